From an optimization exercise on the open Yosys and OpenROAD flow, aimed at small area and a short achievable clock period; shortcuts taken in it are not production practice. RTL that was checked went through simulation tests only; none was proved equivalent to the original. The runs stand in the order in which they began. Some may have run side by side, so a run need not build on the results above it, and the first need not be the original design. The series may have gaps, and a smaller design here may also do less where the tests do not look. The RTL of runs 11, 18, 22, 23, 29 and 35 was laid out without a check of its function. Power is estimated from default activity; no workload was simulated.

`flow/design.v`:
```
module mux2 # (parameter WIDTH = 8)
(input [WIDTH-1:0] d0, d1, input s,
output [WIDTH-1:0] y);
assign y = s ? d1 : d0;
endmodule
module adder (input [3:0] a, b, output [3:0] y);
assign y = a + b;
endmodule
module flopr # (parameter WIDTH = 8)
(input clk, reset,
input [WIDTH-1:0] d,
output reg [WIDTH-1:0] q);
always @ (posedge clk, posedge reset)
if (reset) q <= 0;
else q <= d;
endmodule
module flopenr # (parameter WIDTH = 8)
(input clk, reset, en,
input [WIDTH-1:0] d,
output reg [WIDTH-1:0] q);
always @ (posedge clk, posedge reset)
if (reset) q <= 0;
else if (en) q <= d;
endmodule
module alu (a,b,sel, out, zero);
input [7:0] a,b;
input [2:0] sel; 
output reg [7:0] out;
output reg zero;
    always @ (*) 
    begin 
        case(sel) 
    3'b000: 
	begin
		out=a + b; 
		zero = (out ==0);
    end                   
    3'b001:
	begin
		out= a - b; 
		zero = (out ==0); 
	end		
	 3'b010:
	begin
		out= a + 1; 
		zero = (out ==0); 
	end
	 3'b011:
	begin
		out= 0; 
		zero = 1; 
	end	
	 3'b100:
	begin
		out= a & b; 
		zero = (out ==0); 
	end		
	 3'b101:
	begin
		out= a | b; 
		zero = (out ==0); 
	end	
    3'b110: 
	begin
		out=a ^ b;  
		zero = (out ==0);
    end              
    3'b111: 
	begin
		out= ~a;  
		zero = (out ==0);
    end         
	default: begin
			out = 8'h00;
			zero = 1'b1;
			end
        endcase
    end
endmodule
module dmem (input clk,
input [3:0] a, 
input we,
input [7:0] wd,
output [7:0] rd);
reg [7:0] RAM[15:0];
assign rd = RAM[a];  
always @ (posedge clk)
if(we)
RAM[a] <= wd;
endmodule
module datapath (input clk, reset,
input nop,
input load, store,
input mva, mvr,
input jump,
input [2:0] alucontrol,
output zero,
output [3:0] pc,
input [7:0] instr,
output [7:0] AC);
wire [7:0] aluout;
wire [3:0] pcnext, pcplus1;
wire [7:0] acnext, ldout, R, datamem, alub; 
wire zeronext;
flopr #(4) pcreg(clk, reset, pcnext, pc);
adder pcadd1 (pc, 4'h1, pcplus1);
mux2 #(4) pcmux(pcplus1, instr[3:0], jump, pcnext);
flopenr #(8) AC_reg(clk, reset, ~nop, acnext, AC);
flopenr #(8) R_reg (clk, reset, mva, AC, R);
mux2 #(8) ldmux(aluout, datamem, load, ldout);
mux2 #(8) mvmux(ldout, R, mvr, acnext); 
dmem dmem (clk, instr[3:0], store, AC,datamem);
mux2 #(8) bmux(R, AC, mva, alub);
alu alu(AC, alub, alucontrol, aluout, zeronext);
flopr #(1) zeroreg(clk, reset, zeronext, zero);
endmodule
module controller (input [3:0] op,
input zero,
output nop,
output load, store,
output mva, mvr,
output jump,
output [2:0] alucontrol);
reg [8:0] controls;
assign { nop, load, store, mva, mvr, jump, alucontrol }  = controls;
always@(*)
case(op) 
	4'h0: controls = 9'b100000100;  
	4'h1: controls = 9'b010000100;  
	4'h2: controls = 9'b101000100;  
	4'h3: controls = 9'b000100100;  
	4'h4: controls = 9'b000010000;  
	4'h5: controls = 9'b100001000;  
	4'h6: controls =   zero  ? 9'b100001000 : 9'b100000000;  
	4'h7: controls = (~zero) ? 9'b100001000 : 9'b100000000;  
	4'h8: controls = 9'b000000000;  
	4'h9: controls = 9'b000000001;  
	4'hA: controls = 9'b000000010;  
	4'hB: controls = 9'b000000011;  
	4'hC: controls = 9'b000000100;  
	4'hD: controls = 9'b000000101;  
	4'hE: controls = 9'b000000110;  
	4'hF: controls = 9'b000000111;  
endcase
endmodule
module smp8 (input clk, reset,
output [3:0] pc,
input [7:0] instr,
output [7:0] AC);
wire zero, nop, load, store, mva, mvr, jump;
wire [2:0] alucontrol;
controller c(instr[7:4], zero, nop, load, store, mva, mvr, jump, alucontrol);
datapath dp(clk, reset, nop, load, store, mva, mvr, jump, alucontrol, zero, pc, instr, AC);
endmodule
```
`flow/constraint.sdc`:
```
create_clock -name core_clock -period 3.7 [get_ports {clk}]
set_input_delay 0.7400 -clock core_clock [delete_from_list [all_inputs] [get_ports {clk}]]
set_output_delay 0.7400 -clock core_clock [all_outputs]
set_load 0.01 [all_outputs]
```
`flow/config.mk`:
```
export PLATFORM = sky130hd
export DESIGN_NAME = smp8
export DESIGN_NICKNAME = smp8
export VERILOG_FILES = /design/flow/design.v
export SDC_FILE = /design/flow/constraint.sdc
export NUM_CORES = 4
export LEC_CHECK = 0
export CAP_MARGIN = 20
export CORE_MARGIN = 2
export CORE_UTILIZATION = 40
export SLEW_MARGIN = 20
```
`flow/run.sh`:
```
#!/bin/bash
# synth_recipe.tcl (not shown) runs the flow's synth.tcl, then flattens the netlist and writes it again
# the make line also repeats each setting of config.mk as NAME=value (left out here)
make -C /OpenROAD-flow-scripts/flow DESIGN_CONFIG=/design/flow/config.mk WORK_HOME=/design/flow/orfs CLKGATE_MAP_FILE= SYNTH_SCRIPT=/design/flow/synth_recipe.tcl finish
```
==> results of run 1 <==
## sequential cells by signal, summed over array words and instances (netlist names)
| name | flops |
|---|---|
| dp.zeroreg.q | 1 |
| dp.pcreg.q | 4 |
| dp.R_reg.q | 8 |
| dp.dmem.RAM | 128 |
| dp.AC_reg.q | 8 |
## kinds of logic (layout without fill, tap and decap cells)
kind of cell | Yosys count | count (layout) | share of synthesized area (%)
flops | 149 | 149 | 56.55
simple gates | 140 | 140 | 8.454
compound gates | 121 | 121 | 10.11
buf+inv | 64 | 165 | 3.644
mux | 55 | 55 | 14.25
fa+ha+maj | 28 | 28 | 4.729
xor+xnor | 20 | 20 | 2.267
## layer usage
layer  up-vias  track usage (%)  wire length, um
met5         -                0                0
met4         0            7.764              488
met3        36            4.829             1289
met2       211            34.17            10130
met1      2717            32.56             9651
li1       2417                -                -
## report_power, final
part | internal (mW) | switching [mW]
Combinational | 1.13 | 1.39
Sequential | 2.05 | 0.115
Clock | 0.872 | 0.734
Total | 4.05 | 2.24
## final cells by class
type | instances | area share, %
flip-flops and latches | 149 | 46.99
clock inverters | 15 | 1.292
clock buffers | 17 | 4.575
repair buffers | 104 | 9.311
multi-input cells | 364 | 33.17
inverters | 29 | 1.171
well taps | 260 | 3.498
## synthesized netlist by cell type (8+ instances only)
cell,number
ha_1,26
inv_1,27
buf_2,8
o22ai_1,10
nor2_1,57
mux4_1,14
mux2_2,8
o21ai_0,27
edfxtp_1,128
nor3_1,9
dfrtp_1,21
xnor2_1,16
clkbuf_1,17
a22oi_1,9
a21oi_1,32
nand2_1,30
mux4_2,25
mux2i_1,8
## through the flow
| stage | area, um2 | utilization, % |
|---|---|---|
| floorplan | 7727 | - |
| global placement | 8745 | 46.44 |
| detailed placement | 8745 | 46.44 |
| CTS | 9290 | 49.34 |
| global route | 9299 | 49.38 |
| finish | 9299 | 49.38 |
## how the worst max path moves through the flow
stage	start	end	slack (ps)	depth (start not counted)
after detailed placement	instr[7]	dp.zeroreg.q	-270	13
final	instr[7]	dp.zeroreg.q	250	13
after CTS	instr[7]	dp.zeroreg.q	170	13
after floorplan	instr[6]	dp.AC_reg.q[7]	50	14
after global routing	instr[7]	dp.AC_reg.q[6]	60	16
after global placement	instr[7]	dp.zeroreg.q	-230	13
## critical path, delay by kind of cell
family,cells,cell delay [ps]
AO/OA/AOI/OAI,2,410
adder cells (fa/ha/maj),1,240
multiplexers,1,360
AND/OR/NAND/NOR,5,1160
XOR/XNOR,1,190
buffers and inverters,3,670
## what timing repair did
action,4_1_cts,5_1_grt
endpoints found under the hold margin,0,0
endpoints found under the setup margin,0,3
buffers inserted,0,0
resized for setup,0,3
==> notes.md, run 1 <==
* Seq cells post-synth at 149
* Footprint of the multi-input gates at just over 3000 um2
* Vias in the first global route at 5404
* Slew @ Worst Pin at around 970 ps
* Sequential share of the synthesized area at between 50% and 60%
* Reg2reg start: dp.AC_reg.q[0]
* Antenna violations before repair at 0
* Setup TNS at 0 ps
* Die Ht at between 100 and 150 um
* Slowest stage delay, CP at between 500 and 600 ps
* Vias per cell at about 5.7
* Clock skew at around 7 ps
* Final Hold Vio Count at 0
* Layout cell share with drive strength beyond 1 at between 20% and 30%
* Mapped Area at between 7000 and 8000 um2
* Synthesized instance count at around 580
* Core ar. at ~19000 um2
* N_diodes at 0
* Wirelength per Cell at roughly 23 um
* Run status: timing/DRC/antenna clean
* GP Congestion at roughly 0.97
* Share of the synthesized area in the top cell type at between 40% and 50%
* Main synth FF type: edfxtp_1
* Initial DRT Pass Iterations at 5
* Period minus WS final at approximately 3500 ps
* Endpoint, Worst Hold: dp.pcreg.q[0]
* CP Launch Type: input pin
* Chip Width at 143.0 um
* Number of synthesized flops with an enable pin at between 100 and 150
* Min-delay src: dp.pcreg.q[0]
* Max_cap viols at 0
* Hold path cells at 1
* Critical Path RT at ~4000 ps
* Final hold slack at approximately 520 ps
* Syn Area/Cell at about 13 um2
* Cell Pwr Density at a little under 700 nW/um2
* Setup ws final at ~250 ps
* Commonest non-fill, non-tap cells in the layout: edfxtp_1 (128), buf_4 (80), nor2_1 (57)
* Post-place setup slack at -268.5 ps
* Port bufs at 21
* CP endpoint kind: register
* Largest net degree at the start of global routing at 38
* WL final at 21.56 mm
* CP Cell Sequence: clkdlybuf4s50_1 > nor2_1 > and3_2 > buf_4 > mux2_2 > inv_1 > ha_1 > or4_1 > o22ai_1 > nor2_1 > xnor2_1 > nand4_1 > o31ai_1
* Reg2reg end: dp.zeroreg.q
* RSZ-0062 raised after global routing: no
* Final Setup Violations at 0
* DP HPWL at ~15 mm
* Crit-path slowest cell: or4_1
* Total congestion overflow at 0
* CTS Buffer Depth at 2
* Reg2Reg Depth at 11
* Vias at around 5400
* Total track usage at between 20% and 30%
* Synthesis-to-layout area growth at 20.36%
* CTS tree: yes
* HP Class: register to register
* Fmax at between 200 and 300 MHz
* Placed insts at 906
* I/O pin count at 22
* Final Instance Count excl. Fillers at ~940
* Site Rows at 50
* Yosys warning count at 6
* DRT antenna net count at 0
* Register Area at between 4000 and 5000 um2
* CTS Hold Buffers Added at 0
* Clk latency of the worst-skew pair at 430 ps
* Pleak at roughly 3.4 nW
* Arr. time, crit path at 3780 ps
* Area leader, netlist: edfxtp_1
* Final Max Tran Viols at 0
* Cell variety after synth at 63
* Critical path's most frequent cell: nor2_1
* Drt initial violations at between 600 and 700
* Clock sinks at roughly 150
* Nets at approximately 700
* Root buffer cell: clkbuf_16
* Peak supply drop at roughly 0.33 mV
* Post-synth ARST share at about 14%
* Crit Path Max Fanout at 5
* Synth top area cells: edfxtp_1 (50%), mux4_2 (7.3%), dfrtp_1 (6.8%), mux4_1 (4.8%), ha_1 (4.2%)
* Tot Pwr at around 6.3 mW
* Die area at between 20000 and 25000 um2
* Mapped Nets at a little over 600
* Clock slew at reported path FFs at 60 ps
* Initial Util at 41.03%
* DR DRC count at 0
* Layout fillers at ~1600
* Commonest non-fill, non-tap cell in the layout: edfxtp_1
* First-pass GRT wire length at 33.44 mm
* CP Class: input pin to register
* Period utilization at about 93%
* Worst reg-to-reg setup slack at about 730 ps
* Slew HR at a little over a third
* Num CTS Buffers at 17
* Htree depth at 4
==> run 2, diff against run 1 <==
==> flow/design.v (replaced) <==
module smp8 (input clk, reset,
output reg [3:0] pc,
input [7:0] instr,
output reg [7:0] AC);
wire [3:0] op = instr[7:4];
wire [3:0] a  = instr[3:0];
reg [7:0] R;
reg       Z;
reg [7:0] RAM [15:0];
wire [7:0] mem = RAM[a];
always @(posedge clk)
  if (op == 4'h2) RAM[a] <= AC;
wire [7:0] sum = AC + R;
wire [7:0] dif = AC - R;
wire [7:0] inc = AC + 8'd1;
reg [7:0] acnext;
always @(*)
  case (op)
    4'h1: acnext = mem;
    4'h4: acnext = R;
    4'h8: acnext = sum;
    4'h9: acnext = dif;
    4'hA: acnext = inc;
    4'hB: acnext = 8'h00;
    4'hC: acnext = AC & R;
    4'hD: acnext = AC | R;
    4'hE: acnext = AC ^ R;
    4'hF: acnext = ~AC;
    default: acnext = AC;
  endcase
wire [7:0] p = AC ^ R;
wire [7:0] g = AC | R;
wire z_and = ~|(AC & R);
wire z_ac0 = ~|AC;
wire z_acff = &AC;
wire z_eq  = ~|p;
wire z_or  = ~|g;
wire z_sum = ~p[0] & &(p[7:1] ~^ g[6:0]);    
reg znext;
always @(*)
  case (op)
    4'h3: znext = z_ac0;
    4'h4, 4'h5, 4'h6, 4'h7, 4'h8: znext = z_sum;
    4'h9, 4'hE: znext = z_eq;
    4'hA, 4'hF: znext = z_acff;
    4'hB: znext = 1'b1;
    4'hD: znext = z_or;
    default: znext = z_and;    
  endcase
wire jump = (op == 4'h5) | ((op == 4'h6) & Z) | ((op == 4'h7) & ~Z);
always @(posedge clk, posedge reset)
  if (reset) begin
    pc <= 4'h0;
    AC <= 8'h00;
    R  <= 8'h00;
    Z  <= 1'b0;
  end else begin
    pc <= jump ? a : pc + 4'h1;
    AC <= acnext;
    if (op == 4'h3) R <= AC;
    Z  <= znext;
  end
endmodule
==> run 2 against run 1 <==
Effect of this change:
- via count fell by 16%
- highest routed layer unchanged
- critical path type unchanged
- sequential share of layout area rose by 4.5 points
- still clean
- global-route usage fell by 4.0 points
- die area fell by 4.7%
- flip-flop and latch count did not move
- first-iteration DRC count fell by 32%
- area after synthesis fell by 4.9%
- critical endpoint is now AC[7]
- clock power barely moved
- largest cell class unchanged
==> notes.md, run 2 <==
* Run status: timing/DRC/antenna clean
* CP Buf/Inv Count at 1
* Number of synthesized flops with an enable pin at roughly 130
* Port bufs at 21
* Nets at between 500 and 600
* Seq cells post-synth at between 100 and 150
* Post-CTS Setup Bufs at 0
* Layout cell share with drive strength beyond 1 at ~17%
* Drt initial violations at 425
* Cell Pwr Density at roughly 570 nW/um2
* Slew @ Worst Pin at slightly above 1000 ps
* Yosys warning count at 1
* GP Congestion at approximately 0.9
* Met2 Use GR at between 20 and 30%
* WL final at 17.38 mm
* CP Launch Type: input pin
* Die area at a little under 20000 um2
* Synthesized instance count at around 500
* Gr busiest metal: met2
* CP Class: input pin to register
* Crit-path slowest cell: clkdlybuf4s50_1
* Most common cell in the netlist: edfxtp_1
* Clock sinks at about 150
* Internal power at roughly 3.4 mW
* Sequential share of the synthesized area at about 60%
* N_diodes at 0
* Clock skew at around 8.5 ps
* Root buffer cell: clkbuf_16
* Vias at roughly 4500
* Arr. time, crit path at approximately 3500 ps
* Antenna violations before repair at 0
* Biggest regs: RAM (128), AC (8), R (8)
* Total congestion overflow at 0
* Slowest stage delay, CP at 460 ps
* CP endpoint kind: register
* Period utilization at between 80 and 90%
* Final hold slack at slightly above 500 ps
* DR DRC count at 0
* Critical Path RT at between 3000 and 4000 ps
* RSZ-0062 raised after global routing: no
* Synth top area cells: edfxtp_1 (52%), mux4_2 (8.9%), dfrtp_1 (7.2%), mux4_1 (4.6%), ha_1 (4.4%)
* Htree depth at 4
* Clk pwr share at 33.2%
* Num CTS Buffers at 17
* Final Max Tran Viols at 0
* Fmax at a little over 300 MHz
* DRT antenna net count at 0
* Initial Util at between 40% and 50%
* Syn Area/Cell at roughly 15 um2
* Switch Pwr at 1.459 mW
* I/O pin count at 22
* CP Cell Sequence: clkdlybuf4s50_1 > nand4bb_1 > and2_1 > a22o_1 > ha_1 > a21oi_1 > o211ai_1 > or4_1 > and3_1 > mux2i_1 > a31oi_1
* Max_cap viols at 0
* Crit path max-delay family: simple AND/OR/NAND/NOR gates
* Total track usage at 18.58%
* Reg with most FFs: RAM
* Mapped Area at roughly 7300 um2
* Core ar. at 18020 um2
* # resized after CTS at 0
* Routing usage on met3 at between 3 and 4%
* Number of flip-flops in the largest register at ~130
* Peak supply drop at about 0.32 mV
* Die Ht at 139.6 um
* Synthesis-to-layout area growth at 15.37%
* Flop pwr share at between 40 and 50%
* Crit Path Max Fanout at 7
* Switching share of power at a little under a third
* Mapped Nets at roughly 540
* Chip Width at 139.6 um
* Met1 usage in global routing at a little over a quarter
* Post-synth top cells: edfxtp_1 (128), nor2_1 (36), nand2_1 (33), mux4_2 (29), ha_1 (26)
* Main synth FF type: edfxtp_1
* Post-synth ARST share at between 10% and 20%
* Final Hold Vio Count at 0
* First-pass GRT wire length at roughly 27 mm
* HP Class: register to register
* Commonest non-fill, non-tap cell in the layout: edfxtp_1
* Wirelength per Cell at roughly 22 um
* DP HPWL at 11.66 mm
* Setup TNS at 0 ps
* Commonest non-fill, non-tap cells in the layout: edfxtp_1 (128), nor2_1 (36), nand2_1 (33)
* CTS Buffer Depth at 2
* Site Rows at 49
* Cell variety after synth at a little over 50
* CTS Hold Buffers Added at 0
* Slew HR at between 30% and 40%
* CTS tree: yes
* Vias per cell at between 5 and 6
* Initial DRT Pass Iterations at 5
* Combinational share of power at between 20% and 30%
* Pleak at about 3 nW
* Clk latency of the worst-skew pair at 410 ps
* Share of the synthesized area in the top cell type at roughly 52%
* Vias in the first global route at around 4500
* Area leader, netlist: edfxtp_1
* Largest net degree at the start of global routing at 38
* Period minus WS final at 3233 ps
* Clock slew at reported path FFs at roughly 60 ps
* Final Setup Violations at 0
==> run 2: layout make-up <==
type / instances / area, um2
Clock buffer: 19 / 432.9
Timing Repair Buffer: 52 / 450.4
Multi-Input combinational cell: 306 / 2729
Clock inverter: 13 / 125.1
Tap cell: 229 / 286.5
Inverter: 23 / 86.33
Sequential cell: 149 / 4369
Fill cell: 1577 / 9545
==> run 2: power groups by stage <==
stage,logic [mW],registers [mW],clock network (mW)
CTS,1.12,2.11,1.65
floorplan,0.658,2.17,0
detailed placement,1.11,2.15,0
finish,1.13,2.11,1.61
global route,1.22,2.13,1.72
global placement,1.09,2.14,0
==> run 2: worst paths after layout <==
kind	startpoint	endpoint	slack, ps	cells past startpoint
min reg2reg	pc[0]	pc[0]	510	1
max reg2reg	R[1]	AC[6]	860	11
max	instr[6]	AC[7]	470	11
min in group asynchronous	reset	AC[6]	840	2
min	pc[0]	pc[0]	510	1
max in group asynchronous	reset	R[7]	2300	2
==> run 2: metrics by stage <==
stage,utilization (%),total power [mW],setup slack (ps),instances,cell area [um2]
floorplan,-,2.825,721.8,506,7350
global placement,43.95,3.231,221.6,759,7921
detailed placement,43.95,3.258,81.42,759,7921
CTS,47.04,4.879,519.4,791,8479
global route,47.04,5.070,254.1,791,8479
finish,47.04,4.855,467.1,791,8479
==> run 2: routing by layer <==
metal  wire, um  share of wire, %  vias to the layer above
li1           -                 -                     2062
met1       8049                46                     2305
met2       8236                47                      137
met3        906               5.2                       12
met4        189               1.1                        0
met5          0                 0                        -
==> run 2: logic make-up after synthesis <==
kind of cell	share of synthesized area [%]
flops	59.45
simple gates	8.444
compound gates	7.269
mux	15.05
buf+inv	3.422
fa+ha+maj	4.699
xor+xnor	1.668
==> run 3, diff against run 2 <==
--- a/flow/config.mk
+++ b/flow/config.mk
@@ -9,3 +9,4 @@
 export CORE_MARGIN = 2
 export CORE_UTILIZATION = 40
+export SETUP_SLACK_MARGIN = 1.6
 export SLEW_MARGIN = 20
==> run 3 against run 2 <==
Effect of this change:
- worst hold slack lost 11 ps
- register-to-register slack better by 180 ps
- setup slack better by 530 ps
- total power increased by 10%
- die area unchanged
- final area up 12%
- routed wire length rose by 17%
- still clean on timing, DRC and antenna
- final cell count up 4.6%
- sequential share of layout area fell by 5.4 points
- global-route usage increased by 2.4 points
- via count is 7.8% higher
- non-clock buffer count is 36 higher
==> notes.md, run 3 <==
* Run status: timing/DRC/antenna clean
* Vias at just under 5000
* CTS tree: yes
* Final Instance Count excl. Fillers at about 830
* Num CTS Buffers at 17
* WL final at 20.36 mm
* Mapped Nets at between 500 and 600
* Placed insts at between 700 and 800
* Slew HR at between 30% and 40%
* Synth top area cells: edfxtp_1 (52%), mux4_2 (8.9%), dfrtp_1 (7.2%), mux4_1 (4.6%), ha_1 (4.4%)
* Share of the synthesized area in the top cell type at a little over half
* Max_cap viols at 0
* DRT antenna net count at 0
* Worst Setup SP: instr[4]
* N_diodes at 0
* Period utilization at between 70% and 80%
* Final core utilization at 52.76%
* Clock sinks at around 150
* Synthesis-to-layout area growth at 29.40%
* Peak supply drop at 0.3502 mV
* Period minus WS final at approximately 2700 ps
* Post-synthesis mux area share at around 15%
* Total congestion overflow at 0
* Post-DP Area at between 8000 and 9000 um2
* Area leader, netlist: edfxtp_1
* Port bufs at 21
* Total track usage at a little over a fifth
* Core ar. at roughly 18000 um2
* DP HPWL at approximately 12 mm
* Number of synthesized flops with an enable pin at 128
* Critical Path RT at 3980 ps
* Reg2reg start: R[0]
* Site Rows at 49
* Die Ht at between 100 and 150 um
* Mapped Area at 7350 um2
* Clock skew at 9.034 ps
* Setup TNS at 0 ps
* Final Max Tran Viols at 0
* Commonest non-fill, non-tap cell in the layout: edfxtp_1
* Pleak at 3.384 nW
* I/O pin count at 22
* Antenna violations before repair at 1
* Final Hold Vio Count at 0
* Seq cells post-synth at 149
* Tot Pwr at between 5 and 6 mW
* Wirelength per Cell at ~25 um
* CP Launch Type: input pin
* CTS Hold Buffers Added at 0
* Biggest regs: RAM (128), AC (8), R (8)
* Die area at approximately 19000 um2
* Yosys warning count at 1
* Most common cell in the netlist: edfxtp_1
* Clk latency of the worst-skew pair at between 400 and 500 ps
* RSZ-0062 raised after global routing: yes
* DR DRC count at 0
* Slew @ Worst Pin at 922.8 ps
* Initial Util at roughly two fifths
* Chip Width at roughly 140 um
* CTS Buffer Depth at 2
* First-pass GRT wire length at a little under 30 mm
* Root buffer cell: clkbuf_16
* Commonest non-fill, non-tap cells in the layout: edfxtp_1 (128), buf_4 (39), nand2_1 (30)
* Vias in the first global route at approximately 4800
* Synth Area in Simple Gates at between 8 and 9%
* Post-synth ARST share at between 10% and 20%
* Sequential share of the synthesized area at roughly 60%
* Worst reg-to-reg setup slack at 1040 ps
* Drt initial violations at 601
* GP Congestion at 0.9206
* Nets at between 600 and 700
* Synth Area in Compound Gates at 7.269%
* Synth Area in XOR/XNOR at under 10%
* Final Setup Violations at 0
* Initial DRT Pass Iterations at 4
* Htree depth at 4
* Synthesized instance count at 506
* CP endpoint kind: register
* Main synth FF type: edfxtp_1
* Largest family of logic cells by synthesized area: multiplexers
* Vias per cell at approximately 5.9
* Cell Pwr Density at 562.3 nW/um2
* Number of flip-flops in the largest register at between 100 and 150
* Largest net degree at the start of global routing at 37
* Adder-Cell Fraction of Synth Area at under 10%
* Arr. time, crit path at 2990 ps
* Cell variety after synth at between 50 and 60
* Clock slew at reported path FFs at ~60 ps
* Layout cell share with drive strength beyond 1 at ~34%
* Min-delay src: pc[0]
* Syn Area/Cell at approximately 15 um2
* HP Class: register to register
* Crit Path Max Fanout at 4
* Reg with most FFs: RAM
* Post-synth top cells: edfxtp_1 (128), nor2_1 (36), nand2_1 (33), mux4_2 (29), ha_1 (26)
* Fmax at between 300 and 400 MHz
* Final instance area at between 9000 and 10000 um2
* CP Class: input pin to register
## run 3: path summary, 6_finish.rpt
path                            endpoint  cells after the start
max in group asynchronous          AC[2]                      2
min in group asynchronous          AC[6]                      2
worst min register to register     pc[0]                      1
worst max-delay path               AC[7]                     11
worst min-delay path               pc[0]                      1
worst max register to register     AC[7]                     13
## run 3: where the power goes
group	total [mW]	switching [mW]	internal (mW)
Combinational	1.54	0.847	0.696
Clock	1.70	0.749	0.956
Sequential	2.10	0.112	1.99
## run 3: logic make-up (layout without fill, tap and decap cells)
family | Yosys count | after routing
flops | 149 | 149
mux | 53 | 53
fa+ha+maj | 27 | 27
simple gates | 129 | 129
buf+inv | 51 | 143
compound gates | 83 | 83
xor+xnor | 14 | 14
## run 3: cell type report
class | count | area, um2
clock buffer | 17 | 425.4
tap | 229 | 286.5
multi-input combinational | 306 | 3163
clock inverter | 15 | 161.4
timing repair buffer | 88 | 1002
inverter | 23 | 86.33
fill | 1461 | 8514
sequential | 149 | 4385
## run 3: per-layer routing
| metal | vias up | wire [um] | track usage [%] |
|---|---|---|---|
| li1 | 2152 | - | - |
| met1 | 2479 | 8554 | 29.04 |
| met5 | - | 0 | 0 |
| met3 | 29 | 1657 | 5.162 |
| met4 | 0 | 370 | 7.000 |
| met2 | 208 | 9775 | 32.74 |
## run 3: timing repair
item / in CTS / in global routing
endpoints found under the setup margin: 150 / 136
cloned: 2 / 2
gates resized for setup: 71 / 43
buffers inserted: 29 / 16
pin swaps: 27 / 29
## run 3: critical path, stage by stage
cell	delay [ps]
buf_6	110
nand4bb_4	260
and2_1	170
a22o_1	210
ha_1	310
a21oi_2	170
o211ai_1	130
or4_4	460
and3_4	200
mux2i_1	110
a31oi_1	110
## run 3: stage by stage
step           setup slack [ps]  hold slack [ps]
3_5_place_dp              91.32            502.0
3_3_place_gp              194.0            483.1
6_report                  994.7            503.1
5_1_grt                   899.7            535.3
4_1_cts                    1003            506.4
2_1_floorplan             870.5            525.2
==> run 4, diff against run 3 <==
--- a/flow/config.mk
+++ b/flow/config.mk
@@ -9,4 +9,5 @@
 export CORE_MARGIN = 2
 export CORE_UTILIZATION = 40
-export SETUP_SLACK_MARGIN = 1.6
+export CTS_BUF_LIST = sky130_fd_sc_hd__clkbuf_8
+export GPL_TIMING_DRIVEN = 0
 export SLEW_MARGIN = 20
==> run 4 against run 3 <==
Effect of this change:
- critical path depth increased by 3
- area after synthesis unchanged
- largest cell class unchanged
- still clean on timing, DRC and antenna
- combinational power shrank 36%
- critical path type unchanged
==> notes.md, run 4 <==
* Site Rows at roughly 50
* Final Instance Count excl. Fillers at 785
* Fmax at roughly 290 MHz
* Clock sinks at 149
* Main synth FF type: edfxtp_1
* Area leader, netlist: edfxtp_1
* Num CTS Buffers at 17
* Clk latency of the worst-skew pair at around 450 ps
* Pleak at 2.828 nW
* Slew HR at between 20 and 30%
* Post-synthesis mux area share at 15.05%
* RSZ-0062 raised after global routing: no
* Chip Width at between 100 and 150 um
* Post-place setup slack at -351.8 ps
* Number of synthesized flops with an enable pin at 128
* Number of flip-flops in the largest register at 128
* Clock skew at 20.81 ps
* Post-synth top cells: edfxtp_1 (128), nor2_1 (36), nand2_1 (33), mux4_2 (29), ha_1 (26)
* Placed insts at around 750
* Htree depth at 4
* Final Max Tran Viols at 0
* Clock slew at reported path FFs at 90 ps
* Peak supply drop at about 0.27 mV
* CTS Buffer Depth at 2
* HP Class: register to register
* Reg with most FFs: RAM
* Share of the synthesized area in the top cell type at 52.30%
* I/O pin count at 22
* Syn Area/Cell at between 10 and 15 um2
* CTS Hold Buffers Added at 0
* N_diodes at 0
* DR DRC count at 0
* Initial DRT Pass Iterations at 5
* Most common cell in the netlist: edfxtp_1
* CP Class: input pin to register
* Arr. time, crit path at 3800 ps
* Antenna violations before repair at 0
* Seq cells post-synth at between 100 and 150
* Synth top area cells: edfxtp_1 (52%), mux4_2 (8.9%), dfrtp_1 (7.2%), mux4_1 (4.6%), ha_1 (4.4%)
* CP Launch Type: input pin
* Nets at between 500 and 600
* Setup ws final at about 210 ps
* DRT antenna net count at 0
* Vias in the first global route at around 4500
* Max_cap viols at 0
* Slew @ Worst Pin at roughly 1100 ps
* Mapped Nets at 543
* Core ar. at ~18000 um2
* Total congestion overflow at 0
* Synth Area in Simple Gates at between 8 and 9%
* Wirelength per Cell at approximately 23 um
* Initial Util at roughly 41%
* Commonest non-fill, non-tap cell in the layout: edfxtp_1
* Die Ht at roughly 140 um
* Cell variety after synth at about 50
* Layout cell share with drive strength beyond 1 at between 10% and 20%
* Layout fillers at 1632
* Final instance area at about 8000 um2
* Biggest regs: RAM (128), AC (8), R (8)
* Post-synth ARST share at 14.09%
* Final Hold Vio Count at 0
* GP Congestion at ~0.95
* Drt initial violations at between 400 and 500
* Largest family of logic cells by synthesized area: multiplexers
* Sequential share of the synthesized area at between 50% and 60%
* Post-CTS Setup Bufs at 0
* Largest net degree at the start of global routing at 27
* Root buffer cell: clkbuf_8
* Post-DP Area at approximately 7800 um2
* Crit Path Max Fanout at 10
* Synthesized instance count at 506
* Adder-Cell Fraction of Synth Area at 4.699%
* Period minus WS final at 3489 ps
* Synthesis-to-layout area growth at 11.78%
* Die area at between 15000 and 20000 um2
* Cell Pwr Density at about 540 nW/um2
* Worst reg-to-reg setup slack at ~800 ps
* Final hold slack at 532.9 ps
* Yosys warning count at 1
* Total track usage at about a fifth
* Period utilization at a little over nine tenths
* WL final at about 18 mm
* Vias per cell at approximately 5.8
* Synth Area in Compound Gates at between 7 and 8%
* CTS tree: yes
* CP endpoint kind: register
* Critical Path RT at roughly 4000 ps
* Synth Area in XOR/XNOR at approximately 1.7%
* Mapped Area at about 7300 um2
* Commonest non-fill, non-tap cells in the layout: edfxtp_1 (128), nor2_1 (36), nand2_1 (33)
* Final Setup Violations at 0
* First-pass GRT wire length at around 27 mm
* Port bufs at 17
* Vias at between 4000 and 5000
* DP HPWL at roughly 12 mm
* Run status: timing/DRC/antenna clean
## run 4: cell counts after synthesis
No cell type changed its count.
## run 4: report_power, final
part	switching [mW]	internal [mW]	total, mW
Clock	0.642	0.535	1.18
Sequential	0.252	1.98	2.23
Combinational	0.525	0.462	0.987
## run 4: critical path, cell delays in order
cell,delay (ps)
clkdlybuf4s50_1,510
clkbuf_2,240
nand2b_1,220
nor2_1,250
nand2_1,110
nand3_1,90
o21ai_0,90
ha_1,360
nand3_1,100
o211ai_1,110
or4_1,430
and3_1,190
mux2i_2,230
a31oi_1,110
## run 4: kinds of logic after synthesis
group,after synthesis
fa+ha+maj,27
mux,53
compound gates,83
simple gates,129
flops,149
buf+inv,51
xor+xnor,14
## run 4: routing by layer
metal | up-vias | routed length [um] | share of wire, % | track usage, %
li1 | 2054 | - | - | -
met1 | 2356 | 8364 | 47 | 28.22
met2 | 139 | 8236 | 46 | 28.84
met3 | 15 | 1051 | 5.9 | 3.751
met4 | 0 | 179 | 1.0 | 4.737
met5 | - | 0 | 0 | 0
## run 4: worst paths after layout
path	start	endpoint	cells after the start
worst max-delay path	instr[6]	AC[7]	14
worst min-delay path	pc[0]	pc[0]	1
worst max register to register	AC[1]	AC[7]	7
worst min register to register	pc[0]	pc[0]	1
max in group asynchronous	reset	AC[7]	2
min in group asynchronous	reset	R[0]	2
## run 4: per-stage QoR
step | total power, mW | utilization [%] | TNS (ps)
final | 4.397 | 45.58 | 0
after global routing | 4.604 | 45.58 | 0
after CTS | 4.397 | 45.49 | 0
after detailed placement | 3.232 | 43.46 | -515.8
after global placement | 3.202 | 43.31 | -4509
after floorplan | 2.825 | - | 0
## run 4: final cells by class
type / instances / area [um2] / share of cell area (%)
inverters: 23 / 86.33 / 1.051
clock inverters: 15 / 131.4 / 1.599
repair buffers: 18 / 177.7 / 2.163
well taps: 229 / 286.5 / 3.488
plain buffers: 28 / 167.7 / 2.041
clock buffers: 17 / 234.0 / 2.848
multi-input cells: 306 / 2763 / 33.63
flip-flops and latches: 149 / 4369 / 53.18
## run 4: repair_timing
item | CTS | global route
hold endpoints to repair | 0 | 0
endpoints found under the setup margin | 0 | 1
gates resized for setup | 0 | 7
==> run 5, diff against run 4 <==
==> flow/design.v (replaced) <==
module smp8 (input clk, reset,
output reg [3:0] pc,
input [7:0] instr,
output reg [7:0] AC);
wire [3:0] op = instr[7:4];
wire [3:0] a  = instr[3:0];
reg [7:0] R;
reg       Z;
reg [7:0] RAM [15:0];
wire [15:0] opd = 16'h1 << op;
wire [3:0] lo = 4'h1 << a[1:0];
wire [3:0] hi = 4'h1 << a[3:2];
wire [3:0] hi_ld = hi & {4{opd[1]}};
wire [3:0] hi_st = hi & {4{opd[2]}};
genvar w;
generate for (w = 0; w < 16; w = w + 1) begin : mem_w
  always @(posedge clk)
    if (hi_st[w/4] & lo[w%4]) RAM[w] <= AC;
end endgenerate
reg [7:0] memld;
integer k;
always @(*) begin
  memld = 8'h00;
  for (k = 0; k < 16; k = k + 1)
    memld = memld | (RAM[k] & {8{hi_ld[k/4] & lo[k%4]}});
end
function [7:0] addp(input [7:0] x, input [7:0] z, input cin);
  reg [7:0] g, p, G, P;
  reg [8:0] c;
  integer i;
  begin
    g = x & z; p = x ^ z;
    G = g; P = p;
    G[0] = g[0] | (p[0] & cin);
    G[1] = G[1] | (P[1] & G[0]);  P[1] = P[1] & P[0];
    G[3] = G[3] | (P[3] & G[2]);  P[3] = P[3] & P[2];
    G[5] = G[5] | (P[5] & G[4]);  P[5] = P[5] & P[4];
    G[2] = G[2] | (P[2] & G[1]);
    G[3] = G[3] | (P[3] & G[1]);
    G[6] = G[6] | (P[6] & G[5]);  P[6] = P[6] & P[5];
    G[7] = G[7] | (P[7] & G[5]);  P[7] = P[7] & P[5];
    G[4] = G[4] | (P[4] & G[3]);
    G[5] = G[5] | (P[5] & G[3]);
    G[6] = G[6] | (P[6] & G[3]);
    c = {G[6:0], cin};
    addp = p ^ c[7:0];
  end
endfunction
wire [7:0] sum = addp(AC, R, 1'b0);
wire [7:0] dif = addp(AC, ~R, 1'b1);
wire [7:0] inc = AC + 8'd1;
wire [7:0] acnext = memld
  | (R   & {8{opd[4]}})
  | (sum & {8{opd[8]}})
  | (dif & {8{opd[9]}})
  | (inc & {8{opd[10]}})
  | ((AC & R) & {8{opd[12]}})
  | ((AC | R) & {8{opd[13]}})
  | ((AC ^ R) & {8{opd[14]}})
  | (~AC & {8{opd[15]}})
  | (AC  & {8{opd[0] | opd[2] | opd[3] | opd[5] | opd[6] | opd[7]}});
wire [7:0] p = AC ^ R;
wire [7:0] g = AC | R;
wire z_and = ~|(AC & R);
wire z_ac0 = ~|AC;
wire z_acff = &AC;
wire z_eq  = ~|p;
wire z_or  = ~|g;
wire z_sum = ~p[0] & &(p[7:1] ~^ g[6:0]);    
wire znext = (z_ac0 & opd[3])
  | (z_sum & (opd[4] | opd[5] | opd[6] | opd[7] | opd[8]))
  | (z_eq & (opd[9] | opd[14]))
  | (z_acff & (opd[10] | opd[15]))
  | opd[11]
  | (z_or & opd[13])
  | (z_and & (opd[0] | opd[1] | opd[2] | opd[12]));
wire jump = opd[5] | (opd[6] & Z) | (opd[7] & ~Z);
always @(posedge clk, posedge reset)
  if (reset) begin
    pc <= 4'h0;
    AC <= 8'h00;
    R  <= 8'h00;
    Z  <= 1'b0;
  end else begin
    pc <= jump ? a : pc + 4'h1;
    AC <= acnext;
    if (opd[3]) R <= AC;
    Z  <= znext;
  end
endmodule
--- a/flow/config.mk
+++ b/flow/config.mk
@@ -9,5 +9,4 @@
 export CORE_MARGIN = 2
 export CORE_UTILIZATION = 40
-export CTS_BUF_LIST = sky130_fd_sc_hd__clkbuf_8
-export GPL_TIMING_DRIVEN = 0
+export SETUP_SLACK_MARGIN = 2.0
 export SLEW_MARGIN = 20
==> run 5 against run 4 <==
Effect of this change:
- maximum frequency is 28% higher
- core utilization is 13 points higher
- worst hold slack worse by 8.2 ps
- setup slack better by 770 ps
- area after synthesis is 3.1% higher
- sequential power is 5% lower
- first-iteration DRC count is 74% higher
- final area is 32% higher
- largest cell class unchanged
- highest routed layer unchanged
==> notes.md, run 5 <==
* Reg2reg end: AC[4]
* Peak supply drop at 0.3359 mV
* DR DRC count at 0
* Crit path max-delay family: adder cells
* Critical Path RT at around 4100 ps
* Post-place setup slack at slightly below 400 ps
* Layout cell share with drive strength beyond 1 at around two fifths
* CP Buf/Inv Count at 2
* Post-synth ARST share at ~14%
* Htree depth at 4
* Crit-path slowest cell: dfrtp_4
* Yosys warning count at 2
* Slew @ Worst Pin at ~670 ps
* Setup ws final at 984.8 ps
* Largest net degree at the start of global routing at 26
* Area leader, netlist: edfxtp_1
* Placed insts at 880
* Wirelength per Cell at between 20 and 30 um
* CP Class: register to register
* Chip Width at approximately 140 um
* CP Launch Type: register
* Total track usage at approximately 28%
* Switching share of power at 32.61%
* Reg with most FFs: RAM
* Footprint of the multi-input gates at around 3500 um2
* Cell Pwr Density at 556.6 nW/um2
* CTS tree: yes
* Combinational share of power at roughly 36%
* Biggest regs: RAM (128), AC (8), R (8)
* Slew HR at between 50% and 60%
* Synth top area cells: edfxtp_1 (51%), dfrtp_1 (6.9%), ha_1 (4.1%), nand2_1 (2.6%), nor2_1 (2.4%)
* Total congestion overflow at 0
* CTS Buffer Depth at 2
* Seq cells post-synth at ~150
* Nets at between 800 and 900
* Sequential share of the synthesized area at slightly below 60%
* Synthesis-to-layout area growth at 43.62%
* WL final at ~28 mm
* Num CTS Buffers at 17
* Site Rows at 50
* Arr. time, crit path at about 3100 ps
* DP HPWL at 15.72 mm
* Final Setup Violations at 0
* Post-synth top cells: edfxtp_1 (128), nand2_1 (53), nor2_1 (49), a21oi_1 (35), o21ai_0 (28)
* Mapped Nets at roughly 680
* Reg2Reg Depth at 14
* Layout fillers at around 1400
* Commonest non-fill, non-tap cells in the layout: edfxtp_1 (128), buf_4 (74), nand2_1 (47)
* Synthesized instance count at approximately 640
* Number of flip-flops in the largest register at 128
* Commonest non-fill, non-tap cell in the layout: edfxtp_1
* Clock slew at reported path FFs at 70 ps
* Reg2reg start: AC[0]
* Number of synthesized flops with an enable pin at 128
* Fmax at 368.3 MHz
* Final Instance Count excl. Fillers at 1029
* Core ar. at roughly 19000 um2
* Worst Setup SP: AC[0]
* Vias at about 6400
* Max_cap viols at 0
* Initial DRT Pass Iterations at 7
* Setup TNS at 0 ps
* N_diodes at 0
* Hold path cells at 2
* Drt initial violations at between 700 and 800
* Die area at about 20000 um2
* Syn Area/Cell at roughly 12 um2
* Crit Path Max Fanout at 4
* Clk latency of the worst-skew pair at approximately 440 ps
* Flop pwr share at a little over a third
* Final Hold Vio Count at 0
* Root buffer cell: clkbuf_16
* CP endpoint kind: register
* Period minus WS final at 2715 ps
* Share of the synthesized area in the top cell type at between 50% and 60%
* RSZ-0062 raised after global routing: yes
* Switch Pwr at slightly below 2 mW
* Final Max Tran Viols at 0
* Clock sinks at approximately 150
* Pleak at around 4.0 nW
* First-pass GRT wire length at a little over 40 mm
* Most common cell in the netlist: edfxtp_1
* HP Class: register to register
* CTS Hold Buffers Added at 0
* Run status: timing/DRC/antenna clean
* Mapped Area at 7579 um2
* Slowest stage delay, CP at 530 ps
* Final core utilization at around three fifths
* Initial Util at 40.65%
* Main synth FF type: edfxtp_1
* Antenna violations before repair at 0
* Clk pwr share at about 29%
* Vias in the first global route at 6305
* Port bufs at 21
* Clock skew at 12.70 ps
* GP Congestion at roughly 0.9
* DRT antenna net count at 0
* Internal power at about 4.1 mW
* Endpoint, Worst Hold: AC[2]
* Vias per cell at approximately 6.2
* Worst reg-to-reg setup slack at slightly below 1000 ps
* Die Ht at around 140 um
* Period utilization at around three quarters
* Min-delay src: RAM[4][2]
* Register Area at roughly 4400 um2
* I/O pin count at 22
* Cell variety after synth at 62
* CP Cell Sequence: inv_4 > ha_4 > inv_2 > fa_2 > nand2b_1 > nand2b_1 > a21oi_2 > fa_2 > nand2b_4 > a21oi_4 > o21ai_2 > a21oi_2 > a211oi_1 > o2111ai_1
[run 5: changes by cell type after synthesis, moves of 7 or more]
cell | before | now
a22oi_1 | 3 | 15
mux4_2 | 29 | 3
nor2b_1 | 4 | 11
buf_2 | 5 | 16
nor2_1 | 36 | 49
a21oi_1 | 20 | 35
a221oi_1 | 3 | 11
mux4_1 | 13 | 0
o21ai_0 | 16 | 28
nand3_1 | 10 | 27
nand2_1 | 33 | 53
[run 5: how the worst max path moves through the flow]
stage	end	slack, ps	depth (start not counted)
floorplan	AC[5]	1150	10
global placement	AC[3]	420	8
detailed placement	AC[3]	380	8
CTS	AC[5]	1010	10
global route	AC[5]	880	13
finish	AC[4]	980	14
[run 5: timing repair]
action                                 4_1_cts  5_1_grt
cloned                                      13        0
endpoints found under the hold margin        0        0
buffers inserted                            88       16
pin swaps                                   37       34
setup endpoints to repair                  161      149
resized for setup                          176       46
[run 5: kinds of logic (layout without fill, tap and decap cells)]
logic type	Yosys count	count (layout)	share of synthesized area [%]
muxes	17	17	2.840
buffers and inverters	67	225	4.326
adders and majority gates	31	31	5.712
xor gates and xnor gates	18	18	2.080
and+or+nand+nor	191	191	12.28
DFF	149	149	57.65
AOI/OAI and AO/OA	164	164	15.11
[run 5: power groups by stage]
stage | clock [mW] | combinational, mW | sequential (mW)
6_report | 1.75 | 2.20 | 2.11
5_1_grt | 1.84 | 2.31 | 2.12
4_1_cts | 1.75 | 2.00 | 2.11
3_5_place_dp | 0 | 1.44 | 2.18
3_3_place_gp | 0 | 1.42 | 2.17
2_1_floorplan | 0 | 0.861 | 2.23
[run 5: tightest hold or removal path: cells and delay by family, from the launching register on]
family | cells | cell delay [ps]
AND/OR/NAND/NOR | 1 | 80
flip-flops | 1 | 330
AO/OA/AOI/OAI | 1 | 80
[run 5: area by class of cell]
class	instances	area share, %
clock buffer	21	4.230
sequential	149	40.27
timing repair buffer	168	19.05
inverter	25	0.8852
clock inverter	11	1.173
multi-input combinational	421	31.70
tap	234	2.690
[run 5: metal layers]
layer	track usage, %	up-vias	routed length [um]
li1	-	2746	-
met1	36.10	3171	10670
met2	45.48	403	13330
met3	5.704	102	2382
met4	14.00	0	1413
met5	0	-	0
[run 5: stage by stage]
step                      hold WS [ps]  area, um2  total power, mW
after global placement           489.1       8376            3.596
after detailed placement         511.3       8391            3.622
after CTS                        521.9      10580            5.865
after global routing             542.8      10880            6.274
final                            524.6      10880            6.058
after floorplan                  484.7       7974            3.088
==> run 6, diff against run 5 <==
--- a/flow/config.mk
+++ b/flow/config.mk
@@ -9,4 +9,4 @@
 export CORE_MARGIN = 2
 export CORE_UTILIZATION = 40
-export SETUP_SLACK_MARGIN = 2.0
+export SETUP_SLACK_MARGIN = 1.6
 export SLEW_MARGIN = 20
==> run 6 against run 5 <==
Effect of this change:
- final area fell by 7.8%
- flip-flop and latch count did not move
- total power fell by 2.6%
- core utilization shrank 4.6 points
- via count down 7.9%
- register-to-register slack got worse by 120 ps
- routed wire length is 9.4% lower
- setup slack worse by 120 ps
- count of clock-buffer cells in the layout fell by 4
- combinational power shrank 11%
- maximum frequency is 4.3% lower
- critical path type unchanged
- clock skew shrank 5.3 ps
==> notes.md, run 6 <==
* Post-synth ARST share at approximately 14%
* Cell variety after synth at 62
* CP endpoint kind: register
* CTS tree: yes
* Clk latency of the worst-skew pair at between 400 and 500 ps
* Cell Pwr Density at 587.9 nW/um2
* I/O pin count at 22
* Initial Util at around 41%
* Vias per cell at ~6
* Core ar. at ~19000 um2
* GP Congestion at between 0.8 and 0.9
* Crit Path Max Fanout at 2
* Reg with most FFs: RAM
* Drt initial violations at between 700 and 800
* Antenna violations before repair at 0
* Vias in the first global route at ~5600
* Chip Width at 141.6 um
* RSZ-0062 raised after global routing: yes
* Commonest non-fill, non-tap cell in the layout: edfxtp_1
* Period minus WS final at ~2800 ps
* Fmax at between 300 and 400 MHz
* Total congestion overflow at 0
* Share of the synthesized area in the top cell type at 50.72%
* Slew @ Worst Pin at roughly 950 ps
* Peak supply drop at ~0.37 mV
* DRT antenna net count at 0
* DP HPWL at roughly 15 mm
* Critical Path RT at about 4000 ps
* CTS Buffer Depth at 2
* Main synth FF type: edfxtp_1
* Initial DRT Pass Iterations at 5
* Commonest non-fill, non-tap cells in the layout: edfxtp_1 (128), nand2_1 (49), buf_4 (46)
* Htree depth at 4
* Mapped Nets at 678
* Slew HR at between 30% and 40%
* Root buffer cell: clkbuf_16
* Synthesis-to-layout area growth at 32.39%
* Crit-path slowest cell: fa_2
* Sequential share of the synthesized area at slightly below 60%
* Slowest stage delay, CP at between 400 and 500 ps
* Final Max Tran Viols at 0
* Port bufs at 21
* Die Ht at roughly 140 um
* Synth top area cells: edfxtp_1 (51%), dfrtp_1 (6.9%), ha_1 (4.1%), nand2_1 (2.6%), nor2_1 (2.4%)
* Met1 usage in global routing at between 30% and 40%
* Nets at between 700 and 800
* Seq cells post-synth at between 100 and 150
* Post-DP Area at 8309 um2
* Period utilization at 76.66%
* Clock sinks at approximately 150
* CP Cell Sequence: inv_4 > ha_4 > inv_2 > fa_2 > nand2b_1 > nand2b_1 > a21oi_2 > fa_2 > nand2b_4 > a21oi_4 > o21ai_2 > a21oi_2 > a211oi_2 > o2111ai_2
* Setup TNS at 0 ps
* Clock slew at reported path FFs at 70 ps
* Most common cell in the netlist: edfxtp_1
* Layout cell share with drive strength beyond 1 at approximately 32%
* Post-synth top cells: edfxtp_1 (128), nand2_1 (53), nor2_1 (49), a21oi_1 (35), o21ai_0 (28)
* HP Class: register to register
* Area leader, netlist: edfxtp_1
* Final Setup Violations at 0
* CP Launch Type: register
* Final instance area at ~10000 um2
* N_diodes at 0
* Total track usage at between 20 and 30%
* Die area at 20060 um2
* Arr. time, crit path at around 3200 ps
* Yosys warning count at 2
* Run status: timing/DRC/antenna clean
* Vias at approximately 5900
* First-pass GRT wire length at 36.35 mm
* DR DRC count at 0
* Wirelength per Cell at 26.11 um
* Routing usage on met3 at between 5 and 6%
* WL final at between 20 and 30 mm
* Biggest regs: RAM (128), AC (8), R (8)
* CP Class: register to register
* Pleak at between 3 and 4 nW
* Gr busiest metal: met2
* Number of flip-flops in the largest register at roughly 130
* Syn Area/Cell at approximately 12 um2
* Num CTS Buffers at 17
* Site Rows at 50
* Met2 Use GR at about two fifths
* Largest net degree at the start of global routing at 31
* Mapped Area at approximately 7600 um2
* Number of synthesized flops with an enable pin at roughly 130
* Final Hold Vio Count at 0
* Synthesized instance count at ~640
* Max_cap viols at 0
* Clock skew at between 7 and 8 ps
run 6: area by class of cell:
class | count | area, um2
Inverter | 25 | 100.1
Clock inverter | 15 | 192.7
Clock buffer | 17 | 425.4
Multi-Input combinational cell | 421 | 3436
Sequential cell | 149 | 4384
Timing Repair Buffer | 103 | 1202
Fill cell | 1544 | 8610
Tap cell | 234 | 292.8
run 6: cells by family (layout without fill, tap and decap cells):
family | Yosys count | count (layout) | synth area share [%]
AOI/OAI and AO/OA | 164 | 164 | 15.11
xor gates and xnor gates | 18 | 18 | 2.080
adders and majority gates | 31 | 31 | 5.712
buffers and inverters | 67 | 160 | 4.326
DFF | 149 | 149 | 57.65
muxes | 17 | 17 | 2.840
and+or+nand+nor | 191 | 191 | 12.28
run 6: path summary, 6_finish.rpt:
kind | startpoint | endpoint | slack [ps] | cells past startpoint
min in group asynchronous | reset | AC[1] | 720 | 2
max in group asynchronous | reset | AC[1] | 2480 | 2
worst max register to register | AC[0] | AC[4] | 860 | 14
worst max-delay path | AC[0] | AC[4] | 860 | 14
worst min-delay path | pc[0] | pc[0] | 530 | 1
worst min register to register | pc[0] | pc[0] | 530 | 1
run 6: critical path, delay by kind of cell (launching register included):
| kind | cells | cell delay, ps |
|---|---|---|
| adder cells (fa/ha/maj) | 3 | 940 |
| AND/OR/NAND/NOR | 3 | 360 |
| buffers and inverters | 2 | 100 |
| AO/OA/AOI/OAI | 6 | 900 |
| flip-flops | 1 | 440 |
run 6: report_power, final:
part           switching (mW)  internal [mW]
Sequential              0.105           2.02
Combinational            1.11          0.847
Clock                   0.739           1.08
run 6: metal layers:
| metal | part of all wire [%] | vias up |
|---|---|---|
| met2 | 48 | 314 |
| met3 | 8.0 | 57 |
| li1 | - | 2607 |
| met5 | 0 | - |
| met1 | 41 | 2939 |
| met4 | 3.4 | 0 |
run 6: timing repair:
| item | 4_1_cts | 5_1_grt |
|---|---|---|
| pin swaps | 18 | 20 |
| resized for setup | 93 | 65 |
| endpoints found under the setup margin | 148 | 101 |
| hold buffers | 0 | 0 |
| cloned | 5 | 4 |
| setup buffers | 31 | 13 |
run 6: per-stage QoR:
| step | instances | hold WS, ps | total power, mW | utilization (%) | setup slack (ps) |
|---|---|---|---|---|---|
| floorplan | 637 | 484.7 | 3.077 | - | 1149 |
| global placement | 879 | 485.2 | 3.609 | 44.57 | 616.7 |
| detailed placement | 879 | 517.6 | 3.622 | 44.57 | 581.2 |
| CTS | 947 | 521.9 | 5.587 | 51.46 | 985.7 |
| global route | 964 | 544.1 | 6.150 | 53.82 | 763.6 |
| finish | 964 | 525.2 | 5.899 | 53.82 | 863.6 |
==> run 7, diff against run 6 <==
==> flow/flow/run.sh (new file) <==
#!/bin/bash
# Standard ORFS layout with two changes:
#  - Yosys's full-adder extraction is off, so ABC maps the adders itself;
#  - the port buffers that buffer_ports inserts are plain buf_4 cells
#    instead of the delay cells it otherwise picks.
export ADDER_MAP_FILE=
export BUFFER_PORTS_ARGS="-buffer_cell sky130_fd_sc_hd__buf_4"
bash standard.sh > standard.log 2>&1
==> flow/standard.sh (new file) <==
#!/bin/bash
# synth_recipe.tcl (not shown) runs the flow's synth.tcl, then flattens the netlist and writes it again
# the make line also repeats each setting of config.mk as NAME=value (left out here)
make -C /OpenROAD-flow-scripts/flow DESIGN_CONFIG=/design/flow/config.mk WORK_HOME=/design/flow/orfs CLKGATE_MAP_FILE= SYNTH_SCRIPT=/design/flow/synth_recipe.tcl "${@:-finish}"
--- a/flow/config.mk
+++ b/flow/config.mk
@@ -6,7 +6,8 @@
 export NUM_CORES = 4
 export LEC_CHECK = 0
+export ABC_AREA = 1
 export CAP_MARGIN = 20
 export CORE_MARGIN = 2
 export CORE_UTILIZATION = 40
-export SETUP_SLACK_MARGIN = 1.6
+export SETUP_SLACK_MARGIN = 2.0
 export SLEW_MARGIN = 20
removed: flow/run.sh
==> run 7 against run 6 <==
Effect of this change:
- flip-flop and latch count unchanged
- via count increased by 9.0%
- first-iteration DRC count is 12% higher
- critical path depth decreased by 13
- clock skew shrank 0.54 ps
- count of clock-buffer cells in the layout is 2 higher
- routed wire length about the same
- core utilization increased by 2.1 points
- die area fell by 4.3%
- maximum frequency up 50%
- non-clock buffer count rose by 12
- sequential power increased by 5%
- critical endpoint is now AC[1]
- largest cell class unchanged
- largest power group unchanged
==> notes.md, run 7 <==
* Final Max Tran Viols at 0
* Root buffer cell: clkbuf_16
* Area leader, netlist: edfxtp_1
* Cell Pwr Density at between 500 and 600 nW/um2
* CP Cell Sequence: buf_6
* N_diodes at 0
* Footprint of the multi-input gates at between 3000 and 4000 um2
* Die area at 19200 um2
* Vias at 6447
* GP Congestion at around 0.95
* Syn Area/Cell at about 9.1 um2
* Initial DRT Pass Iterations at 5
* Sequential share of the synthesized area at between 60% and 70%
* Main synth FF type: edfxtp_1
* CP Launch Type: register
* Reg with most FFs: RAM
* Core ar. at 17840 um2
* Chip Width at approximately 140 um
* Pleak at between 4 and 5 nW
* RSZ-0062 raised after global routing: yes
* Wirelength per Cell at 21.48 um
* Crit path max-delay family: flip-flops
* Mapped Area at approximately 7200 um2
* Fmax at 528.4 MHz
* CP endpoint kind: output port
* Seq cells post-synth at approximately 150
* Run status: timing/DRC/antenna clean
* Synthesized instance count at 800
* Vias in the first global route at roughly 6000
* Die Ht at 138.6 um
* Register Area at ~4400 um2
* Clk latency of the worst-skew pair at ~430 ps
* Synthesis-to-layout area growth at 37.74%
* Total track usage at between 20% and 30%
* Tot Pwr at 5.803 mW
* Biggest regs: RAM (128), AC (8), R (8)
* Max_cap viols at 0
* Post-synth top cells: nand2_1 (276), edfxtp_1 (128), nor2_1 (97), nand3_1 (57), inv_1 (56)
* Antenna violations before repair at 0
* Nets at 940
* CTS tree: yes
* Crit-path slowest cell: dfrtp_4
* Critical Path RT at ~3000 ps
* Crit Path Max Fanout at 7
* Slew HR at ~35%
* Setup TNS at 0 ps
* Layout fillers at roughly 1500
* Post-synth ARST share at between 10 and 15%
* Arr. time, crit path at about 1200 ps
* Slowest stage delay, CP at approximately 570 ps
* Commonest non-fill, non-tap cell in the layout: nand2_1
* Peak supply drop at between 0.3 and 0.4 mV
* Clock skew at approximately 7 ps
* CTS Buffer Depth at 2
* DR DRC count at 0
* Synth top area cells: edfxtp_1 (53%), nand2_1 (14%), dfrtp_1 (7.3%), nor2_1 (5.0%), nand3_1 (3.9%)
* Clock sinks at between 100 and 150
* DRT antenna net count at 0
* Vias per cell at roughly 5.5
* DP HPWL at ~16 mm
* Final Setup Violations at 0
* WL final at 25.15 mm
* Slew @ Worst Pin at 976.0 ps
* Share of the synthesized area in the top cell type at between 50% and 60%
* Cell variety after synth at 33
* Number of flip-flops in the largest register at ~130
* HP Class: input pin to asynchronous set/reset pin
* First-pass GRT wire length at between 30 and 40 mm
* Number of synthesized flops with an enable pin at 128
* Num CTS Buffers at 17
* Drt initial violations at around 800
* Total congestion overflow at 0
* CP Class: register to output port
* I/O pin count at 22
* Yosys warning count at 2
* Commonest non-fill, non-tap cells in the layout: nand2_1 (244), edfxtp_1 (128), buf_4 (70)
* Most common cell in the netlist: nand2_1
* CP Buf/Inv Count at 1
* Layout cell share with drive strength beyond 1 at a little under 30%
* Final Hold Vio Count at 0
* Site Rows at a little under 50
* Final core utilization at 55.92%
* Port bufs at 21
* Mapped Nets at a little over 800
* CTS Hold Buffers Added at 0
* Initial Util at ~40%
* Clock slew at reported path FFs at around 60 ps
* Htree depth at 4
* Period minus WS final at between 1500 and 2000 ps
* Largest net degree at the start of global routing at 22
* Period utilization at between 50% and 60%
==> run 7: cell count changes in the layout (fill, tap and decap cells not counted), sizes merged, moves of 17 or more <==
| cell | previous run | this run |
|---|---|---|
| nand2 | 53 | 280 |
| buf | 78 | 115 |
| inv | 29 | 65 |
| nor2 | 49 | 117 |
| nand4 | 6 | 42 |
| a21oi | 35 | 18 |
| ha | 25 | 0 |
| nand3 | 27 | 58 |
==> run 7: final timing paths <==
check                      slack (ps)      start  depth (start not counted)     to
min in group core_clock           560  RAM[1][0]                          4  AC[0]
setup reg to reg                 1850      AC[1]                          9  AC[7]
max in group asynchronous        2760      reset                          2  AC[5]
hold / removal                    420      reset                          2  pc[1]
hold reg to reg                   560  RAM[1][0]                          4  AC[0]
setup / recovery                 1810      AC[1]                          1  AC[1]
==> run 7: what timing repair did <==
item,4_1_cts,5_1_grt
endpoints found under the setup margin,149,120
resized for setup,94,68
pin swaps,23,32
buffers inserted,58,30
cloned,2,0
==> run 7: power breakdown <==
group,switching (mW),internal (mW),total [mW]
registers,0.152,2.08,2.23
logic,1.16,0.738,1.90
clock network,0.686,0.989,1.67
total,2.00,3.80,5.80
==> run 7: cells by family after synthesis <==
kind of cell,count (synthesis),synth area share [%]
and+or+nand+nor,512,30.70
buffers and inverters,75,4.128
xor gates and xnor gates,1,0.1209
AOI/OAI and AO/OA,63,4.733
DFF,149,60.32
==> run 7: routing by layer <==
metal  up-vias  routed length (um)  global-route usage [%]
met5         -                   0                       0
met4         0                1173                   12.19
met3        62                2060                   7.079
met2       308               11410                   38.85
met1      3085               10520                   35.01
li1       2992                   -                       -
==> run 7: area by class of cell <==
class,instances,area share [%]
Tap cell,229,2.872
Clock inverter,12,1.292
Sequential cell,149,43.99
Multi-Input combinational cell,578,31.90
Inverter,69,3.110
Clock buffer,19,4.339
Timing Repair Buffer,115,12.49
==> run 7: through the flow <==
stage | cell area (um2) | setup WS (ps) | cells | hold slack (ps)
after global routing | 9977 | 1774 | 1171 | 460.2
after CTS | 9365 | 1822 | 1141 | 546.7
after floorplan | 7462 | 1942 | 800 | 496.2
after global placement | 7910 | 1096 | 1050 | 507.6
after detailed placement | 7910 | 1082 | 1050 | 515.7
final | 9977 | 1807 | 1171 | 421.6
==> run 8, diff against run 7 <==
--- a/flow/config.mk
+++ b/flow/config.mk
@@ -10,4 +10,4 @@
 export CORE_MARGIN = 2
 export CORE_UTILIZATION = 40
-export SETUP_SLACK_MARGIN = 2.0
+export SETUP_SLACK_MARGIN = 1.75
 export SLEW_MARGIN = 20
==> run 8 against run 7 <==
Effect of this change:
- synthesized cell count did not move
- maximum frequency down 2.7%
- core utilization decreased by 5.9 points
- critical path depth rose by 12
- area after synthesis did not move
- sequential power down 2%
- clock skew rose by 1.3 ps
- critical path type is now input pin to register
- largest power group unchanged
==> notes.md, run 8 <==
* Run status: timing/DRC/antenna clean
* CTS Buffer Depth at 2
* Vias at just over 6000
* Sequential share of the synthesized area at roughly three fifths
* Crit Path Max Fanout at 7
* Vias in the first global route at 5669
* Critical Path RT at around 4000 ps
* Setup ws final at 1755 ps
* Root buffer cell: clkbuf_16
* Post-DP Area at about 7700 um2
* Commonest non-fill, non-tap cells in the layout: nand2_1 (265), edfxtp_1 (128), nor2_1 (66)
* Share of the synthesized area in the top cell type at around 53%
* CP endpoint kind: register
* Pleak at ~3.6 nW
* Total track usage at about 25%
* Synthesis-to-layout area growth at 23.25%
* CP Buf/Inv Count at 3
* Clock slew at reported path FFs at about 70 ps
* I/O pin count at 22
* Max_cap viols at 0
* Critical path's most frequent cell: nand2_1
* Number of synthesized flops with an enable pin at 128
* CP Cell Sequence: buf_4 > inv_4 > nand2_8 > nor2_8 > buf_12 > nand2_1 > nor2_4 > nand2_1 > nand2_1 > nor2_2 > o21ai_1 > a21oi_1 > nand2_1
* Syn Area/Cell at between 9 and 10 um2
* Final Instance Count excl. Fillers at 1115
* Crit path max-delay family: simple AND/OR/NAND/NOR gates
* Site Rows at 49
* DP HPWL at 15.72 mm
* Final hold slack at between 300 and 400 ps
* Slowest stage delay, CP at 210 ps
* Slew @ Worst Pin at 904.1 ps
* Cell Pwr Density at slightly above 600 nW/um2
* Drt initial violations at between 700 and 800
* Yosys warning count at 2
* Number of flip-flops in the largest register at ~130
* Placed insts at around 1100
* Synth top area cells: edfxtp_1 (53%), nand2_1 (14%), dfrtp_1 (7.3%), nor2_1 (5.0%), nand3_1 (3.9%)
* N_diodes at 0
* Final Hold Vio Count at 0
* Mapped Nets at 810
* Most common cell in the netlist: nand2_1
* Core ar. at 17840 um2
* First-pass GRT wire length at roughly 35 mm
* Nets at 883
* Wirelength per Cell at approximately 21 um
* Final core utilization at between 50% and 60%
* Chip Width at approximately 140 um
* Post-synth top cells: nand2_1 (276), edfxtp_1 (128), nor2_1 (97), nand3_1 (57), inv_1 (56)
* RSZ-0062 raised after global routing: yes
* Tot Pwr at between 5 and 6 mW
* Post-place setup slack at ~870 ps
* Num CTS Buffers at 17
* Mapped Area at 7243 um2
* Peak supply drop at 0.3320 mV
* Biggest regs: RAM (128), AC (8), R (8)
* Arr. time, crit path at 2260 ps
* Synthesized instance count at 800
* Largest net degree at the start of global routing at 22
* Period utilization at between 50 and 60%
* Final instance area at slightly below 9000 um2
* Layout cell share with drive strength beyond 1 at between 20% and 30%
* Period minus WS final at about 1900 ps
* CTS tree: yes
* WL final at between 20 and 25 mm
* Crit-path slowest cell: nor2_2
* GP Congestion at 0.9258
* Cell variety after synth at 33
* HP Class: input pin to asynchronous set/reset pin
* Post-synth ARST share at 14.09%
* Die area at about 19000 um2
* Clock skew at 8.220 ps
* DR DRC count at 0
* Area leader, netlist: edfxtp_1
* Seq cells post-synth at ~150
* DRT antenna net count at 0
* Initial DRT Pass Iterations at 6
* CP Class: input pin to register
* Final Max Tran Viols at 0
* Commonest non-fill, non-tap cell in the layout: nand2_1
* Htree depth at 4
* Total congestion overflow at 0
* CP Launch Type: input pin
* Fmax at 514.3 MHz
* Slew HR at roughly 40%
* Clk latency of the worst-skew pair at around 430 ps
* Clock sinks at roughly 150
* Antenna violations before repair at 0
* Die Ht at 138.6 um
* Vias per cell at about 5.6
* Initial Util at about two fifths
* Reg with most FFs: RAM
* Port bufs at 21
* Final Setup Violations at 0
* Main synth FF type: edfxtp_1
* Setup TNS at 0 ps
-- run 8: changes by cell type in the layout (fill, tap and decap cells not counted), moves of 7 or more --
cell / before / now
nand3_1: 46 / 54
nand3_2: 10 / 3
nand2_1: 244 / 265
buf_4: 70 / 46
nor2_2: 8 / 18
nand2_4: 12 / 2
nor2_4: 47 / 31
nand2_2: 20 / 12
buf_6: 20 / 5
buf_12: 24 / 5
-- run 8: cell type report --
| type | instances | area (um2) |
|---|---|---|
| Tap cell | 229 | 286.5 |
| Timing Repair Buffer | 59 | 546.8 |
| Clock buffer | 20 | 446.7 |
| Sequential cell | 149 | 4384 |
| Fill cell | 1631 | 8914 |
| Inverter | 69 | 272.8 |
| Multi-Input combinational cell | 577 | 2872 |
| Clock inverter | 12 | 118.9 |
-- run 8: kinds of logic (layout without fill, tap and decap cells) --
logic type                after synthesis  count (layout)  synth area share, %
and+or+nand+nor                       512             513                30.70
DFF                                   149             149                60.32
buffers and inverters                  75             160                4.128
AOI/OAI and AO/OA                      63              63                4.733
xor gates and xnor gates                1               1               0.1209
-- run 8: layer usage --
metal / share of wire, % / vias up / global-route usage [%] / routed length (um)
met2: 46 / 351 / 37.83 / 10980
li1: - / 2874 / - / -
met1: 40 / 2946 / 34.49 / 9547
met5: 0 / - / 0 / 0
met4: 3.6 / 0 / 10.31 / 856
met3: 9.6 / 55 / 5.076 / 2260
-- run 8: timing repair --
item / CTS / global route
setup endpoints to repair: 145 / 68
cloned: 1 / 0
resized for setup: 67 / 39
pin swaps: 2 / 7
buffers inserted: 15 / 14
hold buffers: 0 / 0
-- run 8: worst register-to-register path, cell delays in order (launching register included) --
cell and delay (ps):
dfrtp_2 420, buf_4 190, inv_1 200, nand2_1 180, nand2_2 170, nand2_1 110
nor2_1 100, nand2_1 90, nand2_1 80, nand2_1 40, nand3_1 110, nand3_1 100
-- run 8: worst paths after layout --
path / start / end / slack (ps) / cells after the start
worst max-delay path: instr[6] / AC[2] / 1760 / 13
worst min-delay path: reset / pc[1] / 400 / 2
worst max register to register: AC[4] / AC[7] / 1790 / 11
worst min register to register: pc[0] / pc[0] / 520 / 1
max in group asynchronous: reset / AC[5] / 2820 / 2
min in group core_clock: pc[0] / pc[0] / 520 / 1
-- run 8: where the power goes --
part / switching, mW / internal, mW
combinational: 1.06 / 0.538
clock: 0.723 / 0.955
sequential: 0.118 / 2.07
==> run 9, diff against run 8 <==
--- a/flow/config.mk
+++ b/flow/config.mk
@@ -10,4 +10,4 @@
 export CORE_MARGIN = 2
 export CORE_UTILIZATION = 40
-export SETUP_SLACK_MARGIN = 1.75
+export SETUP_SLACK_MARGIN = 1.6
 export SLEW_MARGIN = 20
==> run 9 against run 8 <==
Effect of this change:
- sequential power is 3% higher
- die area did not move
- flip-flop and latch count is the same
- register-to-register slack got worse by 70 ps
- core utilization fell by 1.9 points
- final area is 3.7% lower
- worst hold slack lost 120 ps
- non-clock buffer count down 24
- critical path type unchanged
- largest cell class unchanged
- first-iteration DRC count is 10% higher
==> notes.md, run 9 <==
* Worst reg-to-reg setup slack at between 1500 and 2000 ps
* Largest net degree at the start of global routing at 25
* Wirelength per Cell at ~21 um
* Most common cell in the netlist: nand2_1
* CTS tree: yes
* CP Launch Type: input pin
* GP Congestion at 0.9588
* Reg with most FFs: RAM
* Cell Pwr Density at ~620 nW/um2
* Largest family of logic cells by synthesized area: simple AND/OR/NAND/NOR gates
* Total congestion overflow at 0
* Nets at 860
* Initial Util at about two fifths
* Initial DRT Pass Iterations at 6
* Synth Area in Compound Gates at 4.733%
* Seq cells post-synth at approximately 150
* DP HPWL at ~16 mm
* Share of the synthesized area in the top cell type at approximately 53%
* Final Hold Vio Count at 0
* Synthesized instance count at 800
* Biggest regs: RAM (128), AC (8), R (8)
* Die Ht at 138.6 um
* Area leader, netlist: edfxtp_1
* Port bufs at 21
* Commonest non-fill, non-tap cells in the layout: nand2_1 (274), edfxtp_1 (128), nor2_1 (73)
* WL final at around 23 mm
* Site Rows at 49
* Antenna violations before repair at 0
* Slew HR at between 50 and 60%
* Post-synth ARST share at roughly 14%
* Synth Area in XOR/XNOR at less than 1%
* N_diodes at 0
* CTS Buffer Depth at 2
* Post-DP Area at approximately 7700 um2
* Num CTS Buffers at 17
* Flop pwr share at 42.2%
* Sequential share of the synthesized area at about three fifths
* Pleak at 3.499 nW
* RSZ-0062 raised after global routing: yes
* Syn Area/Cell at a little over 9 um2
* Htree depth at 4
* I/O pin count at 22
* Core ar. at roughly 18000 um2
* CP endpoint kind: register
* HP Class: input pin to asynchronous set/reset pin
* CP Class: input pin to register
* Post-synthesis mux area share at 0%
* Adder-Cell Fraction of Synth Area at 0%
* Period minus WS final at around 2200 ps
* Combinational share of power at about a quarter
* Mapped Nets at between 800 and 900
* Max_cap viols at 0
* Switching share of power at 34.82%
* Layout fillers at about 1700
* Clock slew at reported path FFs at about 70 ps
* Yosys warning count at 2
* Vias in the first global route at approximately 5700
* Vias at about 6000
* Post-place setup slack at between 800 and 900 ps
* Mapped Area at 7243 um2
* Clock sinks at ~150
* Fmax at around 450 MHz
* Final Max Tran Viols at 0
* First-pass GRT wire length at approximately 34 mm
* DR DRC count at 0
* Total track usage at about 24%
* Main synth FF type: edfxtp_1
* Peak supply drop at ~0.36 mV
* Drt initial violations at about 820
* Cell variety after synth at 33
* Clock skew at 7.403 ps
* Synthesis-to-layout area growth at 18.64%
* Tot Pwr at 5.354 mW
* Final instance area at ~8600 um2
* CTS Hold Buffers Added at 0
* Die area at approximately 19000 um2
* Internal power at between 3 and 4 mW
* Run status: timing/DRC/antenna clean
* Synth Area in Simple Gates at between 30% and 40%
* Post-synth top cells: nand2_1 (276), edfxtp_1 (128), nor2_1 (97), nand3_1 (57), inv_1 (56)
* Final Setup Violations at 0
* Period utilization at about three fifths
* Synth top area cells: edfxtp_1 (53%), nand2_1 (14%), dfrtp_1 (7.3%), nor2_1 (5.0%), nand3_1 (3.9%)
* Clk pwr share at between 30 and 40%
* Number of synthesized flops with an enable pin at 128
* Worst Setup SP: instr[0]
* Commonest non-fill, non-tap cell in the layout: nand2_1
* Slew @ Worst Pin at 686.4 ps
* Crit Path Max Fanout at 9
* Vias per cell at around 5.6
* DRT antenna net count at 0
* Chip Width at 138.6 um
* Setup ws final at 1479 ps
* Layout cell share with drive strength beyond 1 at 16.11%
* Switch Pwr at around 1.9 mW
* Reg2reg start: AC[2]
* Arr. time, crit path at about 2500 ps
* Number of flip-flops in the largest register at roughly 130
* Clk latency of the worst-skew pair at about 440 ps
* Root buffer cell: clkbuf_16
* Setup TNS at 0 ps
* Critical Path RT at roughly 4000 ps
-- run 9: cell count changes in the layout (fill, tap and decap cells not counted), moves of 3 or more --
cell,before,now
buf_12,5,0
inv_6,5,2
nand3_1,54,57
buf_8,3,0
buf_4,46,28
nor2_1,66,73
nand2_1,265,274
nand2_2,12,5
nor2_4,31,23
inv_1,52,55
-- run 9: critical path, cell delays in order --
cell and delay [ps]:
buf_4 150, nand2_2 350, inv_2 200, nand4_1 150, nand3_1 70, nor2_1 230
nand3_1 200, nor2_1 260, nand3_1 150
-- run 9: kinds of logic (layout without fill, tap and decap cells) --
| logic type | Yosys count | in the layout |
|---|---|---|
| AND/OR/NAND/NOR | 512 | 514 |
| flip-flops | 149 | 149 |
| buffers and inverters | 75 | 136 |
| AO/OA/AOI/OAI | 63 | 63 |
| XOR/XNOR | 1 | 1 |
-- run 9: repair_timing --
action / in CTS / in global routing
setup buffers: 5 / 2
gates resized for setup: 36 / 25
pin swaps: 1 / 1
cloned: 1 / 1
setup endpoints to repair: 145 / 139
-- run 9: layer usage --
metal,GRT usage (%),vias to the layer above,part of all wire (%)
li1,-,2832,-
met1,33.61,2834,41
met2,38.20,358,46
met3,4.765,70,9.1
met4,8.324,0,3.4
met5,0,-,0
-- run 9: per-stage QoR --
| stage | utilization (%) | hold slack [ps] | cells |
|---|---|---|---|
| 6_report | 48.17 | 270.8 | 1092 |
| 5_1_grt | 48.17 | 294.1 | 1092 |
| 4_1_cts | 47.28 | 520.4 | 1088 |
| 3_5_place_dp | 43.12 | 513.6 | 1050 |
| 3_3_place_gp | 43.12 | 509.2 | 1050 |
| 2_1_floorplan | - | 496.2 | 800 |
-- run 9: cell type report --
type	count	area (um2)	share of cell area (%)
clock buffers	17	425.4	4.950
well taps	229	286.5	3.334
multi-input cells	578	2753	32.03
repair buffers	35	305.3	3.553
flip-flops and latches	149	4383	51.00
clock inverters	15	175.2	2.038
inverters	69	265.3	3.087
-- run 9: power by group through the flow --
stage          sequential [mW]  clock [mW]  combinational [mW]
2_1_floorplan             2.29           0               0.681
3_5_place_dp              2.32           0                1.18
6_report                  2.26        1.77                1.33
5_1_grt                   2.28        1.83                1.46
3_3_place_gp              2.32           0                1.18
4_1_cts                   2.28        1.77                1.23
-- run 9: worst paths after layout --
kind | endpoint | cells past startpoint
min in group core_clock | pc[0] | 1
min | pc[0] | 2
max | AC[7] | 9
max reg2reg | AC[5] | 9
min reg2reg | pc[0] | 1
max in group asynchronous | AC[1] | 3
==> run 10, diff against run 9 <==
--- a/flow/config.mk
+++ b/flow/config.mk
@@ -9,5 +9,5 @@
 export CAP_MARGIN = 20
 export CORE_MARGIN = 2
-export CORE_UTILIZATION = 40
-export SETUP_SLACK_MARGIN = 1.6
+export CORE_UTILIZATION = 60
+export SETUP_SLACK_MARGIN = 1.75
 export SLEW_MARGIN = 20
==> run 10 against run 9 <==
Effect of this change:
- final cell count shrank 6.2%
- register-to-register slack gained 60 ps
- synthesized cell count is the same
- area after synthesis is the same
- sequential share of layout area shrank 0.25 points
- count of clock-buffer cells in the layout grew 3
- maximum frequency grew 7.2%
- total power grew 0.39%
- critical endpoint is now RAM[0][6]
- largest power group unchanged
==> notes.md, run 10 <==
* Run status: timing/DRC/antenna clean
* Cell variety after synth at 33
* Clock skew at 10.86 ps
* Antenna violations before repair at 0
* Htree depth at 4
* Biggest regs: RAM (128), AC (8), R (8)
* DP HPWL at roughly 16 mm
* Crit-path slowest cell: nor2_2
* Worst Setup SP: instr[4]
* Final core utilization at between 70% and 80%
* HP Class: register to register
* Commonest non-fill, non-tap cell in the layout: nand2_1
* Synth top area cells: edfxtp_1 (53%), nand2_1 (14%), dfrtp_1 (7.3%), nor2_1 (5.0%), nand3_1 (3.9%)
* RSZ-0062 raised after global routing: yes
* Slowest stage delay, CP at about 460 ps
* Min-delay src: pc[0]
* Crit Path Max Fanout at 8
* Synth Area in XOR/XNOR at less than 1%
* Routing usage on met3 at roughly 9.7%
* Vias in the first global route at just under 6000
* Root buffer cell: clkbuf_16
* Share of the synthesized area in the top cell type at a little over half
* Port bufs at 21
* Most common cell in the netlist: nand2_1
* Gr busiest metal: met2
* Critical path's most frequent cell: nand2_1
* Post-synthesis mux area share at 0%
* Max_cap viols at 0
* Total congestion overflow at 0
* Die Ht at 113.9 um
* Die area at ~13000 um2
* Slew @ Worst Pin at 956.3 ps
* Met1 usage in global routing at about half
* Number of synthesized flops with an enable pin at 128
* Mapped Area at ~7200 um2
* Clk latency of the worst-skew pair at around 430 ps
* Crit path max-delay family: simple AND/OR/NAND/NOR gates
* Cell Pwr Density at 622.9 nW/um2
* CP Buf/Inv Count at 2
* Final Instance Count excl. Fillers at between 1000 and 1500
* Final Setup Violations at 0
* Yosys warning count at 2
* Slew HR at between 30% and 40%
* Period utilization at 55.99%
* Mapped Nets at 810
* Sequential share of the synthesized area at about three fifths
* Reg with most FFs: RAM
* Placed insts at between 900 and 1000
* Site Rows at 40
* Layout cell share with drive strength beyond 1 at a little under a fifth
* Seq cells post-synth at about 150
* DRT antenna net count at 0
* Reg2reg start: AC[1]
* Area leader, netlist: edfxtp_1
* Main synth FF type: edfxtp_1
* GP Congestion at 0.9682
* CTS Buffer Depth at 2
* Core ar. at about 12000 um2
* Adder-Cell Fraction of Synth Area at 0%
* Post-synth ARST share at around 14%
* I/O pin count at 22
* Arr. time, crit path at ~2200 ps
* Met2 Use GR at between 50% and 60%
* Number of flip-flops in the largest register at 128
* Setup TNS at 0 ps
* Final Max Tran Viols at 0
* Largest net degree at the start of global routing at 22
* Vias per cell at roughly 6.2
* Clock sinks at about 150
* Initial Util at 60.81%
* Clock slew at reported path FFs at 60 ps
* Pleak at around 3.6 nW
* Tot Pwr at between 5 and 6 mW
* CP endpoint kind: register
* Commonest non-fill, non-tap cells in the layout: nand2_1 (271), edfxtp_1 (128), nor2_1 (71)
* Nets at slightly below 900
* Peak supply drop at 0.5728 mV
* Critical Path RT at 3780 ps
* First-pass GRT wire length at between 30 and 40 mm
* Syn Area/Cell at between 9 and 10 um2
* Vias at roughly 6400
* Synth Area in Compound Gates at 4.733%
* Synth Area in Simple Gates at between 30% and 40%
* WL final at between 20 and 25 mm
* Drt initial violations at between 1000 and 1500
* Chip Width at 113.9 um
* Final Hold Vio Count at 0
* Post-synth top cells: nand2_1 (276), edfxtp_1 (128), nor2_1 (97), nand3_1 (57), inv_1 (56)
* Wirelength per Cell at ~23 um
* CP Class: input pin to register
* Fmax at just under 500 MHz
* CTS tree: yes
* Largest family of logic cells by synthesized area: simple AND/OR/NAND/NOR gates
* Initial DRT Pass Iterations at 7
* N_diodes at 0
* Total track usage at between 30% and 40%
* CP Launch Type: input pin
* Num CTS Buffers at 17
* Period minus WS final at just over 2000 ps
* CP Cell Sequence: buf_4 > inv_1 > nand2_1 > nor2_4 > nand2_1 > nor2_2
* DR DRC count at 0
* Synthesis-to-layout area growth at 19.12%
* Synthesized instance count at 800
[run 10: cell types whose count changed in the layout (fill, tap and decap cells not counted), sizes merged]
| cell | change |
|---|---|
| buf | +15 |
| clkbuf | +4 |
| inv | -2 |
| bufinv | -1 |
| clkinv | -1 |
| clkinvlp | -1 |
[run 10: power by group]
part / internal, mW / total, mW / switching [mW] / leakage [nW]
combinational: 0.532 / 1.57 / 1.04 / 1.89
clock: 0.922 / 1.60 / 0.680 / 0.261
sequential: 2.07 / 2.20 / 0.131 / 1.42
[run 10: final timing paths]
path                             endpoint  slack (ps)  cells after the start
worst max-delay path            RAM[0][6]        1630                      6
worst min-delay path                pc[0]         510                      1
worst max register to register      AC[5]        1780                     10
worst min register to register      pc[0]         510                      1
max in group asynchronous           AC[5]        2520                      2
min in group asynchronous           AC[4]         530                      2
[run 10: layout make-up]
cell class              count  area (um2)
inverters                  69       266.5
well taps                 147       183.9
clock inverters            10       100.1
clock buffers              20       436.7
multi-input cells         578        2789
repair buffers             51       473.0
fillers                   893        3283
flip-flops and latches    149        4379
[run 10: cell families after synthesis]
logic type                count (synthesis)
and+or+nand+nor                         512
buffers and inverters                    75
DFF                                     149
xor gates and xnor gates                  1
AOI/OAI and AO/OA                        63
[run 10: timing repair]
| item | 4_1_cts | 5_1_grt |
|---|---|---|
| hold buffers | 0 | 0 |
| buffers inserted | 9 | 11 |
| gates cloned | 2 | 1 |
| gates resized for setup | 51 | 26 |
| pin swaps | 3 | 2 |
| endpoints found under the setup margin | 143 | 109 |
[run 10: worst register-to-register path, delay by kind of cell (launching register included)]
kind          cells  cell delay (ps)
simple gates      9             1110
flops             1              440
buf+inv           1              230
[run 10: layer usage]
| metal | wire, um | part of all wire, % |
|---|---|---|
| met5 | 0 | 0 |
| met4 | 1117 | 4.8 |
| met3 | 2907 | 13 |
| met2 | 10180 | 44 |
| met1 | 8849 | 38 |
[run 10: stage by stage]
| step | hold WS, ps | worst slack [ps] | instance area (um2) |
|---|---|---|---|
| floorplan | 496.2 | 1676 | 7251 |
| global route | 542.4 | 1611 | 8628 |
| global placement | 498.3 | 907.1 | 7620 |
| finish | 506.1 | 1628 | 8628 |
| CTS | 512.5 | 1751 | 8422 |
| detailed placement | 504.9 | 843.8 | 7620 |
==> run 11, diff against run 10 <==
--- a/flow/design.v
+++ b/flow/design.v
@@ -18,11 +18,5 @@
     if (hi_st[w/4] & lo[w%4]) RAM[w] <= AC;
 end endgenerate
-reg [7:0] memld;
-integer k;
-always @(*) begin
-  memld = 8'h00;
-  for (k = 0; k < 16; k = k + 1)
-    memld = memld | (RAM[k] & {8{hi_ld[k/4] & lo[k%4]}});
-end
+wire [7:0] memld = RAM[a] & {8{opd[1]}};
 function [7:0] addp(input [7:0] x, input [7:0] z, input cin);
   reg [7:0] g, p, G, P;
@@ -47,17 +41,21 @@
   end
 endfunction
-wire [7:0] sum = addp(AC, R, 1'b0);
-wire [7:0] dif = addp(AC, ~R, 1'b1);
-wire [7:0] inc = AC + 8'd1;
-wire [7:0] acnext = memld
-  | (R   & {8{opd[4]}})
-  | (sum & {8{opd[8]}})
-  | (dif & {8{opd[9]}})
-  | (inc & {8{opd[10]}})
-  | ((AC & R) & {8{opd[12]}})
-  | ((AC | R) & {8{opd[13]}})
-  | ((AC ^ R) & {8{opd[14]}})
-  | (~AC & {8{opd[15]}})
-  | (AC  & {8{opd[0] | opd[2] | opd[3] | opd[5] | opd[6] | opd[7]}});
+wire sub = opd[9];
+wire inc = opd[10];
+wire [7:0] sum = addp(AC, (R ^ {8{sub}}) & {8{~inc}}, sub | inc);
+reg [3:0] tt;
+always @(*)
+  case (op)
+    4'h0, 4'h2, 4'h3, 4'h5, 4'h6, 4'h7: tt = 4'b1100;   
+    4'h4: tt = 4'b1010;   
+    4'hC: tt = 4'b1000;   
+    4'hD: tt = 4'b1110;   
+    4'hE: tt = 4'b0110;   
+    4'hF: tt = 4'b0011;   
+    default: tt = 4'b0000;   
+  endcase
+wire [7:0] lut = ({8{tt[3]}} &  AC &  R) | ({8{tt[2]}} &  AC & ~R)
+               | ({8{tt[1]}} & ~AC &  R) | ({8{tt[0]}} & ~AC & ~R);
+wire [7:0] acnext = memld | (sum & {8{opd[8] | opd[9] | opd[10]}}) | lut;
 wire [7:0] p = AC ^ R;
 wire [7:0] g = AC | R;
--- a/flow/config.mk
+++ b/flow/config.mk
@@ -9,5 +9,6 @@
 export CAP_MARGIN = 20
 export CORE_MARGIN = 2
-export CORE_UTILIZATION = 60
+export CORE_UTILIZATION = 40
+export CTS_BUF_LIST = sky130_fd_sc_hd__clkbuf_8
 export SETUP_SLACK_MARGIN = 1.75
 export SLEW_MARGIN = 20
==> run 11 against run 10 <==
Effect of this change:
- die area is 41% higher
- first-iteration DRC count shrank 34%
- routed wire length shrank 10%
- synthesized cell count decreased by 16%
- combinational power rose by 34%
- critical path depth is 5 higher
- clock skew grew 2.4 ps
- register-to-register slack improved by 150 ps
- setup slack better by 140 ps
- count of clock-buffer cells in the layout shrank 1
- critical endpoint is now AC[5]
- highest routed layer unchanged
==> notes.md, run 11 <==
* Run status: timing/DRC/antenna clean
* First-pass GRT wire length at ~30 mm
* Layout fillers at 1496
* Syn Area/Cell at ~10 um2
* Main synth FF type: edfxtp_1
* CP Buf/Inv Count at 3
* Clock slew at reported path FFs at ~90 ps
* GP Congestion at roughly 0.93
* Commonest non-fill, non-tap cells in the layout: nand2_1 (152), edfxtp_1 (128), buf_4 (68)
* CTS Buffer Depth at 2
* Crit Path Max Fanout at 7
* Mapped Area at 6880 um2
* Internal power at between 3 and 4 mW
* Sequential share of the synthesized area at a little under two thirds
* Cell variety after synth at between 40 and 50
* Largest net degree at the start of global routing at 25
* Gr busiest metal: met2
* CP endpoint kind: register
* CP Cell Sequence: buf_4 > inv_2 > nor2_2 > nand2_2 > inv_4 > nand2_1 > nand4_1 > nor4_4 > a21boi_2 > nor3_1 > nand2_1
* Layout cell share with drive strength beyond 1 at ~29%
* WL final at ~21 mm
* Post-synth top cells: nand2_1 (182), edfxtp_1 (128), inv_1 (70), nor2_1 (61), nand3_1 (41)
* Clk pwr share at between 20 and 25%
* Routing usage on met3 at 5.200%
* Fmax at just over 500 MHz
* Num CTS Buffers at 17
* Area leader, netlist: edfxtp_1
* Clock skew at roughly 13 ps
* Number of flip-flops in the largest register at about 130
* Commonest non-fill, non-tap cell in the layout: nand2_1
* Initial DRT Pass Iterations at 7
* I/O pin count at 22
* Yosys warning count at 2
* Biggest regs: RAM (128), AC (8), R (8)
* Met2 Use GR at roughly a third
* Total congestion overflow at 0
* Final instance area at 8782 um2
* Synthesis-to-layout area growth at 27.64%
* Post-DP Area at 7408 um2
* CP Class: input pin to register
* Pleak at 3.432 nW
* Most common cell in the netlist: nand2_1
* Combinational share of power at between 30% and 40%
* Antenna violations before repair at 0
* Max_cap viols at 0
* Number of synthesized flops with an enable pin at between 100 and 150
* Vias in the first global route at ~5100
* Slew HR at around 36%
* Total track usage at about 23%
* Register Area at 4382 um2
* Root buffer cell: clkbuf_8
* Cell Pwr Density at around 650 nW/um2
* Slowest stage delay, CP at approximately 400 ps
* CP Launch Type: input pin
* Synthesized instance count at between 600 and 700
* Final Setup Violations at 0
* Core ar. at about 17000 um2
* Crit-path slowest cell: nor4_4
* Clock sinks at around 150
* Flop pwr share at around two fifths
* Period utilization at between 50% and 60%
* Vias per cell at 5.636
* Reg with most FFs: RAM
* DRT antenna net count at 0
* Final Max Tran Viols at 0
* Drt initial violations at just over 700
* Port bufs at 21
* Reg2reg start: AC[7]
* Final core utilization at a little over half
* Switch Pwr at around 2.0 mW
* Slew @ Worst Pin at 961.1 ps
* Post-synth ARST share at 14.09%
* Critical path's most frequent cell: nand2_1
* Vias at around 5700
* DR DRC count at 0
* Peak supply drop at approximately 0.28 mV
* Final Hold Vio Count at 0
* Nets at 782
* Critical Path RT at 4040 ps
* Die area at approximately 18000 um2
* Crit path max-delay family: simple AND/OR/NAND/NOR gates
* Initial Util at between 40% and 50%
* Period minus WS final at approximately 1900 ps
* Site Rows at 47
* N_diodes at 0
* Htree depth at 4
* RSZ-0062 raised after global routing: yes
* Clk latency of the worst-skew pair at approximately 460 ps
* Share of the synthesized area in the top cell type at a little under three fifths
* Footprint of the multi-input gates at 2635 um2
* HP Class: input pin to asynchronous set/reset pin
* Seq cells post-synth at roughly 150
* Met1 usage in global routing at around a third
* Die Ht at roughly 140 um
* Mapped Nets at between 600 and 700
* Arr. time, crit path at ~2300 ps
* CTS tree: yes
* Wirelength per Cell at roughly 21 um
* DP HPWL at roughly 14 mm
* Chip Width at 135.2 um
* Switching share of power at a little over a third
* Setup TNS at 0 ps
* CTS Hold Buffers Added at 0
* Synth top area cells: edfxtp_1 (56%), nand2_1 (9.9%), dfrtp_1 (7.6%), inv_1 (3.8%), nor2_1 (3.3%)
* Worst Setup SP: instr[0]
-- run 11: changes by cell type after synthesis, sizes merged, moves of 8 or more --
| cell | change |
|---|---|
| nor2 | -49 |
| a22o | +8 |
| a221oi | +10 |
| nand2 | -85 |
| nor3 | +8 |
| nand4 | -15 |
| nand3 | -16 |
-- run 11: final cells by class --
cell class                      instances  share of cell area, %
Clock inverter                         13                  1.781
Tap cell                              220                  3.134
Multi-Input combinational cell        447                  30.00
Timing Repair Buffer                   83                  8.819
Inverter                               74                  3.391
Sequential cell                       149                  49.89
Clock buffer                           19                  2.978
-- run 11: repair_timing --
action                     in CTS  in global routing
setup endpoints to repair      89                144
setup buffers                  11                 36
gates resized for setup        51                116
gates cloned                    0                  2
pin swaps                       3                 31
-- run 11: kinds of logic after synthesis --
logic type	count (synthesis)	share of synthesized area [%]
simple gates	357	23.22
flops	149	63.50
compound gates	85	8.111
buf+inv	81	4.546
xor+xnor	4	0.6184
-- run 11: worst reg2reg max path: cells and delay by family (launching register included) --
| kind | cells | cell delay, ps |
|---|---|---|
| and+or+nand+nor | 4 | 740 |
| AOI/OAI and AO/OA | 2 | 230 |
| DFF | 1 | 440 |
| buffers and inverters | 2 | 280 |
-- run 11: path summary, 6_finish.rpt --
check	endpoint	slack [ps]	depth (start not counted)
worst max register to register	Z	1930	8
worst max-delay path	AC[5]	1770	11
worst min register to register	pc[0]	590	1
worst min-delay path	R[3]	500	2
min in group core_clock	pc[0]	590	1
max in group asynchronous	AC[3]	2500	2
-- run 11: per-stage QoR --
step / hold slack (ps) / std cells / setup WS [ps] / power, mW
floorplan: 499.3 / 676 / 1578 / 3.155
global placement: 542.2 / 924 / 867.3 / 3.725
detailed placement: 571.7 / 924 / 858.3 / 3.742
CTS: 509.4 / 967 / 1569 / 5.207
global route: 564.4 / 1005 / 1692 / 5.941
finish: 502.9 / 1005 / 1768 / 5.669
-- run 11: routing by layer --
layer	vias to the layer above	wire length, um
met5	-	0
met4	0	626
met3	48	1617
met2	255	9778
met1	2791	8710
li1	2570	-
-- run 11: power groups by stage --
| stage | clock [mW] | combinational, mW | sequential [mW] |
|---|---|---|---|
| detailed placement | 0 | 1.36 | 2.38 |
| finish | 1.32 | 2.10 | 2.26 |
| global placement | 0 | 1.35 | 2.37 |
| CTS | 1.32 | 1.60 | 2.28 |
| floorplan | 0 | 0.780 | 2.38 |
| global route | 1.40 | 2.27 | 2.28 |
==> run 12, diff against run 11 <==
--- a/flow/design.v
+++ b/flow/design.v
@@ -18,5 +18,11 @@
     if (hi_st[w/4] & lo[w%4]) RAM[w] <= AC;
 end endgenerate
-wire [7:0] memld = RAM[a] & {8{opd[1]}};
+reg [7:0] memld;
+integer k;
+always @(*) begin
+  memld = 8'h00;
+  for (k = 0; k < 16; k = k + 1)
+    memld = memld | (RAM[k] & {8{hi_ld[k/4] & lo[k%4]}});
+end
 function [7:0] addp(input [7:0] x, input [7:0] z, input cin);
   reg [7:0] g, p, G, P;
@@ -41,21 +47,17 @@
   end
 endfunction
-wire sub = opd[9];
-wire inc = opd[10];
-wire [7:0] sum = addp(AC, (R ^ {8{sub}}) & {8{~inc}}, sub | inc);
-reg [3:0] tt;
-always @(*)
-  case (op)
-    4'h0, 4'h2, 4'h3, 4'h5, 4'h6, 4'h7: tt = 4'b1100;   
-    4'h4: tt = 4'b1010;   
-    4'hC: tt = 4'b1000;   
-    4'hD: tt = 4'b1110;   
-    4'hE: tt = 4'b0110;   
-    4'hF: tt = 4'b0011;   
-    default: tt = 4'b0000;   
-  endcase
-wire [7:0] lut = ({8{tt[3]}} &  AC &  R) | ({8{tt[2]}} &  AC & ~R)
-               | ({8{tt[1]}} & ~AC &  R) | ({8{tt[0]}} & ~AC & ~R);
-wire [7:0] acnext = memld | (sum & {8{opd[8] | opd[9] | opd[10]}}) | lut;
+wire [7:0] sum = addp(AC, R, 1'b0);
+wire [7:0] dif = addp(AC, ~R, 1'b1);
+wire [7:0] inc = AC + 8'd1;
+wire [7:0] acnext = memld
+  | (R   & {8{opd[4]}})
+  | (sum & {8{opd[8]}})
+  | (dif & {8{opd[9]}})
+  | (inc & {8{opd[10]}})
+  | ((AC & R) & {8{opd[12]}})
+  | ((AC | R) & {8{opd[13]}})
+  | ((AC ^ R) & {8{opd[14]}})
+  | (~AC & {8{opd[15]}})
+  | (AC  & {8{opd[0] | opd[2] | opd[3] | opd[5] | opd[6] | opd[7]}});
 wire [7:0] p = AC ^ R;
 wire [7:0] g = AC | R;
==> run 12 against run 11 <==
Effect of this change:
- critical path type is now register to output port
- largest cell class unchanged
- total power is 10% lower
- synthesized cell count is 18% higher
- clock skew is 1.2 ps lower
- still clean on timing, DRC and antenna
- flip-flop and latch count stayed put
==> notes.md, run 12 <==
* Final Setup Violations at 0
* Period minus WS final at around 2000 ps
* Switching share of power at between 30 and 40%
* Wirelength per Cell at ~21 um
* CP endpoint kind: output port
* Number of synthesized flops with an enable pin at around 130
* RSZ-0062 raised after global routing: yes
* Vias at 6263
* Switch Pwr at 1.890 mW
* Yosys warning count at 2
* CP Buf/Inv Count at 2
* Die Ht at ~140 um
* Root buffer cell: clkbuf_8
* Peak supply drop at 0.2834 mV
* Crit path max-delay family: flip-flops
* Final core utilization at a little under 50%
* Internal power at 3.203 mW
* Clock skew at 12.03 ps
* Most common cell in the netlist: nand2_1
* Layout fillers at 1677
* Chip Width at around 140 um
* CP Launch Type: register
* Slowest stage delay, CP at 500 ps
* Clock slew at reported path FFs at approximately 90 ps
* Placed insts at ~1100
* Post-synth ARST share at between 10% and 20%
* Reg2reg start: AC[2]
* Period utilization at between 50% and 60%
* Total track usage at between 20% and 30%
* Final Hold Vio Count at 0
* Reg2Reg Depth at 10
* Synthesized instance count at 800
* Final hold slack at 204.6 ps
* GP Congestion at between 0.9 and 1
* Commonest non-fill, non-tap cell in the layout: nand2_1
* Pleak at approximately 3.5 nW
* Fmax at 510.2 MHz
* Adder-Cell Fraction of Synth Area at 0%
* Largest net degree at the start of global routing at 22
* Mapped Area at between 7000 and 8000 um2
* Seq cells post-synth at ~150
* Tot Pwr at about 5 mW
* Run status: timing/DRC/antenna clean
* Synth top area cells: edfxtp_1 (53%), nand2_1 (14%), dfrtp_1 (7.3%), nor2_1 (5.0%), nand3_1 (3.9%)
* Die area at a little under 20000 um2
* Critical path depth in cells at 2
* Syn Area/Cell at ~9 um2
* Final Instance Count excl. Fillers at 1112
* Initial Util at about two fifths
* First-pass GRT wire length at 35.36 mm
* Vias in the first global route at ~5800
* Setup ws final at approximately 1700 ps
* Post-synthesis mux area share at 0%
* N_diodes at 0
* Crit-path slowest cell: dfrtp_4
* CTS tree: yes
* Synth Area in XOR/XNOR at less than 1%
* Worst Setup SP: AC[2]
* Htree depth at 4
* Largest family of logic cells by synthesized area: simple AND/OR/NAND/NOR gates
* Slew @ Worst Pin at 678.7 ps
* Post-DP Area at 7722 um2
* Site Rows at between 40 and 50
* Total congestion overflow at 0
* CTS Buffer Depth at 2
* Flop pwr share at a little over two fifths
* WL final at between 20 and 25 mm
* Mapped Nets at between 800 and 900
* Slew HR at 54.62%
* Synth Area in Simple Gates at between 30% and 40%
* Max_cap viols at 0
* Area leader, netlist: edfxtp_1
* Core ar. at about 18000 um2
* Final Max Tran Viols at 0
* CP Class: register to output port
* Commonest non-fill, non-tap cells in the layout: nand2_1 (265), edfxtp_1 (128), nor2_1 (65)
* Cell variety after synth at 33
* HP Class: input pin to asynchronous set/reset pin
* Final instance area at about 8700 um2
* Capture point of the critical path: AC[2]
* Port bufs at 21
* Reg2reg end: AC[3]
* Antenna violations before repair at 0
* Post-synth top cells: nand2_1 (276), edfxtp_1 (128), nor2_1 (97), nand3_1 (57), inv_1 (56)
* Cell Pwr Density at slightly below 600 nW/um2
* Clk latency of the worst-skew pair at ~460 ps
* Reg with most FFs: RAM
* Synthesis-to-layout area growth at 19.85%
* Num CTS Buffers at 17
* Worst reg-to-reg setup slack at ~1800 ps
* Layout cell share with drive strength beyond 1 at about a fifth
* Post-place setup slack at 868.9 ps
* Setup TNS at 0 ps
* Crit Path Max Fanout at 2
* Sequential share of the synthesized area at 60.32%
* Critical Path RT at just under 3000 ps
* Combinational share of power at roughly a third
* Vias per cell at approximately 5.6
* Clock sinks at around 150
* I/O pin count at 22
* Clk pwr share at approximately a quarter
* DRT antenna net count at 0
* Drt initial violations at between 700 and 800
* Share of the synthesized area in the top cell type at 53.07%
* Arr. time, crit path at around 1200 ps
* Synth Area in Compound Gates at approximately 4.7%
* DR DRC count at 0
* Biggest regs: RAM (128), AC (8), R (8)
* Number of flip-flops in the largest register at about 130
* CP Cell Sequence: buf_8 > buf_6
* Nets at roughly 900
* Initial DRT Pass Iterations at 8
* DP HPWL at 15.72 mm
* Main synth FF type: edfxtp_1
-- run 12: worst min path at each step --
stage	to	slack [ps]
floorplan	R[7]	500
global placement	pc[0]	520
detailed placement	pc[0]	530
CTS	pc[3]	510
global route	pc[2]	210
finish	pc[3]	200
-- run 12: repair_timing --
| action | CTS | global route |
|---|---|---|
| setup buffers | 22 | 3 |
| cloned | 1 | 0 |
| pin swaps | 1 | 5 |
| hold buffers | 0 | 0 |
| setup endpoints to repair | 145 | 108 |
| gates resized for setup | 61 | 43 |
-- run 12: cells by family after synthesis --
logic type                Yosys count
and+or+nand+nor                   512
xor gates and xnor gates            1
buffers and inverters              75
DFF                               149
AOI/OAI and AO/OA                  63
-- run 12: per-layer routing --
metal	global-route usage (%)	share of wire, %
met5	0	0
met4	10.96	3.4
met3	4.454	9.3
met2	38.46	46
met1	34.91	41
-- run 12: power by group through the flow --
stage	Clock (mW)	Sequential [mW]	Combinational [mW]
after CTS	1.23	2.19	1.54
final	1.22	2.19	1.68
after floorplan	0	2.29	0.681
after global routing	1.30	2.20	1.81
after detailed placement	0	2.32	1.19
after global placement	0	2.32	1.19
-- run 12: layout make-up --
class	instances	area, um2	share of cell area, %
clock buffer	18	247.7	2.854
clock inverter	14	126.4	1.456
inverter	69	277.8	3.200
sequential	149	4385	50.52
timing repair buffer	56	525.5	6.054
tap	229	286.5	3.301
multi-input combinational	577	2831	32.62
==> run 13, diff against run 12 <==
--- a/flow/config.mk
+++ b/flow/config.mk
@@ -13,2 +13,3 @@
 export SETUP_SLACK_MARGIN = 1.75
 export SLEW_MARGIN = 20
+export TNS_END_PERCENT = 10
==> run 13 against run 12 <==
Effect of this change:
- synthesized cell count is the same
- via count shrank 0.46%
- clock power grew 7%
- count of clock-buffer cells in the layout shrank 1
- core utilization grew 0.070 points
- flip-flop and latch count is the same
- sequential power is essentially flat
- routed wire length shrank 1.3%
- worst hold slack gained 2.5 ps
- clock skew grew 1.7 ps
- global-route usage shrank 0.60 points
- total power shrank 0.16%
- largest cell class unchanged
==> notes.md, run 13 <==
* Max_cap viols at 0
* Area leader, netlist: edfxtp_1
* Final Instance Count excl. Fillers at ~1100
* Core ar. at between 15000 and 20000 um2
* Clock skew at 13.68 ps
* Main synth FF type: edfxtp_1
* Mapped Area at 7243 um2
* Pleak at ~3.5 nW
* Run status: timing/DRC/antenna clean
* Peak supply drop at 0.3953 mV
* Met1 wire length at between 9 and 10 mm
* Largest net degree at the start of global routing at 25
* Layout cell share with drive strength beyond 1 at between 20% and 30%
* Register Area at between 4000 and 5000 um2
* Clk latency of the worst-skew pair at between 400 and 500 ps
* Synthesis-to-layout area growth at 20.02%
* Setup TNS at 0 ps
* CTS Hold Buffers Added at 0
* Vias per cell at between 5 and 6
* Reg with most FFs: RAM
* WL final at ~24 mm
* Number of synthesized flops with an enable pin at 128
* Total congestion overflow at 0
* DRT antenna net count at 0
* Switch Pwr at approximately 1.9 mW
* Share of the synthesized area in the top cell type at between 50% and 60%
* Cell variety after synth at 33
* Final core utilization at between 40% and 50%
* CP endpoint kind: register
* Num CTS Buffers at 17
* Placed insts at 1050
* DP HPWL at 15.73 mm
* First-pass GRT wire length at 34.65 mm
* Clock sinks at 149
* CP Launch Type: input pin
* Nets at ~880
* Top routing layer used: met4
* Slew @ Worst Pin at 529.9 ps
* Post-synth ARST share at 14.09%
* Final Hold Vio Count at 0
* HP Class: input pin to asynchronous set/reset pin
* Commonest non-fill, non-tap cells in the layout: nand2_1 (264), edfxtp_1 (128), nor2_1 (65)
* N_diodes at 0
* Tot Pwr at 5.085 mW
* Final hold slack at 207.2 ps
* Final Max Tran Viols at 0
* Routed met3 length at 2.037 mm
* Critical path's most frequent cell: nand2_1
* Port bufs at 21
* Internal power at about 3.2 mW
* CP Class: input pin to register
* Footprint of the multi-input gates at roughly 2900 um2
* Clk pwr share at between 20% and 30%
* Period minus WS final at roughly 2100 ps
* Clock slew at reported path FFs at roughly 100 ps
* Vias at between 6000 and 7000
* Switching share of power at 36.90%
* CTS tree: yes
* Initial Util at around 41%
* Biggest regs: RAM (128), AC (8), R (8)
* Initial DRT Pass Iterations at 6
* Most common cell in the netlist: nand2_1
* CTS Buffer Depth at 2
* Combinational share of power at between 30% and 40%
* Htree depth at 4
* Vias in the first global route at roughly 5700
* Met2 wire length at 11.04 mm
* Chip Width at 138.6 um
* Layout fillers at 1674
* Commonest non-fill, non-tap cell in the layout: nand2_1
* Crit Path Max Fanout at 8
* Wirelength per Cell at roughly 21 um
* Yosys warning count at 2
* Die Ht at around 140 um
* Synth top area cells: edfxtp_1 (53%), nand2_1 (14%), dfrtp_1 (7.3%), nor2_1 (5.0%), nand3_1 (3.9%)
* Drt initial violations at ~740
* RSZ-0062 raised after global routing: yes
* Sequential share of the synthesized area at between 60% and 70%
* Cell Pwr Density at roughly 600 nW/um2
* Arr. time, crit path at roughly 2200 ps
* Die area at 19200 um2
* Mapped Nets at between 800 and 900
* GP Congestion at between 0.9 and 1
* DR DRC count at 0
* Number of flip-flops in the largest register at approximately 130
* CP Cell Sequence: buf_4 > inv_1 > nand2_1 > nor2_2 > nand2_1 > nor2_4
* Slowest stage delay, CP at 380 ps
* Antenna violations before repair at 0
* Total track usage at between 20% and 30%
* Crit-path slowest cell: nor2_2
* Flop pwr share at a little over two fifths
* Post-synth top cells: nand2_1 (276), edfxtp_1 (128), nor2_1 (97), nand3_1 (57), inv_1 (56)
* Fmax at around 490 MHz
* Final Setup Violations at 0
* I/O pin count at 22
* Period utilization at a little under three fifths
* Critical Path RT at between 3000 and 4000 ps
* Root buffer cell: clkbuf_8
* Synthesized instance count at 800
* Site Rows at just under 50
* Syn Area/Cell at ~9 um2
* Seq cells post-synth at roughly 150
* Slew HR at 64.59%
-- run 13: worst max-delay path, delay by kind of cell --
kind / cells / cell delay, ps
buffers and inverters: 2 / 270
AND/OR/NAND/NOR: 4 / 1190
-- run 13: cells by family after synthesis --
kind of cell / after synthesis / share of synthesized area (%)
flops: 149 / 60.32
simple gates: 512 / 30.70
xor+xnor: 1 / 0.1209
compound gates: 63 / 4.733
buf+inv: 75 / 4.128
-- run 13: final cells by class --
class	count	area share, %
tap	229	3.296
clock buffer	17	2.691
clock inverter	15	2.015
sequential	149	50.43
timing repair inverter	1	0.05757
inverter	69	3.094
timing repair buffer	52	5.354
multi-input combinational	577	33.06
-- run 13: power by group through the flow --
stage                     logic [mW]  clock network [mW]  registers [mW]
after floorplan                0.681                   0            2.29
after global placement          1.18                   0            2.32
after detailed placement        1.18                   0            2.32
after CTS                       1.37                1.31            2.22
after global routing            1.70                1.38            2.22
final                           1.57                1.31            2.21
-- run 13: metal layers --
metal / track usage, % / vias to the layer above
met1: 33.83 / 2960
met5: 0 / -
met3: 3.902 / 53
met2: 38.48 / 360
met4: 9.989 / 0
li1: - / 2861
-- run 13: final timing paths --
kind | to | slack (ps) | cells past startpoint | startpoint
min reg2reg | pc[0] | 530 | 1 | pc[0]
max reg2reg | AC[3] | 1810 | 10 | AC[2]
min in group core_clock | pc[0] | 530 | 1 | pc[0]
min | pc[0] | 210 | 2 | reset
max | RAM[1][6] | 1640 | 6 | instr[4]
max in group asynchronous | AC[2] | 3020 | 3 | reset
-- run 13: timing repair --
action | 4_1_cts | 5_1_grt
pin swaps | 1 | 5
setup buffers | 12 | 12
setup endpoints to repair | 145 | 142
cloned | 1 | 1
gates resized for setup | 44 | 66
-- run 13: metrics by stage --
step	area [um2]	setup slack [ps]
5_1_grt	8693	1600
6_report	8693	1642
4_1_cts	8342	1607
3_5_place_dp	7692	898.0
3_3_place_gp	7692	890.8
2_1_floorplan	7243	1676
==> run 14, diff against run 13 <==
--- a/flow/config.mk
+++ b/flow/config.mk
@@ -11,5 +11,4 @@
 export CORE_UTILIZATION = 40
 export CTS_BUF_LIST = sky130_fd_sc_hd__clkbuf_8
-export SETUP_SLACK_MARGIN = 1.75
+export SETUP_SLACK_MARGIN = 1.85
 export SLEW_MARGIN = 20
-export TNS_END_PERCENT = 10
==> run 14 against run 13 <==
Effect of this change:
- still clean on timing, DRC and antenna
- flip-flop and latch count unchanged
- total power is 4.2% higher
- setup slack better by 130 ps
- core utilization grew 2.7 points
- sequential power about the same
- critical endpoint is now AC[1]
==> notes.md, run 14 <==
* Number of flip-flops in the largest register at about 130
* Commonest non-fill, non-tap cell in the layout: nand2_1
* Synthesized instance count at 800
* Clock skew at approximately 17 ps
* Biggest regs: RAM (128), AC (8), R (8)
* Vias at 6377
* Routed met3 length at ~2.1 mm
* CTS tree: yes
* Met1 wire length at 10.53 mm
* Vias per cell at approximately 5.6
* Antenna violations before repair at 0
* Share of the synthesized area in the top cell type at a little over half
* Layout cell share with drive strength beyond 1 at between 20 and 30%
* Die area at between 15000 and 20000 um2
* Area leader, netlist: edfxtp_1
* HP Class: input pin to asynchronous set/reset pin
* Post-synth top cells: nand2_1 (276), edfxtp_1 (128), nor2_1 (97), nand3_1 (57), inv_1 (56)
* DP HPWL at ~16 mm
* I/O pin count at 22
* Nets at between 900 and 1000
* Drt initial violations at between 700 and 800
* Period utilization at approximately 52%
* Sequential share of the synthesized area at just over 60%
* Clock slew at reported path FFs at 100 ps
* Chip Width at roughly 140 um
* Site Rows at 49
* Arr. time, crit path at around 1200 ps
* Root buffer cell: clkbuf_8
* Main synth FF type: edfxtp_1
* DR DRC count at 0
* Final hold slack at between 200 and 250 ps
* Slowest stage delay, CP at about 450 ps
* Mapped Nets at a little over 800
* Reg with most FFs: RAM
* Mapped Area at about 7200 um2
* Clock sinks at around 150
* CTS Buffer Depth at 2
* Fmax at between 500 and 600 MHz
* Pleak at approximately 3.7 nW
* CTS Hold Buffers Added at 0
* CP Buf/Inv Count at 2
* N_diodes at 0
* Num CTS Buffers at 17
* CP Class: register to output port
* Crit-path slowest cell: dfrtp_2
* Most common cell in the netlist: nand2_1
* Wirelength per Cell at ~22 um
* Setup TNS at 0 ps
* CP Launch Type: register
* First-pass GRT wire length at 36.25 mm
* Slew @ Worst Pin at ~470 ps
* Seq cells post-synth at ~150
* Number of synthesized flops with an enable pin at roughly 130
* Top routing layer used: met4
* Setup ws final at 1773 ps
* Critical Path RT at between 2000 and 3000 ps
* Cell Pwr Density at between 500 and 600 nW/um2
* Peak supply drop at 0.3492 mV
* Initial Util at approximately two fifths
* Post-place setup slack at about 1000 ps
* Final Max Tran Viols at 0
* Crit path max-delay family: flip-flops
* WL final at 25.21 mm
* Htree depth at 4
* Largest net degree at the start of global routing at 22
* RSZ-0062 raised after global routing: yes
* Run status: timing/DRC/antenna clean
* DRT antenna net count at 0
* Initial DRT Pass Iterations at 5
* Yosys warning count at 2
* CP Cell Sequence: buf_12 > buf_6
* Met2 wire length at 11.66 mm
* Commonest non-fill, non-tap cells in the layout: nand2_1 (255), edfxtp_1 (128), nor2_1 (62)
* Core ar. at 17840 um2
* Syn Area/Cell at 9.054 um2
* Port bufs at 21
* Max_cap viols at 0
* Final Setup Violations at 0
* Final Hold Vio Count at 0
* Die Ht at roughly 140 um
* Clk latency of the worst-skew pair at between 400 and 500 ps
* Total congestion overflow at 0
* Post-synth ARST share at approximately 14%
* GP Congestion at between 0.9 and 1
* Period minus WS final at between 1500 and 2000 ps
* CP endpoint kind: output port
* Tot Pwr at between 5 and 6 mW
* Total track usage at 25.83%
* Slew HR at between 60% and 70%
* Cell variety after synth at 33
* Vias in the first global route at a little under 6000
* Final core utilization at 51.47%
* Synth top area cells: edfxtp_1 (53%), nand2_1 (14%), dfrtp_1 (7.3%), nor2_1 (5.0%), nand3_1 (3.9%)
* Synthesis-to-layout area growth at 26.77%
* Crit Path Max Fanout at 5
[run 14: cell types whose count changed in the layout (fill, tap and decap cells not counted), moves of 3 or more]
cell / previous run / this run
dfrtp_2: 6 / 3
nor2_4: 34 / 39
inv_1: 52 / 48
inv_4: 1 / 4
inv_6: 2 / 6
buf_4: 40 / 56
nor2_1: 65 / 62
nand2_2: 13 / 16
buf_12: 3 / 12
nand2_8: 0 / 3
nand2_1: 264 / 255
nand2_4: 3 / 6
[run 14: worst paths after layout]
kind | startpoint | to | slack [ps] | cells after the start
setup / recovery | AC[1] | AC[1] | 1770 | 2
hold / removal | reset | pc[3] | 210 | 2
setup reg to reg | AC[3] | AC[3] | 1880 | 6
hold reg to reg | pc[0] | pc[0] | 530 | 1
max in group asynchronous | reset | AC[3] | 3000 | 3
min in group core_clock | pc[0] | pc[0] | 530 | 1
[run 14: cell type report]
class                   instances  area (um2)
repair buffers                 81       835.8
inverters                      69       285.3
well taps                     229       286.5
fillers                      1634        8658
clock inverters                15       140.1
flip-flops and latches        149        4384
multi-input cells             578        3017
clock buffers                  17       234.0
[run 14: timing repair]
item	CTS	global route
endpoints found under the hold margin	0	0
setup buffers	35	17
cloned	3	0
pin swaps	6	15
gates resized for setup	55	68
setup endpoints to repair	56	74
[run 14: cell families (layout without fill, tap and decap cells)]
group	count (synthesis)	in the layout	share of synthesized area, %
AND/OR/NAND/NOR	512	514	30.70
flip-flops	149	149	60.32
buffers and inverters	75	182	4.128
AO/OA/AOI/OAI	63	63	4.733
XOR/XNOR	1	1	0.1209
[run 14: per-layer routing]
metal	global-route usage, %	up-vias
li1	-	2929
met2	40.59	329
met3	4.696	62
met5	0	-
met1	36.39	3057
met4	8.915	0
[run 14: metrics by stage]
step	cell area (um2)	std cells
2_1_floorplan	7382	800
5_1_grt	9183	1138
3_5_place_dp	7830	1050
6_report	9183	1138
4_1_cts	8720	1120
3_3_place_gp	7830	1050
[run 14: where the power goes]
part           switching [mW]  internal, mW  total [mW]
clock network           0.719         0.494        1.21
logic                    1.19         0.703        1.89
registers               0.120          2.07        2.19
total                    2.03          3.27        5.30
[run 14: worst register-to-register path, delay by kind of cell, from the launching register on]
kind	cells	cell delay, ps
AOI/OAI and AO/OA	2	520
buffers and inverters	1	210
and+or+nand+nor	3	440
DFF	1	530
==> run 15, diff against run 14 <==
--- a/flow/config.mk
+++ b/flow/config.mk
@@ -9,6 +9,6 @@
 export CAP_MARGIN = 20
 export CORE_MARGIN = 2
-export CORE_UTILIZATION = 40
+export CORE_UTILIZATION = 50
 export CTS_BUF_LIST = sky130_fd_sc_hd__clkbuf_8
-export SETUP_SLACK_MARGIN = 1.85
+export SETUP_SLACK_MARGIN = 1.75
 export SLEW_MARGIN = 20
==> run 15 against run 14 <==
Effect of this change:
- still clean
- die area decreased by 19%
- setup slack worse by 100 ps
- combinational power is 4% lower
- first-iteration DRC count up 9.1%
- maximum frequency decreased by 5.0%
- synthesized cell count did not move
- critical path type is now input pin to register
- largest power group unchanged
- highest routed layer unchanged
==> notes.md, run 15 <==
* Synthesis-to-layout area growth at 21.59%
* Vias in the first global route at just under 6000
* CTS Hold Buffers Added at 0
* Post-place setup slack at roughly 960 ps
* N_diodes at 0
* Reg with most FFs: RAM
* Chip Width at approximately 120 um
* Synthesized instance count at 800
* Num CTS Buffers at 17
* Period minus WS final at 2028 ps
* DRT antenna net count at 0
* I/O pin count at 22
* Initial DRT Pass Iterations at 7
* Arr. time, crit path at 2170 ps
* Final Hold Vio Count at 0
* Number of flip-flops in the largest register at between 100 and 150
* Vias per cell at a little under 6
* Fmax at 493.0 MHz
* Mapped Area at slightly above 7000 um2
* Core ar. at between 10000 and 15000 um2
* Drt initial violations at 828
* Port bufs at 21
* Final Max Tran Viols at 0
* Clock sinks at approximately 150
* Slew HR at around a third
* Clk latency of the worst-skew pair at roughly 460 ps
* Die area at approximately 15000 um2
* Critical path's most frequent cell: nand2_1
* Clock slew at reported path FFs at 90 ps
* Commonest non-fill, non-tap cell in the layout: nand2_1
* Critical Path RT at ~3800 ps
* Share of the synthesized area in the top cell type at between 50 and 60%
* Pleak at between 3 and 4 nW
* Die Ht at between 100 and 150 um
* Initial Util at 51.58%
* Root buffer cell: clkbuf_8
* CTS tree: yes
* Setup TNS at 0 ps
* Largest net degree at the start of global routing at 24
* Period utilization at 54.82%
* Biggest regs: RAM (128), AC (8), R (8)
* Site Rows at 43
* Final Setup Violations at 0
* WL final at approximately 24 mm
* Wirelength per Cell at approximately 23 um
* Main synth FF type: edfxtp_1
* First-pass GRT wire length at 34.73 mm
* Slew @ Worst Pin at 980.9 ps
* Sequential share of the synthesized area at 60.32%
* Layout cell share with drive strength beyond 1 at around a fifth
* Crit-path slowest cell: nor2_2
* Post-synth top cells: nand2_1 (276), edfxtp_1 (128), nor2_1 (97), nand3_1 (57), inv_1 (56)
* Commonest non-fill, non-tap cells in the layout: nand2_1 (266), edfxtp_1 (128), nor2_1 (61)
* Seq cells post-synth at between 100 and 150
* Area leader, netlist: edfxtp_1
* CP endpoint kind: register
* CP Launch Type: input pin
* Htree depth at 4
* Number of synthesized flops with an enable pin at 128
* Layout fillers at between 1000 and 1500
* Max_cap viols at 0
* Yosys warning count at 2
* Syn Area/Cell at just over 9 um2
* Most common cell in the netlist: nand2_1
* Antenna violations before repair at 0
* Run status: timing/DRC/antenna clean
* CP Buf/Inv Count at 2
* DP HPWL at 15.89 mm
* RSZ-0062 raised after global routing: yes
* CP Class: input pin to register
* CP Cell Sequence: buf_4 > inv_1 > nand2_1 > nor2_2 > nand2_1 > nor2_4
* CTS Buffer Depth at 2
* Mapped Nets at 810
* Post-synth ARST share at 14.09%
* Crit path max-delay family: simple AND/OR/NAND/NOR gates
* Nets at around 900
* Cell Pwr Density at about 600 nW/um2
* Setup ws final at around 1700 ps
* Clock skew at just over 8 ps
* Total track usage at 30.37%
* GP Congestion at 0.9725
* Peak supply drop at approximately 0.5 mV
* DR DRC count at 0
* Vias at 6331
* Total congestion overflow at 0
* Slowest stage delay, CP at 350 ps
* Crit Path Max Fanout at 8
* Synth top area cells: edfxtp_1 (53%), nand2_1 (14%), dfrtp_1 (7.3%), nor2_1 (5.0%), nand3_1 (3.9%)
* Cell variety after synth at 33
* HP Class: input pin to asynchronous set/reset pin
-- run 15: final cells by class --
type                    instances  area, um2  area share (%)
repair buffers                 62      649.4           7.373
flip-flops and latches        149       4380           49.74
inverters                      69      271.5           3.083
clock inverters                15      176.4           2.003
well taps                     180      225.2           2.557
multi-input cells             577       2870           32.59
clock buffers                  17      234.0           2.657
-- run 15: metrics by stage --
step           cells  hold slack, ps  util (%)  area (um2)  power (mW)
6_report        1069           506.0     62.72        8807       5.316
4_1_cts         1055           519.3     60.71        8526       5.074
5_1_grt         1069           564.7     62.72        8807       5.531
3_5_place_dp    1003           516.3     54.50        7654       3.517
2_1_floorplan    800           496.2         -        7251       2.967
3_3_place_gp    1003           504.0     54.50        7654       3.507
-- run 15: final timing paths --
path                       depth (start not counted)      from   endpoint  slack, ps
max                                                6  instr[4]  RAM[5][1]       1670
min                                                2     reset      AC[7]        510
max reg2reg                                       10     AC[1]      AC[5]       1830
min reg2reg                                        1     pc[0]      pc[0]        530
max in group asynchronous                          2     reset      AC[7]       2490
min in group core_clock                            1     pc[0]      pc[0]        530
-- run 15: kinds of logic (layout without fill, tap and decap cells) --
group,after synthesis,after routing,synth area share (%)
compound gates,63,63,4.733
xor+xnor,1,1,0.1209
buf+inv,75,163,4.128
flops,149,149,60.32
simple gates,512,513,30.70
-- run 15: repair_timing --
| action | 4_1_cts | 5_1_grt |
|---|---|---|
| setup buffers | 16 | 14 |
| resized for setup | 64 | 51 |
| cloned | 4 | 0 |
| setup endpoints to repair | 145 | 142 |
| pin swaps | 1 | 4 |
-- run 15: worst register-to-register path: cells and delay by family, from the launching register on --
kind / cells / cell delay [ps]
flip-flops: 1 / 400
AND/OR/NAND/NOR: 9 / 1140
buffers and inverters: 1 / 210
-- run 15: per-layer routing --
metal / part of all wire (%) / GRT usage, % / vias to the layer above
met2: 46 / 47.25 / 375
met5: 0 / 0 / -
met1: 40 / 41.94 / 3017
met4: 3.5 / 12.03 / 0
met3: 10 / 6.400 / 57
li1: - / - / 2882
-- run 15: power by group --
group          switching [mW]  total (mW)  internal, mW
logic                    1.12        1.81         0.690
registers               0.127        2.19          2.07
clock network           0.692        1.31         0.616
==> run 16, diff against run 15 <==
--- a/flow/config.mk
+++ b/flow/config.mk
@@ -9,5 +9,5 @@
 export CAP_MARGIN = 20
 export CORE_MARGIN = 2
-export CORE_UTILIZATION = 50
+export CORE_UTILIZATION = 30
 export CTS_BUF_LIST = sky130_fd_sc_hd__clkbuf_8
 export SETUP_SLACK_MARGIN = 1.75
==> run 16 against run 15 <==
Effect of this change:
- synthesized cell count unchanged
- total power is 1.1% lower
- flip-flop and latch count unchanged
- area after synthesis unchanged
- setup slack improved by 37 ps
- via count fell by 1.7%
- sequential share of layout area is 0.78 points lower
==> notes.md, run 16 <==
* Internal power at 3.316 mW
* Synthesis-to-layout area growth at 23.65%
* Initial DRT Pass Iterations at 8
* Synth Area in Simple Gates at a little under a third
* Vias in the first global route at slightly below 6000
* Largest family of logic cells by synthesized area: simple AND/OR/NAND/NOR gates
* GP Congestion at between 0.9 and 1
* Period minus WS final at around 2000 ps
* Post-synthesis mux area share at 0%
* Reg2reg start: AC[1]
* Final Hold Vio Count at 0
* Core ar. at about 24000 um2
* Period utilization at 53.83%
* Mapped Area at around 7200 um2
* Most common cell in the netlist: nand2_1
* Wirelength per Cell at approximately 20 um
* Sequential share of the synthesized area at about 60%
* Die area at around 25000 um2
* Clock slew at reported path FFs at 100 ps
* N_diodes at 0
* Clk pwr share at between 20% and 30%
* DR DRC count at 0
* Vias at roughly 6200
* Worst reg-to-reg setup slack at approximately 1800 ps
* Critical Path RT at approximately 4000 ps
* Yosys warning count at 2
* Slew @ Worst Pin at 929.3 ps
* Synthesized instance count at 800
* Htree depth at 4
* Port bufs at 21
* Commonest non-fill, non-tap cells in the layout: nand2_1 (265), edfxtp_1 (128), nor2_1 (68)
* Placed insts at 1143
* DRT antenna net count at 0
* Clock skew at roughly 23 ps
* Post-DP Area at 7835 um2
* Chip Width at 159.4 um
* CP Class: input pin to register
* Post-synth top cells: nand2_1 (276), edfxtp_1 (128), nor2_1 (97), nand3_1 (57), inv_1 (56)
* CP endpoint kind: register
* Antenna violations before repair at 1
* Largest net degree at the start of global routing at 22
* Crit path max-delay family: simple AND/OR/NAND/NOR gates
* Die Ht at roughly 160 um
* Commonest non-fill, non-tap cell in the layout: nand2_1
* CTS Buffer Depth at 2
* Synth top area cells: edfxtp_1 (53%), nand2_1 (14%), dfrtp_1 (7.3%), nor2_1 (5.0%), nand3_1 (3.9%)
* CP Cell Sequence: buf_4 > inv_2 > nor2_4 > inv_2 > nor2_4 > nand2_1 > nand2_1 > nor2_1 > nand3_1 > nor2_2 > nand3_1
* Mapped Nets at 810
* Final instance area at between 8000 and 9000 um2
* Final Max Tran Viols at 0
* Cell Pwr Density at approximately 590 nW/um2
* CP Buf/Inv Count at 3
* Slowest stage delay, CP at 310 ps
* Clk latency of the worst-skew pair at 470 ps
* Num CTS Buffers at 17
* Fmax at approximately 500 MHz
* Tot Pwr at 5.256 mW
* Synth Area in XOR/XNOR at 0.1209%
* Layout cell share with drive strength beyond 1 at a little over a fifth
* Drt initial violations at slightly above 900
* Biggest regs: RAM (128), AC (8), R (8)
* CP Launch Type: input pin
* Area leader, netlist: edfxtp_1
* CTS Hold Buffers Added at 0
* Arr. time, crit path at 2330 ps
* Final Instance Count excl. Fillers at between 1000 and 1500
* Max_cap viols at 0
* Peak supply drop at 0.2290 mV
* WL final at 24.24 mm
* First-pass GRT wire length at between 30 and 40 mm
* Initial Util at between 30 and 40%
* Layout fillers at 2339
* Switch Pwr at about 1.9 mW
* Reg2Reg Depth at 10
* Switching share of power at a little under two fifths
* Setup TNS at 0 ps
* Root buffer cell: clkbuf_8
* Nets at around 900
* Slew HR at around 38%
* Crit-path slowest cell: inv_2
* Worst Setup SP: instr[1]
* Vias per cell at just over 5
* Number of synthesized flops with an enable pin at about 130
* Site Rows at 56
* Pleak at about 3.6 nW
* Reg with most FFs: RAM
* Flop pwr share at between 40% and 50%
* I/O pin count at 22
* Final Setup Violations at 0
* Combinational share of power at between 30 and 40%
* Main synth FF type: edfxtp_1
* Crit Path Max Fanout at 8
* RSZ-0062 raised after global routing: yes
* Clock sinks at 149
* Run status: timing/DRC/antenna clean
* Post-synth ARST share at about 14%
* Final hold slack at roughly 460 ps
* Cell variety after synth at 33
* Seq cells post-synth at between 100 and 150
* Reg2reg end: AC[7]
* Syn Area/Cell at a little over 9 um2
* HP Class: input pin to asynchronous set/reset pin
* Total congestion overflow at 0
* Number of flip-flops in the largest register at between 100 and 150
* Share of the synthesized area in the top cell type at 53.07%
* Synth Area in Compound Gates at between 4 and 5%
* DP HPWL at between 15 and 20 mm
* CTS tree: yes
* Adder-Cell Fraction of Synth Area at 0%
* Total track usage at about a fifth
run 16: power groups by stage:
stage | registers [mW] | logic [mW] | clock network [mW]
detailed placement | 2.28 | 1.25 | 0
global route | 2.23 | 1.87 | 1.37
finish | 2.21 | 1.74 | 1.30
CTS | 2.22 | 1.58 | 1.31
floorplan | 2.29 | 0.681 | 0
global placement | 2.28 | 1.25 | 0
run 16: worst register-to-register path, cell delays in order, from the launching register on:
cell and delay (ps):
dfrtp_2 440, buf_4 160, buf_4 160, nor2_1 220
o21ai_1 120, nand3_1 120, nand2_1 130, nand3_1 120
nand3_1 70, nand3_1 80, nand3_1 130
run 16: cells by family (layout without fill, tap and decap cells):
kind of cell / after synthesis / in the layout
AO/OA/AOI/OAI: 63 / 63
buffers and inverters: 75 / 162
AND/OR/NAND/NOR: 512 / 514
flip-flops: 149 / 149
XOR/XNOR: 1 / 1
run 16: timing repair:
action                                  in CTS  in global routing
setup buffers                               21                  9
pin swaps                                    2                  5
endpoints found under the setup margin     145                141
resized for setup                           62                 59
gates cloned                                 3                  0
run 16: worst max path at each step:
stage,cells after the start,endpoint,slack [ps]
4_1_cts,1,AC[7],1690
3_3_place_gp,6,RAM[7][5],920
5_1_grt,6,RAM[12][6],1700
3_5_place_dp,6,RAM[12][5],870
2_1_floorplan,4,RAM[2][0],1680
6_report,11,AC[7],1710
run 16: final cells by class:
cell class | instances | area [um2] | area share [%]
timing repair buffer | 61 | 584.3 | 6.524
clock buffer | 17 | 234.0 | 2.612
sequential | 149 | 4384 | 48.95
tap | 319 | 399.1 | 4.457
multi-input combinational | 578 | 2894 | 32.31
clock inverter | 15 | 173.9 | 1.942
inverter | 69 | 286.5 | 3.199
run 16: routing by layer:
layer / GRT usage (%) / part of all wire, % / vias up / wire (um)
li1: - / - / 2878 / -
met1: 24.85 / 40 / 2912 / 9811
met2: 28.38 / 44 / 363 / 10700
met3: 5.314 / 10 / 71 / 2540
met4: 9.959 / 4.9 / 2 / 1177
met5: 0 / 0.041 / - / 10
run 16: through the flow:
stage          worst slack (ps)  utilization, %
2_1_floorplan              1676               -
3_3_place_gp              918.5           33.18
3_5_place_dp              868.2           33.18
4_1_cts                    1687           36.69
5_1_grt                    1702           37.93
6_report                   1708           37.93
==> run 17, diff against run 16 <==
--- a/flow/config.mk
+++ b/flow/config.mk
@@ -9,6 +9,8 @@
 export CAP_MARGIN = 20
 export CORE_MARGIN = 2
-export CORE_UTILIZATION = 30
+export CORE_UTILIZATION = 40
 export CTS_BUF_LIST = sky130_fd_sc_hd__clkbuf_8
+export CTS_CLUSTER_DIAMETER = 60
+export CTS_CLUSTER_SIZE = 30
 export SETUP_SLACK_MARGIN = 1.75
 export SLEW_MARGIN = 20
==> run 17 against run 16 <==
Effect of this change:
- maximum frequency up 1.6%
- first-iteration DRC count down 20%
- global-route usage up 6.1 points
- final cell count down 7.9%
- sequential power about the same
- worst hold slack worse by 260 ps
- critical path depth down 9
- largest cell class unchanged
==> notes.md, run 17 <==
* Number of synthesized flops with an enable pin at 128
* Seq cells post-synth at 149
* Clock sinks at around 150
* Final instance area at between 8000 and 9000 um2
* Post-DP Area at 7722 um2
* Clock slew at reported path FFs at 90 ps
* CTS Buffer Depth at 2
* Nets at roughly 900
* Slew HR at a little over half
* RSZ-0062 raised after global routing: yes
* Antenna violations before repair at 0
* CTS tree: yes
* Number of flip-flops in the largest register at about 130
* Max_cap viols at 0
* Combinational share of power at 33.1%
* Reg with most FFs: RAM
* Final Max Tran Viols at 0
* Largest net degree at the start of global routing at 22
* Pleak at ~3.5 nW
* Switching share of power at a little under two fifths
* Reg2Reg Depth at 10
* Slew @ Worst Pin at between 600 and 700 ps
* Commonest non-fill, non-tap cell in the layout: nand2_1
* Clk pwr share at 24.0%
* Synth top area cells: edfxtp_1 (53%), nand2_1 (14%), dfrtp_1 (7.3%), nor2_1 (5.0%), nand3_1 (3.9%)
* Yosys warning count at 2
* Mapped Area at roughly 7200 um2
* Flop pwr share at about 43%
* GP Congestion at around 0.93
* Synthesized instance count at 800
* Clock skew at 12.03 ps
* Site Rows at between 40 and 50
* Worst reg-to-reg setup slack at 1800 ps
* Num CTS Buffers at 17
* Initial Util at 40.60%
* Final core utilization at a little under 50%
* Peak supply drop at around 0.28 mV
* Post-synth ARST share at 14.09%
* Clk latency of the worst-skew pair at 460 ps
* Internal power at approximately 3.2 mW
* First-pass GRT wire length at ~35 mm
* DP HPWL at between 15 and 20 mm
* Critical Path RT at 2960 ps
* Vias per cell at ~5.6
* Drt initial violations at between 700 and 800
* Layout fillers at approximately 1700
* DR DRC count at 0
* CTS Hold Buffers Added at 0
* CP endpoint kind: output port
* Layout cell share with drive strength beyond 1 at between 20% and 30%
* Final Setup Violations at 0
* Arr. time, crit path at around 1200 ps
* Total congestion overflow at 0
* Cell Pwr Density at just under 600 nW/um2
* Sequential share of the synthesized area at about three fifths
* Htree depth at 4
* Setup TNS at 0 ps
* Vias in the first global route at between 5000 and 6000
* Share of the synthesized area in the top cell type at between 50 and 60%
* Vias at 6263
* HP Class: input pin to asynchronous set/reset pin
* Synthesis-to-layout area growth at 19.85%
* Mapped Nets at a little over 800
* Syn Area/Cell at 9.054 um2
* WL final at roughly 24 mm
* Cell variety after synth at 33
* Run status: timing/DRC/antenna clean
* Die Ht at 138.6 um
* CP Cell Sequence: buf_8 > buf_6
* Core ar. at around 18000 um2
* Period utilization at between 50 and 60%
* Reg2reg end: AC[3]
* Crit-path slowest cell: dfrtp_4
* Die area at 19200 um2
* Period minus WS final at slightly below 2000 ps
* Post-synth top cells: nand2_1 (276), edfxtp_1 (128), nor2_1 (97), nand3_1 (57), inv_1 (56)
* Total track usage at approximately a quarter
* Switch Pwr at between 1.5 and 2 mW
* Slowest stage delay, CP at ~500 ps
* Most common cell in the netlist: nand2_1
* Chip Width at between 100 and 150 um
* Port bufs at 21
* Fmax at roughly 510 MHz
* Root buffer cell: clkbuf_8
* CP Class: register to output port
* Wirelength per Cell at about 21 um
* Reg2reg start: AC[2]
* Biggest regs: RAM (128), AC (8), R (8)
* CP Launch Type: register
* I/O pin count at 22
* Final Hold Vio Count at 0
* Initial DRT Pass Iterations at 8
* Area leader, netlist: edfxtp_1
* Worst Setup SP: AC[2]
* Main synth FF type: edfxtp_1
* DRT antenna net count at 0
* Crit Path Max Fanout at 2
* Commonest non-fill, non-tap cells in the layout: nand2_1 (265), edfxtp_1 (128), nor2_1 (65)
* N_diodes at 0
run 17: cell families (layout without fill, tap and decap cells):
kind of cell | count (synthesis) | in the layout | synth area share [%]
compound gates | 63 | 63 | 4.733
xor+xnor | 1 | 1 | 0.1209
buf+inv | 75 | 157 | 4.128
flops | 149 | 149 | 60.32
simple gates | 512 | 513 | 30.70
run 17: worst max path at each step:
stage | cells after the start | slack, ps | endpoint
after detailed placement | 6 | 870 | RAM[1][7]
after floorplan | 4 | 1680 | RAM[2][0]
after global placement | 6 | 910 | RAM[7][4]
final | 2 | 1740 | AC[2]
after CTS | 1 | 1710 | AC[3]
after global routing | 10 | 1670 | AC[3]
run 17: worst max-delay path: cells and delay by family (launching register included):
kind | cells | cell delay, ps
flops | 1 | 500
buf+inv | 2 | 250
run 17: layout make-up:
class                           instances  area [um2]  share of cell area (%)
Tap cell                              229       286.5                   3.301
Clock inverter                         14       126.4                   1.456
Timing Repair Buffer                   56       525.5                   6.054
Sequential cell                       149        4385                   50.52
Clock buffer                           18       247.7                   2.854
Inverter                               69       277.8                   3.200
Multi-Input combinational cell        577        2831                   32.62
run 17: what timing repair did:
| item | in CTS | in global routing |
|---|---|---|
| setup endpoints to repair | 145 | 108 |
| pin swaps | 1 | 5 |
| gates resized for setup | 61 | 43 |
| buffers inserted | 22 | 3 |
| cloned | 1 | 0 |
run 17: layer usage:
layer	track usage, %	routed length, um	vias to the layer above
met5	0	0	-
met4	10.96	805	0
met3	4.454	2214	45
met2	38.46	11050	359
met1	34.91	9794	3002
li1	-	-	2857
run 17: metrics by stage:
step | power [mW] | std cells | hold WS, ps | setup slack (ps)
after floorplan | 2.967 | 800 | 496.2 | 1676
after global placement | 3.506 | 1053 | 522.9 | 907.9
after detailed placement | 3.507 | 1053 | 533.3 | 868.9
after CTS | 4.959 | 1108 | 511.3 | 1707
after global routing | 5.314 | 1112 | 206.4 | 1669
final | 5.093 | 1112 | 204.6 | 1740
run 17: power groups by stage:
| stage | registers (mW) | clock network (mW) | logic [mW] |
|---|---|---|---|
| detailed placement | 2.32 | 0 | 1.19 |
| finish | 2.19 | 1.22 | 1.68 |
| floorplan | 2.29 | 0 | 0.681 |
| global route | 2.20 | 1.30 | 1.81 |
| CTS | 2.19 | 1.23 | 1.54 |
| global placement | 2.32 | 0 | 1.19 |
==> run 18, diff against run 17 <==
--- a/flow/design.v
+++ b/flow/design.v
@@ -47,11 +47,10 @@
   end
 endfunction
-wire [7:0] sum = addp(AC, R, 1'b0);
-wire [7:0] dif = addp(AC, ~R, 1'b1);
+wire sub = opd[9];
+wire [7:0] sum = addp(AC, R ^ {8{sub}}, sub);
 wire [7:0] inc = AC + 8'd1;
 wire [7:0] acnext = memld
   | (R   & {8{opd[4]}})
-  | (sum & {8{opd[8]}})
-  | (dif & {8{opd[9]}})
+  | (sum & {8{opd[8] | opd[9]}})
   | (inc & {8{opd[10]}})
   | ((AC & R) & {8{opd[12]}})
--- a/flow/config.mk
+++ b/flow/config.mk
@@ -11,6 +11,4 @@
 export CORE_UTILIZATION = 40
 export CTS_BUF_LIST = sky130_fd_sc_hd__clkbuf_8
-export CTS_CLUSTER_DIAMETER = 60
-export CTS_CLUSTER_SIZE = 30
 export SETUP_SLACK_MARGIN = 1.75
 export SLEW_MARGIN = 20
==> run 18 against run 17 <==
Effect of this change:
- flip-flop and latch count did not move
- die area fell by 2.4%
- non-clock buffer count rose by 13
- area after synthesis fell by 2.5%
- combinational power fell by 15%
- critical path type is now input pin to register
==> notes.md, run 18 <==
* Run status: timing/DRC/antenna clean
* CP Launch Type: input pin
* First-pass GRT wire length at approximately 33 mm
* Syn Area/Cell at roughly 10 um2
* Chip Width at roughly 140 um
* CP Cell Sequence: buf_4 > inv_2 > nand2_2 > nor2_8 > nand2_4 > nor2_4 > nand2_1 > nand2_1 > a221oi_1 > nand4_1
* Synth Area in XOR/XNOR at less than 1%
* Largest family of logic cells by synthesized area: simple AND/OR/NAND/NOR gates
* Largest net degree at the start of global routing at 23
* Vias in the first global route at between 5000 and 6000
* Vias at between 5000 and 6000
* Final instance area at roughly 8800 um2
* Synthesis-to-layout area growth at 23.89%
* Share of the synthesized area in the top cell type at a little over half
* Final Hold Vio Count at 0
* Fmax at about 510 MHz
* Final Setup Violations at 0
* Total congestion overflow at 0
* Post-synth ARST share at ~14%
* RSZ-0062 raised after global routing: yes
* Nets at around 800
* Initial DRT Pass Iterations at 7
* Biggest regs: RAM (128), AC (8), R (8)
* N_diodes at 0
* CP Class: input pin to register
* CP endpoint kind: register
* Number of synthesized flops with an enable pin at approximately 130
* Wirelength per Cell at between 20 and 25 um
* Sequential share of the synthesized area at 61.85%
* Clk latency of the worst-skew pair at 450 ps
* Clock slew at reported path FFs at around 80 ps
* Vias per cell at 5.626
* Seq cells post-synth at approximately 150
* Slowest stage delay, CP at 560 ps
* Post-synthesis mux area share at 0%
* Reg2reg end: AC[2]
* Reg with most FFs: RAM
* HP Class: input pin to asynchronous set/reset pin
* Drt initial violations at 567
* Synthesized instance count at between 700 and 800
* Final Max Tran Viols at 0
* Crit Path Max Fanout at 7
* Critical path's most frequent cell: nand2_1
* Slew HR at about two fifths
* Synth Area in Simple Gates at 26.59%
* Max_cap viols at 0
* Synth Area in Compound Gates at 7.333%
* Layout cell share with drive strength beyond 1 at 24.69%
* Layout fillers at between 1500 and 2000
* I/O pin count at 22
* Peak supply drop at around 0.35 mV
* Number of flip-flops in the largest register at about 130
* Total track usage at roughly 25%
* Period minus WS final at between 1500 and 2000 ps
* Area leader, netlist: edfxtp_1
* Yosys warning count at 2
* Cell Pwr Density at roughly 540 nW/um2
* Post-synth top cells: nand2_1 (211), edfxtp_1 (128), nor2_1 (66), inv_1 (59), nand3_1 (48)
* Reg2reg start: AC[2]
* Worst reg-to-reg setup slack at ~1800 ps
* CTS Buffer Depth at 2
* CTS Hold Buffers Added at 0
* Site Rows at 48
* Commonest non-fill, non-tap cell in the layout: nand2_1
* Die Ht at around 140 um
* Port bufs at 21
* Clock skew at approximately 9 ps
* Die area at 18740 um2
* GP Congestion at 0.9321
* DP HPWL at between 15 and 20 mm
* Antenna violations before repair at 0
* Most common cell in the netlist: nand2_1
* Arr. time, crit path at 2270 ps
* Reg2Reg Depth at 8
* Critical Path RT at ~4000 ps
* Slew @ Worst Pin at 920.7 ps
* Pleak at approximately 3.4 nW
* Core ar. at ~17000 um2
* Root buffer cell: clkbuf_8
* DR DRC count at 0
* DRT antenna net count at 0
* Htree depth at 4
* Crit-path slowest cell: a221oi_1
* Num CTS Buffers at 17
* Final core utilization at between 50 and 60%
* Main synth FF type: edfxtp_1
* Synth top area cells: edfxtp_1 (54%), nand2_1 (11%), dfrtp_1 (7.4%), nor2_1 (3.5%), nand3_1 (3.4%)
* Setup TNS at 0 ps
* CTS tree: yes
* Final hold slack at slightly below 500 ps
* Mapped Nets at around 700
* Commonest non-fill, non-tap cells in the layout: nand2_1 (201), edfxtp_1 (128), inv_1 (58)
* Period utilization at 53.00%
* Clock sinks at 149
* Post-DP Area at between 7000 and 8000 um2
* Adder-Cell Fraction of Synth Area at 0%
* WL final at between 20 and 25 mm
* Cell variety after synth at roughly 40
* Mapped Area at just over 7000 um2
* Initial Util at 40.84%
==> run 18: power breakdown <==
group          switching [mW]  total [mW]  internal (mW)
sequential              0.129        2.18           2.05
clock                   0.589        1.10          0.510
combinational           0.902        1.43          0.527
==> run 18: logic make-up (layout without fill, tap and decap cells) <==
logic type	after synthesis	in the layout
buf+inv	69	166
simple gates	408	409
compound gates	79	79
xor+xnor	3	3
flops	149	149
==> run 18: metrics by stage <==
step,setup WS [ps],power [mW],instances
after floorplan,1702,2.877,708
after global placement,1048,3.345,958
after detailed placement,1060,3.354,958
after CTS,1712,4.582,1011
after global routing,1701,4.909,1031
final,1739,4.704,1031
==> run 18: worst max-delay path by stage <==
| stage | start | to | slack, ps | cells past startpoint |
|---|---|---|---|---|
| final | instr[5] | AC[1] | 1740 | 10 |
| after global placement | instr[0] | AC[3] | 1050 | 10 |
| after floorplan | instr[7] | AC[7] | 1700 | 16 |
| after detailed placement | instr[0] | AC[4] | 1060 | 11 |
| after CTS | AC[1] | AC[1] | 1710 | 1 |
| after global routing | AC[0] | AC[5] | 1700 | 12 |
==> run 18: worst max-delay path, delay by kind of cell <==
kind            cells  cell delay [ps]
compound gates      1              560
simple gates        7              730
buf+inv             2              210
==> run 18: routing by layer <==
metal | part of all wire, % | track usage [%] | vias to the layer above
li1 | - | - | 2640
met1 | 41 | 32.27 | 2829
met2 | 49 | 41.58 | 279
met3 | 7.8 | 5.185 | 52
met4 | 3.1 | 9.107 | 0
met5 | 0 | 0 | -
==> run 18: final cells by class <==
| type | count | area (um2) | area share, % |
|---|---|---|---|
| sequential | 149 | 4383 | 50.08 |
| multi-input combinational | 491 | 2756 | 31.49 |
| timing repair buffer | 69 | 734.5 | 8.392 |
| tap | 225 | 281.5 | 3.217 |
| inverter | 65 | 262.8 | 3.002 |
| clock buffer | 17 | 234.0 | 2.673 |
| clock inverter | 15 | 100.1 | 1.144 |
==> run 18: repair_timing <==
| action | 4_1_cts | 5_1_grt |
|---|---|---|
| resized for setup | 46 | 26 |
| buffers inserted | 21 | 18 |
| pin swaps | 9 | 19 |
| cloned | 0 | 2 |
| endpoints found under the setup margin | 37 | 141 |
==> run 19, diff against run 18 <==
--- a/flow/design.v
+++ b/flow/design.v
@@ -48,10 +48,9 @@
 endfunction
 wire sub = opd[9];
-wire [7:0] sum = addp(AC, R ^ {8{sub}}, sub);
-wire [7:0] inc = AC + 8'd1;
+wire inc = opd[10];
+wire [7:0] sum = addp(AC, (R ^ {8{sub}}) & {8{~inc}}, sub | inc);
 wire [7:0] acnext = memld
   | (R   & {8{opd[4]}})
-  | (sum & {8{opd[8] | opd[9]}})
-  | (inc & {8{opd[10]}})
+  | (sum & {8{opd[8] | opd[9] | opd[10]}})
   | ((AC & R) & {8{opd[12]}})
   | ((AC | R) & {8{opd[13]}})
==> run 19 against run 18 <==
Effect of this change:
- still clean on timing, DRC and antenna
- total power up 9.0%
- core utilization is 2.3 points higher
- register-to-register slack better by 100 ps
- non-clock buffer count increased by 11
- first-iteration DRC count up 29%
- final area up 0.50%
- routed wire length shrank 3.3%
- via count down 3.5%
- sequential power about the same
- clock power increased by 5%
- global-route usage fell by 0.87 points
- critical path type unchanged
- critical endpoint is now AC[7]
- largest power group unchanged
==> notes.md, run 19 <==
* Mapped Area at 6820 um2
* Total track usage at about a quarter
* Htree depth at 4
* Vias at between 5000 and 6000
* Final Setup Violations at 0
* Clock sinks at 149
* CTS Buffer Depth at 2
* Mapped Nets at 660
* DRT antenna net count at 0
* Arr. time, crit path at around 2300 ps
* Commonest non-fill, non-tap cell in the layout: nand2_1
* Largest net degree at the start of global routing at 23
* Pleak at roughly 3.4 nW
* DP HPWL at 14.10 mm
* Clk latency of the worst-skew pair at about 460 ps
* Layout fillers at 1473
* Synthesis-to-layout area growth at 28.97%
* Sequential share of the synthesized area at between 60% and 70%
* Biggest regs: RAM (128), AC (8), R (8)
* Nets at approximately 760
* Period utilization at roughly 52%
* Cell Pwr Density at between 500 and 600 nW/um2
* Core ar. at 16640 um2
* Number of synthesized flops with an enable pin at between 100 and 150
* Die area at around 18000 um2
* CP endpoint kind: register
* Cell variety after synth at 43
* Final Hold Vio Count at 0
* Initial DRT Pass Iterations at 5
* Synthesized instance count at 650
* Main synth FF type: edfxtp_1
* Antenna violations before repair at 0
* Site Rows at 47
* Reg2reg start: AC[2]
* Syn Area/Cell at 10.49 um2
* HP Class: input pin to asynchronous set/reset pin
* First-pass GRT wire length at roughly 32 mm
* Seq cells post-synth at ~150
* Worst reg-to-reg setup slack at around 1900 ps
* Total congestion overflow at 0
* Commonest non-fill, non-tap cells in the layout: nand2_1 (137), edfxtp_1 (128), buf_4 (61)
* Footprint of the multi-input gates at ~2700 um2
* Slew HR at 35.32%
* CTS tree: yes
* Period minus WS final at ~1900 ps
* Max_cap viols at 0
* RSZ-0062 raised after global routing: yes
* Vias in the first global route at between 5000 and 6000
* Vias per cell at approximately 5.7
* Setup TNS at 0 ps
* DR DRC count at 0
* Reg2Reg Depth at 9
* Crit Path Max Fanout at 7
* Slowest stage delay, CP at approximately 220 ps
* CP Cell Sequence: buf_4 > inv_1 > nand2_1 > buf_6 > inv_1 > nand3_1 > inv_2 > a22o_1 > a21oi_2 > nand3_2 > nor3_2 > nand2_1
* Clock slew at reported path FFs at 90 ps
* Layout cell share with drive strength beyond 1 at roughly a third
* Die Ht at approximately 130 um
* Peak supply drop at 0.3141 mV
* Number of flip-flops in the largest register at ~130
* Fmax at 515.4 MHz
* CP Buf/Inv Count at 5
* WL final at approximately 22 mm
* Final hold slack at ~500 ps
* Wirelength per Cell at 22.39 um
* GP Congestion at a little over 0.9
* CP Launch Type: input pin
* Post-synth top cells: nand2_1 (162), edfxtp_1 (128), inv_1 (71), nor2_1 (53), nand3_1 (51)
* Root buffer cell: clkbuf_8
* Slew @ Worst Pin at roughly 970 ps
* Share of the synthesized area in the top cell type at approximately 56%
* Port bufs at 21
* Crit path max-delay family: simple AND/OR/NAND/NOR gates
* Area leader, netlist: edfxtp_1
* Synth top area cells: edfxtp_1 (56%), nand2_1 (8.9%), dfrtp_1 (7.7%), inv_1 (3.9%), nand3_1 (3.7%)
* Initial Util at roughly two fifths
* I/O pin count at 22
* Most common cell in the netlist: nand2_1
* Num CTS Buffers at 17
* Reg with most FFs: RAM
* CP Class: input pin to register
* Critical Path RT at ~4000 ps
* Yosys warning count at 2
* Final Max Tran Viols at 0
* Chip Width at between 100 and 150 um
* Drt initial violations at 731
* Reg2reg end: AC[2]
* Register Area at between 4000 and 5000 um2
* Post-synth ARST share at between 10 and 15%
* Crit-path slowest cell: a22o_1
* Clock skew at between 10 and 15 ps
* Run status: timing/DRC/antenna clean
==> run 19: changes by cell type after synthesis, sizes merged, moves of 3 or more <==
cell,change
nand2,-62
nor2,-33
a22o,+11
inv,+11
a221oi,+10
a211oi,-4
a21oi,-4
xor2,+4
o211ai,-3
o21ai,+3
o22ai,+3
==> run 19: area by class of cell <==
class / count / area share, %
antenna: 1 / 0.02845
clock buffer: 17 / 2.660
clock inverter: 15 / 1.408
inverter: 76 / 3.471
multi-input combinational: 422 / 30.46
sequential: 149 / 49.80
tap: 220 / 3.129
timing repair buffer: 80 / 9.047
==> run 19: cell families after synthesis <==
family                   Yosys count  synth area share (%)
adder cells (fa/ha/maj)            1                0.1651
AND/OR/NAND/NOR                  315                 20.36
AO/OA/AOI/OAI                     98                 9.943
XOR/XNOR                           6                0.7705
flip-flops                       149                 64.06
buffers and inverters             81                 4.696
==> run 19: worst max-delay path by stage <==
stage | from | end | slack (ps) | depth (start not counted)
3_3_place_gp | instr[7] | AC[6] | 740 | 11
2_1_floorplan | instr[6] | AC[7] | 1530 | 16
6_report | instr[1] | AC[7] | 1760 | 12
5_1_grt | instr[4] | AC[7] | 1720 | 16
4_1_cts | instr[6] | AC[4] | 1670 | 11
3_5_place_dp | instr[7] | AC[6] | 660 | 11
==> run 19: repair_timing <==
item | 4_1_cts | 5_1_grt
gates cloned | 0 | 5
pin swaps | 2 | 22
setup buffers | 14 | 33
hold buffers | 0 | 0
setup endpoints to repair | 75 | 15
resized for setup | 63 | 79
==> run 19: power by group <==
group          internal (mW)  leakage [nW]  switching (mW)
combinational          0.706          1.83            1.08
sequential              2.08          1.42           0.116
clock                  0.481         0.171           0.667
==> run 19: layer usage <==
layer / global-route usage, % / up-vias / routed length (um)
li1: - / 2523 / -
met1: 32.99 / 2714 / 9215
met2: 36.20 / 304 / 9886
met3: 5.781 / 55 / 1873
met4: 11.70 / 0 / 967
met5: 0 / - / 0
==> run 19: stage by stage <==
step | utilization [%] | setup slack [ps] | area [um2] | power [mW] | cells
2_1_floorplan | - | 1533 | 7018 | 2.954 | 650
3_3_place_gp | 44.88 | 740.8 | 7468 | 3.433 | 895
6_report | 52.85 | 1760 | 8796 | 5.128 | 980
5_1_grt | 52.84 | 1718 | 8793 | 5.371 | 979
3_5_place_dp | 44.88 | 660.0 | 7468 | 3.454 | 895
4_1_cts | 49.06 | 1673 | 8165 | 4.796 | 941
==> run 20, diff against run 19 <==
--- a/flow/design.v
+++ b/flow/design.v
@@ -47,10 +47,12 @@
   end
 endfunction
-wire sub = opd[9];
-wire inc = opd[10];
-wire [7:0] sum = addp(AC, (R ^ {8{sub}}) & {8{~inc}}, sub | inc);
+wire [7:0] sum = addp(AC, R, 1'b0);
+wire [7:0] dif = addp(AC, ~R, 1'b1);
+wire [7:0] inc = AC + 8'd1;
 wire [7:0] acnext = memld
   | (R   & {8{opd[4]}})
-  | (sum & {8{opd[8] | opd[9] | opd[10]}})
+  | (sum & {8{opd[8]}})
+  | (dif & {8{opd[9]}})
+  | (inc & {8{opd[10]}})
   | ((AC & R) & {8{opd[12]}})
   | ((AC | R) & {8{opd[13]}})
--- a/flow/config.mk
+++ b/flow/config.mk
@@ -11,4 +11,5 @@
 export CORE_UTILIZATION = 40
 export CTS_BUF_LIST = sky130_fd_sc_hd__clkbuf_8
+export GPL_TIMING_DRIVEN = 0
 export SETUP_SLACK_MARGIN = 1.75
 export SLEW_MARGIN = 20
==> run 20 against run 19 <==
Effect of this change:
- combinational power down 17%
- synthesized cell count rose by 23%
- setup slack got worse by 38 ps
- sequential power is 2% higher
- total power is 2.5% lower
- routed wire length rose by 8.6%
- sequential share of layout area down 0.21 points
- critical path type unchanged
- die area up 6.0%
- maximum frequency fell by 1.9%
- flip-flop and latch count stayed put
- non-clock buffer count down 8
==> notes.md, run 20 <==
* Run status: timing/DRC/antenna clean
* CTS Buffer Depth at 2
* CP Launch Type: input pin
* DRT antenna net count at 0
* Number of flip-flops in the largest register at approximately 130
* First-pass GRT wire length at about 35 mm
* CP Buf/Inv Count at 3
* Reg with most FFs: RAM
* Final core utilization at between 40% and 50%
* HP Class: input pin to asynchronous set/reset pin
* Post-synth top cells: nand2_1 (276), edfxtp_1 (128), nor2_1 (97), nand3_1 (57), inv_1 (56)
* N_diodes at 0
* Biggest regs: RAM (128), AC (8), R (8)
* Peak supply drop at 0.4181 mV
* Area leader, netlist: edfxtp_1
* I/O pin count at 22
* Vias per cell at 5.569
* Root buffer cell: clkbuf_8
* Site Rows at between 40 and 50
* Slew @ Worst Pin at approximately 980 ps
* Clock skew at ~11 ps
* CP Class: input pin to register
* CTS tree: yes
* Largest net degree at the start of global routing at 22
* Slew HR at between 30% and 40%
* Register Area at about 4400 um2
* Pleak at 3.632 nW
* Total track usage at between 20% and 30%
* Period utilization at between 50% and 60%
* Cell Pwr Density at approximately 560 nW/um2
* WL final at 23.83 mm
* Yosys warning count at 2
* Die Ht at between 100 and 150 um
* RSZ-0062 raised after global routing: yes
* Clk latency of the worst-skew pair at about 450 ps
* Number of synthesized flops with an enable pin at about 130
* Crit-path slowest cell: nand2_1
* Final Max Tran Viols at 0
* Reg2reg start: AC[2]
* Nets at 895
* Antenna violations before repair at 0
* Period minus WS final at 1978 ps
* Arr. time, crit path at ~2200 ps
* Reg2reg end: AC[6]
* DP HPWL at approximately 15 mm
* CP Cell Sequence: buf_4 > inv_1 > nand2_1 > nor2_2 > nand2_1 > nor2_4 > buf_4
* Slowest stage delay, CP at slightly above 300 ps
* Final Setup Violations at 0
* Fmax at 505.6 MHz
* DR DRC count at 0
* Initial DRT Pass Iterations at 6
* Synthesized instance count at 800
* Mapped Nets at 810
* Final Hold Vio Count at 0
* Main synth FF type: edfxtp_1
* Syn Area/Cell at between 9 and 10 um2
* Mapped Area at between 7000 and 8000 um2
* Worst reg-to-reg setup slack at about 1800 ps
* Critical Path RT at approximately 3900 ps
* Synth top area cells: edfxtp_1 (53%), nand2_1 (14%), dfrtp_1 (7.3%), nor2_1 (5.0%), nand3_1 (3.9%)
* Port bufs at 21
* Sequential share of the synthesized area at between 60% and 70%
* Crit Path Max Fanout at 6
* Cell variety after synth at 33
* CTS Hold Buffers Added at 0
* Layout fillers at ~1700
* Share of the synthesized area in the top cell type at roughly 53%
* Max_cap viols at 0
* Vias at about 6300
* Num CTS Buffers at 17
* Crit path max-delay family: simple AND/OR/NAND/NOR gates
* Synthesis-to-layout area growth at 22.47%
* CP endpoint kind: register
* Wirelength per Cell at roughly 21 um
* Footprint of the multi-input gates at 2835 um2
* Chip Width at 138.6 um
* Htree depth at 4
* Vias in the first global route at roughly 5700
* Die area at ~19000 um2
* Clock slew at reported path FFs at about 80 ps
* Clock sinks at around 150
* Setup TNS at 0 ps
* Drt initial violations at 664
* Total congestion overflow at 0
* Core ar. at between 15000 and 20000 um2
* Commonest non-fill, non-tap cells in the layout: nand2_1 (269), edfxtp_1 (128), nor2_1 (66)
* Most common cell in the netlist: nand2_1
* GP Congestion at about 0.94
* Reg2Reg Depth at 12
* Layout cell share with drive strength beyond 1 at 20.87%
* Commonest non-fill, non-tap cell in the layout: nand2_1
* Seq cells post-synth at between 100 and 150
* Initial Util at 40.60%
* Post-synth ARST share at between 10% and 20%
-- run 20: repair_timing --
action | CTS | global route
hold endpoints to repair | 0 | 0
pin swaps | 5 | 12
setup endpoints to repair | 145 | 138
gates resized for setup | 44 | 48
setup buffers | 31 | 14
-- run 20: worst register-to-register path, delay by kind of cell, from the launching register on --
| kind | cells | cell delay (ps) |
|---|---|---|
| buf+inv | 2 | 130 |
| simple gates | 10 | 1060 |
| flops | 1 | 560 |
-- run 20: metal layers --
metal / vias up / share of wire, % / track usage [%]
met5: - / 0 / 0
met4: 0 / 4.3 / 10.96
met3: 60 / 8.0 / 3.867
met2: 327 / 47 / 38.59
met1: 2985 / 41 / 33.50
li1: 2893 / - / -
-- run 20: cell type report --
type	count	area share, %
buffer	6	0.4654
clock buffer	17	2.638
clock inverter	13	1.791
inverter	69	3.032
multi-input combinational	576	31.96
sequential	149	49.59
tap	229	3.230
timing repair buffer	66	7.292
-- run 20: logic make-up (layout without fill, tap and decap cells) --
group / count (synthesis) / in the layout / synth area share [%]
simple gates: 512 / 512 / 30.70
buf+inv: 75 / 171 / 4.128
xor+xnor: 1 / 1 / 0.1209
compound gates: 63 / 63 / 4.733
flops: 149 / 149 / 60.32
-- run 20: power by group --
| part | internal [mW] | leakage (nW) | switching [mW] | total [mW] |
|---|---|---|---|---|
| clock | 0.660 | 0.206 | 0.635 | 1.30 |
| combinational | 0.473 | 2.01 | 0.996 | 1.47 |
| sequential | 2.08 | 1.42 | 0.155 | 2.24 |
-- run 20: metrics by stage --
stage / std cells / hold slack, ps / worst slack, ps / cell area, um2 / power (mW)
3_3_place_gp: 1050 / 514.4 / 662.2 / 7695 / 3.415
3_5_place_dp: 1050 / 526.0 / 811.3 / 7697 / 3.424
6_report: 1125 / 508.8 / 1722 / 8871 / 5.001
4_1_cts: 1111 / 536.3 / 1591 / 8503 / 4.943
5_1_grt: 1125 / 574.9 / 1599 / 8871 / 5.224
2_1_floorplan: 800 / 496.2 / 1676 / 7251 / 2.967
-- run 20: how the worst max path moves through the flow --
| stage | startpoint | end | slack, ps | depth (start not counted) |
|---|---|---|---|---|
| 5_1_grt | instr[4] | RAM[1][4] | 1600 | 7 |
| 3_5_place_dp | instr[4] | RAM[7][5] | 810 | 6 |
| 4_1_cts | instr[4] | RAM[12][5] | 1590 | 6 |
| 3_3_place_gp | instr[4] | RAM[1][2] | 660 | 6 |
| 2_1_floorplan | instr[2] | RAM[2][0] | 1680 | 4 |
| 6_report | instr[4] | RAM[1][4] | 1720 | 7 |
==> run 21, diff against run 20 <==
--- a/flow/design.v
+++ b/flow/design.v
@@ -47,12 +47,10 @@
   end
 endfunction
-wire [7:0] sum = addp(AC, R, 1'b0);
-wire [7:0] dif = addp(AC, ~R, 1'b1);
-wire [7:0] inc = AC + 8'd1;
+wire sub = opd[9];
+wire inc = opd[10];
+wire [7:0] sum = addp(AC, (R ^ {8{sub}}) & {8{~inc}}, sub | inc);
 wire [7:0] acnext = memld
   | (R   & {8{opd[4]}})
-  | (sum & {8{opd[8]}})
-  | (dif & {8{opd[9]}})
-  | (inc & {8{opd[10]}})
+  | (sum & {8{opd[8] | opd[9] | opd[10]}})
   | ((AC & R) & {8{opd[12]}})
   | ((AC | R) & {8{opd[13]}})
==> run 21 against run 20 <==
Effect of this change:
- synthesized cell count down 19%
- critical path type unchanged
- final area down 0.49%
- count of clock-buffer cells in the layout unchanged
- still clean
- setup slack better by 33 ps
- flip-flop and latch count unchanged
- largest cell class unchanged
- critical path depth up 4
- sequential power about the same
- combinational power up 6%
- critical endpoint is now AC[4]
- non-clock buffer count up 1
- final cell count down 14%
==> notes.md, run 21 <==
* Arr. time, crit path at around 2300 ps
* Placed insts at a little under 900
* I/O pin count at 22
* CTS tree: yes
* Syn Area/Cell at 10.49 um2
* Core ar. at 16640 um2
* Final Max Tran Viols at 0
* Layout cell share with drive strength beyond 1 at between 30% and 40%
* Setup TNS at 0 ps
* Share of the synthesized area in the top cell type at between 50% and 60%
* Synth Area in Simple Gates at 20.36%
* Final Hold Vio Count at 0
* Total track usage at about a quarter
* RSZ-0062 raised after global routing: yes
* DR DRC count at 0
* Critical path's most frequent cell: nand2_1
* CTS Buffer Depth at 2
* GP Congestion at around 0.93
* Chip Width at ~130 um
* Crit Path Max Fanout at 6
* Cell variety after synth at 43
* Final Instance Count excl. Fillers at 970
* Final Setup Violations at 0
* Area leader, netlist: edfxtp_1
* Max_cap viols at 0
* Clock slew at reported path FFs at 90 ps
* Sequential share of the synthesized area at around 64%
* Critical path depth in cells at 11
* Clock skew at 8.325 ps
* CP Launch Type: input pin
* DRT antenna net count at 0
* Seq cells post-synth at approximately 150
* Reg2Reg Depth at 8
* Clk latency of the worst-skew pair at 450 ps
* Nets at 747
* CP endpoint kind: register
* Synth Area in XOR/XNOR at less than 1%
* Post-synth top cells: nand2_1 (162), edfxtp_1 (128), inv_1 (71), nor2_1 (53), nand3_1 (51)
* Yosys warning count at 2
* Period minus WS final at between 1500 and 2000 ps
* Peak supply drop at 0.3504 mV
* Commonest non-fill, non-tap cell in the layout: nand2_1
* Largest net degree at the start of global routing at 22
* Synthesized instance count at 650
* CP Buf/Inv Count at 3
* Die area at ~18000 um2
* Site Rows at 47
* Clock sinks at around 150
* Post-DP Area at between 7000 and 8000 um2
* Slew HR at between 20 and 25%
* HP Class: input pin to asynchronous set/reset pin
* Final hold slack at roughly 470 ps
* Slowest stage delay, CP at 270 ps
* Layout fillers at approximately 1400
* First-pass GRT wire length at 32.15 mm
* Num CTS Buffers at 17
* Synth Area in Compound Gates at under 10%
* Initial Util at 40.98%
* Post-synth ARST share at between 10 and 15%
* Post-synthesis mux area share at 0%
* WL final at 21.63 mm
* Tot Pwr at about 5.2 mW
* Reg with most FFs: RAM
* Vias at 5459
* CP Cell Sequence: buf_4 > nand2_8 > clkinvlp_4 > nand3_4 > inv_2 > nand2_1 > nand2_1 > a221oi_4 > nand3_2 > nor3_2 > o21ai_1
* Root buffer cell: clkbuf_8
* Vias in the first global route at 5236
* Vias per cell at between 5 and 6
* Total congestion overflow at 0
* Pleak at approximately 3.4 nW
* Commonest non-fill, non-tap cells in the layout: nand2_1 (143), edfxtp_1 (128), buf_4 (57)
* Crit-path slowest cell: a221oi_4
* N_diodes at 0
* Critical Path RT at ~4000 ps
* Final instance area at approximately 9000 um2
* Htree depth at 4
* Initial DRT Pass Iterations at 5
* Adder-Cell Fraction of Synth Area at 0.1651%
* Slew @ Worst Pin at roughly 1100 ps
* Cell Pwr Density at ~580 nW/um2
* Number of flip-flops in the largest register at roughly 130
* Drt initial violations at ~540
* Mapped Area at between 6000 and 7000 um2
* Antenna violations before repair at 0
* Number of synthesized flops with an enable pin at ~130
* Most common cell in the netlist: nand2_1
* Largest family of logic cells by synthesized area: simple AND/OR/NAND/NOR gates
* CTS Hold Buffers Added at 0
* Wirelength per Cell at ~22 um
* DP HPWL at 13.18 mm
* Run status: timing/DRC/antenna clean
* CP Class: input pin to register
* Synthesis-to-layout area growth at 29.43%
* Die Ht at roughly 130 um
* Biggest regs: RAM (128), AC (8), R (8)
* Fmax at roughly 500 MHz
* Mapped Nets at between 600 and 700
* Port bufs at 20
* Crit path max-delay family: simple AND/OR/NAND/NOR gates
* Main synth FF type: edfxtp_1
* Synth top area cells: edfxtp_1 (56%), nand2_1 (8.9%), dfrtp_1 (7.7%), inv_1 (3.9%), nand3_1 (3.7%)
* Period utilization at around 53%
[run 21: changes by cell type in the layout (fill, tap and decap cells not counted), sizes merged, moves of 5 or more]
cell      previous run  this run
o21ai               34        21
inv                 70        75
xor2                 0         5
nor2               115        54
nand3               58        52
nand4               42        21
clkinvlp             2         7
a221oi               0        11
nand2              280       168
o22ai                1        12
a22o                 0        15
[run 21: area by class of cell]
cell class / count / area (um2) / area share (%)
Multi-Input combinational cell: 420 / 2743 / 31.07
Buffer: 5 / 61.31 / 0.6945
Clock buffer: 17 / 234.0 / 2.651
Inverter: 76 / 331.6 / 3.756
Sequential cell: 149 / 4399 / 49.84
Tap cell: 220 / 275.3 / 3.118
Timing Repair Buffer: 68 / 594.3 / 6.733
Clock inverter: 15 / 188.9 / 2.140
[run 21: worst paths after layout]
check / startpoint / to / slack (ps)
min reg2reg: RAM[9][1] / AC[1] / 510
min: reset / pc[0] / 470
max: instr[0] / AC[4] / 1760
max in group asynchronous: reset / AC[3] / 2560
min in group core_clock: RAM[9][1] / AC[1] / 510
max reg2reg: AC[4] / Z / 1800
[run 21: kinds of logic after synthesis]
kind of cell / Yosys count
flops: 149
simple gates: 315
buf+inv: 81
fa+ha+maj: 1
xor+xnor: 6
compound gates: 98
[run 21: through the flow]
step                      worst slack (ps)  util [%]
after floorplan                       1533         -
after global placement               630.6     44.73
after detailed placement             667.8     44.73
after CTS                             1720     50.63
after global routing                  1651     53.04
final                                 1755     53.04
[run 21: worst reg2reg max path, cell delays in order (launching register included)]
cell and delay, ps:
dfrtp_4 490, buf_12 140, inv_1 70, nand2_1 160, nand2_1 150, nand4_1 150
a211oi_1 60, nor4_1 380, o41ai_2 160
[run 21: power breakdown]
part | leakage, nW | total, mW | internal [mW] | switching [mW]
Clock | 0.208 | 1.35 | 0.727 | 0.619
Sequential | 1.42 | 2.25 | 2.09 | 0.152
Combinational | 1.78 | 1.56 | 0.558 | 1.01
Total | 3.40 | 5.16 | 3.38 | 1.78
[run 21: per-layer routing]
layer / GRT usage, % / vias to the layer above / wire length (um)
li1: - / 2496 / -
met1: 34.32 / 2663 / 9261
met2: 36.54 / 250 / 9740
met3: 6.156 / 50 / 1733
met4: 11.40 / 0 / 894
met5: 0 / - / 0
[run 21: what timing repair did]
action	in CTS	in global routing
setup endpoints to repair	104	26
gates resized for setup	85	69
buffers inserted	31	15
hold endpoints to repair	0	0
cloned	0	2
pin swaps	15	25
==> run 22, diff against run 21 <==
--- a/flow/design.v
+++ b/flow/design.v
@@ -18,11 +18,5 @@
     if (hi_st[w/4] & lo[w%4]) RAM[w] <= AC;
 end endgenerate
-reg [7:0] memld;
-integer k;
-always @(*) begin
-  memld = 8'h00;
-  for (k = 0; k < 16; k = k + 1)
-    memld = memld | (RAM[k] & {8{hi_ld[k/4] & lo[k%4]}});
-end
+wire [7:0] memld = RAM[a] & {8{opd[1]}};
 function [7:0] addp(input [7:0] x, input [7:0] z, input cin);
   reg [7:0] g, p, G, P;
@@ -50,12 +44,18 @@
 wire inc = opd[10];
 wire [7:0] sum = addp(AC, (R ^ {8{sub}}) & {8{~inc}}, sub | inc);
-wire [7:0] acnext = memld
-  | (R   & {8{opd[4]}})
-  | (sum & {8{opd[8] | opd[9] | opd[10]}})
-  | ((AC & R) & {8{opd[12]}})
-  | ((AC | R) & {8{opd[13]}})
-  | ((AC ^ R) & {8{opd[14]}})
-  | (~AC & {8{opd[15]}})
-  | (AC  & {8{opd[0] | opd[2] | opd[3] | opd[5] | opd[6] | opd[7]}});
+reg [3:0] tt;
+always @(*)
+  case (op)
+    4'h0, 4'h2, 4'h3, 4'h5, 4'h6, 4'h7: tt = 4'b1100;   
+    4'h4: tt = 4'b1010;   
+    4'hC: tt = 4'b1000;   
+    4'hD: tt = 4'b1110;   
+    4'hE: tt = 4'b0110;   
+    4'hF: tt = 4'b0011;   
+    default: tt = 4'b0000;   
+  endcase
+wire [7:0] lut = ({8{tt[3]}} &  AC &  R) | ({8{tt[2]}} &  AC & ~R)
+               | ({8{tt[1]}} & ~AC &  R) | ({8{tt[0]}} & ~AC & ~R);
+wire [7:0] acnext = memld | (sum & {8{opd[8] | opd[9] | opd[10]}}) | lut;
 wire [7:0] p = AC ^ R;
 wire [7:0] g = AC | R;
==> flow/flow/run.sh (replaced) <==
#!/bin/bash
# Standard ORFS layout with three changes:
#  - Yosys's full-adder extraction is off, so ABC maps the adders itself;
#  - ABC's area script is replaced by flow/abc_area.script (ABC_AREA is 1);
#  - the port buffers that buffer_ports inserts are plain buf_4 cells
#    instead of the delay cells it otherwise picks.
set -e
rm -rf scripts_local
cp -r "$FLOW_HOME/scripts" scripts_local
cp flow/abc_area.script scripts_local/abc_area.script
export SCRIPTS_DIR="$PWD/scripts_local"
export ADDER_MAP_FILE=
export BUFFER_PORTS_ARGS="-buffer_cell sky130_fd_sc_hd__buf_4"
bash standard.sh > standard.log 2>&1
==> flow/flow/abc_area.script (new file) <==
strash
&get -n
&st
&dch -f
&nf
&put
topo
stime -c
buffer -c
upsize -c
dnsize -c
--- a/flow/config.mk
+++ b/flow/config.mk
@@ -11,5 +11,4 @@
 export CORE_UTILIZATION = 40
 export CTS_BUF_LIST = sky130_fd_sc_hd__clkbuf_8
-export GPL_TIMING_DRIVEN = 0
 export SETUP_SLACK_MARGIN = 1.75
 export SLEW_MARGIN = 20
==> run 22 against run 21 <==
Effect of this change:
- critical path depth fell by 3
- sequential power up 6%
- core utilization rose by 3.1 points
- via count fell by 6.9%
- highest routed layer unchanged
- global-route usage fell by 2.3 points
- count of clock-buffer cells in the layout is the same
- critical path type unchanged
- final cell count down 12%
- worst hold slack gained 16 ps
- largest power group unchanged
==> notes.md, run 22 <==
* Total track usage at between 20% and 30%
* Commonest non-fill, non-tap cells in the layout: edfxtp_1 (128), buf_4 (97), nand2_1 (37)
* Critical Path RT at 4010 ps
* Most common cell in the netlist: edfxtp_1
* Initial Util at about 41%
* GP Congestion at 0.8258
* Yosys warning count at 2
* Cell variety after synth at 55
* Syn Area/Cell at between 10 and 15 um2
* Clk pwr share at a little over a fifth
* Max_cap viols at 0
* Slew @ Worst Pin at 912.8 ps
* Crit Path Max Fanout at 7
* Die area at approximately 18000 um2
* Mapped Nets at between 500 and 600
* Seq cells post-synth at 149
* Clk latency of the worst-skew pair at approximately 450 ps
* Sequential share of the synthesized area at around 66%
* Htree depth at 4
* Reg with most FFs: RAM
* Area leader, netlist: edfxtp_1
* Vias in the first global route at between 4000 and 5000
* Share of the synthesized area in the top cell type at approximately 58%
* WL final at between 15 and 20 mm
* Vias at just over 5000
* Peak supply drop at about 0.39 mV
* CP endpoint kind: register
* CTS Buffer Depth at 2
* Post-synth ARST share at 14.09%
* Total congestion overflow at 0
* DR DRC count at 0
* Largest net degree at the start of global routing at 22
* Core ar. at between 15000 and 20000 um2
* Cell Pwr Density at between 600 and 700 nW/um2
* Internal power at approximately 3.8 mW
* Final Hold Vio Count at 0
* Drt initial violations at 495
* Clock slew at reported path FFs at ~90 ps
* Main synth FF type: edfxtp_1
* First-pass GRT wire length at ~29 mm
* Synth top area cells: edfxtp_1 (58%), dfrtp_1 (8.0%), a221oi_1 (2.5%), a22o_1 (2.5%), nor2_1 (2.5%)
* Post-synth top cells: edfxtp_1 (128), nor2_1 (44), nand2_1 (41), a21oi_1 (22), nor3_1 (22)
* Flop pwr share at about 41%
* Final Setup Violations at 0
* Final instance area at ~9000 um2
* Setup TNS at 0 ps
* Root buffer cell: clkbuf_8
* Port bufs at 21
* Period utilization at between 60% and 70%
* Arr. time, crit path at ~2700 ps
* Num CTS Buffers at 17
* N_diodes at 0
* Switch Pwr at 2.065 mW
* RSZ-0062 raised after global routing: yes
* CTS tree: yes
* Post-DP Area at 7308 um2
* I/O pin count at 22
* Switching share of power at around 35%
* CP Class: input pin to register
* Initial DRT Pass Iterations at 5
* Synthesis-to-layout area growth at 35.99%
* Final Max Tran Viols at 0
* Wirelength per Cell at around 23 um
* Number of synthesized flops with an enable pin at 128
* DRT antenna net count at 0
* Layout cell share with drive strength beyond 1 at 40.31%
* HP Class: input pin to asynchronous set/reset pin
* Mapped Area at 6603 um2
* Die Ht at approximately 130 um
* Antenna violations before repair at 0
* Slew HR at around 39%
* Commonest non-fill, non-tap cell in the layout: edfxtp_1
* Chip Width at ~130 um
* Combinational share of power at 37.9%
* Clock skew at 15.22 ps
* Vias per cell at just under 6
* Clock sinks at 149
* Nets at ~640
* Synthesized instance count at 511
* Pleak at around 3.2 nW
* CP Launch Type: input pin
* Period minus WS final at around 2400 ps
* Biggest regs: RAM (128), AC (8), R (8)
* Run status: timing/DRC/antenna clean
* DP HPWL at ~11 mm
* Fmax at ~420 MHz
* Number of flip-flops in the largest register at around 130
* Site Rows at 46
[run 22: changes by cell type after synthesis, sizes merged, moves of 8 or more]
| cell | change |
|---|---|
| nand2 | -127 |
| inv | -72 |
| nand3 | -45 |
| clkbuf | +20 |
| nor3 | +11 |
| xnor2 | +11 |
| a22oi | +10 |
| nor2 | -10 |
| a221oi | +8 |
| nand2b | +8 |
[run 22: power groups by stage]
stage | Combinational [mW] | Sequential (mW) | Clock (mW)
floorplan | 1.02 | 2.37 | 0
global placement | 1.35 | 2.49 | 0
detailed placement | 1.37 | 2.50 | 0
CTS | 2.04 | 2.37 | 1.25
global route | 2.36 | 2.40 | 1.33
finish | 2.21 | 2.38 | 1.25
[run 22: metal layers]
layer  GRT usage [%]  wire length [um]  vias to the layer above  part of all wire (%)
met5               0                 0                        -                     0
met4           9.319               705                        0                   3.6
met3           5.824              1468                       38                   7.5
met2           33.74              9104                      206                    47
met1           30.74              8256                     2576                    42
li1                -                 -                     2265                     -
[run 22: worst max-delay path: stages]
cell and delay, ps:
buf_8 100, and4bb_4 430, a21oi_4 80, maj3_2 320, maj3_2 380, xnor2_2 140, o22ai_1 90, or4_1 400
[run 22: path summary, 6_finish.rpt]
check | from | to | slack [ps] | cells past startpoint
min in group core_clock | instr[0] | pc[0] | 560 | 3
max in group asynchronous | reset | AC[6] | 2530 | 2
max reg2reg | R[0] | AC[2] | 1490 | 7
min reg2reg | pc[0] | pc[0] | 580 | 1
max | instr[5] | AC[2] | 1320 | 8
min | reset | Z | 490 | 2
[run 22: cell families after synthesis]
family,count (synthesis),share of synthesized area [%]
muxes,7,1.194
buffers and inverters,31,2.028
and+or+nand+nor,165,12.30
DFF,149,66.17
adders and majority gates,3,0.4927
AOI/OAI and AO/OA,136,15.16
xor gates and xnor gates,20,2.653
[run 22: repair_timing]
action                     in CTS  in global routing
pin swaps                      20                 26
hold buffers                    0                  0
setup endpoints to repair      91                 76
resized for setup              78                 25
setup buffers                  57                 35
cloned                          2                  0
[run 22: through the flow]
step                total power, mW  instances  setup WS [ps]  hold WS, ps  util, %
CTS                           5.664        821           1359        506.8    53.67
detailed placement            3.878        730          463.2        575.4    45.68
global placement              3.840        730          505.2        558.5    45.68
global route                  6.092        856           1277        548.9    56.12
floorplan                     3.388        511          949.8        495.6        -
finish                        5.839        856           1319        486.8    56.12
[run 22: cell type report]
| cell class | instances | area (um2) |
|---|---|---|
| sequential | 149 | 4392 |
| clock inverter | 15 | 152.6 |
| clock buffer | 17 | 234.0 |
| multi-input combinational | 331 | 2724 |
| fill | 1354 | 7022 |
| timing repair buffer | 124 | 1191 |
| inverter | 4 | 15.01 |
| tap | 216 | 270.3 |
==> run 23, diff against run 22 <==
==> flow/flow/abc_area.script (replaced) <==
strash
dch -f
amap
topo
stime -c
buffer -c
upsize -c
dnsize -c
==> run 23 against run 22 <==
Effect of this change:
- setup slack worse by 450 ps
- area after synthesis shrank 1.2%
- sequential share of layout area rose by 2.3 points
- global-route usage down 0.92 points
- critical path type unchanged
- register-to-register slack worse by 490 ps
- largest power group unchanged
- core utilization shrank 2.5 points
- first-iteration DRC count shrank 17%
- final cell count fell by 3.5%
- combinational power fell by 16%
- die area fell by 1.1%
- count of clock-buffer cells in the layout did not move
- clock skew about the same
==> notes.md, run 23 <==
* Die area at between 15000 and 20000 um2
* Synth top area cells: edfxtp_1 (59%), dfrtp_1 (8.1%), nor2_1 (4.3%), a221oi_1 (2.8%), nor4_1 (2.4%)
* First-pass GRT wire length at approximately 28 mm
* Post-synth top cells: edfxtp_1 (128), nor2_1 (74), inv_1 (31), nand2_1 (28), nor4_1 (25)
* CP Class: input pin to register
* CTS Buffer Depth at 2
* Switch Pwr at between 1.5 and 2 mW
* Final instance area at ~8500 um2
* Pleak at 2.852 nW
* N_diodes at 0
* Cell Pwr Density at between 600 and 700 nW/um2
* Root buffer cell: clkbuf_8
* Setup TNS at 0 ps
* Reg with most FFs: RAM
* DRT antenna net count at 0
* Crit Path Max Fanout at 5
* Vias in the first global route at ~4700
* Switching share of power at 34.73%
* Htree depth at 4
* Chip Width at approximately 130 um
* Post-DP Area at around 7500 um2
* Final core utilization at 53.61%
* WL final at around 18 mm
* Final Setup Violations at 0
* Biggest regs: RAM (128), AC (8), R (8)
* HP Class: input pin to asynchronous set/reset pin
* Site Rows at 46
* Largest net degree at the start of global routing at 22
* Mapped Area at roughly 6500 um2
* Fmax at between 300 and 400 MHz
* Slew @ Worst Pin at around 900 ps
* Clock slew at reported path FFs at approximately 90 ps
* CP Launch Type: input pin
* Antenna violations before repair at 0
* Nets at about 610
* Most common cell in the netlist: edfxtp_1
* Largest family of logic cells by synthesized area: compound AO/OA/AOI/OAI gates
* Wirelength per Cell at approximately 22 um
* Area leader, netlist: edfxtp_1
* Syn Area/Cell at 12.85 um2
* Internal power at 3.622 mW
* Initial DRT Pass Iterations at 7
* Number of synthesized flops with an enable pin at 128
* Num CTS Buffers at 17
* Arr. time, crit path at approximately 3200 ps
* Commonest non-fill, non-tap cells in the layout: edfxtp_1 (128), nor2_1 (65), buf_4 (54)
* Yosys warning count at 2
* Adder-Cell Fraction of Synth Area at 0%
* Synthesized instance count at between 500 and 600
* Commonest non-fill, non-tap cell in the layout: edfxtp_1
* Drt initial violations at 411
* Mapped Nets at 518
* Number of flip-flops in the largest register at around 130
* Post-synth ARST share at 14.09%
* RSZ-0062 raised after global routing: yes
* Core ar. at between 15000 and 20000 um2
* Total track usage at between 20 and 25%
* Main synth FF type: edfxtp_1
* Synth Area in XOR/XNOR at 0%
* GP Congestion at roughly 0.94
* Post-synthesis mux area share at 0%
* Peak supply drop at 0.3199 mV
* DP HPWL at 11.60 mm
* Flop pwr share at between 40% and 50%
* Clock skew at between 15 and 20 ps
* Slew HR at a little under two fifths
* Max_cap viols at 0
* Clock sinks at roughly 150
* Sequential share of the synthesized area at 66.95%
* Combinational share of power at between 30% and 40%
* Clk pwr share at about a quarter
* Synth Area in Simple Gates at 13.21%
* Vias at 4851
* Total congestion overflow at 0
* CTS Hold Buffers Added at 0
* I/O pin count at 22
* Critical Path RT at 4040 ps
* Vias per cell at 5.873
* CP endpoint kind: register
* CTS tree: yes
* Seq cells post-synth at about 150
* Synthesis-to-layout area growth at 30.96%
* Period utilization at about three quarters
* Layout fillers at around 1400
* Clk latency of the worst-skew pair at approximately 460 ps
* Cell variety after synth at 52
* Die Ht at around 130 um
* Synth Area in Compound Gates at 17.06%
* Period minus WS final at 2833 ps
* Final Max Tran Viols at 0
* Port bufs at 21
* Initial Util at between 40 and 50%
* DR DRC count at 0
* Final Hold Vio Count at 0
* Run status: timing/DRC/antenna clean
* Layout cell share with drive strength beyond 1 at between 30% and 40%
* Share of the synthesized area in the top cell type at between 50% and 60%
* Tot Pwr at 5.550 mW
[run 23: cell count changes after synthesis, moves of 14 or more]
cell      previous run  this run
nor2_1              44        74
inv_1                4        31
nor4_1               5        25
nor3_1              22         4
nor2b_1              1        17
clkbuf_1            20         6
[run 23: power by group through the flow]
stage | combinational (mW) | clock [mW] | sequential [mW]
2_1_floorplan | 0.812 | 0 | 2.41
3_3_place_gp | 1.32 | 0 | 2.40
3_5_place_dp | 1.36 | 0 | 2.41
4_1_cts | 1.73 | 1.40 | 2.30
5_1_grt | 1.99 | 1.47 | 2.33
6_report | 1.85 | 1.38 | 2.32
[run 23: metrics by stage]
stage | worst slack (ps) | cells | hold slack [ps]
2_1_floorplan | 715.7 | 508 | 505.7
3_3_place_gp | 394.1 | 750 | 527.6
4_1_cts | 971.4 | 816 | 478.7
6_report | 866.7 | 826 | 474.5
5_1_grt | 788.1 | 826 | 530.6
3_5_place_dp | 281.5 | 750 | 552.8
[run 23: timing repair]
item / in CTS / in global routing
setup buffers: 34 / 9
hold endpoints to repair: 0 / 0
endpoints found under the setup margin: 143 / 142
pin swaps: 12 / 7
gates cloned: 0 / 1
gates resized for setup: 46 / 11
[run 23: cells by family (layout without fill, tap and decap cells)]
logic type             Yosys count  after routing
AND/OR/NAND/NOR                173            173
AO/OA/AOI/OAI                  140            140
flip-flops                     149            149
buffers and inverters           46            148
[run 23: final cells by class]
class,count,area [um2],share of cell area [%]
repair buffers,77,758.2,8.871
inverters,39,227.7,2.664
well taps,216,270.3,3.162
clock inverters,15,203.9,2.386
flip-flops and latches,149,4380,51.25
clock buffers,17,234.0,2.738
multi-input cells,313,2472,28.93
[run 23: routing by layer]
layer / track usage [%] / up-vias / routed length, um
met2: 34.61 / 182 / 8866
met1: 29.20 / 2420 / 7987
met5: 0 / - / 0
met4: 7.669 / 0 / 394
li1: - / 2225 / -
met3: 3.845 / 24 / 956
[run 23: worst paths after layout]
| path | cells past startpoint | slack (ps) | startpoint | end |
|---|---|---|---|---|
| min in group core_clock | 1 | 560 | R[7] | AC[7] |
| max | 20 | 870 | instr[6] | AC[1] |
| max reg2reg | 16 | 1000 | R[0] | AC[1] |
| max in group asynchronous | 2 | 2580 | reset | AC[1] |
| min | 2 | 470 | reset | AC[2] |
| min reg2reg | 1 | 560 | R[7] | AC[7] |
[run 23: worst max-delay path, cell delays in order]
cell,delay (ps)
buf_12,120
inv_16,50
nand3_4,90
nor2_8,180
inv_6,60
a221oi_4,230
and2b_2,230
nor4_4,60
nor2_2,140
nor2_2,60
buf_4,150
buf_4,120
buf_4,120
buf_4,120
buf_4,120
buf_4,120
buf_4,120
a211oi_2,140
nor2_1,90
o311ai_2,80
==> run 24, diff against run 23 <==
--- a/flow/design.v
+++ b/flow/design.v
@@ -18,5 +18,11 @@
     if (hi_st[w/4] & lo[w%4]) RAM[w] <= AC;
 end endgenerate
-wire [7:0] memld = RAM[a] & {8{opd[1]}};
+reg [7:0] memld;
+integer k;
+always @(*) begin
+  memld = 8'h00;
+  for (k = 0; k < 16; k = k + 1)
+    memld = memld | (RAM[k] & {8{hi_ld[k/4] & lo[k%4]}});
+end
 function [7:0] addp(input [7:0] x, input [7:0] z, input cin);
   reg [7:0] g, p, G, P;
@@ -41,21 +47,17 @@
   end
 endfunction
-wire sub = opd[9];
-wire inc = opd[10];
-wire [7:0] sum = addp(AC, (R ^ {8{sub}}) & {8{~inc}}, sub | inc);
-reg [3:0] tt;
-always @(*)
-  case (op)
-    4'h0, 4'h2, 4'h3, 4'h5, 4'h6, 4'h7: tt = 4'b1100;   
-    4'h4: tt = 4'b1010;   
-    4'hC: tt = 4'b1000;   
-    4'hD: tt = 4'b1110;   
-    4'hE: tt = 4'b0110;   
-    4'hF: tt = 4'b0011;   
-    default: tt = 4'b0000;   
-  endcase
-wire [7:0] lut = ({8{tt[3]}} &  AC &  R) | ({8{tt[2]}} &  AC & ~R)
-               | ({8{tt[1]}} & ~AC &  R) | ({8{tt[0]}} & ~AC & ~R);
-wire [7:0] acnext = memld | (sum & {8{opd[8] | opd[9] | opd[10]}}) | lut;
+wire [7:0] sum = addp(AC, R, 1'b0);
+wire [7:0] dif = addp(AC, ~R, 1'b1);
+wire [7:0] inc = AC + 8'd1;
+wire [7:0] acnext = memld
+  | (R   & {8{opd[4]}})
+  | (sum & {8{opd[8]}})
+  | (dif & {8{opd[9]}})
+  | (inc & {8{opd[10]}})
+  | ((AC & R) & {8{opd[12]}})
+  | ((AC | R) & {8{opd[13]}})
+  | ((AC ^ R) & {8{opd[14]}})
+  | (~AC & {8{opd[15]}})
+  | (AC  & {8{opd[0] | opd[2] | opd[3] | opd[5] | opd[6] | opd[7]}});
 wire [7:0] p = AC ^ R;
 wire [7:0] g = AC | R;
==> flow/flow/run.sh (replaced) <==
#!/bin/bash
# Standard ORFS layout with two changes:
#  - Yosys's full-adder extraction is off, so ABC maps the adders itself;
#  - the port buffers that buffer_ports inserts are plain buf_4 cells
#    instead of the delay cells it otherwise picks.
export ADDER_MAP_FILE=
export BUFFER_PORTS_ARGS="-buffer_cell sky130_fd_sc_hd__buf_4"
bash standard.sh > standard.log 2>&1
--- a/flow/config.mk
+++ b/flow/config.mk
@@ -11,4 +11,5 @@
 export CORE_UTILIZATION = 40
 export CTS_BUF_LIST = sky130_fd_sc_hd__clkbuf_8
+export PLACE_DENSITY = 0.85
 export SETUP_SLACK_MARGIN = 1.75
 export SLEW_MARGIN = 20
removed: flow/flow/abc_area.script
==> run 24 against run 23 <==
Effect of this change:
- still clean
- non-clock buffer count down 18
- synthesized cell count increased by 57%
- combinational power decreased by 8%
- count of clock-buffer cells in the layout is the same
- sequential power down 6%
- critical path depth shrank 14
- core utilization shrank 5.2 points
- clock power down 17%
- register-to-register slack improved by 830 ps
- setup slack gained 720 ps
- die area rose by 11%
- sequential share of layout area down 0.56 points
- critical path type unchanged
- critical endpoint is now RAM[5][3]
- highest routed layer unchanged
==> notes.md, run 24 <==
* Run status: timing/DRC/antenna clean
* DRT antenna net count at 0
* Die area at roughly 19000 um2
* Initial Util at 40.60%
* Fmax at between 400 and 500 MHz
* Clock sinks at 149
* Num CTS Buffers at 17
* Commonest non-fill, non-tap cells in the layout: nand2_1 (265), edfxtp_1 (128), nor2_1 (71)
* Syn Area/Cell at around 9.1 um2
* Crit-path slowest cell: nand2_1
* CP Buf/Inv Count at 2
* Commonest non-fill, non-tap cell in the layout: nand2_1
* Core ar. at 17840 um2
* Period utilization at 57.08%
* Yosys warning count at 2
* Crit path max-delay family: simple AND/OR/NAND/NOR gates
* Crit Path Max Fanout at 8
* Max_cap viols at 0
* Vias at 6511
* Final Max Tran Viols at 0
* Final Hold Vio Count at 0
* Chip Width at ~140 um
* Slew @ Worst Pin at slightly below 900 ps
* Nets at 884
* Post-DP Area at 7700 um2
* Critical path's most frequent cell: nand2_1
* CTS Hold Buffers Added at 0
* Port bufs at 21
* WL final at approximately 23 mm
* Synthesized instance count at 800
* Biggest regs: RAM (128), AC (8), R (8)
* Number of synthesized flops with an enable pin at roughly 130
* First-pass GRT wire length at approximately 34 mm
* Clock skew at ~12 ps
* RSZ-0062 raised after global routing: yes
* I/O pin count at 22
* Critical Path RT at ~3800 ps
* HP Class: input pin to asynchronous set/reset pin
* Total track usage at a little under a quarter
* Clk latency of the worst-skew pair at ~470 ps
* Synth top area cells: edfxtp_1 (53%), nand2_1 (14%), dfrtp_1 (7.3%), nor2_1 (5.0%), nand3_1 (3.9%)
* Number of flip-flops in the largest register at 128
* CP Launch Type: input pin
* CP endpoint kind: register
* Sequential share of the synthesized area at 60.32%
* GP Congestion at between 0.9 and 1
* Reg with most FFs: RAM
* Htree depth at 4
* CP Cell Sequence: buf_4 > inv_1 > nand2_1 > nor2_2 > nand2_1 > nor2_4
* Die Ht at approximately 140 um
* Clock slew at reported path FFs at 80 ps
* Peak supply drop at approximately 0.49 mV
* Vias per cell at around 5.8
* Final Setup Violations at 0
* Layout fillers at between 1500 and 2000
* Layout cell share with drive strength beyond 1 at roughly a fifth
* CTS tree: yes
* Slew HR at 41.96%
* Synthesis-to-layout area growth at 19.35%
* Vias in the first global route at roughly 6000
* Cell Pwr Density at 581.4 nW/um2
* Seq cells post-synth at between 100 and 150
* Arr. time, crit path at 2260 ps
* Share of the synthesized area in the top cell type at 53.07%
* Final instance area at 8645 um2
* Mapped Nets at 810
* Slowest stage delay, CP at around 390 ps
* Antenna violations before repair at 0
* Setup TNS at 0 ps
* Largest net degree at the start of global routing at 22
* Root buffer cell: clkbuf_8
* Post-synth ARST share at 14.09%
* Cell variety after synth at 33
* Initial DRT Pass Iterations at 8
* Pleak at 3.538 nW
* N_diodes at 0
* CTS Buffer Depth at 2
* Post-synth top cells: nand2_1 (276), edfxtp_1 (128), nor2_1 (97), nand3_1 (57), inv_1 (56)
* Wirelength per Cell at slightly above 20 um
* Site Rows at 49
* Main synth FF type: edfxtp_1
* Area leader, netlist: edfxtp_1
* Period minus WS final at 2112 ps
* Total congestion overflow at 0
* CP Class: input pin to register
* DP HPWL at around 15 mm
* Mapped Area at between 7000 and 8000 um2
* Drt initial violations at between 1000 and 1500
* DR DRC count at 0
* Most common cell in the netlist: nand2_1
run 24: cell count changes after synthesis, sizes merged, moves of 11 or more:
cell and delta:
nor2b -17, nor4 -25, a222oi -11, a22oi -17
nor2 +37, a221oi -22, nand3 +51, a22o -13
a211oi -12, nand2 +252, nand4 +34, inv +30
o21ai +23
run 24: routing by layer:
layer | wire (um) | part of all wire [%] | vias up | global-route usage, %
li1 | - | - | 2874 | -
met3 | 3007 | 13 | 114 | 6.077
met5 | 0 | 0 | - | 0
met2 | 10410 | 46 | 508 | 36.89
met4 | 1296 | 5.7 | 0 | 12.62
met1 | 8016 | 35 | 3015 | 30.17
run 24: final timing paths:
path                                from  slack [ps]  cells past startpoint         to
worst max-delay path            instr[4]        1590                      6  RAM[5][3]
worst min-delay path               reset         450                      2      AC[6]
worst max register to register     AC[0]        1830                     11      AC[5]
worst min register to register     pc[0]         520                      1      pc[0]
max in group asynchronous          reset        2620                      2      AC[5]
min in group core_clock            pc[0]         520                      1      pc[0]
run 24: repair_timing:
action                     in CTS  in global routing
gates resized for setup        45                 50
pin swaps                       1                  4
hold endpoints to repair        0                  0
cloned                          1                  1
buffers inserted               21                 11
setup endpoints to repair     145                140
run 24: logic make-up (layout without fill, tap and decap cells):
family	Yosys count	count (layout)	share of synthesized area (%)
AOI/OAI and AO/OA	63	63	4.733
buffers and inverters	75	160	4.128
DFF	149	149	60.32
xor gates and xnor gates	1	1	0.1209
and+or+nand+nor	512	514	30.70
run 24: cell type report:
class	count	area, um2	area share, %
inverters	69	265.3	3.068
clock buffers	17	234.0	2.707
flip-flops and latches	149	4382	50.69
well taps	229	286.5	3.315
clock inverters	15	117.6	1.361
repair buffers	59	519.2	6.007
multi-input cells	578	2840	32.86
run 24: power by group:
group	internal, mW	total [mW]	switching, mW
sequential	2.07	2.18	0.114
clock	0.522	1.15	0.625
combinational	0.594	1.70	1.10
total	3.18	5.03	1.84
run 24: per-stage QoR:
stage               hold slack, ps  utilization, %  worst slack (ps)  power, mW  std cells
global route                 518.8           48.45              1612      5.226       1116
CTS                          464.5           46.90              1686      4.805       1104
finish                       451.4           48.45              1588      5.026       1116
detailed placement           512.8           43.16             906.0      3.485       1050
floorplan                    496.2               -              1676      2.967        800
global placement             500.7           43.16              1048      3.469       1050
==> run 25, diff against run 24 <==
--- a/flow/design.v
+++ b/flow/design.v
@@ -47,12 +47,10 @@
   end
 endfunction
-wire [7:0] sum = addp(AC, R, 1'b0);
-wire [7:0] dif = addp(AC, ~R, 1'b1);
-wire [7:0] inc = AC + 8'd1;
+wire sub = opd[9];
+wire inc = opd[10];
+wire [7:0] sum = addp(AC, (R ^ {8{sub}}) & {8{~inc}}, sub | inc);
 wire [7:0] acnext = memld
   | (R   & {8{opd[4]}})
-  | (sum & {8{opd[8]}})
-  | (dif & {8{opd[9]}})
-  | (inc & {8{opd[10]}})
+  | (sum & {8{opd[8] | opd[9] | opd[10]}})
   | ((AC & R) & {8{opd[12]}})
   | ((AC | R) & {8{opd[13]}})
==> run 25 against run 24 <==
Effect of this change:
- sequential power barely moved
- setup slack gained 9.9 ps
- die area shrank 5.7%
- largest cell class unchanged
- largest power group unchanged
==> notes.md, run 25 <==
* Run status: timing/DRC/antenna clean
* CTS Buffer Depth at 2
* Die area at 18110 um2
* Clk latency of the worst-skew pair at between 400 and 500 ps
* Slew @ Worst Pin at 898.1 ps
* Synthesis-to-layout area growth at 30.86%
* Reg2reg start: AC[6]
* Setup ws final at around 1600 ps
* Layout fillers at 1332
* Port bufs at 21
* DP HPWL at 13.50 mm
* Seq cells post-synth at about 150
* Final Setup Violations at 0
* Fmax at between 400 and 500 MHz
* Root buffer cell: clkbuf_8
* CP endpoint kind: register
* WL final at ~23 mm
* Pleak at 3.489 nW
* Reg2Reg Depth at 9
* Htree depth at 4
* CP Launch Type: input pin
* CP Cell Sequence: buf_12 > clkinvlp_4 > nand2_4 > nor2_4 > nand3_2 > clkinvlp_4 > a22o_1 > nor2_1 > nand3_2 > nor3_2 > nand2_1
* Post-place setup slack at 727.7 ps
* RSZ-0062 raised after global routing: yes
* Main synth FF type: edfxtp_1
* Num CTS Buffers at 17
* Mapped Nets at 660
* Reg with most FFs: RAM
* Initial DRT Pass Iterations at 9
* Synthesized instance count at 650
* Reg2reg end: AC[6]
* Syn Area/Cell at between 10 and 15 um2
* Cell Pwr Density at between 600 and 700 nW/um2
* Commonest non-fill, non-tap cell in the layout: nand2_1
* Peak supply drop at ~0.45 mV
* DR DRC count at 0
* Vias in the first global route at 5380
* Synth top area cells: edfxtp_1 (56%), nand2_1 (8.9%), dfrtp_1 (7.7%), inv_1 (3.9%), nand3_1 (3.7%)
* Largest net degree at the start of global routing at 23
* Layout cell share with drive strength beyond 1 at roughly 28%
* Initial Util at between 40% and 50%
* Commonest non-fill, non-tap cells in the layout: nand2_1 (147), edfxtp_1 (128), inv_1 (60)
* Post-synth top cells: nand2_1 (162), edfxtp_1 (128), inv_1 (71), nor2_1 (53), nand3_1 (51)
* Cell variety after synth at 43
* Drt initial violations at slightly below 1000
* Tot Pwr at between 5 and 6 mW
* First-pass GRT wire length at 31.79 mm
* Mapped Area at 6820 um2
* Final Instance Count excl. Fillers at roughly 970
* N_diodes at 0
* Final Hold Vio Count at 0
* Final Max Tran Viols at 0
* Vias at ~6000
* Final hold slack at roughly 470 ps
* Arr. time, crit path at roughly 2500 ps
* Die Ht at 134.6 um
* GP Congestion at 0.9596
* Total congestion overflow at 0
* Post-synth ARST share at ~14%
* Number of synthesized flops with an enable pin at 128
* Share of the synthesized area in the top cell type at between 50% and 60%
* Slowest stage delay, CP at 300 ps
* Slew HR at around two fifths
* Yosys warning count at 2
* HP Class: input pin to asynchronous set/reset pin
* Post-DP Area at about 7500 um2
* Vias per cell at around 6.1
* Period utilization at roughly 57%
* Max_cap viols at 0
* Number of flip-flops in the largest register at around 130
* Chip Width at between 100 and 150 um
* Site Rows at 47
* Antenna violations before repair at 0
* Wirelength per Cell at between 20 and 25 um
* Area leader, netlist: edfxtp_1
* Final instance area at 8925 um2
* Most common cell in the netlist: nand2_1
* DRT antenna net count at 0
* Nets at about 750
* Sequential share of the synthesized area at between 60 and 70%
* Biggest regs: RAM (128), AC (8), R (8)
* Critical Path RT at around 4100 ps
* Core ar. at ~17000 um2
* Setup TNS at 0 ps
* CTS tree: yes
* Worst Setup SP: instr[6]
* Crit Path Max Fanout at 8
* I/O pin count at 22
* Period minus WS final at about 2100 ps
* Crit-path slowest cell: a22o_1
* Total track usage at roughly 24%
* CP Class: input pin to register
* Capture point of the critical path: AC[7]
* Clock skew at roughly 12 ps
* Clock sinks at roughly 150
* Worst reg-to-reg setup slack at 1660 ps
* Final core utilization at between 50% and 60%
* Clock slew at reported path FFs at ~90 ps
* Placed insts at roughly 900
[run 25: cell count changes in the layout (fill, tap and decap cells not counted), moves of 7 or more]
cell / change
a21oi_1: -7
o22ai_1: +11
nor2_1: -42
nand2_1: -118
nand3_1: -17
nand3_2: +10
a22o_1: +15
buf_12: +9
nor2_4: -11
nand4_1: -22
nor2_2: -9
o21ai_0: -10
[run 25: logic make-up (layout without fill, tap and decap cells)]
| kind of cell | after synthesis | in the layout | share of synthesized area, % |
|---|---|---|---|
| compound gates | 98 | 98 | 9.943 |
| fa+ha+maj | 1 | 1 | 0.1651 |
| flops | 149 | 149 | 64.06 |
| xor+xnor | 6 | 6 | 0.7705 |
| simple gates | 315 | 317 | 20.36 |
| buf+inv | 81 | 180 | 4.696 |
[run 25: where the power goes]
group          internal [mW]  switching [mW]  total, mW
sequential              2.08           0.112       2.19
combinational          0.823            1.14       1.97
clock                  0.686           0.670       1.36
[run 25: how the worst min path moves through the flow]
stage,startpoint,end
floorplan,RAM[14][1],AC[1]
global placement,RAM[14][1],AC[1]
detailed placement,RAM[0][1],AC[1]
CTS,reset,pc[3]
global route,reset,Z
finish,reset,pc[3]
[run 25: layout make-up]
cell class,instances,area (um2),area share [%]
Clock buffer,17,234.0,2.622
Clock inverter,15,192.7,2.159
Inverter,76,305.3,3.421
Multi-Input combinational cell,422,2658,29.78
Sequential cell,149,4378,49.05
Tap cell,220,275.3,3.084
Timing Repair Buffer,72,882.1,9.884
[run 25: worst max-delay path, delay by kind of cell]
kind            cells  cell delay, ps
simple gates        7             930
compound gates      1             300
buf+inv             3             470
[run 25: per-layer routing]
layer / vias to the layer above / wire length [um] / track usage [%]
met3: 132 / 2979 / 6.907
met4: 0 / 1396 / 11.46
li1: 2502 / - / -
met2: 473 / 10270 / 38.07
met1: 2796 / 8299 / 30.72
met5: - / 0 / 0
[run 25: repair_timing]
item / CTS / global route
gates resized for setup: 52 / 77
gates cloned: 5 / 4
pin swaps: 7 / 27
setup endpoints to repair: 89 / 16
hold buffers: 0 / 0
setup buffers: 13 / 21
==> run 26, diff against run 25 <==
--- a/flow/config.mk
+++ b/flow/config.mk
@@ -11,5 +11,4 @@
 export CORE_UTILIZATION = 40
 export CTS_BUF_LIST = sky130_fd_sc_hd__clkbuf_8
-export PLACE_DENSITY = 0.85
-export SETUP_SLACK_MARGIN = 1.75
+export SETUP_SLACK_MARGIN = 1.8
 export SLEW_MARGIN = 20
==> run 26 against run 25 <==
Effect of this change:
- via count is 5.4% lower
- worst hold slack better by 15 ps
- final area is 1.0% lower
- flip-flop and latch count stayed put
- area after synthesis stayed put
- total power is 4.6% lower
- die area stayed put
- non-clock buffer count is 1 lower
- count of clock-buffer cells in the layout is 1 higher
- routed wire length is 3.0% lower
- first-iteration DRC count is 32% lower
- synthesized cell count stayed put
==> notes.md, run 26 <==
* Vias per cell at 5.765
* Synthesized instance count at 650
* Post-synth ARST share at 14.09%
* Yosys warning count at 2
* Reg2reg end: Z
* Total congestion overflow at 0
* Flop pwr share at a little over two fifths
* Drt initial violations at between 600 and 700
* Switching share of power at 36.12%
* DR DRC count at 0
* Nets at 746
* RSZ-0062 raised after global routing: yes
* Crit-path slowest cell: nor2_8
* CP Buf/Inv Count at 2
* Run status: timing/DRC/antenna clean
* Commonest non-fill, non-tap cell in the layout: nand2_1
* Cell Pwr Density at 595.4 nW/um2
* Largest net degree at the start of global routing at 22
* Clk pwr share at 23.9%
* Combinational share of power at between 30% and 40%
* Critical Path RT at 4040 ps
* Site Rows at between 40 and 50
* Reg2reg start: AC[0]
* Num CTS Buffers at 17
* Crit path max-delay family: simple AND/OR/NAND/NOR gates
* Capture point of the critical path: AC[5]
* Syn Area/Cell at roughly 10 um2
* Die area at roughly 18000 um2
* DP HPWL at 14.13 mm
* CP Cell Sequence: buf_12 > inv_8 > nor2_8 > nand2_8 > nand2_4 > nand3_4 > nor2_4 > a21oi_4 > o21bai_4 > nand2_1 > nand2_2 > nand2_2 > nand2_1 > nand2_1 > nand3_2 > nand2_1
* DRT antenna net count at 0
* First-pass GRT wire length at roughly 33 mm
* CP Class: input pin to register
* Period utilization at between 50% and 60%
* Initial Util at between 40% and 50%
* Area leader, netlist: edfxtp_1
* Clock sinks at 149
* Main synth FF type: edfxtp_1
* Final Setup Violations at 0
* Sequential share of the synthesized area at 64.06%
* CP endpoint kind: register
* Reg2Reg Depth at 8
* Antenna violations before repair at 0
* Slowest stage delay, CP at about 200 ps
* Synth top area cells: edfxtp_1 (56%), nand2_1 (8.9%), dfrtp_1 (7.7%), inv_1 (3.9%), nand3_1 (3.7%)
* Cell variety after synth at between 40 and 50
* Htree depth at 4
* Wirelength per Cell at between 20 and 25 um
* Layout cell share with drive strength beyond 1 at roughly a third
* Biggest regs: RAM (128), AC (8), R (8)
* Final Hold Vio Count at 0
* Layout fillers at 1449
* Setup TNS at 0 ps
* Most common cell in the netlist: nand2_1
* Vias in the first global route at 5350
* Max_cap viols at 0
* WL final at between 20 and 25 mm
* Clk latency of the worst-skew pair at about 460 ps
* Fmax at 507.1 MHz
* Vias at about 5600
* Final Max Tran Viols at 0
* I/O pin count at 22
* Commonest non-fill, non-tap cells in the layout: nand2_1 (140), edfxtp_1 (128), inv_1 (51)
* CTS tree: yes
* HP Class: input pin to asynchronous set/reset pin
* Critical path depth in cells at 16
* Synthesis-to-layout area growth at 29.52%
* Seq cells post-synth at between 100 and 150
* Core ar. at 16640 um2
* Total track usage at around 25%
* Port bufs at 21
* Critical path's most frequent cell: nand2_1
* Initial DRT Pass Iterations at 5
* Worst reg-to-reg setup slack at about 1800 ps
* Peak supply drop at 0.2948 mV
* Post-synth top cells: nand2_1 (162), edfxtp_1 (128), inv_1 (71), nor2_1 (53), nand3_1 (51)
* Reg with most FFs: RAM
* CTS Hold Buffers Added at 0
* Number of flip-flops in the largest register at ~130
* Arr. time, crit path at around 2300 ps
* Share of the synthesized area in the top cell type at around 56%
* Period minus WS final at 1972 ps
* Worst Setup SP: instr[7]
* Crit Path Max Fanout at 7
* Slew @ Worst Pin at about 950 ps
* Tot Pwr at ~5.3 mW
* Internal power at approximately 3.4 mW
* Number of synthesized flops with an enable pin at between 100 and 150
* Die Ht at about 130 um
* Switch Pwr at between 1.5 and 2 mW
* Slew HR at roughly 37%
* CP Launch Type: input pin
* Chip Width at 134.6 um
* Mapped Area at 6820 um2
* Mapped Nets at 660
* Clock slew at reported path FFs at around 100 ps
* GP Congestion at roughly 0.94
* N_diodes at 0
* Clock skew at about 17 ps
* CTS Buffer Depth at 2
* Pleak at about 3.4 nW
* Root buffer cell: clkbuf_8
run 26: cell count changes in the layout (fill, tap and decap cells not counted), moves of 5 or more:
cell     before  now
inv_1        60   51
nand2_2      10   18
nand2_1     147  140
nor2_1       29   22
nor2_2        3    9
buf_4        45   50
inv_2        13   18
run 26: metrics by stage:
| step | utilization (%) | hold WS [ps] | area [um2] | cells | setup slack (ps) |
|---|---|---|---|---|---|
| 2_1_floorplan | - | 468.8 | 7018 | 650 | 1533 |
| 3_3_place_gp | 44.88 | 498.1 | 7468 | 895 | 673.5 |
| 3_5_place_dp | 44.88 | 503.7 | 7468 | 895 | 649.4 |
| 4_1_cts | 51.64 | 495.2 | 8593 | 966 | 1766 |
| 5_1_grt | 53.08 | 536.4 | 8833 | 969 | 1640 |
| 6_report | 53.08 | 486.5 | 8833 | 969 | 1728 |
run 26: area by class of cell:
cell class                      instances  area, um2  area share (%)
Timing Repair Buffer                   71      719.4           8.144
Sequential cell                       149       4382           49.60
Clock inverter                         14      141.4           1.601
Multi-Input combinational cell        421       2748           31.10
Inverter                               76      320.3           3.626
Tap cell                              220      275.3           3.116
Clock buffer                           18      247.7           2.805
run 26: repair_timing:
action | in CTS | in global routing
gates resized for setup | 112 | 56
gates cloned | 2 | 0
pin swaps | 18 | 23
buffers inserted | 37 | 3
endpoints found under the setup margin | 145 | 19
run 26: logic make-up (layout without fill, tap and decap cells):
kind of cell,after synthesis,after routing,synth area share [%]
XOR/XNOR,6,6,0.7705
buffers and inverters,81,179,4.696
AO/OA/AOI/OAI,98,98,9.943
AND/OR/NAND/NOR,315,316,20.36
flip-flops,149,149,64.06
adder cells (fa/ha/maj),1,1,0.1651
run 26: per-layer routing:
metal	wire length (um)	part of all wire (%)	global-route usage (%)
met5	0	0	0
met4	708	3.2	10.35
met3	1647	7.4	5.330
met2	10260	46	39.12
met1	9651	43	35.24
run 26: worst min-delay path by stage:
stage	start	endpoint	slack [ps]
3_3_place_gp	RAM[14][1]	AC[1]	500
6_report	reset	pc[3]	490
2_1_floorplan	RAM[14][1]	AC[1]	470
4_1_cts	reset	Z	500
5_1_grt	reset	pc[1]	540
3_5_place_dp	RAM[14][1]	AC[1]	500
run 26: power by group through the flow:
stage	Sequential (mW)	Combinational, mW	Clock, mW
2_1_floorplan	2.31	0.642	0
3_3_place_gp	2.28	1.17	0
3_5_place_dp	2.29	1.18	0
4_1_cts	2.19	1.67	1.27
5_1_grt	2.21	1.95	1.35
6_report	2.19	1.81	1.26
==> run 27, diff against run 26 <==
--- a/flow/config.mk
+++ b/flow/config.mk
@@ -7,8 +7,8 @@
 export LEC_CHECK = 0
 export ABC_AREA = 1
-export CAP_MARGIN = 20
+export CAP_MARGIN = 0
 export CORE_MARGIN = 2
 export CORE_UTILIZATION = 40
 export CTS_BUF_LIST = sky130_fd_sc_hd__clkbuf_8
-export SETUP_SLACK_MARGIN = 1.8
-export SLEW_MARGIN = 20
+export SETUP_SLACK_MARGIN = 1.75
+export SLEW_MARGIN = 0
==> run 27 against run 26 <==
Effect of this change:
- count of clock-buffer cells in the layout shrank 1
- final cell count grew 1.1%
- setup slack gained 32 ps
- clock power shrank 9%
- die area is the same
- final area is 0.42% lower
- non-clock buffer count rose by 9
- critical path type unchanged
- largest power group unchanged
==> notes.md, run 27 <==
* Largest net degree at the start of global routing at 23
* Biggest regs: RAM (128), AC (8), R (8)
* CTS Buffer Depth at 2
* Die area at ~18000 um2
* Total congestion overflow at 0
* Run status: timing/DRC/antenna clean
* CP Class: input pin to register
* Mapped Area at between 6000 and 7000 um2
* Final Instance Count excl. Fillers at 980
* Antenna violations before repair at 0
* DP HPWL at approximately 14 mm
* Cell variety after synth at between 40 and 50
* Final Setup Violations at 0
* GP Congestion at just over 0.9
* Final instance area at around 8800 um2
* Worst reg-to-reg setup slack at 1860 ps
* Commonest non-fill, non-tap cells in the layout: nand2_1 (137), edfxtp_1 (128), buf_4 (61)
* Share of the synthesized area in the top cell type at ~56%
* RSZ-0062 raised after global routing: yes
* Slew @ Worst Pin at 969.1 ps
* HP Class: input pin to asynchronous set/reset pin
* Chip Width at about 130 um
* Number of flip-flops in the largest register at about 130
* Reg2reg start: AC[2]
* Synthesis-to-layout area growth at 28.97%
* Slew HR at 35.32%
* Period minus WS final at 1940 ps
* CP Launch Type: input pin
* WL final at 21.94 mm
* Vias in the first global route at approximately 5200
* Clock slew at reported path FFs at approximately 90 ps
* Final Hold Vio Count at 0
* Final Max Tran Viols at 0
* DR DRC count at 0
* Cell Pwr Density at a little under 600 nW/um2
* Crit Path Max Fanout at 7
* Root buffer cell: clkbuf_8
* Vias at about 5600
* Seq cells post-synth at 149
* Die Ht at approximately 130 um
* Max_cap viols at 0
* Initial DRT Pass Iterations at 5
* Reg2reg end: AC[2]
* Final core utilization at roughly 53%
* Vias per cell at 5.710
* Placed insts at 895
* Synthesized instance count at 650
* Mapped Nets at 660
* Initial Util at 40.98%
* Clock skew at approximately 15 ps
* Num CTS Buffers at 17
* CTS tree: yes
* Footprint of the multi-input gates at 2679 um2
* Commonest non-fill, non-tap cell in the layout: nand2_1
* Pleak at 3.422 nW
* Nets at approximately 760
* Area leader, netlist: edfxtp_1
* Core ar. at 16640 um2
* Peak supply drop at ~0.31 mV
* CTS Hold Buffers Added at 0
* Synth top area cells: edfxtp_1 (56%), nand2_1 (8.9%), dfrtp_1 (7.7%), inv_1 (3.9%), nand3_1 (3.7%)
* Arr. time, crit path at between 2000 and 2500 ps
* Total track usage at 24.08%
* Clk latency of the worst-skew pair at around 460 ps
* Reg2Reg Depth at 9
* Sequential share of the synthesized area at between 60 and 70%
* Layout cell share with drive strength beyond 1 at 31.62%
* Clock sinks at about 150
* First-pass GRT wire length at about 32 mm
* Worst Setup SP: instr[1]
* Syn Area/Cell at between 10 and 15 um2
* Post-synth top cells: nand2_1 (162), edfxtp_1 (128), inv_1 (71), nor2_1 (53), nand3_1 (51)
* Layout fillers at about 1500
* I/O pin count at 22
* Wirelength per Cell at between 20 and 25 um
* Setup TNS at 0 ps
* DRT antenna net count at 0
* Register Area at approximately 4400 um2
* Number of synthesized flops with an enable pin at between 100 and 150
* Most common cell in the netlist: nand2_1
* Reg with most FFs: RAM
* Main synth FF type: edfxtp_1
* Htree depth at 4
* Fmax at 515.4 MHz
* Capture point of the critical path: AC[7]
* Critical Path RT at roughly 4000 ps
* Period utilization at between 50% and 60%
* CP endpoint kind: register
* Post-synth ARST share at 14.09%
* Post-DP Area at around 7500 um2
* Port bufs at 21
* Site Rows at 47
* Tot Pwr at about 5.1 mW
* Yosys warning count at 2
* Drt initial violations at 731
## run 27: cell counts after synthesis
Identical to the previous run, type by type.
## run 27: worst min path at each step
stage | from | end
2_1_floorplan | RAM[14][1] | AC[1]
3_3_place_gp | RAM[14][1] | AC[1]
3_5_place_dp | RAM[14][1] | AC[1]
4_1_cts | reset | Z
5_1_grt | reset | pc[0]
6_report | reset | AC[0]
## run 27: layout make-up
class                           count  area share (%)
Sequential cell                   149           49.80
Multi-Input combinational cell    422           30.46
Timing Repair Buffer               80           9.047
Inverter                           76           3.471
Tap cell                          220           3.129
Clock buffer                       17           2.660
Clock inverter                     15           1.408
Antenna cell                        1         0.02845
## run 27: worst max-delay path: stages
cell and delay, ps:
buf_4 100, inv_1 90, nand2_1 90, buf_6 120, inv_1 70, nand3_1 110
inv_2 110, a22o_1 220, a21oi_2 180, nand3_2 170, nor3_2 200, nand2_1 70
## run 27: logic make-up after synthesis
logic type	after synthesis	synth area share [%]
xor+xnor	6	0.7705
buf+inv	81	4.696
simple gates	315	20.36
compound gates	98	9.943
flops	149	64.06
fa+ha+maj	1	0.1651
## run 27: report_power, final
| part | internal (mW) | total [mW] | switching (mW) |
|---|---|---|---|
| Clock | 0.481 | 1.15 | 0.667 |
| Sequential | 2.08 | 2.20 | 0.116 |
| Combinational | 0.706 | 1.78 | 1.08 |
| Total | 3.27 | 5.13 | 1.86 |
## run 27: what timing repair did
action | CTS | global route
pin swaps | 2 | 22
setup buffers | 14 | 33
resized for setup | 63 | 79
cloned | 0 | 5
endpoints found under the setup margin | 75 | 15
## run 27: metrics by stage
stage	setup WS, ps	hold slack (ps)
after floorplan	1533	468.8
after global placement	740.8	496.6
after detailed placement	660.0	510.9
after CTS	1673	528.0
after global routing	1718	560.5
final	1760	501.4
## run 27: routing by layer
layer | vias up | part of all wire, % | global-route usage [%] | wire length (um)
met4 | 0 | 4.4 | 11.70 | 967
met3 | 55 | 8.5 | 5.781 | 1873
met2 | 304 | 45 | 36.20 | 9886
li1 | 2523 | - | - | -
met1 | 2714 | 42 | 32.99 | 9215
met5 | - | 0 | 0 | 0
==> run 28, diff against run 27 <==
--- a/flow/flow/run.sh
+++ b/flow/flow/run.sh
@@ -6,3 +6,4 @@
 export ADDER_MAP_FILE=
 export BUFFER_PORTS_ARGS="-buffer_cell sky130_fd_sc_hd__buf_4"
+export RECOVER_POWER=20
 bash standard.sh > standard.log 2>&1
--- a/flow/config.mk
+++ b/flow/config.mk
@@ -7,8 +7,8 @@
 export LEC_CHECK = 0
 export ABC_AREA = 1
-export CAP_MARGIN = 0
+export CAP_MARGIN = 20
 export CORE_MARGIN = 2
 export CORE_UTILIZATION = 40
 export CTS_BUF_LIST = sky130_fd_sc_hd__clkbuf_8
 export SETUP_SLACK_MARGIN = 1.75
-export SLEW_MARGIN = 0
+export SLEW_MARGIN = 20
==> run 28 against run 27 <==
Effect of this change:
- synthesized cell count unchanged
- sequential power about the same
- final cell count down 0.10%
- worst hold slack better by 1.9 ps
==> notes.md, run 28 <==
* Total congestion overflow at 0
* Peak supply drop at between 0.3 and 0.4 mV
* HP Class: input pin to asynchronous set/reset pin
* Final Max Tran Viols at 0
* Critical Path RT at about 3000 ps
* Initial DRT Pass Iterations at 5
* Synthesized instance count at 650
* Clock slew at reported path FFs at roughly 90 ps
* Reg2Reg Depth at 8
* Commonest non-fill, non-tap cells in the layout: nand2_1 (137), edfxtp_1 (128), inv_1 (55)
* Area leader, netlist: edfxtp_1
* Max_cap viols at 0
* CP endpoint kind: output port
* Total track usage at 24.08%
* Run status: timing/DRC/antenna clean
* Nets at between 700 and 800
* Synthesis-to-layout area growth at 26.80%
* Largest net degree at the start of global routing at 23
* Syn Area/Cell at 10.49 um2
* Vias in the first global route at 5185
* Top routing layer used: met4
* Reg with most FFs: RAM
* Mapped Area at 6820 um2
* DR DRC count at 0
* Seq cells post-synth at around 150
* Crit Path Max Fanout at 13
* Final instance area at 8648 um2
* Antenna violations before repair at 0
* Slowest stage delay, CP at between 500 and 600 ps
* DP HPWL at 14.10 mm
* Routed met3 length at approximately 1.9 mm
* Met1 wire length at 9.236 mm
* Synth top area cells: edfxtp_1 (56%), nand2_1 (8.9%), dfrtp_1 (7.7%), inv_1 (3.9%), nand3_1 (3.7%)
* Reg2reg start: AC[2]
* Vias at between 5000 and 6000
* Yosys warning count at 2
* Worst Setup SP: AC[3]
* Slew HR at a little over a third
* CP Class: register to output port
* Core ar. at roughly 17000 um2
* Commonest non-fill, non-tap cell in the layout: nand2_1
* RSZ-0062 raised after global routing: yes
* Clock sinks at about 150
* Layout cell share with drive strength beyond 1 at slightly below 30%
* Port bufs at 21
* CTS Hold Buffers Added at 0
* Htree depth at 4
* Num CTS Buffers at 17
* Most common cell in the netlist: nand2_1
* Clock skew at around 15 ps
* Post-synth top cells: nand2_1 (162), edfxtp_1 (128), inv_1 (71), nor2_1 (53), nand3_1 (51)
* Reg2reg end: Z
* CP Cell Sequence: clkbuf_1 > buf_4
* CTS Buffer Depth at 2
* Vias per cell at 5.801
* Final Setup Violations at 0
* Slew @ Worst Pin at around 970 ps
* Mapped Nets at 660
* Cell variety after synth at 43
* Number of flip-flops in the largest register at around 130
* Pleak at between 3 and 4 nW
* Main synth FF type: edfxtp_1
* Final Hold Vio Count at 0
* Post-DP Area at 7468 um2
* Share of the synthesized area in the top cell type at between 50% and 60%
* Post-synth ARST share at 14.09%
* Sequential share of the synthesized area at between 60 and 70%
* Biggest regs: RAM (128), AC (8), R (8)
* Initial Util at between 40 and 50%
* Period utilization at a little over three fifths
* Clk latency of the worst-skew pair at between 400 and 500 ps
* Root buffer cell: clkbuf_8
* Drt initial violations at 690
* WL final at 22.03 mm
* Met2 wire length at 9.942 mm
* Setup TNS at 0 ps
* Wirelength per Cell at around 23 um
* Crit-path slowest cell: clkbuf_1
* Chip Width at between 100 and 150 um
* CP Launch Type: register
* I/O pin count at 22
* DRT antenna net count at 0
* Period minus WS final at between 2000 and 2500 ps
* Layout fillers at between 1500 and 2000
* Worst reg-to-reg setup slack at 1570 ps
* Fmax at between 400 and 500 MHz
* Number of synthesized flops with an enable pin at 128
* GP Congestion at about 0.93
* Die Ht at roughly 130 um
* N_diodes at 0
* Cell Pwr Density at 578.9 nW/um2
* Die area at roughly 18000 um2
* CTS tree: yes
* First-pass GRT wire length at ~32 mm
* Site Rows at 47
* Arr. time, crit path at approximately 1600 ps
run 28: cell counts after synthesis:
No cell type changed its count.
run 28: worst max path at each step:
stage / end / slack, ps / depth (start not counted)
final: AC[3] / 1370 / 2
after global routing: AC[3] / 1310 / 2
after CTS: AC[4] / 1670 / 11
after detailed placement: AC[6] / 660 / 11
after global placement: AC[6] / 740 / 11
after floorplan: AC[7] / 1530 / 16
run 28: cell families after synthesis:
group | count (synthesis) | synth area share, %
buf+inv | 81 | 4.696
simple gates | 315 | 20.36
flops | 149 | 64.06
compound gates | 98 | 9.943
fa+ha+maj | 1 | 0.1651
xor+xnor | 6 | 0.7705
run 28: layout make-up:
cell class	count	area, um2	share of cell area (%)
sequential	149	4375	50.59
multi-input combinational	422	2679	30.98
timing repair buffer	80	655.6	7.581
inverter	76	305.3	3.530
tap	220	275.3	3.183
clock buffer	17	234.0	2.705
clock inverter	15	123.9	1.432
run 28: timing repair:
item / in CTS / in global routing
gates resized for setup: 63 / 79
gates cloned: 0 / 5
buffers inserted: 14 / 33
endpoints found under the setup margin: 75 / 15
pin swaps: 2 / 22
run 28: report_power, final:
part | leakage (nW) | switching [mW] | internal [mW] | total (mW)
Clock | 0.171 | 0.665 | 0.481 | 1.15
Sequential | 1.42 | 0.108 | 2.08 | 2.18
Combinational | 1.74 | 1.08 | 0.598 | 1.68
Total | 3.33 | 1.85 | 3.15 | 5.01
run 28: through the flow:
stage / setup WS [ps] / std cells / utilization (%) / power, mW / hold WS, ps
after floorplan: 1533 / 650 / - / 2.954 / 468.8
after global placement: 740.8 / 895 / 44.88 / 3.433 / 496.6
after detailed placement: 660.0 / 895 / 44.88 / 3.454 / 510.9
after global routing: 1307 / 979 / 51.97 / 5.245 / 560.6
final: 1366 / 979 / 51.97 / 5.007 / 503.3
after CTS: 1673 / 941 / 49.06 / 4.796 / 528.0
run 28: critical path: cells and delay by family, from the launching register on:
kind / cells / cell delay, ps
buffers and inverters: 2 / 770
flip-flops: 1 / 370
run 28: routing by layer:
| metal | vias up | global-route usage, % |
|---|---|---|
| met5 | - | 0 |
| met4 | 0 | 11.70 |
| met3 | 60 | 5.781 |
| met2 | 307 | 36.20 |
| met1 | 2791 | 32.99 |
| li1 | 2521 | - |
==> run 29, diff against run 28 <==
--- a/flow/design.v
+++ b/flow/design.v
@@ -18,11 +18,5 @@
     if (hi_st[w/4] & lo[w%4]) RAM[w] <= AC;
 end endgenerate
-reg [7:0] memld;
-integer k;
-always @(*) begin
-  memld = 8'h00;
-  for (k = 0; k < 16; k = k + 1)
-    memld = memld | (RAM[k] & {8{hi_ld[k/4] & lo[k%4]}});
-end
+wire [7:0] memld = RAM[a] & {8{opd[1]}};
 function [7:0] addp(input [7:0] x, input [7:0] z, input cin);
   reg [7:0] g, p, G, P;
@@ -50,12 +44,18 @@
 wire inc = opd[10];
 wire [7:0] sum = addp(AC, (R ^ {8{sub}}) & {8{~inc}}, sub | inc);
-wire [7:0] acnext = memld
-  | (R   & {8{opd[4]}})
-  | (sum & {8{opd[8] | opd[9] | opd[10]}})
-  | ((AC & R) & {8{opd[12]}})
-  | ((AC | R) & {8{opd[13]}})
-  | ((AC ^ R) & {8{opd[14]}})
-  | (~AC & {8{opd[15]}})
-  | (AC  & {8{opd[0] | opd[2] | opd[3] | opd[5] | opd[6] | opd[7]}});
+reg [3:0] tt;
+always @(*)
+  case (op)
+    4'h0, 4'h2, 4'h3, 4'h5, 4'h6, 4'h7: tt = 4'b1100;   
+    4'h4: tt = 4'b1010;   
+    4'hC: tt = 4'b1000;   
+    4'hD: tt = 4'b1110;   
+    4'hE: tt = 4'b0110;   
+    4'hF: tt = 4'b0011;   
+    default: tt = 4'b0000;   
+  endcase
+wire [7:0] lut = ({8{tt[3]}} &  AC &  R) | ({8{tt[2]}} &  AC & ~R)
+               | ({8{tt[1]}} & ~AC &  R) | ({8{tt[0]}} & ~AC & ~R);
+wire [7:0] acnext = memld | (sum & {8{opd[8] | opd[9] | opd[10]}}) | lut;
 wire [7:0] p = AC ^ R;
 wire [7:0] g = AC | R;
==> flow/flow/run.sh (replaced) <==
#!/bin/bash
# Standard ORFS layout with two changes:
#  - Yosys's full-adder extraction is off, so ABC maps the adders itself;
#  - the port buffers that buffer_ports inserts are plain buf_2 cells
#    instead of the delay cells it otherwise picks.
export ADDER_MAP_FILE=
export BUFFER_PORTS_ARGS="-buffer_cell sky130_fd_sc_hd__buf_2"
bash standard.sh > standard.log 2>&1
==> run 29 against run 28 <==
Effect of this change:
- synthesized cell count grew 4.0%
- clock power is 3% higher
- largest power group unchanged
- count of clock-buffer cells in the layout did not move
- global-route usage fell by 0.25 points
- still clean on timing, DRC and antenna
- flip-flop and latch count did not move
- highest routed layer unchanged
- final cell count increased by 1.1%
- critical endpoint is now AC[7]
- maximum frequency grew 15%
- final area is 2.3% lower
==> notes.md, run 29 <==
* Clock skew at 10.55 ps
* Met1 usage in global routing at 33.49%
* Nets at 767
* Slew @ Worst Pin at around 960 ps
* CP Launch Type: input pin
* Period minus WS final at roughly 2000 ps
* Mapped Area at roughly 6900 um2
* Clk latency of the worst-skew pair at roughly 470 ps
* N_diodes at 0
* Die Ht at about 140 um
* Crit path max-delay family: simple AND/OR/NAND/NOR gates
* Crit Path Max Fanout at 8
* Antenna violations before repair at 0
* DR DRC count at 0
* Htree depth at 4
* Switching share of power at between 30% and 40%
* Mapped Nets at ~690
* CTS Hold Buffers Added at 0
* Period utilization at a little under three fifths
* Port bufs at 21
* CP endpoint kind: register
* Vias at ~5600
* DRT antenna net count at 0
* Gr busiest metal: met2
* Post-synth ARST share at 14.09%
* Final Max Tran Viols at 0
* Clock slew at reported path FFs at roughly 90 ps
* Clock sinks at about 150
* HP Class: input pin to asynchronous set/reset pin
* Arr. time, crit path at 2380 ps
* Met2 Use GR at 36.69%
* Slew HR at between 30% and 40%
* Initial Util at around two fifths
* Biggest regs: RAM (128), AC (8), R (8)
* Total track usage at 23.83%
* Vias in the first global route at approximately 5200
* Root buffer cell: clkbuf_8
* Commonest non-fill, non-tap cell in the layout: nand2_1
* CP Cell Sequence: buf_2 > inv_1 > nand2_4 > nor2_2 > nand2_1 > nand3_1 > nor2_1 > nand3_1 > a211oi_1 > nand2_1
* Placed insts at slightly above 900
* Footprint of the multi-input gates at 2547 um2
* RSZ-0062 raised after global routing: yes
* Core ar. at 16700 um2
* Drt initial violations at between 700 and 800
* CTS Buffer Depth at 2
* Final Hold Vio Count at 0
* CTS tree: yes
* Reg with most FFs: RAM
* Routing usage on met3 at approximately 4.8%
* Critical Path RT at approximately 4000 ps
* Site Rows at 47
* Clk pwr share at about 22%
* Chip Width at approximately 140 um
* Syn Area/Cell at ~10 um2
* Commonest non-fill, non-tap cells in the layout: nand2_1 (160), edfxtp_1 (128), inv_1 (62)
* Share of the synthesized area in the top cell type at between 50% and 60%
* DP HPWL at 13.81 mm
* Combinational share of power at 35.4%
* Flop pwr share at a little over two fifths
* First-pass GRT wire length at 31.55 mm
* Synthesized instance count at slightly below 700
* Layout fillers at between 1500 and 2000
* Fmax at approximately 490 MHz
* Cell Pwr Density at 632.2 nW/um2
* I/O pin count at 22
* CP Class: input pin to register
* Switch Pwr at just over 2 mW
* Number of synthesized flops with an enable pin at roughly 130
* Sequential share of the synthesized area at between 60% and 70%
* CP Buf/Inv Count at 2
* Run status: timing/DRC/antenna clean
* Internal power at approximately 3.3 mW
* Wirelength per Cell at between 20 and 25 um
* Synth top area cells: edfxtp_1 (56%), nand2_1 (9.9%), dfrtp_1 (7.6%), inv_1 (3.8%), nor2_1 (3.3%)
* Slowest stage delay, CP at around 320 ps
* Synthesis-to-layout area growth at 22.75%
* Max_cap viols at 0
* Total congestion overflow at 0
* Num CTS Buffers at 17
* Vias per cell at 5.705
* Die area at about 18000 um2
* Seq cells post-synth at ~150
* Final Instance Count excl. Fillers at 990
* Final Setup Violations at 0
* Most common cell in the netlist: nand2_1
* Initial DRT Pass Iterations at 5
* Area leader, netlist: edfxtp_1
* Layout cell share with drive strength beyond 1 at 26.62%
* Register Area at about 4400 um2
* Setup TNS at 0 ps
* Main synth FF type: edfxtp_1
* Largest net degree at the start of global routing at 25
* GP Congestion at roughly 0.95
* Cell variety after synth at 42
* Number of flip-flops in the largest register at 128
* Peak supply drop at about 0.28 mV
* Post-synth top cells: nand2_1 (182), edfxtp_1 (128), inv_1 (70), nor2_1 (61), nand3_1 (41)
* WL final at 21.19 mm
* Yosys warning count at 2
* Pleak at 3.286 nW
* Crit-path slowest cell: a211oi_1
[run 29: changes by cell type after synthesis, sizes merged, moves of 3 or more]
cell and change:
nor3 +9, o21ai +12, o2bb2ai -3, o22ai -10, clkbuf +4, a21oi -4, nand2 +27, nand3 -10
o211ai -3, nand4 +6, a22o -7, nor2 +12
[run 29: logic make-up after synthesis]
logic type	count (synthesis)	synth area share (%)
and+or+nand+nor	357	23.22
AOI/OAI and AO/OA	85	8.111
xor gates and xnor gates	4	0.6184
DFF	149	63.50
buffers and inverters	81	4.546
[run 29: final cells by class]
cell class / instances / area share (%)
timing repair buffer: 67 / 6.741
clock inverter: 15 / 1.630
sequential: 149 / 51.91
inverter: 74 / 3.526
multi-input combinational: 448 / 30.16
tap: 220 / 3.259
clock buffer: 17 / 2.770
[run 29: metrics by stage]
stage	hold slack, ps	setup slack [ps]	power (mW)	area [um2]	utilization, %
2_1_floorplan	499.3	1578	3.155	6920	-
3_3_place_gp	549.8	949.5	3.695	7363	44.09
3_5_place_dp	564.8	906.2	3.714	7363	44.09
4_1_cts	471.1	1616	5.173	8113	48.58
5_1_grt	537.7	1635	5.587	8446	50.57
6_report	473.8	1664	5.340	8446	50.57
[run 29: path summary, 6_finish.rpt]
check,slack (ps),end,startpoint,cells after the start
max reg2reg,1770,Z,AC[7],9
min reg2reg,580,pc[0],pc[0],1
min,470,AC[0],reset,2
min in group core_clock,580,pc[0],pc[0],1
max,1660,AC[7],instr[3],10
max in group asynchronous,2540,AC[4],reset,2
[run 29: what timing repair did]
| action | 4_1_cts | 5_1_grt |
|---|---|---|
| setup endpoints to repair | 104 | 51 |
| cloned | 0 | 2 |
| resized for setup | 76 | 61 |
| pin swaps | 7 | 22 |
| setup buffers | 19 | 12 |
[run 29: routing by layer]
metal	share of wire [%]	wire, um
met4	3.2	675
met3	8.4	1787
met2	47	9860
met5	0	0
met1	42	8867
[run 29: power by group through the flow]
stage               sequential, mW  combinational (mW)  clock, mW
global route                  2.27                2.05       1.27
finish                        2.26                1.89       1.19
global placement              2.39                1.30          0
CTS                           2.30                1.68       1.20
detailed placement            2.40                1.32          0
floorplan                     2.38               0.780          0
[run 29: worst register-to-register path: stages (launching register included)]
cell,delay [ps]
dfrtp_2,450
buf_4,170
buf_4,180
nor2_1,190
nor2_1,100
inv_1,80
o21ai_0,110
nor4_2,330
o2111ai_1,160
nand4_1,110
==> run 30, diff against run 29 <==
--- a/flow/design.v
+++ b/flow/design.v
@@ -18,5 +18,11 @@
     if (hi_st[w/4] & lo[w%4]) RAM[w] <= AC;
 end endgenerate
-wire [7:0] memld = RAM[a] & {8{opd[1]}};
+reg [7:0] memld;
+integer k;
+always @(*) begin
+  memld = 8'h00;
+  for (k = 0; k < 16; k = k + 1)
+    memld = memld | (RAM[k] & {8{hi_ld[k/4] & lo[k%4]}});
+end
 function [7:0] addp(input [7:0] x, input [7:0] z, input cin);
   reg [7:0] g, p, G, P;
@@ -41,21 +47,17 @@
   end
 endfunction
-wire sub = opd[9];
-wire inc = opd[10];
-wire [7:0] sum = addp(AC, (R ^ {8{sub}}) & {8{~inc}}, sub | inc);
-reg [3:0] tt;
-always @(*)
-  case (op)
-    4'h0, 4'h2, 4'h3, 4'h5, 4'h6, 4'h7: tt = 4'b1100;   
-    4'h4: tt = 4'b1010;   
-    4'hC: tt = 4'b1000;   
-    4'hD: tt = 4'b1110;   
-    4'hE: tt = 4'b0110;   
-    4'hF: tt = 4'b0011;   
-    default: tt = 4'b0000;   
-  endcase
-wire [7:0] lut = ({8{tt[3]}} &  AC &  R) | ({8{tt[2]}} &  AC & ~R)
-               | ({8{tt[1]}} & ~AC &  R) | ({8{tt[0]}} & ~AC & ~R);
-wire [7:0] acnext = memld | (sum & {8{opd[8] | opd[9] | opd[10]}}) | lut;
+wire [7:0] sum = addp(AC, R, 1'b0);
+wire [7:0] dif = addp(AC, ~R, 1'b1);
+wire [7:0] inc = AC + 8'd1;
+wire [7:0] acnext = memld
+  | (R   & {8{opd[4]}})
+  | (sum & {8{opd[8]}})
+  | (dif & {8{opd[9]}})
+  | (inc & {8{opd[10]}})
+  | ((AC & R) & {8{opd[12]}})
+  | ((AC | R) & {8{opd[13]}})
+  | ((AC ^ R) & {8{opd[14]}})
+  | (~AC & {8{opd[15]}})
+  | (AC  & {8{opd[0] | opd[2] | opd[3] | opd[5] | opd[6] | opd[7]}});
 wire [7:0] p = AC ^ R;
 wire [7:0] g = AC | R;
==> run 30 against run 29 <==
Effect of this change:
- clock power is 11% higher
- routed wire length is 11% higher
- synthesized cell count is 18% higher
- sequential power is 3% lower
- clock skew is 6.9 ps higher
- worst hold slack worse by 13 ps
- critical path depth is 1 higher
- global-route usage is 0.46 points higher
- final cell count is 13% higher
==> notes.md, run 30 <==
* Period utilization at between 50 and 60%
* GP Congestion at 0.9240
* Nets at approximately 900
* Clk latency of the worst-skew pair at 470 ps
* Synthesized instance count at 800
* Drt initial violations at around 890
* Main synth FF type: edfxtp_1
* Crit path max-delay family: simple AND/OR/NAND/NOR gates
* Peak supply drop at 0.3206 mV
* Reg2Reg Depth at 10
* Area leader, netlist: edfxtp_1
* Period minus WS final at between 1500 and 2000 ps
* Critical Path RT at ~4100 ps
* CTS Buffer Depth at 2
* Final core utilization at between 40% and 50%
* Largest net degree at the start of global routing at 22
* Setup TNS at 0 ps
* Max_cap viols at 0
* Arr. time, crit path at 2340 ps
* Initial DRT Pass Iterations at 6
* Slowest stage delay, CP at about 260 ps
* Num CTS Buffers at 17
* Fmax at a little over 500 MHz
* Core ar. at 17840 um2
* Total congestion overflow at 0
* Clock slew at reported path FFs at roughly 100 ps
* Number of flip-flops in the largest register at 128
* Mapped Area at 7243 um2
* Pleak at roughly 3.6 nW
* Worst Setup SP: instr[7]
* First-pass GRT wire length at 34.44 mm
* CP Class: input pin to register
* Final Hold Vio Count at 0
* Biggest regs: RAM (128), AC (8), R (8)
* WL final at around 23 mm
* Post-synth top cells: nand2_1 (276), edfxtp_1 (128), nor2_1 (97), nand3_1 (57), inv_1 (56)
* Mapped Nets at between 800 and 900
* Sequential share of the synthesized area at roughly three fifths
* Htree depth at 4
* Critical path depth in cells at 11
* Post-synth ARST share at 14.09%
* Clock sinks at ~150
* Clock skew at around 17 ps
* Number of synthesized flops with an enable pin at 128
* HP Class: input pin to asynchronous set/reset pin
* Antenna violations before repair at 0
* Final Setup Violations at 0
* CP Cell Sequence: buf_2 > inv_4 > nand2_8 > nor2_4 > buf_4 > nand3_2 > o21ai_1 > nor2_1 > nand3_1 > nor2_1 > nand3_1
* Wirelength per Cell at 20.93 um
* CP Buf/Inv Count at 3
* RSZ-0062 raised after global routing: yes
* Syn Area/Cell at 9.054 um2
* I/O pin count at 22
* Port bufs at 21
* N_diodes at 0
* DR DRC count at 0
* Most common cell in the netlist: nand2_1
* Yosys warning count at 2
* Share of the synthesized area in the top cell type at a little over half
* Reg2reg start: AC[2]
* Total track usage at 24.29%
* Run status: timing/DRC/antenna clean
* Vias in the first global route at 5714
* Vias per cell at 5.600
* Chip Width at approximately 140 um
* Initial Util at 40.60%
* Seq cells post-synth at about 150
* Final Max Tran Viols at 0
* Die area at a little under 20000 um2
* DRT antenna net count at 0
* Commonest non-fill, non-tap cell in the layout: nand2_1
* CP Launch Type: input pin
* Crit Path Max Fanout at 11
* Root buffer cell: clkbuf_8
* CP endpoint kind: register
* Cell variety after synth at 33
* Slew HR at 38.29%
* Synth top area cells: edfxtp_1 (53%), nand2_1 (14%), dfrtp_1 (7.3%), nor2_1 (5.0%), nand3_1 (3.9%)
* Reg with most FFs: RAM
* Synthesis-to-layout area growth at 21.30%
* Crit-path slowest cell: nor2_4
* Slew @ Worst Pin at roughly 900 ps
* Vias at 6278
* CTS tree: yes
* DP HPWL at around 15 mm
* Cell Pwr Density at roughly 600 nW/um2
* Die Ht at 138.6 um
* Site Rows at 49
* Layout cell share with drive strength beyond 1 at about a fifth
* Commonest non-fill, non-tap cells in the layout: nand2_1 (265), edfxtp_1 (128), nor2_1 (65)
run 30: metal layers:
metal	share of wire, %	vias up	global-route usage, %
met2	46	344	37.91
met1	41	2986	33.50
met5	0	-	0
met3	9.6	62	4.385
li1	-	2886	-
met4	3.5	0	10.63
run 30: path summary, 6_finish.rpt:
| check | endpoint | slack, ps |
|---|---|---|
| max | AC[6] | 1750 |
| min | R[4] | 460 |
| max reg2reg | AC[5] | 1830 |
| min reg2reg | pc[0] | 530 |
| max in group asynchronous | AC[3] | 2560 |
| min in group core_clock | pc[0] | 530 |
run 30: cell families (layout without fill, tap and decap cells):
kind of cell | Yosys count | after routing | share of synthesized area [%]
AOI/OAI and AO/OA | 63 | 63 | 4.733
xor gates and xnor gates | 1 | 1 | 0.1209
buffers and inverters | 75 | 165 | 4.128
DFF | 149 | 149 | 60.32
and+or+nand+nor | 512 | 514 | 30.70
run 30: layout make-up:
type | instances | area (um2)
inverter | 69 | 269.0
fill | 1652 | 9055
clock buffer | 17 | 234.0
multi-input combinational | 578 | 2874
tap | 229 | 286.5
timing repair buffer | 64 | 571.8
sequential | 149 | 4384
clock inverter | 15 | 166.4
run 30: power breakdown:
group	leakage, nW	internal, mW	total, mW	switching [mW]
sequential	1.42	2.07	2.20	0.128
combinational	1.97	0.562	1.64	1.08
clock	0.216	0.664	1.32	0.653
total	3.60	3.30	5.15	1.86
run 30: metrics by stage:
stage          total power [mW]  std cells  area (um2)  setup slack (ps)  hold slack (ps)
2_1_floorplan             2.967        800        7251              1676            496.2
3_3_place_gp              3.464       1051        7655             891.0            510.0
3_5_place_dp              3.468       1051        7655             837.3            526.6
4_1_cts                   4.959       1099        8407              1715            489.3
5_1_grt                   5.378       1121        8786              1699            551.0
6_report                  5.155       1121        8786              1750            460.7
run 30: repair_timing:
item                                    in CTS  in global routing
pin swaps                                    1                  8
gates resized for setup                     60                 48
cloned                                       2                  0
endpoints found under the setup margin     145                111
endpoints found under the hold margin        0                  0
buffers inserted                            14                 22
hold buffers                                 0                  0
==> run 31, diff against run 30 <==
--- a/flow/design.v
+++ b/flow/design.v
@@ -47,12 +47,10 @@
   end
 endfunction
-wire [7:0] sum = addp(AC, R, 1'b0);
-wire [7:0] dif = addp(AC, ~R, 1'b1);
-wire [7:0] inc = AC + 8'd1;
+wire sub = opd[9];
+wire inc = opd[10];
+wire [7:0] sum = addp(AC, (R ^ {8{sub}}) & {8{~inc}}, sub | inc);
 wire [7:0] acnext = memld
   | (R   & {8{opd[4]}})
-  | (sum & {8{opd[8]}})
-  | (dif & {8{opd[9]}})
-  | (inc & {8{opd[10]}})
+  | (sum & {8{opd[8] | opd[9] | opd[10]}})
   | ((AC & R) & {8{opd[12]}})
   | ((AC | R) & {8{opd[13]}})
==> run 31 against run 30 <==
Effect of this change:
- synthesized cell count shrank 19%
- still clean on timing, DRC and antenna
- clock power about the same
- first-iteration DRC count is 23% lower
- critical path type is now register to output port
- register-to-register slack got worse by 40 ps
- global-route usage rose by 0.74 points
- critical endpoint is now AC[4]
- total power grew 2.7%
- via count decreased by 11%
- count of clock-buffer cells in the layout unchanged
==> notes.md, run 31 <==
* Run status: timing/DRC/antenna clean
* Crit path max-delay family: flip-flops
* Final hold slack at ~470 ps
* Synth top area cells: edfxtp_1 (56%), nand2_1 (8.9%), dfrtp_1 (7.7%), inv_1 (3.9%), nand3_1 (3.7%)
* Die area at between 15000 and 20000 um2
* Final Max Tran Viols at 0
* Post-synth ARST share at between 10% and 20%
* Tot Pwr at 5.293 mW
* Period utilization at 52.35%
* Peak supply drop at about 0.32 mV
* Core ar. at ~17000 um2
* Sequential share of the synthesized area at between 60% and 70%
* Pleak at 3.441 nW
* Area leader, netlist: edfxtp_1
* Clk latency of the worst-skew pair at 470 ps
* Share of the synthesized area in the top cell type at between 50% and 60%
* Number of flip-flops in the largest register at about 130
* Total congestion overflow at 0
* Antenna violations before repair at 0
* Cell variety after synth at between 40 and 50
* Initial DRT Pass Iterations at 5
* Setup TNS at 0 ps
* Clock skew at 7.350 ps
* Slew HR at 36.50%
* Biggest regs: RAM (128), AC (8), R (8)
* Num CTS Buffers at 17
* Chip Width at ~130 um
* Fmax at between 500 and 600 MHz
* Root buffer cell: clkbuf_8
* CP Class: register to output port
* Final Hold Vio Count at 0
* Die Ht at 134.6 um
* Crit Path Max Fanout at 7
* Reg with most FFs: RAM
* Total track usage at 25.03%
* Clock slew at reported path FFs at 90 ps
* Commonest non-fill, non-tap cell in the layout: nand2_1
* Drt initial violations at 686
* Cell Pwr Density at around 600 nW/um2
* CP endpoint kind: output port
* CP Launch Type: register
* Mapped Nets at 660
* Commonest non-fill, non-tap cells in the layout: nand2_1 (141), edfxtp_1 (128), inv_1 (56)
* Layout fillers at between 1000 and 1500
* Largest net degree at the start of global routing at 22
* Htree depth at 4
* Register Area at about 4400 um2
* CTS Hold Buffers Added at 0
* DRT antenna net count at 0
* Crit-path slowest cell: dfrtp_4
* CP Cell Sequence: buf_6
* Most common cell in the netlist: nand2_1
* CP Buf/Inv Count at 1
* DR DRC count at 0
* Nets at between 700 and 800
* Synthesized instance count at 650
* Post-synth top cells: nand2_1 (162), edfxtp_1 (128), inv_1 (71), nor2_1 (53), nand3_1 (51)
* Final Setup Violations at 0
* RSZ-0062 raised after global routing: yes
* GP Congestion at ~0.96
* HP Class: input pin to asynchronous set/reset pin
* DP HPWL at approximately 14 mm
* Footprint of the multi-input gates at roughly 2700 um2
* Initial Util at about two fifths
* N_diodes at 0
* Period minus WS final at just under 2000 ps
* Vias per cell at around 5.8
* Slew @ Worst Pin at roughly 950 ps
* CTS Buffer Depth at 2
* Vias in the first global route at ~5300
* Mapped Area at between 6000 and 7000 um2
* Final Instance Count excl. Fillers at about 970
* Layout cell share with drive strength beyond 1 at between 30% and 40%
* Main synth FF type: edfxtp_1
* Critical Path RT at ~3000 ps
* Synthesis-to-layout area growth at 28.10%
* First-pass GRT wire length at around 33 mm
* Max_cap viols at 0
* Slowest stage delay, CP at ~570 ps
* Arr. time, crit path at 1200 ps
* CTS tree: yes
* Vias at roughly 5600
* Syn Area/Cell at between 10 and 15 um2
* Clock sinks at approximately 150
* I/O pin count at 22
* Yosys warning count at 2
* Port bufs at 21
* Site Rows at 47
* Seq cells post-synth at ~150
* WL final at ~22 mm
* Number of synthesized flops with an enable pin at between 100 and 150
* Placed insts at around 900
* Wirelength per Cell at 22.96 um
-- run 31: cell count changes after synthesis, moves of 7 or more --
cell	before	now
nand4_1	42	20
nand2_1	276	162
nor2_1	97	53
nor2_2	14	0
o22ai_1	1	12
inv_1	56	71
a221oi_1	0	11
inv_2	12	5
o21ai_0	30	20
a22o_1	0	15
-- run 31: routing by layer --
| layer | part of all wire, % | GRT usage [%] | vias up |
|---|---|---|---|
| met4 | 2.7 | 8.187 | 0 |
| met1 | 43 | 35.08 | 2749 |
| met2 | 46 | 39.26 | 289 |
| met3 | 7.7 | 5.180 | 51 |
| li1 | - | - | 2504 |
| met5 | 0 | 0 | - |
-- run 31: kinds of logic (layout without fill, tap and decap cells) --
| logic type | count (synthesis) | in the layout | share of synthesized area (%) |
|---|---|---|---|
| AOI/OAI and AO/OA | 98 | 98 | 9.943 |
| xor gates and xnor gates | 6 | 6 | 0.7705 |
| adders and majority gates | 1 | 1 | 0.1651 |
| buffers and inverters | 81 | 180 | 4.696 |
| DFF | 149 | 149 | 64.06 |
| and+or+nand+nor | 315 | 317 | 20.36 |
-- run 31: final timing paths --
kind | startpoint | to | slack (ps) | cells past startpoint
max | AC[4] | AC[4] | 1760 | 1
min | reset | pc[1] | 470 | 2
max reg2reg | AC[7] | AC[7] | 1790 | 10
min reg2reg | RAM[14][1] | AC[1] | 530 | 2
max in group asynchronous | reset | AC[4] | 2530 | 2
min in group core_clock | RAM[14][1] | AC[1] | 530 | 2
-- run 31: stage by stage --
step,utilization (%),instance area (um2),worst slack (ps)
6_report,52.50,8737,1763
2_1_floorplan,-,7018,1533
5_1_grt,52.50,8737,1664
4_1_cts,49.85,8295,1704
3_5_place_dp,44.52,7408,595.6
3_3_place_gp,44.52,7408,658.2
-- run 31: layout make-up --
| cell class | instances | area share, % |
|---|---|---|
| Tap cell | 220 | 3.151 |
| Timing Repair Buffer | 72 | 7.991 |
| Clock buffer | 17 | 2.678 |
| Multi-Input combinational cell | 422 | 30.52 |
| Inverter | 76 | 3.437 |
| Sequential cell | 149 | 50.16 |
| Clock inverter | 15 | 2.062 |
-- run 31: power by group --
group / switching, mW / leakage [nW] / internal [mW]
Combinational: 1.07 / 1.81 / 0.674
Sequential: 0.126 / 1.42 / 2.08
Clock: 0.665 / 0.216 / 0.675
Total: 1.86 / 3.44 / 3.43
-- run 31: what timing repair did --
action | in CTS | in global routing
setup endpoints to repair | 69 | 13
gates resized for setup | 72 | 72
gates cloned | 2 | 2
buffers inserted | 21 | 20
pin swaps | 6 | 19
==> run 32, diff against run 31 <==
--- a/flow/config.mk
+++ b/flow/config.mk
@@ -11,4 +11,4 @@
 export CORE_UTILIZATION = 40
 export CTS_BUF_LIST = sky130_fd_sc_hd__clkbuf_8
-export SETUP_SLACK_MARGIN = 1.75
+export SETUP_SLACK_MARGIN = 1.7
 export SLEW_MARGIN = 20
==> run 32 against run 31 <==
Effect of this change:
- global-route usage down 0.63 points
- first-iteration DRC count down 5.2%
- die area unchanged
- sequential power about the same
- largest cell class unchanged
- clock power down 3%
- routed wire length down 2.8%
- critical path depth up 11
- clock skew up 5.9 ps
- area after synthesis unchanged
- register-to-register slack about the same
- critical endpoint is now AC[7]
- maximum frequency down 5.6%
==> notes.md, run 32 <==
* Run status: timing/DRC/antenna clean
* Port bufs at 21
* Initial Util at between 40 and 50%
* First-pass GRT wire length at roughly 32 mm
* Syn Area/Cell at ~10 um2
* Pleak at between 3 and 4 nW
* Commonest non-fill, non-tap cell in the layout: nand2_1
* HP Class: input pin to asynchronous set/reset pin
* CP Class: input pin to register
* Clock sinks at between 100 and 150
* Main synth FF type: edfxtp_1
* Reg with most FFs: RAM
* Period minus WS final at 2051 ps
* Total congestion overflow at 0
* Cell Pwr Density at between 500 and 600 nW/um2
* Die Ht at ~130 um
* I/O pin count at 22
* Initial DRT Pass Iterations at 5
* Clock slew at reported path FFs at around 90 ps
* DR DRC count at 0
* Share of the synthesized area in the top cell type at between 50% and 60%
* Number of flip-flops in the largest register at 128
* Vias in the first global route at roughly 5200
* Nets at ~750
* Antenna violations before repair at 1
* Vias at roughly 5600
* Clock skew at approximately 13 ps
* Vias per cell at roughly 5.7
* CTS tree: yes
* Post-place setup slack at 702.4 ps
* Final Setup Violations at 0
* Core ar. at between 15000 and 20000 um2
* CTS Buffer Depth at 2
* Chip Width at 134.6 um
* Post-synth top cells: nand2_1 (162), edfxtp_1 (128), inv_1 (71), nor2_1 (53), nand3_1 (51)
* Final Hold Vio Count at 0
* WL final at around 22 mm
* Htree depth at 4
* DRT antenna net count at 0
* Synthesis-to-layout area growth at 27.17%
* Slew HR at 35.04%
* Area leader, netlist: edfxtp_1
* Final Max Tran Viols at 0
* Period utilization at a little under three fifths
* DP HPWL at about 14 mm
* Wirelength per Cell at roughly 22 um
* Layout cell share with drive strength beyond 1 at between 20 and 30%
* Number of synthesized flops with an enable pin at around 130
* Register Area at approximately 4400 um2
* Footprint of the multi-input gates at around 2600 um2
* Die area at between 15000 and 20000 um2
* Crit Path Max Fanout at 7
* Final hold slack at between 400 and 500 ps
* Root buffer cell: clkbuf_8
* Largest net degree at the start of global routing at 22
* Commonest non-fill, non-tap cells in the layout: nand2_1 (144), edfxtp_1 (128), inv_1 (58)
* Top routing layer used: met5
* Num CTS Buffers at 17
* Clk latency of the worst-skew pair at approximately 460 ps
* Fmax at ~490 MHz
* N_diodes at 0
* Synth top area cells: edfxtp_1 (56%), nand2_1 (8.9%), dfrtp_1 (7.7%), inv_1 (3.9%), nand3_1 (3.7%)
* Biggest regs: RAM (128), AC (8), R (8)
* Layout fillers at between 1000 and 1500
* Synthesized instance count at 650
* Max_cap viols at 0
* CTS Hold Buffers Added at 0
* Cell variety after synth at 43
* Mapped Area at 6820 um2
* Mapped Nets at 660
* Yosys warning count at 2
* Slew @ Worst Pin at between 900 and 1000 ps
* Arr. time, crit path at between 2000 and 2500 ps
* Post-DP Area at 7408 um2
* RSZ-0062 raised after global routing: yes
* Met1 wire length at 9.034 mm
* Critical Path RT at between 4000 and 5000 ps
* Setup ws final at 1649 ps
* CP Launch Type: input pin
* Peak supply drop at about 0.32 mV
* Routed met3 length at 1.996 mm
* Post-synth ARST share at ~14%
* Total track usage at between 20% and 30%
* Final instance area at around 8700 um2
* Most common cell in the netlist: nand2_1
* Sequential share of the synthesized area at between 60 and 70%
* Drt initial violations at 650
* GP Congestion at slightly above 0.9
* CP endpoint kind: register
* Setup TNS at 0 ps
* Site Rows at 47
* Seq cells post-synth at approximately 150
* Met2 wire length at roughly 9.9 mm
-- run 32: cell counts after synthesis --
No cell type changed its count.
-- run 32: worst paths after layout --
kind / from / to / slack, ps / depth (start not counted)
worst max-delay path: instr[5] / AC[7] / 1650 / 12
worst min-delay path: reset / pc[3] / 490 / 2
worst max register to register: AC[6] / AC[6] / 1790 / 8
worst min register to register: RAM[14][1] / AC[1] / 540 / 2
max in group asynchronous: reset / AC[7] / 2490 / 2
min in group core_clock: RAM[14][1] / AC[1] / 540 / 2
-- run 32: what timing repair did --
item	CTS	global route
gates resized for setup	60	68
pin swaps	7	26
buffers inserted	14	24
endpoints found under the setup margin	17	141
cloned	1	1
-- run 32: cell families (layout without fill, tap and decap cells) --
logic type               count (synthesis)  count (layout)  share of synthesized area [%]
AO/OA/AOI/OAI                           98              98                          9.943
XOR/XNOR                                 6               6                         0.7705
adder cells (fa/ha/maj)                  1               1                         0.1651
buffers and inverters                   81             178                          4.696
flip-flops                             149             149                          64.06
AND/OR/NAND/NOR                        315             316                          20.36
-- run 32: report_power, final --
part           internal, mW  switching (mW)
logic                 0.547           0.969
clock network         0.615           0.683
registers              2.08           0.142
-- run 32: critical path, cell delays in order --
cell and delay (ps):
clkbuf_4 150, nor2_1 190, nand2_2 120, nor2_1 300, inv_2 140, o21ai_0 190
nor2_1 70, o211ai_1 180, a21oi_1 70, nand4_1 160, nor3_4 60, nand2_1 70
-- run 32: final cells by class --
class                      count  area share, %
sequential                   149          50.50
tap                          220          3.174
clock inverter                15          1.947
clock buffer                  17          2.698
multi-input combinational    421          30.28
timing repair buffer          70          7.905
inverter                      76          3.491
-- run 32: metrics by stage --
| stage | util (%) | std cells | power, mW |
|---|---|---|---|
| finish | 52.12 | 968 | 5.036 |
| global route | 52.12 | 968 | 5.261 |
| CTS | 49.19 | 943 | 4.882 |
| detailed placement | 44.52 | 896 | 3.437 |
| global placement | 44.52 | 896 | 3.419 |
| floorplan | - | 650 | 2.953 |
-- run 32: per-layer routing --
layer / global-route usage [%] / up-vias
li1: - / 2495
met4: 9.766 / 2
met1: 33.99 / 2704
met2: 37.05 / 297
met5: 0 / -
met3: 5.781 / 58
==> run 33, diff against run 32 <==
--- a/flow/config.mk
+++ b/flow/config.mk
@@ -9,6 +9,6 @@
 export CAP_MARGIN = 20
 export CORE_MARGIN = 2
-export CORE_UTILIZATION = 40
+export CORE_UTILIZATION = 45
 export CTS_BUF_LIST = sky130_fd_sc_hd__clkbuf_8
-export SETUP_SLACK_MARGIN = 1.7
+export SETUP_SLACK_MARGIN = 1.75
 export SLEW_MARGIN = 20
==> run 33 against run 32 <==
Effect of this change:
- still clean
- register-to-register slack about the same
- setup slack improved by 26 ps
- total power increased by 2.4%
- maximum frequency increased by 1.3%
- final cell count decreased by 3.4%
- global-route usage increased by 2.0 points
- clock power about the same
- core utilization increased by 7.5 points
- synthesized cell count unchanged
- sequential power about the same
- combinational power increased by 11%
- first-iteration DRC count decreased by 12%
- largest power group unchanged
==> notes.md, run 33 <==
* Final Max Tran Viols at 0
* Die Ht at roughly 130 um
* Setup TNS at 0 ps
* HP Class: input pin to asynchronous set/reset pin
* Root buffer cell: clkbuf_8
* Clk latency of the worst-skew pair at between 400 and 500 ps
* Nets at ~750
* Final instance area at ~8700 um2
* Met2 Use GR at slightly below 40%
* DRT antenna net count at 0
* I/O pin count at 22
* Routing usage on met3 at 5.067%
* Number of flip-flops in the largest register at 128
* Pleak at between 3 and 4 nW
* Layout fillers at ~1200
* Final Hold Vio Count at 0
* Die area at between 15000 and 20000 um2
* Drt initial violations at between 500 and 600
* Initial DRT Pass Iterations at 7
* Commonest non-fill, non-tap cell in the layout: nand2_1
* Port bufs at 21
* Syn Area/Cell at roughly 10 um2
* Total congestion overflow at 0
* Cell Pwr Density at about 600 nW/um2
* Period utilization at a little over half
* Mapped Nets at between 600 and 700
* Fmax at 493.7 MHz
* CTS tree: yes
* Clock slew at reported path FFs at around 90 ps
* Slew HR at between 30% and 40%
* Mapped Area at between 6000 and 7000 um2
* Area leader, netlist: edfxtp_1
* Sequential share of the synthesized area at 64.06%
* Total track usage at between 20% and 30%
* Core ar. at 14640 um2
* Vias in the first global route at around 5000
* Slowest stage delay, CP at around 320 ps
* Crit Path Max Fanout at 4
* Slew @ Worst Pin at between 900 and 1000 ps
* Clock sinks at around 150
* RSZ-0062 raised after global routing: yes
* Reg2Reg Depth at 8
* Period minus WS final at 2026 ps
* Post-synth top cells: nand2_1 (162), edfxtp_1 (128), inv_1 (71), nor2_1 (53), nand3_1 (51)
* CP endpoint kind: register
* Post-synth ARST share at between 10% and 20%
* Largest net degree at the start of global routing at 24
* Chip Width at ~130 um
* Htree depth at 4
* Post-DP Area at 7378 um2
* Yosys warning count at 2
* Share of the synthesized area in the top cell type at 56.36%
* Layout cell share with drive strength beyond 1 at between 30 and 40%
* Crit-path slowest cell: a211oi_1
* N_diodes at 0
* CP Class: input pin to register
* Footprint of the multi-input gates at roughly 2700 um2
* Met1 usage in global routing at ~38%
* First-pass GRT wire length at slightly above 30 mm
* Peak supply drop at about 0.33 mV
* Register Area at 4377 um2
* Antenna violations before repair at 1
* Seq cells post-synth at roughly 150
* Critical path's most frequent cell: nand2_1
* Num CTS Buffers at 17
* DP HPWL at 13.83 mm
* Initial Util at a little under half
* CTS Buffer Depth at 2
* Vias at around 5600
* Synthesized instance count at 650
* Commonest non-fill, non-tap cells in the layout: nand2_1 (145), edfxtp_1 (128), inv_1 (56)
* Reg with most FFs: RAM
* Wirelength per Cell at 23.15 um
* CP Cell Sequence: buf_8 > nor2_1 > nand2_1 > inv_1 > nor3_2 > nand2_1 > o2111ai_1 > a211oi_1 > nand4_1 > nor2_1 > nand2_1
* Most common cell in the netlist: nand2_1
* Final Setup Violations at 0
* Max_cap viols at 0
* Number of synthesized flops with an enable pin at approximately 130
* Arr. time, crit path at between 2000 and 2500 ps
* Clock skew at 11.30 ps
* Critical Path RT at around 4100 ps
* DR DRC count at 0
* WL final at about 22 mm
* CP Launch Type: input pin
* Site Rows at 44
* Synth top area cells: edfxtp_1 (56%), nand2_1 (8.9%), dfrtp_1 (7.7%), inv_1 (3.9%), nand3_1 (3.7%)
* Biggest regs: RAM (128), AC (8), R (8)
* Gr busiest metal: met2
* Main synth FF type: edfxtp_1
* Run status: timing/DRC/antenna clean
* Vias per cell at between 5 and 6
* GP Congestion at a little under 1
* Synthesis-to-layout area growth at 27.92%
* Cell variety after synth at 43
run 33: worst max-delay path: cells and delay by family:
kind,cells,cell delay [ps]
AO/OA/AOI/OAI,2,490
AND/OR/NAND/NOR,7,930
buffers and inverters,2,220
run 33: timing repair:
action,in CTS,in global routing
hold buffers,0,0
gates resized for setup,64,80
setup endpoints to repair,43,71
setup buffers,10,28
pin swaps,10,15
cloned,1,4
run 33: cell type report:
class                      instances  area share, %
clock buffer                      17          2.682
tap                              184          2.639
timing repair buffer              72          8.318
multi-input combinational        422          30.70
sequential                       149          50.16
inverter                          76          3.585
clock inverter                    15          1.907
run 33: kinds of logic after synthesis:
kind of cell	count (synthesis)	synth area share, %
AO/OA/AOI/OAI	98	9.943
adder cells (fa/ha/maj)	1	0.1651
XOR/XNOR	6	0.7705
AND/OR/NAND/NOR	315	20.36
flip-flops	149	64.06
buffers and inverters	81	4.696
run 33: path summary, 6_finish.rpt:
path                           from  endpoint  slack, ps
setup / recovery           instr[5]     AC[6]       1670
hold / removal                reset      R[3]        490
setup reg to reg              AC[6]     AC[6]       1790
hold reg to reg               pc[0]     pc[0]        520
max in group asynchronous     reset     AC[5]       2530
min in group core_clock       pc[0]     pc[0]        520
run 33: per-layer routing:
metal	part of all wire [%]	wire length, um
met1	43	9286
met5	0	0
met4	4.2	918
met3	7.8	1682
met2	45	9758
run 33: per-stage QoR:
| stage | power, mW | util, % | hold slack, ps | instances | setup WS [ps] |
|---|---|---|---|---|---|
| floorplan | 2.954 | - | 468.8 | 650 | 1533 |
| global placement | 3.400 | 50.38 | 501.2 | 860 | 736.9 |
| detailed placement | 3.419 | 50.38 | 515.2 | 860 | 717.0 |
| CTS | 4.841 | 55.43 | 498.6 | 903 | 1645 |
| global route | 5.398 | 59.58 | 548.7 | 935 | 1637 |
| finish | 5.155 | 59.58 | 490.0 | 935 | 1674 |
run 33: power breakdown:
part / internal [mW] / switching, mW
clock network: 0.659 / 0.618
registers: 2.08 / 0.113
logic: 0.645 / 1.04
==> run 34, diff against run 33 <==
--- a/flow/config.mk
+++ b/flow/config.mk
@@ -9,6 +9,7 @@
 export CAP_MARGIN = 20
 export CORE_MARGIN = 2
-export CORE_UTILIZATION = 45
+export CORE_UTILIZATION = 40
 export CTS_BUF_LIST = sky130_fd_sc_hd__clkbuf_8
+export PLACE_DENSITY = 0.5
 export SETUP_SLACK_MARGIN = 1.75
 export SLEW_MARGIN = 20
==> run 34 against run 33 <==
Effect of this change:
- routed wire length up 5.1%
- flip-flop and latch count unchanged
- largest cell class unchanged
- synthesized cell count unchanged
- critical path type unchanged
- sequential power about the same
- critical endpoint is now AC[7]
==> notes.md, run 34 <==
* Routing usage on met3 at 5.968%
* Final Setup Violations at 0
* Initial DRT Pass Iterations at 5
* Most common cell in the netlist: nand2_1
* Num CTS Buffers at 17
* RSZ-0062 raised after global routing: yes
* Layout cell share with drive strength beyond 1 at 29.83%
* Layout fillers at 1471
* Yosys warning count at 2
* Reg2reg start: AC[5]
* CTS Hold Buffers Added at 0
* Post-synth ARST share at 14.09%
* Seq cells post-synth at between 100 and 150
* Synth top area cells: edfxtp_1 (56%), nand2_1 (8.9%), dfrtp_1 (7.7%), inv_1 (3.9%), nand3_1 (3.7%)
* Die Ht at 134.6 um
* Crit path max-delay family: simple AND/OR/NAND/NOR gates
* Root buffer cell: clkbuf_8
* Sequential share of the synthesized area at 64.06%
* Final instance area at a little under 9000 um2
* Fmax at approximately 500 MHz
* Number of synthesized flops with an enable pin at around 130
* N_diodes at 0
* Commonest non-fill, non-tap cells in the layout: nand2_1 (145), edfxtp_1 (128), inv_1 (55)
* First-pass GRT wire length at between 30 and 40 mm
* Drt initial violations at 525
* Total congestion overflow at 0
* GP Congestion at a little under 0.9
* Port bufs at 21
* Cell Pwr Density at 585.8 nW/um2
* Post-synth top cells: nand2_1 (162), edfxtp_1 (128), inv_1 (71), nor2_1 (53), nand3_1 (51)
* I/O pin count at 22
* Commonest non-fill, non-tap cell in the layout: nand2_1
* Antenna violations before repair at 1
* Main synth FF type: edfxtp_1
* Number of flip-flops in the largest register at between 100 and 150
* Critical path's most frequent cell: nand2_1
* Run status: timing/DRC/antenna clean
* Gr busiest metal: met2
* Site Rows at between 40 and 50
* Wirelength per Cell at roughly 23 um
* Post-DP Area at 7416 um2
* WL final at ~23 mm
* CP Buf/Inv Count at 1
* Clock slew at reported path FFs at 90 ps
* CP Class: input pin to register
* Period utilization at a little over half
* Slowest stage delay, CP at approximately 250 ps
* Slew @ Worst Pin at roughly 900 ps
* Vias in the first global route at 5124
* Max_cap viols at 0
* Critical Path RT at roughly 4000 ps
* Peak supply drop at approximately 0.26 mV
* Mapped Nets at between 600 and 700
* Slew HR at 38.46%
* Clk latency of the worst-skew pair at 440 ps
* Met2 Use GR at about two fifths
* Setup TNS at 0 ps
* Reg with most FFs: RAM
* CP Launch Type: input pin
* DP HPWL at approximately 14 mm
* Synthesized instance count at between 600 and 700
* Crit Path Max Fanout at 6
* Vias at 5485
* Pleak at ~3.4 nW
* Biggest regs: RAM (128), AC (8), R (8)
* Largest net degree at the start of global routing at 22
* Share of the synthesized area in the top cell type at a little under three fifths
* Htree depth at 4
* Area leader, netlist: edfxtp_1
* Crit-path slowest cell: nor2_4
* Total track usage at approximately a quarter
* CTS Buffer Depth at 2
* CP endpoint kind: register
* Chip Width at between 100 and 150 um
* Arr. time, crit path at roughly 2300 ps
* CP Cell Sequence: buf_8 > nor2_4 > nand2_8 > nand2_2 > nand3_2 > nor2_2 > a21oi_2 > o21bai_2 > nand2_1 > nand2_2 > nand2_2 > nand2_1 > nand2_1 > nand3_2 > nand2_1
* Synthesis-to-layout area growth at 27.22%
* Met1 usage in global routing at 35.16%
* Nets at between 700 and 800
* Initial Util at approximately two fifths
* HP Class: input pin to asynchronous set/reset pin
* CTS tree: yes
* Vias per cell at 5.649
* Clock skew at between 10 and 15 ps
* Period minus WS final at ~2000 ps
* Worst Setup SP: instr[5]
* DRT antenna net count at 0
* Die area at 18110 um2
* Mapped Area at just under 7000 um2
* Syn Area/Cell at approximately 10 um2
* Final Max Tran Viols at 0
* Clock sinks at about 150
* Cell variety after synth at between 40 and 50
* DR DRC count at 0
* Final Hold Vio Count at 0
* Core ar. at 16640 um2
[run 34: final cells by class]
class | count | area (um2) | area share [%]
sequential | 149 | 4383 | 50.51
multi-input combinational | 422 | 2638 | 30.40
timing repair buffer | 72 | 699.4 | 8.061
inverter | 76 | 316.6 | 3.648
tap | 220 | 275.3 | 3.172
clock buffer | 17 | 234.0 | 2.696
clock inverter | 15 | 131.4 | 1.514
[run 34: repair_timing]
item / CTS / global route
setup buffers: 22 / 17
setup endpoints to repair: 105 / 65
gates cloned: 3 / 2
resized for setup: 82 / 49
pin swaps: 12 / 17
[run 34: cell families (layout without fill, tap and decap cells)]
logic type | count (synthesis) | in the layout | share of synthesized area [%]
buffers and inverters | 81 | 180 | 4.696
XOR/XNOR | 6 | 6 | 0.7705
adder cells (fa/ha/maj) | 1 | 1 | 0.1651
AND/OR/NAND/NOR | 315 | 317 | 20.36
flip-flops | 149 | 149 | 64.06
AO/OA/AOI/OAI | 98 | 98 | 9.943
[run 34: worst paths after layout]
| kind | end | slack [ps] | cells after the start |
|---|---|---|---|
| setup / recovery | AC[7] | 1690 | 15 |
| hold / removal | pc[0] | 480 | 2 |
| setup reg to reg | AC[5] | 1810 | 10 |
| hold reg to reg | AC[1] | 520 | 2 |
| max in group asynchronous | AC[4] | 2540 | 2 |
| min in group core_clock | AC[1] | 520 | 2 |
[run 34: routing by layer]
| layer | wire [um] | vias to the layer above |
|---|---|---|
| li1 | - | 2504 |
| met1 | 9826 | 2706 |
| met2 | 10620 | 231 |
| met3 | 1659 | 44 |
| met4 | 637 | 0 |
| met5 | 0 | - |
[run 34: power by group]
group	switching [mW]	internal [mW]	leakage, nW
logic	1.04	0.653	1.77
clock network	0.650	0.535	0.177
registers	0.128	2.08	1.42
[run 34: stage by stage]
step	std cells	worst slack, ps	hold WS [ps]	utilization (%)	power [mW]
2_1_floorplan	650	1533	468.8	-	2.954
3_3_place_gp	895	678.0	509.6	44.56	3.418
3_5_place_dp	895	635.1	505.3	44.56	3.425
4_1_cts	952	1680	520.4	49.81	4.872
5_1_grt	971	1605	536.8	52.14	5.336
6_report	971	1695	481.3	52.14	5.083
==> run 35, diff against run 34 <==
--- a/flow/design.v
+++ b/flow/design.v
@@ -18,11 +18,5 @@
     if (hi_st[w/4] & lo[w%4]) RAM[w] <= AC;
 end endgenerate
-reg [7:0] memld;
-integer k;
-always @(*) begin
-  memld = 8'h00;
-  for (k = 0; k < 16; k = k + 1)
-    memld = memld | (RAM[k] & {8{hi_ld[k/4] & lo[k%4]}});
-end
+wire [7:0] memld = RAM[a] & {8{opd[1]}};
 function [7:0] addp(input [7:0] x, input [7:0] z, input cin);
   reg [7:0] g, p, G, P;
--- a/flow/config.mk
+++ b/flow/config.mk
@@ -11,5 +11,4 @@
 export CORE_UTILIZATION = 40
 export CTS_BUF_LIST = sky130_fd_sc_hd__clkbuf_8
-export PLACE_DENSITY = 0.5
 export SETUP_SLACK_MARGIN = 1.75
 export SLEW_MARGIN = 20
==> run 35 against run 34 <==
Effect of this change:
- count of clock-buffer cells in the layout is the same
- worst hold slack got worse by 10 ps
- sequential power is 2% lower
- clock power up about 10%
- area after synthesis up 1.1%
- highest routed layer unchanged
==> notes.md, run 35 <==
* Vias in the first global route at roughly 5200
* Die Ht at around 140 um
* Post-place setup slack at roughly 900 ps
* Site Rows at 48
* Total track usage at a little under a quarter
* Number of synthesized flops with an enable pin at between 100 and 150
* Final Hold Vio Count at 0
* Reg with most FFs: RAM
* CTS Hold Buffers Added at 0
* Final Instance Count excl. Fillers at between 900 and 1000
* Mapped Nets at around 680
* I/O pin count at 22
* DRT antenna net count at 0
* Synthesis-to-layout area growth at 23.41%
* Gr busiest metal: met2
* Period utilization at 55.24%
* Vias per cell at roughly 5.5
* GP Congestion at 0.8972
* Clock slew at reported path FFs at 90 ps
* CP endpoint kind: output port
* Antenna violations before repair at 0
* Clock sinks at about 150
* Biggest regs: RAM (128), AC (8), R (8)
* Cell Pwr Density at between 500 and 600 nW/um2
* Share of the synthesized area in the top cell type at between 50% and 60%
* Peak supply drop at around 0.28 mV
* Num CTS Buffers at 17
* Max_cap viols at 0
* Worst Setup SP: AC[5]
* Crit Path Max Fanout at 6
* Setup TNS at 0 ps
* Pleak at roughly 3.3 nW
* Drt initial violations at between 500 and 600
* Final hold slack at roughly 470 ps
* Placed insts at roughly 900
* Critical Path RT at 2960 ps
* Met2 Use GR at between 30% and 40%
* CP Class: register to output port
* Layout cell share with drive strength beyond 1 at approximately 28%
* N_diodes at 0
* DR DRC count at 0
* Setup ws final at 1656 ps
* Area leader, netlist: edfxtp_1
* CTS tree: yes
* Final Max Tran Viols at 0
* DP HPWL at roughly 14 mm
* Wirelength per Cell at ~21 um
* Port bufs at 21
* Sequential share of the synthesized area at 63.36%
* Nets at 762
* Commonest non-fill, non-tap cell in the layout: nand2_1
* Clk latency of the worst-skew pair at 470 ps
* Clock skew at roughly 14 ps
* Largest net degree at the start of global routing at 22
* WL final at a little over 20 mm
* Slew @ Worst Pin at 934.0 ps
* CP Launch Type: register
* Chip Width at between 100 and 150 um
* Initial DRT Pass Iterations at 5
* Fmax at slightly below 500 MHz
* Syn Area/Cell at around 10 um2
* Total congestion overflow at 0
* Cell variety after synth at between 40 and 50
* Core ar. at 17060 um2
* Main synth FF type: edfxtp_1
* Die area at around 18000 um2
* Seq cells post-synth at approximately 150
* Initial Util at between 40% and 50%
* Vias at about 5500
* RSZ-0062 raised after global routing: yes
* Run status: timing/DRC/antenna clean
* Mapped Area at about 7000 um2
* Synthesized instance count at ~670
* Period minus WS final at between 2000 and 2500 ps
* Final Setup Violations at 0
* Number of flip-flops in the largest register at about 130
* Yosys warning count at 2
* Synth top area cells: edfxtp_1 (56%), nand2_1 (10%), dfrtp_1 (7.6%), inv_1 (4.2%), nor2_1 (2.8%)
* Reg2reg start: AC[6]
* Met1 usage in global routing at a little under a third
* Most common cell in the netlist: nand2_1
* Post-synth ARST share at 14.09%
* Routing usage on met3 at slightly below 5%
* Slew HR at 37.66%
* CTS Buffer Depth at 2
* Root buffer cell: clkbuf_8
* Arr. time, crit path at 1300 ps
* Commonest non-fill, non-tap cells in the layout: nand2_1 (173), edfxtp_1 (128), inv_1 (59)
* Htree depth at 4
* HP Class: input pin to asynchronous set/reset pin
* Tot Pwr at 4.979 mW
* First-pass GRT wire length at 31.20 mm
* Post-synth top cells: nand2_1 (190), edfxtp_1 (128), inv_1 (77), nor2_1 (52), nand3_1 (35)
==> run 35: kinds of logic (layout without fill, tap and decap cells) <==
logic type	Yosys count	in the layout	synth area share, %
and+or+nand+nor	338	339	21.74
DFF	149	149	63.36
AOI/OAI and AO/OA	97	97	9.581
buffers and inverters	87	177	4.936
xor gates and xnor gates	3	3	0.3811
==> run 35: what timing repair did <==
item	in CTS	in global routing
resized for setup	65	78
gates cloned	1	1
endpoints found under the setup margin	145	139
pin swaps	3	25
setup buffers	19	14
==> run 35: area by class of cell <==
cell class / count / area (um2)
Clock buffer: 17 / 234.0
Clock inverter: 15 / 177.7
Fill cell: 1555 / 8547
Inverter: 80 / 324.1
Multi-Input combinational cell: 439 / 2526
Sequential cell: 149 / 4384
Tap cell: 225 / 281.5
Timing Repair Buffer: 65 / 581.8
==> run 35: worst max-delay path: stages, from the launching register on <==
cell and delay (ps):
dfrtp_4 560, buf_8 150, buf_2 130
==> run 35: report_power, final <==
part / internal, mW / switching (mW)
logic: 0.554 / 0.970
clock network: 0.574 / 0.721
registers: 2.05 / 0.107
total: 3.18 / 1.80
==> run 35: metal layers <==
layer / vias to the layer above / share of wire (%) / wire [um]
li1: 2547 / - / -
met1: 2651 / 42 / 8712
met2: 236 / 48 / 9976
met3: 39 / 6.4 / 1314
met4: 0 / 3.2 / 665
met5: - / 0 / 0
==> run 35: worst paths after layout <==
| check | cells after the start | slack [ps] | end |
|---|---|---|---|
| setup / recovery | 2 | 1660 | AC[5] |
| hold / removal | 2 | 470 | R[4] |
| setup reg to reg | 9 | 1780 | Z |
| hold reg to reg | 1 | 570 | pc[0] |
| max in group asynchronous | 2 | 2560 | AC[5] |
| min in group core_clock | 1 | 570 | pc[0] |
==> run 35: per-stage QoR <==
stage | util (%) | instance area (um2)
floorplan | - | 6910
global placement | 43.02 | 7337
detailed placement | 43.02 | 7337
CTS | 47.78 | 8149
global route | 49.89 | 8509
finish | 49.89 | 8509
==> run 36, diff against run 35 <==
--- a/flow/design.v
+++ b/flow/design.v
@@ -41,10 +41,12 @@
   end
 endfunction
-wire sub = opd[9];
-wire inc = opd[10];
-wire [7:0] sum = addp(AC, (R ^ {8{sub}}) & {8{~inc}}, sub | inc);
+wire [7:0] sum = addp(AC, R, 1'b0);
+wire [7:0] dif = addp(AC, ~R, 1'b1);
+wire [7:0] inc = AC + 8'd1;
 wire [7:0] acnext = memld
   | (R   & {8{opd[4]}})
-  | (sum & {8{opd[8] | opd[9] | opd[10]}})
+  | (sum & {8{opd[8]}})
+  | (dif & {8{opd[9]}})
+  | (inc & {8{opd[10]}})
   | ((AC & R) & {8{opd[12]}})
   | ((AC | R) & {8{opd[13]}})
==> run 36 against run 35 <==
Effect of this change:
- critical path type unchanged
- via count is 5.4% higher
- routed wire length increased by 1.1%
- non-clock buffer count down 9
- final cell count up 8.7%
- global-route usage decreased by 0.15 points
- largest power group unchanged
==> notes.md, run 36 <==
* Root buffer cell: clkbuf_8
* Vias at ~5800
* Layout cell share with drive strength beyond 1 at a little under a fifth
* Critical Path RT at between 2000 and 3000 ps
* Run status: timing/DRC/antenna clean
* Pleak at ~3.5 nW
* Fmax at between 500 and 600 MHz
* Crit Path Max Fanout at 22
* Clock sinks at ~150
* Synthesis-to-layout area growth at 20.04%
* Clock slew at reported path FFs at approximately 90 ps
* Number of synthesized flops with an enable pin at 128
* Slew HR at about 57%
* Setup ws final at 1782 ps
* Synth Area in XOR/XNOR at about 1.1%
* Main synth FF type: edfxtp_1
* First-pass GRT wire length at around 32 mm
* Layout fillers at about 1600
* CTS Buffer Depth at 2
* Switching share of power at 35.44%
* Chip Width at approximately 140 um
* Arr. time, crit path at roughly 1200 ps
* Vias per cell at approximately 5.4
* Seq cells post-synth at roughly 150
* CP Cell Sequence: buf_12 > buf_2
* CP Launch Type: register
* RSZ-0062 raised after global routing: yes
* CP endpoint kind: output port
* Die Ht at between 100 and 150 um
* Setup TNS at 0 ps
* WL final at roughly 21 mm
* Tot Pwr at roughly 5.2 mW
* Post-DP Area at between 7000 and 8000 um2
* Peak supply drop at between 0.2 and 0.3 mV
* Biggest regs: RAM (128), AC (8), R (8)
* Number of flip-flops in the largest register at approximately 130
* Worst reg-to-reg setup slack at about 1800 ps
* Slowest stage delay, CP at between 400 and 500 ps
* Nets at roughly 850
* DRT antenna net count at 0
* Core ar. at approximately 17000 um2
* Most common cell in the netlist: nand2_1
* Internal power at roughly 3.4 mW
* Drt initial violations at ~560
* Post-synth top cells: nand2_1 (264), edfxtp_1 (128), nor2_1 (85), inv_1 (54), nand3_1 (54)
* Cell Pwr Density at a little over 600 nW/um2
* Sequential share of the synthesized area at 61.44%
* Footprint of the multi-input gates at roughly 2800 um2
* Num CTS Buffers at 17
* Initial DRT Pass Iterations at 7
* Area leader, netlist: edfxtp_1
* CTS tree: yes
* Final Setup Violations at 0
* Mapped Nets at just under 800
* Largest net degree at the start of global routing at 23
* Adder-Cell Fraction of Synth Area at 0%
* Commonest non-fill, non-tap cells in the layout: nand2_1 (259), edfxtp_1 (128), nor2_1 (71)
* Commonest non-fill, non-tap cell in the layout: nand2_1
* Die area at 18860 um2
* Cell variety after synth at 32
* HP Class: input pin to asynchronous set/reset pin
* Period utilization at 51.83%
* Port bufs at 21
* Synthesized instance count at 767
* Final instance area at roughly 8500 um2
* Wirelength per Cell at 19.43 um
* Site Rows at 48
* Post-synthesis mux area share at 0%
* Clk latency of the worst-skew pair at approximately 460 ps
* Combinational share of power at 32.5%
* Period minus WS final at 1918 ps
* Initial Util at 40.97%
* Max_cap viols at 0
* Clock skew at around 17 ps
* DR DRC count at 0
* Clk pwr share at between 20% and 30%
* Htree depth at 4
* Switch Pwr at between 1.5 and 2 mW
* Total track usage at a little under a quarter
* Final Hold Vio Count at 0
* Register Area at about 4400 um2
* Synth Area in Simple Gates at approximately 29%
* GP Congestion at slightly above 0.9
* Flop pwr share at 42.1%
* Largest family of logic cells by synthesized area: simple AND/OR/NAND/NOR gates
* I/O pin count at 22
* Slew @ Worst Pin at between 600 and 700 ps
* Total congestion overflow at 0
* Synth top area cells: edfxtp_1 (54%), nand2_1 (14%), dfrtp_1 (7.4%), nor2_1 (4.5%), nand3_1 (3.8%)
* Reg with most FFs: RAM
* Syn Area/Cell at a little over 9 um2
* DP HPWL at roughly 14 mm
* Synth Area in Compound Gates at 5.401%
* Vias in the first global route at 5292
* Final Max Tran Viols at 0
* Mapped Area at approximately 7000 um2
* CP Class: register to output port
* Post-place setup slack at 1199 ps
* Final hold slack at 205.2 ps
* Antenna violations before repair at 0
* Post-synth ARST share at between 10 and 15%
* Crit-path slowest cell: dfrtp_1
* N_diodes at 0
* Yosys warning count at 2
* Share of the synthesized area in the top cell type at a little over half
[run 36: cell count changes in the layout (fill, tap and decap cells not counted), sizes merged, moves of 6 or more]
cell,before,now
a211oi,6,0
a221oi,10,0
buf,63,54
inv,89,58
nand2,203,276
nand3,36,54
nand4,27,18
nor2,58,97
nor3,8,29
o2111ai,7,1
o21ai,25,38
[run 36: final cells by class]
class	count	share of cell area (%)
clock buffer	17	2.741
clock inverter	15	2.096
inverter	57	2.594
multi-input combinational	557	32.27
sequential	149	51.36
tap	225	3.298
timing repair buffer	56	5.643
[run 36: cell families (layout without fill, tap and decap cells)]
logic type / after synthesis / after routing
simple gates: 479 / 479
flops: 149 / 149
compound gates: 69 / 69
xor+xnor: 9 / 9
buf+inv: 61 / 145
[run 36: worst paths after layout]
kind,to,startpoint,depth (start not counted)
max,AC[7],AC[7],2
min,AC[7],reset,2
max reg2reg,Z,AC[4],8
min reg2reg,R[1],R[1],2
max in group asynchronous,AC[0],reset,3
min in group core_clock,R[1],R[1],2
[run 36: critical path: cells and delay by family (launching register included)]
| kind | cells | cell delay (ps) |
|---|---|---|
| buffers and inverters | 2 | 300 |
| flip-flops | 1 | 410 |
[run 36: power by group through the flow]
| stage | clock network, mW | registers [mW] | logic [mW] |
|---|---|---|---|
| floorplan | 0 | 2.32 | 0.783 |
| global placement | 0 | 2.29 | 1.28 |
| detailed placement | 0 | 2.29 | 1.29 |
| CTS | 1.34 | 2.21 | 1.62 |
| global route | 1.41 | 2.22 | 1.88 |
| finish | 1.32 | 2.20 | 1.70 |
[run 36: per-stage QoR]
| stage | std cells | util [%] |
|---|---|---|
| floorplan | 767 | - |
| global placement | 1020 | 44.25 |
| detailed placement | 1020 | 44.25 |
| CTS | 1069 | 48.07 |
| global route | 1076 | 49.19 |
| finish | 1076 | 49.19 |
[run 36: metal layers]
| layer | part of all wire, % | track usage (%) |
|---|---|---|
| met5 | 0 | 0 |
| met4 | 1.3 | 6.873 |
| met3 | 5.7 | 3.753 |
| met2 | 48 | 37.04 |
| met1 | 45 | 33.07 |
[run 36: timing repair]
item | 4_1_cts | 5_1_grt
hold buffers | 0 | 0
gates resized for setup | 24 | 34
buffers inserted | 15 | 6
pin swaps | 0 | 2
endpoints found under the setup margin | 15 | 36
gates cloned | 2 | 0
==> run 37, diff against run 36 <==
--- a/flow/config.mk
+++ b/flow/config.mk
@@ -11,4 +11,4 @@
 export CORE_UTILIZATION = 40
 export CTS_BUF_LIST = sky130_fd_sc_hd__clkbuf_8
-export SETUP_SLACK_MARGIN = 1.75
+export SETUP_SLACK_MARGIN = 1.8
 export SLEW_MARGIN = 20
==> run 37 against run 36 <==
Effect of this change:
- still clean
- die area is the same
- total power shrank 1.9%
- non-clock buffer count grew 8
- setup slack gained 34 ps
- critical path depth increased by 9
- core utilization increased by 0.48 points
- largest cell class unchanged
- largest power group unchanged
==> notes.md, run 37 <==
* Worst reg-to-reg setup slack at 1860 ps
* GP Congestion at ~0.95
* Vias at between 5000 and 6000
* Cell Pwr Density at 595.0 nW/um2
* Clock sinks at 149
* Number of flip-flops in the largest register at roughly 130
* Port bufs at 21
* I/O pin count at 22
* Switching share of power at a little over a third
* Seq cells post-synth at ~150
* Main synth FF type: edfxtp_1
* Biggest regs: RAM (128), AC (8), R (8)
* Crit path max-delay family: simple AND/OR/NAND/NOR gates
* Vias per cell at roughly 5.4
* Clk latency of the worst-skew pair at 450 ps
* Pleak at 3.597 nW
* Wirelength per Cell at between 15 and 20 um
* Final Max Tran Viols at 0
* HP Class: input pin to asynchronous set/reset pin
* Combinational share of power at ~33%
* CP Class: input pin to register
* Post-synth top cells: nand2_1 (264), edfxtp_1 (128), nor2_1 (85), inv_1 (54), nand3_1 (54)
* DR DRC count at 0
* Reg2reg end: AC[6]
* Die Ht at around 140 um
* Share of the synthesized area in the top cell type at 54.05%
* Most common cell in the netlist: nand2_1
* Antenna violations before repair at 0
* Number of synthesized flops with an enable pin at ~130
* Area leader, netlist: edfxtp_1
* Run status: timing/DRC/antenna clean
* Initial Util at about two fifths
* Clock slew at reported path FFs at 80 ps
* Reg with most FFs: RAM
* DRT antenna net count at 0
* Period utilization at between 50% and 60%
* Internal power at 3.315 mW
* Mapped Area at roughly 7100 um2
* Site Rows at 48
* CP Cell Sequence: buf_2 > nand2_2 > inv_1 > nand3_1 > nand2_1 > nor2_1 > nand2_1 > o21ai_1 > nand2_1 > nor2_1 > nand3_1
* Reg2reg start: AC[3]
* CP endpoint kind: register
* N_diodes at 0
* Core ar. at ~17000 um2
* Total track usage at between 20% and 30%
* Peak supply drop at between 0.2 and 0.3 mV
* Clock skew at between 10 and 15 ps
* Final Hold Vio Count at 0
* Vias in the first global route at around 5700
* Final instance area at 8621 um2
* First-pass GRT wire length at 33.02 mm
* Total congestion overflow at 0
* Initial DRT Pass Iterations at 5
* Commonest non-fill, non-tap cells in the layout: nand2_1 (259), edfxtp_1 (128), nor2_1 (72)
* CP Buf/Inv Count at 2
* CTS Hold Buffers Added at 0
* Num CTS Buffers at 17
* Drt initial violations at 505
* Nets at approximately 860
* Cell variety after synth at 32
* CTS Buffer Depth at 2
* CTS tree: yes
* Fmax at between 500 and 600 MHz
* Crit Path Max Fanout at 9
* Yosys warning count at 2
* Post-synth ARST share at between 10% and 20%
* Reg2Reg Depth at 10
* Slowest stage delay, CP at 260 ps
* Critical Path RT at 4030 ps
* Layout cell share with drive strength beyond 1 at between 10% and 20%
* Commonest non-fill, non-tap cell in the layout: nand2_1
* Sequential share of the synthesized area at around three fifths
* Slew HR at roughly 40%
* Htree depth at 4
* Crit-path slowest cell: nand2_2
* Largest net degree at the start of global routing at 24
* Final Setup Violations at 0
* Synthesized instance count at between 700 and 800
* Post-DP Area at about 7700 um2
* Final core utilization at between 40% and 50%
* Chip Width at between 100 and 150 um
* Syn Area/Cell at between 9 and 10 um2
* Mapped Nets at around 780
* Arr. time, crit path at between 2000 and 2500 ps
* Max_cap viols at 0
* Period minus WS final at 1883 ps
* Root buffer cell: clkbuf_8
* Synth top area cells: edfxtp_1 (54%), nand2_1 (14%), dfrtp_1 (7.4%), nor2_1 (4.5%), nand3_1 (3.8%)
* DP HPWL at between 10 and 15 mm
* RSZ-0062 raised after global routing: yes
* Clk pwr share at about a quarter
* Synthesis-to-layout area growth at 21.22%
* Die area at 18860 um2
* Critical path's most frequent cell: nand2_1
* Switch Pwr at roughly 1.8 mW
* Slew @ Worst Pin at approximately 900 ps
* CP Launch Type: input pin
* WL final at around 22 mm
* Flop pwr share at 43.2%
* Setup TNS at 0 ps
## run 37: cell counts after synthesis
No cell type changed its count.
## run 37: final cells by class
cell class              count  area (um2)
inverters                  57       214.0
fillers                  1627        8736
flip-flops and latches    149        4383
clock inverters            13       143.9
multi-input cells         557        2755
well taps                 225       281.5
repair buffers             64       609.3
clock buffers              17       234.0
## run 37: worst max-delay path by stage
stage | startpoint | end | cells past startpoint
6_report | instr[3] | AC[7] | 11
5_1_grt | AC[6] | AC[6] | 9
4_1_cts | AC[0] | AC[0] | 1
3_5_place_dp | instr[6] | RAM[11][2] | 5
3_3_place_gp | instr[6] | RAM[11][2] | 5
2_1_floorplan | instr[1] | RAM[13][0] | 3
## run 37: kinds of logic after synthesis
group | Yosys count | synth area share, %
buffers and inverters | 61 | 3.290
and+or+nand+nor | 479 | 28.77
DFF | 149 | 61.44
AOI/OAI and AO/OA | 69 | 5.401
xor gates and xnor gates | 9 | 1.108
## run 37: per-layer routing
layer | part of all wire, % | wire [um] | global-route usage [%]
met4 | 3.1 | 677 | 8.362
met3 | 6.7 | 1452 | 4.893
met5 | 0 | 0 | 0
met1 | 42 | 9120 | 32.28
met2 | 48 | 10260 | 39.25
## run 37: power by group through the flow
stage               sequential (mW)  clock [mW]  combinational (mW)
global placement               2.31           0                1.30
global route                   2.23        1.31                1.84
finish                         2.22        1.24                1.67
detailed placement             2.31           0                1.31
CTS                            2.24        1.26                1.56
floorplan                      2.32           0               0.783
## run 37: timing repair
item                                    4_1_cts  5_1_grt
resized for setup                            32       26
pin swaps                                     6        4
buffers inserted                             22        9
gates cloned                                  1        0
endpoints found under the setup margin       75       48
## run 37: through the flow
| step | std cells | total power, mW | worst slack, ps | hold slack (ps) |
|---|---|---|---|---|
| 6_report | 1082 | 5.130 | 1817 | 476.7 |
| 3_5_place_dp | 1020 | 3.621 | 1200 | 521.4 |
| 3_3_place_gp | 1020 | 3.614 | 1175 | 488.8 |
| 2_1_floorplan | 767 | 3.101 | 1681 | 475.6 |
| 5_1_grt | 1082 | 5.384 | 1744 | 548.8 |
| 4_1_cts | 1073 | 5.052 | 1679 | 481.0 |
==> run 38, diff against run 37 <==
==> flow/flow/run.sh (replaced) <==
#!/bin/bash
# Standard ORFS layout with two changes:
#  - Yosys's full-adder extraction is off, so ABC maps the adders itself;
#  - the port buffers that buffer_ports inserts are plain buf_4 cells
#    instead of the delay cells it otherwise picks.
export ADDER_MAP_FILE=
export BUFFER_PORTS_ARGS="-buffer_cell sky130_fd_sc_hd__buf_4"
bash standard.sh > standard.log 2>&1
--- a/flow/config.mk
+++ b/flow/config.mk
@@ -11,4 +11,4 @@
 export CORE_UTILIZATION = 40
 export CTS_BUF_LIST = sky130_fd_sc_hd__clkbuf_8
-export SETUP_SLACK_MARGIN = 1.8
+export SETUP_SLACK_MARGIN = 1.75
 export SLEW_MARGIN = 20
==> run 38 against run 37 <==
Effect of this change:
- final area grew 0.84%
- core utilization grew 0.42 points
- routed wire length shrank 0.92%
- highest routed layer unchanged
- total power grew 1.6%
==> notes.md, run 38 <==
* Layout cell share with drive strength beyond 1 at approximately a fifth
* Commonest non-fill, non-tap cells in the layout: nand2_1 (261), edfxtp_1 (128), nor2_1 (72)
* Arr. time, crit path at 2060 ps
* Max_cap viols at 0
* Period minus WS final at between 1500 and 2000 ps
* Period utilization at between 50% and 60%
* CP Cell Sequence: buf_4 > inv_1 > nand2_1 > inv_1 > nand2_2 > buf_4 > nor3_4
* Initial DRT Pass Iterations at 5
* CP Launch Type: input pin
* Slew @ Worst Pin at between 600 and 700 ps
* Crit Path Max Fanout at 10
* DR DRC count at 0
* Syn Area/Cell at between 9 and 10 um2
* Commonest non-fill, non-tap cell in the layout: nand2_1
* Crit path max-delay family: simple AND/OR/NAND/NOR gates
* Chip Width at about 140 um
* DP HPWL at around 15 mm
* Yosys warning count at 2
* Final core utilization at 50.09%
* Setup TNS at 0 ps
* Number of synthesized flops with an enable pin at approximately 130
* Post-synth ARST share at 14.09%
* I/O pin count at 22
* Critical path depth in cells at 7
* Placed insts at between 1000 and 1500
* Final Hold Vio Count at 0
* Slowest stage delay, CP at ~380 ps
* Nets at 854
* Site Rows at 48
* Clock skew at around 15 ps
* Vias per cell at around 5.4
* N_diodes at 0
* CP endpoint kind: register
* Synthesized instance count at between 700 and 800
* Number of flip-flops in the largest register at about 130
* Die Ht at approximately 140 um
* Initial Util at just over 40%
* Synthesis-to-layout area growth at 22.24%
* Cell Pwr Density at around 600 nW/um2
* Final Max Tran Viols at 0
* Biggest regs: RAM (128), AC (8), R (8)
* Synth top area cells: edfxtp_1 (54%), nand2_1 (14%), dfrtp_1 (7.4%), nor2_1 (4.5%), nand3_1 (3.8%)
* Wirelength per Cell at between 15 and 20 um
* CP Class: input pin to register
* Htree depth at 4
* Mapped Nets at about 780
* Reg with most FFs: RAM
* Vias at around 5800
* Port bufs at 21
* Antenna violations before repair at 0
* Sequential share of the synthesized area at 61.44%
* CTS Hold Buffers Added at 0
* Total congestion overflow at 0
* WL final at 21.32 mm
* CTS Buffer Depth at 2
* Vias in the first global route at roughly 5400
* Cell variety after synth at 32
* CP Buf/Inv Count at 4
* HP Class: input pin to asynchronous set/reset pin
* Final Instance Count excl. Fillers at approximately 1100
* Peak supply drop at 0.3464 mV
* Post-synth top cells: nand2_1 (264), edfxtp_1 (128), nor2_1 (85), inv_1 (54), nand3_1 (54)
* Final Setup Violations at 0
* Crit-path slowest cell: nor3_4
* Num CTS Buffers at 17
* Pleak at about 3.6 nW
* Slew HR at between 50% and 60%
* Root buffer cell: clkbuf_8
* Drt initial violations at 543
* Clock slew at reported path FFs at ~90 ps
* Clk latency of the worst-skew pair at roughly 440 ps
* Clock sinks at roughly 150
* Most common cell in the netlist: nand2_1
* Critical Path RT at around 3800 ps
* Mapped Area at slightly above 7000 um2
* First-pass GRT wire length at approximately 32 mm
* CTS tree: yes
* GP Congestion at 0.9310
* Largest net degree at the start of global routing at 22
* Seq cells post-synth at 149
* Total track usage at approximately a quarter
* Share of the synthesized area in the top cell type at 54.05%
* Run status: timing/DRC/antenna clean
* Die area at about 19000 um2
* Final hold slack at 354.0 ps
* RSZ-0062 raised after global routing: yes
* Fmax at 507.1 MHz
* Main synth FF type: edfxtp_1
* Reg2Reg Depth at 9
* Area leader, netlist: edfxtp_1
* DRT antenna net count at 0
* Core ar. at 17360 um2
==> run 38: cell counts after synthesis <==
Identical to the previous run, type by type.
==> run 38: cells by family after synthesis <==
family | share of synthesized area, %
buf+inv | 3.290
xor+xnor | 1.108
compound gates | 5.401
flops | 61.44
simple gates | 28.77
==> run 38: metal layers <==
layer,up-vias,wire [um],track usage [%]
met1,2822,9190,31.35
met4,0,389,7.388
met5,-,0,0
li1,2772,-,-
met3,29,1217,4.857
met2,221,10520,38.11
==> run 38: report_power, final <==
group          internal [mW]  switching, mW  total, mW
sequential              2.08          0.123       2.21
combinational          0.614           1.09       1.70
clock                  0.669          0.637       1.31
==> run 38: cell type report <==
cell class | count | area [um2]
Fill cell | 1600 | 8663
Timing Repair Buffer | 62 | 631.9
Multi-Input combinational cell | 557 | 2773
Tap cell | 225 | 281.5
Clock inverter | 15 | 178.9
Sequential cell | 149 | 4380
Inverter | 57 | 214.0
Clock buffer | 17 | 234.0
==> run 38: worst paths after layout <==
kind	startpoint	endpoint	slack, ps
hold / removal	reset	R[7]	350
setup / recovery	instr[4]	RAM[9][6]	1730
setup reg to reg	AC[2]	AC[4]	1840
max in group asynchronous	reset	AC[3]	2820
hold reg to reg	pc[0]	pc[0]	540
min in group core_clock	pc[0]	pc[0]	540
==> run 38: through the flow <==
step | worst slack (ps) | total power, mW | area (um2)
2_1_floorplan | 1681 | 3.101 | 7241
3_3_place_gp | 1075 | 3.636 | 7740
3_5_place_dp | 1099 | 3.645 | 7740
4_1_cts | 1654 | 5.057 | 8356
5_1_grt | 1692 | 5.486 | 8693
6_report | 1728 | 5.213 | 8693
==> run 38: repair_timing <==
| item | in CTS | in global routing |
|---|---|---|
| setup buffers | 10 | 17 |
| gates resized for setup | 33 | 34 |
| setup endpoints to repair | 35 | 54 |
| pin swaps | 1 | 5 |
| cloned | 0 | 1 |
| endpoints found under the hold margin | 0 | 0 |
==> run 39, diff against run 38 <==
==> flow/flow/run.sh (replaced) <==
#!/bin/bash
# Standard ORFS layout with two changes:
#  - Yosys's full-adder extraction is off, so ABC maps the adders itself;
#  - the port buffers that buffer_ports inserts are plain buf_2 cells
#    instead of the delay cells it otherwise picks.
export ADDER_MAP_FILE=
export BUFFER_PORTS_ARGS="-buffer_cell sky130_fd_sc_hd__buf_2"
bash standard.sh > standard.log 2>&1
--- a/flow/config.mk
+++ b/flow/config.mk
@@ -11,4 +11,4 @@
 export CORE_UTILIZATION = 40
 export CTS_BUF_LIST = sky130_fd_sc_hd__clkbuf_8
-export SETUP_SLACK_MARGIN = 1.75
+export SETUP_SLACK_MARGIN = 1.7
 export SLEW_MARGIN = 20
==> run 39 against run 38 <==
Effect of this change:
- setup slack worse by 31 ps
- first-iteration DRC count up 12%
- synthesized cell count unchanged
- flip-flop and latch count unchanged
- clock power up 5%
- sequential share of layout area up 2.2 points
- count of clock-buffer cells in the layout up 2
- largest power group unchanged
==> notes.md, run 39 <==
* Pleak at about 3.5 nW
* GP Congestion at 0.9694
* Final Setup Violations at 0
* Synth top area cells: edfxtp_1 (54%), nand2_1 (14%), dfrtp_1 (7.4%), nor2_1 (4.5%), nand3_1 (3.8%)
* DR DRC count at 0
* Chip Width at approximately 140 um
* Internal power at between 3 and 4 mW
* Site Rows at 48
* Commonest non-fill, non-tap cells in the layout: nand2_1 (262), edfxtp_1 (128), nor2_1 (77)
* Number of flip-flops in the largest register at 128
* Fmax at 499.3 MHz
* Sequential share of the synthesized area at between 60% and 70%
* Post-synth top cells: nand2_1 (264), edfxtp_1 (128), nor2_1 (85), inv_1 (54), nand3_1 (54)
* Period utilization at a little over half
* Switching share of power at a little over a third
* Total track usage at a little under a quarter
* Flop pwr share at 43.0%
* Die area at around 19000 um2
* Critical Path RT at just over 4000 ps
* Synthesis-to-layout area growth at 17.01%
* Cell variety after synth at 32
* Htree depth at 4
* Post-place setup slack at around 1200 ps
* Slew HR at 34.54%
* Yosys warning count at 2
* Syn Area/Cell at 9.272 um2
* Reg2reg end: AC[4]
* CP endpoint kind: register
* CTS Buffer Depth at 2
* Main synth FF type: edfxtp_1
* WL final at approximately 21 mm
* Tot Pwr at around 5.2 mW
* Antenna violations before repair at 0
* Drt initial violations at 607
* Peak supply drop at slightly above 0.3 mV
* Final core utilization at between 40% and 50%
* Critical path depth in cells at 10
* Crit-path slowest cell: nor2_1
* CP Launch Type: input pin
* CTS tree: yes
* Worst reg-to-reg setup slack at ~1800 ps
* Placed insts at approximately 1000
* Mapped Area at slightly above 7000 um2
* Vias per cell at 5.367
* Max_cap viols at 0
* Num CTS Buffers at 17
* Final hold slack at roughly 370 ps
* CP Class: input pin to register
* Combinational share of power at a little under a third
* Layout fillers at roughly 1600
* Port bufs at 21
* DP HPWL at between 10 and 15 mm
* Final Max Tran Viols at 0
* Setup ws final at between 1500 and 2000 ps
* Cell Pwr Density at 620.3 nW/um2
* Reg2Reg Depth at 9
* Initial Util at 40.97%
* Commonest non-fill, non-tap cell in the layout: nand2_1
* Reg with most FFs: RAM
* Post-synth ARST share at 14.09%
* HP Class: input pin to asynchronous set/reset pin
* Root buffer cell: clkbuf_8
* Initial DRT Pass Iterations at 5
* Vias in the first global route at between 5000 and 6000
* Vias at ~5700
* Share of the synthesized area in the top cell type at between 50% and 60%
* Biggest regs: RAM (128), AC (8), R (8)
* N_diodes at 0
* Layout cell share with drive strength beyond 1 at approximately 16%
* DRT antenna net count at 0
* Reg2reg start: AC[4]
* Largest net degree at the start of global routing at 24
* I/O pin count at 22
* Clk pwr share at around a quarter
* Setup TNS at 0 ps
* Wirelength per Cell at 19.79 um
* Final Hold Vio Count at 0
* Seq cells post-synth at ~150
* Total congestion overflow at 0
* Run status: timing/DRC/antenna clean
* CP Cell Sequence: buf_2 > nor2_1 > inv_1 > nor2_1 > inv_1 > a21oi_1 > a21oi_1 > nand2_1 > nor2_1 > nand3_1
* Switch Pwr at ~1.9 mW
* Critical path's most frequent cell: nor2_1
* Die Ht at 137.3 um
* Clk latency of the worst-skew pair at around 460 ps
* Number of synthesized flops with an enable pin at 128
* RSZ-0062 raised after global routing: yes
* Arr. time, crit path at about 2400 ps
* Final instance area at ~8300 um2
* Core ar. at approximately 17000 um2
* Mapped Nets at between 700 and 800
* Most common cell in the netlist: nand2_1
* Final Instance Count excl. Fillers at between 1000 and 1500
* Synthesized instance count at 767
* Clock sinks at 149
* Nets at around 840
* Slowest stage delay, CP at 600 ps
* Post-DP Area at roughly 7700 um2
* Crit path max-delay family: simple AND/OR/NAND/NOR gates
* Slew @ Worst Pin at 975.9 ps
* Area leader, netlist: edfxtp_1
* CP Buf/Inv Count at 3
* Clock slew at reported path FFs at 90 ps
* Clock skew at between 15 and 20 ps
* First-pass GRT wire length at 31.29 mm
* Crit Path Max Fanout at 8
* Period minus WS final at roughly 2000 ps
[run 39: cell types whose count changed in the layout (fill, tap and decap cells not counted), sizes merged]
| cell | previous run | this run |
|---|---|---|
| clkinv | 4 | 3 |
| inv | 60 | 62 |
| clkinvlp | 5 | 2 |
| buf | 61 | 44 |
| clkbuf | 18 | 19 |
[run 39: cell families after synthesis]
| logic type | after synthesis | share of synthesized area, % |
|---|---|---|
| XOR/XNOR | 9 | 1.108 |
| flip-flops | 149 | 61.44 |
| AO/OA/AOI/OAI | 69 | 5.401 |
| buffers and inverters | 61 | 3.290 |
| AND/OR/NAND/NOR | 479 | 28.77 |
[run 39: power by group through the flow]
stage          clock (mW)  sequential [mW]  combinational (mW)
4_1_cts              1.39             2.22                1.47
3_3_place_gp            0             2.27                1.34
5_1_grt              1.46             2.23                1.73
2_1_floorplan           0             2.32               0.781
6_report             1.37             2.22                1.57
3_5_place_dp            0             2.27                1.36
[run 39: what timing repair did]
item                       in CTS  in global routing
resized for setup              19                 22
setup buffers                   4                  5
gates cloned                    0                  0
hold buffers                    0                  0
setup endpoints to repair      15                 20
[run 39: layout make-up]
cell class	count	area (um2)	share of cell area (%)
Clock buffer	19	261.5	3.142
Clock inverter	13	168.9	2.030
Inverter	57	214.0	2.571
Multi-Input combinational cell	557	2691	32.34
Sequential cell	149	4379	52.62
Tap cell	225	281.5	3.383
Timing Repair Buffer	44	325.3	3.909
[run 39: per-layer routing]
metal | vias up | track usage [%] | share of wire (%)
li1 | 2737 | - | -
met5 | - | 0 | 0
met1 | 2724 | 31.38 | 43
met3 | 34 | 4.857 | 6.2
met4 | 0 | 6.987 | 2.1
met2 | 216 | 38.11 | 49
[run 39: worst max-delay path by stage]
stage | start | end
2_1_floorplan | instr[6] | RAM[11][0]
3_3_place_gp | instr[2] | AC[7]
3_5_place_dp | instr[6] | RAM[10][7]
4_1_cts | AC[6] | AC[6]
5_1_grt | instr[2] | AC[7]
6_report | instr[5] | AC[5]

[port drivers added, routing unchanged]
The results above use ideal ports. As a check the final layouts listed here were re-extracted and re-timed, cells and wires unchanged.
Step 1: set_driving_cell puts a clkbuf_16 on clk and a buf_2 on each other input, an assumption about the parent block.
Step 2 adds t to the input delays and takes it off the output delays; t is the mean of the earliest and latest rising clock arrival at the registers after step 1. Input paths then give back, and output paths get back, about the clock's delay inside the block.
Slacks: no drivers / after step 1 / after step 2; pairs: no drivers / after step 1.
run	t, ns	slack for setup (ns)	latest minus earliest clock arrival (ns)	worst data-port slew with drivers (ns)
run 1	0.468	0.248 / 0.267 / -0.201	0.010 / 0.010	0.03
run 2	0.453	0.467 / 0.485 / 0.033	0.009 / 0.009	0.03
run 3	0.468	0.995 / 1.000 / 0.532	0.010 / 0.009	0.06
run 4	0.479	0.211 / 0.222 / -0.256	0.021 / 0.021	0.05
run 5	0.475	0.985 / 0.985 / 0.983	0.016 / 0.016	0.07
run 6	0.470	0.864 / 0.864 / 0.864	0.009 / 0.010	0.04
run 7	0.464	1.807 / 1.766 / 1.431	0.011 / 0.012	0.06
run 8	0.466	1.755 / 1.730 / 1.294	0.011 / 0.010	0.04
run 9	0.477	1.479 / 1.501 / 1.024	0.009 / 0.008	0.03
run 10	0.471	1.628 / 1.645 / 1.174	0.012 / 0.012	0.05
run 11	0.489	1.768 / 1.744 / 1.255	0.013 / 0.013	0.06
run 12	0.496	1.740 / 1.701 / 1.261	0.012 / 0.012	0.04
run 13	0.499	1.642 / 1.608 / 1.157	0.015 / 0.015	0.03
run 14	0.504	1.773 / 1.731 / 1.363	0.020 / 0.019	0.03
run 15	0.493	1.672 / 1.691 / 1.198	0.009 / 0.009	0.03
run 16	0.500	1.708 / 1.700 / 1.220	0.024 / 0.024	0.04
run 17	0.496	1.740 / 1.701 / 1.261	0.012 / 0.012	0.04
run 18	0.481	1.739 / 1.738 / 1.268	0.014 / 0.014	0.04
run 19	0.488	1.760 / 1.745 / 1.270	0.015 / 0.015	0.07
run 20	0.487	1.722 / 1.725 / 1.245	0.014 / 0.013	0.04
run 21	0.486	1.755 / 1.740 / 1.254	0.013 / 0.013	0.07
run 22	0.484	1.319 / 1.320 / 0.835	0.015 / 0.015	0.06
run 23	0.490	0.867 / 0.856 / 0.366	0.019 / 0.018	0.07
run 24	0.504	1.588 / 1.602 / 1.098	0.018 / 0.018	0.04
run 25	0.488	1.598 / 1.523 / 1.034	0.013 / 0.013	0.11
run 26	0.488	1.728 / 1.698 / 1.210	0.018 / 0.018	0.06
run 27	0.488	1.760 / 1.745 / 1.270	0.015 / 0.015	0.07
run 28	0.489	1.366 / 1.328 / 1.256	0.016 / 0.016	0.07
run 29	0.508	1.664 / 1.684 / 1.176	0.014 / 0.014	0.06
run 30	0.498	1.750 / 1.713 / 1.271	0.022 / 0.022	0.03
run 31	0.498	1.763 / 1.727 / 1.247	0.012 / 0.012	0.07
run 32	0.491	1.649 / 1.662 / 1.171	0.013 / 0.014	0.07
run 33	0.496	1.674 / 1.670 / 1.173	0.012 / 0.013	0.07
run 34	0.474	1.695 / 1.668 / 1.194	0.014 / 0.014	0.07
run 35	0.499	1.656 / 1.615 / 1.188	0.014 / 0.014	0.04
run 36	0.492	1.782 / 1.744 / 1.355	0.018 / 0.018	0.05
run 37	0.479	1.817 / 1.780 / 1.356	0.015 / 0.015	0.03
run 38	0.476	1.728 / 1.740 / 1.265	0.015 / 0.015	0.03
run 39	0.491	1.697 / 1.712 / 1.221	0.019 / 0.020	0.03
Met with ideal ports but missed after step 2: setup timing in run 1 and run 4. The setup slack of run 25, which loses most, moves by -0.075 ns with the drivers and by -0.564 ns with both steps.
